Source: an optimization exercise on an open RTL-to-GDS flow (aim: small area and a short achievable clock period). Production flows keep margins and buffers that such runs may drop.
At most, simulation tests tie the RTL to the original design; equivalence was not proved.
Order is by start time. A run may have started before the one above it ended, and the first run may already hold edits.
Not every run is shown, and edits may drop behaviour that the tests do not exercise.
Only the layout flow was run in runs 2 to 4, 8, 9, 11 and 20; the RTL was not checked for function there.

[flow/config.mk]
export PLATFORM = sky130hd
export DESIGN_NAME = neural_network
export DESIGN_NICKNAME = neural_network
export VERILOG_FILES = /design/flow/design.v
export SDC_FILE = /design/flow/constraint.sdc
export NUM_CORES = 4
export LEC_CHECK = 0
export CAP_MARGIN = 20
export CORE_MARGIN = 2
export CORE_UTILIZATION = 40
export SLEW_MARGIN = 20
[flow/constraint.sdc]
create_clock -name core_clock -period 9.0 [get_ports {clk}]
set_input_delay 1.8000 -clock core_clock [delete_from_list [all_inputs] [get_ports {clk}]]
set_output_delay 1.8000 -clock core_clock [all_outputs]
set_load 0.01 [all_outputs]
[flow/design.v]
module machine (
    input wire clk,
    input wire reset,
    input wire changes,
    output reg [1:0] state
);
parameter state_data_IN = 2'b00;
parameter state_data_BUFF = 2'b01;
parameter state_data_OUT = 2'b10;
reg [1:0] current_state, next_state;
always@(posedge clk) begin 
    if (reset)
        current_state <= state_data_IN;
    else
        current_state <= next_state;
end 
always @(*) begin
    next_state = current_state;
    case (current_state)
        state_data_IN: if (changes) begin
                        next_state = state_data_BUFF;
                        end
        state_data_BUFF: if (changes) begin
                        next_state = state_data_OUT;
                        end
        state_data_OUT: if (changes) begin
                        next_state = state_data_BUFF;
                        end
        default: if (changes) begin
                next_state=current_state;
                end
    endcase
end
always@(posedge clk) begin 
    if (reset)
        state <= state_data_IN;
    else
        state <= current_state;
end 
endmodule
module shift_register_inputs(
    input clk,rstn,
    input [7:0] data_in,
    input [1:0] selector,   
    input [1:0] selector_output,
    input [7:0] neuron0_output,  
    input [7:0] neuron1_output,  
    input [7:0] neuron2_output,  
    input [7:0] neuron3_output,  
    output reg [7:0] neuron_input0,  
    output reg [7:0] neuron_input1,  
    output reg [7:0] neuron_input2,  
    output reg [7:0] neuron_input3,  
    output reg [7:0] network_outputs
);
always@(posedge clk)
begin
    if(rstn) 
    begin
        neuron_input0 <= 8'b00000000;
        neuron_input1 <= 8'b00000000;
        neuron_input2 <= 8'b00000000;
        neuron_input3 <= 8'b00000000;
        network_outputs <= 8'b00000000;
    end
    else
    begin
        case(selector)
            2'b00   :   begin                                    
                            neuron_input0 <= data_in;            
                            neuron_input1 <= neuron_input0;
                            neuron_input2 <= neuron_input1;
                            neuron_input3 <= neuron_input2;
                        end
            2'b01   :   begin
                            neuron_input0 <= neuron_input0;
                            neuron_input1 <= neuron_input1;
                            neuron_input2 <= neuron_input2;
                            neuron_input3 <= neuron_input3;
                        end
            2'b10   :   begin
                            neuron_input0 <= neuron0_output;
                            neuron_input1 <= neuron1_output;
                            neuron_input2 <= neuron2_output;
                            neuron_input3 <= neuron3_output;
                        end
            default :   begin                                
                            neuron_input0 <= neuron_input0;
                            neuron_input1 <= neuron_input1;
                            neuron_input2 <= neuron_input2;
                            neuron_input3 <= neuron_input3;
                        end
        endcase
    end
    begin
        case(selector_output)
            2'b00   :   begin  
                            network_outputs <= neuron_input0;
            end 
            2'b01   :   begin  
                            network_outputs <= neuron_input1;
            end 
            2'b10   :   begin  
                            network_outputs <= neuron_input2;
            end 
            2'b11   :   begin  
                            network_outputs <= neuron_input3;
            end 
            default: begin
                    network_outputs <= network_outputs;
            end
        endcase
    end
end
endmodule
module register_parameters(
    input wire clk,
    input wire reset,
    input wire [7:0] data_in,
    input [1:0] selector,
    output reg [7:0] th3,
    output reg [7:0] b3,
    output reg [7:0] w33,
    output reg [7:0] w32,
    output reg [7:0] w31,
    output reg [7:0] w30,
    output reg [7:0] th2,
    output reg [7:0] b2,
    output reg [7:0] w23,
    output reg [7:0] w22,
    output reg [7:0] w21,
    output reg [7:0] w20,
    output reg [7:0] th1,
    output reg [7:0] b1,
    output reg [7:0] w13,
    output reg [7:0] w12,
    output reg [7:0] w11,
    output reg [7:0] w10,
    output reg [7:0] th0,
    output reg [7:0] b0,
    output reg [7:0] w03,
    output reg [7:0] w02,
    output reg [7:0] w01,
    output reg [7:0] w00
);
always @(posedge clk)
begin
    if (reset) begin
    w00<=8'd0;
    w01<=8'd0;
    w02<=8'd0;
    w03<=8'd0;
    b0<=8'd0;
    th0<=8'd0;
    w10<=8'd0;
    w11<=8'd0;
    w12<=8'd0;
    w13<=8'd0;
    b1<=8'd0;
    th1<=8'd0;
    w20<=8'd0;
    w21<=8'd0;
    w22<=8'd0;
    w23<=8'd0;
    b2<=8'd0;
    th2<=8'd0;
    w30<=8'd0;
    w31<=8'd0;
    w32<=8'd0;
    w33<=8'd0;
    b3<=8'd0;
    th3<=8'd0;
    end
    else begin
        case(selector)
            2'b00   :   begin 
                        w00<=w00;
                        w01<=w01;
                        w02<=w02;
                        w03<=w03;
                        b0<=b0;
                        th0<=th0;
                        w10<=w10;
                        w11<=w11;
                        w12<=w12;
                        w13<=w13;
                        b1<=b1;
                        th1<=th1;
                        w20<=w20;
                        w21<=w21;
                        w22<=w22;
                        w23<=w23;
                        b2<=b2;
                        th2<=th2;
                        w30<=w30;
                        w31<=w31;
                        w32<=w32;
                        w33<=w33;
                        b3<=b3;
                        th3<=th3;
                        end
            2'b01   :   begin 
                        w00<=w01;
                        w01<=w02;
                        w02<=w03;
                        w03<=b0;
                        b0<=th0;
                        th0<=w10;
                        w10<=w11;
                        w11<=w12;
                        w12<=w13;
                        w13<=b1;
                        b1<=th1;
                        th1<=w20;
                        w20<=w21;
                        w21<=w22;
                        w22<=w23;
                        w23<=b2;
                        b2<=th2;
                        th2<=w30;
                        w30<=w31;
                        w31<=w32;
                        w32<=w33;
                        w33<=b3;
                        b3<=th3;
                        th3<=data_in;
                        end
            2'b10   :   begin 
                        w00<=w00;
                        w01<=w01;
                        w02<=w02;
                        w03<=w03;
                        b0<=b0;
                        th0<=th0;
                        w10<=w10;
                        w11<=w11;
                        w12<=w12;
                        w13<=w13;
                        b1<=b1;
                        th1<=th1;
                        w20<=w20;
                        w21<=w21;
                        w22<=w22;
                        w23<=w23;
                        b2<=b2;
                        th2<=th2;
                        w30<=w30;
                        w31<=w31;
                        w32<=w32;
                        w33<=w33;
                        b3<=b3;
                        th3<=th3;
                        end
            default :   begin 
                        w00<=w00;
                        w01<=w01;
                        w02<=w02;
                        w03<=w03;
                        b0<=b0;
                        th0<=th0;
                        w10<=w10;
                        w11<=w11;
                        w12<=w12;
                        w13<=w13;
                        b1<=b1;
                        th1<=th1;
                        w20<=w20;
                        w21<=w21;
                        w22<=w22;
                        w23<=w23;
                        b2<=b2;
                        th2<=th2;
                        w30<=w30;
                        w31<=w31;
                        w32<=w32;
                        w33<=w33;
                        b3<=b3;
                        th3<=th3;
                        end
            endcase
    end
end
endmodule
module perceptron(
    input [7:0] in0,
    input [7:0] in1,
    input [7:0] in2,
    input [7:0] in3,
    input [7:0] weight0,  
    input [7:0] weight1,
    input [7:0] weight2,
    input [7:0] weight3,
    input [7:0] bias,
    input [7:0] threshold,
    output reg [7:0] out
);
reg [7:0] sum_p;
reg [7:0] res;
always@(*)
begin
    sum_p=in0*weight0+in1*weight1+in2*weight2+in3*weight3+bias;
    res = sum_p - threshold;
    if (res[7])
        out = 8'b00000000;
    else
        out = sum_p;
end
endmodule
module neural_network (
    input wire clk,
    input wire reset,
    input wire changes,
    input wire [1:0] selector_output,
    input wire [7:0] data_in,
    output wire [7:0] network_outputs
);
wire [1:0] state;
wire [7:0] neuron_input0, neuron_input1, neuron_input2, neuron_input3;
wire [7:0] neuron0_output, neuron1_output, neuron2_output, neuron3_output;
wire [7:0] w00, w01, w02, w03, b0, th0;
wire [7:0] w10, w11, w12, w13, b1, th1;
wire [7:0] w20, w21, w22, w23, b2, th2;
wire [7:0] w30, w31, w32, w33, b3, th3;
machine machine_inst (
    .clk(clk),
    .reset(reset),
    .changes(changes),
    .state(state)
);
shift_register_inputs shift_reg_inst (
    .clk(clk),
    .rstn(reset),
    .data_in(data_in),
    .selector(state),
    .selector_output(selector_output),
    .neuron0_output(neuron0_output),
    .neuron1_output(neuron1_output),
    .neuron2_output(neuron2_output),
    .neuron3_output(neuron3_output),
    .neuron_input0(neuron_input0),
    .neuron_input1(neuron_input1),
    .neuron_input2(neuron_input2),
    .neuron_input3(neuron_input3),
    .network_outputs(network_outputs)
);
perceptron perceptron0 (
    .in0(neuron_input0),
    .in1(neuron_input1),
    .in2(neuron_input2),
    .in3(neuron_input3),
    .weight0(w00),
    .weight1(w01),
    .weight2(w02),
    .weight3(w03),
    .bias(b0),
    .threshold(th0),
    .out(neuron0_output)
);
perceptron perceptron1 (
    .in0(neuron_input0),
    .in1(neuron_input1),
    .in2(neuron_input2),
    .in3(neuron_input3),
    .weight0(w10),
    .weight1(w11),
    .weight2(w12),
    .weight3(w13),
    .bias(b1),
    .threshold(th1),
    .out(neuron1_output)
);
perceptron perceptron2 (
    .in0(neuron_input0),
    .in1(neuron_input1),
    .in2(neuron_input2),
    .in3(neuron_input3),
    .weight0(w20),
    .weight1(w21),
    .weight2(w22),
    .weight3(w23),
    .bias(b2),
    .threshold(th2),
    .out(neuron2_output)
);
perceptron perceptron3 (
    .in0(neuron_input0),
    .in1(neuron_input1),
    .in2(neuron_input2),
    .in3(neuron_input3),
    .weight0(w30),
    .weight1(w31),
    .weight2(w32),
    .weight3(w33),
    .bias(b3),
    .threshold(th3),
    .out(neuron3_output)
);
register_parameters reg_params_inst (
    .clk(clk),
    .reset(reset),
    .data_in(data_in),
    .selector(state),
    .th3(th3),
    .b3(b3),
    .w33(w33),
    .w32(w32),
    .w31(w31),
    .w30(w30),
    .th2(th2),
    .b2(b2),
    .w23(w23),
    .w22(w22),
    .w21(w21),
    .w20(w20),
    .th1(th1),
    .b1(b1),
    .w13(w13),
    .w12(w12),
    .w11(w11),
    .w10(w10),
    .th0(th0),
    .b0(b0),
    .w03(w03),
    .w02(w02),
    .w01(w01),
    .w00(w00)
);
endmodule
[flow/run.sh]
#!/bin/bash
# synth_recipe.tcl (not shown) runs the flow's synth.tcl, then flattens the netlist and writes it again
# the make line also repeats each setting of config.mk as NAME=value (left out here)
make -C /OpenROAD-flow-scripts/flow DESIGN_CONFIG=/design/flow/config.mk WORK_HOME=/design/flow/orfs CLKGATE_MAP_FILE= SYNTH_SCRIPT=/design/flow/synth_recipe.tcl finish
==> results.py, run 1 <==
metrics = {
    "sta": {
        "finalSetupViolations": 0,
        "rsz0062_at_grt": "no",
        "post-route-period-util_pct": 89.3,
        "finClkSkew_ns": 0.0151,
        "fmax_mhz": 124,
        "min_period_ns": 8.04,
        "setup_slack_ns": 0.965,
        "worst_pin_slew_ns": 1.10,
        "timing.max_slew.rel_slack_pct": 26.4,
        "hold_viol_final": 0,
        "slew_violations": 0,
        "tns_ns": 0,
    },
    "route": {
        "drc_errors": 0,
        "drt-pass1-iter-count": 5,
        "ant_nets": 0,
        "routed_wl_um": 77300,
        "drt_iter0_drc": 1794,
        "wire_per_inst_um": 19.7,
        "vias_per_cell": 5.07,
        "vias": 19900,
    },
    "clocking": {
        "tritoncts": "yes",
        "cts_buffers": 30,
        "cts.reportedPaths.clkPinSlew_ns": 0.06,
        "clock_sinks": 236,
        "postCtsResizedCells": 0,
        "root_buffer": "clkbuf_16",
        "insertion_delay_ns": 0.60,
        "ctsLongestPathBuffers": 3,
        "cts_setup_buffers": 0,
        "ctsHoldBuffers": 0,
        "htree_levels": 1,
    },
    "global_route": {
        "antenna_found_initial": 2,
        "grt_pass1_vias": 20000,
        "grt_pass1_wl_um": 122000,
        "grt-ovfl-total": 0,
        "grt_usage_pct": 23.5,
        "grt_max_degree": 193,
    },
    "yosys": {
        "synth_area_leader_cell": "fa_1",
        "netlist.area_leader.share_pct": 23.9,
        "synth_most_common_cell": "nand2_1",
        "async_reset_ff_share_pct": 0,
        "ys_seq_area_share_pct": 18.1,
        "synth_area_leaders": "fa_1 24%, dfxtp_1 18%, ha_1 13%",
        "yosys_warnings": 4,
        "ys_top_cells_by_count": "687 x nand2_1, 507 x inv_1, 312 x fa_1",
        "synth_area_per_cell_um2": 8.35,
        "ys_types": 40,
        "synth_ff_type": "dfxtp_1",
        "synth_edf_count": 0,
        "synthCells": 3123,
        "ys_seq_elements": 236,
        "synth.cell_area_mm2": 0.0261,
        "synth_nets": 3728,
    },
    "worst_setup_path": {
        "critPathBufInv": 3,
        "crit_slowest_cell": "dfxtp_1",
        "r2r_start": "shift_reg_inst.neuron_input3[2]",
        "cp_common_cell": "fa_1",
        "critPathMaxFanout": 18,
        "critPathKind": "reg2reg",
        "timing.critical_path.arrival_ns": 8.50,
        "cp-startpoint": "shift_reg_inst.neuron_input3[2]",
        "crit_family": "adder cells",
        "end_kind": "flip-flop",
        "slowest_delay_ns": 1.01,
        "required_ns": 9.47,
        "cp-start-kind": "flip-flop",
        "worstPathCellList": "nand2_1, fa_1, fa_1, fa_1, inv_1, fa_1, fa_1, fa_1, fa_1, inv_1, fa_1, inv_1, ha_1, a21o_1, a21oi_1, xnor2_1, xnor2_1, xnor3_1, xnor3_1, nor4_4, o21ai_1, a2111oi_1",
    },
    "floorplan": {
        "coreArea_mm2": 0.0645,
        "io_pins": 21,
        "die-area_mm2": 0.0673,
        "die_y_um": 259,
        "die_x_um": 259,
        "rows": 93,
        "start_util_pct": 40.5,
    },
    "layout": {
        "ff_latch_area_mm2": 0.00472,
        "fillCellCount": 6474,
        "syn2layout_area_growth_pct": 7.89,
        "multi_input_area_mm2": 0.0188,
        "post_route_cells_drive_above_1_share_pct": 3.67,
        "diodes": 0,
        "nets": 3660,
    },
    "placement": {
        "hpwl_um": 57900,
        "io_buffers": 20,
        "globalplace.congestion": 0.915,
        "pre_cts_ws_ns": 0.994,
    },
    "flow_run": {
        "cap_violations": 0,
    },
    "hold_path": {
        "min-delay-start": "reg_params_inst.w00[7]",
        "min_path_type": "reg2reg",
    },
    "status": {
        "outcome": "finished clean",
    },
}
==> layout make-up <==
class | instances | share of cell area, %
Clock buffer | 42 | 3.04
Clock inverter | 11 | 0.547
Inverter | 507 | 6.76
Multi-Input combinational cell | 2208 | 66.8
Sequential cell | 236 | 16.8
Tap cell | 855 | 3.80
Timing Repair Buffer | 72 | 2.25
==> tightest hold or removal path: stages (launching register included) <==
cell and delay, ns:
dfxtp_1 0.31, nand2_1 0.05, a21oi_1 0.05
==> layer usage <==
metal,share of wire [%],GRT usage [%]
met3,7.5,3.64
met1,45,33.7
met5,0,0
met4,2.6,5.81
met2,45,37.2
==> cell families (layout without fill, tap and decap cells) <==
family / count (synthesis) / after routing / share of synthesized area (%)
AO/OA/AOI/OAI: 303 / 303 / 6.37
XOR/XNOR: 262 / 262 / 9.38
adder cells (fa/ha/maj): 592 / 592 / 37.4
buffers and inverters: 679 / 632 / 9.86
flip-flops: 236 / 236 / 18.1
multiplexers: 8 / 8 / 0.691
AND/OR/NAND/NOR: 1043 / 1043 / 18.2
==> through the flow <==
stage / hold slack, ns / instances / area (um2) / utilization (%)
after floorplan: 0.437 / 3123 / 26100 / -
after global placement: 0.448 / 3878 / 27100 / 42.1
after detailed placement: 0.453 / 3878 / 27100 / 42.1
after CTS: 0.462 / 3931 / 28100 / 43.7
after global routing: 0.487 / 3931 / 28100 / 43.7
final: 0.462 / 3931 / 28100 / 43.7
==> layout by cell type, fill, tap and decap left out, types with 4 or more instances in the layout <==
| cell | synthesis | routed |
|---|---|---|
| nand2b_1 | 9 | 9 |
| clkbuf_1 | 152 | 6 |
| nor3_1 | 24 | 24 |
| o21ai_0 | 18 | 18 |
| mux4_2 | 8 | 8 |
| and2_1 | 276 | 276 |
| or3_1 | 13 | 13 |
| o21ai_1 | 6 | 6 |
| nor2b_1 | 5 | 5 |
| nand3_1 | 4 | 4 |
| xor2_1 | 48 | 48 |
| inv_1 | 507 | 507 |
| xnor3_1 | 11 | 11 |
| fa_1 | 312 | 312 |
| nand2_1 | 687 | 686 |
| ha_1 | 280 | 280 |
| dfxtp_1 | 236 | 236 |
| a21o_1 | 18 | 18 |
| a2111oi_1 | 7 | 7 |
| xnor2_1 | 203 | 203 |
| and3_1 | 8 | 8 |
| clkdlybuf4s50_1 | 0 | 19 |
| clkinvlp_4 | 0 | 5 |
| clkbuf_16 | 0 | 30 |
| buf_4 | 2 | 49 |
| a21oi_1 | 233 | 233 |
| nor2_1 | 14 | 13 |
| clkbuf_8 | 0 | 7 |
==> path summary, 6_finish.rpt <==
path | endpoint | slack [ns] | depth (start not counted)
min reg2reg | reg_params_inst.w00[7] | 0.46 | 2
max | shift_reg_inst.neuron_input3[4] | 0.96 | 22
min | reg_params_inst.w00[7] | 0.46 | 2
max reg2reg | shift_reg_inst.neuron_input3[4] | 0.96 | 22
Power of run 1 is not shown: the default activity estimate is doubtful for this run.
==> run 2, diff against run 1 <==
==> flow/design.v (replaced) <==
module machine (
    input wire clk,
    input wire reset,
    input wire changes,
    output reg st_in,
    output reg st_buff,
    output reg st_out
);
reg cur_buff, cur_out;
always @(posedge clk) begin
    if (reset) begin
        cur_buff <= 1'b0;
        cur_out <= 1'b0;
        st_in <= 1'b1;
        st_buff <= 1'b0;
        st_out <= 1'b0;
    end else begin
        if (changes) begin
            cur_buff <= ~cur_buff;
            cur_out <= cur_buff;
        end
        st_in <= ~(cur_buff | cur_out);
        st_buff <= cur_buff;
        st_out <= cur_out;
    end
end
endmodule
module shift_register_inputs (
    input wire clk,
    input wire reset,
    input wire st_in,
    input wire st_out,
    input wire [7:0] data_in,
    input wire [1:0] selector_output,
    input wire [7:0] s0, s1, s2, s3,
    input wire [3:0] neg_r,
    output reg [7:0] x0, x1, x2, x3,
    output reg [7:0] network_outputs
);
always @(posedge clk) begin
    if (reset) begin
        x0 <= 8'hff;
        x1 <= 8'hff;
        x2 <= 8'hff;
        x3 <= 8'hff;
    end else if (st_in) begin
        x0 <= ~data_in;
        x1 <= x0;
        x2 <= x1;
        x3 <= x2;
    end else if (st_out) begin
        x0 <= neg_r[0] ? 8'hff : ~s0;
        x1 <= neg_r[1] ? 8'hff : ~s1;
        x2 <= neg_r[2] ? 8'hff : ~s2;
        x3 <= neg_r[3] ? 8'hff : ~s3;
    end
end
always @(posedge clk) begin
    case (selector_output)
        2'd0: network_outputs <= ~x0;
        2'd1: network_outputs <= ~x1;
        2'd2: network_outputs <= ~x2;
        default: network_outputs <= ~x3;
    endcase
end
endmodule
module register_parameters (
    input wire clk,
    input wire reset,
    input wire shift,
    input wire [7:0] data_in,
    output reg [191:0] p
);
always @(posedge clk) begin
    if (reset)
        p <= {192{1'b1}};
    else if (shift)
        p <= {~data_in, p[191:8]};
end
endmodule
module perceptron(
    input [7:0] xn0,
    input [7:0] xn1,
    input [7:0] xn2,
    input [7:0] xn3,
    input [7:0] wn0,
    input [7:0] wn1,
    input [7:0] wn2,
    input [7:0] wn3,
    input [7:0] bn,
    input [7:0] thn,
    output [7:0] s,
    output neg_r
);
wire p0 = ~(xn0[0] | wn0[0]);
wire p1 = ~(xn0[0] | wn0[1]);
wire p2 = ~(xn0[0] | wn0[2]);
wire p3 = ~(xn0[0] | wn0[3]);
wire p4 = ~(xn0[0] | wn0[4]);
wire p5 = ~(xn0[0] | wn0[5]);
wire p6 = ~(xn0[0] | wn0[6]);
wire p7 = ~(xn0[0] | wn0[7]);
wire p8 = ~(xn0[1] | wn0[0]);
wire p9 = ~(xn0[1] | wn0[1]);
wire p10 = ~(xn0[1] | wn0[2]);
wire p11 = ~(xn0[1] | wn0[3]);
wire p12 = ~(xn0[1] | wn0[4]);
wire p13 = ~(xn0[1] | wn0[5]);
wire p14 = ~(xn0[1] | wn0[6]);
wire p15 = ~(xn0[2] | wn0[0]);
wire p16 = ~(xn0[2] | wn0[1]);
wire p17 = ~(xn0[2] | wn0[2]);
wire p18 = ~(xn0[2] | wn0[3]);
wire p19 = ~(xn0[2] | wn0[4]);
wire p20 = ~(xn0[2] | wn0[5]);
wire p21 = ~(xn0[3] | wn0[0]);
wire p22 = ~(xn0[3] | wn0[1]);
wire p23 = ~(xn0[3] | wn0[2]);
wire p24 = ~(xn0[3] | wn0[3]);
wire p25 = ~(xn0[3] | wn0[4]);
wire p26 = ~(xn0[4] | wn0[0]);
wire p27 = ~(xn0[4] | wn0[1]);
wire p28 = ~(xn0[4] | wn0[2]);
wire p29 = ~(xn0[4] | wn0[3]);
wire p30 = ~(xn0[5] | wn0[0]);
wire p31 = ~(xn0[5] | wn0[1]);
wire p32 = ~(xn0[5] | wn0[2]);
wire p33 = ~(xn0[6] | wn0[0]);
wire p34 = ~(xn0[6] | wn0[1]);
wire p35 = ~(xn0[7] | wn0[0]);
wire p36 = ~(xn1[0] | wn1[0]);
wire p37 = ~(xn1[0] | wn1[1]);
wire p38 = ~(xn1[0] | wn1[2]);
wire p39 = ~(xn1[0] | wn1[3]);
wire p40 = ~(xn1[0] | wn1[4]);
wire p41 = ~(xn1[0] | wn1[5]);
wire p42 = ~(xn1[0] | wn1[6]);
wire p43 = ~(xn1[0] | wn1[7]);
wire p44 = ~(xn1[1] | wn1[0]);
wire p45 = ~(xn1[1] | wn1[1]);
wire p46 = ~(xn1[1] | wn1[2]);
wire p47 = ~(xn1[1] | wn1[3]);
wire p48 = ~(xn1[1] | wn1[4]);
wire p49 = ~(xn1[1] | wn1[5]);
wire p50 = ~(xn1[1] | wn1[6]);
wire p51 = ~(xn1[2] | wn1[0]);
wire p52 = ~(xn1[2] | wn1[1]);
wire p53 = ~(xn1[2] | wn1[2]);
wire p54 = ~(xn1[2] | wn1[3]);
wire p55 = ~(xn1[2] | wn1[4]);
wire p56 = ~(xn1[2] | wn1[5]);
wire p57 = ~(xn1[3] | wn1[0]);
wire p58 = ~(xn1[3] | wn1[1]);
wire p59 = ~(xn1[3] | wn1[2]);
wire p60 = ~(xn1[3] | wn1[3]);
wire p61 = ~(xn1[3] | wn1[4]);
wire p62 = ~(xn1[4] | wn1[0]);
wire p63 = ~(xn1[4] | wn1[1]);
wire p64 = ~(xn1[4] | wn1[2]);
wire p65 = ~(xn1[4] | wn1[3]);
wire p66 = ~(xn1[5] | wn1[0]);
wire p67 = ~(xn1[5] | wn1[1]);
wire p68 = ~(xn1[5] | wn1[2]);
wire p69 = ~(xn1[6] | wn1[0]);
wire p70 = ~(xn1[6] | wn1[1]);
wire p71 = ~(xn1[7] | wn1[0]);
wire p72 = ~(xn2[0] | wn2[0]);
wire p73 = ~(xn2[0] | wn2[1]);
wire p74 = ~(xn2[0] | wn2[2]);
wire p75 = ~(xn2[0] | wn2[3]);
wire p76 = ~(xn2[0] | wn2[4]);
wire p77 = ~(xn2[0] | wn2[5]);
wire p78 = ~(xn2[0] | wn2[6]);
wire p79 = ~(xn2[0] | wn2[7]);
wire p80 = ~(xn2[1] | wn2[0]);
wire p81 = ~(xn2[1] | wn2[1]);
wire p82 = ~(xn2[1] | wn2[2]);
wire p83 = ~(xn2[1] | wn2[3]);
wire p84 = ~(xn2[1] | wn2[4]);
wire p85 = ~(xn2[1] | wn2[5]);
wire p86 = ~(xn2[1] | wn2[6]);
wire p87 = ~(xn2[2] | wn2[0]);
wire p88 = ~(xn2[2] | wn2[1]);
wire p89 = ~(xn2[2] | wn2[2]);
wire p90 = ~(xn2[2] | wn2[3]);
wire p91 = ~(xn2[2] | wn2[4]);
wire p92 = ~(xn2[2] | wn2[5]);
wire p93 = ~(xn2[3] | wn2[0]);
wire p94 = ~(xn2[3] | wn2[1]);
wire p95 = ~(xn2[3] | wn2[2]);
wire p96 = ~(xn2[3] | wn2[3]);
wire p97 = ~(xn2[3] | wn2[4]);
wire p98 = ~(xn2[4] | wn2[0]);
wire p99 = ~(xn2[4] | wn2[1]);
wire p100 = ~(xn2[4] | wn2[2]);
wire p101 = ~(xn2[4] | wn2[3]);
wire p102 = ~(xn2[5] | wn2[0]);
wire p103 = ~(xn2[5] | wn2[1]);
wire p104 = ~(xn2[5] | wn2[2]);
wire p105 = ~(xn2[6] | wn2[0]);
wire p106 = ~(xn2[6] | wn2[1]);
wire p107 = ~(xn2[7] | wn2[0]);
wire p108 = ~(xn3[0] | wn3[0]);
wire p109 = ~(xn3[0] | wn3[1]);
wire p110 = ~(xn3[0] | wn3[2]);
wire p111 = ~(xn3[0] | wn3[3]);
wire p112 = ~(xn3[0] | wn3[4]);
wire p113 = ~(xn3[0] | wn3[5]);
wire p114 = ~(xn3[0] | wn3[6]);
wire p115 = ~(xn3[0] | wn3[7]);
wire p116 = ~(xn3[1] | wn3[0]);
wire p117 = ~(xn3[1] | wn3[1]);
wire p118 = ~(xn3[1] | wn3[2]);
wire p119 = ~(xn3[1] | wn3[3]);
wire p120 = ~(xn3[1] | wn3[4]);
wire p121 = ~(xn3[1] | wn3[5]);
wire p122 = ~(xn3[1] | wn3[6]);
wire p123 = ~(xn3[2] | wn3[0]);
wire p124 = ~(xn3[2] | wn3[1]);
wire p125 = ~(xn3[2] | wn3[2]);
wire p126 = ~(xn3[2] | wn3[3]);
wire p127 = ~(xn3[2] | wn3[4]);
wire p128 = ~(xn3[2] | wn3[5]);
wire p129 = ~(xn3[3] | wn3[0]);
wire p130 = ~(xn3[3] | wn3[1]);
wire p131 = ~(xn3[3] | wn3[2]);
wire p132 = ~(xn3[3] | wn3[3]);
wire p133 = ~(xn3[3] | wn3[4]);
wire p134 = ~(xn3[4] | wn3[0]);
wire p135 = ~(xn3[4] | wn3[1]);
wire p136 = ~(xn3[4] | wn3[2]);
wire p137 = ~(xn3[4] | wn3[3]);
wire p138 = ~(xn3[5] | wn3[0]);
wire p139 = ~(xn3[5] | wn3[1]);
wire p140 = ~(xn3[5] | wn3[2]);
wire p141 = ~(xn3[6] | wn3[0]);
wire p142 = ~(xn3[6] | wn3[1]);
wire p143 = ~(xn3[7] | wn3[0]);
wire s144 = ~bn[0] ^ p0 ^ p36;
wire c145 = (~bn[0] & p0) | (~bn[0] & p36) | (p0 & p36);
wire h146 = p72 ^ p108;
wire k147 = p72 & p108;
wire s148 = ~bn[1] ^ p1 ^ p8;
wire c149 = (~bn[1] & p1) | (~bn[1] & p8) | (p1 & p8);
wire s150 = p37 ^ p44 ^ p73;
wire c151 = (p37 & p44) | (p37 & p73) | (p44 & p73);
wire s152 = p80 ^ p109 ^ p116;
wire c153 = (p80 & p109) | (p80 & p116) | (p109 & p116);
wire s154 = k147 ^ c145 ^ s148;
wire c155 = (k147 & c145) | (k147 & s148) | (c145 & s148);
wire h156 = s150 ^ s152;
wire k157 = s150 & s152;
wire s158 = ~bn[2] ^ p2 ^ p9;
wire c159 = (~bn[2] & p2) | (~bn[2] & p9) | (p2 & p9);
wire s160 = p15 ^ p38 ^ p45;
wire c161 = (p15 & p38) | (p15 & p45) | (p38 & p45);
wire s162 = p51 ^ p74 ^ p81;
wire c163 = (p51 & p74) | (p51 & p81) | (p74 & p81);
wire s164 = p87 ^ p110 ^ p117;
wire c165 = (p87 & p110) | (p87 & p117) | (p110 & p117);
wire s166 = p123 ^ c149 ^ c151;
wire c167 = (p123 & c149) | (p123 & c151) | (c149 & c151);
wire s168 = c153 ^ s158 ^ s160;
wire c169 = (c153 & s158) | (c153 & s160) | (s158 & s160);
wire s170 = s162 ^ s164 ^ k157;
wire c171 = (s162 & s164) | (s162 & k157) | (s164 & k157);
wire s172 = c155 ^ s166 ^ s168;
wire c173 = (c155 & s166) | (c155 & s168) | (s166 & s168);
wire s174 = ~bn[3] ^ p3 ^ p10;
wire c175 = (~bn[3] & p3) | (~bn[3] & p10) | (p3 & p10);
wire s176 = p16 ^ p21 ^ p39;
wire c177 = (p16 & p21) | (p16 & p39) | (p21 & p39);
wire s178 = p46 ^ p52 ^ p57;
wire c179 = (p46 & p52) | (p46 & p57) | (p52 & p57);
wire s180 = p75 ^ p82 ^ p88;
wire c181 = (p75 & p82) | (p75 & p88) | (p82 & p88);
wire s182 = p93 ^ p111 ^ p118;
wire c183 = (p93 & p111) | (p93 & p118) | (p111 & p118);
wire s184 = p124 ^ p129 ^ c159;
wire c185 = (p124 & p129) | (p124 & c159) | (p129 & c159);
wire s186 = c161 ^ c163 ^ c165;
wire c187 = (c161 & c163) | (c161 & c165) | (c163 & c165);
wire s188 = s174 ^ s176 ^ s178;
wire c189 = (s174 & s176) | (s174 & s178) | (s176 & s178);
wire s190 = s180 ^ s182 ^ c167;
wire c191 = (s180 & s182) | (s180 & c167) | (s182 & c167);
wire s192 = c169 ^ s184 ^ s186;
wire c193 = (c169 & s184) | (c169 & s186) | (s184 & s186);
wire s194 = s188 ^ c171 ^ s190;
wire c195 = (s188 & c171) | (s188 & s190) | (c171 & s190);
wire h196 = c173 ^ s192;
wire k197 = c173 & s192;
wire s198 = ~bn[4] ^ p4 ^ p11;
wire c199 = (~bn[4] & p4) | (~bn[4] & p11) | (p4 & p11);
wire s200 = p17 ^ p22 ^ p26;
wire c201 = (p17 & p22) | (p17 & p26) | (p22 & p26);
wire s202 = p40 ^ p47 ^ p53;
wire c203 = (p40 & p47) | (p40 & p53) | (p47 & p53);
wire s204 = p58 ^ p62 ^ p76;
wire c205 = (p58 & p62) | (p58 & p76) | (p62 & p76);
wire s206 = p83 ^ p89 ^ p94;
wire c207 = (p83 & p89) | (p83 & p94) | (p89 & p94);
wire s208 = p98 ^ p112 ^ p119;
wire c209 = (p98 & p112) | (p98 & p119) | (p112 & p119);
wire s210 = p125 ^ p130 ^ p134;
wire c211 = (p125 & p130) | (p125 & p134) | (p130 & p134);
wire s212 = c175 ^ c177 ^ c179;
wire c213 = (c175 & c177) | (c175 & c179) | (c177 & c179);
wire s214 = c181 ^ c183 ^ s198;
wire c215 = (c181 & c183) | (c181 & s198) | (c183 & s198);
wire s216 = s200 ^ s202 ^ s204;
wire c217 = (s200 & s202) | (s200 & s204) | (s202 & s204);
wire s218 = s206 ^ s208 ^ s210;
wire c219 = (s206 & s208) | (s206 & s210) | (s208 & s210);
wire s220 = c185 ^ c187 ^ c189;
wire c221 = (c185 & c187) | (c185 & c189) | (c187 & c189);
wire s222 = s212 ^ s214 ^ s216;
wire c223 = (s212 & s214) | (s212 & s216) | (s214 & s216);
wire s224 = s218 ^ c191 ^ c193;
wire c225 = (s218 & c191) | (s218 & c193) | (c191 & c193);
wire s226 = s220 ^ s222 ^ k197;
wire c227 = (s220 & s222) | (s220 & k197) | (s222 & k197);
wire h228 = c195 ^ s224;
wire k229 = c195 & s224;
wire s230 = ~bn[5] ^ p5 ^ p12;
wire c231 = (~bn[5] & p5) | (~bn[5] & p12) | (p5 & p12);
wire s232 = p18 ^ p23 ^ p27;
wire c233 = (p18 & p23) | (p18 & p27) | (p23 & p27);
wire s234 = p30 ^ p41 ^ p48;
wire c235 = (p30 & p41) | (p30 & p48) | (p41 & p48);
wire s236 = p54 ^ p59 ^ p63;
wire c237 = (p54 & p59) | (p54 & p63) | (p59 & p63);
wire s238 = p66 ^ p77 ^ p84;
wire c239 = (p66 & p77) | (p66 & p84) | (p77 & p84);
wire s240 = p90 ^ p95 ^ p99;
wire c241 = (p90 & p95) | (p90 & p99) | (p95 & p99);
wire s242 = p102 ^ p113 ^ p120;
wire c243 = (p102 & p113) | (p102 & p120) | (p113 & p120);
wire s244 = p126 ^ p131 ^ p135;
wire c245 = (p126 & p131) | (p126 & p135) | (p131 & p135);
wire s246 = p138 ^ c199 ^ c201;
wire c247 = (p138 & c199) | (p138 & c201) | (c199 & c201);
wire s248 = c203 ^ c205 ^ c207;
wire c249 = (c203 & c205) | (c203 & c207) | (c205 & c207);
wire s250 = c209 ^ c211 ^ s230;
wire c251 = (c209 & c211) | (c209 & s230) | (c211 & s230);
wire s252 = s232 ^ s234 ^ s236;
wire c253 = (s232 & s234) | (s232 & s236) | (s234 & s236);
wire s254 = s238 ^ s240 ^ s242;
wire c255 = (s238 & s240) | (s238 & s242) | (s240 & s242);
wire s256 = s244 ^ c213 ^ c215;
wire c257 = (s244 & c213) | (s244 & c215) | (c213 & c215);
wire s258 = c217 ^ c219 ^ s246;
wire c259 = (c217 & c219) | (c217 & s246) | (c219 & s246);
wire s260 = s248 ^ s250 ^ s252;
wire c261 = (s248 & s250) | (s248 & s252) | (s250 & s252);
wire s262 = s254 ^ c221 ^ c223;
wire c263 = (s254 & c221) | (s254 & c223) | (c221 & c223);
wire s264 = s256 ^ s258 ^ s260;
wire c265 = (s256 & s258) | (s256 & s260) | (s258 & s260);
wire s266 = c225 ^ s262 ^ c227;
wire c267 = (c225 & s262) | (c225 & c227) | (s262 & c227);
wire h268 = k229 ^ s264;
wire k269 = k229 & s264;
wire s270 = ~bn[6] ^ p6 ^ p13;
wire c271 = (~bn[6] & p6) | (~bn[6] & p13) | (p6 & p13);
wire s272 = p19 ^ p24 ^ p28;
wire c273 = (p19 & p24) | (p19 & p28) | (p24 & p28);
wire s274 = p31 ^ p33 ^ p42;
wire c275 = (p31 & p33) | (p31 & p42) | (p33 & p42);
wire s276 = p49 ^ p55 ^ p60;
wire c277 = (p49 & p55) | (p49 & p60) | (p55 & p60);
wire s278 = p64 ^ p67 ^ p69;
wire c279 = (p64 & p67) | (p64 & p69) | (p67 & p69);
wire s280 = p78 ^ p85 ^ p91;
wire c281 = (p78 & p85) | (p78 & p91) | (p85 & p91);
wire s282 = p96 ^ p100 ^ p103;
wire c283 = (p96 & p100) | (p96 & p103) | (p100 & p103);
wire s284 = p105 ^ p114 ^ p121;
wire c285 = (p105 & p114) | (p105 & p121) | (p114 & p121);
wire s286 = p127 ^ p132 ^ p136;
wire c287 = (p127 & p132) | (p127 & p136) | (p132 & p136);
wire s288 = p139 ^ p141 ^ c231;
wire c289 = (p139 & p141) | (p139 & c231) | (p141 & c231);
wire s290 = c233 ^ c235 ^ c237;
wire c291 = (c233 & c235) | (c233 & c237) | (c235 & c237);
wire s292 = c239 ^ c241 ^ c243;
wire c293 = (c239 & c241) | (c239 & c243) | (c241 & c243);
wire s294 = c245 ^ s270 ^ s272;
wire c295 = (c245 & s270) | (c245 & s272) | (s270 & s272);
wire s296 = s274 ^ s276 ^ s278;
wire c297 = (s274 & s276) | (s274 & s278) | (s276 & s278);
wire s298 = s280 ^ s282 ^ s284;
wire c299 = (s280 & s282) | (s280 & s284) | (s282 & s284);
wire s300 = s286 ^ c247 ^ c249;
wire c301 = (s286 & c247) | (s286 & c249) | (c247 & c249);
wire s302 = c251 ^ c253 ^ c255;
wire c303 = (c251 & c253) | (c251 & c255) | (c253 & c255);
wire s304 = s288 ^ s290 ^ s292;
wire c305 = (s288 & s290) | (s288 & s292) | (s290 & s292);
wire s306 = s294 ^ s296 ^ s298;
wire c307 = (s294 & s296) | (s294 & s298) | (s296 & s298);
wire s308 = c257 ^ c259 ^ s300;
wire c309 = (c257 & c259) | (c257 & s300) | (c259 & s300);
wire s310 = c261 ^ s302 ^ s304;
wire c311 = (c261 & s302) | (c261 & s304) | (s302 & s304);
wire s312 = s306 ^ c263 ^ s308;
wire c313 = (s306 & c263) | (s306 & s308) | (c263 & s308);
wire s314 = c265 ^ s310 ^ k269;
wire c315 = (c265 & s310) | (c265 & k269) | (s310 & k269);
wire h316 = s312 ^ c267;
wire k317 = s312 & c267;
wire x318 = ~bn[7] ^ p7;
wire x319 = p14 ^ p20;
wire x320 = p25 ^ p29;
wire x321 = p32 ^ p34;
wire x322 = p35 ^ p43;
wire x323 = p50 ^ p56;
wire x324 = p61 ^ p65;
wire x325 = p68 ^ p70;
wire x326 = p71 ^ p79;
wire x327 = p86 ^ p92;
wire x328 = p97 ^ p101;
wire x329 = p104 ^ p106;
wire x330 = p107 ^ p115;
wire x331 = p122 ^ p128;
wire x332 = p133 ^ p137;
wire x333 = p140 ^ p142;
wire x334 = p143 ^ x318;
wire x335 = x319 ^ x320;
wire x336 = x321 ^ x322;
wire x337 = x323 ^ x324;
wire x338 = x325 ^ x326;
wire x339 = x327 ^ x328;
wire x340 = x329 ^ x330;
wire x341 = x331 ^ x332;
wire x342 = x333 ^ c271;
wire x343 = c273 ^ c275;
wire x344 = c277 ^ c279;
wire x345 = c281 ^ c283;
wire x346 = c285 ^ c287;
wire x347 = x334 ^ x335;
wire x348 = x336 ^ x337;
wire x349 = x338 ^ x339;
wire x350 = x340 ^ x341;
wire x351 = x342 ^ x343;
wire x352 = x344 ^ x345;
wire x353 = x346 ^ x347;
wire x354 = x348 ^ x349;
wire x355 = x350 ^ c289;
wire x356 = c291 ^ c293;
wire x357 = x351 ^ x352;
wire x358 = x353 ^ x354;
wire x359 = c295 ^ c297;
wire x360 = c299 ^ x355;
wire x361 = x356 ^ x357;
wire x362 = x358 ^ x359;
wire x363 = x360 ^ x361;
wire x364 = c301 ^ c303;
wire x365 = c305 ^ x362;
wire x366 = c307 ^ x363;
wire x367 = x364 ^ x365;
wire x368 = x366 ^ x367;
wire x369 = c309 ^ c311;
wire x370 = x368 ^ x369;
wire x371 = c313 ^ x370;
wire x372 = x371 ^ c315;
wire x373 = k317 ^ x372;
wire h374 = s144 ^ h146;
wire k375 = s144 & h146;
wire s376 = s154 ^ h156 ^ thn[1];
wire c377 = (s154 & h156) | (s154 & thn[1]) | (h156 & thn[1]);
wire s378 = s170 ^ s172 ^ thn[2];
wire c379 = (s170 & s172) | (s170 & thn[2]) | (s172 & thn[2]);
wire s380 = s194 ^ h196 ^ thn[3];
wire c381 = (s194 & h196) | (s194 & thn[3]) | (h196 & thn[3]);
wire s382 = s226 ^ h228 ^ thn[4];
wire c383 = (s226 & h228) | (s226 & thn[4]) | (h228 & thn[4]);
wire s384 = s266 ^ h268 ^ thn[5];
wire c385 = (s266 & h268) | (s266 & thn[5]) | (h268 & thn[5]);
wire s386 = s314 ^ h316 ^ thn[6];
wire c387 = (s314 & h316) | (s314 & thn[6]) | (h316 & thn[6]);
wire x388 = x373 ^ thn[7];
wire x389 = x388 ^ c387;
wire [6:0] ra = {s314, s266, s226, s194, s170, s154, s144};
wire [6:0] rb = {h316, h268, h228, h196, s172, h156, h146};
wire [7:0] lo = {1'b0, ra} + {1'b0, rb};
assign s = {x373 ^ lo[7], lo[6:0]};
wire [6:0] ta = {c385, c383, c381, c379, c377, k375, thn[0]};
wire [6:0] tb = {s386, s384, s382, s380, s378, s376, h374};
wire [7:0] tl = {1'b0, ta} + {1'b0, tb} + 8'd1;
assign neg_r = x389 ^ tl[7];
endmodule
module neural_network (
    input wire clk,
    input wire reset,
    input wire changes,
    input wire [1:0] selector_output,
    input wire [7:0] data_in,
    output wire [7:0] network_outputs
);
wire st_in, st_buff, st_out;
machine machine_inst (
    .clk(clk), .reset(reset), .changes(changes),
    .st_in(st_in), .st_buff(st_buff), .st_out(st_out)
);
wire [191:0] p;
register_parameters reg_params_inst (
    .clk(clk), .reset(reset), .shift(st_buff), .data_in(data_in), .p(p)
);
wire [7:0] x0, x1, x2, x3;
wire [7:0] s0, s1, s2, s3;
wire [3:0] neg_r;
shift_register_inputs shift_reg_inst (
    .clk(clk), .reset(reset), .st_in(st_in), .st_out(st_out),
    .data_in(data_in), .selector_output(selector_output),
    .s0(s0), .s1(s1), .s2(s2), .s3(s3), .neg_r(neg_r),
    .x0(x0), .x1(x1), .x2(x2), .x3(x3),
    .network_outputs(network_outputs)
);
wire [7:0] w00 = p[7:0];
wire [7:0] w01 = p[15:8];
wire [7:0] w02 = p[23:16];
wire [7:0] w03 = p[31:24];
wire [7:0] b0 = p[39:32];
wire [7:0] th0 = p[47:40];
wire [7:0] w10 = p[55:48];
wire [7:0] w11 = p[63:56];
wire [7:0] w12 = p[71:64];
wire [7:0] w13 = p[79:72];
wire [7:0] b1 = p[87:80];
wire [7:0] th1 = p[95:88];
wire [7:0] w20 = p[103:96];
wire [7:0] w21 = p[111:104];
wire [7:0] w22 = p[119:112];
wire [7:0] w23 = p[127:120];
wire [7:0] b2 = p[135:128];
wire [7:0] th2 = p[143:136];
wire [7:0] w30 = p[151:144];
wire [7:0] w31 = p[159:152];
wire [7:0] w32 = p[167:160];
wire [7:0] w33 = p[175:168];
wire [7:0] b3 = p[183:176];
wire [7:0] th3 = p[191:184];
perceptron perceptron0 (.xn0(x0), .xn1(x1), .xn2(x2), .xn3(x3), .wn0(w00), .wn1(w01), .wn2(w02), .wn3(w03), .bn(b0), .thn(th0), .s(s0), .neg_r(neg_r[0]));
perceptron perceptron1 (.xn0(x0), .xn1(x1), .xn2(x2), .xn3(x3), .wn0(w10), .wn1(w11), .wn2(w12), .wn3(w13), .bn(b1), .thn(th1), .s(s1), .neg_r(neg_r[1]));
perceptron perceptron2 (.xn0(x0), .xn1(x1), .xn2(x2), .xn3(x3), .wn0(w20), .wn1(w21), .wn2(w22), .wn3(w23), .bn(b2), .thn(th2), .s(s2), .neg_r(neg_r[2]));
perceptron perceptron3 (.xn0(x0), .xn1(x1), .xn2(x2), .xn3(x3), .wn0(w30), .wn1(w31), .wn2(w32), .wn3(w33), .bn(b3), .thn(th3), .s(s3), .neg_r(neg_r[3]));
endmodule
==> run 2 against run 1 <==
Against the previous run:
- cell count shrank 14%
- via count shrank 12%
- area after synthesis shrank 9.0%
- clock skew grew 0.0051 ns
- synthesized cell count shrank 15%
- first-iteration DRC count shrank 21%
- sequential share of layout area grew 1.9 points
- clock-buffer cell count shrank 8
- wire length shrank 7.1%
- sequential cell count grew 1
- maximum frequency grew 14%
- largest cell class unchanged
==> results.py, run 2 <==
metrics = {
    "hold_path": {
        "min_path_type": "reg2reg",
        "min_delay_path_depth": 2,
        "holdPathEnd": "reg_params_inst.p[75]",
        "min-delay-start": "reg_params_inst.p[83]",
    },
    "yosys": {
        "synth_area_leader_cell": "fa_1",
        "synth_most_common_cell": "nor2_1",
        "synth_area_per_cell_um2": 8.95,
        "synth_compound_area_share_pct": 5.00,
        "ys_top_cells_by_count": "468 x nor2_1, 395 x inv_1, 352 x fa_1",
        "synth-simple-area-share_pct": 14.5,
        "ys_seq_area_share_pct": 20.0,
        "netlist.area_leader.share_pct": 29.7,
        "ys_seq_elements": 237,
        "synth.cell_area_mm2": 0.0237,
        "synth_area_leaders": "fa_1 30%, dfxtp_1 20%, nor2_1 7.4%",
        "synth_edf_count": 0,
        "synth.mux.area_fraction_pct": 7.72,
        "ys_types": 47,
        "synthCells": 2653,
        "synth_nets": 3094,
        "synth_top_family_by_area": "adder cells",
        "synth_fa_ha_area_share_pct": 33.7,
        "synth_xor_area_share_pct": 9.90,
        "yosys_warnings": 3,
        "synth_ff_type": "dfxtp_1",
        "async_reset_ff_share_pct": 0,
    },
    "layout": {
        "top_register": "reg_params_inst.p",
        "largest_reg_flops": 192,
        "layout.cells.most_common_list": "467 x nor2_1, 394 x inv_1, 352 x fa_1, 234 x dfxtp_1, 205 x nand2_1",
        "post_route_cells_drive_above_1_share_pct": 8.87,
        "diodes": 0,
        "final_common_cell": "nor2_1",
        "nets": 3011,
        "syn2layout_area_growth_pct": 7.10,
    },
    "worst_setup_path": {
        "critPathKind": "reg2reg",
        "reg2reg_slack_ns": 1.94,
        "timing.critical_path.arrival_ns": 7.53,
        "required_ns": 9.47,
        "critPathMaxFanout": 14,
        "end_kind": "flip-flop",
        "r2r-end": "shift_reg_inst.x2[3]",
        "cp-start-kind": "flip-flop",
        "reg2regPathDepth": 21,
        "r2r_start": "shift_reg_inst.x3[1]",
    },
    "sta": {
        "finalSetupViolations": 0,
        "setup_slack_ns": 1.94,
        "fmax_mhz": 142,
        "finClkSkew_ns": 0.0202,
        "hold_viol_final": 0,
        "worst_pin_slew_ns": 1.26,
        "min_period_ns": 7.06,
        "slew_violations": 0,
        "post-route-period-util_pct": 78.5,
        "tns_ns": 0,
        "rsz0062_at_grt": "no",
        "timing.max_slew.rel_slack_pct": 16.2,
    },
    "clocking": {
        "insertion_delay_ns": 0.60,
        "cts_setup_buffers": 0,
        "root_buffer": "clkbuf_16",
        "clock_sinks": 237,
        "cts_buffers": 28,
        "tritoncts": "yes",
        "ctsLongestPathBuffers": 3,
        "ctsHoldBuffers": 0,
        "cts.reportedPaths.clkPinSlew_ns": 0.06,
        "postCtsResizedCells": 0,
        "htree_levels": 1,
    },
    "global_route": {
        "grt_pass1_wl_um": 111000,
        "grt_pass1_vias": 18400,
        "grt_max_degree": 99,
        "grt_usage_pct": 24.1,
        "grt-ovfl-total": 0,
        "antenna_found_initial": 0,
    },
    "route": {
        "routed_wl_um": 71800,
        "wire_per_inst_um": 21.3,
        "vias": 17500,
        "drt-pass1-iter-count": 6,
        "ant_nets": 0,
        "vias_per_cell": 5.21,
        "drc_errors": 0,
        "drt_iter0_drc": 1426,
    },
    "floorplan": {
        "rows": 89,
        "coreArea_mm2": 0.0588,
        "start_util_pct": 40.4,
        "io_pins": 21,
        "die_y_um": 248,
        "die-area_mm2": 0.0613,
        "die_x_um": 248,
    },
    "flow_run": {
        "cap_violations": 0,
    },
    "placement": {
        "io_buffers": 20,
        "globalplace.congestion": 0.907,
        "pre_cts_ws_ns": 2.02,
        "hpwl_um": 52100,
    },
    "status": {
        "outcome": "finished clean",
    },
}
## run 2: cells by family after synthesis
family / count (synthesis)
mux: 173
compound gates: 179
simple gates: 820
buf+inv: 563
fa+ha+maj: 428
flops: 237
xor+xnor: 253
## run 2: critical path: stages, from the launching register on
cell       delay, ns
dfxtp_1         1.15
buf_4           0.34
nor2_1          0.08
fa_1            0.47
fa_1            0.52
fa_1            0.43
inv_1           0.09
fa_1            0.38
inv_1           0.07
ha_1            0.14
ha_1            0.15
inv_1           0.06
fa_1            0.48
fa_1            0.52
inv_1           0.04
ha_1            0.18
a2111oi_0       0.45
a21oi_1         0.13
xnor2_1         0.57
xnor2_4         0.22
a31oi_1         0.13
a211o_1         0.31
## run 2: per-layer routing
layer / routed length (um) / vias to the layer above / GRT usage [%]
li1: - / 7861 / -
met5: 0 / - / 0
met3: 5960 / 150 / 4.26
met2: 32400 / 697 / 38.1
met4: 2840 / 0 / 8.54
met1: 30600 / 8815 / 33.1
## run 2: metrics by stage
stage	cell area [um2]	cells	hold WS (ns)	utilization, %
2_1_floorplan	23700	2653	0.442	-
3_3_place_gp	24500	3313	0.454	41.6
3_5_place_dp	24500	3313	0.463	41.6
4_1_cts	25400	3365	0.483	43.2
5_1_grt	25400	3365	0.503	43.2
6_report	25400	3365	0.477	43.2
## run 2: layout make-up
type | instances | area, um2
Sequential cell | 237 | 4750
Clock inverter | 18 | 208
Multi-Input combinational cell | 1853 | 16800
Fill cell | 5763 | 33400
Tap cell | 773 | 967
Clock buffer | 34 | 743
Timing Repair Buffer | 54 | 455
Inverter | 396 | 1490
## run 2: worst max-delay path by stage
stage,start,end,slack (ns),cells past startpoint
2_1_floorplan,shift_reg_inst.x1[3],shift_reg_inst.x3[2],2.92,19
3_3_place_gp,shift_reg_inst.x3[1],shift_reg_inst.x2[3],2.26,21
3_5_place_dp,shift_reg_inst.x3[1],shift_reg_inst.x2[3],2.02,20
4_1_cts,shift_reg_inst.x3[1],shift_reg_inst.x2[0],2.00,20
5_1_grt,shift_reg_inst.x2[0],shift_reg_inst.x2[6],1.65,20
6_report,shift_reg_inst.x3[1],shift_reg_inst.x2[3],1.94,21
Power of run 2 is not shown: the default activity estimate is doubtful for this run.
==> run 3, diff against run 2 <==
--- a/flow/design.v
+++ b/flow/design.v
@@ -41,8 +41,8 @@
     if (reset) begin
-        x0 <= 8'hff;
-        x1 <= 8'hff;
-        x2 <= 8'hff;
-        x3 <= 8'hff;
+        x0 <= 8'd0;
+        x1 <= 8'd0;
+        x2 <= 8'd0;
+        x3 <= 8'd0;
     end else if (st_in) begin
-        x0 <= ~data_in;
+        x0 <= data_in;
         x1 <= x0;
@@ -51,6 +51,6 @@
     end else if (st_out) begin
-        x0 <= neg_r[0] ? 8'hff : ~s0;
-        x1 <= neg_r[1] ? 8'hff : ~s1;
-        x2 <= neg_r[2] ? 8'hff : ~s2;
-        x3 <= neg_r[3] ? 8'hff : ~s3;
+        x0 <= neg_r[0] ? 8'd0 : s0;
+        x1 <= neg_r[1] ? 8'd0 : s1;
+        x2 <= neg_r[2] ? 8'd0 : s2;
+        x3 <= neg_r[3] ? 8'd0 : s3;
     end
@@ -59,6 +59,6 @@
     case (selector_output)
-        2'd0: network_outputs <= ~x0;
-        2'd1: network_outputs <= ~x1;
-        2'd2: network_outputs <= ~x2;
-        default: network_outputs <= ~x3;
+        2'd0: network_outputs <= x0;
+        2'd1: network_outputs <= x1;
+        2'd2: network_outputs <= x2;
+        default: network_outputs <= x3;
     endcase
@@ -75,5 +75,5 @@
     if (reset)
-        p <= {192{1'b1}};
+        p <= 192'd0;
     else if (shift)
-        p <= {~data_in, p[191:8]};
+        p <= {data_in, p[191:8]};
 end
@@ -81,12 +81,12 @@
 module perceptron(
-    input [7:0] xn0,
-    input [7:0] xn1,
-    input [7:0] xn2,
-    input [7:0] xn3,
-    input [7:0] wn0,
-    input [7:0] wn1,
-    input [7:0] wn2,
-    input [7:0] wn3,
-    input [7:0] bn,
-    input [7:0] thn,
+    input [7:0] x0,
+    input [7:0] x1,
+    input [7:0] x2,
+    input [7:0] x3,
+    input [7:0] w0,
+    input [7:0] w1,
+    input [7:0] w2,
+    input [7:0] w3,
+    input [7:0] b,
+    input [7:0] th,
     output [7:0] s,
@@ -94,152 +94,152 @@
 );
-wire p0 = ~(xn0[0] | wn0[0]);
-wire p1 = ~(xn0[0] | wn0[1]);
-wire p2 = ~(xn0[0] | wn0[2]);
-wire p3 = ~(xn0[0] | wn0[3]);
-wire p4 = ~(xn0[0] | wn0[4]);
-wire p5 = ~(xn0[0] | wn0[5]);
-wire p6 = ~(xn0[0] | wn0[6]);
-wire p7 = ~(xn0[0] | wn0[7]);
-wire p8 = ~(xn0[1] | wn0[0]);
-wire p9 = ~(xn0[1] | wn0[1]);
-wire p10 = ~(xn0[1] | wn0[2]);
-wire p11 = ~(xn0[1] | wn0[3]);
-wire p12 = ~(xn0[1] | wn0[4]);
-wire p13 = ~(xn0[1] | wn0[5]);
-wire p14 = ~(xn0[1] | wn0[6]);
-wire p15 = ~(xn0[2] | wn0[0]);
-wire p16 = ~(xn0[2] | wn0[1]);
-wire p17 = ~(xn0[2] | wn0[2]);
-wire p18 = ~(xn0[2] | wn0[3]);
-wire p19 = ~(xn0[2] | wn0[4]);
-wire p20 = ~(xn0[2] | wn0[5]);
-wire p21 = ~(xn0[3] | wn0[0]);
-wire p22 = ~(xn0[3] | wn0[1]);
-wire p23 = ~(xn0[3] | wn0[2]);
-wire p24 = ~(xn0[3] | wn0[3]);
-wire p25 = ~(xn0[3] | wn0[4]);
-wire p26 = ~(xn0[4] | wn0[0]);
-wire p27 = ~(xn0[4] | wn0[1]);
-wire p28 = ~(xn0[4] | wn0[2]);
-wire p29 = ~(xn0[4] | wn0[3]);
-wire p30 = ~(xn0[5] | wn0[0]);
-wire p31 = ~(xn0[5] | wn0[1]);
-wire p32 = ~(xn0[5] | wn0[2]);
-wire p33 = ~(xn0[6] | wn0[0]);
-wire p34 = ~(xn0[6] | wn0[1]);
-wire p35 = ~(xn0[7] | wn0[0]);
-wire p36 = ~(xn1[0] | wn1[0]);
-wire p37 = ~(xn1[0] | wn1[1]);
-wire p38 = ~(xn1[0] | wn1[2]);
-wire p39 = ~(xn1[0] | wn1[3]);
-wire p40 = ~(xn1[0] | wn1[4]);
-wire p41 = ~(xn1[0] | wn1[5]);
-wire p42 = ~(xn1[0] | wn1[6]);
-wire p43 = ~(xn1[0] | wn1[7]);
-wire p44 = ~(xn1[1] | wn1[0]);
-wire p45 = ~(xn1[1] | wn1[1]);
-wire p46 = ~(xn1[1] | wn1[2]);
-wire p47 = ~(xn1[1] | wn1[3]);
-wire p48 = ~(xn1[1] | wn1[4]);
-wire p49 = ~(xn1[1] | wn1[5]);
-wire p50 = ~(xn1[1] | wn1[6]);
-wire p51 = ~(xn1[2] | wn1[0]);
-wire p52 = ~(xn1[2] | wn1[1]);
-wire p53 = ~(xn1[2] | wn1[2]);
-wire p54 = ~(xn1[2] | wn1[3]);
-wire p55 = ~(xn1[2] | wn1[4]);
-wire p56 = ~(xn1[2] | wn1[5]);
-wire p57 = ~(xn1[3] | wn1[0]);
-wire p58 = ~(xn1[3] | wn1[1]);
-wire p59 = ~(xn1[3] | wn1[2]);
-wire p60 = ~(xn1[3] | wn1[3]);
-wire p61 = ~(xn1[3] | wn1[4]);
-wire p62 = ~(xn1[4] | wn1[0]);
-wire p63 = ~(xn1[4] | wn1[1]);
-wire p64 = ~(xn1[4] | wn1[2]);
-wire p65 = ~(xn1[4] | wn1[3]);
-wire p66 = ~(xn1[5] | wn1[0]);
-wire p67 = ~(xn1[5] | wn1[1]);
-wire p68 = ~(xn1[5] | wn1[2]);
-wire p69 = ~(xn1[6] | wn1[0]);
-wire p70 = ~(xn1[6] | wn1[1]);
-wire p71 = ~(xn1[7] | wn1[0]);
-wire p72 = ~(xn2[0] | wn2[0]);
-wire p73 = ~(xn2[0] | wn2[1]);
-wire p74 = ~(xn2[0] | wn2[2]);
-wire p75 = ~(xn2[0] | wn2[3]);
-wire p76 = ~(xn2[0] | wn2[4]);
-wire p77 = ~(xn2[0] | wn2[5]);
-wire p78 = ~(xn2[0] | wn2[6]);
-wire p79 = ~(xn2[0] | wn2[7]);
-wire p80 = ~(xn2[1] | wn2[0]);
-wire p81 = ~(xn2[1] | wn2[1]);
-wire p82 = ~(xn2[1] | wn2[2]);
-wire p83 = ~(xn2[1] | wn2[3]);
-wire p84 = ~(xn2[1] | wn2[4]);
-wire p85 = ~(xn2[1] | wn2[5]);
-wire p86 = ~(xn2[1] | wn2[6]);
-wire p87 = ~(xn2[2] | wn2[0]);
-wire p88 = ~(xn2[2] | wn2[1]);
-wire p89 = ~(xn2[2] | wn2[2]);
-wire p90 = ~(xn2[2] | wn2[3]);
-wire p91 = ~(xn2[2] | wn2[4]);
-wire p92 = ~(xn2[2] | wn2[5]);
-wire p93 = ~(xn2[3] | wn2[0]);
-wire p94 = ~(xn2[3] | wn2[1]);
-wire p95 = ~(xn2[3] | wn2[2]);
-wire p96 = ~(xn2[3] | wn2[3]);
-wire p97 = ~(xn2[3] | wn2[4]);
-wire p98 = ~(xn2[4] | wn2[0]);
-wire p99 = ~(xn2[4] | wn2[1]);
-wire p100 = ~(xn2[4] | wn2[2]);
-wire p101 = ~(xn2[4] | wn2[3]);
-wire p102 = ~(xn2[5] | wn2[0]);
-wire p103 = ~(xn2[5] | wn2[1]);
-wire p104 = ~(xn2[5] | wn2[2]);
-wire p105 = ~(xn2[6] | wn2[0]);
-wire p106 = ~(xn2[6] | wn2[1]);
-wire p107 = ~(xn2[7] | wn2[0]);
-wire p108 = ~(xn3[0] | wn3[0]);
-wire p109 = ~(xn3[0] | wn3[1]);
-wire p110 = ~(xn3[0] | wn3[2]);
-wire p111 = ~(xn3[0] | wn3[3]);
-wire p112 = ~(xn3[0] | wn3[4]);
-wire p113 = ~(xn3[0] | wn3[5]);
-wire p114 = ~(xn3[0] | wn3[6]);
-wire p115 = ~(xn3[0] | wn3[7]);
-wire p116 = ~(xn3[1] | wn3[0]);
-wire p117 = ~(xn3[1] | wn3[1]);
-wire p118 = ~(xn3[1] | wn3[2]);
-wire p119 = ~(xn3[1] | wn3[3]);
-wire p120 = ~(xn3[1] | wn3[4]);
-wire p121 = ~(xn3[1] | wn3[5]);
-wire p122 = ~(xn3[1] | wn3[6]);
-wire p123 = ~(xn3[2] | wn3[0]);
-wire p124 = ~(xn3[2] | wn3[1]);
-wire p125 = ~(xn3[2] | wn3[2]);
-wire p126 = ~(xn3[2] | wn3[3]);
-wire p127 = ~(xn3[2] | wn3[4]);
-wire p128 = ~(xn3[2] | wn3[5]);
-wire p129 = ~(xn3[3] | wn3[0]);
-wire p130 = ~(xn3[3] | wn3[1]);
-wire p131 = ~(xn3[3] | wn3[2]);
-wire p132 = ~(xn3[3] | wn3[3]);
-wire p133 = ~(xn3[3] | wn3[4]);
-wire p134 = ~(xn3[4] | wn3[0]);
-wire p135 = ~(xn3[4] | wn3[1]);
-wire p136 = ~(xn3[4] | wn3[2]);
-wire p137 = ~(xn3[4] | wn3[3]);
-wire p138 = ~(xn3[5] | wn3[0]);
-wire p139 = ~(xn3[5] | wn3[1]);
-wire p140 = ~(xn3[5] | wn3[2]);
-wire p141 = ~(xn3[6] | wn3[0]);
-wire p142 = ~(xn3[6] | wn3[1]);
-wire p143 = ~(xn3[7] | wn3[0]);
-wire s144 = ~bn[0] ^ p0 ^ p36;
-wire c145 = (~bn[0] & p0) | (~bn[0] & p36) | (p0 & p36);
-wire h146 = p72 ^ p108;
-wire k147 = p72 & p108;
-wire s148 = ~bn[1] ^ p1 ^ p8;
-wire c149 = (~bn[1] & p1) | (~bn[1] & p8) | (p1 & p8);
+wire p0 = ~(x0[0] & w0[0]);
+wire p1 = ~(x0[0] & w0[1]);
+wire p2 = ~(x0[0] & w0[2]);
+wire p3 = ~(x0[0] & w0[3]);
+wire p4 = ~(x0[0] & w0[4]);
+wire p5 = ~(x0[0] & w0[5]);
+wire p6 = ~(x0[0] & w0[6]);
+wire p7 = ~(x0[0] & w0[7]);
+wire p8 = ~(x0[1] & w0[0]);
+wire p9 = ~(x0[1] & w0[1]);
+wire p10 = ~(x0[1] & w0[2]);
+wire p11 = ~(x0[1] & w0[3]);
+wire p12 = ~(x0[1] & w0[4]);
+wire p13 = ~(x0[1] & w0[5]);
+wire p14 = ~(x0[1] & w0[6]);
+wire p15 = ~(x0[2] & w0[0]);
+wire p16 = ~(x0[2] & w0[1]);
+wire p17 = ~(x0[2] & w0[2]);
+wire p18 = ~(x0[2] & w0[3]);
+wire p19 = ~(x0[2] & w0[4]);
+wire p20 = ~(x0[2] & w0[5]);
+wire p21 = ~(x0[3] & w0[0]);
+wire p22 = ~(x0[3] & w0[1]);
+wire p23 = ~(x0[3] & w0[2]);
+wire p24 = ~(x0[3] & w0[3]);
+wire p25 = ~(x0[3] & w0[4]);
+wire p26 = ~(x0[4] & w0[0]);
+wire p27 = ~(x0[4] & w0[1]);
+wire p28 = ~(x0[4] & w0[2]);
+wire p29 = ~(x0[4] & w0[3]);
+wire p30 = ~(x0[5] & w0[0]);
+wire p31 = ~(x0[5] & w0[1]);
+wire p32 = ~(x0[5] & w0[2]);
+wire p33 = ~(x0[6] & w0[0]);
+wire p34 = ~(x0[6] & w0[1]);
+wire p35 = ~(x0[7] & w0[0]);
+wire p36 = ~(x1[0] & w1[0]);
+wire p37 = ~(x1[0] & w1[1]);
+wire p38 = ~(x1[0] & w1[2]);
+wire p39 = ~(x1[0] & w1[3]);
+wire p40 = ~(x1[0] & w1[4]);
+wire p41 = ~(x1[0] & w1[5]);
+wire p42 = ~(x1[0] & w1[6]);
+wire p43 = ~(x1[0] & w1[7]);
+wire p44 = ~(x1[1] & w1[0]);
+wire p45 = ~(x1[1] & w1[1]);
+wire p46 = ~(x1[1] & w1[2]);
+wire p47 = ~(x1[1] & w1[3]);
+wire p48 = ~(x1[1] & w1[4]);
+wire p49 = ~(x1[1] & w1[5]);
+wire p50 = ~(x1[1] & w1[6]);
+wire p51 = ~(x1[2] & w1[0]);
+wire p52 = ~(x1[2] & w1[1]);
+wire p53 = ~(x1[2] & w1[2]);
+wire p54 = ~(x1[2] & w1[3]);
+wire p55 = ~(x1[2] & w1[4]);
+wire p56 = ~(x1[2] & w1[5]);
+wire p57 = ~(x1[3] & w1[0]);
+wire p58 = ~(x1[3] & w1[1]);
+wire p59 = ~(x1[3] & w1[2]);
+wire p60 = ~(x1[3] & w1[3]);
+wire p61 = ~(x1[3] & w1[4]);
+wire p62 = ~(x1[4] & w1[0]);
+wire p63 = ~(x1[4] & w1[1]);
+wire p64 = ~(x1[4] & w1[2]);
+wire p65 = ~(x1[4] & w1[3]);
+wire p66 = ~(x1[5] & w1[0]);
+wire p67 = ~(x1[5] & w1[1]);
+wire p68 = ~(x1[5] & w1[2]);
+wire p69 = ~(x1[6] & w1[0]);
+wire p70 = ~(x1[6] & w1[1]);
+wire p71 = ~(x1[7] & w1[0]);
+wire p72 = ~(x2[0] & w2[0]);
+wire p73 = ~(x2[0] & w2[1]);
+wire p74 = ~(x2[0] & w2[2]);
+wire p75 = ~(x2[0] & w2[3]);
+wire p76 = ~(x2[0] & w2[4]);
+wire p77 = ~(x2[0] & w2[5]);
+wire p78 = ~(x2[0] & w2[6]);
+wire p79 = ~(x2[0] & w2[7]);
+wire p80 = ~(x2[1] & w2[0]);
+wire p81 = ~(x2[1] & w2[1]);
+wire p82 = ~(x2[1] & w2[2]);
+wire p83 = ~(x2[1] & w2[3]);
+wire p84 = ~(x2[1] & w2[4]);
+wire p85 = ~(x2[1] & w2[5]);
+wire p86 = ~(x2[1] & w2[6]);
+wire p87 = ~(x2[2] & w2[0]);
+wire p88 = ~(x2[2] & w2[1]);
+wire p89 = ~(x2[2] & w2[2]);
+wire p90 = ~(x2[2] & w2[3]);
+wire p91 = ~(x2[2] & w2[4]);
+wire p92 = ~(x2[2] & w2[5]);
+wire p93 = ~(x2[3] & w2[0]);
+wire p94 = ~(x2[3] & w2[1]);
+wire p95 = ~(x2[3] & w2[2]);
+wire p96 = ~(x2[3] & w2[3]);
+wire p97 = ~(x2[3] & w2[4]);
+wire p98 = ~(x2[4] & w2[0]);
+wire p99 = ~(x2[4] & w2[1]);
+wire p100 = ~(x2[4] & w2[2]);
+wire p101 = ~(x2[4] & w2[3]);
+wire p102 = ~(x2[5] & w2[0]);
+wire p103 = ~(x2[5] & w2[1]);
+wire p104 = ~(x2[5] & w2[2]);
+wire p105 = ~(x2[6] & w2[0]);
+wire p106 = ~(x2[6] & w2[1]);
+wire p107 = ~(x2[7] & w2[0]);
+wire p108 = ~(x3[0] & w3[0]);
+wire p109 = ~(x3[0] & w3[1]);
+wire p110 = ~(x3[0] & w3[2]);
+wire p111 = ~(x3[0] & w3[3]);
+wire p112 = ~(x3[0] & w3[4]);
+wire p113 = ~(x3[0] & w3[5]);
+wire p114 = ~(x3[0] & w3[6]);
+wire p115 = ~(x3[0] & w3[7]);
+wire p116 = ~(x3[1] & w3[0]);
+wire p117 = ~(x3[1] & w3[1]);
+wire p118 = ~(x3[1] & w3[2]);
+wire p119 = ~(x3[1] & w3[3]);
+wire p120 = ~(x3[1] & w3[4]);
+wire p121 = ~(x3[1] & w3[5]);
+wire p122 = ~(x3[1] & w3[6]);
+wire p123 = ~(x3[2] & w3[0]);
+wire p124 = ~(x3[2] & w3[1]);
+wire p125 = ~(x3[2] & w3[2]);
+wire p126 = ~(x3[2] & w3[3]);
+wire p127 = ~(x3[2] & w3[4]);
+wire p128 = ~(x3[2] & w3[5]);
+wire p129 = ~(x3[3] & w3[0]);
+wire p130 = ~(x3[3] & w3[1]);
+wire p131 = ~(x3[3] & w3[2]);
+wire p132 = ~(x3[3] & w3[3]);
+wire p133 = ~(x3[3] & w3[4]);
+wire p134 = ~(x3[4] & w3[0]);
+wire p135 = ~(x3[4] & w3[1]);
+wire p136 = ~(x3[4] & w3[2]);
+wire p137 = ~(x3[4] & w3[3]);
+wire p138 = ~(x3[5] & w3[0]);
+wire p139 = ~(x3[5] & w3[1]);
+wire p140 = ~(x3[5] & w3[2]);
+wire p141 = ~(x3[6] & w3[0]);
+wire p142 = ~(x3[6] & w3[1]);
+wire p143 = ~(x3[7] & w3[0]);
+wire s144 = ~b[0] ^ p0 ^ p36;
+wire c145 = (~b[0] & p0) | (~b[0] & p36) | (p0 & p36);
+wire h146 = ~(p72 ^ p108);
+wire k147 = p72 | p108;
+wire s148 = ~b[1] ^ p1 ^ p8;
+wire c149 = (~b[1] & p1) | (~b[1] & p8) | (p1 & p8);
 wire s150 = p37 ^ p44 ^ p73;
@@ -250,6 +250,6 @@
 wire c155 = (k147 & c145) | (k147 & s148) | (c145 & s148);
-wire h156 = s150 ^ s152;
-wire k157 = s150 & s152;
-wire s158 = ~bn[2] ^ p2 ^ p9;
-wire c159 = (~bn[2] & p2) | (~bn[2] & p9) | (p2 & p9);
+wire h156 = ~(s150 ^ s152);
+wire k157 = s150 | s152;
+wire s158 = ~b[2] ^ p2 ^ p9;
+wire c159 = (~b[2] & p2) | (~b[2] & p9) | (p2 & p9);
 wire s160 = p15 ^ p38 ^ p45;
@@ -268,4 +268,4 @@
 wire c173 = (c155 & s166) | (c155 & s168) | (s166 & s168);
-wire s174 = ~bn[3] ^ p3 ^ p10;
-wire c175 = (~bn[3] & p3) | (~bn[3] & p10) | (p3 & p10);
+wire s174 = ~b[3] ^ p3 ^ p10;
+wire c175 = (~b[3] & p3) | (~b[3] & p10) | (p3 & p10);
 wire s176 = p16 ^ p21 ^ p39;
@@ -290,6 +290,6 @@
 wire c195 = (s188 & c171) | (s188 & s190) | (c171 & s190);
-wire h196 = c173 ^ s192;
-wire k197 = c173 & s192;
-wire s198 = ~bn[4] ^ p4 ^ p11;
-wire c199 = (~bn[4] & p4) | (~bn[4] & p11) | (p4 & p11);
+wire h196 = ~(c173 ^ s192);
+wire k197 = c173 | s192;
+wire s198 = ~b[4] ^ p4 ^ p11;
+wire c199 = (~b[4] & p4) | (~b[4] & p11) | (p4 & p11);
 wire s200 = p17 ^ p22 ^ p26;
@@ -322,6 +322,6 @@
 wire c227 = (s220 & s222) | (s220 & k197) | (s222 & k197);
-wire h228 = c195 ^ s224;
-wire k229 = c195 & s224;
-wire s230 = ~bn[5] ^ p5 ^ p12;
-wire c231 = (~bn[5] & p5) | (~bn[5] & p12) | (p5 & p12);
+wire h228 = ~(c195 ^ s224);
+wire k229 = c195 | s224;
+wire s230 = ~b[5] ^ p5 ^ p12;
+wire c231 = (~b[5] & p5) | (~b[5] & p12) | (p5 & p12);
 wire s232 = p18 ^ p23 ^ p27;
@@ -362,6 +362,6 @@
 wire c267 = (c225 & s262) | (c225 & c227) | (s262 & c227);
-wire h268 = k229 ^ s264;
-wire k269 = k229 & s264;
-wire s270 = ~bn[6] ^ p6 ^ p13;
-wire c271 = (~bn[6] & p6) | (~bn[6] & p13) | (p6 & p13);
+wire h268 = ~(k229 ^ s264);
+wire k269 = k229 | s264;
+wire s270 = ~b[6] ^ p6 ^ p13;
+wire c271 = (~b[6] & p6) | (~b[6] & p13) | (p6 & p13);
 wire s272 = p19 ^ p24 ^ p28;
@@ -410,5 +410,5 @@
 wire c315 = (c265 & s310) | (c265 & k269) | (s310 & k269);
-wire h316 = s312 ^ c267;
-wire k317 = s312 & c267;
-wire x318 = ~bn[7] ^ p7;
+wire h316 = ~(s312 ^ c267);
+wire k317 = s312 | c267;
+wire x318 = ~b[7] ^ p7;
 wire x319 = p14 ^ p20;
@@ -468,26 +468,26 @@
 wire x373 = k317 ^ x372;
-wire h374 = s144 ^ h146;
-wire k375 = s144 & h146;
-wire s376 = s154 ^ h156 ^ thn[1];
-wire c377 = (s154 & h156) | (s154 & thn[1]) | (h156 & thn[1]);
-wire s378 = s170 ^ s172 ^ thn[2];
-wire c379 = (s170 & s172) | (s170 & thn[2]) | (s172 & thn[2]);
-wire s380 = s194 ^ h196 ^ thn[3];
-wire c381 = (s194 & h196) | (s194 & thn[3]) | (h196 & thn[3]);
-wire s382 = s226 ^ h228 ^ thn[4];
-wire c383 = (s226 & h228) | (s226 & thn[4]) | (h228 & thn[4]);
-wire s384 = s266 ^ h268 ^ thn[5];
-wire c385 = (s266 & h268) | (s266 & thn[5]) | (h268 & thn[5]);
-wire s386 = s314 ^ h316 ^ thn[6];
-wire c387 = (s314 & h316) | (s314 & thn[6]) | (h316 & thn[6]);
-wire x388 = x373 ^ thn[7];
+wire h374 = ~(s144 ^ h146);
+wire k375 = s144 | h146;
+wire s376 = s154 ^ h156 ^ th[1];
+wire c377 = (s154 & h156) | (s154 & th[1]) | (h156 & th[1]);
+wire s378 = s170 ^ s172 ^ th[2];
+wire c379 = (s170 & s172) | (s170 & th[2]) | (s172 & th[2]);
+wire s380 = s194 ^ h196 ^ th[3];
+wire c381 = (s194 & h196) | (s194 & th[3]) | (h196 & th[3]);
+wire s382 = s226 ^ h228 ^ th[4];
+wire c383 = (s226 & h228) | (s226 & th[4]) | (h228 & th[4]);
+wire s384 = s266 ^ h268 ^ th[5];
+wire c385 = (s266 & h268) | (s266 & th[5]) | (h268 & th[5]);
+wire s386 = s314 ^ h316 ^ th[6];
+wire c387 = (s314 & h316) | (s314 & th[6]) | (h316 & th[6]);
+wire x388 = ~x373 ^ ~th[7];
 wire x389 = x388 ^ c387;
-wire [6:0] ra = {s314, s266, s226, s194, s170, s154, s144};
-wire [6:0] rb = {h316, h268, h228, h196, s172, h156, h146};
+wire [6:0] ra = {~s314, ~s266, ~s226, ~s194, ~s170, ~s154, ~s144};
+wire [6:0] rb = {~h316, ~h268, ~h228, ~h196, ~s172, ~h156, ~h146};
 wire [7:0] lo = {1'b0, ra} + {1'b0, rb};
-assign s = {x373 ^ lo[7], lo[6:0]};
-wire [6:0] ta = {c385, c383, c381, c379, c377, k375, thn[0]};
-wire [6:0] tb = {s386, s384, s382, s380, s378, s376, h374};
+assign s = {~x373 ^ lo[7], lo[6:0]};
+wire [6:0] ta = {~c385, ~c383, ~c381, ~c379, ~c377, ~k375, ~th[0]};
+wire [6:0] tb = {~s386, ~s384, ~s382, ~s380, ~s378, ~s376, ~h374};
 wire [7:0] tl = {1'b0, ta} + {1'b0, tb} + 8'd1;
-assign neg_r = x389 ^ tl[7];
+assign neg_r = ~x389 ^ tl[7];
 endmodule
@@ -544,6 +544,6 @@
 wire [7:0] th3 = p[191:184];
-perceptron perceptron0 (.xn0(x0), .xn1(x1), .xn2(x2), .xn3(x3), .wn0(w00), .wn1(w01), .wn2(w02), .wn3(w03), .bn(b0), .thn(th0), .s(s0), .neg_r(neg_r[0]));
-perceptron perceptron1 (.xn0(x0), .xn1(x1), .xn2(x2), .xn3(x3), .wn0(w10), .wn1(w11), .wn2(w12), .wn3(w13), .bn(b1), .thn(th1), .s(s1), .neg_r(neg_r[1]));
-perceptron perceptron2 (.xn0(x0), .xn1(x1), .xn2(x2), .xn3(x3), .wn0(w20), .wn1(w21), .wn2(w22), .wn3(w23), .bn(b2), .thn(th2), .s(s2), .neg_r(neg_r[2]));
-perceptron perceptron3 (.xn0(x0), .xn1(x1), .xn2(x2), .xn3(x3), .wn0(w30), .wn1(w31), .wn2(w32), .wn3(w33), .bn(b3), .thn(th3), .s(s3), .neg_r(neg_r[3]));
+perceptron perceptron0 (.x0(x0), .x1(x1), .x2(x2), .x3(x3), .w0(w00), .w1(w01), .w2(w02), .w3(w03), .b(b0), .th(th0), .s(s0), .neg_r(neg_r[0]));
+perceptron perceptron1 (.x0(x0), .x1(x1), .x2(x2), .x3(x3), .w0(w10), .w1(w11), .w2(w12), .w3(w13), .b(b1), .th(th1), .s(s1), .neg_r(neg_r[1]));
+perceptron perceptron2 (.x0(x0), .x1(x1), .x2(x2), .x3(x3), .w0(w20), .w1(w21), .w2(w22), .w3(w23), .b(b2), .th(th2), .s(s2), .neg_r(neg_r[2]));
+perceptron perceptron3 (.x0(x0), .x1(x1), .x2(x2), .x3(x3), .w0(w30), .w1(w31), .w2(w32), .w3(w33), .b(b3), .th(th3), .s(s3), .neg_r(neg_r[3]));
 endmodule
==> run 3 against run 2 <==
Against the previous run:
- die area is 1.6% higher
- sequential share of layout area is 0.45 points lower
- sequential cell count stayed put
- still clean
- via count is 1.7% lower
- core utilization is 0.18 points higher
- global-route usage is 0.14 points higher
==> results.py, run 3 <==
metrics = {
    "route": {
        "wire_per_inst_um": 22.3,
        "vias_per_cell": 5.19,
        "ant_nets": 0,
        "drt-pass1-iter-count": 5,
        "drt_iter0_drc": 1377,
        "vias": 17200,
        "drc_errors": 0,
        "routed_wl_um": 74000,
    },
    "yosys": {
        "synthCells": 2562,
        "synth_area_per_cell_um2": 9.42,
        "synth.cell_area_mm2": 0.0241,
        "synth_nets": 3013,
        "synth_top_family_by_area": "adder cells",
        "synth_area_leaders": "fa_1 29%, dfxtp_1 20%, and2_1 9.9%",
        "netlist.area_leader.share_pct": 29.2,
        "synth_fa_ha_area_share_pct": 33.7,
        "ys_top_cells_by_count": "381 x and2_1, 352 x fa_1, 327 x inv_1",
        "synth_most_common_cell": "and2_1",
        "synth_area_leader_cell": "fa_1",
        "synth-simple-area-share_pct": 18.0,
        "async_reset_ff_share_pct": 0,
        "yosys_warnings": 3,
        "synth_ff_type": "dfxtp_1",
        "synth_xor_area_share_pct": 9.34,
        "synth.mux.area_fraction_pct": 8.93,
        "ys_types": 35,
        "ys_seq_elements": 237,
        "synth_edf_count": 0,
        "ys_seq_area_share_pct": 19.7,
        "synth_compound_area_share_pct": 3.10,
    },
    "worst_setup_path": {
        "cp_common_cell": "fa_1",
        "end_kind": "flip-flop",
        "cp-start-kind": "flip-flop",
        "path_depth": 18,
        "r2r_start": "shift_reg_inst.x2[3]",
        "critPathBufInv": 3,
        "slowest_delay_ns": 0.63,
        "r2r-end": "shift_reg_inst.x2[5]",
        "reg2regPathDepth": 18,
        "worstPathCellList": "buf_4, and2_1, fa_1, fa_1, fa_1, fa_1, inv_1, fa_1, inv_1, ha_1, fa_1, ha_1, a2111oi_0, a21oi_1, xnor2_1, xor2_2, nor2_1, a31o_1",
        "reg2reg_slack_ns": 2.53,
        "critPathKind": "reg2reg",
        "timing.critical_path.arrival_ns": 6.95,
        "required_ns": 9.48,
        "critPathMaxFanout": 13,
        "crit_family": "adder cells",
        "crit_slowest_cell": "dfxtp_1",
    },
    "global_route": {
        "grt_max_degree": 136,
        "grt-ovfl-total": 0,
        "grt_pass1_wl_um": 115000,
        "grt_pass1_vias": 18600,
        "grt_usage_pct": 24.2,
        "antenna_found_initial": 6,
    },
    "clocking": {
        "tritoncts": "yes",
        "insertion_delay_ns": 0.59,
        "htree_levels": 1,
        "cts_buffers": 29,
        "ctsHoldBuffers": 0,
        "root_buffer": "clkbuf_16",
        "clock_sinks": 237,
        "cts.reportedPaths.clkPinSlew_ns": 0.06,
        "ctsLongestPathBuffers": 3,
        "cts_setup_buffers": 0,
        "postCtsResizedCells": 0,
    },
    "sta": {
        "tns_ns": 0,
        "slew_violations": 0,
        "min_period_ns": 6.47,
        "worst_pin_slew_ns": 1.12,
        "timing.max_slew.rel_slack_pct": 25.2,
        "fmax_mhz": 155,
        "finalSetupViolations": 0,
        "post-route-period-util_pct": 71.8,
        "hold_viol_final": 0,
        "hold_ws_ns": 0.493,
        "rsz0062_at_grt": "no",
        "finClkSkew_ns": 0.0158,
    },
    "placement": {
        "globalplace.congestion": 0.938,
        "hpwl_um": 53600,
        "io_buffers": 20,
    },
    "floorplan": {
        "die_x_um": 250,
        "io_pins": 21,
        "die_y_um": 250,
        "die-area_mm2": 0.0623,
        "coreArea_mm2": 0.0600,
        "rows": 90,
        "start_util_pct": 40.2,
    },
    "layout": {
        "top_register": "reg_params_inst.p",
        "final_common_cell": "and2_1",
        "layout.cells.most_common_list": "381 x and2_1, 352 x fa_1, 327 x inv_1, 233 x dfxtp_1, 209 x nand2_1",
        "syn2layout_area_growth_pct": 7.99,
        "ff_latch_area_mm2": 0.00475,
        "fillCellCount": 5804,
        "largest_reg_flops": 192,
        "nets": 2962,
        "post_route_cells_drive_above_1_share_pct": 4.18,
        "multi_input_area_mm2": 0.0176,
    },
    "hold_path": {
        "holdPathEnd": "machine_inst.st_out",
        "min-delay-start": "machine_inst.cur_out",
        "min_delay_path_depth": 1,
        "min_path_type": "reg2reg",
    },
    "status": {
        "outcome": "finished clean",
    },
    "flow_run": {
        "cap_violations": 0,
    },
}
## run 3: cell count changes in the layout (fill, tap and decap cells not counted), moves of 10 or more
| cell | previous run | this run |
|---|---|---|
| o22ai_1 | 1 | 11 |
| mux2i_1 | 165 | 197 |
| o32ai_1 | 0 | 15 |
| nor3b_1 | 0 | 32 |
| nor2_1 | 467 | 205 |
| a211o_1 | 17 | 0 |
| ha_1 | 76 | 86 |
| or2_2 | 120 | 0 |
| a31oi_1 | 17 | 0 |
| inv_1 | 394 | 327 |
| and2_1 | 0 | 381 |
| o211ai_1 | 20 | 0 |
| a21o_1 | 20 | 8 |
| nand2b_1 | 1 | 12 |
## run 3: cell families (layout without fill, tap and decap cells)
group,after synthesis,in the layout
AND/OR/NAND/NOR,853,853
buffers and inverters,460,432
adder cells (fa/ha/maj),438,438
XOR/XNOR,248,248
flip-flops,237,237
multiplexers,205,205
AO/OA/AOI/OAI,121,121
other,0,3
## run 3: worst max path at each step
stage / slack, ns / to / startpoint
finish: 2.53 / shift_reg_inst.x2[5] / shift_reg_inst.x2[3]
global route: 2.22 / shift_reg_inst.x2[5] / shift_reg_inst.x2[3]
CTS: 2.53 / shift_reg_inst.x2[5] / shift_reg_inst.x2[3]
detailed placement: 2.56 / shift_reg_inst.x2[5] / shift_reg_inst.x2[3]
global placement: 2.67 / shift_reg_inst.x2[5] / shift_reg_inst.x2[3]
floorplan: 3.23 / shift_reg_inst.x2[5] / shift_reg_inst.x0[3]
## run 3: stage by stage
step	area [um2]	cells	setup WS, ns	utilization (%)
floorplan	24100	2562	3.23	-
finish	26100	3319	2.53	43.4
global route	26100	3316	2.22	43.4
detailed placement	25000	3262	2.56	41.7
global placement	25000	3262	2.67	41.7
CTS	26100	3316	2.53	43.4
## run 3: final cells by class
cell class              count  share of cell area, %
flip-flops and latches    237                   18.2
diodes                      3                 0.0288
clock buffers              38                   3.18
clock inverters            16                  0.720
repair buffers             51                   1.72
inverters                 327                   4.71
multi-input cells        1865                   67.6
well taps                 782                   3.75
## run 3: per-layer routing
layer / wire, um / share of wire [%] / global-route usage [%]
met1: 31600 / 43 / 32.7
met2: 34700 / 47 / 40.0
met3: 4730 / 6.4 / 3.10
met4: 3040 / 4.1 / 8.88
met5: 12 / 0.016 / 0
## run 3: worst reg2reg max path, cell delays in order, from the launching register on
cell       delay, ns
dfxtp_1         0.63
buf_4           0.37
and2_1          0.20
fa_1            0.46
fa_1            0.47
fa_1            0.52
fa_1            0.55
inv_1           0.06
fa_1            0.53
inv_1           0.04
ha_1            0.32
fa_1            0.46
ha_1            0.22
a2111oi_0       0.35
a21oi_1         0.09
xnor2_1         0.39
xor2_2          0.33
nor2_1          0.11
a31o_1          0.22
Power of run 3 is not shown: the default activity estimate is doubtful for this run.
==> run 4, diff against run 3 <==
==> flow/design.v (replaced) <==
module machine (
    input wire clk,
    input wire reset,
    input wire changes,
    output reg st_in,
    output reg st_buff,
    output reg st_out
);
reg cur_buff, cur_out;
always @(posedge clk) begin
    if (reset) begin
        cur_buff <= 1'b0;
        cur_out <= 1'b0;
        st_in <= 1'b1;
        st_buff <= 1'b0;
        st_out <= 1'b0;
    end else begin
        if (changes) begin
            cur_buff <= ~cur_buff;
            cur_out <= cur_buff;
        end
        st_in <= ~(cur_buff | cur_out);
        st_buff <= cur_buff;
        st_out <= cur_out;
    end
end
endmodule
module shift_register_inputs (
    input wire clk,
    input wire reset,
    input wire st_in,
    input wire st_buff,
    input wire st_out,
    input wire [7:0] data_in,
    input wire [1:0] selector_output,
    input wire [7:0] s0, s1, s2, s3,
    input wire [3:0] neg_r,
    output reg [7:0] x0, x1, x2, x3,
    output reg [7:0] network_outputs
);
wire n_in = ~st_in | reset;
wire n_hold = ~st_buff | reset;
wire n_out = ~st_out | reset;
wire [3:0] kill = neg_r | {4{n_out}};
always @(posedge clk) begin
    x0 <= (~data_in | {8{n_in}}) & (x0 | {8{n_hold}}) & (~s0 | {8{kill[0]}});
    x1 <= (x0 | {8{n_in}}) & (x1 | {8{n_hold}}) & (~s1 | {8{kill[1]}});
    x2 <= (x1 | {8{n_in}}) & (x2 | {8{n_hold}}) & (~s2 | {8{kill[2]}});
    x3 <= (x2 | {8{n_in}}) & (x3 | {8{n_hold}}) & (~s3 | {8{kill[3]}});
end
always @(posedge clk) begin
    case (selector_output)
        2'd0: network_outputs <= ~x0;
        2'd1: network_outputs <= ~x1;
        2'd2: network_outputs <= ~x2;
        default: network_outputs <= ~x3;
    endcase
end
endmodule
module register_parameters (
    input wire clk,
    input wire reset,
    input wire shift,
    input wire [7:0] data_in,
    output reg [191:0] p
);
wire take = ~shift | reset;
wire keep = shift | reset;
always @(posedge clk)
    p <= ({~data_in, p[191:8]} | {192{take}}) & (p | {192{keep}});
endmodule
module perceptron(
    input [7:0] xn0,
    input [7:0] xn1,
    input [7:0] xn2,
    input [7:0] xn3,
    input [7:0] wn0,
    input [7:0] wn1,
    input [7:0] wn2,
    input [7:0] wn3,
    input [7:0] bn,
    input [7:0] thn,
    output [7:0] s,
    output neg_r
);
wire p0 = ~xn0[0] & ~wn0[0];
wire p1 = ~xn0[0] & ~wn0[1];
wire p2 = ~xn0[0] & ~wn0[2];
wire p3 = ~xn0[0] & ~wn0[3];
wire p4 = ~xn0[0] & ~wn0[4];
wire p5 = ~xn0[0] & ~wn0[5];
wire p6 = ~xn0[0] & ~wn0[6];
wire p7 = ~xn0[0] & ~wn0[7];
wire p8 = ~xn0[1] & ~wn0[0];
wire p9 = ~xn0[1] & ~wn0[1];
wire p10 = ~xn0[1] & ~wn0[2];
wire p11 = ~xn0[1] & ~wn0[3];
wire p12 = ~xn0[1] & ~wn0[4];
wire p13 = ~xn0[1] & ~wn0[5];
wire p14 = ~xn0[1] & ~wn0[6];
wire p15 = ~xn0[2] & ~wn0[0];
wire p16 = ~xn0[2] & ~wn0[1];
wire p17 = ~xn0[2] & ~wn0[2];
wire p18 = ~xn0[2] & ~wn0[3];
wire p19 = ~xn0[2] & ~wn0[4];
wire p20 = ~xn0[2] & ~wn0[5];
wire p21 = ~xn0[3] & ~wn0[0];
wire p22 = ~xn0[3] & ~wn0[1];
wire p23 = ~xn0[3] & ~wn0[2];
wire p24 = ~xn0[3] & ~wn0[3];
wire p25 = ~xn0[3] & ~wn0[4];
wire p26 = ~xn0[4] & ~wn0[0];
wire p27 = ~xn0[4] & ~wn0[1];
wire p28 = ~xn0[4] & ~wn0[2];
wire p29 = ~xn0[4] & ~wn0[3];
wire p30 = ~xn0[5] & ~wn0[0];
wire p31 = ~xn0[5] & ~wn0[1];
wire p32 = ~xn0[5] & ~wn0[2];
wire p33 = ~xn0[6] & ~wn0[0];
wire p34 = ~xn0[6] & ~wn0[1];
wire p35 = ~xn0[7] & ~wn0[0];
wire p36 = ~xn1[0] & ~wn1[0];
wire p37 = ~xn1[0] & ~wn1[1];
wire p38 = ~xn1[0] & ~wn1[2];
wire p39 = ~xn1[0] & ~wn1[3];
wire p40 = ~xn1[0] & ~wn1[4];
wire p41 = ~xn1[0] & ~wn1[5];
wire p42 = ~xn1[0] & ~wn1[6];
wire p43 = ~xn1[0] & ~wn1[7];
wire p44 = ~xn1[1] & ~wn1[0];
wire p45 = ~xn1[1] & ~wn1[1];
wire p46 = ~xn1[1] & ~wn1[2];
wire p47 = ~xn1[1] & ~wn1[3];
wire p48 = ~xn1[1] & ~wn1[4];
wire p49 = ~xn1[1] & ~wn1[5];
wire p50 = ~xn1[1] & ~wn1[6];
wire p51 = ~xn1[2] & ~wn1[0];
wire p52 = ~xn1[2] & ~wn1[1];
wire p53 = ~xn1[2] & ~wn1[2];
wire p54 = ~xn1[2] & ~wn1[3];
wire p55 = ~xn1[2] & ~wn1[4];
wire p56 = ~xn1[2] & ~wn1[5];
wire p57 = ~xn1[3] & ~wn1[0];
wire p58 = ~xn1[3] & ~wn1[1];
wire p59 = ~xn1[3] & ~wn1[2];
wire p60 = ~xn1[3] & ~wn1[3];
wire p61 = ~xn1[3] & ~wn1[4];
wire p62 = ~xn1[4] & ~wn1[0];
wire p63 = ~xn1[4] & ~wn1[1];
wire p64 = ~xn1[4] & ~wn1[2];
wire p65 = ~xn1[4] & ~wn1[3];
wire p66 = ~xn1[5] & ~wn1[0];
wire p67 = ~xn1[5] & ~wn1[1];
wire p68 = ~xn1[5] & ~wn1[2];
wire p69 = ~xn1[6] & ~wn1[0];
wire p70 = ~xn1[6] & ~wn1[1];
wire p71 = ~xn1[7] & ~wn1[0];
wire p72 = ~xn2[0] & ~wn2[0];
wire p73 = ~xn2[0] & ~wn2[1];
wire p74 = ~xn2[0] & ~wn2[2];
wire p75 = ~xn2[0] & ~wn2[3];
wire p76 = ~xn2[0] & ~wn2[4];
wire p77 = ~xn2[0] & ~wn2[5];
wire p78 = ~xn2[0] & ~wn2[6];
wire p79 = ~xn2[0] & ~wn2[7];
wire p80 = ~xn2[1] & ~wn2[0];
wire p81 = ~xn2[1] & ~wn2[1];
wire p82 = ~xn2[1] & ~wn2[2];
wire p83 = ~xn2[1] & ~wn2[3];
wire p84 = ~xn2[1] & ~wn2[4];
wire p85 = ~xn2[1] & ~wn2[5];
wire p86 = ~xn2[1] & ~wn2[6];
wire p87 = ~xn2[2] & ~wn2[0];
wire p88 = ~xn2[2] & ~wn2[1];
wire p89 = ~xn2[2] & ~wn2[2];
wire p90 = ~xn2[2] & ~wn2[3];
wire p91 = ~xn2[2] & ~wn2[4];
wire p92 = ~xn2[2] & ~wn2[5];
wire p93 = ~xn2[3] & ~wn2[0];
wire p94 = ~xn2[3] & ~wn2[1];
wire p95 = ~xn2[3] & ~wn2[2];
wire p96 = ~xn2[3] & ~wn2[3];
wire p97 = ~xn2[3] & ~wn2[4];
wire p98 = ~xn2[4] & ~wn2[0];
wire p99 = ~xn2[4] & ~wn2[1];
wire p100 = ~xn2[4] & ~wn2[2];
wire p101 = ~xn2[4] & ~wn2[3];
wire p102 = ~xn2[5] & ~wn2[0];
wire p103 = ~xn2[5] & ~wn2[1];
wire p104 = ~xn2[5] & ~wn2[2];
wire p105 = ~xn2[6] & ~wn2[0];
wire p106 = ~xn2[6] & ~wn2[1];
wire p107 = ~xn2[7] & ~wn2[0];
wire p108 = ~xn3[0] & ~wn3[0];
wire p109 = ~xn3[0] & ~wn3[1];
wire p110 = ~xn3[0] & ~wn3[2];
wire p111 = ~xn3[0] & ~wn3[3];
wire p112 = ~xn3[0] & ~wn3[4];
wire p113 = ~xn3[0] & ~wn3[5];
wire p114 = ~xn3[0] & ~wn3[6];
wire p115 = ~xn3[0] & ~wn3[7];
wire p116 = ~xn3[1] & ~wn3[0];
wire p117 = ~xn3[1] & ~wn3[1];
wire p118 = ~xn3[1] & ~wn3[2];
wire p119 = ~xn3[1] & ~wn3[3];
wire p120 = ~xn3[1] & ~wn3[4];
wire p121 = ~xn3[1] & ~wn3[5];
wire p122 = ~xn3[1] & ~wn3[6];
wire p123 = ~xn3[2] & ~wn3[0];
wire p124 = ~xn3[2] & ~wn3[1];
wire p125 = ~xn3[2] & ~wn3[2];
wire p126 = ~xn3[2] & ~wn3[3];
wire p127 = ~xn3[2] & ~wn3[4];
wire p128 = ~xn3[2] & ~wn3[5];
wire p129 = ~xn3[3] & ~wn3[0];
wire p130 = ~xn3[3] & ~wn3[1];
wire p131 = ~xn3[3] & ~wn3[2];
wire p132 = ~xn3[3] & ~wn3[3];
wire p133 = ~xn3[3] & ~wn3[4];
wire p134 = ~xn3[4] & ~wn3[0];
wire p135 = ~xn3[4] & ~wn3[1];
wire p136 = ~xn3[4] & ~wn3[2];
wire p137 = ~xn3[4] & ~wn3[3];
wire p138 = ~xn3[5] & ~wn3[0];
wire p139 = ~xn3[5] & ~wn3[1];
wire p140 = ~xn3[5] & ~wn3[2];
wire p141 = ~xn3[6] & ~wn3[0];
wire p142 = ~xn3[6] & ~wn3[1];
wire p143 = ~xn3[7] & ~wn3[0];
wire s0_144, c0_145;
csa_fa u146 (~bn[0], p0, p36, s0_144, c0_145);
wire h0_147, k0_148;
csa_ha u149 (p72, p108, h0_147, k0_148);
wire s1_150, c1_151;
csa_fa u152 (~bn[1], p1, p8, s1_150, c1_151);
wire s1_153, c1_154;
csa_fa u155 (p37, p44, p73, s1_153, c1_154);
wire s1_156, c1_157;
csa_fa u158 (p80, p109, p116, s1_156, c1_157);
wire s1_159, c1_160;
csa_fa u161 (k0_148, c0_145, s1_150, s1_159, c1_160);
wire h1_162, k1_163;
csa_ha u164 (s1_153, s1_156, h1_162, k1_163);
wire s2_165, c2_166;
csa_fa u167 (~bn[2], p2, p9, s2_165, c2_166);
wire s2_168, c2_169;
csa_fa u170 (p15, p38, p45, s2_168, c2_169);
wire s2_171, c2_172;
csa_fa u173 (p51, p74, p81, s2_171, c2_172);
wire s2_174, c2_175;
csa_fa u176 (p87, p110, p117, s2_174, c2_175);
wire s2_177, c2_178;
csa_fa u179 (p123, c1_151, c1_154, s2_177, c2_178);
wire s2_180, c2_181;
csa_fa u182 (c1_157, s2_165, s2_168, s2_180, c2_181);
wire s2_183, c2_184;
csa_fa u185 (s2_171, s2_174, k1_163, s2_183, c2_184);
wire s2_186, c2_187;
csa_fa u188 (c1_160, s2_177, s2_180, s2_186, c2_187);
wire s3_189, c3_190;
csa_fa u191 (~bn[3], p3, p10, s3_189, c3_190);
wire s3_192, c3_193;
csa_fa u194 (p16, p21, p39, s3_192, c3_193);
wire s3_195, c3_196;
csa_fa u197 (p46, p52, p57, s3_195, c3_196);
wire s3_198, c3_199;
csa_fa u200 (p75, p82, p88, s3_198, c3_199);
wire s3_201, c3_202;
csa_fa u203 (p93, p111, p118, s3_201, c3_202);
wire s3_204, c3_205;
csa_fa u206 (p124, p129, c2_166, s3_204, c3_205);
wire s3_207, c3_208;
csa_fa u209 (c2_169, c2_172, c2_175, s3_207, c3_208);
wire s3_210, c3_211;
csa_fa u212 (s3_189, s3_192, s3_195, s3_210, c3_211);
wire s3_213, c3_214;
csa_fa u215 (s3_198, s3_201, c2_178, s3_213, c3_214);
wire s3_216, c3_217;
csa_fa u218 (c2_181, s3_204, s3_207, s3_216, c3_217);
wire s3_219, c3_220;
csa_fa u221 (s3_210, c2_184, s3_213, s3_219, c3_220);
wire h3_222, k3_223;
csa_ha u224 (c2_187, s3_216, h3_222, k3_223);
wire s4_225, c4_226;
csa_fa u227 (~bn[4], p4, p11, s4_225, c4_226);
wire s4_228, c4_229;
csa_fa u230 (p17, p22, p26, s4_228, c4_229);
wire s4_231, c4_232;
csa_fa u233 (p40, p47, p53, s4_231, c4_232);
wire s4_234, c4_235;
csa_fa u236 (p58, p62, p76, s4_234, c4_235);
wire s4_237, c4_238;
csa_fa u239 (p83, p89, p94, s4_237, c4_238);
wire s4_240, c4_241;
csa_fa u242 (p98, p112, p119, s4_240, c4_241);
wire s4_243, c4_244;
csa_fa u245 (p125, p130, p134, s4_243, c4_244);
wire s4_246, c4_247;
csa_fa u248 (c3_190, c3_193, c3_196, s4_246, c4_247);
wire s4_249, c4_250;
csa_fa u251 (c3_199, c3_202, s4_225, s4_249, c4_250);
wire s4_252, c4_253;
csa_fa u254 (s4_228, s4_231, s4_234, s4_252, c4_253);
wire s4_255, c4_256;
csa_fa u257 (s4_237, s4_240, s4_243, s4_255, c4_256);
wire s4_258, c4_259;
csa_fa u260 (c3_205, c3_208, c3_211, s4_258, c4_259);
wire s4_261, c4_262;
csa_fa u263 (s4_246, s4_249, s4_252, s4_261, c4_262);
wire s4_264, c4_265;
csa_fa u266 (s4_255, c3_214, c3_217, s4_264, c4_265);
wire s4_267, c4_268;
csa_fa u269 (s4_258, s4_261, k3_223, s4_267, c4_268);
wire h4_270, k4_271;
csa_ha u272 (c3_220, s4_264, h4_270, k4_271);
wire s5_273, c5_274;
csa_fa u275 (~bn[5], p5, p12, s5_273, c5_274);
wire s5_276, c5_277;
csa_fa u278 (p18, p23, p27, s5_276, c5_277);
wire s5_279, c5_280;
csa_fa u281 (p30, p41, p48, s5_279, c5_280);
wire s5_282, c5_283;
csa_fa u284 (p54, p59, p63, s5_282, c5_283);
wire s5_285, c5_286;
csa_fa u287 (p66, p77, p84, s5_285, c5_286);
wire s5_288, c5_289;
csa_fa u290 (p90, p95, p99, s5_288, c5_289);
wire s5_291, c5_292;
csa_fa u293 (p102, p113, p120, s5_291, c5_292);
wire s5_294, c5_295;
csa_fa u296 (p126, p131, p135, s5_294, c5_295);
wire s5_297, c5_298;
csa_fa u299 (p138, c4_226, c4_229, s5_297, c5_298);
wire s5_300, c5_301;
csa_fa u302 (c4_232, c4_235, c4_238, s5_300, c5_301);
wire s5_303, c5_304;
csa_fa u305 (c4_241, c4_244, s5_273, s5_303, c5_304);
wire s5_306, c5_307;
csa_fa u308 (s5_276, s5_279, s5_282, s5_306, c5_307);
wire s5_309, c5_310;
csa_fa u311 (s5_285, s5_288, s5_291, s5_309, c5_310);
wire s5_312, c5_313;
csa_fa u314 (s5_294, c4_247, c4_250, s5_312, c5_313);
wire s5_315, c5_316;
csa_fa u317 (c4_253, c4_256, s5_297, s5_315, c5_316);
wire s5_318, c5_319;
csa_fa u320 (s5_300, s5_303, s5_306, s5_318, c5_319);
wire s5_321, c5_322;
csa_fa u323 (s5_309, c4_259, c4_262, s5_321, c5_322);
wire s5_324, c5_325;
csa_fa u326 (s5_312, s5_315, s5_318, s5_324, c5_325);
wire s5_327, c5_328;
csa_fa u329 (c4_265, s5_321, c4_268, s5_327, c5_328);
wire h5_330, k5_331;
csa_ha u332 (k4_271, s5_324, h5_330, k5_331);
wire s6_333, c6_334;
csa_fa u335 (~bn[6], p6, p13, s6_333, c6_334);
wire s6_336, c6_337;
csa_fa u338 (p19, p24, p28, s6_336, c6_337);
wire s6_339, c6_340;
csa_fa u341 (p31, p33, p42, s6_339, c6_340);
wire s6_342, c6_343;
csa_fa u344 (p49, p55, p60, s6_342, c6_343);
wire s6_345, c6_346;
csa_fa u347 (p64, p67, p69, s6_345, c6_346);
wire s6_348, c6_349;
csa_fa u350 (p78, p85, p91, s6_348, c6_349);
wire s6_351, c6_352;
csa_fa u353 (p96, p100, p103, s6_351, c6_352);
wire s6_354, c6_355;
csa_fa u356 (p105, p114, p121, s6_354, c6_355);
wire s6_357, c6_358;
csa_fa u359 (p127, p132, p136, s6_357, c6_358);
wire s6_360, c6_361;
csa_fa u362 (p139, p141, c5_274, s6_360, c6_361);
wire s6_363, c6_364;
csa_fa u365 (c5_277, c5_280, c5_283, s6_363, c6_364);
wire s6_366, c6_367;
csa_fa u368 (c5_286, c5_289, c5_292, s6_366, c6_367);
wire s6_369, c6_370;
csa_fa u371 (c5_295, s6_333, s6_336, s6_369, c6_370);
wire s6_372, c6_373;
csa_fa u374 (s6_339, s6_342, s6_345, s6_372, c6_373);
wire s6_375, c6_376;
csa_fa u377 (s6_348, s6_351, s6_354, s6_375, c6_376);
wire s6_378, c6_379;
csa_fa u380 (s6_357, c5_298, c5_301, s6_378, c6_379);
wire s6_381, c6_382;
csa_fa u383 (c5_304, c5_307, c5_310, s6_381, c6_382);
wire s6_384, c6_385;
csa_fa u386 (s6_360, s6_363, s6_366, s6_384, c6_385);
wire s6_387, c6_388;
csa_fa u389 (s6_369, s6_372, s6_375, s6_387, c6_388);
wire s6_390, c6_391;
csa_fa u392 (c5_313, c5_316, s6_378, s6_390, c6_391);
wire s6_393, c6_394;
csa_fa u395 (c5_319, s6_381, s6_384, s6_393, c6_394);
wire s6_396, c6_397;
csa_fa u398 (s6_387, c5_322, s6_390, s6_396, c6_397);
wire s6_399, c6_400;
csa_fa u401 (c5_325, s6_393, k5_331, s6_399, c6_400);
wire h6_402, k6_403;
csa_ha u404 (s6_396, c5_328, h6_402, k6_403);
wire x405 = ~bn[7] ^ p7;
wire x406 = p14 ^ p20;
wire x407 = p25 ^ p29;
wire x408 = p32 ^ p34;
wire x409 = p35 ^ p43;
wire x410 = p50 ^ p56;
wire x411 = p61 ^ p65;
wire x412 = p68 ^ p70;
wire x413 = p71 ^ p79;
wire x414 = p86 ^ p92;
wire x415 = p97 ^ p101;
wire x416 = p104 ^ p106;
wire x417 = p107 ^ p115;
wire x418 = p122 ^ p128;
wire x419 = p133 ^ p137;
wire x420 = p140 ^ p142;
wire x421 = p143 ^ x405;
wire x422 = x406 ^ x407;
wire x423 = x408 ^ x409;
wire x424 = x410 ^ x411;
wire x425 = x412 ^ x413;
wire x426 = x414 ^ x415;
wire x427 = x416 ^ x417;
wire x428 = x418 ^ x419;
wire x429 = x420 ^ c6_334;
wire x430 = c6_337 ^ c6_340;
wire x431 = c6_343 ^ c6_346;
wire x432 = c6_349 ^ c6_352;
wire x433 = c6_355 ^ c6_358;
wire x434 = x421 ^ x422;
wire x435 = x423 ^ x424;
wire x436 = x425 ^ x426;
wire x437 = x427 ^ x428;
wire x438 = x429 ^ x430;
wire x439 = x431 ^ x432;
wire x440 = x433 ^ x434;
wire x441 = x435 ^ x436;
wire x442 = x437 ^ c6_361;
wire x443 = c6_364 ^ c6_367;
wire x444 = x438 ^ x439;
wire x445 = x440 ^ x441;
wire x446 = c6_370 ^ c6_373;
wire x447 = c6_376 ^ x442;
wire x448 = x443 ^ x444;
wire x449 = x445 ^ x446;
wire x450 = x447 ^ x448;
wire x451 = c6_379 ^ c6_382;
wire x452 = c6_385 ^ x449;
wire x453 = c6_388 ^ x450;
wire x454 = x451 ^ x452;
wire x455 = x453 ^ x454;
wire x456 = c6_391 ^ c6_394;
wire x457 = x455 ^ x456;
wire x458 = c6_397 ^ x457;
wire x459 = x458 ^ c6_400;
wire x460 = k6_403 ^ x459;
wire th0_461, tk0_462;
csa_ha u463 (s0_144, h0_147, th0_461, tk0_462);
wire ts1_464, tc1_465;
csa_fa u466 (s1_159, h1_162, thn[1], ts1_464, tc1_465);
wire ts2_467, tc2_468;
csa_fa u469 (s2_183, s2_186, thn[2], ts2_467, tc2_468);
wire ts3_470, tc3_471;
csa_fa u472 (s3_219, h3_222, thn[3], ts3_470, tc3_471);
wire ts4_473, tc4_474;
csa_fa u475 (s4_267, h4_270, thn[4], ts4_473, tc4_474);
wire ts5_476, tc5_477;
csa_fa u478 (s5_327, h5_330, thn[5], ts5_476, tc5_477);
wire ts6_479, tc6_480;
csa_fa u481 (s6_399, h6_402, thn[6], ts6_479, tc6_480);
wire x482 = x460 ^ thn[7];
wire x483 = x482 ^ tc6_480;
wire [6:0] ra = {s6_399, s5_327, s4_267, s3_219, s2_183, s1_159, s0_144};
wire [6:0] rb = {h6_402, h5_330, h4_270, h3_222, s2_186, h1_162, h0_147};
wire [7:0] lo = {1'b0, ra} + {1'b0, rb};
assign s = {x460 ^ lo[7], lo[6:0]};
wire [6:0] ta = {tc5_477, tc4_474, tc3_471, tc2_468, tc1_465, tk0_462, thn[0]};
wire [6:0] tb = {ts6_479, ts5_476, ts4_473, ts3_470, ts2_467, ts1_464, th0_461};
wire [7:0] tl = {1'b0, ta} + {1'b0, tb} + 8'd1;
assign neg_r = x483 ^ tl[7];
endmodule
module csa_fa(input a, input b, input c, output s, output co);
assign s = a ^ b ^ c;
assign co = (a & b) | (a & c) | (b & c);
endmodule
module csa_ha(input a, input b, output s, output co);
assign s = a ^ b;
assign co = a & b;
endmodule
module neural_network (
    input wire clk,
    input wire reset,
    input wire changes,
    input wire [1:0] selector_output,
    input wire [7:0] data_in,
    output wire [7:0] network_outputs
);
wire st_in, st_buff, st_out;
machine machine_inst (
    .clk(clk), .reset(reset), .changes(changes),
    .st_in(st_in), .st_buff(st_buff), .st_out(st_out)
);
wire [191:0] p;
register_parameters reg_params_inst (
    .clk(clk), .reset(reset), .shift(st_buff), .data_in(data_in), .p(p)
);
wire [7:0] x0, x1, x2, x3;
wire [7:0] s0, s1, s2, s3;
wire [3:0] neg_r;
shift_register_inputs shift_reg_inst (
    .clk(clk), .reset(reset), .st_in(st_in), .st_buff(st_buff), .st_out(st_out),
    .data_in(data_in), .selector_output(selector_output),
    .s0(s0), .s1(s1), .s2(s2), .s3(s3), .neg_r(neg_r),
    .x0(x0), .x1(x1), .x2(x2), .x3(x3),
    .network_outputs(network_outputs)
);
wire [7:0] w00 = p[7:0];
wire [7:0] w01 = p[15:8];
wire [7:0] w02 = p[23:16];
wire [7:0] w03 = p[31:24];
wire [7:0] b0 = p[39:32];
wire [7:0] th0 = p[47:40];
wire [7:0] w10 = p[55:48];
wire [7:0] w11 = p[63:56];
wire [7:0] w12 = p[71:64];
wire [7:0] w13 = p[79:72];
wire [7:0] b1 = p[87:80];
wire [7:0] th1 = p[95:88];
wire [7:0] w20 = p[103:96];
wire [7:0] w21 = p[111:104];
wire [7:0] w22 = p[119:112];
wire [7:0] w23 = p[127:120];
wire [7:0] b2 = p[135:128];
wire [7:0] th2 = p[143:136];
wire [7:0] w30 = p[151:144];
wire [7:0] w31 = p[159:152];
wire [7:0] w32 = p[167:160];
wire [7:0] w33 = p[175:168];
wire [7:0] b3 = p[183:176];
wire [7:0] th3 = p[191:184];
perceptron perceptron0 (.xn0(x0), .xn1(x1), .xn2(x2), .xn3(x3), .wn0(w00), .wn1(w01), .wn2(w02), .wn3(w03), .bn(b0), .thn(th0), .s(s0), .neg_r(neg_r[0]));
perceptron perceptron1 (.xn0(x0), .xn1(x1), .xn2(x2), .xn3(x3), .wn0(w10), .wn1(w11), .wn2(w12), .wn3(w13), .bn(b1), .thn(th1), .s(s1), .neg_r(neg_r[1]));
perceptron perceptron2 (.xn0(x0), .xn1(x1), .xn2(x2), .xn3(x3), .wn0(w20), .wn1(w21), .wn2(w22), .wn3(w23), .bn(b2), .thn(th2), .s(s2), .neg_r(neg_r[2]));
perceptron perceptron3 (.xn0(x0), .xn1(x1), .xn2(x2), .xn3(x3), .wn0(w30), .wn1(w31), .wn2(w32), .wn3(w33), .bn(b3), .thn(th3), .s(s3), .neg_r(neg_r[3]));
endmodule
==> flow/flow/run.sh (new file) <==
#!/bin/bash
# The standard layout with its standard synthesis unchanged; the only
# difference is MATCH_CELL_FOOTPRINT=0, which lets timing repair resize cells
# to footprints other than the one synthesis chose. ORFS writes each tool's
# log under orfs/logs; make's own output goes to standard.log.
set -euo pipefail
bash standard.sh MATCH_CELL_FOOTPRINT=0 finish > standard.log 2>&1
==> flow/standard.sh (new file) <==
#!/bin/bash
# synth_recipe.tcl (not shown) runs the flow's synth.tcl, then flattens the netlist and writes it again
# the make line also repeats each setting of config.mk as NAME=value (left out here)
make -C /OpenROAD-flow-scripts/flow DESIGN_CONFIG=/design/flow/config.mk WORK_HOME=/design/flow/orfs CLKGATE_MAP_FILE= SYNTH_SCRIPT=/design/flow/synth_recipe.tcl "${@:-finish}"
--- a/flow/config.mk
+++ b/flow/config.mk
@@ -10,2 +10,4 @@
 export CORE_UTILIZATION = 40
+export SETUP_SLACK_MARGIN = 5
 export SLEW_MARGIN = 20
+export SYNTH_HIERARCHICAL = 1
removed: flow/run.sh
==> run 4 against run 3 <==
Against the previous run:
- cell count fell by 7.4%
- synthesized cell count fell by 14%
- via count increased by 2.4%
- sequential cell count is the same
- setup slack improved by 1.1 ns
- die area decreased by 7.1%
- final area is 1.9% higher
- clock skew is 0.022 ns higher
- maximum frequency is 20% higher
- still clean on timing, DRC and antenna
==> results.py, run 4 <==
metrics = {
    "worst_setup_path": {
        "critPathMaxFanout": 8,
        "r2r_start": "shift_reg_inst.x1[0]",
        "cp-start-kind": "flip-flop",
        "end_kind": "flip-flop",
        "cp-startpoint": "shift_reg_inst.x1[0]",
        "cp_common_cell": "fa_2",
        "crit_family": "adder cells",
        "critPathBufInv": 3,
        "timing.critical_path.arrival_ns": 5.91,
        "slowest_delay_ns": 0.58,
        "crit_slowest_cell": "fa_2",
        "required_ns": 9.51,
        "critPathKind": "reg2reg",
        "worstPathCellList": "buf_12, buf_6, nor2_4, fa_2, fa_2, fa_2, ha_4, fa_2, fa_2, fa_1, ha_4, o2111ai_2, nand4b_1, a21oi_2, xnor2_2, xnor2_2, nor3b_4, buf_6, a222oi_1",
    },
    "hold_path": {
        "min-delay-start": "machine_inst.cur_out",
        "min_path_type": "reg2reg",
    },
    "sta": {
        "finalSetupViolations": 0,
        "worst_pin_slew_ns": 1.09,
        "rsz0062_at_grt": "yes",
        "tns_ns": 0,
        "fmax_mhz": 185,
        "hold_ws_ns": 0.478,
        "slew_violations": 0,
        "hold_viol_final": 0,
        "finClkSkew_ns": 0.0382,
        "timing.max_slew.rel_slack_pct": 27.1,
        "min_period_ns": 5.40,
        "post-route-period-util_pct": 60.0,
    },
    "global_route": {
        "met3_usage_pct": 6.41,
        "grt_pass1_vias": 18700,
        "antenna_found_initial": 2,
        "grt_max_degree": 97,
        "met1_usage_pct": 36.4,
        "grt_usage_pct": 27.9,
        "grt_pass1_wl_um": 119000,
        "grt-ovfl-total": 0,
        "grt_use_met2_pct": 43.2,
        "grt.busiest_layer": "met2",
    },
    "yosys": {
        "synth_edf_count": 0,
        "ys_seq_area_share_pct": 21.2,
        "synth_ff_type": "dfxtp_1",
        "synth_nets": 2659,
        "ys_top_cells_by_count": "550 x nor2_1, 352 x fa_1, 237 x dfxtp_1",
        "synth_most_common_cell": "nor2_1",
        "synth.cell_area_mm2": 0.0224,
        "netlist.area_leader.share_pct": 31.5,
        "async_reset_ff_share_pct": 0,
        "ys_types": 33,
        "ys_seq_elements": 237,
        "synth_area_leader_cell": "fa_1",
        "synth_area_per_cell_um2": 10.1,
        "yosys_warnings": 9,
        "synth_area_leaders": "fa_1 31%, dfxtp_1 21%, nor2_1 9.2%",
        "synthCells": 2214,
    },
    "clocking": {
        "root_buffer": "clkbuf_16",
        "clock_sinks": 237,
        "insertion_delay_ns": 0.63,
        "ctsLongestPathBuffers": 3,
        "cts.reportedPaths.clkPinSlew_ns": 0.07,
        "tritoncts": "yes",
        "cts_buffers": 30,
        "htree_levels": 1,
    },
    "layout": {
        "top_register": "reg_params_inst.p",
        "final_common_cell": "nor2_1",
        "diodes": 0,
        "largest_reg_flops": 192,
        "fillCellCount": 4975,
        "post_route_cells_drive_above_1_share_pct": 20.8,
        "nets": 2747,
        "syn2layout_area_growth_pct": 18.6,
        "utilization_pct": 48.1,
        "layout.cells.most_common_list": "496 x nor2_1, 282 x fa_1, 190 x xnor2_1, 186 x nor2b_1, 184 x a211o_1",
    },
    "floorplan": {
        "rows": 86,
        "io_pins": 21,
        "die_x_um": 241,
        "die_y_um": 241,
        "die-area_mm2": 0.0579,
        "start_util_pct": 40.5,
        "coreArea_mm2": 0.0552,
    },
    "route": {
        "drc_errors": 0,
        "drt_iter0_drc": 2239,
        "vias_per_cell": 5.74,
        "drt-pass1-iter-count": 9,
        "ant_nets": 0,
        "vias": 17600,
        "routed_wl_um": 78700,
        "wire_per_inst_um": 25.6,
    },
    "placement": {
        "globalplace.congestion": 0.901,
        "io_buffers": 20,
        "hpwl_um": 49400,
    },
    "flow_run": {
        "cap_violations": 0,
    },
    "status": {
        "outcome": "finished clean",
    },
}
## run 4: cell count changes after synthesis, sizes merged, moves of 70 or more
cell	change
nand2	-193
and2	-384
nor2	+373
nor2b	+182
mux2i	-196
inv	-235
a211o	+184
clkbuf	-70
## run 4: cells by family (layout without fill, tap and decap cells)
logic type               count (synthesis)  count (layout)  share of synthesized area, %
AND/OR/NAND/NOR                        802             802                          16.6
adder cells (fa/ha/maj)                432             432                          36.0
AO/OA/AOI/OAI                          281             281                          10.5
XOR/XNOR                               257             257                          10.5
flip-flops                             237             237                          21.2
buffers and inverters                  196             308                          4.39
multiplexers                             9               9                         0.850
## run 4: worst reg2reg max path, delay by kind of cell, from the launching register on
family                     cells  cell delay [ns]
adders and majority gates      8             3.25
AOI/OAI and AO/OA              3             0.51
and+or+nand+nor                3             0.25
xor gates and xnor gates       2             0.39
DFF                            1             0.45
buffers and inverters          3             0.45
## run 4: timing repair
action / CTS / global route
buffers inserted: 125 / 2
gates cloned: 2 / 0
hold buffers: 0 / 0
gates resized for setup: 152 / 28
setup endpoints to repair: 32 / 32
pin swaps: 105 / 30
## run 4: area by class of cell
cell class	count	area [um2]	share of cell area [%]
multi-input combinational	1781	17300	65.2
sequential	237	4920	18.5
timing repair buffer	160	2000	7.54
tap	748	936	3.53
clock buffer	34	786	2.96
inverter	92	345	1.30
clock inverter	22	236	0.891
## run 4: metal layers
| metal | vias to the layer above | wire length, um |
|---|---|---|
| met5 | - | 13 |
| met3 | 300 | 8390 |
| li1 | 7402 | - |
| met1 | 8933 | 30500 |
| met2 | 998 | 34800 |
| met4 | 2 | 4980 |
## run 4: stage by stage
stage          worst slack (ns)  instance area, um2  cells
2_1_floorplan              4.06               22800   2214
3_3_place_gp               3.16               23300   2889
3_5_place_dp               3.07               23300   2889
4_1_cts                    3.67               26400   3072
5_1_grt                    3.47               26500   3074
6_report                   3.60               26500   3074
## run 4: worst paths after layout
check / end / slack, ns / cells past startpoint
max reg2reg: shift_reg_inst.x3[0] / 3.60 / 19
min reg2reg: machine_inst.st_in / 0.48 / 1
min: machine_inst.st_in / 0.48 / 1
max: shift_reg_inst.x3[0] / 3.60 / 19
## run 4: Yosys stat by module (local to each module, per instance), a selection
module,flops+latches,area (um2)
csa_fa,0,20.0
csa_ha,0,12.5
machine,5,146
perceptron,0,1560
register_parameters,192,7060
shift_register_inputs,40,1600
Power of run 4 is not shown: the default activity estimate is doubtful for this run.
==> run 5, diff against run 4 <==
--- a/flow/design.v
+++ b/flow/design.v
@@ -6,4 +6,14 @@
     output reg st_buff,
-    output reg st_out
+    output reg st_out,
+    output wire n_in,
+    output wire n_hold,
+    output wire n_out,
+    output wire p_take,
+    output wire p_keep
 );
+assign n_in = ~st_in | reset;
+assign n_hold = ~st_buff | reset;
+assign n_out = ~st_out | reset;
+assign p_take = ~st_buff | reset;
+assign p_keep = st_buff | reset;
 reg cur_buff, cur_out;
@@ -29,6 +39,5 @@
     input wire clk,
-    input wire reset,
-    input wire st_in,
-    input wire st_buff,
-    input wire st_out,
+    input wire n_in,
+    input wire n_hold,
+    input wire n_out,
     input wire [7:0] data_in,
@@ -40,5 +49,2 @@
 );
-wire n_in = ~st_in | reset;
-wire n_hold = ~st_buff | reset;
-wire n_out = ~st_out | reset;
 wire [3:0] kill = neg_r | {4{n_out}};
@@ -61,4 +67,4 @@
     input wire clk,
-    input wire reset,
-    input wire shift,
+    input wire take,
+    input wire keep,
     input wire [7:0] data_in,
@@ -66,4 +72,2 @@
 );
-wire take = ~shift | reset;
-wire keep = shift | reset;
 always @(posedge clk)
@@ -403,74 +407,132 @@
 csa_ha u404 (s6_396, c5_328, h6_402, k6_403);
-wire x405 = ~bn[7] ^ p7;
-wire x406 = p14 ^ p20;
-wire x407 = p25 ^ p29;
-wire x408 = p32 ^ p34;
-wire x409 = p35 ^ p43;
-wire x410 = p50 ^ p56;
-wire x411 = p61 ^ p65;
-wire x412 = p68 ^ p70;
-wire x413 = p71 ^ p79;
-wire x414 = p86 ^ p92;
-wire x415 = p97 ^ p101;
-wire x416 = p104 ^ p106;
-wire x417 = p107 ^ p115;
-wire x418 = p122 ^ p128;
-wire x419 = p133 ^ p137;
-wire x420 = p140 ^ p142;
-wire x421 = p143 ^ x405;
-wire x422 = x406 ^ x407;
-wire x423 = x408 ^ x409;
-wire x424 = x410 ^ x411;
-wire x425 = x412 ^ x413;
-wire x426 = x414 ^ x415;
-wire x427 = x416 ^ x417;
-wire x428 = x418 ^ x419;
-wire x429 = x420 ^ c6_334;
-wire x430 = c6_337 ^ c6_340;
-wire x431 = c6_343 ^ c6_346;
-wire x432 = c6_349 ^ c6_352;
-wire x433 = c6_355 ^ c6_358;
-wire x434 = x421 ^ x422;
-wire x435 = x423 ^ x424;
-wire x436 = x425 ^ x426;
-wire x437 = x427 ^ x428;
-wire x438 = x429 ^ x430;
-wire x439 = x431 ^ x432;
-wire x440 = x433 ^ x434;
-wire x441 = x435 ^ x436;
-wire x442 = x437 ^ c6_361;
-wire x443 = c6_364 ^ c6_367;
-wire x444 = x438 ^ x439;
-wire x445 = x440 ^ x441;
-wire x446 = c6_370 ^ c6_373;
-wire x447 = c6_376 ^ x442;
-wire x448 = x443 ^ x444;
-wire x449 = x445 ^ x446;
-wire x450 = x447 ^ x448;
-wire x451 = c6_379 ^ c6_382;
-wire x452 = c6_385 ^ x449;
-wire x453 = c6_388 ^ x450;
-wire x454 = x451 ^ x452;
-wire x455 = x453 ^ x454;
-wire x456 = c6_391 ^ c6_394;
-wire x457 = x455 ^ x456;
-wire x458 = c6_397 ^ x457;
-wire x459 = x458 ^ c6_400;
-wire x460 = k6_403 ^ x459;
-wire th0_461, tk0_462;
-csa_ha u463 (s0_144, h0_147, th0_461, tk0_462);
-wire ts1_464, tc1_465;
-csa_fa u466 (s1_159, h1_162, thn[1], ts1_464, tc1_465);
-wire ts2_467, tc2_468;
-csa_fa u469 (s2_183, s2_186, thn[2], ts2_467, tc2_468);
-wire ts3_470, tc3_471;
-csa_fa u472 (s3_219, h3_222, thn[3], ts3_470, tc3_471);
-wire ts4_473, tc4_474;
-csa_fa u475 (s4_267, h4_270, thn[4], ts4_473, tc4_474);
-wire ts5_476, tc5_477;
-csa_fa u478 (s5_327, h5_330, thn[5], ts5_476, tc5_477);
-wire ts6_479, tc6_480;
-csa_fa u481 (s6_399, h6_402, thn[6], ts6_479, tc6_480);
-wire x482 = x460 ^ thn[7];
-wire x483 = x482 ^ tc6_480;
+wire x405;
+csa_x u406 (~bn[7], p7, x405);
+wire x407;
+csa_x u408 (p14, p20, x407);
+wire x409;
+csa_x u410 (p25, p29, x409);
+wire x411;
+csa_x u412 (p32, p34, x411);
+wire x413;
+csa_x u414 (p35, p43, x413);
+wire x415;
+csa_x u416 (p50, p56, x415);
+wire x417;
+csa_x u418 (p61, p65, x417);
+wire x419;
+csa_x u420 (p68, p70, x419);
+wire x421;
+csa_x u422 (p71, p79, x421);
+wire x423;
+csa_x u424 (p86, p92, x423);
+wire x425;
+csa_x u426 (p97, p101, x425);
+wire x427;
+csa_x u428 (p104, p106, x427);
+wire x429;
+csa_x u430 (p107, p115, x429);
+wire x431;
+csa_x u432 (p122, p128, x431);
+wire x433;
+csa_x u434 (p133, p137, x433);
+wire x435;
+csa_x u436 (p140, p142, x435);
+wire x437;
+csa_x u438 (p143, x405, x437);
+wire x439;
+csa_x u440 (x407, x409, x439);
+wire x441;
+csa_x u442 (x411, x413, x441);
+wire x443;
+csa_x u444 (x415, x417, x443);
+wire x445;
+csa_x u446 (x419, x421, x445);
+wire x447;
+csa_x u448 (x423, x425, x447);
+wire x449;
+csa_x u450 (x427, x429, x449);
+wire x451;
+csa_x u452 (x431, x433, x451);
+wire x453;
+csa_x u454 (x435, c6_334, x453);
+wire x455;
+csa_x u456 (c6_337, c6_340, x455);
+wire x457;
+csa_x u458 (c6_343, c6_346, x457);
+wire x459;
+csa_x u460 (c6_349, c6_352, x459);
+wire x461;
+csa_x u462 (c6_355, c6_358, x461);
+wire x463;
+csa_x u464 (x437, x439, x463);
+wire x465;
+csa_x u466 (x441, x443, x465);
+wire x467;
+csa_x u468 (x445, x447, x467);
+wire x469;
+csa_x u470 (x449, x451, x469);
+wire x471;
+csa_x u472 (x453, x455, x471);
+wire x473;
+csa_x u474 (x457, x459, x473);
+wire x475;
+csa_x u476 (x461, x463, x475);
+wire x477;
+csa_x u478 (x465, x467, x477);
+wire x479;
+csa_x u480 (x469, c6_361, x479);
+wire x481;
+csa_x u482 (c6_364, c6_367, x481);
+wire x483;
+csa_x u484 (x471, x473, x483);
+wire x485;
+csa_x u486 (x475, x477, x485);
+wire x487;
+csa_x u488 (c6_370, c6_373, x487);
+wire x489;
+csa_x u490 (c6_376, x479, x489);
+wire x491;
+csa_x u492 (x481, x483, x491);
+wire x493;
+csa_x u494 (x485, x487, x493);
+wire x495;
+csa_x u496 (x489, x491, x495);
+wire x497;
+csa_x u498 (c6_379, c6_382, x497);
+wire x499;
+csa_x u500 (c6_385, x493, x499);
+wire x501;
+csa_x u502 (c6_388, x495, x501);
+wire x503;
+csa_x u504 (x497, x499, x503);
+wire x505;
+csa_x u506 (x501, x503, x505);
+wire x507;
+csa_x u508 (c6_391, c6_394, x507);
+wire x509;
+csa_x u510 (x505, x507, x509);
+wire x511;
+csa_x u512 (c6_397, x509, x511);
+wire x513;
+csa_x u514 (x511, c6_400, x513);
+wire x515;
+csa_x u516 (k6_403, x513, x515);
+wire th0_517, tk0_518;
+csa_ha u519 (s0_144, h0_147, th0_517, tk0_518);
+wire ts1_520, tc1_521;
+csa_fa u522 (s1_159, h1_162, thn[1], ts1_520, tc1_521);
+wire ts2_523, tc2_524;
+csa_fa u525 (s2_183, s2_186, thn[2], ts2_523, tc2_524);
+wire ts3_526, tc3_527;
+csa_fa u528 (s3_219, h3_222, thn[3], ts3_526, tc3_527);
+wire ts4_529, tc4_530;
+csa_fa u531 (s4_267, h4_270, thn[4], ts4_529, tc4_530);
+wire ts5_532, tc5_533;
+csa_fa u534 (s5_327, h5_330, thn[5], ts5_532, tc5_533);
+wire ts6_535, tc6_536;
+csa_fa u537 (s6_399, h6_402, thn[6], ts6_535, tc6_536);
+wire tx538;
+csa_x u539 (x515, thn[7], tx538);
+wire tx540;
+csa_x u541 (tx538, tc6_536, tx540);
 wire [6:0] ra = {s6_399, s5_327, s4_267, s3_219, s2_183, s1_159, s0_144};
@@ -478,7 +540,7 @@
 wire [7:0] lo = {1'b0, ra} + {1'b0, rb};
-assign s = {x460 ^ lo[7], lo[6:0]};
-wire [6:0] ta = {tc5_477, tc4_474, tc3_471, tc2_468, tc1_465, tk0_462, thn[0]};
-wire [6:0] tb = {ts6_479, ts5_476, ts4_473, ts3_470, ts2_467, ts1_464, th0_461};
+assign s = {x515 ^ lo[7], lo[6:0]};
+wire [6:0] ta = {tc5_533, tc4_530, tc3_527, tc2_524, tc1_521, tk0_518, thn[0]};
+wire [6:0] tb = {ts6_535, ts5_532, ts4_529, ts3_526, ts2_523, ts1_520, th0_517};
 wire [7:0] tl = {1'b0, ta} + {1'b0, tb} + 8'd1;
-assign neg_r = x483 ^ tl[7];
+assign neg_r = tx540 ^ tl[7];
 endmodule
@@ -492,2 +554,5 @@
 endmodule
+module csa_x(input a, input b, output s);
+assign s = a ^ b;
+endmodule
 module neural_network (
@@ -501,5 +566,7 @@
 wire st_in, st_buff, st_out;
+wire n_in, n_hold, n_out, p_take, p_keep;
 machine machine_inst (
     .clk(clk), .reset(reset), .changes(changes),
-    .st_in(st_in), .st_buff(st_buff), .st_out(st_out)
+    .st_in(st_in), .st_buff(st_buff), .st_out(st_out),
+    .n_in(n_in), .n_hold(n_hold), .n_out(n_out), .p_take(p_take), .p_keep(p_keep)
 );
@@ -507,3 +574,3 @@
 register_parameters reg_params_inst (
-    .clk(clk), .reset(reset), .shift(st_buff), .data_in(data_in), .p(p)
+    .clk(clk), .take(p_take), .keep(p_keep), .data_in(data_in), .p(p)
 );
@@ -513,3 +580,3 @@
 shift_register_inputs shift_reg_inst (
-    .clk(clk), .reset(reset), .st_in(st_in), .st_buff(st_buff), .st_out(st_out),
+    .clk(clk), .n_in(n_in), .n_hold(n_hold), .n_out(n_out),
     .data_in(data_in), .selector_output(selector_output),
==> run 5 against run 4 <==
Against the previous run:
- area after synthesis down 6.5%
- sequential share of layout area up 1.1 points
- setup slack better by 0.018 ns
- global-route usage is 1.2 points lower
- first-iteration DRC count is 35% lower
- die area is 6.3% lower
==> results.py, run 5 <==
metrics = {
    "status": {
        "outcome": "finished clean",
    },
    "floorplan": {
        "start_util_pct": 40.7,
        "rows": 83,
        "io_pins": 21,
        "die_y_um": 233,
        "die_x_um": 233,
        "coreArea_mm2": 0.0515,
        "die-area_mm2": 0.0542,
    },
    "route": {
        "routed_wl_um": 70900,
        "vias_per_cell": 5.78,
        "drt_iter0_drc": 1456,
        "drt-pass1-iter-count": 7,
        "top_layer": "met4",
        "ant_nets": 0,
        "wl_met3_um": 6290,
        "wire_per_inst_um": 25.0,
        "drc_errors": 0,
        "wl_met2_um": 31600,
        "wl_met1_um": 28000,
        "vias": 16400,
    },
    "worst_setup_path": {
        "crit_slowest_cell": "fa_1",
        "critPathMaxFanout": 8,
        "critPathBufInv": 2,
        "cp-start-kind": "flip-flop",
        "critPathKind": "reg2reg",
        "slowest_delay_ns": 0.58,
        "cp_common_cell": "fa_1",
        "timing.critical_path.arrival_ns": 5.85,
        "r2r_start": "shift_reg_inst.x0[5]",
        "end_kind": "flip-flop",
        "crit_family": "adder cells",
        "r2r-end": "shift_reg_inst.x0[1]",
        "required_ns": 9.47,
        "worstPathCellList": "buf_6, buf_6, nor2_2, fa_1, fa_1, fa_1, fa_1, ha_4, fa_1, fa_1, ha_4, nand2_4, nor2_4, a2111oi_4, xnor2_2, nor2_4, a221oi_2",
        "reg2regPathDepth": 17,
        "reg2reg_slack_ns": 3.61,
    },
    "yosys": {
        "ys_top_cells_by_count": "614 x nor2_1, 352 x fa_1, 237 x dfxtp_1",
        "synth_edf_count": 0,
        "synthCells": 2049,
        "ys_seq_elements": 237,
        "synth_ff_type": "dfxtp_1",
        "yosys_warnings": 9,
        "synth.cell_area_mm2": 0.0209,
        "synth_nets": 2494,
        "synth_most_common_cell": "nor2_1",
        "synth_area_leaders": "fa_1 34%, dfxtp_1 23%, nor2_1 11%",
        "synth_area_per_cell_um2": 10.2,
        "ys_types": 40,
        "ys_seq_area_share_pct": 22.7,
        "synth_area_leader_cell": "fa_1",
        "async_reset_ff_share_pct": 0,
        "netlist.area_leader.share_pct": 33.7,
    },
    "clocking": {
        "htree_levels": 1,
        "cts.reportedPaths.clkPinSlew_ns": 0.06,
        "clock_sinks": 237,
        "cts_buffers": 28,
        "ctsLongestPathBuffers": 3,
        "tritoncts": "yes",
        "root_buffer": "clkbuf_16",
        "insertion_delay_ns": 0.58,
    },
    "placement": {
        "io_buffers": 20,
        "dpl_cell_area_mm2": 0.0218,
        "hpwl_um": 43800,
        "placed_cells": 2675,
        "globalplace.congestion": 0.921,
        "pre_cts_ws_ns": 3.04,
    },
    "layout": {
        "syn2layout_area_growth_pct": 19.3,
        "largest_reg_flops": 192,
        "layout.cells.non_filler": 2831,
        "nets": 2573,
        "layout.cells.most_common_list": "559 x nor2_1, 306 x fa_1, 232 x xor2_1, 184 x o22a_1, 165 x dfxtp_1",
        "post_route_cells_drive_above_1_share_pct": 18.9,
        "final_common_cell": "nor2_1",
        "multi_input_area_mm2": 0.0162,
        "final_area_mm2": 0.0250,
        "top_register": "reg_params_inst.p",
        "fillCellCount": 4704,
        "ff_latch_area_mm2": 0.00491,
    },
    "hold_path": {
        "min_delay_path_depth": 1,
        "min-delay-start": "machine_inst.cur_out",
        "min_path_type": "reg2reg",
        "holdPathEnd": "machine_inst.st_in",
    },
    "sta": {
        "post-route-period-util_pct": 59.8,
        "timing.max_slew.rel_slack_pct": 31.8,
        "finalSetupViolations": 0,
        "slew_violations": 0,
        "tns_ns": 0,
        "worst_pin_slew_ns": 1.02,
        "setup_slack_ns": 3.61,
        "finClkSkew_ns": 0.0283,
        "fmax_mhz": 186,
        "hold_viol_final": 0,
        "rsz0062_at_grt": "yes",
        "min_period_ns": 5.39,
    },
    "global_route": {
        "grt_usage_pct": 26.7,
        "grt-ovfl-total": 0,
        "grt_max_degree": 94,
        "grt_pass1_vias": 17500,
        "antenna_found_initial": 0,
        "grt_pass1_wl_um": 107000,
    },
    "flow_run": {
        "cap_violations": 0,
    },
}
[run 5: cell count changes in the layout (fill, tap and decap cells not counted), sizes merged, moves of 20 or more]
cell    change
a21oi      +20
o22ai      +24
nor2b     -186
o22a      +184
a222oi     -32
xnor2     -184
buf        -27
nor2       +36
a211o     -184
inv        -25
xor2      +184
[run 5: area by class of cell]
cell class	count	share of cell area, %
sequential	237	19.7
clock buffer	38	3.33
inverter	70	1.05
multi-input combinational	1659	64.8
antenna	2	0.0200
clock inverter	13	0.826
timing repair buffer	132	6.89
tap	680	3.41
[run 5: logic make-up after synthesis]
| kind of cell | count (synthesis) | synth area share (%) |
|---|---|---|
| compound gates | 309 | 11.6 |
| xor+xnor | 253 | 10.6 |
| fa+ha+maj | 432 | 38.4 |
| buf+inv | 153 | 3.62 |
| flops | 237 | 22.7 |
| mux | 9 | 0.908 |
| simple gates | 656 | 12.2 |
[run 5: what timing repair did]
action	in CTS	in global routing
pin swaps	77	52
endpoints found under the setup margin	32	105
gates cloned	2	0
hold buffers	0	0
buffers inserted	98	3
gates resized for setup	170	49
[run 5: worst max path at each step]
stage,from,endpoint,cells after the start
floorplan,shift_reg_inst.x0[0],shift_reg_inst.x2[0],17
global placement,shift_reg_inst.x2[0],shift_reg_inst.x2[7],16
detailed placement,shift_reg_inst.x2[0],shift_reg_inst.x2[5],16
CTS,shift_reg_inst.x0[5],shift_reg_inst.x2[5],18
global route,shift_reg_inst.x0[5],shift_reg_inst.x0[1],17
finish,shift_reg_inst.x0[5],shift_reg_inst.x0[1],17
[run 5: through the flow]
step,util (%),hold slack (ns)
2_1_floorplan,-,0.419
3_3_place_gp,42.3,0.437
3_5_place_dp,42.3,0.469
4_1_cts,48.1,0.478
5_1_grt,48.5,0.494
6_report,48.5,0.464
[run 5: modules after synthesis (local to each module, per instance), excerpt]
module | flip-flops and latches | cells inside
csa_ha | 0 | 1
csa_fa | 0 | 1
shift_register_inputs | 40 | 133
perceptron | 0 | 214
machine | 5 | 17
register_parameters | 192 | 435
csa_x | 0 | 1
[run 5: layer usage]
layer	track usage, %	vias up
met5	0	-
met4	15.0	0
met3	5.93	252
met2	41.6	848
met1	34.2	8315
li1	-	6941
Power of run 5 is not shown: the default activity estimate is doubtful for this run.
==> run 6, diff against run 5 <==
==> flow/run.sh (new file) <==
#!/bin/bash
# synth_recipe.tcl (not shown) runs the flow's synth.tcl, then flattens the netlist and writes it again
# the make line also repeats each setting of config.mk as NAME=value (left out here)
make -C /OpenROAD-flow-scripts/flow DESIGN_CONFIG=/design/flow/config.mk WORK_HOME=/design/flow/orfs CLKGATE_MAP_FILE= SYNTH_SCRIPT=/design/flow/synth_recipe.tcl finish
--- a/flow/config.mk
+++ b/flow/config.mk
@@ -10,3 +10,3 @@
 export CORE_UTILIZATION = 40
-export SETUP_SLACK_MARGIN = 5
+export SETUP_SLACK_MARGIN = 4.5
 export SLEW_MARGIN = 20
removed: flow/flow/run.sh
removed: flow/standard.sh
==> run 6 against run 5 <==
Against the previous run:
- still clean on timing, DRC and antenna
- core utilization grew 0.34 points
- via count grew 1.4%
- global-route usage grew 0.65 points
- setup slack gained 0.098 ns
- cell count grew 0.60%
- sequential share of layout area shrank 0.10 points
- wire length grew 4.2%
- maximum frequency grew 1.8%
- area after synthesis is the same
- synthesized cell count is the same
- hold slack lost 0.021 ns
- first-iteration DRC count shrank 4.6%
- highest routed layer unchanged
==> results.py, run 6 <==
metrics = {
    "global_route": {
        "met1_usage_pct": 34.0,
        "antenna_found_initial": 0,
        "grt-ovfl-total": 0,
        "grt_max_degree": 218,
        "grt.busiest_layer": "met2",
        "grt_use_met2_pct": 44.0,
        "grt_usage_pct": 27.3,
        "met3_usage_pct": 7.08,
        "grt_pass1_wl_um": 109000,
        "grt_pass1_vias": 17500,
    },
    "layout": {
        "syn2layout_area_growth_pct": 20.2,
        "layout.cells.most_common_list": "541 x nor2_1, 280 x fa_1, 232 x xor2_1, 184 x o22a_1, 158 x dfxtp_1",
        "top_register": "reg_params_inst.p",
        "final_common_cell": "nor2_1",
        "post_route_cells_drive_above_1_share_pct": 21.7,
        "largest_reg_flops": 192,
        "nets": 2589,
        "final_area_mm2": 0.0252,
    },
    "clocking": {
        "cts_buffers": 28,
        "insertion_delay_ns": 0.59,
        "htree_levels": 1,
        "root_buffer": "clkbuf_16",
        "tritoncts": "yes",
        "ctsLongestPathBuffers": 3,
        "cts.reportedPaths.clkPinSlew_ns": 0.06,
        "ctsHoldBuffers": 0,
        "clock_sinks": 237,
    },
    "worst_setup_path": {
        "crit_family": "adder cells",
        "end_kind": "flip-flop",
        "critPathBufInv": 3,
        "r2r_start": "shift_reg_inst.x0[1]",
        "slowest_delay_ns": 0.62,
        "crit_slowest_cell": "fa_1",
        "cp-startpoint": "shift_reg_inst.x0[1]",
        "required_ns": 9.51,
        "timing.critical_path.arrival_ns": 5.80,
        "cp-start-kind": "flip-flop",
        "critPathKind": "reg2reg",
        "worstPathCellList": "buf_4, buf_12, nor2_1, fa_2, fa_2, fa_2, fa_1, ha_2, ha_2, fa_1, fa_1, ha_4, nand2_4, nor2_4, a2111oi_4, xnor2_1, nor2_2, buf_6, a21oi_2",
        "critPathMaxFanout": 8,
    },
    "placement": {
        "dpl_cell_area_mm2": 0.0220,
        "hpwl_um": 44500,
        "io_buffers": 20,
        "globalplace.congestion": 0.893,
    },
    "status": {
        "outcome": "finished clean",
    },
    "yosys": {
        "synth_nets": 2494,
        "synth_xor_area_share_pct": 10.6,
        "ys_seq_elements": 237,
        "synth_top_family_by_area": "adder cells",
        "synth.cell_area_mm2": 0.0209,
        "synth_area_leader_cell": "fa_1",
        "synth_area_per_cell_um2": 10.2,
        "ys_types": 40,
        "synth_edf_count": 0,
        "synth_most_common_cell": "nor2_1",
        "ys_top_cells_by_count": "614 x nor2_1, 352 x fa_1, 237 x dfxtp_1",
        "ys_seq_area_share_pct": 22.7,
        "synth_ff_type": "dfxtp_1",
        "synthCells": 2049,
        "netlist.area_leader.share_pct": 33.7,
        "yosys_warnings": 9,
        "synth_fa_ha_area_share_pct": 38.4,
        "async_reset_ff_share_pct": 0,
        "synth.mux.area_fraction_pct": 0.908,
        "synth-simple-area-share_pct": 12.2,
        "synth_area_leaders": "fa_1 34%, dfxtp_1 23%, nor2_1 11%",
        "synth_compound_area_share_pct": 11.6,
    },
    "flow_run": {
        "cap_violations": 0,
    },
    "sta": {
        "finClkSkew_ns": 0.0177,
        "hold_viol_final": 0,
        "timing.max_slew.rel_slack_pct": 31.0,
        "worst_pin_slew_ns": 1.04,
        "post-route-period-util_pct": 58.8,
        "finalSetupViolations": 0,
        "slew_violations": 0,
        "rsz0062_at_grt": "yes",
        "fmax_mhz": 189,
        "min_period_ns": 5.29,
        "tns_ns": 0,
    },
    "floorplan": {
        "coreArea_mm2": 0.0515,
        "die_y_um": 233,
        "start_util_pct": 40.7,
        "rows": 83,
        "die_x_um": 233,
        "die-area_mm2": 0.0542,
        "io_pins": 21,
    },
    "route": {
        "ant_nets": 0,
        "drt_iter0_drc": 1389,
        "vias": 16600,
        "wire_per_inst_um": 25.9,
        "drt-pass1-iter-count": 8,
        "routed_wl_um": 73900,
        "vias_per_cell": 5.82,
        "drc_errors": 0,
    },
    "hold_path": {
        "min_path_type": "reg2reg",
        "min-delay-start": "machine_inst.cur_out",
    },
}
[run 6: cell counts after synthesis]
Identical to the previous run, type by type.
[run 6: final cells by class]
cell class              instances  area, um2
well taps                     680        851
repair buffers                148       1880
inverters                      70        263
multi-input cells            1659      16300
fillers                      4660      26400
clock buffers                  39        825
diodes                          3       7.51
flip-flops and latches        237       4920
clock inverters                12        144
[run 6: modules after synthesis, one instance, submodules excluded, a selection]
module	copies in the design	flops+latches	cell area [um2]
csa_x	232	0	8.76
perceptron	4	0	1030
machine	1	5	179
shift_register_inputs	1	40	1450
register_parameters	1	192	5850
csa_fa	348	0	20.0
csa_ha	28	0	12.5
[run 6: logic make-up (layout without fill, tap and decap cells)]
family | count (synthesis) | count (layout)
and+or+nand+nor | 656 | 656
buffers and inverters | 153 | 269
other | 0 | 3
adders and majority gates | 432 | 432
DFF | 237 | 237
xor gates and xnor gates | 253 | 253
muxes | 9 | 9
AOI/OAI and AO/OA | 309 | 309
[run 6: what timing repair did]
action	CTS	global route
hold endpoints to repair	0	0
gates resized for setup	143	50
setup endpoints to repair	32	32
pin swaps	51	41
setup buffers	106	16
[run 6: stage by stage]
step / utilization [%] / setup slack, ns / instances / hold WS [ns]
after detailed placement: 42.7 / 3.33 / 2672 / 0.434
after global routing: 48.8 / 3.56 / 2845 / 0.479
after CTS: 48.1 / 3.71 / 2829 / 0.443
after floorplan: - / 4.07 / 2049 / 0.419
after global placement: 42.7 / 3.38 / 2672 / 0.437
final: 48.8 / 3.71 / 2848 / 0.442
[run 6: worst paths after layout]
check | end | slack [ns] | cells past startpoint
worst max register to register | shift_reg_inst.x2[3] | 3.71 | 19
worst min-delay path | machine_inst.st_in | 0.44 | 1
worst min register to register | machine_inst.st_in | 0.44 | 1
worst max-delay path | shift_reg_inst.x2[3] | 3.71 | 19
[run 6: metal layers]
metal  up-vias  wire length, um
met2       892            33800
met3       258             7150
met5         -                0
met1      8480            28400
li1       6955                -
met4         0             4540
Power of run 6 is not shown: the default activity estimate is doubtful for this run.
==> run 7, diff against run 6 <==
--- a/flow/config.mk
+++ b/flow/config.mk
@@ -10,3 +10,3 @@
 export CORE_UTILIZATION = 40
-export SETUP_SLACK_MARGIN = 4.5
+export SETUP_SLACK_MARGIN = 5
 export SLEW_MARGIN = 20
==> run 7 against run 6 <==
Against the previous run:
- register-to-register slack barely moved
- setup slack did not move
- first-iteration DRC count did not move
- critical path depth did not move
- core utilization did not move
- via count did not move
- global-route usage did not move
- sequential cell count did not move
- maximum frequency did not move
- non-clock buffer count did not move
- clock skew did not move
- critical endpoint unchanged
- largest cell class unchanged
==> results.py, run 7 <==
metrics = {
    "yosys": {
        "netlist.area_leader.share_pct": 33.7,
        "ys_seq_elements": 237,
        "synth_edf_count": 0,
        "synth.cell_area_mm2": 0.0209,
        "synth_area_per_cell_um2": 10.2,
        "synth_nets": 2494,
        "synth_ff_type": "dfxtp_1",
        "synth_most_common_cell": "nor2_1",
        "yosys_warnings": 9,
        "ys_top_cells_by_count": "614 x nor2_1, 352 x fa_1, 237 x dfxtp_1",
        "synth_area_leaders": "fa_1 34%, dfxtp_1 23%, nor2_1 11%",
        "synthCells": 2049,
        "ys_seq_area_share_pct": 22.7,
        "synth_area_leader_cell": "fa_1",
        "ys_types": 40,
        "async_reset_ff_share_pct": 0,
    },
    "placement": {
        "hpwl_um": 44500,
        "dpl_cell_area_mm2": 0.0220,
        "globalplace.congestion": 0.893,
        "io_buffers": 20,
    },
    "floorplan": {
        "die_x_um": 233,
        "coreArea_mm2": 0.0515,
        "rows": 83,
        "io_pins": 21,
        "die_y_um": 233,
        "die-area_mm2": 0.0542,
        "start_util_pct": 40.7,
    },
    "clocking": {
        "cts.reportedPaths.clkPinSlew_ns": 0.06,
        "tritoncts": "yes",
        "clock_sinks": 237,
        "insertion_delay_ns": 0.59,
        "ctsLongestPathBuffers": 3,
        "htree_levels": 1,
        "root_buffer": "clkbuf_16",
        "cts_buffers": 28,
    },
    "worst_setup_path": {
        "critPathMaxFanout": 8,
        "r2r_start": "shift_reg_inst.x0[1]",
        "worstPathCellList": "buf_4, buf_12, nor2_1, fa_2, fa_2, fa_2, fa_1, ha_2, ha_2, fa_1, fa_1, ha_4, nand2_4, nor2_4, a2111oi_4, xnor2_1, nor2_2, buf_6, a21oi_2",
        "critPathBufInv": 3,
        "cp-start-kind": "flip-flop",
        "required_ns": 9.51,
        "slowest_delay_ns": 0.62,
        "timing.critical_path.arrival_ns": 5.80,
        "crit_family": "adder cells",
        "critPathKind": "reg2reg",
        "crit_slowest_cell": "fa_1",
        "end_kind": "flip-flop",
        "cp-startpoint": "shift_reg_inst.x0[1]",
    },
    "global_route": {
        "grt_max_degree": 218,
        "grt_pass1_wl_um": 109000,
        "grt_pass1_vias": 17500,
        "grt-ovfl-total": 0,
        "grt_usage_pct": 27.3,
        "antenna_found_initial": 0,
    },
    "route": {
        "vias_per_cell": 5.82,
        "ant_nets": 0,
        "drc_errors": 0,
        "drt_iter0_drc": 1389,
        "vias": 16600,
        "routed_wl_um": 73900,
        "wire_per_inst_um": 25.9,
        "drt-pass1-iter-count": 8,
    },
    "hold_path": {
        "min_path_type": "reg2reg",
        "min-delay-start": "machine_inst.cur_out",
    },
    "sta": {
        "finalSetupViolations": 0,
        "slew_violations": 0,
        "timing.max_slew.rel_slack_pct": 31.0,
        "worst_pin_slew_ns": 1.04,
        "finClkSkew_ns": 0.0177,
        "min_period_ns": 5.29,
        "tns_ns": 0,
        "fmax_mhz": 189,
        "rsz0062_at_grt": "yes",
        "hold_ws_ns": 0.442,
        "hold_viol_final": 0,
        "post-route-period-util_pct": 58.8,
    },
    "status": {
        "outcome": "finished clean",
    },
    "layout": {
        "final_common_cell": "nor2_1",
        "syn2layout_area_growth_pct": 20.2,
        "largest_reg_flops": 192,
        "final_area_mm2": 0.0252,
        "top_register": "reg_params_inst.p",
        "nets": 2589,
        "fillCellCount": 4660,
        "post_route_cells_drive_above_1_share_pct": 21.7,
        "layout.cells.most_common_list": "541 x nor2_1, 280 x fa_1, 232 x xor2_1, 184 x o22a_1, 158 x dfxtp_1",
    },
    "flow_run": {
        "cap_violations": 0,
    },
}
## run 7: cell counts after synthesis
Identical to the previous run, type by type.
## run 7: timing repair
action | CTS | global route
resized for setup | 143 | 50
setup endpoints to repair | 32 | 32
pin swaps | 51 | 41
cloned | 0 | 0
setup buffers | 106 | 16
hold buffers | 0 | 0
## run 7: cell families (layout without fill, tap and decap cells)
group                    Yosys count  in the layout  share of synthesized area (%)
other                              0              3                              0
buffers and inverters            153            269                           3.62
flip-flops                       237            237                           22.7
XOR/XNOR                         253            253                           10.6
adder cells (fa/ha/maj)          432            432                           38.4
AND/OR/NAND/NOR                  656            656                           12.2
AO/OA/AOI/OAI                    309            309                           11.6
multiplexers                       9              9                          0.908
## run 7: routing by layer
layer	track usage, %	part of all wire, %
met3	7.08	9.7
met5	0	0
met1	34.0	38
met2	44.0	46
met4	13.4	6.1
## run 7: per-module statistics from Yosys, one instance, submodules excluded, excerpt
module | cells inside | times used
machine | 17 | 1
perceptron | 214 | 4
csa_fa | 1 | 348
csa_ha | 1 | 28
shift_register_inputs | 133 | 1
register_parameters | 435 | 1
csa_x | 1 | 232
## run 7: worst paths after layout
kind / slack [ns] / endpoint / cells past startpoint
min: 0.44 / machine_inst.st_in / 1
min reg2reg: 0.44 / machine_inst.st_in / 1
max: 3.71 / shift_reg_inst.x2[3] / 19
max reg2reg: 3.71 / shift_reg_inst.x2[3] / 19
## run 7: per-stage QoR
| step | worst slack (ns) | std cells | utilization (%) |
|---|---|---|---|
| after floorplan | 4.07 | 2049 | - |
| after global placement | 3.38 | 2672 | 42.7 |
| after detailed placement | 3.33 | 2672 | 42.7 |
| after CTS | 3.71 | 2829 | 48.1 |
| after global routing | 3.56 | 2845 | 48.8 |
| final | 3.71 | 2848 | 48.8 |
## run 7: final cells by class
type,count,area (um2),area share [%]
multi-input combinational,1659,16300,64.7
timing repair buffer,148,1880,7.45
clock buffer,39,825,3.28
inverter,70,263,1.04
sequential,237,4920,19.6
antenna,3,7.51,0.0298
clock inverter,12,144,0.572
tap,680,851,3.38
## run 7: worst register-to-register path, stage by stage (launching register included)
cell and delay, ns:
dfxtp_4 0.36, buf_4 0.14, buf_12 0.14, nor2_1 0.14, fa_2 0.46, fa_2 0.38, fa_2 0.41, fa_1 0.46
ha_2 0.19, ha_2 0.18, fa_1 0.49, fa_1 0.62, ha_4 0.24, nand2_4 0.08, nor2_4 0.04, a2111oi_4 0.32
xnor2_1 0.17, nor2_2 0.05, buf_6 0.18, a21oi_2 0.13
Power of run 7 is not shown: the default activity estimate is doubtful for this run.
==> run 8, diff against run 7 <==
--- a/flow/design.v
+++ b/flow/design.v
@@ -235,4 +235,4 @@
 csa_fa u146 (~bn[0], p0, p36, s0_144, c0_145);
-wire h0_147, k0_148;
-csa_ha u149 (p72, p108, h0_147, k0_148);
+wire s0_147, c0_148;
+csa_fa u149 (p72, p108, s0_144, s0_147, c0_148);
 wire s1_150, c1_151;
@@ -244,5 +244,5 @@
 wire s1_159, c1_160;
-csa_fa u161 (k0_148, c0_145, s1_150, s1_159, c1_160);
-wire h1_162, k1_163;
-csa_ha u164 (s1_153, s1_156, h1_162, k1_163);
+csa_fa u161 (c0_145, s1_150, s1_153, s1_159, c1_160);
+wire s1_162, c1_163;
+csa_fa u164 (s1_156, c0_148, s1_159, s1_162, c1_163);
 wire s2_165, c2_166;
@@ -260,5 +260,5 @@
 wire s2_183, c2_184;
-csa_fa u185 (s2_171, s2_174, k1_163, s2_183, c2_184);
+csa_fa u185 (s2_171, s2_174, c1_160, s2_183, c2_184);
 wire s2_186, c2_187;
-csa_fa u188 (c1_160, s2_177, s2_180, s2_186, c2_187);
+csa_fa u188 (s2_177, s2_180, c1_163, s2_186, c2_187);
 wire s3_189, c3_190;
@@ -285,4 +285,4 @@
 csa_fa u221 (s3_210, c2_184, s3_213, s3_219, c3_220);
-wire h3_222, k3_223;
-csa_ha u224 (c2_187, s3_216, h3_222, k3_223);
+wire s3_222, c3_223;
+csa_fa u224 (s3_216, c2_187, s3_219, s3_222, c3_223);
 wire s4_225, c4_226;
@@ -316,5 +316,5 @@
 wire s4_267, c4_268;
-csa_fa u269 (s4_258, s4_261, k3_223, s4_267, c4_268);
-wire h4_270, k4_271;
-csa_ha u272 (c3_220, s4_264, h4_270, k4_271);
+csa_fa u269 (s4_258, s4_261, c3_220, s4_267, c4_268);
+wire s4_270, c4_271;
+csa_fa u272 (s4_264, c3_223, s4_267, s4_270, c4_271);
 wire s5_273, c5_274;
@@ -356,5 +356,5 @@
 wire s5_327, c5_328;
-csa_fa u329 (c4_265, s5_321, c4_268, s5_327, c5_328);
-wire h5_330, k5_331;
-csa_ha u332 (k4_271, s5_324, h5_330, k5_331);
+csa_fa u329 (c4_265, s5_321, s5_324, s5_327, c5_328);
+wire s5_330, c5_331;
+csa_fa u332 (c4_268, s5_327, c4_271, s5_330, c5_331);
 wire s6_333, c6_334;
@@ -404,5 +404,5 @@
 wire s6_399, c6_400;
-csa_fa u401 (c5_325, s6_393, k5_331, s6_399, c6_400);
-wire h6_402, k6_403;
-csa_ha u404 (s6_396, c5_328, h6_402, k6_403);
+csa_fa u401 (c5_325, s6_393, s6_396, s6_399, c6_400);
+wire s6_402, c6_403;
+csa_fa u404 (c5_328, s6_399, c5_331, s6_402, c6_403);
 wire x405;
@@ -518,29 +518,25 @@
 wire x515;
-csa_x u516 (k6_403, x513, x515);
-wire th0_517, tk0_518;
-csa_ha u519 (s0_144, h0_147, th0_517, tk0_518);
-wire ts1_520, tc1_521;
-csa_fa u522 (s1_159, h1_162, thn[1], ts1_520, tc1_521);
-wire ts2_523, tc2_524;
-csa_fa u525 (s2_183, s2_186, thn[2], ts2_523, tc2_524);
-wire ts3_526, tc3_527;
-csa_fa u528 (s3_219, h3_222, thn[3], ts3_526, tc3_527);
-wire ts4_529, tc4_530;
-csa_fa u531 (s4_267, h4_270, thn[4], ts4_529, tc4_530);
-wire ts5_532, tc5_533;
-csa_fa u534 (s5_327, h5_330, thn[5], ts5_532, tc5_533);
-wire ts6_535, tc6_536;
-csa_fa u537 (s6_399, h6_402, thn[6], ts6_535, tc6_536);
-wire tx538;
-csa_x u539 (x515, thn[7], tx538);
-wire tx540;
-csa_x u541 (tx538, tc6_536, tx540);
-wire [6:0] ra = {s6_399, s5_327, s4_267, s3_219, s2_183, s1_159, s0_144};
-wire [6:0] rb = {h6_402, h5_330, h4_270, h3_222, s2_186, h1_162, h0_147};
+csa_x u516 (x513, c6_403, x515);
+wire ts2_517, tc2_518;
+csa_fa u519 (s2_183, s2_186, thn[2], ts2_517, tc2_518);
+wire ts3_520, tc3_521;
+csa_fa u522 (s3_222, thn[3], tc2_518, ts3_520, tc3_521);
+wire ts4_523, tc4_524;
+csa_fa u525 (s4_270, thn[4], tc3_521, ts4_523, tc4_524);
+wire ts5_526, tc5_527;
+csa_fa u528 (s5_330, thn[5], tc4_524, ts5_526, tc5_527);
+wire ts6_529, tc6_530;
+csa_fa u531 (s6_402, thn[6], tc5_527, ts6_529, tc6_530);
+wire tx532;
+csa_x u533 (x515, thn[7], tx532);
+wire tx534;
+csa_x u535 (tx532, tc6_530, tx534);
+wire [6:0] ra = {s6_402, s5_330, s4_270, s3_222, s2_183, s1_162, s0_147};
+wire [6:0] rb = {1'b0, 1'b0, 1'b0, 1'b0, s2_186, 1'b0, 1'b0};
 wire [7:0] lo = {1'b0, ra} + {1'b0, rb};
 assign s = {x515 ^ lo[7], lo[6:0]};
-wire [6:0] ta = {tc5_533, tc4_530, tc3_527, tc2_524, tc1_521, tk0_518, thn[0]};
-wire [6:0] tb = {ts6_535, ts5_532, ts4_529, ts3_526, ts2_523, ts1_520, th0_517};
+wire [6:0] ta = {ts6_529, ts5_526, ts4_523, ts3_520, ts2_517, s1_162, s0_147};
+wire [6:0] tb = {1'b0, 1'b0, 1'b0, 1'b0, 1'b0, thn[1], thn[0]};
 wire [7:0] tl = {1'b0, ta} + {1'b0, tb} + 8'd1;
-assign neg_r = tx540 ^ tl[7];
+assign neg_r = tx534 ^ tl[7];
 endmodule
--- a/flow/config.mk
+++ b/flow/config.mk
@@ -10,3 +10,3 @@
 export CORE_UTILIZATION = 40
-export SETUP_SLACK_MARGIN = 5
+export SETUP_SLACK_MARGIN = 4.5
 export SLEW_MARGIN = 20
==> run 8 against run 7 <==
Against the previous run:
- still clean
- register-to-register slack lost 0.31 ns
- via count decreased by 8.3%
- setup slack worse by 0.31 ns
- cell count down 5.7%
- sequential cell count is the same
- synthesized cell count down 7.6%
- clock skew about the same
- critical path type unchanged
- largest cell class unchanged
==> results.py, run 8 <==
metrics = {
    "status": {
        "outcome": "finished clean",
    },
    "worst_setup_path": {
        "path_depth": 17,
        "crit_slowest_cell": "fa_1",
        "critPathBufInv": 3,
        "required_ns": 9.47,
        "worstPathCellList": "buf_12, buf_12, nor2_4, fa_1, fa_1, fa_1, fa_1, fa_1, fa_2, fa_2, fa_1, and3_4, o2111ai_4, xnor2_2, nor2_2, buf_6, a21oi_2",
        "timing.critical_path.arrival_ns": 6.06,
        "slowest_delay_ns": 0.60,
        "end_kind": "flip-flop",
        "critPathKind": "reg2reg",
        "critPathMaxFanout": 5,
        "cp-start-kind": "flip-flop",
        "reg2regPathDepth": 17,
        "crit_family": "adder cells",
        "cp_common_cell": "fa_1",
    },
    "yosys": {
        "synth.cell_area_mm2": 0.0198,
        "ys_seq_elements": 237,
        "async_reset_ff_share_pct": 0,
        "synth_edf_count": 0,
        "synth_area_leaders": "fa_1 37%, dfxtp_1 24%, nor2_1 11%",
        "yosys_warnings": 9,
        "ys_seq_area_share_pct": 23.9,
        "synth_nets": 2286,
        "netlist.area_leader.share_pct": 37.1,
        "synth_area_leader_cell": "fa_1",
        "synthCells": 1893,
        "ys_top_cells_by_count": "602 x nor2_1, 368 x fa_1, 240 x xor2_1",
        "synth_ff_type": "dfxtp_1",
        "synth_area_per_cell_um2": 10.5,
        "synth_most_common_cell": "nor2_1",
        "ys_types": 28,
    },
    "sta": {
        "slew_violations": 0,
        "timing.max_slew.rel_slack_pct": 30.5,
        "tns_ns": 0,
        "hold_viol_final": 0,
        "hold_ws_ns": 0.447,
        "finClkSkew_ns": 0.0175,
        "min_period_ns": 5.59,
        "fmax_mhz": 179,
        "post-route-period-util_pct": 62.2,
        "worst_pin_slew_ns": 1.04,
        "finalSetupViolations": 0,
        "rsz0062_at_grt": "yes",
        "setup_slack_ns": 3.41,
    },
    "route": {
        "top_layer": "met4",
        "wl_met3_um": 5750,
        "ant_nets": 0,
        "routed_wl_um": 69100,
        "drt_iter0_drc": 1440,
        "drc_errors": 0,
        "wire_per_inst_um": 25.7,
        "vias": 15200,
        "wl_met2_um": 33000,
        "drt-pass1-iter-count": 7,
        "vias_per_cell": 5.66,
        "wl_met1_um": 27100,
    },
    "clocking": {
        "clock_sinks": 237,
        "cts.reportedPaths.clkPinSlew_ns": 0.06,
        "tritoncts": "yes",
        "insertion_delay_ns": 0.59,
        "ctsLongestPathBuffers": 3,
        "htree_levels": 1,
        "root_buffer": "clkbuf_16",
        "ctsHoldBuffers": 0,
        "cts_buffers": 29,
    },
    "layout": {
        "largest_reg_flops": 192,
        "nets": 2394,
        "layout.cells.most_common_list": "532 x nor2_1, 256 x fa_1, 240 x xor2_1, 184 x o22a_1, 162 x dfxtp_1",
        "final_common_cell": "nor2_1",
        "diodes": 0,
        "syn2layout_area_growth_pct": 21.2,
        "fillCellCount": 4354,
        "top_register": "reg_params_inst.p",
        "post_route_cells_drive_above_1_share_pct": 25.0,
    },
    "global_route": {
        "grt_pass1_vias": 16400,
        "grt_max_degree": 218,
        "grt_pass1_wl_um": 104000,
        "grt-ovfl-total": 0,
        "grt_usage_pct": 27.5,
        "antenna_found_initial": 1,
    },
    "floorplan": {
        "start_util_pct": 40.5,
        "die_y_um": 227,
        "die-area_mm2": 0.0514,
        "rows": 81,
        "die_x_um": 227,
        "io_pins": 21,
        "coreArea_mm2": 0.0490,
    },
    "placement": {
        "io_buffers": 20,
        "globalplace.congestion": 0.902,
        "pre_cts_ws_ns": 2.79,
        "hpwl_um": 41100,
    },
    "flow_run": {
        "cap_violations": 0,
    },
    "hold_path": {
        "min_delay_path_depth": 1,
        "min_path_type": "reg2reg",
    },
}
[run 8: cell types whose count changed in the layout (fill, tap and decap cells not counted), sizes merged, moves of 16 or more]
cell,delta
buf,+20
ha,-68
fa,+16
inv,-26
[run 8: final timing paths]
check,endpoint,startpoint,slack (ns)
min,machine_inst.st_in,machine_inst.cur_out,0.45
min reg2reg,machine_inst.st_in,machine_inst.cur_out,0.45
max,shift_reg_inst.x2[0],shift_reg_inst.x0[3],3.41
max reg2reg,shift_reg_inst.x2[0],shift_reg_inst.x0[3],3.41
[run 8: area by class of cell]
class	instances	area, um2	share of cell area (%)
Sequential cell	237	4920	20.5
Tap cell	664	831	3.45
Multi-Input combinational cell	1523	15100	62.8
Inverter	42	158	0.655
Clock buffer	38	831	3.45
Timing Repair Buffer	168	2030	8.43
Clock inverter	15	175	0.728
[run 8: kinds of logic (layout without fill, tap and decap cells)]
| logic type | after synthesis | after routing | share of synthesized area, % |
|---|---|---|---|
| AOI/OAI and AO/OA | 257 | 257 | 10.5 |
| xor gates and xnor gates | 253 | 253 | 11.2 |
| and+or+nand+nor | 624 | 624 | 12.0 |
| muxes | 9 | 9 | 0.958 |
| buffers and inverters | 133 | 263 | 3.59 |
| adders and majority gates | 380 | 380 | 37.9 |
| DFF | 237 | 237 | 23.9 |
[run 8: timing repair]
item                       in CTS  in global routing
setup buffers                 135                  5
pin swaps                      76                 44
setup endpoints to repair      32                 32
cloned                          1                  0
resized for setup             182                 61
[run 8: per-stage QoR]
stage                     area, um2  util [%]  std cells
after global routing          24100      49.2       2687
after detailed placement      20700      42.3       2493
final                         24100      49.2       2687
after floorplan               20300         -       1893
after global placement        20700      42.3       2493
after CTS                     23800      48.7       2682
[run 8: per-module statistics from Yosys, one instance, submodules excluded, excerpt]
module	cell area, um2	cells inside	flip-flops and latches
register_parameters	5850	435	192
shift_register_inputs	1450	133	40
perceptron	743	177	0
machine	179	17	5
csa_fa	20.0	1	0
csa_x	8.76	1	0
[run 8: layer usage]
layer,GRT usage (%),vias to the layer above
met1,35.1,7939
met4,12.2,0
met3,5.71,177
met5,0,-
met2,45.2,729
li1,-,6369
Power of run 8 is not shown: the default activity estimate is doubtful for this run.
==> run 9, diff against run 8 <==
--- a/flow/design.v
+++ b/flow/design.v
@@ -235,4 +235,4 @@
 csa_fa u146 (~bn[0], p0, p36, s0_144, c0_145);
-wire s0_147, c0_148;
-csa_fa u149 (p72, p108, s0_144, s0_147, c0_148);
+wire h0_147, k0_148;
+csa_ha u149 (p72, p108, h0_147, k0_148);
 wire s1_150, c1_151;
@@ -244,5 +244,5 @@
 wire s1_159, c1_160;
-csa_fa u161 (c0_145, s1_150, s1_153, s1_159, c1_160);
-wire s1_162, c1_163;
-csa_fa u164 (s1_156, c0_148, s1_159, s1_162, c1_163);
+csa_fa u161 (k0_148, c0_145, s1_150, s1_159, c1_160);
+wire h1_162, k1_163;
+csa_ha u164 (s1_153, s1_156, h1_162, k1_163);
 wire s2_165, c2_166;
@@ -260,5 +260,5 @@
 wire s2_183, c2_184;
-csa_fa u185 (s2_171, s2_174, c1_160, s2_183, c2_184);
+csa_fa u185 (s2_171, s2_174, k1_163, s2_183, c2_184);
 wire s2_186, c2_187;
-csa_fa u188 (s2_177, s2_180, c1_163, s2_186, c2_187);
+csa_fa u188 (c1_160, s2_177, s2_180, s2_186, c2_187);
 wire s3_189, c3_190;
@@ -285,4 +285,4 @@
 csa_fa u221 (s3_210, c2_184, s3_213, s3_219, c3_220);
-wire s3_222, c3_223;
-csa_fa u224 (s3_216, c2_187, s3_219, s3_222, c3_223);
+wire h3_222, k3_223;
+csa_ha u224 (c2_187, s3_216, h3_222, k3_223);
 wire s4_225, c4_226;
@@ -316,5 +316,5 @@
 wire s4_267, c4_268;
-csa_fa u269 (s4_258, s4_261, c3_220, s4_267, c4_268);
-wire s4_270, c4_271;
-csa_fa u272 (s4_264, c3_223, s4_267, s4_270, c4_271);
+csa_fa u269 (s4_258, s4_261, k3_223, s4_267, c4_268);
+wire h4_270, k4_271;
+csa_ha u272 (c3_220, s4_264, h4_270, k4_271);
 wire s5_273, c5_274;
@@ -355,188 +355,198 @@
 csa_fa u326 (s5_312, s5_315, s5_318, s5_324, c5_325);
-wire s5_327, c5_328;
-csa_fa u329 (c4_265, s5_321, s5_324, s5_327, c5_328);
-wire s5_330, c5_331;
-csa_fa u332 (c4_268, s5_327, c4_271, s5_330, c5_331);
-wire s6_333, c6_334;
-csa_fa u335 (~bn[6], p6, p13, s6_333, c6_334);
-wire s6_336, c6_337;
-csa_fa u338 (p19, p24, p28, s6_336, c6_337);
-wire s6_339, c6_340;
-csa_fa u341 (p31, p33, p42, s6_339, c6_340);
-wire s6_342, c6_343;
-csa_fa u344 (p49, p55, p60, s6_342, c6_343);
-wire s6_345, c6_346;
-csa_fa u347 (p64, p67, p69, s6_345, c6_346);
-wire s6_348, c6_349;
-csa_fa u350 (p78, p85, p91, s6_348, c6_349);
-wire s6_351, c6_352;
-csa_fa u353 (p96, p100, p103, s6_351, c6_352);
-wire s6_354, c6_355;
-csa_fa u356 (p105, p114, p121, s6_354, c6_355);
-wire s6_357, c6_358;
-csa_fa u359 (p127, p132, p136, s6_357, c6_358);
-wire s6_360, c6_361;
-csa_fa u362 (p139, p141, c5_274, s6_360, c6_361);
-wire s6_363, c6_364;
-csa_fa u365 (c5_277, c5_280, c5_283, s6_363, c6_364);
-wire s6_366, c6_367;
-csa_fa u368 (c5_286, c5_289, c5_292, s6_366, c6_367);
-wire s6_369, c6_370;
-csa_fa u371 (c5_295, s6_333, s6_336, s6_369, c6_370);
-wire s6_372, c6_373;
-csa_fa u374 (s6_339, s6_342, s6_345, s6_372, c6_373);
-wire s6_375, c6_376;
-csa_fa u377 (s6_348, s6_351, s6_354, s6_375, c6_376);
-wire s6_378, c6_379;
-csa_fa u380 (s6_357, c5_298, c5_301, s6_378, c6_379);
-wire s6_381, c6_382;
-csa_fa u383 (c5_304, c5_307, c5_310, s6_381, c6_382);
-wire s6_384, c6_385;
-csa_fa u386 (s6_360, s6_363, s6_366, s6_384, c6_385);
-wire s6_387, c6_388;
-csa_fa u389 (s6_369, s6_372, s6_375, s6_387, c6_388);
-wire s6_390, c6_391;
-csa_fa u392 (c5_313, c5_316, s6_378, s6_390, c6_391);
-wire s6_393, c6_394;
-csa_fa u395 (c5_319, s6_381, s6_384, s6_393, c6_394);
-wire s6_396, c6_397;
-csa_fa u398 (s6_387, c5_322, s6_390, s6_396, c6_397);
-wire s6_399, c6_400;
-csa_fa u401 (c5_325, s6_393, s6_396, s6_399, c6_400);
-wire s6_402, c6_403;
-csa_fa u404 (c5_328, s6_399, c5_331, s6_402, c6_403);
-wire x405;
-csa_x u406 (~bn[7], p7, x405);
-wire x407;
-csa_x u408 (p14, p20, x407);
-wire x409;
-csa_x u410 (p25, p29, x409);
-wire x411;
-csa_x u412 (p32, p34, x411);
-wire x413;
-csa_x u414 (p35, p43, x413);
-wire x415;
-csa_x u416 (p50, p56, x415);
-wire x417;
-csa_x u418 (p61, p65, x417);
-wire x419;
-csa_x u420 (p68, p70, x419);
-wire x421;
-csa_x u422 (p71, p79, x421);
-wire x423;
-csa_x u424 (p86, p92, x423);
-wire x425;
-csa_x u426 (p97, p101, x425);
-wire x427;
-csa_x u428 (p104, p106, x427);
-wire x429;
-csa_x u430 (p107, p115, x429);
-wire x431;
-csa_x u432 (p122, p128, x431);
-wire x433;
-csa_x u434 (p133, p137, x433);
-wire x435;
-csa_x u436 (p140, p142, x435);
-wire x437;
-csa_x u438 (p143, x405, x437);
-wire x439;
-csa_x u440 (x407, x409, x439);
-wire x441;
-csa_x u442 (x411, x413, x441);
-wire x443;
-csa_x u444 (x415, x417, x443);
-wire x445;
-csa_x u446 (x419, x421, x445);
-wire x447;
-csa_x u448 (x423, x425, x447);
-wire x449;
-csa_x u450 (x427, x429, x449);
-wire x451;
-csa_x u452 (x431, x433, x451);
-wire x453;
-csa_x u454 (x435, c6_334, x453);
-wire x455;
-csa_x u456 (c6_337, c6_340, x455);
-wire x457;
-csa_x u458 (c6_343, c6_346, x457);
-wire x459;
-csa_x u460 (c6_349, c6_352, x459);
-wire x461;
-csa_x u462 (c6_355, c6_358, x461);
-wire x463;
-csa_x u464 (x437, x439, x463);
-wire x465;
-csa_x u466 (x441, x443, x465);
-wire x467;
-csa_x u468 (x445, x447, x467);
-wire x469;
-csa_x u470 (x449, x451, x469);
-wire x471;
-csa_x u472 (x453, x455, x471);
-wire x473;
-csa_x u474 (x457, x459, x473);
-wire x475;
-csa_x u476 (x461, x463, x475);
-wire x477;
-csa_x u478 (x465, x467, x477);
-wire x479;
-csa_x u480 (x469, c6_361, x479);
-wire x481;
-csa_x u482 (c6_364, c6_367, x481);
-wire x483;
-csa_x u484 (x471, x473, x483);
-wire x485;
-csa_x u486 (x475, x477, x485);
-wire x487;
-csa_x u488 (c6_370, c6_373, x487);
-wire x489;
-csa_x u490 (c6_376, x479, x489);
-wire x491;
-csa_x u492 (x481, x483, x491);
-wire x493;
-csa_x u494 (x485, x487, x493);
-wire x495;
-csa_x u496 (x489, x491, x495);
-wire x497;
-csa_x u498 (c6_379, c6_382, x497);
-wire x499;
-csa_x u500 (c6_385, x493, x499);
-wire x501;
-csa_x u502 (c6_388, x495, x501);
-wire x503;
-csa_x u504 (x497, x499, x503);
-wire x505;
-csa_x u506 (x501, x503, x505);
-wire x507;
-csa_x u508 (c6_391, c6_394, x507);
-wire x509;
-csa_x u510 (x505, x507, x509);
-wire x511;
-csa_x u512 (c6_397, x509, x511);
-wire x513;
-csa_x u514 (x511, c6_400, x513);
-wire x515;
-csa_x u516 (x513, c6_403, x515);
-wire ts2_517, tc2_518;
-csa_fa u519 (s2_183, s2_186, thn[2], ts2_517, tc2_518);
-wire ts3_520, tc3_521;
-csa_fa u522 (s3_222, thn[3], tc2_518, ts3_520, tc3_521);
-wire ts4_523, tc4_524;
-csa_fa u525 (s4_270, thn[4], tc3_521, ts4_523, tc4_524);
-wire ts5_526, tc5_527;
-csa_fa u528 (s5_330, thn[5], tc4_524, ts5_526, tc5_527);
-wire ts6_529, tc6_530;
-csa_fa u531 (s6_402, thn[6], tc5_527, ts6_529, tc6_530);
-wire tx532;
-csa_x u533 (x515, thn[7], tx532);
-wire tx534;
-csa_x u535 (tx532, tc6_530, tx534);
-wire [6:0] ra = {s6_402, s5_330, s4_270, s3_222, s2_183, s1_162, s0_147};
-wire [6:0] rb = {1'b0, 1'b0, 1'b0, 1'b0, s2_186, 1'b0, 1'b0};
+wire s5_327;
+csa_s u328 (c4_265, s5_321, c4_268, s5_327);
+wire c5_329;
+csa_c u330 (c4_265, s5_321, c4_268, c5_329);
+wire h5_331, k5_332;
+csa_ha u333 (k4_271, s5_324, h5_331, k5_332);
+wire s6_334, c6_335;
+csa_fa u336 (~bn[6], p6, p13, s6_334, c6_335);
+wire s6_337, c6_338;
+csa_fa u339 (p19, p24, p28, s6_337, c6_338);
+wire s6_340, c6_341;
+csa_fa u342 (p31, p33, p42, s6_340, c6_341);
+wire s6_343, c6_344;
+csa_fa u345 (p49, p55, p60, s6_343, c6_344);
+wire s6_346, c6_347;
+csa_fa u348 (p64, p67, p69, s6_346, c6_347);
+wire s6_349, c6_350;
+csa_fa u351 (p78, p85, p91, s6_349, c6_350);
+wire s6_352, c6_353;
+csa_fa u354 (p96, p100, p103, s6_352, c6_353);
+wire s6_355, c6_356;
+csa_fa u357 (p105, p114, p121, s6_355, c6_356);
+wire s6_358, c6_359;
+csa_fa u360 (p127, p132, p136, s6_358, c6_359);
+wire s6_361, c6_362;
+csa_fa u363 (p139, p141, c5_274, s6_361, c6_362);
+wire s6_364, c6_365;
+csa_fa u366 (c5_277, c5_280, c5_283, s6_364, c6_365);
+wire s6_367, c6_368;
+csa_fa u369 (c5_286, c5_289, c5_292, s6_367, c6_368);
+wire s6_370, c6_371;
+csa_fa u372 (c5_295, s6_334, s6_337, s6_370, c6_371);
+wire s6_373, c6_374;
+csa_fa u375 (s6_340, s6_343, s6_346, s6_373, c6_374);
+wire s6_376, c6_377;
+csa_fa u378 (s6_349, s6_352, s6_355, s6_376, c6_377);
+wire s6_379, c6_380;
+csa_fa u381 (s6_358, c5_298, c5_301, s6_379, c6_380);
+wire s6_382, c6_383;
+csa_fa u384 (c5_304, c5_307, c5_310, s6_382, c6_383);
+wire s6_385, c6_386;
+csa_fa u387 (s6_361, s6_364, s6_367, s6_385, c6_386);
+wire s6_388, c6_389;
+csa_fa u390 (s6_370, s6_373, s6_376, s6_388, c6_389);
+wire s6_391, c6_392;
+csa_fa u393 (c5_313, c5_316, s6_379, s6_391, c6_392);
+wire s6_394, c6_395;
+csa_fa u396 (c5_319, s6_382, s6_385, s6_394, c6_395);
+wire s6_397;
+csa_s u398 (s6_388, c5_322, s6_391, s6_397);
+wire c6_399;
+csa_c u400 (s6_388, c5_322, s6_391, c6_399);
+wire s6_401;
+csa_s u402 (c5_325, s6_394, k5_332, s6_401);
+wire c6_403;
+csa_c u404 (c5_325, s6_394, k5_332, c6_403);
+wire h6_405, k6_406;
+csa_ha u407 (s6_397, c5_329, h6_405, k6_406);
+wire x408;
+csa_x u409 (~bn[7], p7, x408);
+wire x410;
+csa_x u411 (p14, p20, x410);
+wire x412;
+csa_x u413 (p25, p29, x412);
+wire x414;
+csa_x u415 (p32, p34, x414);
+wire x416;
+csa_x u417 (p35, p43, x416);
+wire x418;
+csa_x u419 (p50, p56, x418);
+wire x420;
+csa_x u421 (p61, p65, x420);
+wire x422;
+csa_x u423 (p68, p70, x422);
+wire x424;
+csa_x u425 (p71, p79, x424);
+wire x426;
+csa_x u427 (p86, p92, x426);
+wire x428;
+csa_x u429 (p97, p101, x428);
+wire x430;
+csa_x u431 (p104, p106, x430);
+wire x432;
+csa_x u433 (p107, p115, x432);
+wire x434;
+csa_x u435 (p122, p128, x434);
+wire x436;
+csa_x u437 (p133, p137, x436);
+wire x438;
+csa_x u439 (p140, p142, x438);
+wire x440;
+csa_x u441 (p143, x408, x440);
+wire x442;
+csa_x u443 (x410, x412, x442);
+wire x444;
+csa_x u445 (x414, x416, x444);
+wire x446;
+csa_x u447 (x418, x420, x446);
+wire x448;
+csa_x u449 (x422, x424, x448);
+wire x450;
+csa_x u451 (x426, x428, x450);
+wire x452;
+csa_x u453 (x430, x432, x452);
+wire x454;
+csa_x u455 (x434, x436, x454);
+wire x456;
+csa_x u457 (x438, c6_335, x456);
+wire x458;
+csa_x u459 (c6_338, c6_341, x458);
+wire x460;
+csa_x u461 (c6_344, c6_347, x460);
+wire x462;
+csa_x u463 (c6_350, c6_353, x462);
+wire x464;
+csa_x u465 (c6_356, c6_359, x464);
+wire x466;
+csa_x u467 (x440, x442, x466);
+wire x468;
+csa_x u469 (x444, x446, x468);
+wire x470;
+csa_x u471 (x448, x450, x470);
+wire x472;
+csa_x u473 (x452, x454, x472);
+wire x474;
+csa_x u475 (x456, x458, x474);
+wire x476;
+csa_x u477 (x460, x462, x476);
+wire x478;
+csa_x u479 (x464, x466, x478);
+wire x480;
+csa_x u481 (x468, x470, x480);
+wire x482;
+csa_x u483 (x472, c6_362, x482);
+wire x484;
+csa_x u485 (c6_365, c6_368, x484);
+wire x486;
+csa_x u487 (x474, x476, x486);
+wire x488;
+csa_x u489 (x478, x480, x488);
+wire x490;
+csa_x u491 (c6_371, c6_374, x490);
+wire x492;
+csa_x u493 (c6_377, x482, x492);
+wire x494;
+csa_x u495 (x484, x486, x494);
+wire x496;
+csa_x u497 (x488, x490, x496);
+wire x498;
+csa_x u499 (x492, x494, x498);
+wire x500;
+csa_x u501 (c6_380, c6_383, x500);
+wire x502;
+csa_x u503 (c6_386, x496, x502);
+wire x504;
+csa_x u505 (c6_389, x498, x504);
+wire x506;
+csa_x u507 (x500, x502, x506);
+wire x508;
+csa_x u509 (x504, x506, x508);
+wire x510;
+csa_x u511 (c6_392, c6_395, x510);
+wire x512;
+csa_x u513 (x508, x510, x512);
+wire x514;
+csa_x u515 (c6_399, x512, x514);
+wire x516;
+csa_x u517 (x514, c6_403, x516);
+wire x518;
+csa_x u519 (k6_406, x516, x518);
+wire th0_520, tk0_521;
+csa_ha u522 (s0_144, h0_147, th0_520, tk0_521);
+wire ts1_523, tc1_524;
+csa_fa u525 (s1_159, h1_162, thn[1], ts1_523, tc1_524);
+wire ts2_526, tc2_527;
+csa_fa u528 (s2_183, s2_186, thn[2], ts2_526, tc2_527);
+wire ts3_529, tc3_530;
+csa_fa u531 (s3_219, h3_222, thn[3], ts3_529, tc3_530);
+wire ts4_532, tc4_533;
+csa_fa u534 (s4_267, h4_270, thn[4], ts4_532, tc4_533);
+wire ts5_535, tc5_536;
+csa_fa u537 (s5_327, h5_331, thn[5], ts5_535, tc5_536);
+wire ts6_538, tc6_539;
+csa_fa u540 (s6_401, h6_405, thn[6], ts6_538, tc6_539);
+wire tx541;
+csa_x u542 (x518, thn[7], tx541);
+wire tx543;
+csa_x u544 (tx541, tc6_539, tx543);
+wire [6:0] ra = {s6_401, s5_327, s4_267, s3_219, s2_183, s1_159, s0_144};
+wire [6:0] rb = {h6_405, h5_331, h4_270, h3_222, s2_186, h1_162, h0_147};
 wire [7:0] lo = {1'b0, ra} + {1'b0, rb};
-assign s = {x515 ^ lo[7], lo[6:0]};
-wire [6:0] ta = {ts6_529, ts5_526, ts4_523, ts3_520, ts2_517, s1_162, s0_147};
-wire [6:0] tb = {1'b0, 1'b0, 1'b0, 1'b0, 1'b0, thn[1], thn[0]};
+assign s = {x518 ^ lo[7], lo[6:0]};
+wire [6:0] ta = {tc5_536, tc4_533, tc3_530, tc2_527, tc1_524, tk0_521, thn[0]};
+wire [6:0] tb = {ts6_538, ts5_535, ts4_532, ts3_529, ts2_526, ts1_523, th0_520};
 wire [7:0] tl = {1'b0, ta} + {1'b0, tb} + 8'd1;
-assign neg_r = tx534 ^ tl[7];
+assign neg_r = tx543 ^ tl[7];
 endmodule
@@ -553,2 +563,8 @@
 endmodule
+module csa_s(input a, input b, input c, output s);
+assign s = a ^ b ^ c;
+endmodule
+module csa_c(input a, input b, input c, output co);
+assign co = (a & b) | (a & c) | (b & c);
+endmodule
 module neural_network (
==> run 9 against run 8 <==
Against the previous run:
- cell count is 8.2% higher
- clock-buffer cell count unchanged
- non-clock buffer count is 23 higher
- die area is 6.4% higher
- area after synthesis rose by 6.6%
- hold slack gained 0.0069 ns
- critical path depth did not move
- sequential share of layout area fell by 1.5 points
- maximum frequency increased by 6.7%
- global-route usage hardly changed
- highest routed layer is now met5
- final area increased by 7.9%
- first-iteration DRC count up 13%
==> results.py, run 9 <==
metrics = {
    "route": {
        "drt_iter0_drc": 1628,
        "drc_errors": 0,
        "wl_met1_um": 29900,
        "routed_wl_um": 74100,
        "wire_per_inst_um": 25.5,
        "top_layer": "met5",
        "wl_met3_um": 7330,
        "ant_nets": 0,
        "wl_met2_um": 32900,
        "drt-pass1-iter-count": 6,
        "vias": 16900,
        "vias_per_cell": 5.80,
    },
    "status": {
        "outcome": "finished clean",
    },
    "layout": {
        "largest_reg_flops": 192,
        "nets": 2628,
        "layout.cells.most_common_list": "558 x nor2_1, 239 x fa_1, 236 x xor2_1, 184 x o22a_1, 155 x dfxtp_1",
        "post_route_cells_drive_above_1_share_pct": 25.2,
        "top_register": "reg_params_inst.p",
        "final_area_mm2": 0.0260,
        "syn2layout_area_growth_pct": 22.7,
        "final_common_cell": "nor2_1",
        "fillCellCount": 4600,
        "utilization_pct": 49.5,
    },
    "placement": {
        "hpwl_um": 44300,
        "dpl_cell_area_mm2": 0.0220,
        "io_buffers": 20,
        "globalplace.congestion": 0.891,
    },
    "floorplan": {
        "die_x_um": 234,
        "coreArea_mm2": 0.0524,
        "die-area_mm2": 0.0547,
        "die_y_um": 234,
        "io_pins": 21,
        "rows": 84,
        "start_util_pct": 40.3,
    },
    "worst_setup_path": {
        "critPathKind": "reg2reg",
        "r2r-end": "shift_reg_inst.x1[3]",
        "critPathMaxFanout": 6,
        "reg2regPathDepth": 17,
        "reg2reg_slack_ns": 3.76,
        "cp-start-kind": "flip-flop",
        "end_kind": "flip-flop",
        "r2r_start": "shift_reg_inst.x1[0]",
        "required_ns": 9.50,
        "timing.critical_path.arrival_ns": 5.74,
    },
    "sta": {
        "min_period_ns": 5.24,
        "worst_pin_slew_ns": 1.03,
        "tns_ns": 0,
        "finClkSkew_ns": 0.0122,
        "rsz0062_at_grt": "yes",
        "timing.max_slew.rel_slack_pct": 31.0,
        "finalSetupViolations": 0,
        "slew_violations": 0,
        "post-route-period-util_pct": 58.2,
        "hold_viol_final": 0,
        "fmax_mhz": 191,
    },
    "hold_path": {
        "holdPathEnd": "machine_inst.st_in",
        "min-delay-start": "machine_inst.cur_out",
        "min_delay_path_depth": 1,
        "min_path_type": "reg2reg",
    },
    "clocking": {
        "insertion_delay_ns": 0.58,
        "clock_sinks": 237,
        "tritoncts": "yes",
        "ctsHoldBuffers": 0,
        "cts.reportedPaths.clkPinSlew_ns": 0.06,
        "root_buffer": "clkbuf_16",
        "ctsLongestPathBuffers": 3,
        "cts_buffers": 28,
        "htree_levels": 1,
    },
    "global_route": {
        "grt_max_degree": 96,
        "antenna_found_initial": 3,
        "grt_pass1_wl_um": 111000,
        "grt-ovfl-total": 0,
        "grt_pass1_vias": 17600,
        "grt_usage_pct": 27.5,
    },
    "flow_run": {
        "cap_violations": 0,
    },
    "yosys": {
        "ys_top_cells_by_count": "622 x nor2_1, 340 x fa_1, 237 x dfxtp_1",
        "ys_seq_area_share_pct": 22.4,
        "synth_ff_type": "dfxtp_1",
        "synth_area_leaders": "fa_1 32%, dfxtp_1 22%, nor2_1 11%",
        "synthCells": 2057,
        "synth_most_common_cell": "nor2_1",
        "synth_edf_count": 0,
        "synth_nets": 2490,
        "ys_types": 38,
        "yosys_warnings": 9,
        "async_reset_ff_share_pct": 0,
        "synth.cell_area_mm2": 0.0211,
        "netlist.area_leader.share_pct": 32.2,
        "synth_area_per_cell_um2": 10.3,
        "synth_area_leader_cell": "fa_1",
        "ys_seq_elements": 237,
    },
}
==> run 9: cell types whose count changed after synthesis, sizes merged, moves of 20 or more <==
cell  change
ha       +68
fa       -28
inv      +20
nor2     +20
==> run 9: cells by family after synthesis <==
kind of cell               synth area share [%]
AOI/OAI and AO/OA                          11.7
DFF                                        22.4
buffers and inverters                      3.44
xor gates and xnor gates                   11.8
adders and majority gates                  37.6
muxes                                     0.899
and+or+nand+nor                            12.1
==> run 9: layout make-up <==
class | instances | area [um2] | area share, %
Antenna cell | 3 | 7.51 | 0.0289
Clock buffer | 38 | 852 | 3.28
Clock inverter | 14 | 160 | 0.617
Inverter | 62 | 233 | 0.897
Multi-Input combinational cell | 1675 | 16500 | 63.5
Sequential cell | 237 | 4920 | 19.0
Tap cell | 688 | 861 | 3.32
Timing Repair Buffer | 191 | 2430 | 9.38
==> run 9: Yosys stat by module (local to each module, per instance), a selection <==
module	cells	times used
csa_fa	1	336
csa_s	1	12
csa_x	1	232
machine	17	1
perceptron	213	4
register_parameters	435	1
==> run 9: worst max path at each step <==
stage,start,endpoint,slack [ns],depth (start not counted)
2_1_floorplan,shift_reg_inst.x2[0],shift_reg_inst.x1[6],4.18,17
3_3_place_gp,shift_reg_inst.x2[0],shift_reg_inst.x3[6],3.37,16
3_5_place_dp,shift_reg_inst.x2[0],shift_reg_inst.x1[7],3.29,16
4_1_cts,shift_reg_inst.x1[0],shift_reg_inst.x1[3],3.79,18
5_1_grt,reg_params_inst.p[48],shift_reg_inst.x1[3],3.60,16
6_report,shift_reg_inst.x1[0],shift_reg_inst.x1[3],3.76,17
==> run 9: critical path: stages (launching register included) <==
cell and delay (ns):
dfxtp_4 0.41, buf_12 0.17, nor2_2 0.06, fa_1 0.46, fa_1 0.46, fa_1 0.49, fa_1 0.53, xor3_1 0.46
ha_4 0.30, fa_1 0.44, ha_4 0.30, nand4_1 0.11, a211oi_2 0.31, a2111oi_4 0.06, xnor2_1 0.20, nor2_2 0.07
buf_6 0.18, a21oi_1 0.14
==> run 9: per-stage QoR <==
| stage | worst slack [ns] | instances | hold slack [ns] |
|---|---|---|---|
| after global placement | 3.37 | 2689 | 0.442 |
| after CTS | 3.79 | 2894 | 0.456 |
| after global routing | 3.60 | 2906 | 0.500 |
| after detailed placement | 3.29 | 2689 | 0.447 |
| final | 3.76 | 2908 | 0.454 |
| after floorplan | 4.18 | 2057 | 0.419 |
==> run 9: repair_timing <==
item | 4_1_cts | 5_1_grt
gates resized for setup | 254 | 56
pin swaps | 74 | 44
endpoints found under the setup margin | 32 | 32
hold endpoints to repair | 0 | 0
gates cloned | 3 | 0
setup buffers | 150 | 10
==> run 9: per-layer routing <==
layer | vias up | GRT usage, %
li1 | 7119 | -
met5 | - | 0
met3 | 225 | 5.76
met1 | 8595 | 37.0
met4 | 2 | 12.6
met2 | 934 | 42.6
Power of run 9 is not shown: the default activity estimate is doubtful for this run.
==> run 10, diff against run 9 <==
==> flow/design.v: back to that of run 5 <==
--- a/flow/config.mk
+++ b/flow/config.mk
@@ -9,3 +9,3 @@
 export CORE_MARGIN = 2
-export CORE_UTILIZATION = 40
+export CORE_UTILIZATION = 55
 export SETUP_SLACK_MARGIN = 4.5
==> run 10 against run 9 <==
Against the previous run:
- still clean on timing, DRC and antenna
- wire length fell by 1.1%
- global-route usage rose by 11 points
- non-clock buffer count fell by 31
- cell count fell by 7.5%
- first-iteration DRC count fell by 17%
- hold slack improved by 0.0060 ns
- critical path depth fell by 1
- die area fell by 28%
- clock skew rose by 0.0054 ns
- critical endpoint is now shift_reg_inst.x0[5]
- highest routed layer unchanged
==> results.py, run 10 <==
metrics = {
    "route": {
        "drt-pass1-iter-count": 5,
        "vias": 16500,
        "wire_per_inst_um": 27.2,
        "drc_errors": 0,
        "routed_wl_um": 73200,
        "vias_per_cell": 6.13,
        "drt_iter0_drc": 1356,
        "ant_nets": 0,
    },
    "sta": {
        "tns_ns": 0,
        "hold_viol_final": 0,
        "fmax_mhz": 190,
        "post-route-period-util_pct": 58.5,
        "finClkSkew_ns": 0.0176,
        "worst_pin_slew_ns": 1.02,
        "finalSetupViolations": 0,
        "setup_slack_ns": 3.73,
        "min_period_ns": 5.27,
        "rsz0062_at_grt": "yes",
        "timing.max_slew.rel_slack_pct": 32.0,
        "slew_violations": 0,
    },
    "global_route": {
        "grt_max_degree": 218,
        "grt-ovfl-total": 0,
        "grt_usage_pct": 38.1,
        "grt_pass1_wl_um": 109000,
        "grt_pass1_vias": 17400,
        "antenna_found_initial": 2,
    },
    "yosys": {
        "synth_xor_area_share_pct": 10.6,
        "synth_area_leaders": "fa_1 34%, dfxtp_1 23%, nor2_1 11%",
        "ys_seq_area_share_pct": 22.7,
        "async_reset_ff_share_pct": 0,
        "synthCells": 2049,
        "synth_top_family_by_area": "adder cells",
        "netlist.area_leader.share_pct": 33.7,
        "yosys_warnings": 9,
        "ys_seq_elements": 237,
        "synth_area_per_cell_um2": 10.2,
        "synth_most_common_cell": "nor2_1",
        "synth_ff_type": "dfxtp_1",
        "synth_fa_ha_area_share_pct": 38.4,
        "synth.mux.area_fraction_pct": 0.908,
        "ys_types": 40,
        "synth-simple-area-share_pct": 12.2,
        "ys_top_cells_by_count": "614 x nor2_1, 352 x fa_1, 237 x dfxtp_1",
        "synth_area_leader_cell": "fa_1",
        "synth_edf_count": 0,
        "synth_nets": 2494,
        "synth.cell_area_mm2": 0.0209,
        "synth_compound_area_share_pct": 11.6,
    },
    "floorplan": {
        "coreArea_mm2": 0.0376,
        "start_util_pct": 55.7,
        "die_x_um": 199,
        "die-area_mm2": 0.0396,
        "io_pins": 21,
        "rows": 71,
        "die_y_um": 199,
    },
    "layout": {
        "ff_latch_area_mm2": 0.00492,
        "post_route_cells_drive_above_1_share_pct": 23.0,
        "diodes": 0,
        "largest_reg_flops": 192,
        "layout.cells.most_common_list": "536 x nor2_1, 275 x fa_1, 232 x xor2_1, 184 x o22a_1, 153 x dfxtp_1",
        "syn2layout_area_growth_pct": 19.6,
        "top_register": "reg_params_inst.p",
        "multi_input_area_mm2": 0.0163,
        "nets": 2601,
        "utilization_pct": 66.6,
        "fillCellCount": 2993,
        "final_common_cell": "nor2_1",
    },
    "worst_setup_path": {
        "reg2reg_slack_ns": 3.73,
        "timing.critical_path.arrival_ns": 5.71,
        "r2r-end": "shift_reg_inst.x0[5]",
        "required_ns": 9.44,
        "end_kind": "flip-flop",
        "critPathMaxFanout": 8,
        "reg2regPathDepth": 16,
        "r2r_start": "shift_reg_inst.x1[2]",
        "critPathKind": "reg2reg",
        "cp-start-kind": "flip-flop",
    },
    "flow_run": {
        "cap_violations": 0,
    },
    "clocking": {
        "clock_sinks": 237,
        "root_buffer": "clkbuf_16",
        "insertion_delay_ns": 0.59,
        "cts.reportedPaths.clkPinSlew_ns": 0.06,
        "tritoncts": "yes",
        "ctsHoldBuffers": 0,
        "cts_buffers": 28,
        "ctsLongestPathBuffers": 3,
        "htree_levels": 1,
    },
    "placement": {
        "globalplace.congestion": 0.894,
        "hpwl_um": 43500,
        "io_buffers": 20,
        "pre_cts_ws_ns": 3.31,
    },
    "hold_path": {
        "min_path_type": "reg2reg",
        "min_delay_path_depth": 1,
        "min-delay-start": "machine_inst.cur_out",
        "holdPathEnd": "machine_inst.st_in",
    },
    "status": {
        "outcome": "finished clean",
    },
}
-- run 10: metrics by stage --
stage | hold WS, ns | instance area (um2) | cells
finish | 0.460 | 25000 | 2689
global route | 0.476 | 25000 | 2689
CTS | 0.460 | 24600 | 2676
detailed placement | 0.447 | 21800 | 2503
global placement | 0.436 | 21800 | 2502
floorplan | 0.419 | 21600 | 2049
-- run 10: per-module statistics from Yosys (local to each module, per instance), a selection --
module	copies in the design	cell area, um2	flops+latches	cells inside
csa_fa	348	20.0	0	1
csa_ha	28	12.5	0	1
csa_x	232	8.76	0	1
machine	1	179	5	17
perceptron	4	1030	0	214
register_parameters	1	5850	192	435
shift_register_inputs	1	1450	40	133
-- run 10: logic make-up (layout without fill, tap and decap cells) --
family                     count (synthesis)  count (layout)
buffers and inverters                    153             282
DFF                                      237             237
xor gates and xnor gates                 253             253
and+or+nand+nor                          656             656
AOI/OAI and AO/OA                        309             309
adders and majority gates                432             432
muxes                                      9               9
-- run 10: worst max-delay path by stage --
stage | cells after the start | start | end
2_1_floorplan | 16 | shift_reg_inst.x0[0] | shift_reg_inst.x0[5]
3_3_place_gp | 16 | shift_reg_inst.x0[0] | shift_reg_inst.x0[5]
3_5_place_dp | 16 | shift_reg_inst.x0[0] | shift_reg_inst.x1[0]
4_1_cts | 17 | shift_reg_inst.x0[2] | shift_reg_inst.x0[0]
5_1_grt | 16 | shift_reg_inst.x0[4] | shift_reg_inst.x0[3]
6_report | 16 | shift_reg_inst.x1[2] | shift_reg_inst.x0[5]
-- run 10: final cells by class --
| type | instances | share of cell area, % |
|---|---|---|
| multi-input cells | 1659 | 65.1 |
| clock buffers | 35 | 3.15 |
| clock inverters | 17 | 0.600 |
| well taps | 511 | 2.55 |
| flip-flops and latches | 237 | 19.7 |
| inverters | 70 | 1.05 |
| repair buffers | 160 | 7.88 |
-- run 10: metal layers --
metal | track usage [%] | wire length (um)
met1 | 48.5 | 28300
met2 | 61.5 | 33900
met3 | 6.33 | 5930
met4 | 22.4 | 5060
met5 | 0 | 27
-- run 10: timing repair --
item	4_1_cts	5_1_grt
gates resized for setup	130	88
pin swaps	33	56
setup buffers	121	13
setup endpoints to repair	32	32
-- run 10: critical path, stage by stage (launching register included) --
cell and delay (ns):
dfxtp_4 0.39, buf_12 0.14, nor2_2 0.04, fa_1 0.59, fa_1 0.47, fa_1 0.53, fa_1 0.53, ha_2 0.17
fa_2 0.45, fa_1 0.59, ha_4 0.23, nand2_4 0.07, nor2_2 0.05, a2111oi_4 0.37, xnor2_2 0.12, nor2_4 0.27
a221oi_1 0.12
Power of run 10 is not shown: the default activity estimate is doubtful for this run.
==> run 11, diff against run 10 <==
--- a/flow/design.v
+++ b/flow/design.v
@@ -65,2 +65,20 @@
 endmodule
+module input_copy (
+    input wire clk,
+    input wire n_in,
+    input wire n_hold,
+    input wire n_out,
+    input wire [7:0] data_in,
+    input wire [7:0] s0, s1, s2, s3,
+    input wire [3:0] neg_r,
+    output reg [7:0] x0, x1, x2, x3
+);
+wire [3:0] kill = neg_r | {4{n_out}};
+always @(posedge clk) begin
+    x0 <= (~data_in | {8{n_in}}) & (x0 | {8{n_hold}}) & (~s0 | {8{kill[0]}});
+    x1 <= (x0 | {8{n_in}}) & (x1 | {8{n_hold}}) & (~s1 | {8{kill[1]}});
+    x2 <= (x1 | {8{n_in}}) & (x2 | {8{n_hold}}) & (~s2 | {8{kill[2]}});
+    x3 <= (x2 | {8{n_in}}) & (x3 | {8{n_hold}}) & (~s3 | {8{kill[3]}});
+end
+endmodule
 module register_parameters (
@@ -586,2 +604,9 @@
 );
+wire [7:0] y0, y1, y2, y3;
+input_copy input_copy_inst (
+    .clk(clk), .n_in(n_in), .n_hold(n_hold), .n_out(n_out),
+    .data_in(data_in),
+    .s0(s0), .s1(s1), .s2(s2), .s3(s3), .neg_r(neg_r),
+    .x0(y0), .x1(y1), .x2(y2), .x3(y3)
+);
 wire [7:0] w00 = p[7:0];
@@ -612,4 +637,4 @@
 perceptron perceptron1 (.xn0(x0), .xn1(x1), .xn2(x2), .xn3(x3), .wn0(w10), .wn1(w11), .wn2(w12), .wn3(w13), .bn(b1), .thn(th1), .s(s1), .neg_r(neg_r[1]));
-perceptron perceptron2 (.xn0(x0), .xn1(x1), .xn2(x2), .xn3(x3), .wn0(w20), .wn1(w21), .wn2(w22), .wn3(w23), .bn(b2), .thn(th2), .s(s2), .neg_r(neg_r[2]));
-perceptron perceptron3 (.xn0(x0), .xn1(x1), .xn2(x2), .xn3(x3), .wn0(w30), .wn1(w31), .wn2(w32), .wn3(w33), .bn(b3), .thn(th3), .s(s3), .neg_r(neg_r[3]));
+perceptron perceptron2 (.xn0(y0), .xn1(y1), .xn2(y2), .xn3(y3), .wn0(w20), .wn1(w21), .wn2(w22), .wn3(w23), .bn(b2), .thn(th2), .s(s2), .neg_r(neg_r[2]));
+perceptron perceptron3 (.xn0(y0), .xn1(y1), .xn2(y2), .xn3(y3), .wn0(w30), .wn1(w31), .wn2(w32), .wn3(w33), .bn(b3), .thn(th3), .s(s3), .neg_r(neg_r[3]));
 endmodule
--- a/flow/config.mk
+++ b/flow/config.mk
@@ -9,3 +9,3 @@
 export CORE_MARGIN = 2
-export CORE_UTILIZATION = 55
+export CORE_UTILIZATION = 40
 export SETUP_SLACK_MARGIN = 4.5
==> run 11 against run 10 <==
Against the previous run:
- still clean on timing, DRC and antenna
- critical path depth is 1 higher
- synthesized cell count is 5.4% higher
- maximum frequency down 1.1%
- sequential share of layout area up 1.8 points
- sequential cell count grew 32
- area after synthesis up 5.4%
- non-clock buffer count up 21
- global-route usage down 12 points
- die area is 44% higher
- clock skew rose by 0.0011 ns
- register-to-register slack got worse by 0.06 ns
- final area is 6.5% higher
- highest routed layer is now met4
==> results.py, run 11 <==
metrics = {
    "hold_path": {
        "min_delay_path_depth": 1,
        "min-delay-start": "machine_inst.cur_out",
        "min_path_type": "reg2reg",
        "holdPathEnd": "machine_inst.st_in",
    },
    "yosys": {
        "synth_top_family_by_area": "adder cells",
        "ys_types": 40,
        "synth.mux.area_fraction_pct": 0.862,
        "synth_nets": 2605,
        "ys_seq_elements": 269,
        "synth_fa_ha_area_share_pct": 36.5,
        "synth_ff_type": "dfxtp_1",
        "synth.cell_area_mm2": 0.0221,
        "netlist.area_leader.share_pct": 31.9,
        "synth_xor_area_share_pct": 10.0,
        "ys_top_cells_by_count": "629 x nor2_1, 352 x fa_1, 269 x dfxtp_1",
        "yosys_warnings": 10,
        "ys_seq_area_share_pct": 24.4,
        "synth-simple-area-share_pct": 12.0,
        "async_reset_ff_share_pct": 0,
        "synth_compound_area_share_pct": 12.6,
        "synth_area_leader_cell": "fa_1",
        "synth_most_common_cell": "nor2_1",
        "synth_area_leaders": "fa_1 32%, dfxtp_1 24%, nor2_1 11%",
        "synthCells": 2160,
        "synth_edf_count": 0,
        "synth_area_per_cell_um2": 10.2,
    },
    "route": {
        "wire_per_inst_um": 24.2,
        "routed_wl_um": 72900,
        "ant_nets": 0,
        "vias": 17400,
        "vias_per_cell": 5.76,
        "drc_errors": 0,
        "drt_iter0_drc": 1441,
        "drt-pass1-iter-count": 5,
    },
    "floorplan": {
        "io_pins": 21,
        "die_x_um": 239,
        "die-area_mm2": 0.0571,
        "rows": 86,
        "die_y_um": 239,
        "start_util_pct": 40.3,
        "coreArea_mm2": 0.0548,
    },
    "global_route": {
        "grt-ovfl-total": 0,
        "met3_usage_pct": 4.17,
        "grt_pass1_wl_um": 112000,
        "met1_usage_pct": 34.6,
        "grt.busiest_layer": "met2",
        "grt_max_degree": 250,
        "grt_usage_pct": 25.7,
        "grt_use_met2_pct": 41.3,
        "antenna_found_initial": 0,
        "grt_pass1_vias": 18600,
    },
    "sta": {
        "finalSetupViolations": 0,
        "rsz0062_at_grt": "yes",
        "hold_viol_final": 0,
        "min_period_ns": 5.33,
        "finClkSkew_ns": 0.0188,
        "timing.max_slew.rel_slack_pct": 25.5,
        "slew_violations": 0,
        "fmax_mhz": 188,
        "tns_ns": 0,
        "post-route-period-util_pct": 59.2,
        "worst_pin_slew_ns": 1.12,
    },
    "flow_run": {
        "cap_violations": 0,
    },
    "layout": {
        "layout.cells.most_common_list": "547 x nor2_1, 270 x fa_1, 230 x xor2_1, 184 x o22a_1, 149 x dfxtp_1",
        "largest_reg_flops": 192,
        "post_route_cells_drive_above_1_share_pct": 26.0,
        "syn2layout_area_growth_pct": 20.9,
        "diodes": 0,
        "fillCellCount": 4898,
        "nets": 2730,
        "top_register": "reg_params_inst.p",
        "final_common_cell": "nor2_1",
        "utilization_pct": 48.7,
    },
    "worst_setup_path": {
        "reg2reg_slack_ns": 3.67,
        "slowest_delay_ns": 0.60,
        "reg2regPathDepth": 17,
        "critPathBufInv": 2,
        "crit_slowest_cell": "fa_1",
        "r2r_start": "shift_reg_inst.x1[3]",
        "worstPathCellList": "nor2_1, fa_1, fa_1, fa_1, fa_1, ha_2, fa_1, fa_1, ha_4, nand2_4, nor2_2, a2111oi_4, xnor2_2, buf_6, nor2_4, buf_12, a221oi_2",
        "crit_family": "adder cells",
        "timing.critical_path.arrival_ns": 5.82,
        "end_kind": "flip-flop",
        "r2r-end": "shift_reg_inst.x0[0]",
        "cp-start-kind": "flip-flop",
        "cp_common_cell": "fa_1",
        "critPathMaxFanout": 9,
        "required_ns": 9.50,
        "critPathKind": "reg2reg",
    },
    "clocking": {
        "ctsLongestPathBuffers": 3,
        "cts_buffers": 31,
        "cts.reportedPaths.clkPinSlew_ns": 0.06,
        "insertion_delay_ns": 0.60,
        "tritoncts": "yes",
        "htree_levels": 1,
        "root_buffer": "clkbuf_16",
        "clock_sinks": 269,
        "ctsHoldBuffers": 0,
    },
    "status": {
        "outcome": "finished clean",
    },
    "placement": {
        "globalplace.congestion": 0.896,
        "hpwl_um": 48100,
        "io_buffers": 20,
    },
}
[run 11: how the worst max path moves through the flow]
stage | from | endpoint | slack, ns | depth (start not counted)
finish | shift_reg_inst.x1[3] | shift_reg_inst.x0[0] | 3.67 | 17
global route | shift_reg_inst.x1[4] | shift_reg_inst.x0[2] | 3.52 | 17
CTS | input_copy_inst.x1[0] | input_copy_inst.x2[2] | 3.68 | 19
detailed placement | input_copy_inst.x3[0] | input_copy_inst.x2[2] | 3.16 | 16
global placement | input_copy_inst.x3[0] | input_copy_inst.x3[0] | 3.31 | 16
floorplan | shift_reg_inst.x0[0] | shift_reg_inst.x0[0] | 3.95 | 16
[run 11: kinds of logic after synthesis]
kind of cell	Yosys count
flops	269
buf+inv	160
fa+ha+maj	432
compound gates	361
simple gates	676
xor+xnor	253
mux	9
[run 11: cell type report]
cell class | count | area, um2 | area share, %
Sequential cell | 269 | 5710 | 21.4
Timing Repair Buffer | 181 | 1810 | 6.80
Inverter | 71 | 267 | 0.999
Clock inverter | 13 | 158 | 0.591
Tap cell | 704 | 881 | 3.30
Clock buffer | 43 | 922 | 3.46
Multi-Input combinational cell | 1731 | 16900 | 63.4
[run 11: metrics by stage]
step	area [um2]	setup WS, ns	cells	hold slack (ns)
floorplan	22700	3.95	2160	0.419
global placement	23000	3.31	2800	0.441
detailed placement	23000	3.16	2800	0.445
CTS	26200	3.68	2992	0.458
global route	26700	3.52	3012	0.493
finish	26700	3.67	3012	0.449
[run 11: worst reg2reg max path: cells and delay by family, from the launching register on]
| family | cells | cell delay (ns) |
|---|---|---|
| AOI/OAI and AO/OA | 2 | 0.54 |
| DFF | 1 | 0.45 |
| adders and majority gates | 8 | 3.48 |
| xor gates and xnor gates | 1 | 0.16 |
| buffers and inverters | 2 | 0.33 |
| and+or+nand+nor | 4 | 0.26 |
[run 11: layer usage]
| layer | wire (um) | part of all wire [%] | vias up |
|---|---|---|---|
| met5 | 0 | 0 | - |
| met4 | 3250 | 4.5 | 0 |
| met3 | 5750 | 7.9 | 201 |
| met2 | 33700 | 46 | 795 |
| met1 | 30200 | 41 | 8915 |
| li1 | - | - | 7449 |
[run 11: what timing repair did]
item,4_1_cts,5_1_grt
pin swaps,72,68
resized for setup,267,103
endpoints found under the setup margin,64,64
gates cloned,0,0
buffers inserted,136,20
[run 11: per-module statistics from Yosys (local to each module, per instance), excerpt]
module | flops+latches | copies in the design | cell area, um2
register_parameters | 192 | 1 | 5850
input_copy | 32 | 1 | 1110
shift_register_inputs | 40 | 1 | 1450
csa_ha | 0 | 28 | 12.5
machine | 5 | 1 | 179
csa_fa | 0 | 348 | 20.0
perceptron | 0 | 4 | 1030
csa_x | 0 | 232 | 8.76
Power of run 11 is not shown: the default activity estimate is doubtful for this run.
==> run 12, diff against run 11 <==
--- a/flow/design.v
+++ b/flow/design.v
@@ -65,20 +65,2 @@
 endmodule
-module input_copy (
-    input wire clk,
-    input wire n_in,
-    input wire n_hold,
-    input wire n_out,
-    input wire [7:0] data_in,
-    input wire [7:0] s0, s1, s2, s3,
-    input wire [3:0] neg_r,
-    output reg [7:0] x0, x1, x2, x3
-);
-wire [3:0] kill = neg_r | {4{n_out}};
-always @(posedge clk) begin
-    x0 <= (~data_in | {8{n_in}}) & (x0 | {8{n_hold}}) & (~s0 | {8{kill[0]}});
-    x1 <= (x0 | {8{n_in}}) & (x1 | {8{n_hold}}) & (~s1 | {8{kill[1]}});
-    x2 <= (x1 | {8{n_in}}) & (x2 | {8{n_hold}}) & (~s2 | {8{kill[2]}});
-    x3 <= (x2 | {8{n_in}}) & (x3 | {8{n_hold}}) & (~s3 | {8{kill[3]}});
-end
-endmodule
 module register_parameters (
@@ -604,9 +586,2 @@
 );
-wire [7:0] y0, y1, y2, y3;
-input_copy input_copy_inst (
-    .clk(clk), .n_in(n_in), .n_hold(n_hold), .n_out(n_out),
-    .data_in(data_in),
-    .s0(s0), .s1(s1), .s2(s2), .s3(s3), .neg_r(neg_r),
-    .x0(y0), .x1(y1), .x2(y2), .x3(y3)
-);
 wire [7:0] w00 = p[7:0];
@@ -637,4 +612,4 @@
 perceptron perceptron1 (.xn0(x0), .xn1(x1), .xn2(x2), .xn3(x3), .wn0(w10), .wn1(w11), .wn2(w12), .wn3(w13), .bn(b1), .thn(th1), .s(s1), .neg_r(neg_r[1]));
-perceptron perceptron2 (.xn0(y0), .xn1(y1), .xn2(y2), .xn3(y3), .wn0(w20), .wn1(w21), .wn2(w22), .wn3(w23), .bn(b2), .thn(th2), .s(s2), .neg_r(neg_r[2]));
-perceptron perceptron3 (.xn0(y0), .xn1(y1), .xn2(y2), .xn3(y3), .wn0(w30), .wn1(w31), .wn2(w32), .wn3(w33), .bn(b3), .thn(th3), .s(s3), .neg_r(neg_r[3]));
+perceptron perceptron2 (.xn0(x0), .xn1(x1), .xn2(x2), .xn3(x3), .wn0(w20), .wn1(w21), .wn2(w22), .wn3(w23), .bn(b2), .thn(th2), .s(s2), .neg_r(neg_r[2]));
+perceptron perceptron3 (.xn0(x0), .xn1(x1), .xn2(x2), .xn3(x3), .wn0(w30), .wn1(w31), .wn2(w32), .wn3(w33), .bn(b3), .thn(th3), .s(s3), .neg_r(neg_r[3]));
 endmodule
--- a/flow/config.mk
+++ b/flow/config.mk
@@ -10,2 +10,3 @@
 export CORE_UTILIZATION = 40
+export CTS_BUF_LIST = sky130_fd_sc_hd__clkbuf_4 sky130_fd_sc_hd__clkbuf_8
 export SETUP_SLACK_MARGIN = 4.5
==> run 12 against run 11 <==
Against the previous run:
- still clean
- area after synthesis decreased by 5.1%
- critical path depth increased by 1
- sequential cell count decreased by 32
- core utilization increased by 0.083 points
- setup slack got worse by 0.081 ns
- die area decreased by 5.0%
- critical endpoint is now shift_reg_inst.x1[6]
- highest routed layer unchanged
==> results.py, run 12 <==
metrics = {
    "yosys": {
        "ys_seq_area_share_pct": 22.7,
        "synth_most_common_cell": "nor2_1",
        "synth_area_leaders": "fa_1 34%, dfxtp_1 23%, nor2_1 11%",
        "yosys_warnings": 9,
        "synth_edf_count": 0,
        "synth_area_per_cell_um2": 10.2,
        "async_reset_ff_share_pct": 0,
        "netlist.area_leader.share_pct": 33.7,
        "ys_top_cells_by_count": "614 x nor2_1, 352 x fa_1, 237 x dfxtp_1",
        "ys_types": 40,
        "synth_area_leader_cell": "fa_1",
        "synth.cell_area_mm2": 0.0209,
        "synth_nets": 2494,
        "synth_ff_type": "dfxtp_1",
        "synthCells": 2049,
        "ys_seq_elements": 237,
    },
    "worst_setup_path": {
        "cp-start-kind": "flip-flop",
        "slowest_delay_ns": 0.60,
        "critPathBufInv": 3,
        "critPathMaxFanout": 8,
        "critPathKind": "reg2reg",
        "path_depth": 18,
        "end_kind": "flip-flop",
        "crit_family": "adder cells",
        "required_ns": 9.52,
        "timing.critical_path.arrival_ns": 5.93,
        "crit_slowest_cell": "fa_1",
        "worstPathCellList": "buf_12, buf_8, nor2_4, fa_1, fa_1, fa_1, fa_1, ha_2, fa_2, fa_1, ha_4, nand2_4, nor2_2, a2111oi_4, xnor2_2, nor2_2, buf_6, a21oi_2",
        "reg2regPathDepth": 18,
        "cp_common_cell": "fa_1",
    },
    "placement": {
        "io_buffers": 20,
        "dpl_cell_area_mm2": 0.0220,
        "globalplace.congestion": 0.893,
        "hpwl_um": 44500,
    },
    "clocking": {
        "htree_levels": 2,
        "ctsLongestPathBuffers": 3,
        "insertion_delay_ns": 0.66,
        "clock_sinks": 237,
        "root_buffer": "clkbuf_8",
        "cts_buffers": 45,
        "tritoncts": "yes",
        "cts.reportedPaths.clkPinSlew_ns": 0.06,
    },
    "sta": {
        "worst_pin_slew_ns": 1.02,
        "tns_ns": 0,
        "slew_violations": 0,
        "finClkSkew_ns": 0.0430,
        "min_period_ns": 5.41,
        "fmax_mhz": 185,
        "post-route-period-util_pct": 60.1,
        "rsz0062_at_grt": "yes",
        "timing.max_slew.rel_slack_pct": 32.0,
        "finalSetupViolations": 0,
        "hold_viol_final": 0,
    },
    "floorplan": {
        "io_pins": 21,
        "start_util_pct": 40.7,
        "die_y_um": 233,
        "coreArea_mm2": 0.0515,
        "die-area_mm2": 0.0542,
        "rows": 83,
        "die_x_um": 233,
    },
    "layout": {
        "post_route_cells_drive_above_1_share_pct": 22.7,
        "nets": 2595,
        "utilization_pct": 48.8,
        "fillCellCount": 4707,
        "top_register": "reg_params_inst.p",
        "final_common_cell": "nor2_1",
        "largest_reg_flops": 192,
        "layout.cells.most_common_list": "544 x nor2_1, 288 x fa_1, 232 x xor2_1, 184 x o22a_1, 154 x dfxtp_1",
        "syn2layout_area_growth_pct": 20.0,
        "final_area_mm2": 0.0251,
    },
    "hold_path": {
        "min_path_type": "reg2reg",
        "min_delay_path_depth": 1,
    },
    "route": {
        "vias": 16500,
        "routed_wl_um": 72700,
        "drt_iter0_drc": 1587,
        "drc_errors": 0,
        "wire_per_inst_um": 25.4,
        "vias_per_cell": 5.77,
        "drt-pass1-iter-count": 6,
        "ant_nets": 0,
    },
    "global_route": {
        "grt_max_degree": 218,
        "grt_pass1_wl_um": 108000,
        "grt_pass1_vias": 17600,
        "met3_usage_pct": 7.98,
        "met1_usage_pct": 33.5,
        "grt-ovfl-total": 0,
        "antenna_found_initial": 1,
        "grt.busiest_layer": "met2",
        "grt_use_met2_pct": 43.6,
        "grt_usage_pct": 27.1,
    },
    "flow_run": {
        "cap_violations": 0,
    },
    "status": {
        "outcome": "finished clean",
    },
}
==> run 12: cell types whose count changed after synthesis, moves of 6 or more <==
cell      delta
o22ai_1     -24
a221oi_2     -6
a21oi_1     -24
dfxtp_1     -32
nor2b_1      -8
nor2_1      -15
==> run 12: per-stage QoR <==
step / worst slack [ns] / hold WS (ns) / cells
6_report: 3.59 / 0.463 / 2866
4_1_cts: 3.70 / 0.464 / 2849
3_3_place_gp: 3.38 / 0.437 / 2672
3_5_place_dp: 3.33 / 0.434 / 2672
2_1_floorplan: 4.07 / 0.419 / 2049
5_1_grt: 3.44 / 0.489 / 2865
==> run 12: kinds of logic (layout without fill, tap and decap cells) <==
group	Yosys count	in the layout	synth area share, %
other	0	1	0
muxes	9	9	0.908
adders and majority gates	432	432	38.4
DFF	237	237	22.7
AOI/OAI and AO/OA	309	309	11.6
buffers and inverters	153	289	3.62
and+or+nand+nor	656	656	12.2
xor gates and xnor gates	253	253	10.6
==> run 12: layer usage <==
metal / wire (um) / vias to the layer above / part of all wire [%]
met4: 4450 / 0 / 6.1
met1: 27800 / 8340 / 38
met5: 0 / - / 0
li1: - / 6981 / -
met2: 32900 / 939 / 45
met3: 7470 / 286 / 10
==> run 12: area by class of cell <==
cell class	instances	area, um2	share of cell area [%]
timing repair buffer	137	1840	7.31
clock buffer	64	812	3.23
sequential	237	4930	19.6
antenna	1	2.50	0.00996
inverter	70	263	1.05
multi-input combinational	1659	16300	64.8
clock inverter	18	164	0.652
tap	680	851	3.39
==> run 12: what timing repair did <==
item,4_1_cts,5_1_grt
pin swaps,45,52
endpoints found under the setup margin,32,32
endpoints found under the hold margin,0,0
hold buffers,0,0
buffers inserted,95,16
gates resized for setup,137,57
==> run 12: modules after synthesis, one instance, submodules excluded, excerpt <==
| module | cell area, um2 | cells | flops+latches |
|---|---|---|---|
| csa_x | 8.76 | 1 | 0 |
| csa_fa | 20.0 | 1 | 0 |
| machine | 179 | 17 | 5 |
| register_parameters | 5850 | 435 | 192 |
| shift_register_inputs | 1450 | 133 | 40 |
| csa_ha | 12.5 | 1 | 0 |
| perceptron | 1030 | 214 | 0 |
==> run 12: final timing paths <==
kind	slack, ns	startpoint	endpoint
worst max register to register	3.59	shift_reg_inst.x0[2]	shift_reg_inst.x1[6]
worst max-delay path	3.59	shift_reg_inst.x0[2]	shift_reg_inst.x1[6]
worst min-delay path	0.46	machine_inst.cur_out	machine_inst.st_in
worst min register to register	0.46	machine_inst.cur_out	machine_inst.st_in
Power of run 12 is not shown: the default activity estimate is doubtful for this run.
==> run 13, diff against run 12 <==
--- a/flow/config.mk
+++ b/flow/config.mk
@@ -10,4 +10,3 @@
 export CORE_UTILIZATION = 40
-export CTS_BUF_LIST = sky130_fd_sc_hd__clkbuf_4 sky130_fd_sc_hd__clkbuf_8
-export SETUP_SLACK_MARGIN = 4.5
+export SETUP_SLACK_MARGIN = 4
 export SLEW_MARGIN = 20
==> run 13 against run 12 <==
Against the previous run:
- still clean on timing, DRC and antenna
- critical path depth fell by 1
- sequential cell count is the same
- area after synthesis unchanged
- core utilization is 0.37 points lower
- wire length fell by 2.5%
==> results.py, run 13 <==
metrics = {
    "worst_setup_path": {
        "cp-startpoint": "shift_reg_inst.x0[0]",
        "timing.critical_path.arrival_ns": 5.83,
        "end_kind": "flip-flop",
        "reg2regPathDepth": 17,
        "critPathKind": "reg2reg",
        "required_ns": 9.46,
        "cp-start-kind": "flip-flop",
        "critPathMaxFanout": 6,
        "r2r_start": "shift_reg_inst.x0[0]",
    },
    "layout": {
        "diodes": 0,
        "largest_reg_flops": 192,
        "post_route_cells_drive_above_1_share_pct": 19.5,
        "top_register": "reg_params_inst.p",
        "layout.cells.non_filler": 2847,
        "layout.cells.most_common_list": "568 x nor2_1, 307 x fa_1, 232 x xor2_1, 184 x o22a_1, 155 x dfxtp_1",
        "syn2layout_area_growth_pct": 19.1,
        "final_common_cell": "nor2_1",
        "nets": 2591,
    },
    "yosys": {
        "yosys_warnings": 9,
        "ys_types": 40,
        "synth.cell_area_mm2": 0.0209,
        "async_reset_ff_share_pct": 0,
        "synth_area_leaders": "fa_1 34%, dfxtp_1 23%, nor2_1 11%",
        "synthCells": 2049,
        "ys_seq_elements": 237,
        "synth_ff_type": "dfxtp_1",
        "synth_most_common_cell": "nor2_1",
        "synth_area_per_cell_um2": 10.2,
        "netlist.area_leader.share_pct": 33.7,
        "synth_edf_count": 0,
        "ys_top_cells_by_count": "614 x nor2_1, 352 x fa_1, 237 x dfxtp_1",
        "synth_area_leader_cell": "fa_1",
        "ys_seq_area_share_pct": 22.7,
        "synth_nets": 2494,
    },
    "hold_path": {
        "min_delay_path_depth": 1,
        "min-delay-start": "machine_inst.cur_out",
        "min_path_type": "reg2reg",
    },
    "sta": {
        "finalSetupViolations": 0,
        "hold_viol_final": 0,
        "slew_violations": 0,
        "post-route-period-util_pct": 59.7,
        "timing.max_slew.rel_slack_pct": 36.3,
        "min_period_ns": 5.37,
        "rsz0062_at_grt": "yes",
        "worst_pin_slew_ns": 0.956,
        "fmax_mhz": 186,
        "finClkSkew_ns": 0.0139,
        "tns_ns": 0,
    },
    "global_route": {
        "grt-ovfl-total": 0,
        "antenna_found_initial": 1,
        "grt_usage_pct": 26.7,
        "grt_pass1_vias": 17400,
        "grt_pass1_wl_um": 108000,
        "grt_max_degree": 85,
    },
    "placement": {
        "hpwl_um": 44800,
        "placed_cells": 2677,
        "globalplace.congestion": 0.893,
        "io_buffers": 20,
    },
    "clocking": {
        "ctsLongestPathBuffers": 3,
        "htree_levels": 1,
        "root_buffer": "clkbuf_16",
        "clock_sinks": 237,
        "insertion_delay_ns": 0.58,
        "ctsHoldBuffers": 0,
        "cts.reportedPaths.clkPinSlew_ns": 0.06,
        "tritoncts": "yes",
        "cts_buffers": 28,
    },
    "floorplan": {
        "rows": 83,
        "die_y_um": 233,
        "io_pins": 21,
        "start_util_pct": 40.7,
        "die-area_mm2": 0.0542,
        "die_x_um": 233,
        "coreArea_mm2": 0.0515,
    },
    "route": {
        "drt-pass1-iter-count": 5,
        "wire_per_inst_um": 24.9,
        "vias_per_cell": 5.70,
        "routed_wl_um": 70900,
        "ant_nets": 0,
        "drc_errors": 0,
        "drt_iter0_drc": 1316,
        "vias": 16200,
    },
    "status": {
        "outcome": "finished clean",
    },
    "flow_run": {
        "cap_violations": 0,
    },
}
run 13: cell counts after synthesis:
Identical to the previous run, type by type.
run 13: metal layers:
metal  track usage, %  up-vias  part of all wire [%]
li1                 -     6959                     -
met1             36.4     8341                    42
met2             42.6      767                    45
met3             4.84      163                   8.8
met4             9.45        0                   4.3
met5                0        -                     0
run 13: critical path, stage by stage (launching register included):
cell and delay, ns:
dfxtp_4 0.42, buf_12 0.16, nor2_4 0.04, fa_1 0.58, fa_1 0.46, fa_1 0.50, fa_1 0.53, ha_2 0.19
fa_2 0.47, fa_1 0.61, ha_4 0.24, nand2_4 0.09, nor2_4 0.05, a2111oi_4 0.39, xnor2_2 0.15, nor2_2 0.14
buf_6 0.16, a21oi_2 0.05
run 13: repair_timing:
item / in CTS / in global routing
resized for setup: 180 / 84
setup buffers: 106 / 12
pin swaps: 82 / 70
cloned: 1 / 0
endpoints found under the setup margin: 32 / 32
run 13: worst paths after layout:
check	to	slack, ns
max	shift_reg_inst.x1[0]	3.63
min	machine_inst.st_in	0.46
max reg2reg	shift_reg_inst.x1[0]	3.63
min reg2reg	machine_inst.st_in	0.46
run 13: kinds of logic (layout without fill, tap and decap cells):
kind of cell / after synthesis / in the layout / synth area share (%)
fa+ha+maj: 432 / 432 / 38.4
simple gates: 656 / 656 / 12.2
buf+inv: 153 / 271 / 3.62
mux: 9 / 9 / 0.908
compound gates: 309 / 309 / 11.6
flops: 237 / 237 / 22.7
xor+xnor: 253 / 253 / 10.6
run 13: through the flow:
stage / setup slack (ns) / hold WS, ns / utilization [%] / area (um2)
CTS: 3.64 / 0.466 / 47.6 / 24500
finish: 3.63 / 0.462 / 48.4 / 24900
detailed placement: 2.89 / 0.452 / 42.0 / 21700
global route: 3.54 / 0.495 / 48.4 / 24900
global placement: 2.89 / 0.438 / 42.0 / 21700
floorplan: 3.95 / 0.419 / - / 21100
run 13: Yosys stat by module (local to each module, per instance), excerpt:
module / times used / cells inside / flops+latches
register_parameters: 1 / 435 / 192
csa_x: 232 / 1 / 0
csa_ha: 28 / 1 / 0
machine: 1 / 17 / 5
shift_register_inputs: 1 / 133 / 40
perceptron: 4 / 214 / 0
csa_fa: 348 / 1 / 0
run 13: area by class of cell:
type / instances / area [um2]
sequential: 237 / 4900
tap: 680 / 851
clock buffer: 40 / 860
fill: 4684 / 26600
inverter: 70 / 263
clock inverter: 11 / 77.6
timing repair buffer: 150 / 1850
multi-input combinational: 1659 / 16100
Power of run 13 is not shown: the default activity estimate is doubtful for this run.
==> run 14, diff against run 13 <==
--- a/flow/design.v
+++ b/flow/design.v
@@ -519,20 +519,2 @@
 csa_x u516 (k6_403, x513, x515);
-wire th0_517, tk0_518;
-csa_ha u519 (s0_144, h0_147, th0_517, tk0_518);
-wire ts1_520, tc1_521;
-csa_fa u522 (s1_159, h1_162, thn[1], ts1_520, tc1_521);
-wire ts2_523, tc2_524;
-csa_fa u525 (s2_183, s2_186, thn[2], ts2_523, tc2_524);
-wire ts3_526, tc3_527;
-csa_fa u528 (s3_219, h3_222, thn[3], ts3_526, tc3_527);
-wire ts4_529, tc4_530;
-csa_fa u531 (s4_267, h4_270, thn[4], ts4_529, tc4_530);
-wire ts5_532, tc5_533;
-csa_fa u534 (s5_327, h5_330, thn[5], ts5_532, tc5_533);
-wire ts6_535, tc6_536;
-csa_fa u537 (s6_399, h6_402, thn[6], ts6_535, tc6_536);
-wire tx538;
-csa_x u539 (x515, thn[7], tx538);
-wire tx540;
-csa_x u541 (tx538, tc6_536, tx540);
 wire [6:0] ra = {s6_399, s5_327, s4_267, s3_219, s2_183, s1_159, s0_144};
@@ -541,6 +523,4 @@
 assign s = {x515 ^ lo[7], lo[6:0]};
-wire [6:0] ta = {tc5_533, tc4_530, tc3_527, tc2_524, tc1_521, tk0_518, thn[0]};
-wire [6:0] tb = {ts6_535, ts5_532, ts4_529, ts3_526, ts2_523, ts1_520, th0_517};
-wire [7:0] tl = {1'b0, ta} + {1'b0, tb} + 8'd1;
-assign neg_r = tx540 ^ tl[7];
+wire [7:0] rr = s + thn + 8'd1;
+assign neg_r = rr[7];
 endmodule
--- a/flow/config.mk
+++ b/flow/config.mk
@@ -10,3 +10,3 @@
 export CORE_UTILIZATION = 40
-export SETUP_SLACK_MARGIN = 4
+export SETUP_SLACK_MARGIN = 4.5
 export SLEW_MARGIN = 20
==> run 14 against run 13 <==
Against the previous run:
- still clean
- sequential share of layout area grew 0.27 points
- global-route usage about the same
- final area shrank 0.57%
- largest cell class unchanged
==> results.py, run 14 <==
metrics = {
    "yosys": {
        "yosys_warnings": 9,
        "synth.cell_area_mm2": 0.0202,
        "synth_most_common_cell": "nor2_1",
        "synth_area_per_cell_um2": 10.2,
        "ys_top_cells_by_count": "602 x nor2_1, 328 x fa_1, 237 x dfxtp_1",
        "synthCells": 1977,
        "netlist.area_leader.share_pct": 32.5,
        "async_reset_ff_share_pct": 0,
        "synth_edf_count": 0,
        "synth_ff_type": "dfxtp_1",
        "synth_area_leader_cell": "fa_1",
        "synth_nets": 2394,
        "synth_area_leaders": "fa_1 32%, dfxtp_1 23%, nor2_1 11%",
        "ys_types": 33,
        "ys_seq_area_share_pct": 23.5,
        "ys_seq_elements": 237,
    },
    "layout": {
        "post_route_cells_drive_above_1_share_pct": 24.0,
        "nets": 2492,
        "largest_reg_flops": 192,
        "final_common_cell": "nor2_1",
        "top_register": "reg_params_inst.p",
        "diodes": 0,
        "syn2layout_area_growth_pct": 22.6,
        "layout.cells.most_common_list": "526 x nor2_1, 264 x fa_1, 236 x xor2_1, 184 x o22a_1, 152 x dfxtp_1",
    },
    "global_route": {
        "grt_max_degree": 87,
        "grt_pass1_wl_um": 105000,
        "grt-ovfl-total": 0,
        "grt_pass1_vias": 17000,
        "antenna_found_initial": 1,
        "grt_usage_pct": 26.7,
    },
    "worst_setup_path": {
        "reg2reg_slack_ns": 3.66,
        "cp-start-kind": "flip-flop",
        "r2r_start": "shift_reg_inst.x1[1]",
        "r2r-end": "shift_reg_inst.x0[4]",
        "reg2regPathDepth": 19,
        "required_ns": 9.46,
        "end_kind": "flip-flop",
        "critPathMaxFanout": 8,
        "critPathKind": "reg2reg",
        "timing.critical_path.arrival_ns": 5.80,
    },
    "floorplan": {
        "die_x_um": 229,
        "die-area_mm2": 0.0524,
        "io_pins": 21,
        "coreArea_mm2": 0.0501,
        "die_y_um": 229,
        "rows": 82,
        "start_util_pct": 40.4,
    },
    "placement": {
        "globalplace.congestion": 0.910,
        "hpwl_um": 42000,
        "io_buffers": 20,
    },
    "clocking": {
        "insertion_delay_ns": 0.58,
        "ctsLongestPathBuffers": 3,
        "root_buffer": "clkbuf_16",
        "clock_sinks": 237,
        "htree_levels": 1,
        "cts_buffers": 28,
        "ctsHoldBuffers": 0,
        "tritoncts": "yes",
        "cts.reportedPaths.clkPinSlew_ns": 0.06,
    },
    "sta": {
        "hold_viol_final": 0,
        "timing.max_slew.rel_slack_pct": 38.4,
        "min_period_ns": 5.34,
        "finalSetupViolations": 0,
        "post-route-period-util_pct": 59.3,
        "rsz0062_at_grt": "yes",
        "slew_violations": 0,
        "finClkSkew_ns": 0.0194,
        "fmax_mhz": 187,
        "worst_pin_slew_ns": 0.922,
        "tns_ns": 0,
    },
    "hold_path": {
        "holdPathEnd": "machine_inst.st_in",
        "min_delay_path_depth": 1,
        "min-delay-start": "machine_inst.cur_out",
        "min_path_type": "reg2reg",
    },
    "flow_run": {
        "cap_violations": 0,
    },
    "route": {
        "drc_errors": 0,
        "drt-pass1-iter-count": 7,
        "wire_per_inst_um": 25.2,
        "drt_iter0_drc": 1460,
        "ant_nets": 0,
        "routed_wl_um": 69800,
        "vias_per_cell": 5.75,
        "vias": 15900,
    },
    "status": {
        "outcome": "finished clean",
    },
}
## run 14: layout make-up
type                    instances  area, um2
clock buffers                  41        831
clock inverters                11        115
fillers                      4520      25300
inverters                      46        173
multi-input cells            1611      15900
flip-flops and latches        237       4940
well taps                     672        841
repair buffers                151       1980
## run 14: metrics by stage
stage	hold slack (ns)	std cells	worst slack (ns)	utilization, %	instance area [um2]
2_1_floorplan	0.419	1977	4.13	-	21000
3_3_place_gp	0.433	2591	3.17	42.5	21300
3_5_place_dp	0.446	2591	3.10	42.5	21300
4_1_cts	0.456	2758	3.78	48.7	24400
5_1_grt	0.498	2769	3.51	49.5	24800
6_report	0.453	2769	3.66	49.5	24800
## run 14: cell families after synthesis
logic type | after synthesis | synth area share (%)
simple gates | 636 | 12.2
compound gates | 305 | 11.7
flops | 237 | 23.5
buf+inv | 129 | 3.30
mux | 9 | 0.940
xor+xnor | 257 | 11.3
fa+ha+maj | 404 | 37.2
## run 14: timing repair
action	in CTS	in global routing
setup buffers	115	9
pin swaps	73	61
setup endpoints to repair	32	32
cloned	0	2
resized for setup	178	67
## run 14: routing by layer
layer / vias up / wire (um) / GRT usage [%]
met5: - / 10 / 0
met4: 2 / 4520 / 14.2
met3: 254 / 5490 / 5.10
met2: 746 / 32000 / 43.2
met1: 8140 / 27800 / 33.9
li1: 6771 / - / -
## run 14: worst max-delay path by stage
stage / slack (ns) / cells past startpoint / startpoint / end
after floorplan: 4.13 / 17 / shift_reg_inst.x2[1] / shift_reg_inst.x0[5]
after CTS: 3.78 / 19 / shift_reg_inst.x1[0] / shift_reg_inst.x0[5]
final: 3.66 / 19 / shift_reg_inst.x1[1] / shift_reg_inst.x0[4]
after global placement: 3.17 / 18 / shift_reg_inst.x3[0] / shift_reg_inst.x1[2]
after detailed placement: 3.10 / 18 / shift_reg_inst.x3[0] / shift_reg_inst.x2[4]
after global routing: 3.51 / 19 / shift_reg_inst.x1[0] / shift_reg_inst.x0[4]
## run 14: per-module statistics from Yosys (local to each module, per instance), excerpt
module | flops+latches | cells | times used
csa_x | 0 | 1 | 224
machine | 5 | 17 | 1
csa_fa | 0 | 1 | 324
shift_register_inputs | 40 | 133 | 1
register_parameters | 192 | 435 | 1
perceptron | 0 | 205 | 4
csa_ha | 0 | 1 | 24
## run 14: worst max-delay path, cell delays in order, from the launching register on
cell and delay, ns:
dfxtp_4 0.40, buf_12 0.11, buf_16 0.14, buf_4 0.17, nor2_1 0.07, fa_1 0.60
fa_1 0.46, fa_1 0.56, fa_1 0.61, ha_4 0.22, ha_4 0.26, xnor2_4 0.15
ha_4 0.29, nand4_1 0.10, a21oi_2 0.14, nor2_2 0.05, xnor2_1 0.17, xor2_1 0.27
nor2_4 0.12, a221oi_2 0.32
Power of run 14 is not shown: the default activity estimate is doubtful for this run.
==> run 15, diff against run 14 <==
--- a/flow/config.mk
+++ b/flow/config.mk
@@ -10,2 +10,4 @@
 export CORE_UTILIZATION = 40
+export CTS_CLUSTER_DIAMETER = 100
+export CTS_CLUSTER_SIZE = 40
 export SETUP_SLACK_MARGIN = 4.5
==> run 15 against run 14 <==
Against the previous run:
- wire length down 1.9%
- maximum frequency up 0.18%
- non-clock buffer count down 4
- core utilization down 1.4 points
- hold slack better by 0.012 ns
- critical path type unchanged
- first-iteration DRC count up 1.2%
- largest cell class unchanged
==> results.py, run 15 <==
metrics = {
    "route": {
        "vias": 15800,
        "drt_iter0_drc": 1477,
        "wire_per_inst_um": 25.0,
        "drt-pass1-iter-count": 5,
        "routed_wl_um": 68500,
        "vias_per_cell": 5.78,
        "drc_errors": 0,
        "ant_nets": 0,
    },
    "clocking": {
        "cts_buffers": 15,
        "htree_levels": 1,
        "cts.reportedPaths.clkPinSlew_ns": 0.12,
        "ctsLongestPathBuffers": 3,
        "tritoncts": "yes",
        "ctsHoldBuffers": 0,
        "insertion_delay_ns": 0.55,
        "clock_sinks": 237,
        "root_buffer": "clkbuf_16",
    },
    "yosys": {
        "synth_nets": 2394,
        "ys_top_cells_by_count": "602 x nor2_1, 328 x fa_1, 237 x dfxtp_1",
        "synth_ff_type": "dfxtp_1",
        "synth_area_leader_cell": "fa_1",
        "ys_seq_area_share_pct": 23.5,
        "synth_area_per_cell_um2": 10.2,
        "netlist.area_leader.share_pct": 32.5,
        "synth_area_leaders": "fa_1 32%, dfxtp_1 23%, nor2_1 11%",
        "async_reset_ff_share_pct": 0,
        "synth_most_common_cell": "nor2_1",
        "ys_types": 33,
        "yosys_warnings": 9,
        "ys_seq_elements": 237,
        "synth.cell_area_mm2": 0.0202,
        "synth_edf_count": 0,
        "synthCells": 1977,
    },
    "layout": {
        "syn2layout_area_growth_pct": 19.1,
        "final_common_cell": "nor2_1",
        "top_register": "reg_params_inst.p",
        "layout.cells.most_common_list": "544 x nor2_1, 271 x fa_1, 236 x xor2_1, 184 x o22a_1, 164 x dfxtp_1",
        "ff_latch_area_mm2": 0.00492,
        "layout.cells.non_filler": 2739,
        "largest_reg_flops": 192,
        "post_route_cells_drive_above_1_share_pct": 21.1,
        "nets": 2475,
        "utilization_pct": 48.1,
        "multi_input_area_mm2": 0.0158,
        "fillCellCount": 4581,
        "diodes": 0,
    },
    "worst_setup_path": {
        "critPathKind": "reg2reg",
        "required_ns": 9.48,
        "timing.critical_path.arrival_ns": 5.81,
        "end_kind": "flip-flop",
        "critPathMaxFanout": 10,
        "cp-start-kind": "flip-flop",
    },
    "sta": {
        "min_period_ns": 5.33,
        "finClkSkew_ns": 0.0386,
        "slew_violations": 0,
        "worst_pin_slew_ns": 0.897,
        "fmax_mhz": 188,
        "tns_ns": 0,
        "timing.max_slew.rel_slack_pct": 40.2,
        "post-route-period-util_pct": 59.2,
        "finalSetupViolations": 0,
        "rsz0062_at_grt": "yes",
        "hold_viol_final": 0,
    },
    "placement": {
        "hpwl_um": 42000,
        "io_buffers": 20,
        "globalplace.congestion": 0.910,
        "placed_cells": 2591,
    },
    "floorplan": {
        "die_x_um": 229,
        "die-area_mm2": 0.0524,
        "coreArea_mm2": 0.0501,
        "start_util_pct": 40.4,
        "rows": 82,
        "die_y_um": 229,
        "io_pins": 21,
    },
    "flow_run": {
        "cap_violations": 0,
    },
    "status": {
        "outcome": "finished clean",
    },
    "global_route": {
        "grt-ovfl-total": 0,
        "antenna_found_initial": 1,
        "grt_usage_pct": 26.4,
        "grt_pass1_wl_um": 104000,
        "grt_pass1_vias": 16900,
        "grt_max_degree": 87,
    },
    "hold_path": {
        "min_path_type": "reg2reg",
    },
}
## run 15: cell counts after synthesis
Identical to the previous run, type by type.
## run 15: through the flow
stage | cell area, um2 | setup WS, ns | hold WS, ns
floorplan | 21000 | 4.13 | 0.419
global placement | 21300 | 3.17 | 0.433
detailed placement | 21300 | 3.10 | 0.446
CTS | 23900 | 3.76 | 0.462
global route | 24100 | 3.52 | 0.503
finish | 24100 | 3.67 | 0.466
## run 15: repair_timing
action | 4_1_cts | 5_1_grt
gates cloned | 1 | 0
gates resized for setup | 130 | 51
setup buffers | 119 | 2
pin swaps | 34 | 25
setup endpoints to repair | 32 | 32
## run 15: layout make-up
class	instances	area share, %
Timing Repair Buffer	147	7.81
Multi-Input combinational cell	1611	65.4
Inverter	46	0.717
Clock buffer	16	1.57
Tap cell	672	3.49
Clock inverter	10	0.613
Sequential cell	237	20.4
## run 15: final timing paths
check,from,end,slack [ns],cells past startpoint
worst max-delay path,reg_params_inst.p[144],shift_reg_inst.x3[0],3.67,18
worst min register to register,machine_inst.cur_out,machine_inst.st_in,0.47,1
worst max register to register,reg_params_inst.p[144],shift_reg_inst.x3[0],3.67,18
worst min-delay path,machine_inst.cur_out,machine_inst.st_in,0.47,1
## run 15: cells by family after synthesis
kind of cell / synth area share [%]
mux: 0.940
simple gates: 12.2
compound gates: 11.7
flops: 23.5
xor+xnor: 11.3
buf+inv: 3.30
fa+ha+maj: 37.2
## run 15: per-module statistics from Yosys, one instance, submodules excluded, excerpt
module                 flops+latches  times used  cell area (um2)  cells
csa_ha                             0          24             12.5      1
register_parameters              192           1             5850    435
csa_x                              0         224             8.76      1
csa_fa                             0         324             20.0      1
shift_register_inputs             40           1             1450    133
machine                            5           1              179     17
perceptron                         0           4             1000    205
## run 15: critical path, stage by stage, from the launching register on
cell     delay [ns]
dfxtp_2        0.55
nor2_1         0.12
fa_1           0.59
fa_1           0.46
fa_1           0.58
fa_1           0.45
ha_2           0.20
fa_1           0.48
ha_4           0.29
xnor2_4        0.24
ha_4           0.26
a21oi_2        0.11
nand3_1        0.09
nor2_2         0.14
xnor2_2        0.13
xor2_1         0.20
nor2_2         0.06
buf_6          0.18
a21oi_2        0.14
## run 15: layer usage
| metal | part of all wire (%) | vias up | GRT usage (%) |
|---|---|---|---|
| li1 | - | 6728 | - |
| met1 | 40 | 8153 | 34.0 |
| met2 | 47 | 747 | 43.6 |
| met3 | 7.6 | 200 | 4.43 |
| met4 | 5.4 | 2 | 12.1 |
| met5 | 0.019 | - | 0 |
Power of run 15 is not shown: the default activity estimate is doubtful for this run.
==> run 16, diff against run 15 <==
--- a/flow/config.mk
+++ b/flow/config.mk
@@ -10,5 +10,5 @@
 export CORE_UTILIZATION = 40
-export CTS_CLUSTER_DIAMETER = 100
-export CTS_CLUSTER_SIZE = 40
-export SETUP_SLACK_MARGIN = 4.5
+export CTS_CLUSTER_DIAMETER = 80
+export CTS_CLUSTER_SIZE = 30
+export SETUP_SLACK_MARGIN = 3.5
 export SLEW_MARGIN = 20
==> run 16 against run 15 <==
Against the previous run:
- wire length decreased by 5.5%
- critical endpoint is now shift_reg_inst.x0[1]
- maximum frequency decreased by 1.6%
- sequential cell count unchanged
- largest cell class unchanged
==> results.py, run 16 <==
metrics = {
    "sta": {
        "tns_ns": 0,
        "min_period_ns": 5.41,
        "hold_viol_final": 0,
        "finalSetupViolations": 0,
        "worst_pin_slew_ns": 1.08,
        "finClkSkew_ns": 0.0355,
        "slew_violations": 0,
        "post-route-period-util_pct": 60.2,
        "fmax_mhz": 185,
        "rsz0062_at_grt": "no",
        "timing.max_slew.rel_slack_pct": 28.3,
        "hold_ws_ns": 0.455,
    },
    "clocking": {
        "htree_levels": 1,
        "root_buffer": "clkbuf_16",
        "tritoncts": "yes",
        "cts_buffers": 18,
        "ctsLongestPathBuffers": 3,
        "insertion_delay_ns": 0.56,
        "clock_sinks": 237,
        "cts.reportedPaths.clkPinSlew_ns": 0.10,
    },
    "yosys": {
        "synth.cell_area_mm2": 0.0202,
        "synth_edf_count": 0,
        "synth_xor_area_share_pct": 11.3,
        "ys_seq_elements": 237,
        "synth_fa_ha_area_share_pct": 37.2,
        "synth-simple-area-share_pct": 12.2,
        "synthCells": 1977,
        "synth.mux.area_fraction_pct": 0.940,
        "netlist.area_leader.share_pct": 32.5,
        "ys_types": 33,
        "synth_compound_area_share_pct": 11.7,
        "synth_area_leaders": "fa_1 32%, dfxtp_1 23%, nor2_1 11%",
        "yosys_warnings": 9,
        "synth_most_common_cell": "nor2_1",
        "synth_area_leader_cell": "fa_1",
        "synth_nets": 2394,
        "synth_area_per_cell_um2": 10.2,
        "synth_top_family_by_area": "adder cells",
        "ys_seq_area_share_pct": 23.5,
        "ys_top_cells_by_count": "602 x nor2_1, 328 x fa_1, 237 x dfxtp_1",
        "synth_ff_type": "dfxtp_1",
        "async_reset_ff_share_pct": 0,
    },
    "placement": {
        "io_buffers": 20,
        "globalplace.congestion": 0.918,
        "hpwl_um": 42300,
        "dpl_cell_area_mm2": 0.0210,
    },
    "route": {
        "wire_per_inst_um": 24.1,
        "drc_errors": 0,
        "vias_per_cell": 5.71,
        "vias": 15400,
        "drt-pass1-iter-count": 5,
        "ant_nets": 0,
        "drt_iter0_drc": 1320,
        "routed_wl_um": 64800,
    },
    "hold_path": {
        "min_path_type": "reg2reg",
    },
    "layout": {
        "post_route_cells_drive_above_1_share_pct": 13.5,
        "multi_input_area_mm2": 0.0153,
        "top_register": "reg_params_inst.p",
        "fillCellCount": 4702,
        "ff_latch_area_mm2": 0.00487,
        "final_area_mm2": 0.0232,
        "utilization_pct": 46.4,
        "nets": 2425,
        "syn2layout_area_growth_pct": 14.9,
        "layout.cells.most_common_list": "580 x nor2_1, 306 x fa_1, 236 x xor2_1, 184 x o22a_1, 176 x dfxtp_1",
        "final_common_cell": "nor2_1",
        "largest_reg_flops": 192,
        "diodes": 0,
    },
    "floorplan": {
        "io_pins": 21,
        "die-area_mm2": 0.0524,
        "rows": 82,
        "die_y_um": 229,
        "start_util_pct": 40.4,
        "die_x_um": 229,
        "coreArea_mm2": 0.0501,
    },
    "worst_setup_path": {
        "critPathMaxFanout": 8,
        "required_ns": 9.46,
        "end_kind": "flip-flop",
        "critPathKind": "reg2reg",
        "timing.critical_path.arrival_ns": 5.87,
        "cp-start-kind": "flip-flop",
    },
    "global_route": {
        "grt_pass1_wl_um": 93800,
        "grt_max_degree": 96,
        "grt-ovfl-total": 0,
        "grt_pass1_vias": 16000,
        "grt_usage_pct": 23.4,
        "antenna_found_initial": 3,
    },
    "status": {
        "outcome": "finished clean",
    },
    "flow_run": {
        "cap_violations": 0,
    },
}
[run 16: cell types whose count changed in the layout (fill, tap and decap cells not counted), moves of 13 or more]
| cell | before | now |
|---|---|---|
| nor2_4 | 17 | 2 |
| nor2_2 | 41 | 20 |
| a21oi_2 | 29 | 10 |
| buf_4 | 71 | 28 |
| clkbuf_16 | 15 | 28 |
| fa_1 | 271 | 306 |
| a21oi_1 | 27 | 46 |
| nor2_1 | 544 | 580 |
| fa_2 | 57 | 22 |
[run 16: final timing paths]
kind                                      startpoint  cells past startpoint  slack, ns                   end
worst max-delay path            shift_reg_inst.x0[1]                     20       3.59  shift_reg_inst.x0[1]
worst min-delay path            machine_inst.cur_out                      1       0.45    machine_inst.st_in
worst max register to register  shift_reg_inst.x0[1]                     20       3.59  shift_reg_inst.x0[1]
worst min register to register  machine_inst.cur_out                      1       0.45    machine_inst.st_in
[run 16: through the flow]
stage,setup WS (ns),std cells
6_report,3.59,2692
4_1_cts,3.50,2659
2_1_floorplan,3.57,1977
5_1_grt,3.45,2692
3_5_place_dp,2.67,2614
3_3_place_gp,2.77,2614
[run 16: routing by layer]
| layer | vias to the layer above | track usage, % | wire length, um |
|---|---|---|---|
| met5 | - | 0 | 13 |
| met4 | 2 | 11.2 | 3450 |
| met3 | 184 | 4.38 | 5440 |
| met2 | 702 | 37.3 | 29200 |
| met1 | 7873 | 30.7 | 26600 |
| li1 | 6614 | - | - |
[run 16: kinds of logic after synthesis]
group / after synthesis
AND/OR/NAND/NOR: 636
adder cells (fa/ha/maj): 404
AO/OA/AOI/OAI: 305
XOR/XNOR: 257
flip-flops: 237
buffers and inverters: 129
multiplexers: 9
[run 16: worst max-delay path, cell delays in order, from the launching register on]
cell and delay, ns:
dfxtp_4 0.41, buf_12 0.18, buf_12 0.16, nor2_1 0.07, fa_1 0.39, fa_1 0.42
fa_1 0.40, fa_1 0.47, ha_1 0.20, ha_1 0.21, fa_1 0.56, ha_4 0.24
xnor2_4 0.21, ha_4 0.24, a21oi_1 0.15, nand3_1 0.09, nor2_1 0.12, xnor2_1 0.15
xor2_1 0.25, nor2_4 0.12, a221oi_2 0.29
[run 16: Yosys stat by module (local to each module, per instance), a selection]
module | cell area (um2) | cells
csa_fa | 20.0 | 1
csa_ha | 12.5 | 1
csa_x | 8.76 | 1
machine | 179 | 17
perceptron | 1000 | 205
register_parameters | 5850 | 435
shift_register_inputs | 1450 | 133
[run 16: final cells by class]
type | count | area share, %
clock buffer | 21 | 2.17
clock inverter | 11 | 1.02
inverter | 46 | 0.743
multi-input combinational | 1611 | 65.9
sequential | 237 | 21.0
tap | 672 | 3.62
timing repair buffer | 94 | 5.61
[run 16: what timing repair did]
item                       4_1_cts  5_1_grt
pin swaps                        2       31
setup endpoints to repair       32       32
buffers inserted                12       24
gates resized for setup         77      160
cloned                           1        9
hold buffers                     0        0
Power of run 16 is not shown: the default activity estimate is doubtful for this run.
==> run 17, diff against run 16 <==
--- a/flow/config.mk
+++ b/flow/config.mk
@@ -10,4 +10,2 @@
 export CORE_UTILIZATION = 40
-export CTS_CLUSTER_DIAMETER = 80
-export CTS_CLUSTER_SIZE = 30
 export SETUP_SLACK_MARGIN = 3.5
==> run 17 against run 16 <==
Against the previous run:
- global-route usage grew 0.22 points
- synthesized cell count stayed put
- wire length up 0.94%
- non-clock buffer count is 7 lower
- maximum frequency up 0.16%
- largest cell class unchanged
- sequential share of layout area is essentially flat
- first-iteration DRC count is 5.4% higher
==> results.py, run 17 <==
metrics = {
    "worst_setup_path": {
        "timing.critical_path.arrival_ns": 5.90,
        "r2r-end": "shift_reg_inst.x0[2]",
        "required_ns": 9.49,
        "critPathMaxFanout": 8,
        "crit_slowest_cell": "fa_1",
        "crit_family": "adder cells",
        "reg2reg_slack_ns": 3.59,
        "worstPathCellList": "buf_12, clkbuf_16, nor2_1, fa_1, fa_1, fa_1, fa_1, fa_1, ha_1, ha_4, xnor2_4, ha_4, a21oi_1, nand3_1, nor2_1, xnor2_1, xor2_1, nor2_4, a221oi_1",
        "r2r_start": "shift_reg_inst.x0[1]",
        "slowest_delay_ns": 0.49,
        "cp_common_cell": "fa_1",
        "end_kind": "flip-flop",
        "reg2regPathDepth": 19,
        "critPathKind": "reg2reg",
        "cp-start-kind": "flip-flop",
        "critPathBufInv": 2,
    },
    "floorplan": {
        "die_y_um": 229,
        "start_util_pct": 40.4,
        "die_x_um": 229,
        "coreArea_mm2": 0.0501,
        "die-area_mm2": 0.0524,
        "io_pins": 21,
        "rows": 82,
    },
    "yosys": {
        "synth_area_leaders": "fa_1 32%, dfxtp_1 23%, nor2_1 11%",
        "synth_edf_count": 0,
        "yosys_warnings": 9,
        "synth_most_common_cell": "nor2_1",
        "synth.cell_area_mm2": 0.0202,
        "async_reset_ff_share_pct": 0,
        "synth_ff_type": "dfxtp_1",
        "synth_nets": 2394,
        "ys_types": 33,
        "ys_top_cells_by_count": "602 x nor2_1, 328 x fa_1, 237 x dfxtp_1",
        "netlist.area_leader.share_pct": 32.5,
        "synth_area_per_cell_um2": 10.2,
        "synthCells": 1977,
        "ys_seq_elements": 237,
        "ys_seq_area_share_pct": 23.5,
        "synth_area_leader_cell": "fa_1",
    },
    "hold_path": {
        "min_path_type": "reg2reg",
        "holdPathEnd": "machine_inst.st_out",
        "min_delay_path_depth": 1,
        "min-delay-start": "machine_inst.cur_out",
    },
    "sta": {
        "fmax_mhz": 185,
        "hold_ws_ns": 0.447,
        "min_period_ns": 5.41,
        "finClkSkew_ns": 0.0407,
        "rsz0062_at_grt": "yes",
        "timing.max_slew.rel_slack_pct": 27.8,
        "slew_violations": 0,
        "hold_viol_final": 0,
        "worst_pin_slew_ns": 1.08,
        "tns_ns": 0,
        "post-route-period-util_pct": 60.1,
        "finalSetupViolations": 0,
    },
    "route": {
        "drt_iter0_drc": 1391,
        "ant_nets": 0,
        "vias_per_cell": 5.72,
        "drc_errors": 0,
        "drt-pass1-iter-count": 5,
        "vias": 15400,
        "wire_per_inst_um": 24.2,
        "routed_wl_um": 65400,
    },
    "clocking": {
        "cts_buffers": 27,
        "root_buffer": "clkbuf_16",
        "htree_levels": 1,
        "cts.reportedPaths.clkPinSlew_ns": 0.06,
        "ctsHoldBuffers": 0,
        "clock_sinks": 237,
        "ctsLongestPathBuffers": 3,
        "insertion_delay_ns": 0.59,
        "tritoncts": "yes",
    },
    "layout": {
        "utilization_pct": 46.2,
        "largest_reg_flops": 192,
        "final_common_cell": "nor2_1",
        "layout.cells.most_common_list": "585 x nor2_1, 320 x fa_1, 236 x xor2_1, 184 x o22a_1, 182 x dfxtp_1",
        "syn2layout_area_growth_pct": 14.5,
        "fillCellCount": 4700,
        "post_route_cells_drive_above_1_share_pct": 12.4,
        "layout.cells.non_filler": 2701,
        "top_register": "reg_params_inst.p",
        "nets": 2427,
        "diodes": 0,
    },
    "global_route": {
        "grt_pass1_wl_um": 94400,
        "grt_usage_pct": 23.6,
        "grt_max_degree": 96,
        "grt-ovfl-total": 0,
        "antenna_found_initial": 1,
        "grt_pass1_vias": 16000,
    },
    "placement": {
        "io_buffers": 20,
        "placed_cells": 2614,
        "globalplace.congestion": 0.918,
        "hpwl_um": 42300,
    },
    "flow_run": {
        "cap_violations": 0,
    },
    "status": {
        "outcome": "finished clean",
    },
}
run 17: routing by layer:
metal / up-vias / GRT usage [%] / part of all wire, %
met5: - / 0 / 0
met4: 0 / 12.0 / 6.7
met2: 798 / 37.3 / 44
met1: 7807 / 30.7 / 40
li1: 6615 / - / -
met3: 226 / 4.85 / 8.9
run 17: kinds of logic (layout without fill, tap and decap cells):
group	count (synthesis)	count (layout)	synth area share, %
compound gates	305	305	11.7
simple gates	636	636	12.2
buf+inv	129	181	3.30
fa+ha+maj	404	404	37.2
mux	9	9	0.940
xor+xnor	257	257	11.3
flops	237	237	23.5
run 17: modules after synthesis (local to each module, per instance), a selection:
module / cells / area, um2 / flip-flops and latches
csa_fa: 1 / 20.0 / 0
register_parameters: 435 / 5850 / 192
machine: 17 / 179 / 5
perceptron: 205 / 1000 / 0
shift_register_inputs: 133 / 1450 / 40
csa_x: 1 / 8.76 / 0
csa_ha: 1 / 12.5 / 0
run 17: worst max path at each step:
stage | slack [ns] | from | cells after the start | end
6_report | 3.59 | shift_reg_inst.x0[1] | 19 | shift_reg_inst.x0[2]
4_1_cts | 3.47 | shift_reg_inst.x1[2] | 20 | shift_reg_inst.x3[5]
5_1_grt | 3.44 | shift_reg_inst.x0[1] | 20 | shift_reg_inst.x0[2]
2_1_floorplan | 3.57 | shift_reg_inst.x2[1] | 18 | shift_reg_inst.x0[0]
3_5_place_dp | 2.67 | shift_reg_inst.x1[0] | 18 | shift_reg_inst.x3[1]
3_3_place_gp | 2.77 | shift_reg_inst.x1[0] | 18 | shift_reg_inst.x2[0]
run 17: per-stage QoR:
| step | setup slack (ns) | instance area (um2) |
|---|---|---|
| global route | 3.44 | 23200 |
| detailed placement | 2.67 | 21000 |
| global placement | 2.77 | 21000 |
| floorplan | 3.57 | 20200 |
| finish | 3.59 | 23200 |
| CTS | 3.47 | 22200 |
run 17: layout make-up:
cell class / count / area, um2 / share of cell area [%]
inverter: 46 / 173 / 0.746
sequential: 237 / 4860 / 21.0
tap: 672 / 841 / 3.63
clock buffer: 35 / 736 / 3.18
clock inverter: 13 / 134 / 0.578
multi-input combinational: 1611 / 15200 / 65.8
timing repair buffer: 87 / 1190 / 5.12
run 17: timing repair:
| item | 4_1_cts | 5_1_grt |
|---|---|---|
| endpoints found under the setup margin | 32 | 32 |
| gates resized for setup | 77 | 125 |
| setup buffers | 12 | 15 |
| pin swaps | 2 | 20 |
| gates cloned | 2 | 10 |
Power of run 17 is not shown: the default activity estimate is doubtful for this run.
==> run 18, diff against run 17 <==
--- a/flow/config.mk
+++ b/flow/config.mk
@@ -10,3 +10,3 @@
 export CORE_UTILIZATION = 40
-export SETUP_SLACK_MARGIN = 3.5
+export SETUP_SLACK_MARGIN = 3
 export SLEW_MARGIN = 20
==> run 18 against run 17 <==
Against the previous run:
- first-iteration DRC count fell by 17%
- clock-buffer cell count did not move
- sequential cell count did not move
- maximum frequency fell by 6.3%
- wire length fell by 7.7%
- still clean on timing, DRC and antenna
- hold slack improved by 0.0041 ns
- via count fell by 2.9%
- area after synthesis did not move
==> results.py, run 18 <==
metrics = {
    "status": {
        "outcome": "finished clean",
    },
    "layout": {
        "syn2layout_area_growth_pct": 8.48,
        "layout.cells.most_common_list": "598 x nor2_1, 328 x fa_1, 236 x xor2_1, 224 x dfxtp_1, 184 x o22a_1",
        "top_register": "reg_params_inst.p",
        "diodes": 0,
        "final_common_cell": "nor2_1",
        "largest_reg_flops": 192,
        "nets": 2388,
        "post_route_cells_drive_above_1_share_pct": 5.58,
    },
    "floorplan": {
        "die_x_um": 229,
        "start_util_pct": 40.4,
        "die_y_um": 229,
        "coreArea_mm2": 0.0501,
        "io_pins": 21,
        "die-area_mm2": 0.0524,
        "rows": 82,
    },
    "yosys": {
        "synth_area_leaders": "fa_1 32%, dfxtp_1 23%, nor2_1 11%",
        "ys_seq_area_share_pct": 23.5,
        "synth.cell_area_mm2": 0.0202,
        "async_reset_ff_share_pct": 0,
        "synth_ff_type": "dfxtp_1",
        "synth_area_leader_cell": "fa_1",
        "synth_area_per_cell_um2": 10.2,
        "netlist.area_leader.share_pct": 32.5,
        "yosys_warnings": 9,
        "ys_top_cells_by_count": "602 x nor2_1, 328 x fa_1, 237 x dfxtp_1",
        "ys_seq_elements": 237,
        "synth_edf_count": 0,
        "ys_types": 33,
        "synth_most_common_cell": "nor2_1",
        "synthCells": 1977,
        "synth_nets": 2394,
    },
    "hold_path": {
        "min_path_type": "reg2reg",
    },
    "worst_setup_path": {
        "cp_common_cell": "fa_1",
        "worstPathCellList": "buf_4, nor2_1, fa_1, fa_1, fa_1, ha_1, fa_1, fa_1, ha_1, ha_1, xnor2_1, ha_1, a21oi_1, nand3_1, nor2_1, xnor2_1, xor2_1, nor2_2, a21oi_1",
        "crit_slowest_cell": "fa_1",
        "critPathMaxFanout": 27,
        "critPathKind": "reg2reg",
        "required_ns": 9.45,
        "reg2reg_slack_ns": 3.23,
        "timing.critical_path.arrival_ns": 6.22,
        "crit_family": "adder cells",
        "end_kind": "flip-flop",
        "critPathBufInv": 1,
        "cp-start-kind": "flip-flop",
        "slowest_delay_ns": 0.59,
    },
    "route": {
        "drt-pass1-iter-count": 5,
        "drt_iter0_drc": 1156,
        "vias_per_cell": 5.64,
        "ant_nets": 0,
        "routed_wl_um": 60300,
        "vias": 15000,
        "wire_per_inst_um": 22.7,
        "drc_errors": 0,
    },
    "sta": {
        "slew_violations": 0,
        "post-route-period-util_pct": 64.1,
        "hold_viol_final": 0,
        "min_period_ns": 5.77,
        "worst_pin_slew_ns": 1.06,
        "rsz0062_at_grt": "no",
        "finalSetupViolations": 0,
        "fmax_mhz": 173,
        "tns_ns": 0,
        "timing.max_slew.rel_slack_pct": 29.5,
        "finClkSkew_ns": 0.0382,
    },
    "global_route": {
        "grt_use_met2_pct": 36.7,
        "met3_usage_pct": 4.42,
        "antenna_found_initial": 1,
        "grt_pass1_vias": 15900,
        "grt-ovfl-total": 0,
        "met1_usage_pct": 30.5,
        "grt_pass1_wl_um": 93600,
        "grt_max_degree": 96,
        "grt.busiest_layer": "met2",
        "grt_usage_pct": 23.3,
    },
    "clocking": {
        "cts_buffers": 27,
        "cts.reportedPaths.clkPinSlew_ns": 0.06,
        "htree_levels": 1,
        "clock_sinks": 237,
        "root_buffer": "clkbuf_16",
        "insertion_delay_ns": 0.59,
        "ctsLongestPathBuffers": 3,
        "tritoncts": "yes",
    },
    "placement": {
        "globalplace.congestion": 0.918,
        "io_buffers": 20,
        "hpwl_um": 42300,
    },
    "flow_run": {
        "cap_violations": 0,
    },
}
-- run 18: cell count changes in the layout (fill, tap and decap cells not counted), sizes merged --
cell	previous run	this run
buf	57	28
clkbuf	45	35
-- run 18: area by class of cell --
class                      instances  area (um2)
fill                            4853       28100
multi-input combinational       1611       14800
sequential                       237        4780
tap                              672         841
clock buffer                      35         736
timing repair buffer              48         449
inverter                          46         173
clock inverter                    13         134
-- run 18: metal layers --
layer  vias to the layer above  share of wire, %
met5                         -                 0
met4                         0               6.0
met3                       182               7.3
met2                       646                45
met1                      7640                42
li1                       6533                 -
-- run 18: Yosys stat by module, one instance, submodules excluded, excerpt --
| module | times used | flops+latches | cells |
|---|---|---|---|
| register_parameters | 1 | 192 | 435 |
| shift_register_inputs | 1 | 40 | 133 |
| perceptron | 4 | 0 | 205 |
| machine | 1 | 5 | 17 |
| csa_fa | 324 | 0 | 1 |
| csa_ha | 24 | 0 | 1 |
| csa_x | 224 | 0 | 1 |
-- run 18: timing repair --
| action | 4_1_cts | 5_1_grt |
|---|---|---|
| endpoints found under the setup margin | 32 | 32 |
| resized for setup | 10 | 24 |
| cloned | 0 | 0 |
| hold buffers | 0 | 0 |
| buffers inserted | 0 | 0 |
-- run 18: logic make-up after synthesis --
family	share of synthesized area, %
AND/OR/NAND/NOR	12.2
flip-flops	23.5
XOR/XNOR	11.3
buffers and inverters	3.30
multiplexers	0.940
AO/OA/AOI/OAI	11.7
adder cells (fa/ha/maj)	37.2
-- run 18: path summary, 6_finish.rpt --
kind | cells after the start | from | end
min | 1 | machine_inst.cur_out | machine_inst.st_in
max reg2reg | 19 | shift_reg_inst.x0[2] | shift_reg_inst.x3[5]
min reg2reg | 1 | machine_inst.cur_out | machine_inst.st_in
max | 19 | shift_reg_inst.x0[2] | shift_reg_inst.x3[5]
-- run 18: metrics by stage --
| stage | hold WS (ns) | area [um2] | setup slack [ns] | util (%) | std cells |
|---|---|---|---|---|---|
| floorplan | 0.419 | 20200 | 3.57 | - | 1977 |
| global placement | 0.436 | 21000 | 2.77 | 41.9 | 2614 |
| detailed placement | 0.443 | 21000 | 2.67 | 41.9 | 2614 |
| CTS | 0.453 | 21900 | 3.00 | 43.7 | 2662 |
| global route | 0.473 | 21900 | 3.00 | 43.8 | 2662 |
| finish | 0.451 | 21900 | 3.23 | 43.8 | 2662 |
Power of run 18 is not shown: the default activity estimate is doubtful for this run.
==> run 19, diff against run 18 <==
--- a/flow/config.mk
+++ b/flow/config.mk
@@ -10,3 +10,3 @@
 export CORE_UTILIZATION = 40
-export SETUP_SLACK_MARGIN = 3
+export SETUP_SLACK_MARGIN = 3.75
 export SLEW_MARGIN = 20
==> run 19 against run 18 <==
Against the previous run:
- still clean
- via count grew 4.9%
- register-to-register slack gained 0.32 ns
- cell count grew 2.6%
- clock-buffer cell count grew 1
- sequential share of layout area shrank 1.6 points
- core utilization grew 4.4 points
- sequential cell count is the same
- area after synthesis is the same
- hold slack gained 0.0062 ns
- clock skew shrank 0.025 ns
- first-iteration DRC count grew 18%
- critical endpoint is now shift_reg_inst.x2[5]
- highest routed layer unchanged
==> results.py, run 19 <==
metrics = {
    "status": {
        "outcome": "finished clean",
    },
    "yosys": {
        "synth_area_leader_cell": "fa_1",
        "synth_nets": 2394,
        "async_reset_ff_share_pct": 0,
        "synth_edf_count": 0,
        "netlist.area_leader.share_pct": 32.5,
        "synth_area_per_cell_um2": 10.2,
        "ys_seq_area_share_pct": 23.5,
        "ys_top_cells_by_count": "602 x nor2_1, 328 x fa_1, 237 x dfxtp_1",
        "synth_ff_type": "dfxtp_1",
        "synth_xor_area_share_pct": 11.3,
        "synth_top_family_by_area": "adder cells",
        "ys_types": 33,
        "synth_most_common_cell": "nor2_1",
        "synth_fa_ha_area_share_pct": 37.2,
        "synth.mux.area_fraction_pct": 0.940,
        "synth_compound_area_share_pct": 11.7,
        "ys_seq_elements": 237,
        "synth_area_leaders": "fa_1 32%, dfxtp_1 23%, nor2_1 11%",
        "synthCells": 1977,
        "yosys_warnings": 9,
        "synth-simple-area-share_pct": 12.2,
        "synth.cell_area_mm2": 0.0202,
    },
    "route": {
        "routed_wl_um": 69100,
        "vias": 15700,
        "wire_per_inst_um": 25.3,
        "drt_iter0_drc": 1367,
        "vias_per_cell": 5.76,
        "drc_errors": 0,
        "drt-pass1-iter-count": 5,
        "ant_nets": 0,
    },
    "worst_setup_path": {
        "required_ns": 9.51,
        "timing.critical_path.arrival_ns": 5.96,
        "cp-start-kind": "flip-flop",
        "end_kind": "flip-flop",
        "critPathMaxFanout": 8,
        "critPathKind": "reg2reg",
    },
    "layout": {
        "nets": 2454,
        "post_route_cells_drive_above_1_share_pct": 17.9,
        "top_register": "reg_params_inst.p",
        "largest_reg_flops": 192,
        "diodes": 0,
        "layout.cells.most_common_list": "574 x nor2_1, 286 x fa_1, 235 x xor2_1, 184 x o22a_1, 175 x dfxtp_1",
        "final_common_cell": "nor2_1",
        "syn2layout_area_growth_pct": 19.3,
    },
    "clocking": {
        "cts.reportedPaths.clkPinSlew_ns": 0.06,
        "htree_levels": 1,
        "cts_buffers": 28,
        "insertion_delay_ns": 0.59,
        "ctsHoldBuffers": 0,
        "tritoncts": "yes",
        "root_buffer": "clkbuf_16",
        "clock_sinks": 237,
        "ctsLongestPathBuffers": 3,
    },
    "floorplan": {
        "start_util_pct": 40.4,
        "rows": 82,
        "die_x_um": 229,
        "coreArea_mm2": 0.0501,
        "die-area_mm2": 0.0524,
        "io_pins": 21,
        "die_y_um": 229,
    },
    "sta": {
        "min_period_ns": 5.45,
        "post-route-period-util_pct": 60.6,
        "tns_ns": 0,
        "worst_pin_slew_ns": 0.998,
        "timing.max_slew.rel_slack_pct": 33.4,
        "rsz0062_at_grt": "yes",
        "finalSetupViolations": 0,
        "slew_violations": 0,
        "fmax_mhz": 183,
        "finClkSkew_ns": 0.0131,
        "hold_viol_final": 0,
    },
    "global_route": {
        "grt_usage_pct": 26.1,
        "grt-ovfl-total": 0,
        "grt_pass1_vias": 16500,
        "grt_pass1_wl_um": 103000,
        "antenna_found_initial": 0,
        "grt_max_degree": 89,
    },
    "placement": {
        "hpwl_um": 41900,
        "io_buffers": 20,
        "globalplace.congestion": 0.890,
    },
    "flow_run": {
        "cap_violations": 0,
    },
    "hold_path": {
        "min_path_type": "reg2reg",
    },
}
==> run 19: worst paths after layout <==
check	startpoint	slack, ns	end	cells past startpoint
worst max-delay path	shift_reg_inst.x1[0]	3.55	shift_reg_inst.x2[5]	20
worst min-delay path	machine_inst.cur_out	0.46	machine_inst.st_in	1
worst max register to register	shift_reg_inst.x1[0]	3.55	shift_reg_inst.x2[5]	20
worst min register to register	machine_inst.cur_out	0.46	machine_inst.st_in	1
==> run 19: logic make-up after synthesis <==
family,after synthesis
AO/OA/AOI/OAI,305
XOR/XNOR,257
multiplexers,9
AND/OR/NAND/NOR,636
buffers and inverters,129
flip-flops,237
adder cells (fa/ha/maj),404
==> run 19: critical path, cell delays in order (launching register included) <==
cell     delay, ns
dfxtp_4       0.43
buf_12        0.18
buf_12        0.12
nor2_4        0.04
fa_1          0.53
fa_1          0.45
fa_1          0.55
fa_1          0.43
ha_2          0.20
fa_1          0.58
ha_4          0.23
xnor2_4       0.20
ha_4          0.24
a21oi_2       0.14
nand3_1       0.10
nor2_2        0.14
xnor2_1       0.17
xor2_1        0.26
nor2_4        0.07
buf_12        0.17
a21oi_2       0.13
==> run 19: repair_timing <==
item	4_1_cts	5_1_grt
gates resized for setup	189	82
cloned	6	2
endpoints found under the setup margin	32	32
buffers inserted	57	10
hold endpoints to repair	0	0
pin swaps	45	32
==> run 19: metrics by stage <==
| step | hold WS (ns) | cells | area [um2] | setup slack, ns | util [%] |
|---|---|---|---|---|---|
| after CTS | 0.465 | 2719 | 23700 | 3.70 | 47.3 |
| after global routing | 0.498 | 2731 | 24100 | 3.40 | 48.2 |
| after global placement | 0.433 | 2604 | 20900 | 2.62 | 41.8 |
| after detailed placement | 0.457 | 2604 | 20900 | 2.55 | 41.8 |
| after floorplan | 0.419 | 1977 | 20200 | 3.76 | - |
| final | 0.457 | 2731 | 24100 | 3.55 | 48.2 |
==> run 19: layout make-up <==
class	count	area (um2)
Clock buffer	36	782
Clock inverter	16	292
Fill cell	4650	25900
Inverter	46	173
Multi-Input combinational cell	1611	15600
Sequential cell	237	4860
Tap cell	672	841
Timing Repair Buffer	113	1620
==> run 19: routing by layer <==
metal	share of wire, %	GRT usage [%]	up-vias
li1	-	-	6683
met4	5.0	10.4	0
met2	47	43.1	736
met3	8.6	4.93	191
met5	0	0	-
met1	40	33.8	8128
==> run 19: Yosys stat by module, one instance, submodules excluded, a selection <==
module                 area [um2]  times used
register_parameters          5850           1
perceptron                   1000           4
shift_register_inputs        1450           1
csa_x                        8.76         224
csa_ha                       12.5          24
csa_fa                       20.0         324
machine                       179           1
Power of run 19 is not shown: the default activity estimate is doubtful for this run.
==> run 20, diff against run 19 <==
--- a/flow/design.v
+++ b/flow/design.v
@@ -235,4 +235,4 @@
 csa_fa u146 (~bn[0], p0, p36, s0_144, c0_145);
-wire h0_147, k0_148;
-csa_ha u149 (p72, p108, h0_147, k0_148);
+wire s0_147, c0_148;
+csa_fa u149 (p72, p108, s0_144, s0_147, c0_148);
 wire s1_150, c1_151;
@@ -244,5 +244,5 @@
 wire s1_159, c1_160;
-csa_fa u161 (k0_148, c0_145, s1_150, s1_159, c1_160);
-wire h1_162, k1_163;
-csa_ha u164 (s1_153, s1_156, h1_162, k1_163);
+csa_fa u161 (c0_145, s1_150, s1_153, s1_159, c1_160);
+wire s1_162, c1_163;
+csa_fa u164 (s1_156, c0_148, s1_159, s1_162, c1_163);
 wire s2_165, c2_166;
@@ -260,5 +260,5 @@
 wire s2_183, c2_184;
-csa_fa u185 (s2_171, s2_174, k1_163, s2_183, c2_184);
+csa_fa u185 (s2_171, s2_174, c1_160, s2_183, c2_184);
 wire s2_186, c2_187;
-csa_fa u188 (c1_160, s2_177, s2_180, s2_186, c2_187);
+csa_fa u188 (s2_177, s2_180, c1_163, s2_186, c2_187);
 wire s3_189, c3_190;
@@ -285,4 +285,4 @@
 csa_fa u221 (s3_210, c2_184, s3_213, s3_219, c3_220);
-wire h3_222, k3_223;
-csa_ha u224 (c2_187, s3_216, h3_222, k3_223);
+wire s3_222, c3_223;
+csa_fa u224 (s3_216, c2_187, s3_219, s3_222, c3_223);
 wire s4_225, c4_226;
@@ -316,5 +316,5 @@
 wire s4_267, c4_268;
-csa_fa u269 (s4_258, s4_261, k3_223, s4_267, c4_268);
-wire h4_270, k4_271;
-csa_ha u272 (c3_220, s4_264, h4_270, k4_271);
+csa_fa u269 (s4_258, s4_261, c3_220, s4_267, c4_268);
+wire s4_270, c4_271;
+csa_fa u272 (s4_264, c3_223, s4_267, s4_270, c4_271);
 wire s5_273, c5_274;
@@ -356,5 +356,5 @@
 wire s5_327, c5_328;
-csa_fa u329 (c4_265, s5_321, c4_268, s5_327, c5_328);
-wire h5_330, k5_331;
-csa_ha u332 (k4_271, s5_324, h5_330, k5_331);
+csa_fa u329 (c4_265, s5_321, s5_324, s5_327, c5_328);
+wire s5_330, c5_331;
+csa_fa u332 (c4_268, s5_327, c4_271, s5_330, c5_331);
 wire s6_333, c6_334;
@@ -404,5 +404,5 @@
 wire s6_399, c6_400;
-csa_fa u401 (c5_325, s6_393, k5_331, s6_399, c6_400);
-wire h6_402, k6_403;
-csa_ha u404 (s6_396, c5_328, h6_402, k6_403);
+csa_fa u401 (c5_325, s6_393, s6_396, s6_399, c6_400);
+wire s6_402, c6_403;
+csa_fa u404 (c5_328, s6_399, c5_331, s6_402, c6_403);
 wire x405;
@@ -518,5 +518,5 @@
 wire x515;
-csa_x u516 (k6_403, x513, x515);
-wire [6:0] ra = {s6_399, s5_327, s4_267, s3_219, s2_183, s1_159, s0_144};
-wire [6:0] rb = {h6_402, h5_330, h4_270, h3_222, s2_186, h1_162, h0_147};
+csa_x u516 (x513, c6_403, x515);
+wire [6:0] ra = {s6_402, s5_330, s4_270, s3_222, s2_183, s1_162, s0_147};
+wire [6:0] rb = {1'b0, 1'b0, 1'b0, 1'b0, s2_186, 1'b0, 1'b0};
 wire [7:0] lo = {1'b0, ra} + {1'b0, rb};
--- a/flow/config.mk
+++ b/flow/config.mk
@@ -10,3 +10,3 @@
 export CORE_UTILIZATION = 40
-export SETUP_SLACK_MARGIN = 3.75
+export SETUP_SLACK_MARGIN = 3.5
 export SLEW_MARGIN = 20
==> run 20 against run 19 <==
Against the previous run:
- still clean
- global-route usage up 0.35 points
- sequential share of layout area rose by 1.0 points
- clock skew rose by 0.019 ns
- wire length fell by 4.6%
- die area down 1.8%
- sequential cell count did not move
==> results.py, run 20 <==
metrics = {
    "route": {
        "routed_wl_um": 65900,
        "drt_iter0_drc": 1419,
        "ant_nets": 0,
        "vias_per_cell": 5.65,
        "wire_per_inst_um": 24.7,
        "vias": 15100,
        "drc_errors": 0,
        "drt-pass1-iter-count": 5,
    },
    "clocking": {
        "tritoncts": "yes",
        "cts_buffers": 28,
        "insertion_delay_ns": 0.59,
        "ctsLongestPathBuffers": 3,
        "root_buffer": "clkbuf_16",
        "cts.reportedPaths.clkPinSlew_ns": 0.07,
        "clock_sinks": 237,
        "ctsHoldBuffers": 0,
        "htree_levels": 1,
    },
    "placement": {
        "globalplace.congestion": 0.895,
        "pre_cts_ws_ns": 2.52,
        "hpwl_um": 41400,
        "io_buffers": 20,
    },
    "layout": {
        "fillCellCount": 4424,
        "post_route_cells_drive_above_1_share_pct": 16.5,
        "layout.cells.most_common_list": "581 x nor2_1, 308 x fa_1, 236 x xor2_1, 184 x o22a_1, 170 x dfxtp_1",
        "final_common_cell": "nor2_1",
        "largest_reg_flops": 192,
        "utilization_pct": 47.1,
        "syn2layout_area_growth_pct": 16.1,
        "diodes": 0,
        "nets": 2381,
        "top_register": "reg_params_inst.p",
    },
    "worst_setup_path": {
        "required_ns": 9.49,
        "timing.critical_path.arrival_ns": 6.17,
        "critPathKind": "reg2reg",
        "critPathMaxFanout": 8,
        "cp-start-kind": "flip-flop",
        "end_kind": "flip-flop",
        "crit_slowest_cell": "fa_2",
        "slowest_delay_ns": 0.57,
        "worstPathCellList": "buf_8, buf_8, nor2_4, fa_1, fa_1, fa_1, fa_1, fa_1, fa_2, fa_2, xnor2_2, ha_1, nand4_1, a211oi_2, a211oi_2, xor2_1, nor2_4, a221oi_2",
        "cp_common_cell": "fa_1",
    },
    "yosys": {
        "synth_edf_count": 0,
        "ys_types": 31,
        "netlist.area_leader.share_pct": 35.1,
        "synth_ff_type": "dfxtp_1",
        "synth_nets": 2310,
        "synth_area_leaders": "fa_1 35%, dfxtp_1 24%, nor2_1 12%",
        "yosys_warnings": 9,
        "synth_area_leader_cell": "fa_1",
        "async_reset_ff_share_pct": 0,
        "ys_seq_elements": 237,
        "ys_seq_area_share_pct": 23.9,
        "synth.cell_area_mm2": 0.0199,
        "synthCells": 1913,
        "synth_most_common_cell": "nor2_1",
        "synth_area_per_cell_um2": 10.4,
        "ys_top_cells_by_count": "610 x nor2_1, 348 x fa_1, 237 x dfxtp_1",
    },
    "sta": {
        "hold_viol_final": 0,
        "min_period_ns": 5.68,
        "rsz0062_at_grt": "yes",
        "worst_pin_slew_ns": 0.858,
        "slew_violations": 0,
        "fmax_mhz": 176,
        "tns_ns": 0,
        "finalSetupViolations": 0,
        "timing.max_slew.rel_slack_pct": 42.7,
        "finClkSkew_ns": 0.0325,
        "setup_slack_ns": 3.32,
        "post-route-period-util_pct": 63.1,
    },
    "global_route": {
        "grt_usage_pct": 26.4,
        "grt_max_degree": 90,
        "grt-ovfl-total": 0,
        "grt_pass1_vias": 16200,
        "antenna_found_initial": 0,
        "grt_pass1_wl_um": 99500,
    },
    "floorplan": {
        "die_x_um": 227,
        "die_y_um": 227,
        "io_pins": 21,
        "die-area_mm2": 0.0515,
        "start_util_pct": 40.6,
        "coreArea_mm2": 0.0490,
        "rows": 81,
    },
    "status": {
        "outcome": "finished clean",
    },
    "flow_run": {
        "cap_violations": 0,
    },
    "hold_path": {
        "min_path_type": "reg2reg",
    },
}
run 20: final cells by class:
type	count	area, um2	area share, %
Multi-Input combinational cell	1543	14800	64.0
Sequential cell	237	4890	21.2
Timing Repair Buffer	132	1580	6.83
Tap cell	664	831	3.60
Clock buffer	35	737	3.19
Inverter	42	158	0.683
Clock inverter	14	125	0.542
run 20: routing by layer:
layer / global-route usage (%) / vias to the layer above / routed length (um)
met5: 0 / - / 0
met1: 33.4 / 7739 / 25800
li1: - / 6404 / -
met4: 12.8 / 0 / 3660
met2: 42.4 / 745 / 30300
met3: 6.49 / 184 / 6090
run 20: path summary, 6_finish.rpt:
check                            start                   end  slack (ns)  cells after the start
setup reg to reg  shift_reg_inst.x0[0]  shift_reg_inst.x0[4]        3.32                     18
setup / recovery  shift_reg_inst.x0[0]  shift_reg_inst.x0[4]        3.32                     18
hold / removal    machine_inst.cur_out    machine_inst.st_in        0.46                      1
hold reg to reg   machine_inst.cur_out    machine_inst.st_in        0.46                      1
run 20: kinds of logic after synthesis:
family,Yosys count,synth area share (%)
AND/OR/NAND/NOR,632,12.1
adder cells (fa/ha/maj),384,37.3
AO/OA/AOI/OAI,269,10.9
XOR/XNOR,249,11.3
flip-flops,237,23.9
buffers and inverters,133,3.59
multiplexers,9,0.957
run 20: timing repair:
action	4_1_cts	5_1_grt
buffers inserted	80	9
gates resized for setup	151	56
pin swaps	56	40
setup endpoints to repair	32	32
cloned	2	0
run 20: critical path, delay by kind of cell (launching register included):
family	cells	cell delay, ns
adder cells (fa/ha/maj)	8	3.64
flip-flops	1	0.39
AND/OR/NAND/NOR	3	0.26
AO/OA/AOI/OAI	3	0.60
XOR/XNOR	2	0.39
buffers and inverters	2	0.28
run 20: per-module statistics from Yosys (local to each module, per instance), excerpt:
module                 area [um2]  flip-flops and latches  cells inside
csa_fa                       20.0                       0             1
shift_register_inputs        1450                      40           133
csa_x                        8.76                       0             1
register_parameters          5850                     192           435
perceptron                    866                       0           189
machine                       179                       5            17
run 20: per-stage QoR:
step	hold slack [ns]	area, um2	cells
2_1_floorplan	0.419	20000	1913
3_3_place_gp	0.432	20500	2525
3_5_place_dp	0.449	20500	2525
4_1_cts	0.462	22800	2656
5_1_grt	0.486	23100	2667
6_report	0.455	23100	2667
Power of run 20 is not shown: the default activity estimate is doubtful for this run.
==> run 21, diff against run 20 <==
==> flow/design.v: back to that of run 14 <==
--- a/flow/config.mk
+++ b/flow/config.mk
@@ -10,3 +10,3 @@
 export CORE_UTILIZATION = 40
-export SETUP_SLACK_MARGIN = 3.5
+export SETUP_SLACK_MARGIN = 3.25
 export SLEW_MARGIN = 20
==> run 21 against run 20 <==
Against the previous run:
- clock skew grew 0.0027 ns
- first-iteration DRC count shrank 12%
- area after synthesis grew 1.8%
- synthesized cell count grew 3.3%
- non-clock buffer count shrank 75
- clock-buffer cell count is the same
- die area grew 1.8%
==> results.py, run 21 <==
metrics = {
    "yosys": {
        "synth_nets": 2394,
        "synth_area_leaders": "fa_1 32%, dfxtp_1 23%, nor2_1 11%",
        "synth_area_per_cell_um2": 10.2,
        "ys_top_cells_by_count": "602 x nor2_1, 328 x fa_1, 237 x dfxtp_1",
        "ys_seq_area_share_pct": 23.5,
        "yosys_warnings": 9,
        "ys_types": 33,
        "async_reset_ff_share_pct": 0,
        "synth_area_leader_cell": "fa_1",
        "synth_edf_count": 0,
        "synth.cell_area_mm2": 0.0202,
        "ys_seq_elements": 237,
        "netlist.area_leader.share_pct": 32.5,
        "synthCells": 1977,
        "synth_most_common_cell": "nor2_1",
        "synth_ff_type": "dfxtp_1",
    },
    "sta": {
        "rsz0062_at_grt": "yes",
        "slew_violations": 0,
        "finClkSkew_ns": 0.0352,
        "tns_ns": 0,
        "min_period_ns": 5.56,
        "finalSetupViolations": 0,
        "fmax_mhz": 180,
        "hold_viol_final": 0,
        "worst_pin_slew_ns": 1.07,
        "post-route-period-util_pct": 61.7,
        "timing.max_slew.rel_slack_pct": 28.6,
    },
    "global_route": {
        "grt-ovfl-total": 0,
        "grt_usage_pct": 23.3,
        "grt_max_degree": 96,
        "grt_pass1_wl_um": 93500,
        "antenna_found_initial": 1,
        "grt_pass1_vias": 15900,
    },
    "route": {
        "wire_per_inst_um": 22.8,
        "ant_nets": 0,
        "routed_wl_um": 60800,
        "drc_errors": 0,
        "drt_iter0_drc": 1255,
        "vias_per_cell": 5.63,
        "drt-pass1-iter-count": 5,
        "vias": 15000,
    },
    "clocking": {
        "insertion_delay_ns": 0.59,
        "root_buffer": "clkbuf_16",
        "cts_buffers": 27,
        "ctsHoldBuffers": 0,
        "htree_levels": 1,
        "ctsLongestPathBuffers": 3,
        "cts.reportedPaths.clkPinSlew_ns": 0.06,
        "tritoncts": "yes",
        "clock_sinks": 237,
    },
    "worst_setup_path": {
        "required_ns": 9.49,
        "critPathKind": "reg2reg",
        "cp-start-kind": "flip-flop",
        "cp-startpoint": "shift_reg_inst.x2[6]",
        "crit_slowest_cell": "dfxtp_1",
        "timing.critical_path.arrival_ns": 6.04,
        "worstPathCellList": "nor2_1, fa_1, fa_1, fa_1, fa_1, ha_1, ha_1, xnor2_2, ha_1, a21oi_1, nand3_1, nor2_1, xnor2_1, xor2_1, nor2_2, a221oi_1",
        "cp_common_cell": "fa_1",
        "reg2reg_slack_ns": 3.44,
        "r2r-end": "shift_reg_inst.x0[3]",
        "reg2regPathDepth": 16,
        "critPathMaxFanout": 11,
        "r2r_start": "shift_reg_inst.x2[6]",
        "slowest_delay_ns": 0.88,
        "end_kind": "flip-flop",
        "cp-endpoint": "shift_reg_inst.x0[3]",
    },
    "floorplan": {
        "start_util_pct": 40.4,
        "die-area_mm2": 0.0524,
        "die_x_um": 229,
        "rows": 82,
        "die_y_um": 229,
        "coreArea_mm2": 0.0501,
        "io_pins": 21,
    },
    "layout": {
        "layout.cells.most_common_list": "598 x nor2_1, 328 x fa_1, 236 x xor2_1, 211 x dfxtp_1, 184 x o22a_1",
        "diodes": 0,
        "syn2layout_area_growth_pct": 9.86,
        "final_area_mm2": 0.0222,
        "fillCellCount": 4826,
        "nets": 2397,
        "final_common_cell": "nor2_1",
        "utilization_pct": 44.4,
        "post_route_cells_drive_above_1_share_pct": 6.90,
        "largest_reg_flops": 192,
        "ff_latch_area_mm2": 0.00481,
        "multi_input_area_mm2": 0.0149,
        "top_register": "reg_params_inst.p",
    },
    "status": {
        "outcome": "finished clean",
    },
    "placement": {
        "hpwl_um": 42300,
        "io_buffers": 20,
        "dpl_cell_area_mm2": 0.0210,
        "globalplace.congestion": 0.918,
    },
    "hold_path": {
        "min_path_type": "reg2reg",
    },
    "flow_run": {
        "cap_violations": 0,
    },
}
run 21: changes by cell type in the layout (fill, tap and decap cells not counted), moves of 30 or more:
cell	before	now
dfxtp_1	170	211
buf_4	64	17
dfxtp_2	44	14
a21oi_1	25	56
fa_2	40	0
ha_1	36	75
run 21: repair_timing:
| action | CTS | global route |
|---|---|---|
| setup endpoints to repair | 32 | 32 |
| resized for setup | 29 | 55 |
| pin swaps | 0 | 2 |
| gates cloned | 0 | 1 |
| setup buffers | 0 | 8 |
run 21: how the worst min path moves through the flow:
stage                               from                 end  slack, ns  cells after the start
global route        machine_inst.cur_out  machine_inst.st_in       0.47                      1
global placement    machine_inst.cur_out  machine_inst.st_in       0.44                      1
CTS                 machine_inst.cur_out  machine_inst.st_in       0.45                      1
finish              machine_inst.cur_out  machine_inst.st_in       0.45                      1
floorplan           machine_inst.cur_out  machine_inst.st_in       0.42                      1
detailed placement  machine_inst.cur_out  machine_inst.st_in       0.44                      1
run 21: kinds of logic (layout without fill, tap and decap cells):
kind of cell | count (synthesis) | in the layout | synth area share, %
flip-flops | 237 | 237 | 23.5
multiplexers | 9 | 9 | 0.940
XOR/XNOR | 257 | 257 | 11.3
buffers and inverters | 129 | 151 | 3.30
AO/OA/AOI/OAI | 305 | 305 | 11.7
adder cells (fa/ha/maj) | 404 | 404 | 37.2
AND/OR/NAND/NOR | 636 | 636 | 12.2
run 21: per-stage QoR:
stage	hold WS (ns)	cells	setup slack, ns
2_1_floorplan	0.419	1977	3.57
3_3_place_gp	0.436	2614	2.77
3_5_place_dp	0.443	2614	2.67
4_1_cts	0.453	2662	3.27
5_1_grt	0.473	2671	3.24
6_report	0.451	2671	3.44
run 21: per-layer routing:
metal | vias up | share of wire [%] | global-route usage [%]
met5 | - | 0 | 0
met4 | 0 | 6.1 | 12.3
met3 | 184 | 7.9 | 4.44
met2 | 662 | 45 | 36.7
met1 | 7625 | 41 | 30.5
li1 | 6560 | - | -
run 21: per-module statistics from Yosys, one instance, submodules excluded, excerpt:
module / area, um2 / flops+latches / copies in the design / cells
perceptron: 1000 / 0 / 4 / 205
register_parameters: 5850 / 192 / 1 / 435
csa_ha: 12.5 / 0 / 24 / 1
machine: 179 / 5 / 1 / 17
csa_fa: 20.0 / 0 / 324 / 1
csa_x: 8.76 / 0 / 224 / 1
shift_register_inputs: 1450 / 40 / 1 / 133
run 21: cell type report:
type	count	area share [%]
Inverter	46	0.777
Multi-Input combinational cell	1611	67.0
Clock inverter	13	0.602
Tap cell	672	3.78
Sequential cell	237	21.6
Clock buffer	35	3.31
Timing Repair Buffer	57	2.90
run 21: worst max-delay path: cells and delay by family (launching register included):
kind / cells / cell delay (ns)
adders and majority gates: 7 / 3.08
DFF: 1 / 0.88
xor gates and xnor gates: 3 / 0.56
and+or+nand+nor: 4 / 0.46
AOI/OAI and AO/OA: 2 / 0.46
Power of run 21 is not shown: the default activity estimate is doubtful for this run.
==> run 22, diff against run 21 <==
--- a/flow/config.mk
+++ b/flow/config.mk
@@ -10,3 +10,3 @@
 export CORE_UTILIZATION = 40
-export SETUP_SLACK_MARGIN = 3.25
+export SETUP_SLACK_MARGIN = 3.4
 export SLEW_MARGIN = 20
==> run 22 against run 21 <==
Against the previous run:
- setup slack gained 0.077 ns
- clock skew grew 0.0052 ns
- core utilization grew 1.2 points
- register-to-register slack gained 0.08 ns
- wire length grew 5.4%
- first-iteration DRC count grew 11%
- non-clock buffer count grew 20
- global-route usage grew 0.16 points
- critical path depth grew 3
- sequential cell count is the same
- via count grew 1.8%
- critical path type unchanged
- critical endpoint is now shift_reg_inst.x0[2]
==> results.py, run 22 <==
metrics = {
    "status": {
        "outcome": "finished clean",
    },
    "worst_setup_path": {
        "r2r_start": "shift_reg_inst.x0[1]",
        "reg2reg_slack_ns": 3.52,
        "reg2regPathDepth": 19,
        "cp-start-kind": "flip-flop",
        "end_kind": "flip-flop",
        "timing.critical_path.arrival_ns": 5.97,
        "r2r-end": "shift_reg_inst.x0[2]",
        "critPathKind": "reg2reg",
        "required_ns": 9.49,
        "cp-startpoint": "shift_reg_inst.x0[1]",
        "critPathMaxFanout": 13,
    },
    "yosys": {
        "netlist.area_leader.share_pct": 32.5,
        "synth_area_per_cell_um2": 10.2,
        "synth_nets": 2394,
        "ys_seq_area_share_pct": 23.5,
        "synth_area_leader_cell": "fa_1",
        "synth_most_common_cell": "nor2_1",
        "async_reset_ff_share_pct": 0,
        "synth_edf_count": 0,
        "synth-simple-area-share_pct": 12.2,
        "synth_compound_area_share_pct": 11.7,
        "synth_fa_ha_area_share_pct": 37.2,
        "synth_top_family_by_area": "adder cells",
        "synth_xor_area_share_pct": 11.3,
        "synth.cell_area_mm2": 0.0202,
        "synth.mux.area_fraction_pct": 0.940,
        "synth_ff_type": "dfxtp_1",
        "ys_top_cells_by_count": "602 x nor2_1, 328 x fa_1, 237 x dfxtp_1",
        "synthCells": 1977,
        "ys_seq_elements": 237,
        "synth_area_leaders": "fa_1 32%, dfxtp_1 23%, nor2_1 11%",
        "yosys_warnings": 9,
        "ys_types": 33,
    },
    "clocking": {
        "clock_sinks": 237,
        "cts_buffers": 27,
        "root_buffer": "clkbuf_16",
        "ctsHoldBuffers": 0,
        "insertion_delay_ns": 0.59,
        "htree_levels": 1,
        "ctsLongestPathBuffers": 3,
        "cts.reportedPaths.clkPinSlew_ns": 0.06,
        "tritoncts": "yes",
    },
    "floorplan": {
        "die-area_mm2": 0.0524,
        "rows": 82,
        "start_util_pct": 40.4,
        "io_pins": 21,
        "die_y_um": 229,
        "coreArea_mm2": 0.0501,
        "die_x_um": 229,
    },
    "sta": {
        "post-route-period-util_pct": 60.9,
        "rsz0062_at_grt": "yes",
        "tns_ns": 0,
        "hold_viol_final": 0,
        "finalSetupViolations": 0,
        "slew_violations": 0,
        "fmax_mhz": 182,
        "worst_pin_slew_ns": 1.10,
        "min_period_ns": 5.48,
        "timing.max_slew.rel_slack_pct": 26.6,
        "finClkSkew_ns": 0.0404,
        "setup_slack_ns": 3.52,
    },
    "route": {
        "drt-pass1-iter-count": 5,
        "vias_per_cell": 5.69,
        "ant_nets": 0,
        "vias": 15300,
        "routed_wl_um": 64100,
        "drc_errors": 0,
        "wire_per_inst_um": 23.8,
        "drt_iter0_drc": 1391,
    },
    "layout": {
        "final_common_cell": "nor2_1",
        "layout.cells.most_common_list": "589 x nor2_1, 327 x fa_1, 236 x xor2_1, 186 x dfxtp_1, 184 x o22a_1",
        "nets": 2417,
        "diodes": 0,
        "largest_reg_flops": 192,
        "top_register": "reg_params_inst.p",
        "syn2layout_area_growth_pct": 12.8,
        "post_route_cells_drive_above_1_share_pct": 10.6,
        "final_area_mm2": 0.0228,
        "layout.cells.non_filler": 2691,
    },
    "global_route": {
        "antenna_found_initial": 1,
        "grt-ovfl-total": 0,
        "grt_pass1_wl_um": 94000,
        "grt_pass1_vias": 16000,
        "grt_usage_pct": 23.4,
        "grt_max_degree": 96,
    },
    "hold_path": {
        "min-delay-start": "machine_inst.cur_out",
        "min_path_type": "reg2reg",
        "min_delay_path_depth": 1,
        "holdPathEnd": "machine_inst.st_out",
    },
    "placement": {
        "hpwl_um": 42300,
        "pre_cts_ws_ns": 2.67,
        "placed_cells": 2614,
        "globalplace.congestion": 0.918,
        "io_buffers": 20,
        "dpl_cell_area_mm2": 0.0210,
    },
    "flow_run": {
        "cap_violations": 0,
    },
}
run 22: cell types whose count changed in the layout (fill, tap and decap cells not counted), sizes merged:
cell / before / now
buf: 35 / 50
clkbuf: 37 / 42
run 22: how the worst max path moves through the flow:
stage                            to  slack [ns]
2_1_floorplan  shift_reg_inst.x0[0]        3.57
3_3_place_gp   shift_reg_inst.x2[0]        2.77
3_5_place_dp   shift_reg_inst.x3[1]        2.67
4_1_cts        shift_reg_inst.x0[5]        3.41
5_1_grt        shift_reg_inst.x0[6]        3.37
6_report       shift_reg_inst.x0[2]        3.52
run 22: critical path, cell delays in order, from the launching register on:
cell      delay [ns]
dfxtp_2         0.41
buf_12          0.20
buf_4           0.17
nor2_1          0.06
fa_1            0.49
fa_1            0.41
fa_1            0.42
fa_1            0.57
fa_1            0.42
ha_1            0.35
ha_4            0.33
xnor2_4         0.14
ha_4            0.24
a21oi_1         0.15
nand3_1         0.09
nor2_1          0.12
xnor2_1         0.15
xor2_1          0.26
nor2_4          0.11
a221oi_1        0.29
run 22: per-module statistics from Yosys (local to each module, per instance), a selection:
module                 flip-flops and latches  area, um2  times used  cells
register_parameters                       192       5850           1    435
shift_register_inputs                      40       1450           1    133
perceptron                                  0       1000           4    205
machine                                     5        179           1     17
csa_fa                                      0       20.0         324      1
csa_ha                                      0       12.5          24      1
csa_x                                       0       8.76         224      1
run 22: layout make-up:
cell class | instances | area, um2
fill | 4759 | 27200
multi-input combinational | 1611 | 15100
sequential | 237 | 4850
timing repair buffer | 77 | 1020
tap | 672 | 841
clock buffer | 35 | 736
inverter | 46 | 173
clock inverter | 13 | 134
run 22: cell families after synthesis:
family                   after synthesis
flip-flops                           237
AO/OA/AOI/OAI                        305
AND/OR/NAND/NOR                      636
buffers and inverters                129
adder cells (fa/ha/maj)              404
XOR/XNOR                             257
multiplexers                           9
run 22: routing by layer:
layer	track usage, %	routed length (um)
met1	30.7	25900
met3	4.57	5380
met4	11.9	3870
met2	37.1	28900
met5	0	0
run 22: metrics by stage:
stage                     utilization, %  hold WS (ns)
after floorplan                        -         0.419
after CTS                           44.2         0.453
after global placement              41.9         0.436
final                               45.6         0.451
after detailed placement            41.9         0.443
after global routing                45.6         0.473
run 22: what timing repair did:
action / CTS / global route
gates resized for setup: 60 / 98
pin swaps: 2 / 2
setup buffers: 9 / 12
endpoints found under the setup margin: 32 / 32
cloned: 1 / 7
Power of run 22 is not shown: the default activity estimate is doubtful for this run.
==> run 23, diff against run 22 <==
==> flow/flow/run.sh (new file) <==
#!/bin/bash
# The standard layout with its standard synthesis unchanged; the only
# difference is MATCH_CELL_FOOTPRINT=0, which lets timing repair resize cells
# to footprints other than the one synthesis chose. ORFS writes each tool's
# log under orfs/logs; make's own output goes to standard.log.
set -euo pipefail
bash standard.sh MATCH_CELL_FOOTPRINT=0 finish > standard.log 2>&1
==> flow/standard.sh (new file) <==
#!/bin/bash
# synth_recipe.tcl (not shown) runs the flow's synth.tcl, then flattens the netlist and writes it again
# the make line also repeats each setting of config.mk as NAME=value (left out here)
make -C /OpenROAD-flow-scripts/flow DESIGN_CONFIG=/design/flow/config.mk WORK_HOME=/design/flow/orfs CLKGATE_MAP_FILE= SYNTH_SCRIPT=/design/flow/synth_recipe.tcl "${@:-finish}"
--- a/flow/config.mk
+++ b/flow/config.mk
@@ -10,3 +10,3 @@
 export CORE_UTILIZATION = 40
-export SETUP_SLACK_MARGIN = 3.4
+export SETUP_SLACK_MARGIN = 3.25
 export SLEW_MARGIN = 20
removed: flow/run.sh
==> run 23 against run 22 <==
Against the previous run:
- sequential cell count did not move
- cell count shrank 0.74%
- area after synthesis unchanged
- critical endpoint is now shift_reg_inst.x0[3]
==> results.py, run 23 <==
metrics = {
    "yosys": {
        "ys_types": 33,
        "synth.mux.area_fraction_pct": 0.940,
        "synth_top_family_by_area": "adder cells",
        "synthCells": 1977,
        "synth_edf_count": 0,
        "synth_area_per_cell_um2": 10.2,
        "ys_top_cells_by_count": "602 x nor2_1, 328 x fa_1, 237 x dfxtp_1",
        "ys_seq_elements": 237,
        "yosys_warnings": 9,
        "synth_area_leader_cell": "fa_1",
        "synth_ff_type": "dfxtp_1",
        "synth.cell_area_mm2": 0.0202,
        "async_reset_ff_share_pct": 0,
        "synth_xor_area_share_pct": 11.3,
        "synth_fa_ha_area_share_pct": 37.2,
        "synth_compound_area_share_pct": 11.7,
        "synth_nets": 2394,
        "synth_area_leaders": "fa_1 32%, dfxtp_1 23%, nor2_1 11%",
        "synth-simple-area-share_pct": 12.2,
        "netlist.area_leader.share_pct": 32.5,
        "ys_seq_area_share_pct": 23.5,
        "synth_most_common_cell": "nor2_1",
    },
    "worst_setup_path": {
        "worstPathCellList": "nor2_1, fa_1, fa_1, fa_1, fa_1, ha_1, ha_1, xnor2_2, ha_1, a21oi_1, nand3_1, nor2_1, xnor2_1, xor2_1, nor2_2, a221oi_1",
        "cp_common_cell": "fa_1",
        "end_kind": "flip-flop",
        "r2r_start": "shift_reg_inst.x2[6]",
        "required_ns": 9.49,
        "cp-startpoint": "shift_reg_inst.x2[6]",
        "cp-start-kind": "flip-flop",
        "slowest_delay_ns": 0.88,
        "cp-endpoint": "shift_reg_inst.x0[3]",
        "critPathKind": "reg2reg",
        "crit_slowest_cell": "dfxtp_1",
        "path_depth": 16,
        "reg2reg_slack_ns": 3.44,
        "crit_family": "adder cells",
        "critPathMaxFanout": 11,
        "r2r-end": "shift_reg_inst.x0[3]",
        "reg2regPathDepth": 16,
        "critPathBufInv": 0,
        "timing.critical_path.arrival_ns": 6.04,
    },
    "hold_path": {
        "min_path_type": "reg2reg",
    },
    "global_route": {
        "grt_max_degree": 96,
        "grt_pass1_vias": 15900,
        "antenna_found_initial": 1,
        "grt_pass1_wl_um": 93500,
        "grt_usage_pct": 23.3,
        "grt-ovfl-total": 0,
    },
    "placement": {
        "hpwl_um": 42300,
        "globalplace.congestion": 0.918,
        "placed_cells": 2614,
        "pre_cts_ws_ns": 2.67,
        "io_buffers": 20,
    },
    "route": {
        "drt-pass1-iter-count": 5,
        "vias": 15000,
        "drc_errors": 0,
        "wire_per_inst_um": 22.8,
        "drt_iter0_drc": 1255,
        "routed_wl_um": 60800,
        "vias_per_cell": 5.63,
        "ant_nets": 0,
    },
    "layout": {
        "syn2layout_area_growth_pct": 9.86,
        "top_register": "reg_params_inst.p",
        "final_common_cell": "nor2_1",
        "layout.cells.non_filler": 2671,
        "fillCellCount": 4826,
        "layout.cells.most_common_list": "598 x nor2_1, 328 x fa_1, 236 x xor2_1, 211 x dfxtp_1, 184 x o22a_1",
        "nets": 2397,
        "post_route_cells_drive_above_1_share_pct": 6.90,
        "largest_reg_flops": 192,
        "diodes": 0,
    },
    "sta": {
        "hold_viol_final": 0,
        "fmax_mhz": 180,
        "tns_ns": 0,
        "slew_violations": 0,
        "timing.max_slew.rel_slack_pct": 28.6,
        "finalSetupViolations": 0,
        "hold_ws_ns": 0.451,
        "finClkSkew_ns": 0.0352,
        "setup_slack_ns": 3.44,
        "post-route-period-util_pct": 61.7,
        "min_period_ns": 5.56,
        "rsz0062_at_grt": "yes",
        "worst_pin_slew_ns": 1.07,
    },
    "floorplan": {
        "coreArea_mm2": 0.0501,
        "start_util_pct": 40.4,
        "die-area_mm2": 0.0524,
        "io_pins": 21,
        "die_x_um": 229,
        "rows": 82,
        "die_y_um": 229,
    },
    "clocking": {
        "tritoncts": "yes",
        "root_buffer": "clkbuf_16",
        "ctsLongestPathBuffers": 3,
        "cts_buffers": 27,
        "insertion_delay_ns": 0.59,
        "htree_levels": 1,
        "cts.reportedPaths.clkPinSlew_ns": 0.06,
        "clock_sinks": 237,
    },
    "flow_run": {
        "cap_violations": 0,
    },
    "status": {
        "outcome": "finished clean",
    },
}
[run 23: area by class of cell]
class                           instances  area [um2]  share of cell area, %
Clock buffer                           35         736                   3.31
Clock inverter                         13         134                  0.602
Inverter                               46         173                  0.777
Multi-Input combinational cell       1611       14900                   67.0
Sequential cell                       237        4810                   21.6
Tap cell                              672         841                   3.78
Timing Repair Buffer                   57         644                   2.90
[run 23: metal layers]
layer / vias to the layer above / share of wire [%] / global-route usage [%]
met4: 0 / 6.1 / 12.3
met1: 7625 / 41 / 30.5
met5: - / 0 / 0
met2: 662 / 45 / 36.7
met3: 184 / 7.9 / 4.44
li1: 6560 / - / -
[run 23: worst min-delay path by stage]
stage | startpoint | to | cells after the start
after global routing | machine_inst.cur_out | machine_inst.st_in | 1
final | machine_inst.cur_out | machine_inst.st_in | 1
after global placement | machine_inst.cur_out | machine_inst.st_in | 1
after floorplan | machine_inst.cur_out | machine_inst.st_in | 1
after detailed placement | machine_inst.cur_out | machine_inst.st_in | 1
after CTS | machine_inst.cur_out | machine_inst.st_in | 1
[run 23: repair_timing]
item / CTS / global route
setup endpoints to repair: 32 / 32
hold buffers: 0 / 0
buffers inserted: 0 / 8
cloned: 0 / 1
gates resized for setup: 30 / 55
pin swaps: 0 / 2
[run 23: worst register-to-register path: stages, from the launching register on]
cell and delay (ns):
dfxtp_1 0.88, nor2_1 0.16, fa_1 0.60, fa_1 0.46, fa_1 0.54, fa_1 0.51, ha_1 0.31, ha_1 0.36
xnor2_2 0.22, ha_1 0.30, a21oi_1 0.15, nand3_1 0.09, nor2_1 0.12, xnor2_1 0.15, xor2_1 0.19, nor2_2 0.10
a221oi_1 0.31
[run 23: stage by stage]
step                      area [um2]  utilization (%)
after floorplan                20200                -
after global placement         21000             41.9
after detailed placement       21000             41.9
after CTS                      21900             43.8
after global routing           22200             44.4
final                          22200             44.4
[run 23: Yosys stat by module, one instance, submodules excluded, excerpt]
module                 flip-flops and latches  copies in the design  cells  cell area, um2
csa_ha                                      0                    24      1            12.5
perceptron                                  0                     4    205            1000
machine                                     5                     1     17             179
register_parameters                       192                     1    435            5850
csa_x                                       0                   224      1            8.76
csa_fa                                      0                   324      1            20.0
shift_register_inputs                      40                     1    133            1450
[run 23: logic make-up (layout without fill, tap and decap cells)]
group | Yosys count | in the layout
multiplexers | 9 | 9
adder cells (fa/ha/maj) | 404 | 404
flip-flops | 237 | 237
buffers and inverters | 129 | 151
AO/OA/AOI/OAI | 305 | 305
XOR/XNOR | 257 | 257
AND/OR/NAND/NOR | 636 | 636
Power of run 23 is not shown: the default activity estimate is doubtful for this run.
==> run 24, diff against run 23 <==
==> flow/run.sh (new file) <==
#!/bin/bash
# synth_recipe.tcl (not shown) runs the flow's synth.tcl, then flattens the netlist and writes it again
# the make line also repeats each setting of config.mk as NAME=value (left out here)
make -C /OpenROAD-flow-scripts/flow DESIGN_CONFIG=/design/flow/config.mk WORK_HOME=/design/flow/orfs CLKGATE_MAP_FILE= SYNTH_SCRIPT=/design/flow/synth_recipe.tcl finish
--- a/flow/config.mk
+++ b/flow/config.mk
@@ -10,2 +10,3 @@
 export CORE_UTILIZATION = 40
+export PLACE_DENSITY = 0.7
 export SETUP_SLACK_MARGIN = 3.25
removed: flow/flow/run.sh
removed: flow/standard.sh
==> run 24 against run 23 <==
Against the previous run:
- sequential cell count unchanged
- clock-buffer cell count increased by 2
- via count increased by 4.0%
==> results.py, run 24 <==
metrics = {
    "status": {
        "outcome": "finished clean",
    },
    "hold_path": {
        "min_delay_path_depth": 1,
        "min_path_type": "reg2reg",
        "holdPathEnd": "machine_inst.st_in",
        "min-delay-start": "machine_inst.cur_out",
    },
    "layout": {
        "fillCellCount": 4706,
        "ff_latch_area_mm2": 0.00482,
        "final_common_cell": "nor2_1",
        "utilization_pct": 45.0,
        "layout.cells.non_filler": 2681,
        "top_register": "reg_params_inst.p",
        "multi_input_area_mm2": 0.0149,
        "nets": 2405,
        "post_route_cells_drive_above_1_share_pct": 8.32,
        "largest_reg_flops": 192,
        "syn2layout_area_growth_pct": 11.3,
        "layout.cells.most_common_list": "597 x nor2_1, 328 x fa_1, 236 x xor2_1, 200 x dfxtp_1, 184 x o22a_1",
    },
    "clocking": {
        "cts.reportedPaths.clkPinSlew_ns": 0.06,
        "root_buffer": "clkbuf_16",
        "ctsLongestPathBuffers": 3,
        "insertion_delay_ns": 0.56,
        "htree_levels": 1,
        "cts_buffers": 27,
        "clock_sinks": 237,
        "tritoncts": "yes",
    },
    "worst_setup_path": {
        "worstPathCellList": "nor2_1, fa_1, fa_1, fa_1, fa_1, fa_1, ha_1, ha_1, xnor2_2, ha_1, a21oi_1, nand3_1, nor2_1, xnor2_1, xor2_1, nor2_4, a21oi_1",
        "r2r_start": "reg_params_inst.p[170]",
        "crit_slowest_cell": "dfxtp_1",
        "cp-start-kind": "flip-flop",
        "cp_common_cell": "fa_1",
        "end_kind": "flip-flop",
        "r2r-end": "shift_reg_inst.x3[1]",
        "critPathMaxFanout": 8,
        "required_ns": 9.48,
        "timing.critical_path.arrival_ns": 6.14,
        "slowest_delay_ns": 0.66,
        "critPathKind": "reg2reg",
        "reg2reg_slack_ns": 3.35,
        "reg2regPathDepth": 17,
    },
    "floorplan": {
        "die_y_um": 229,
        "start_util_pct": 40.4,
        "coreArea_mm2": 0.0501,
        "die-area_mm2": 0.0524,
        "rows": 82,
        "die_x_um": 229,
        "io_pins": 21,
    },
    "route": {
        "routed_wl_um": 62400,
        "drt-pass1-iter-count": 5,
        "ant_nets": 0,
        "vias_per_cell": 5.83,
        "drt_iter0_drc": 1456,
        "vias": 15600,
        "drc_errors": 0,
        "wire_per_inst_um": 23.3,
    },
    "yosys": {
        "synthCells": 1977,
        "synth_area_per_cell_um2": 10.2,
        "ys_seq_area_share_pct": 23.5,
        "async_reset_ff_share_pct": 0,
        "synth_nets": 2394,
        "synth_area_leader_cell": "fa_1",
        "ys_top_cells_by_count": "602 x nor2_1, 328 x fa_1, 237 x dfxtp_1",
        "synth_edf_count": 0,
        "netlist.area_leader.share_pct": 32.5,
        "synth.cell_area_mm2": 0.0202,
        "ys_seq_elements": 237,
        "synth_area_leaders": "fa_1 32%, dfxtp_1 23%, nor2_1 11%",
        "ys_types": 33,
        "yosys_warnings": 9,
        "synth_most_common_cell": "nor2_1",
        "synth_ff_type": "dfxtp_1",
    },
    "sta": {
        "rsz0062_at_grt": "no",
        "finalSetupViolations": 0,
        "post-route-period-util_pct": 62.8,
        "timing.max_slew.rel_slack_pct": 31.2,
        "hold_ws_ns": 0.457,
        "tns_ns": 0,
        "finClkSkew_ns": 0.0124,
        "worst_pin_slew_ns": 1.03,
        "fmax_mhz": 177,
        "slew_violations": 0,
        "min_period_ns": 5.65,
        "hold_viol_final": 0,
    },
    "placement": {
        "placed_cells": 2609,
        "io_buffers": 20,
        "globalplace.congestion": 0.922,
        "hpwl_um": 41700,
    },
    "global_route": {
        "grt_usage_pct": 23.2,
        "antenna_found_initial": 0,
        "grt-ovfl-total": 0,
        "grt_max_degree": 97,
        "grt_pass1_vias": 16600,
        "grt_pass1_wl_um": 94100,
    },
    "flow_run": {
        "cap_violations": 0,
    },
}
## run 24: cell counts after synthesis
Identical to the previous run, type by type.
## run 24: through the flow
stage | area, um2 | setup WS [ns]
after floorplan | 20200 | 3.57
after global placement | 21000 | 2.81
after detailed placement | 21000 | 2.61
after CTS | 22100 | 3.24
after global routing | 22500 | 3.16
final | 22500 | 3.35
## run 24: worst max path at each step
stage	from	to	slack, ns	depth (start not counted)
after detailed placement	shift_reg_inst.x2[4]	shift_reg_inst.x1[5]	2.61	18
after global routing	shift_reg_inst.x1[0]	shift_reg_inst.x3[6]	3.16	19
after global placement	shift_reg_inst.x2[4]	shift_reg_inst.x1[7]	2.81	18
after CTS	shift_reg_inst.x2[4]	shift_reg_inst.x1[5]	3.24	18
after floorplan	shift_reg_inst.x2[1]	shift_reg_inst.x0[0]	3.57	18
final	reg_params_inst.p[170]	shift_reg_inst.x3[1]	3.35	17
## run 24: cell type report
type                    instances  area share, %
multi-input cells            1611           66.3
inverters                      46          0.767
flip-flops and latches        237           21.4
diodes                          1         0.0111
clock inverters                12          0.783
well taps                     672           3.73
clock buffers                  37           3.39
repair buffers                 65           3.63
## run 24: kinds of logic (layout without fill, tap and decap cells)
family	count (synthesis)	after routing	synth area share [%]
simple gates	636	636	12.2
fa+ha+maj	404	404	37.2
compound gates	305	305	11.7
xor+xnor	257	257	11.3
flops	237	237	23.5
buf+inv	129	160	3.30
mux	9	9	0.940
other cells	0	1	0
## run 24: timing repair
| item | in CTS | in global routing |
|---|---|---|
| pin swaps | 0 | 1 |
| hold buffers | 0 | 0 |
| hold endpoints to repair | 0 | 0 |
| setup buffers | 4 | 14 |
| endpoints found under the setup margin | 32 | 32 |
| gates resized for setup | 48 | 57 |
| gates cloned | 0 | 4 |
## run 24: Yosys stat by module, one instance, submodules excluded, a selection
module                 flip-flops and latches  area (um2)  cells inside  copies in the design
machine                                     5         179            17                     1
perceptron                                  0        1000           205                     4
csa_ha                                      0        12.5             1                    24
csa_fa                                      0        20.0             1                   324
shift_register_inputs                      40        1450           133                     1
csa_x                                       0        8.76             1                   224
register_parameters                       192        5850           435                     1
## run 24: worst max-delay path, delay by kind of cell, from the launching register on
kind            cells  cell delay (ns)
simple gates        4             0.49
fa+ha+maj           8             3.36
xor+xnor            3             0.73
compound gates      2             0.33
flops               1             0.66
## run 24: metal layers
layer,track usage (%),vias up,wire length (um)
met5,0,-,0
met4,10.4,0,3140
met3,5.25,234,6510
met2,38.0,921,29000
met1,29.3,7904,23800
li1,-,6569,-
Power of run 24 is not shown: the default activity estimate is doubtful for this run.
==> run 25, diff against run 24 <==
--- a/flow/config.mk
+++ b/flow/config.mk
@@ -10,3 +10,3 @@
 export CORE_UTILIZATION = 40
-export PLACE_DENSITY = 0.7
+export PLACE_DENSITY = 0.8
 export SETUP_SLACK_MARGIN = 3.25
==> run 25 against run 24 <==
Against the previous run:
- core utilization about the same
- sequential share of layout area about the same
- die area unchanged
- synthesized cell count unchanged
- clock skew down 0.0013 ns
- wire length up 2.4%
==> results.py, run 25 <==
metrics = {
    "global_route": {
        "grt_max_degree": 102,
        "grt-ovfl-total": 0,
        "grt_usage_pct": 22.8,
        "grt_pass1_wl_um": 93400,
        "antenna_found_initial": 0,
        "grt_pass1_vias": 16700,
    },
    "worst_setup_path": {
        "cp-startpoint": "shift_reg_inst.x0[0]",
        "cp-endpoint": "shift_reg_inst.x2[7]",
        "r2r_start": "shift_reg_inst.x0[0]",
        "critPathBufInv": 2,
        "reg2regPathDepth": 20,
        "critPathKind": "reg2reg",
        "cp_common_cell": "fa_1",
        "timing.critical_path.arrival_ns": 6.09,
        "reg2reg_slack_ns": 3.39,
        "worstPathCellList": "buf_12, buf_4, nor2_1, fa_1, fa_1, fa_1, fa_1, ha_1, ha_1, fa_1, ha_2, xnor2_2, ha_1, a21oi_1, nand3_1, nor2_1, xnor2_1, xor2_1, nor2_4, a21oi_1",
        "crit_family": "adder cells",
        "end_kind": "flip-flop",
        "path_depth": 20,
        "crit_slowest_cell": "fa_1",
        "cp-start-kind": "flip-flop",
        "required_ns": 9.48,
        "r2r-end": "shift_reg_inst.x2[7]",
        "critPathMaxFanout": 17,
        "slowest_delay_ns": 0.51,
    },
    "route": {
        "drt_iter0_drc": 1642,
        "vias_per_cell": 5.99,
        "drc_errors": 0,
        "wire_per_inst_um": 23.9,
        "routed_wl_um": 63900,
        "ant_nets": 0,
        "vias": 16000,
        "drt-pass1-iter-count": 8,
    },
    "clocking": {
        "htree_levels": 1,
        "cts.reportedPaths.clkPinSlew_ns": 0.06,
        "clock_sinks": 237,
        "insertion_delay_ns": 0.56,
        "ctsHoldBuffers": 0,
        "root_buffer": "clkbuf_16",
        "ctsLongestPathBuffers": 3,
        "tritoncts": "yes",
        "cts_buffers": 25,
    },
    "yosys": {
        "synth_edf_count": 0,
        "synth_most_common_cell": "nor2_1",
        "async_reset_ff_share_pct": 0,
        "synth_nets": 2394,
        "ys_seq_area_share_pct": 23.5,
        "synth.cell_area_mm2": 0.0202,
        "synthCells": 1977,
        "ys_seq_elements": 237,
        "synth_ff_type": "dfxtp_1",
        "synth_area_leaders": "fa_1 32%, dfxtp_1 23%, nor2_1 11%",
        "synth_area_per_cell_um2": 10.2,
        "ys_top_cells_by_count": "602 x nor2_1, 328 x fa_1, 237 x dfxtp_1",
        "yosys_warnings": 9,
        "netlist.area_leader.share_pct": 32.5,
        "synth_area_leader_cell": "fa_1",
        "ys_types": 33,
    },
    "placement": {
        "globalplace.congestion": 0.955,
        "hpwl_um": 41200,
        "io_buffers": 20,
        "pre_cts_ws_ns": 2.65,
        "dpl_cell_area_mm2": 0.0210,
        "placed_cells": 2610,
    },
    "layout": {
        "final_area_mm2": 0.0225,
        "final_common_cell": "nor2_1",
        "largest_reg_flops": 192,
        "layout.cells.non_filler": 2678,
        "syn2layout_area_growth_pct": 11.3,
        "layout.cells.most_common_list": "597 x nor2_1, 328 x fa_1, 236 x xor2_1, 197 x dfxtp_1, 184 x o22a_1",
        "top_register": "reg_params_inst.p",
        "nets": 2403,
        "post_route_cells_drive_above_1_share_pct": 8.58,
    },
    "sta": {
        "min_period_ns": 5.61,
        "worst_pin_slew_ns": 1.14,
        "post-route-period-util_pct": 62.4,
        "setup_slack_ns": 3.39,
        "slew_violations": 0,
        "finalSetupViolations": 0,
        "tns_ns": 0,
        "rsz0062_at_grt": "no",
        "timing.max_slew.rel_slack_pct": 24.1,
        "hold_viol_final": 0,
        "fmax_mhz": 178,
        "finClkSkew_ns": 0.0111,
    },
    "floorplan": {
        "rows": 82,
        "die_y_um": 229,
        "coreArea_mm2": 0.0501,
        "start_util_pct": 40.4,
        "die-area_mm2": 0.0524,
        "die_x_um": 229,
        "io_pins": 21,
    },
    "hold_path": {
        "min_path_type": "reg2reg",
    },
    "status": {
        "outcome": "finished clean",
    },
    "flow_run": {
        "cap_violations": 0,
    },
}
## run 25: cell types whose count changed in the layout (fill, tap and decap cells not counted), sizes merged
| cell | delta |
|---|---|
| buf | -4 |
| clkinv | +4 |
| clkinvlp | -3 |
| bufinv | -2 |
| clkbuf | +2 |
## run 25: per-layer routing
metal	vias to the layer above	GRT usage, %	routed length, um
met5	-	0	0
met4	0	11.4	4410
li1	6569	-	-
met2	1148	37.4	28900
met1	8007	28.2	22900
met3	321	5.24	7740
## run 25: repair_timing
action / in CTS / in global routing
endpoints found under the setup margin: 32 / 32
pin swaps: 0 / 4
gates resized for setup: 29 / 97
buffers inserted: 0 / 13
gates cloned: 0 / 8
## run 25: per-module statistics from Yosys, one instance, submodules excluded, excerpt
| module | area, um2 | flops+latches |
|---|---|---|
| csa_fa | 20.0 | 0 |
| perceptron | 1000 | 0 |
| csa_x | 8.76 | 0 |
| shift_register_inputs | 1450 | 40 |
| machine | 179 | 5 |
| csa_ha | 12.5 | 0 |
| register_parameters | 5850 | 192 |
## run 25: worst register-to-register path: cells and delay by family (launching register included)
family / cells / cell delay (ns)
AOI/OAI and AO/OA: 2 / 0.40
xor gates and xnor gates: 3 / 0.61
adders and majority gates: 9 / 3.36
buffers and inverters: 2 / 0.37
DFF: 1 / 0.41
and+or+nand+nor: 4 / 0.36
## run 25: metrics by stage
stage | utilization [%] | hold WS (ns)
finish | 45.0 | 0.459
global route | 44.9 | 0.491
CTS | 43.7 | 0.462
detailed placement | 41.9 | 0.450
global placement | 41.9 | 0.431
floorplan | - | 0.419
## run 25: how the worst min path moves through the flow
stage / depth (start not counted) / slack, ns / end / startpoint
detailed placement: 1 / 0.45 / machine_inst.st_in / machine_inst.cur_out
CTS: 1 / 0.46 / machine_inst.st_in / machine_inst.cur_out
global route: 1 / 0.49 / reg_params_inst.p[7] / reg_params_inst.p[7]
floorplan: 1 / 0.42 / machine_inst.st_in / machine_inst.cur_out
global placement: 1 / 0.43 / machine_inst.st_in / machine_inst.cur_out
finish: 1 / 0.46 / machine_inst.st_in / machine_inst.cur_out
## run 25: cell families after synthesis
| logic type | count (synthesis) | share of synthesized area, % |
|---|---|---|
| AND/OR/NAND/NOR | 636 | 12.2 |
| buffers and inverters | 129 | 3.30 |
| XOR/XNOR | 257 | 11.3 |
| adder cells (fa/ha/maj) | 404 | 37.2 |
| AO/OA/AOI/OAI | 305 | 11.7 |
| multiplexers | 9 | 0.940 |
| flip-flops | 237 | 23.5 |
## run 25: area by class of cell
type	instances	area, um2
Antenna cell	1	2.50
Clock buffer	35	723
Clock inverter	11	125
Fill cell	4519	27600
Inverter	46	173
Multi-Input combinational cell	1611	15000
Sequential cell	237	4820
Tap cell	672	841
Timing Repair Buffer	65	861
Power of run 25 is not shown: the default activity estimate is doubtful for this run.

==> re-timing with driven ports <==
Ports are ideal in the flow. The routed layouts listed here were re-timed in OpenROAD. Step 1 assumes that a clkbuf_16 drives the clock port and a buf_2 every other input. Step 2, shift: input delay + t, output delay - t, t = (earliest + latest rising clock arrival at the registers) / 2. This alone moves slack from input paths to output paths. a / b / c = ideal / step 1 / step 2; a / b = the first two.
run	shift t [ns]	slack for setup (ns)	cell pins on the clock port's net
run 1	0.654	0.965 / 0.965 / 0.965	1
run 2	0.641	1.938 / 1.938 / 1.938	1
run 3	0.637	2.535 / 2.535 / 2.535	1
run 4	0.667	3.596 / 3.596 / 3.596	1
run 5	0.627	3.614 / 3.614 / 3.614	1
run 6	0.641	3.712 / 3.712 / 3.712	1
run 7	0.641	3.712 / 3.712 / 3.712	1
run 8	0.634	3.406 / 3.406 / 3.406	1
run 9	0.631	3.759 / 3.759 / 3.759	1
run 10	0.632	3.735 / 3.735 / 3.735	1
run 11	0.647	3.674 / 3.674 / 3.674	1
run 12	0.694	3.593 / 3.593 / 3.593	1
run 13	0.634	3.629 / 3.629 / 3.629	1
run 14	0.627	3.661 / 3.661 / 3.661	1
run 15	0.584	3.670 / 3.670 / 3.670	1
run 16	0.593	3.586 / 3.586 / 3.586	1
run 17	0.627	3.594 / 3.594 / 3.594	1
run 18	0.623	3.234 / 3.234 / 3.234	1
run 19	0.633	3.549 / 3.549 / 3.549	1
run 20	0.623	3.323 / 3.323 / 3.323	1
run 21	0.622	3.443 / 3.443 / 3.443	1
run 22	0.625	3.520 / 3.520 / 3.520	1
run 23	0.622	3.443 / 3.443 / 3.443	1
run 24	0.611	3.348 / 3.348 / 3.348	1
run 25	0.605	3.387 / 3.387 / 3.387	1
After both steps every run listed still meets setup and hold.
